From an optimization exercise on the open Yosys and OpenROAD flow, aimed at small area and a short achievable clock period; shortcuts taken in it are not production practice. At most, simulation tests tie the RTL to the original design; equivalence was not proved. Runs are listed by start time; runs that overlapped did not see each other's results, and the first one shown may already differ from the original design. Not every run is shown, and edits may drop behaviour that the tests do not exercise. No functional check of the RTL was part of runs 3, 5 to 10, 13, 27, 29 and 30. Power and IR drop assume default switching activity.

### flow/design.v
module MAC #(parameter ABIT = 16, BBIT = 16, EBIT = 8)  
(
	i_clk,
	i_a, i_b, i_loadVal,
	i_load, i_add, i_useMul,
	o_result
);
	localparam MBIT = ABIT+BBIT;  
	localparam TBIT = MBIT+EBIT;  
	input i_clk, i_load, i_add, i_useMul;
	input signed [ABIT-1:0] i_a;
	input signed [BBIT-1:0] i_b;
	input signed [TBIT-1:0] i_loadVal;
	output reg signed [TBIT-1:0] o_result;
	wire signed [MBIT-1:0] i_a_se = {{BBIT{i_a[ABIT-1]}}, i_a};
	wire signed [TBIT-1:0] prevVal = i_load? i_loadVal: o_result;
	wire signed [MBIT-1:0] mul_result = i_a_se * i_b;
	wire signed [TBIT-1:0] mac_result = i_add? (prevVal+mul_result): (prevVal-mul_result);
	always@(posedge i_clk) begin
		o_result <= i_useMul? mac_result: prevVal;
	end
endmodule
### flow/run.sh
#!/bin/bash
# synth_recipe.tcl (not shown) runs the flow's synth.tcl, then flattens the netlist and writes it again
# the make line also repeats each setting of config.mk as NAME=value (left out here)
make -C /OpenROAD-flow-scripts/flow DESIGN_CONFIG=/design/flow/config.mk WORK_HOME=/design/flow/orfs CLKGATE_MAP_FILE= SYNTH_SCRIPT=/design/flow/synth_recipe.tcl finish
### flow/config.mk
export PLATFORM = sky130hd
export DESIGN_NAME = MAC
export DESIGN_NICKNAME = MAC
export VERILOG_FILES = /design/flow/design.v
export SDC_FILE = /design/flow/constraint.sdc
export NUM_CORES = 4
export LEC_CHECK = 0
export CAP_MARGIN = 20
export CORE_MARGIN = 2
export CORE_UTILIZATION = 40
export SLEW_MARGIN = 20
### flow/constraint.sdc
create_clock -name core_clock -period 12.0 [get_ports {i_clk}]
set_input_delay 2.4000 -clock core_clock [delete_from_list [all_inputs] [get_ports {i_clk}]]
set_output_delay 2.4000 -clock core_clock [all_outputs]
set_load 0.01 [all_outputs]
==> results_dict.tcl, run 1 <==
set metrics [dict create \
    grt_remaining_overflow 0 \
    largest_register_ffs 40 \
    wl_per_cell_um 15.3 \
    rr_endpoint "o_result[30]$_DFF_P_" \
    ys_ff_latch 40 \
    syn_inst 1718 \
    numCtsBuffers 5 \
    synth-seq-area-share_pct 5.39 \
    clockRootBuffer "clkbuf_16" \
    ios 116 \
    first_pass_iters 5 \
    final_max_slew_viol_count 0 \
    place_congestion 0.881 \
    reg2reg_from "o_result[0]$_DFF_P_" \
    status "complete, no violations" \
    path_clk_slew_ps 70 \
    ff2ff_path_depth 17 \
    grt_max_degree 75 \
    cp.required_ps 12200 \
    nNetsFinal 2294 \
    start_kind "input port" \
    async_reset_ff_share_pct 0 \
    syn_avg_cell_area_sq_um 8.64 \
    holdPathEnd "o_result[0]$_DFF_P_" \
    layout-drive-gt1-share_pct 7.66 \
    drc 0 \
    antenna_found_initial 0 \
    hp-start "o_result[0]$_DFF_P_" \
    hold_class "flop to flop" \
    grt_pass1_wl_um 60900 \
    drt-initial-drc-count 600 \
    relSlewSlack_pct 53.2 \
    synth_nets 2185 \
    wirelength_um 35200 \
    dieArea_sq_um 38700 \
    track_usage_pct 19.2 \
    final_hold_viol_count 0 \
    min_period_ps 11470 \
    worstMarginPinSlew_ps 701 \
    finalCritPeriodShare_pct 95.6 \
    skew_ps 12.1 \
    finalSetupViolations 0 \
    dieWidth_um 197 \
    rrSetupSlack_ps 8090 \
    vias 11813 \
    port-buffer-count 115 \
    grt_pass1_vias 12753 \
    num_rows 70 \
    h-tree-depth 2 \
    route.antenna.remaining_nets 0 \
    synth_cell_types 81 \
    synth_edf_count 0 \
    critPathKind "input port to flop" \
    dp.cells 2287 \
    reg_top3 "o_result: 40 flops" \
    hold_depth 2 \
    top_register "o_result" \
    dp_hpwl_um 30700 \
    start_util_pct 40.6 \
    cts.sinks 40 \
    end_kind "flop" \
    core_area_sq_um 36600 \
    syn_area_sq_um 14800 \
    viasPerCell 5.15 \
    fmax_mhz 87.2 \
    diodes 0 \
    worst_skew_pair.late_latency_ps 290 \
    ys.flop_type "dfxtp_1" \
    syn2layout_area_growth_pct 14.0 \
    clock_tree.buffer_depth 2 \
    die_h_um 197 \
    worst_path_largest_cell_delay_ps 890 \
    ys.warnings.count 1 \
    postCtsHoldBufs 0 \
    timing.critical_path.mode_cell "fa_1" \
    fin_cells 2296 \
    slowest_stage "clkdlybuf4s50_1" \
    drv_cap 0 \
    cp_max_fo 16 \
    worstPathArrival_ps 11670 \
    cts_tree "yes" \
]
final cells by class:
class,count,area (sq um)
clock inverters,3,42.5
inverters,303,1140
clock buffers,5,125
repair buffers,166,1570
multi-input cells,1311,12700
fillers,3622,19700
flip-flops and latches,40,801
well taps,468,586
synth_stat cells, types with 15 or more instances:
cell,n,share of area (%)
a31oi_1,15,0.63
nor2_1,92,2.3
xnor2_1,57,3.4
o21a_1,18,0.91
nand2b_1,21,0.88
ha_1,128,11
a21o_1,23,1.2
inv_1,303,7.7
and2_1,125,5.3
xor2_1,37,2.2
mux2_2,51,3.9
clkbuf_1,52,1.3
o21ai_0,38,1.3
nand3_1,21,0.71
a21oi_1,94,3.2
dfxtp_1,40,5.4
fa_1,263,35
nand2_1,159,4.0
per-layer routing:
layer | share of wire, % | track usage [%]
met3 | 2.4 | 1.30
met4 | 1.9 | 3.73
met1 | 43 | 24.0
met2 | 53 | 36.7
met5 | 0 | 0
critical path, delay by kind of cell:
| kind | cells | cell delay (ps) |
|---|---|---|
| buffers and inverters | 5 | 1200 |
| AOI/OAI and AO/OA | 8 | 1690 |
| and+or+nand+nor | 10 | 2260 |
| adders and majority gates | 8 | 3790 |
| xor gates and xnor gates | 2 | 330 |
worst max path at each step:
stage	startpoint	to
2_1_floorplan	i_a[15]	o_result[39]$_DFF_P_
3_3_place_gp	i_a[15]	o_result[39]$_DFF_P_
3_5_place_dp	i_a[15]	o_result[39]$_DFF_P_
4_1_cts	i_a[15]	o_result[39]$_DFF_P_
5_1_grt	i_a[14]	o_result[39]$_DFF_P_
6_report	i_b[13]	o_result[39]$_DFF_P_
metrics by stage:
| stage | cell area (sq um) | setup slack [ps] | setup TNS [ps] | hold slack (ps) | utilization, % |
|---|---|---|---|---|---|
| 6_report | 16900 | 529 | 0 | 639 | 46.2 |
| 5_1_grt | 16900 | -9.42 | -9.42 | 690 | 46.2 |
| 4_1_cts | 16900 | 316 | 0 | 648 | 46.0 |
| 3_5_place_dp | 16700 | 57.0 | 0 | 630 | 45.6 |
| 3_3_place_gp | 16700 | 238 | 0 | 625 | 45.6 |
| 2_1_floorplan | 14800 | 1110 | 0 | 648 | - |
repair_timing:
action | CTS | global route
setup endpoints to repair | 0 | 1
endpoints found under the hold margin | 0 | 0
buffers inserted | 0 | 1
gates resized for setup | 0 | 22
logic make-up after synthesis:
logic type               share of synthesized area, %
multiplexers                                     4.00
adder cells (fa/ha/maj)                          46.2
buffers and inverters                            9.41
XOR/XNOR                                         5.65
flip-flops                                       5.39
AND/OR/NAND/NOR                                  17.2
AO/OA/AOI/OAI                                    12.1
cells in the final DEF, fill, tap and decap left out, types with 4 or more instances in the layout:
cell type	instances
inv_1	303
xor2_1	36
fa_1	263
o21bai_1	11
a211o_1	4
or2_2	5
nor3_1	10
o31a_1	4
nand2b_1	21
a211oi_1	11
or3_1	7
clkbuf_16	5
and2_1	125
a21oi_1	94
dlymetal6s2s_1	18
nand4_1	11
nand3b_1	5
buf_4	51
and3_1	10
mux2_2	51
xnor2_1	57
clkdlybuf4s50_1	95
nand2_1	159
a21o_1	23
nor2_1	91
nor2b_1	7
nand3_1	21
nor3b_1	6
o21ai_0	37
ha_1	128
o21ai_1	4
o21a_1	18
o31ai_1	4
a31oi_1	15
dfxtp_1	40
Power of run 1 is left out: the tool's default activity adds up to more than one toggle a clock period on the data nets, which glitch-free logic cannot reach.
==> run 2: changes to the inputs <==
==> flow/design.v (replaced) <==
module MAC #(parameter ABIT = 16, BBIT = 16, EBIT = 8)
(
	i_clk,
	i_a, i_b, i_loadVal,
	i_load, i_add, i_useMul,
	o_result
);
	input i_clk, i_load, i_add, i_useMul;
	input signed [15:0] i_a;
	input signed [15:0] i_b;
	input signed [39:0] i_loadVal;
	output signed [39:0] o_result;
  reg [39:0] A;
  reg [30:0] PS;
  reg [28:0] PC;
  wire one1;
  wire two2;
  wire neg3;
  wire pp4;
  wire pp5;
  wire pp6;
  wire pp7;
  wire pp8;
  wire pp9;
  wire pp10;
  wire pp11;
  wire pp12;
  wire pp13;
  wire pp14;
  wire pp15;
  wire pp16;
  wire pp17;
  wire pp18;
  wire pp19;
  wire pp20;
  wire one21;
  wire two22;
  wire neg23;
  wire pp24;
  wire pp25;
  wire pp26;
  wire pp27;
  wire pp28;
  wire pp29;
  wire pp30;
  wire pp31;
  wire pp32;
  wire pp33;
  wire pp34;
  wire pp35;
  wire pp36;
  wire pp37;
  wire pp38;
  wire pp39;
  wire pp40;
  wire one41;
  wire two42;
  wire neg43;
  wire pp44;
  wire pp45;
  wire pp46;
  wire pp47;
  wire pp48;
  wire pp49;
  wire pp50;
  wire pp51;
  wire pp52;
  wire pp53;
  wire pp54;
  wire pp55;
  wire pp56;
  wire pp57;
  wire pp58;
  wire pp59;
  wire pp60;
  wire one61;
  wire two62;
  wire neg63;
  wire pp64;
  wire pp65;
  wire pp66;
  wire pp67;
  wire pp68;
  wire pp69;
  wire pp70;
  wire pp71;
  wire pp72;
  wire pp73;
  wire pp74;
  wire pp75;
  wire pp76;
  wire pp77;
  wire pp78;
  wire pp79;
  wire pp80;
  wire one81;
  wire two82;
  wire neg83;
  wire pp84;
  wire pp85;
  wire pp86;
  wire pp87;
  wire pp88;
  wire pp89;
  wire pp90;
  wire pp91;
  wire pp92;
  wire pp93;
  wire pp94;
  wire pp95;
  wire pp96;
  wire pp97;
  wire pp98;
  wire pp99;
  wire pp100;
  wire one101;
  wire two102;
  wire neg103;
  wire pp104;
  wire pp105;
  wire pp106;
  wire pp107;
  wire pp108;
  wire pp109;
  wire pp110;
  wire pp111;
  wire pp112;
  wire pp113;
  wire pp114;
  wire pp115;
  wire pp116;
  wire pp117;
  wire pp118;
  wire pp119;
  wire pp120;
  wire one121;
  wire two122;
  wire neg123;
  wire pp124;
  wire pp125;
  wire pp126;
  wire pp127;
  wire pp128;
  wire pp129;
  wire pp130;
  wire pp131;
  wire pp132;
  wire pp133;
  wire pp134;
  wire pp135;
  wire pp136;
  wire pp137;
  wire pp138;
  wire pp139;
  wire pp140;
  wire one141;
  wire two142;
  wire neg143;
  wire pp144;
  wire pp145;
  wire pp146;
  wire pp147;
  wire pp148;
  wire pp149;
  wire pp150;
  wire pp151;
  wire pp152;
  wire pp153;
  wire pp154;
  wire pp155;
  wire pp156;
  wire pp157;
  wire pp158;
  wire pp159;
  wire pp160;
  wire n161;
  wire n162;
  wire n163;
  wire n164;
  wire n165;
  wire n166;
  wire n167;
  wire n168;
  wire n169;
  wire n170;
  wire n171;
  wire n172;
  wire n173;
  wire n174;
  wire n175;
  wire n176;
  wire n177;
  wire n178;
  wire n179;
  wire n180;
  wire n181;
  wire n182;
  wire n183;
  wire n184;
  wire n185;
  wire n186;
  wire n187;
  wire n188;
  wire n189;
  wire n190;
  wire n191;
  wire n192;
  wire n193;
  wire n194;
  wire n195;
  wire n196;
  wire n197;
  wire n198;
  wire n199;
  wire n200;
  wire n201;
  wire n202;
  wire n203;
  wire n204;
  wire n205;
  wire n206;
  wire n207;
  wire n208;
  wire n209;
  wire n210;
  wire n211;
  wire n212;
  wire n213;
  wire n214;
  wire n215;
  wire n216;
  wire n217;
  wire n218;
  wire n219;
  wire n220;
  wire n221;
  wire n222;
  wire n223;
  wire n224;
  wire n225;
  wire n226;
  wire n227;
  wire n228;
  wire n229;
  wire n230;
  wire n231;
  wire n232;
  wire n233;
  wire n234;
  wire n235;
  wire n236;
  wire n237;
  wire n238;
  wire n239;
  wire n240;
  wire n241;
  wire n242;
  wire n243;
  wire n244;
  wire n245;
  wire n246;
  wire n247;
  wire n248;
  wire n249;
  wire n250;
  wire n251;
  wire n252;
  wire n253;
  wire n254;
  wire n255;
  wire n256;
  wire n257;
  wire n258;
  wire n259;
  wire n260;
  wire n261;
  wire n262;
  wire n263;
  wire n264;
  wire n265;
  wire n266;
  wire n267;
  wire n268;
  wire n269;
  wire n270;
  wire n271;
  wire n272;
  wire n273;
  wire n274;
  wire n275;
  wire n276;
  wire n277;
  wire n278;
  wire n279;
  wire n280;
  wire n281;
  wire n282;
  wire n283;
  wire n284;
  wire n285;
  wire n286;
  wire n287;
  wire n288;
  wire n289;
  wire n290;
  wire n291;
  wire n292;
  wire n293;
  wire n294;
  wire n295;
  wire n296;
  wire n297;
  wire n298;
  wire n299;
  wire n300;
  wire n301;
  wire n302;
  wire n303;
  wire n304;
  wire n305;
  wire n306;
  wire n307;
  wire n308;
  wire n309;
  wire n310;
  wire n311;
  wire n312;
  wire n313;
  wire n314;
  wire n315;
  wire n316;
  wire n317;
  wire n318;
  wire n319;
  wire n320;
  wire n321;
  wire n322;
  wire n323;
  wire n324;
  wire n325;
  wire n326;
  wire n327;
  wire n328;
  wire n329;
  wire n330;
  wire n331;
  wire n332;
  wire n333;
  wire n334;
  wire n335;
  wire n336;
  wire n337;
  wire n338;
  wire n339;
  wire n340;
  wire n341;
  wire n342;
  wire n343;
  wire n344;
  wire n345;
  wire n346;
  wire n347;
  wire n348;
  wire n349;
  wire n350;
  wire n351;
  wire n352;
  wire n353;
  wire n354;
  wire n355;
  wire n356;
  wire n357;
  wire n358;
  wire n359;
  wire n360;
  wire n361;
  wire n362;
  wire n363;
  wire n364;
  wire n365;
  wire n366;
  wire n367;
  wire n368;
  wire n369;
  wire n370;
  wire n371;
  wire n372;
  wire n373;
  wire n374;
  wire n375;
  wire n376;
  wire n377;
  wire n378;
  wire n379;
  wire n380;
  wire n381;
  wire n382;
  wire n383;
  wire n384;
  wire n385;
  wire n386;
  wire n387;
  wire n388;
  wire n389;
  wire n390;
  wire n391;
  wire n392;
  wire n393;
  wire n394;
  wire n395;
  wire n396;
  wire n397;
  wire n398;
  wire n399;
  wire n400;
  wire n401;
  wire n402;
  wire n403;
  wire n404;
  wire n405;
  wire n406;
  wire n407;
  wire n408;
  wire n409;
  wire n410;
  wire n411;
  wire n412;
  wire n413;
  wire n414;
  wire n415;
  wire n416;
  wire n417;
  wire n418;
  wire n419;
  wire n420;
  wire n421;
  wire n422;
  wire n423;
  wire n424;
  wire n425;
  wire n426;
  wire n427;
  wire n428;
  wire n429;
  wire n430;
  wire n431;
  wire n432;
  wire n433;
  wire n434;
  wire n435;
  wire n436;
  wire n437;
  wire n438;
  wire n439;
  wire n440;
  wire n441;
  wire n442;
  wire n443;
  wire n444;
  wire n445;
  wire n446;
  wire n447;
  wire n448;
  wire n449;
  wire n450;
  wire n451;
  wire n452;
  wire n453;
  wire n454;
  wire n455;
  wire n456;
  wire n457;
  wire n458;
  wire n459;
  wire n460;
  wire n461;
  wire n462;
  wire n463;
  wire n464;
  wire n465;
  wire n466;
  wire n467;
  wire n468;
  wire n469;
  wire n470;
  wire n471;
  wire n472;
  wire n473;
  wire n474;
  wire n475;
  wire n476;
  wire n477;
  wire n478;
  wire [39:0] X, Y;
  assign one1 = i_useMul & i_b[0];
  assign two2 = i_useMul & i_b[1] & ~i_b[0];
  assign neg3 = i_b[1] ^ ~i_add;
  assign pp4 = (one1 & i_a[0]) ^ neg3;
  assign pp5 = ((one1 & i_a[1]) | (two2 & i_a[0])) ^ neg3;
  assign pp6 = ((one1 & i_a[2]) | (two2 & i_a[1])) ^ neg3;
  assign pp7 = ((one1 & i_a[3]) | (two2 & i_a[2])) ^ neg3;
  assign pp8 = ((one1 & i_a[4]) | (two2 & i_a[3])) ^ neg3;
  assign pp9 = ((one1 & i_a[5]) | (two2 & i_a[4])) ^ neg3;
  assign pp10 = ((one1 & i_a[6]) | (two2 & i_a[5])) ^ neg3;
  assign pp11 = ((one1 & i_a[7]) | (two2 & i_a[6])) ^ neg3;
  assign pp12 = ((one1 & i_a[8]) | (two2 & i_a[7])) ^ neg3;
  assign pp13 = ((one1 & i_a[9]) | (two2 & i_a[8])) ^ neg3;
  assign pp14 = ((one1 & i_a[10]) | (two2 & i_a[9])) ^ neg3;
  assign pp15 = ((one1 & i_a[11]) | (two2 & i_a[10])) ^ neg3;
  assign pp16 = ((one1 & i_a[12]) | (two2 & i_a[11])) ^ neg3;
  assign pp17 = ((one1 & i_a[13]) | (two2 & i_a[12])) ^ neg3;
  assign pp18 = ((one1 & i_a[14]) | (two2 & i_a[13])) ^ neg3;
  assign pp19 = ((one1 & i_a[15]) | (two2 & i_a[14])) ^ neg3;
  assign pp20 = ~(((one1 & i_a[15]) | (two2 & i_a[15])) ^ neg3);
  assign one21 = i_useMul & (i_b[2] ^ i_b[1]);
  assign two22 = i_useMul & ((i_b[3] & ~i_b[2] & ~i_b[1]) | (~i_b[3] & i_b[2] & i_b[1]));
  assign neg23 = i_b[3] ^ ~i_add;
  assign pp24 = (one21 & i_a[0]) ^ neg23;
  assign pp25 = ((one21 & i_a[1]) | (two22 & i_a[0])) ^ neg23;
  assign pp26 = ((one21 & i_a[2]) | (two22 & i_a[1])) ^ neg23;
  assign pp27 = ((one21 & i_a[3]) | (two22 & i_a[2])) ^ neg23;
  assign pp28 = ((one21 & i_a[4]) | (two22 & i_a[3])) ^ neg23;
  assign pp29 = ((one21 & i_a[5]) | (two22 & i_a[4])) ^ neg23;
  assign pp30 = ((one21 & i_a[6]) | (two22 & i_a[5])) ^ neg23;
  assign pp31 = ((one21 & i_a[7]) | (two22 & i_a[6])) ^ neg23;
  assign pp32 = ((one21 & i_a[8]) | (two22 & i_a[7])) ^ neg23;
  assign pp33 = ((one21 & i_a[9]) | (two22 & i_a[8])) ^ neg23;
  assign pp34 = ((one21 & i_a[10]) | (two22 & i_a[9])) ^ neg23;
  assign pp35 = ((one21 & i_a[11]) | (two22 & i_a[10])) ^ neg23;
  assign pp36 = ((one21 & i_a[12]) | (two22 & i_a[11])) ^ neg23;
  assign pp37 = ((one21 & i_a[13]) | (two22 & i_a[12])) ^ neg23;
  assign pp38 = ((one21 & i_a[14]) | (two22 & i_a[13])) ^ neg23;
  assign pp39 = ((one21 & i_a[15]) | (two22 & i_a[14])) ^ neg23;
  assign pp40 = ~(((one21 & i_a[15]) | (two22 & i_a[15])) ^ neg23);
  assign one41 = i_useMul & (i_b[4] ^ i_b[3]);
  assign two42 = i_useMul & ((i_b[5] & ~i_b[4] & ~i_b[3]) | (~i_b[5] & i_b[4] & i_b[3]));
  assign neg43 = i_b[5] ^ ~i_add;
  assign pp44 = (one41 & i_a[0]) ^ neg43;
  assign pp45 = ((one41 & i_a[1]) | (two42 & i_a[0])) ^ neg43;
  assign pp46 = ((one41 & i_a[2]) | (two42 & i_a[1])) ^ neg43;
  assign pp47 = ((one41 & i_a[3]) | (two42 & i_a[2])) ^ neg43;
  assign pp48 = ((one41 & i_a[4]) | (two42 & i_a[3])) ^ neg43;
  assign pp49 = ((one41 & i_a[5]) | (two42 & i_a[4])) ^ neg43;
  assign pp50 = ((one41 & i_a[6]) | (two42 & i_a[5])) ^ neg43;
  assign pp51 = ((one41 & i_a[7]) | (two42 & i_a[6])) ^ neg43;
  assign pp52 = ((one41 & i_a[8]) | (two42 & i_a[7])) ^ neg43;
  assign pp53 = ((one41 & i_a[9]) | (two42 & i_a[8])) ^ neg43;
  assign pp54 = ((one41 & i_a[10]) | (two42 & i_a[9])) ^ neg43;
  assign pp55 = ((one41 & i_a[11]) | (two42 & i_a[10])) ^ neg43;
  assign pp56 = ((one41 & i_a[12]) | (two42 & i_a[11])) ^ neg43;
  assign pp57 = ((one41 & i_a[13]) | (two42 & i_a[12])) ^ neg43;
  assign pp58 = ((one41 & i_a[14]) | (two42 & i_a[13])) ^ neg43;
  assign pp59 = ((one41 & i_a[15]) | (two42 & i_a[14])) ^ neg43;
  assign pp60 = ~(((one41 & i_a[15]) | (two42 & i_a[15])) ^ neg43);
  assign one61 = i_useMul & (i_b[6] ^ i_b[5]);
  assign two62 = i_useMul & ((i_b[7] & ~i_b[6] & ~i_b[5]) | (~i_b[7] & i_b[6] & i_b[5]));
  assign neg63 = i_b[7] ^ ~i_add;
  assign pp64 = (one61 & i_a[0]) ^ neg63;
  assign pp65 = ((one61 & i_a[1]) | (two62 & i_a[0])) ^ neg63;
  assign pp66 = ((one61 & i_a[2]) | (two62 & i_a[1])) ^ neg63;
  assign pp67 = ((one61 & i_a[3]) | (two62 & i_a[2])) ^ neg63;
  assign pp68 = ((one61 & i_a[4]) | (two62 & i_a[3])) ^ neg63;
  assign pp69 = ((one61 & i_a[5]) | (two62 & i_a[4])) ^ neg63;
  assign pp70 = ((one61 & i_a[6]) | (two62 & i_a[5])) ^ neg63;
  assign pp71 = ((one61 & i_a[7]) | (two62 & i_a[6])) ^ neg63;
  assign pp72 = ((one61 & i_a[8]) | (two62 & i_a[7])) ^ neg63;
  assign pp73 = ((one61 & i_a[9]) | (two62 & i_a[8])) ^ neg63;
  assign pp74 = ((one61 & i_a[10]) | (two62 & i_a[9])) ^ neg63;
  assign pp75 = ((one61 & i_a[11]) | (two62 & i_a[10])) ^ neg63;
  assign pp76 = ((one61 & i_a[12]) | (two62 & i_a[11])) ^ neg63;
  assign pp77 = ((one61 & i_a[13]) | (two62 & i_a[12])) ^ neg63;
  assign pp78 = ((one61 & i_a[14]) | (two62 & i_a[13])) ^ neg63;
  assign pp79 = ((one61 & i_a[15]) | (two62 & i_a[14])) ^ neg63;
  assign pp80 = ~(((one61 & i_a[15]) | (two62 & i_a[15])) ^ neg63);
  assign one81 = i_useMul & (i_b[8] ^ i_b[7]);
  assign two82 = i_useMul & ((i_b[9] & ~i_b[8] & ~i_b[7]) | (~i_b[9] & i_b[8] & i_b[7]));
  assign neg83 = i_b[9] ^ ~i_add;
  assign pp84 = (one81 & i_a[0]) ^ neg83;
  assign pp85 = ((one81 & i_a[1]) | (two82 & i_a[0])) ^ neg83;
  assign pp86 = ((one81 & i_a[2]) | (two82 & i_a[1])) ^ neg83;
  assign pp87 = ((one81 & i_a[3]) | (two82 & i_a[2])) ^ neg83;
  assign pp88 = ((one81 & i_a[4]) | (two82 & i_a[3])) ^ neg83;
  assign pp89 = ((one81 & i_a[5]) | (two82 & i_a[4])) ^ neg83;
  assign pp90 = ((one81 & i_a[6]) | (two82 & i_a[5])) ^ neg83;
  assign pp91 = ((one81 & i_a[7]) | (two82 & i_a[6])) ^ neg83;
  assign pp92 = ((one81 & i_a[8]) | (two82 & i_a[7])) ^ neg83;
  assign pp93 = ((one81 & i_a[9]) | (two82 & i_a[8])) ^ neg83;
  assign pp94 = ((one81 & i_a[10]) | (two82 & i_a[9])) ^ neg83;
  assign pp95 = ((one81 & i_a[11]) | (two82 & i_a[10])) ^ neg83;
  assign pp96 = ((one81 & i_a[12]) | (two82 & i_a[11])) ^ neg83;
  assign pp97 = ((one81 & i_a[13]) | (two82 & i_a[12])) ^ neg83;
  assign pp98 = ((one81 & i_a[14]) | (two82 & i_a[13])) ^ neg83;
  assign pp99 = ((one81 & i_a[15]) | (two82 & i_a[14])) ^ neg83;
  assign pp100 = ~(((one81 & i_a[15]) | (two82 & i_a[15])) ^ neg83);
  assign one101 = i_useMul & (i_b[10] ^ i_b[9]);
  assign two102 = i_useMul & ((i_b[11] & ~i_b[10] & ~i_b[9]) | (~i_b[11] & i_b[10] & i_b[9]));
  assign neg103 = i_b[11] ^ ~i_add;
  assign pp104 = (one101 & i_a[0]) ^ neg103;
  assign pp105 = ((one101 & i_a[1]) | (two102 & i_a[0])) ^ neg103;
  assign pp106 = ((one101 & i_a[2]) | (two102 & i_a[1])) ^ neg103;
  assign pp107 = ((one101 & i_a[3]) | (two102 & i_a[2])) ^ neg103;
  assign pp108 = ((one101 & i_a[4]) | (two102 & i_a[3])) ^ neg103;
  assign pp109 = ((one101 & i_a[5]) | (two102 & i_a[4])) ^ neg103;
  assign pp110 = ((one101 & i_a[6]) | (two102 & i_a[5])) ^ neg103;
  assign pp111 = ((one101 & i_a[7]) | (two102 & i_a[6])) ^ neg103;
  assign pp112 = ((one101 & i_a[8]) | (two102 & i_a[7])) ^ neg103;
  assign pp113 = ((one101 & i_a[9]) | (two102 & i_a[8])) ^ neg103;
  assign pp114 = ((one101 & i_a[10]) | (two102 & i_a[9])) ^ neg103;
  assign pp115 = ((one101 & i_a[11]) | (two102 & i_a[10])) ^ neg103;
  assign pp116 = ((one101 & i_a[12]) | (two102 & i_a[11])) ^ neg103;
  assign pp117 = ((one101 & i_a[13]) | (two102 & i_a[12])) ^ neg103;
  assign pp118 = ((one101 & i_a[14]) | (two102 & i_a[13])) ^ neg103;
  assign pp119 = ((one101 & i_a[15]) | (two102 & i_a[14])) ^ neg103;
  assign pp120 = ~(((one101 & i_a[15]) | (two102 & i_a[15])) ^ neg103);
  assign one121 = i_useMul & (i_b[12] ^ i_b[11]);
  assign two122 = i_useMul & ((i_b[13] & ~i_b[12] & ~i_b[11]) | (~i_b[13] & i_b[12] & i_b[11]));
  assign neg123 = i_b[13] ^ ~i_add;
  assign pp124 = (one121 & i_a[0]) ^ neg123;
  assign pp125 = ((one121 & i_a[1]) | (two122 & i_a[0])) ^ neg123;
  assign pp126 = ((one121 & i_a[2]) | (two122 & i_a[1])) ^ neg123;
  assign pp127 = ((one121 & i_a[3]) | (two122 & i_a[2])) ^ neg123;
  assign pp128 = ((one121 & i_a[4]) | (two122 & i_a[3])) ^ neg123;
  assign pp129 = ((one121 & i_a[5]) | (two122 & i_a[4])) ^ neg123;
  assign pp130 = ((one121 & i_a[6]) | (two122 & i_a[5])) ^ neg123;
  assign pp131 = ((one121 & i_a[7]) | (two122 & i_a[6])) ^ neg123;
  assign pp132 = ((one121 & i_a[8]) | (two122 & i_a[7])) ^ neg123;
  assign pp133 = ((one121 & i_a[9]) | (two122 & i_a[8])) ^ neg123;
  assign pp134 = ((one121 & i_a[10]) | (two122 & i_a[9])) ^ neg123;
  assign pp135 = ((one121 & i_a[11]) | (two122 & i_a[10])) ^ neg123;
  assign pp136 = ((one121 & i_a[12]) | (two122 & i_a[11])) ^ neg123;
  assign pp137 = ((one121 & i_a[13]) | (two122 & i_a[12])) ^ neg123;
  assign pp138 = ((one121 & i_a[14]) | (two122 & i_a[13])) ^ neg123;
  assign pp139 = ((one121 & i_a[15]) | (two122 & i_a[14])) ^ neg123;
  assign pp140 = ~(((one121 & i_a[15]) | (two122 & i_a[15])) ^ neg123);
  assign one141 = i_useMul & (i_b[14] ^ i_b[13]);
  assign two142 = i_useMul & ((i_b[15] & ~i_b[14] & ~i_b[13]) | (~i_b[15] & i_b[14] & i_b[13]));
  assign neg143 = i_b[15] ^ ~i_add;
  assign pp144 = (one141 & i_a[0]) ^ neg143;
  assign pp145 = ((one141 & i_a[1]) | (two142 & i_a[0])) ^ neg143;
  assign pp146 = ((one141 & i_a[2]) | (two142 & i_a[1])) ^ neg143;
  assign pp147 = ((one141 & i_a[3]) | (two142 & i_a[2])) ^ neg143;
  assign pp148 = ((one141 & i_a[4]) | (two142 & i_a[3])) ^ neg143;
  assign pp149 = ((one141 & i_a[5]) | (two142 & i_a[4])) ^ neg143;
  assign pp150 = ((one141 & i_a[6]) | (two142 & i_a[5])) ^ neg143;
  assign pp151 = ((one141 & i_a[7]) | (two142 & i_a[6])) ^ neg143;
  assign pp152 = ((one141 & i_a[8]) | (two142 & i_a[7])) ^ neg143;
  assign pp153 = ((one141 & i_a[9]) | (two142 & i_a[8])) ^ neg143;
  assign pp154 = ((one141 & i_a[10]) | (two142 & i_a[9])) ^ neg143;
  assign pp155 = ((one141 & i_a[11]) | (two142 & i_a[10])) ^ neg143;
  assign pp156 = ((one141 & i_a[12]) | (two142 & i_a[11])) ^ neg143;
  assign pp157 = ((one141 & i_a[13]) | (two142 & i_a[12])) ^ neg143;
  assign pp158 = ((one141 & i_a[14]) | (two142 & i_a[13])) ^ neg143;
  assign pp159 = ((one141 & i_a[15]) | (two142 & i_a[14])) ^ neg143;
  assign pp160 = ~(((one141 & i_a[15]) | (two142 & i_a[15])) ^ neg143);
  assign n161 = neg23 ^ pp6;
  assign n162 = neg23 & pp6;
  assign n163 = pp7 ^ pp25;
  assign n164 = pp7 & pp25;
  assign n165 = neg43 ^ pp8 ^ pp26;
  assign n166 = (neg43 & pp8) | (neg43 & pp26) | (pp8 & pp26);
  assign n167 = pp44 ^ n164;
  assign n168 = pp44 & n164;
  assign n169 = pp9 ^ pp27 ^ pp45;
  assign n170 = (pp9 & pp27) | (pp9 & pp45) | (pp27 & pp45);
  assign n171 = n166 ^ n168;
  assign n172 = n166 & n168;
  assign n173 = neg63 ^ pp10 ^ pp28;
  assign n174 = (neg63 & pp10) | (neg63 & pp28) | (pp10 & pp28);
  assign n175 = pp46 ^ pp64 ^ n170;
  assign n176 = (pp46 & pp64) | (pp46 & n170) | (pp64 & n170);
  assign n177 = n173 ^ n172;
  assign n178 = n173 & n172;
  assign n179 = pp11 ^ pp29 ^ pp47;
  assign n180 = (pp11 & pp29) | (pp11 & pp47) | (pp29 & pp47);
  assign n181 = pp65 ^ n174 ^ n179;
  assign n182 = (pp65 & n174) | (pp65 & n179) | (n174 & n179);
  assign n183 = n176 ^ n178;
  assign n184 = n176 & n178;
  assign n185 = neg83 ^ pp12 ^ pp30;
  assign n186 = (neg83 & pp12) | (neg83 & pp30) | (pp12 & pp30);
  assign n187 = pp48 ^ pp66 ^ pp84;
  assign n188 = (pp48 & pp66) | (pp48 & pp84) | (pp66 & pp84);
  assign n189 = n180 ^ n185 ^ n187;
  assign n190 = (n180 & n185) | (n180 & n187) | (n185 & n187);
  assign n191 = n182 ^ n189;
  assign n192 = n182 & n189;
  assign n193 = pp13 ^ pp31 ^ pp49;
  assign n194 = (pp13 & pp31) | (pp13 & pp49) | (pp31 & pp49);
  assign n195 = pp67 ^ pp85 ^ n186;
  assign n196 = (pp67 & pp85) | (pp67 & n186) | (pp85 & n186);
  assign n197 = n188 ^ n193 ^ n195;
  assign n198 = (n188 & n193) | (n188 & n195) | (n193 & n195);
  assign n199 = n190 ^ n192;
  assign n200 = n190 & n192;
  assign n201 = neg103 ^ pp14 ^ pp32;
  assign n202 = (neg103 & pp14) | (neg103 & pp32) | (pp14 & pp32);
  assign n203 = pp50 ^ pp68 ^ pp86;
  assign n204 = (pp50 & pp68) | (pp50 & pp86) | (pp68 & pp86);
  assign n205 = pp104 ^ n194 ^ n201;
  assign n206 = (pp104 & n194) | (pp104 & n201) | (n194 & n201);
  assign n207 = n203 ^ n196 ^ n205;
  assign n208 = (n203 & n196) | (n203 & n205) | (n196 & n205);
  assign n209 = n198 ^ n200;
  assign n210 = n198 & n200;
  assign n211 = pp15 ^ pp33 ^ pp51;
  assign n212 = (pp15 & pp33) | (pp15 & pp51) | (pp33 & pp51);
  assign n213 = pp69 ^ pp87 ^ pp105;
  assign n214 = (pp69 & pp87) | (pp69 & pp105) | (pp87 & pp105);
  assign n215 = n202 ^ n204 ^ n211;
  assign n216 = (n202 & n204) | (n202 & n211) | (n204 & n211);
  assign n217 = n213 ^ n206 ^ n215;
  assign n218 = (n213 & n206) | (n213 & n215) | (n206 & n215);
  assign n219 = n208 ^ n217;
  assign n220 = n208 & n217;
  assign n221 = neg123 ^ pp16 ^ pp34;
  assign n222 = (neg123 & pp16) | (neg123 & pp34) | (pp16 & pp34);
  assign n223 = pp52 ^ pp70 ^ pp88;
  assign n224 = (pp52 & pp70) | (pp52 & pp88) | (pp70 & pp88);
  assign n225 = pp106 ^ pp124 ^ n212;
  assign n226 = (pp106 & pp124) | (pp106 & n212) | (pp124 & n212);
  assign n227 = n214 ^ n221 ^ n223;
  assign n228 = (n214 & n221) | (n214 & n223) | (n221 & n223);
  assign n229 = n225 ^ n216 ^ n227;
  assign n230 = (n225 & n216) | (n225 & n227) | (n216 & n227);
  assign n231 = n218 ^ n229;
  assign n232 = n218 & n229;
  assign n233 = pp17 ^ pp35 ^ pp53;
  assign n234 = (pp17 & pp35) | (pp17 & pp53) | (pp35 & pp53);
  assign n235 = pp71 ^ pp89 ^ pp107;
  assign n236 = (pp71 & pp89) | (pp71 & pp107) | (pp89 & pp107);
  assign n237 = pp125 ^ n222 ^ n224;
  assign n238 = (pp125 & n222) | (pp125 & n224) | (n222 & n224);
  assign n239 = n233 ^ n235 ^ n226;
  assign n240 = (n233 & n235) | (n233 & n226) | (n235 & n226);
  assign n241 = n237 ^ n228 ^ n239;
  assign n242 = (n237 & n228) | (n237 & n239) | (n228 & n239);
  assign n243 = n230 ^ n232;
  assign n244 = n230 & n232;
  assign n245 = neg143 ^ pp18 ^ pp36;
  assign n246 = (neg143 & pp18) | (neg143 & pp36) | (pp18 & pp36);
  assign n247 = pp54 ^ pp72 ^ pp90;
  assign n248 = (pp54 & pp72) | (pp54 & pp90) | (pp72 & pp90);
  assign n249 = pp108 ^ pp126 ^ pp144;
  assign n250 = (pp108 & pp126) | (pp108 & pp144) | (pp126 & pp144);
  assign n251 = n234 ^ n236 ^ n245;
  assign n252 = (n234 & n236) | (n234 & n245) | (n236 & n245);
  assign n253 = n247 ^ n249 ^ n238;
  assign n254 = (n247 & n249) | (n247 & n238) | (n249 & n238);
  assign n255 = n251 ^ n240 ^ n253;
  assign n256 = (n251 & n240) | (n251 & n253) | (n240 & n253);
  assign n257 = n242 ^ n255;
  assign n258 = n242 & n255;
  assign n259 = pp19 ^ pp37 ^ pp55;
  assign n260 = (pp19 & pp37) | (pp19 & pp55) | (pp37 & pp55);
  assign n261 = pp73 ^ pp91 ^ pp109;
  assign n262 = (pp73 & pp91) | (pp73 & pp109) | (pp91 & pp109);
  assign n263 = pp127 ^ pp145 ^ n246;
  assign n264 = (pp127 & pp145) | (pp127 & n246) | (pp145 & n246);
  assign n265 = n248 ^ n250 ^ n259;
  assign n266 = (n248 & n250) | (n248 & n259) | (n250 & n259);
  assign n267 = n261 ^ n263 ^ n252;
  assign n268 = (n261 & n263) | (n261 & n252) | (n263 & n252);
  assign n269 = n265 ^ n254 ^ n267;
  assign n270 = (n265 & n254) | (n265 & n267) | (n254 & n267);
  assign n271 = n256 ^ n269;
  assign n272 = n256 & n269;
  assign n273 = pp20 ^ pp38 ^ pp56;
  assign n274 = (pp20 & pp38) | (pp20 & pp56) | (pp38 & pp56);
  assign n275 = pp74 ^ pp92 ^ pp110;
  assign n276 = (pp74 & pp92) | (pp74 & pp110) | (pp92 & pp110);
  assign n277 = pp128 ^ pp146 ^ n260;
  assign n278 = (pp128 & pp146) | (pp128 & n260) | (pp146 & n260);
  assign n279 = n262 ^ n273 ^ n275;
  assign n280 = (n262 & n273) | (n262 & n275) | (n273 & n275);
  assign n281 = n264 ^ n277 ^ n266;
  assign n282 = (n264 & n277) | (n264 & n266) | (n277 & n266);
  assign n283 = n279 ^ n268 ^ n281;
  assign n284 = (n279 & n268) | (n279 & n281) | (n268 & n281);
  assign n285 = n270 ^ n283;
  assign n286 = n270 & n283;
  assign n287 = pp39 ^ pp57 ^ pp75;
  assign n288 = (pp39 & pp57) | (pp39 & pp75) | (pp57 & pp75);
  assign n289 = pp93 ^ pp111 ^ pp129;
  assign n290 = (pp93 & pp111) | (pp93 & pp129) | (pp111 & pp129);
  assign n291 = pp147 ^ n274 ^ n276;
  assign n292 = (pp147 & n274) | (pp147 & n276) | (n274 & n276);
  assign n293 = n287 ^ n289 ^ n278;
  assign n294 = (n287 & n289) | (n287 & n278) | (n289 & n278);
  assign n295 = n291 ^ n280 ^ n293;
  assign n296 = (n291 & n280) | (n291 & n293) | (n280 & n293);
  assign n297 = n282 ^ n295 ^ n284;
  assign n298 = (n282 & n295) | (n282 & n284) | (n295 & n284);
  assign n299 = pp40 ^ pp58 ^ pp76;
  assign n300 = (pp40 & pp58) | (pp40 & pp76) | (pp58 & pp76);
  assign n301 = pp94 ^ pp112 ^ pp130;
  assign n302 = (pp94 & pp112) | (pp94 & pp130) | (pp112 & pp130);
  assign n303 = pp148 ^ n288 ^ n290;
  assign n304 = (pp148 & n288) | (pp148 & n290) | (n288 & n290);
  assign n305 = n299 ^ n301 ^ n292;
  assign n306 = (n299 & n301) | (n299 & n292) | (n301 & n292);
  assign n307 = n303 ^ n294 ^ n305;
  assign n308 = (n303 & n294) | (n303 & n305) | (n294 & n305);
  assign n309 = n296 ^ n307;
  assign n310 = n296 & n307;
  assign n311 = pp59 ^ pp77 ^ pp95;
  assign n312 = (pp59 & pp77) | (pp59 & pp95) | (pp77 & pp95);
  assign n313 = pp113 ^ pp131 ^ pp149;
  assign n314 = (pp113 & pp131) | (pp113 & pp149) | (pp131 & pp149);
  assign n315 = n300 ^ n302 ^ n311;
  assign n316 = (n300 & n302) | (n300 & n311) | (n302 & n311);
  assign n317 = n313 ^ n304 ^ n315;
  assign n318 = (n313 & n304) | (n313 & n315) | (n304 & n315);
  assign n319 = n306 ^ n317 ^ n308;
  assign n320 = (n306 & n317) | (n306 & n308) | (n317 & n308);
  assign n321 = pp60 ^ pp78 ^ pp96;
  assign n322 = (pp60 & pp78) | (pp60 & pp96) | (pp78 & pp96);
  assign n323 = pp114 ^ pp132 ^ pp150;
  assign n324 = (pp114 & pp132) | (pp114 & pp150) | (pp132 & pp150);
  assign n325 = n312 ^ n314 ^ n321;
  assign n326 = (n312 & n314) | (n312 & n321) | (n314 & n321);
  assign n327 = n323 ^ n316 ^ n325;
  assign n328 = (n323 & n316) | (n323 & n325) | (n316 & n325);
  assign n329 = n318 ^ n327;
  assign n330 = n318 & n327;
  assign n331 = pp79 ^ pp97 ^ pp115;
  assign n332 = (pp79 & pp97) | (pp79 & pp115) | (pp97 & pp115);
  assign n333 = pp133 ^ pp151 ^ n322;
  assign n334 = (pp133 & pp151) | (pp133 & n322) | (pp151 & n322);
  assign n335 = n324 ^ n331 ^ n333;
  assign n336 = (n324 & n331) | (n324 & n333) | (n331 & n333);
  assign n337 = n326 ^ n328 ^ n335;
  assign n338 = (n326 & n328) | (n326 & n335) | (n328 & n335);
  assign n339 = pp80 ^ pp98 ^ pp116;
  assign n340 = (pp80 & pp98) | (pp80 & pp116) | (pp98 & pp116);
  assign n341 = pp134 ^ pp152 ^ n332;
  assign n342 = (pp134 & pp152) | (pp134 & n332) | (pp152 & n332);
  assign n343 = n339 ^ n334 ^ n341;
  assign n344 = (n339 & n334) | (n339 & n341) | (n334 & n341);
  assign n345 = n336 ^ n343;
  assign n346 = n336 & n343;
  assign n347 = pp99 ^ pp117 ^ pp135;
  assign n348 = (pp99 & pp117) | (pp99 & pp135) | (pp117 & pp135);
  assign n349 = pp153 ^ n340 ^ n347;
  assign n350 = (pp153 & n340) | (pp153 & n347) | (n340 & n347);
  assign n351 = n342 ^ n349 ^ n344;
  assign n352 = (n342 & n349) | (n342 & n344) | (n349 & n344);
  assign n353 = pp100 ^ pp118 ^ pp136;
  assign n354 = (pp100 & pp118) | (pp100 & pp136) | (pp118 & pp136);
  assign n355 = pp154 ^ n348 ^ n353;
  assign n356 = (pp154 & n348) | (pp154 & n353) | (n348 & n353);
  assign n357 = n350 ^ n355;
  assign n358 = n350 & n355;
  assign n359 = pp119 ^ pp137 ^ pp155;
  assign n360 = (pp119 & pp137) | (pp119 & pp155) | (pp137 & pp155);
  assign n361 = n354 ^ n359 ^ n356;
  assign n362 = (n354 & n359) | (n354 & n356) | (n359 & n356);
  assign n363 = pp120 ^ pp138 ^ pp156;
  assign n364 = (pp120 & pp138) | (pp120 & pp156) | (pp138 & pp156);
  assign n365 = n360 ^ n363;
  assign n366 = n360 & n363;
  assign n367 = pp139 ^ pp157 ^ n364;
  assign n368 = (pp139 & pp157) | (pp139 & n364) | (pp157 & n364);
  assign n369 = pp140 ^ pp158;
  assign n370 = pp140 & pp158;
  assign n371 = A[0] ^ PS[0];
  assign n372 = A[0] & PS[0];
  assign n373 = A[1] ^ PS[1];
  assign n374 = A[1] & PS[1];
  assign n375 = A[2] ^ PS[2] ^ PC[1];
  assign n376 = (A[2] & PS[2]) | (A[2] & PC[1]) | (PS[2] & PC[1]);
  assign n377 = A[3] ^ PS[3] ^ PC[2];
  assign n378 = (A[3] & PS[3]) | (A[3] & PC[2]) | (PS[3] & PC[2]);
  assign n379 = A[4] ^ PS[4] ^ PC[3];
  assign n380 = (A[4] & PS[4]) | (A[4] & PC[3]) | (PS[4] & PC[3]);
  assign n381 = A[5] ^ PS[5] ^ PC[4];
  assign n382 = (A[5] & PS[5]) | (A[5] & PC[4]) | (PS[5] & PC[4]);
  assign n383 = A[6] ^ PS[6] ^ PC[5];
  assign n384 = (A[6] & PS[6]) | (A[6] & PC[5]) | (PS[6] & PC[5]);
  assign n385 = A[7] ^ PS[7] ^ PC[6];
  assign n386 = (A[7] & PS[7]) | (A[7] & PC[6]) | (PS[7] & PC[6]);
  assign n387 = A[8] ^ PS[8] ^ PC[7];
  assign n388 = (A[8] & PS[8]) | (A[8] & PC[7]) | (PS[8] & PC[7]);
  assign n389 = A[9] ^ PS[9] ^ PC[8];
  assign n390 = (A[9] & PS[9]) | (A[9] & PC[8]) | (PS[9] & PC[8]);
  assign n391 = A[10] ^ PS[10] ^ PC[9];
  assign n392 = (A[10] & PS[10]) | (A[10] & PC[9]) | (PS[10] & PC[9]);
  assign n393 = A[11] ^ PS[11] ^ PC[10];
  assign n394 = (A[11] & PS[11]) | (A[11] & PC[10]) | (PS[11] & PC[10]);
  assign n395 = A[12] ^ PS[12] ^ PC[11];
  assign n396 = (A[12] & PS[12]) | (A[12] & PC[11]) | (PS[12] & PC[11]);
  assign n397 = A[13] ^ PS[13] ^ PC[12];
  assign n398 = (A[13] & PS[13]) | (A[13] & PC[12]) | (PS[13] & PC[12]);
  assign n399 = A[14] ^ PS[14] ^ PC[13];
  assign n400 = (A[14] & PS[14]) | (A[14] & PC[13]) | (PS[14] & PC[13]);
  assign n401 = A[15] ^ PS[15] ^ PC[14];
  assign n402 = (A[15] & PS[15]) | (A[15] & PC[14]) | (PS[15] & PC[14]);
  assign n403 = ~(A[16] ^ PS[16]);
  assign n404 = A[16] | PS[16];
  assign n405 = PC[15] ^ n403;
  assign n406 = PC[15] & n403;
  assign n407 = ~(A[17] ^ PS[17]);
  assign n408 = A[17] | PS[17];
  assign n409 = PC[16] ^ n404 ^ n407;
  assign n410 = (PC[16] & n404) | (PC[16] & n407) | (n404 & n407);
  assign n411 = A[18] ^ PS[18] ^ PC[17];
  assign n412 = (A[18] & PS[18]) | (A[18] & PC[17]) | (PS[18] & PC[17]);
  assign n413 = n408 ^ n411;
  assign n414 = n408 & n411;
  assign n415 = ~(A[19] ^ PS[19]);
  assign n416 = A[19] | PS[19];
  assign n417 = PC[18] ^ n415 ^ n412;
  assign n418 = (PC[18] & n415) | (PC[18] & n412) | (n415 & n412);
  assign n419 = A[20] ^ PS[20] ^ PC[19];
  assign n420 = (A[20] & PS[20]) | (A[20] & PC[19]) | (PS[20] & PC[19]);
  assign n421 = n416 ^ n419;
  assign n422 = n416 & n419;
  assign n423 = ~(A[21] ^ PS[21]);
  assign n424 = A[21] | PS[21];
  assign n425 = PC[20] ^ n423 ^ n420;
  assign n426 = (PC[20] & n423) | (PC[20] & n420) | (n423 & n420);
  assign n427 = A[22] ^ PS[22] ^ PC[21];
  assign n428 = (A[22] & PS[22]) | (A[22] & PC[21]) | (PS[22] & PC[21]);
  assign n429 = n424 ^ n427;
  assign n430 = n424 & n427;
  assign n431 = ~(A[23] ^ PS[23]);
  assign n432 = A[23] | PS[23];
  assign n433 = PC[22] ^ n431 ^ n428;
  assign n434 = (PC[22] & n431) | (PC[22] & n428) | (n431 & n428);
  assign n435 = A[24] ^ PS[24] ^ PC[23];
  assign n436 = (A[24] & PS[24]) | (A[24] & PC[23]) | (PS[24] & PC[23]);
  assign n437 = n432 ^ n435;
  assign n438 = n432 & n435;
  assign n439 = ~(A[25] ^ PS[25]);
  assign n440 = A[25] | PS[25];
  assign n441 = PC[24] ^ n439 ^ n436;
  assign n442 = (PC[24] & n439) | (PC[24] & n436) | (n439 & n436);
  assign n443 = A[26] ^ PS[26] ^ PC[25];
  assign n444 = (A[26] & PS[26]) | (A[26] & PC[25]) | (PS[26] & PC[25]);
  assign n445 = n440 ^ n443;
  assign n446 = n440 & n443;
  assign n447 = ~(A[27] ^ PS[27]);
  assign n448 = A[27] | PS[27];
  assign n449 = PC[26] ^ n447 ^ n444;
  assign n450 = (PC[26] & n447) | (PC[26] & n444) | (n447 & n444);
  assign n451 = A[28] ^ PS[28] ^ PC[27];
  assign n452 = (A[28] & PS[28]) | (A[28] & PC[27]) | (PS[28] & PC[27]);
  assign n453 = n448 ^ n451;
  assign n454 = n448 & n451;
  assign n455 = ~(A[29] ^ PS[29]);
  assign n456 = A[29] | PS[29];
  assign n457 = PC[28] ^ n455 ^ n452;
  assign n458 = (PC[28] & n455) | (PC[28] & n452) | (n455 & n452);
  assign n459 = A[30] ^ PS[30] ^ n456;
  assign n460 = (A[30] & PS[30]) | (A[30] & n456) | (PS[30] & n456);
  assign n461 = ~(A[31] ^ n460);
  assign n462 = A[31] | n460;
  assign n463 = ~(A[32] ^ n462);
  assign n464 = A[32] | n462;
  assign n465 = ~(A[33] ^ n464);
  assign n466 = A[33] | n464;
  assign n467 = ~(A[34] ^ n466);
  assign n468 = A[34] | n466;
  assign n469 = ~(A[35] ^ n468);
  assign n470 = A[35] | n468;
  assign n471 = ~(A[36] ^ n470);
  assign n472 = A[36] | n470;
  assign n473 = ~(A[37] ^ n472);
  assign n474 = A[37] | n472;
  assign n475 = ~(A[38] ^ n474);
  assign n476 = A[38] | n474;
  assign n477 = ~(A[39] ^ n476);
  assign n478 = A[39] | n476;
  assign X = {n477, n475, n473, n471, n469, n467, n465, n463, n461, n459, n454, n450, n446, n442, n438, n434, n430, n426, n422, n418, n414, n410, n406, n402, n400, n398, n396, n394, n392, n390, n388, n386, n384, n382, n380, n378, n376, n374, n372, PC[0]};
  assign Y = {1'b0, 1'b0, 1'b0, 1'b0, 1'b0, 1'b0, 1'b0, 1'b0, 1'b0, n458, n457, n453, n449, n445, n441, n437, n433, n429, n425, n421, n417, n413, n409, n405, n401, n399, n397, n395, n393, n391, n389, n387, n385, n383, n381, n379, n377, n375, n373, n371};
  assign o_result = X + Y;
  always @(posedge i_clk) begin
    A <= i_load ? i_loadVal : o_result;
    PS <= {pp160, pp159, n369, n366, n365, n358, n357, n346, n345, n330, n329, n310, n309, n286, n272, n258, n244, n241, n220, n210, n207, n197, n184, n181, n175, n169, n165, n162, pp24, pp5, neg3};
    PC <= {n370, n368, n367, n362, n361, n352, n351, n338, n337, n320, n319, n298, n297, n285, n271, n257, n243, n231, n219, n209, n199, n191, n183, n177, n171, n167, n163, n161, pp4};
  end
endmodule
==> run 2 against run 1 <==
Effect of this change: still clean on timing, DRC and antenna; via count shrank 30%; non-clock buffer count fell by 35; routed wire length is 24% lower; largest cell class unchanged; critical endpoint is now o_result[39].
==> results_dict.tcl, run 2 <==
set metrics [dict create \
    dp_hpwl_um 20300 \
    rsz0062_at_grt "false" \
    post-place-ws_ps 5130 \
    ys_ff_latch 100 \
    final_hold_viol_count 0 \
    synth_compound_area_share_pct 16.9 \
    rr_endpoint "A[31]$_DFF_P_" \
    core_area_sq_um 26800 \
    antenna_found_initial 0 \
    drc 0 \
    synth_edf_count 0 \
    final_max_slew_viol_count 0 \
    first_pass_iters 6 \
    holdWs_ps 621 \
    syn2layout_area_growth_pct 15.2 \
    synth-seq-area-share_pct 18.5 \
    nNetsFinal 1507 \
    postCtsSetupRepairBufs 0 \
    skew_ps 7.71 \
    synthTopCellsByCount "inv_1 (154), a22oi_1 (120), fa_1 (113), xnor2_1 (105), dfxtp_1 (100)" \
    yosys-top-cells-area "fa_1 (21%), dfxtp_1 (18%), ha_1 (8.9%)" \
    synth_adder_area_share_pct 29.7 \
    syn_inst 1199 \
    crit_chain "inv_1, ha_1, inv_1, fa_1, ha_1, a21oi_1, o21ai_0, a2111oi_2, a211oi_2, o311ai_1, a21o_1, or4_1, and2_1, clkdlybuf4s50_1" \
    yosys.area.top_type "fa_1" \
    h-tree-depth 3 \
    largest_register_ffs 40 \
    hold_depth 2 \
    dieArea_sq_um 28500 \
    synth_cell_types 59 \
    drv_cap 0 \
    worst_skew_pair.late_latency_ps 350 \
    ff2ff_path_depth 13 \
    ys.warnings.count 1 \
    synth_mux_area_share_pct 3.63 \
    clock_tree.buffer_depth 2 \
    numCtsBuffers 9 \
    final_common_cell "inv_1" \
    relSlewSlack_pct 35.8 \
    fin_area_sq_um 12500 \
    cts_resized 0 \
    cts.sinks 100 \
    hp-start "PC[0]$_DFF_P_" \
    end_kind "output port" \
    wl_met1_um 13500 \
    synth-simple-area-share_pct 7.52 \
    port-buffer-count 115 \
    synth.top_cell.area_share_pct 20.9 \
    postCtsHoldBufs 0 \
    viasPerCell 5.19 \
    synth-xor-area-share_pct 14.9 \
    top_register "A" \
    wirelength_um 26800 \
    cp_max_fo 5 \
    finalSetupViolations 0 \
    route.antenna.remaining_nets 0 \
    critPathKind "flop to output port" \
    crit_family "compound AO/OA/AOI/OAI gates" \
    setup_ws_ps 5110 \
    grt_max_degree 38 \
    route.met3.wl_um 1620 \
    vias 8243 \
    rrSetupSlack_ps 8170 \
    clockRootBuffer "clkbuf_16" \
    fmax_mhz 145 \
    drt-initial-drc-count 675 \
    grt_pass1_wl_um 43400 \
    min_period_ps 6890 \
    diodes 0 \
    fillers 2617 \
    holdPathEnd "A[0]$_DFF_P_" \
    async_reset_ff_share_pct 0 \
    start_util_pct 40.5 \
    finalCritPeriodShare_pct 57.4 \
    syn_area_sq_um 10800 \
    track_usage_pct 19.1 \
    crit_buf_inv 3 \
    fin_setup_tns_ps 0 \
    path_clk_slew_ps 70 \
    topRoutingLayerUsed "met4" \
    worstMarginPinSlew_ps 964 \
    placedInstanceArea_sq_um 12200 \
    slowest_stage "o311ai_1" \
    start_kind "flop" \
    layout-drive-gt1-share_pct 6.58 \
    wl_per_cell_um 16.9 \
    synth.most_common_cell "inv_1" \
    final_cell_mix "inv_1 (154), a22oi_1 (120), clkdlybuf4s50_1 (114)" \
    worst_path_largest_cell_delay_ps 530 \
    status "complete, no violations" \
    ios 116 \
    reg2reg_from "A[17]$_DFF_P_" \
    cts_tree "yes" \
    dieWidth_um 169 \
    ys.flop_type "dfxtp_1" \
    synth_top_family_by_area "adder cells" \
    die_h_um 169 \
    syn_avg_cell_area_sq_um 9.05 \
    reg_top3 "A: 40 flops, PS: 31 flops, PC: 29 flops" \
    grt_pass1_vias 8053 \
    worstPathArrival_ps 4490 \
    synth_nets 1465 \
    num_rows 60 \
    grt_remaining_overflow 0 \
    dr_wl_met2_um 11400 \
    place_congestion 0.896 \
    hold_class "flop to flop" \
    cp.required_ps 9600 \
]
-- run 2: worst max-delay path by stage --
stage | start | to | slack, ps | cells after the start
floorplan | i_add | PC[18]$_DFF_P_ | 5560 | 12
global placement | i_useMul | PC[16]$_DFF_P_ | 5220 | 14
detailed placement | i_b[1] | PC[16]$_DFF_P_ | 5130 | 15
CTS | A[17]$_DFF_P_ | o_result[39] | 5060 | 14
global route | A[17]$_DFF_P_ | o_result[39] | 4820 | 14
finish | A[17]$_DFF_P_ | o_result[39] | 5110 | 14
-- run 2: per-stage QoR --
stage	instances	util (%)
2_1_floorplan	1199	-
3_3_place_gp	1571	45.6
3_5_place_dp	1571	45.6
4_1_cts	1587	46.6
5_1_grt	1587	46.6
6_report	1587	46.6
-- run 2: kinds of logic after synthesis --
group                      count (synthesis)
AOI/OAI and AO/OA                        261
xor gates and xnor gates                 184
adders and majority gates                190
buffers and inverters                    257
DFF                                      100
muxes                                     35
and+or+nand+nor                          172
-- run 2: layout make-up --
cell class / count / area (sq um) / area share, %
Tap cell: 341 / 427 / 3.41
Clock inverter: 6 / 53.8 / 0.430
Inverter: 157 / 589 / 4.71
Clock buffer: 10 / 239 / 1.91
Multi-Input combinational cell: 842 / 7920 / 63.4
Timing Repair Buffer: 131 / 1270 / 10.1
Sequential cell: 100 / 2000 / 16.0
-- run 2: tightest hold or removal path: stages, from the launching register on --
cell and delay, ps:
dfxtp_1 320, ha_1 140, mux2_2 140
-- run 2: routing by layer --
metal,vias up,GRT usage (%)
li1,4047,-
met1,3875,29.4
met2,296,28.0
met3,25,2.60
met4,0,4.84
met5,-,0
Power of run 2 is left out for the same reason.
==> run 3: changes to the inputs <==
--- a/flow/design.v
+++ b/flow/design.v
@@ -13,3 +13,3 @@
   reg [39:0] A;
-  reg [30:0] PS;
+  reg [31:0] PS;
   reg [28:0] PC;
@@ -479,16 +479,2 @@
   wire n464;
-  wire n465;
-  wire n466;
-  wire n467;
-  wire n468;
-  wire n469;
-  wire n470;
-  wire n471;
-  wire n472;
-  wire n473;
-  wire n474;
-  wire n475;
-  wire n476;
-  wire n477;
-  wire n478;
   wire [39:0] X, Y;
@@ -766,210 +752,196 @@
   assign n272 = n256 & n269;
-  assign n273 = pp20 ^ pp38 ^ pp56;
-  assign n274 = (pp20 & pp38) | (pp20 & pp56) | (pp38 & pp56);
-  assign n275 = pp74 ^ pp92 ^ pp110;
-  assign n276 = (pp74 & pp92) | (pp74 & pp110) | (pp92 & pp110);
-  assign n277 = pp128 ^ pp146 ^ n260;
-  assign n278 = (pp128 & pp146) | (pp128 & n260) | (pp146 & n260);
-  assign n279 = n262 ^ n273 ^ n275;
-  assign n280 = (n262 & n273) | (n262 & n275) | (n273 & n275);
-  assign n281 = n264 ^ n277 ^ n266;
-  assign n282 = (n264 & n277) | (n264 & n266) | (n277 & n266);
-  assign n283 = n279 ^ n268 ^ n281;
-  assign n284 = (n279 & n268) | (n279 & n281) | (n268 & n281);
-  assign n285 = n270 ^ n283;
-  assign n286 = n270 & n283;
-  assign n287 = pp39 ^ pp57 ^ pp75;
-  assign n288 = (pp39 & pp57) | (pp39 & pp75) | (pp57 & pp75);
-  assign n289 = pp93 ^ pp111 ^ pp129;
-  assign n290 = (pp93 & pp111) | (pp93 & pp129) | (pp111 & pp129);
-  assign n291 = pp147 ^ n274 ^ n276;
-  assign n292 = (pp147 & n274) | (pp147 & n276) | (n274 & n276);
-  assign n293 = n287 ^ n289 ^ n278;
-  assign n294 = (n287 & n289) | (n287 & n278) | (n289 & n278);
-  assign n295 = n291 ^ n280 ^ n293;
-  assign n296 = (n291 & n280) | (n291 & n293) | (n280 & n293);
-  assign n297 = n282 ^ n295 ^ n284;
-  assign n298 = (n282 & n295) | (n282 & n284) | (n295 & n284);
-  assign n299 = pp40 ^ pp58 ^ pp76;
-  assign n300 = (pp40 & pp58) | (pp40 & pp76) | (pp58 & pp76);
-  assign n301 = pp94 ^ pp112 ^ pp130;
-  assign n302 = (pp94 & pp112) | (pp94 & pp130) | (pp112 & pp130);
-  assign n303 = pp148 ^ n288 ^ n290;
-  assign n304 = (pp148 & n288) | (pp148 & n290) | (n288 & n290);
-  assign n305 = n299 ^ n301 ^ n292;
-  assign n306 = (n299 & n301) | (n299 & n292) | (n301 & n292);
-  assign n307 = n303 ^ n294 ^ n305;
-  assign n308 = (n303 & n294) | (n303 & n305) | (n294 & n305);
-  assign n309 = n296 ^ n307;
-  assign n310 = n296 & n307;
-  assign n311 = pp59 ^ pp77 ^ pp95;
-  assign n312 = (pp59 & pp77) | (pp59 & pp95) | (pp77 & pp95);
-  assign n313 = pp113 ^ pp131 ^ pp149;
-  assign n314 = (pp113 & pp131) | (pp113 & pp149) | (pp131 & pp149);
-  assign n315 = n300 ^ n302 ^ n311;
-  assign n316 = (n300 & n302) | (n300 & n311) | (n302 & n311);
-  assign n317 = n313 ^ n304 ^ n315;
-  assign n318 = (n313 & n304) | (n313 & n315) | (n304 & n315);
-  assign n319 = n306 ^ n317 ^ n308;
-  assign n320 = (n306 & n317) | (n306 & n308) | (n317 & n308);
-  assign n321 = pp60 ^ pp78 ^ pp96;
-  assign n322 = (pp60 & pp78) | (pp60 & pp96) | (pp78 & pp96);
-  assign n323 = pp114 ^ pp132 ^ pp150;
-  assign n324 = (pp114 & pp132) | (pp114 & pp150) | (pp132 & pp150);
-  assign n325 = n312 ^ n314 ^ n321;
-  assign n326 = (n312 & n314) | (n312 & n321) | (n314 & n321);
-  assign n327 = n323 ^ n316 ^ n325;
-  assign n328 = (n323 & n316) | (n323 & n325) | (n316 & n325);
-  assign n329 = n318 ^ n327;
-  assign n330 = n318 & n327;
-  assign n331 = pp79 ^ pp97 ^ pp115;
-  assign n332 = (pp79 & pp97) | (pp79 & pp115) | (pp97 & pp115);
-  assign n333 = pp133 ^ pp151 ^ n322;
-  assign n334 = (pp133 & pp151) | (pp133 & n322) | (pp151 & n322);
-  assign n335 = n324 ^ n331 ^ n333;
-  assign n336 = (n324 & n331) | (n324 & n333) | (n331 & n333);
-  assign n337 = n326 ^ n328 ^ n335;
-  assign n338 = (n326 & n328) | (n326 & n335) | (n328 & n335);
-  assign n339 = pp80 ^ pp98 ^ pp116;
-  assign n340 = (pp80 & pp98) | (pp80 & pp116) | (pp98 & pp116);
-  assign n341 = pp134 ^ pp152 ^ n332;
-  assign n342 = (pp134 & pp152) | (pp134 & n332) | (pp152 & n332);
-  assign n343 = n339 ^ n334 ^ n341;
-  assign n344 = (n339 & n334) | (n339 & n341) | (n334 & n341);
-  assign n345 = n336 ^ n343;
-  assign n346 = n336 & n343;
-  assign n347 = pp99 ^ pp117 ^ pp135;
-  assign n348 = (pp99 & pp117) | (pp99 & pp135) | (pp117 & pp135);
-  assign n349 = pp153 ^ n340 ^ n347;
-  assign n350 = (pp153 & n340) | (pp153 & n347) | (n340 & n347);
-  assign n351 = n342 ^ n349 ^ n344;
-  assign n352 = (n342 & n349) | (n342 & n344) | (n349 & n344);
-  assign n353 = pp100 ^ pp118 ^ pp136;
-  assign n354 = (pp100 & pp118) | (pp100 & pp136) | (pp118 & pp136);
-  assign n355 = pp154 ^ n348 ^ n353;
-  assign n356 = (pp154 & n348) | (pp154 & n353) | (n348 & n353);
-  assign n357 = n350 ^ n355;
-  assign n358 = n350 & n355;
-  assign n359 = pp119 ^ pp137 ^ pp155;
-  assign n360 = (pp119 & pp137) | (pp119 & pp155) | (pp137 & pp155);
-  assign n361 = n354 ^ n359 ^ n356;
-  assign n362 = (n354 & n359) | (n354 & n356) | (n359 & n356);
-  assign n363 = pp120 ^ pp138 ^ pp156;
-  assign n364 = (pp120 & pp138) | (pp120 & pp156) | (pp138 & pp156);
-  assign n365 = n360 ^ n363;
-  assign n366 = n360 & n363;
-  assign n367 = pp139 ^ pp157 ^ n364;
-  assign n368 = (pp139 & pp157) | (pp139 & n364) | (pp157 & n364);
-  assign n369 = pp140 ^ pp158;
-  assign n370 = pp140 & pp158;
-  assign n371 = A[0] ^ PS[0];
-  assign n372 = A[0] & PS[0];
-  assign n373 = A[1] ^ PS[1];
-  assign n374 = A[1] & PS[1];
-  assign n375 = A[2] ^ PS[2] ^ PC[1];
-  assign n376 = (A[2] & PS[2]) | (A[2] & PC[1]) | (PS[2] & PC[1]);
-  assign n377 = A[3] ^ PS[3] ^ PC[2];
-  assign n378 = (A[3] & PS[3]) | (A[3] & PC[2]) | (PS[3] & PC[2]);
-  assign n379 = A[4] ^ PS[4] ^ PC[3];
-  assign n380 = (A[4] & PS[4]) | (A[4] & PC[3]) | (PS[4] & PC[3]);
-  assign n381 = A[5] ^ PS[5] ^ PC[4];
-  assign n382 = (A[5] & PS[5]) | (A[5] & PC[4]) | (PS[5] & PC[4]);
-  assign n383 = A[6] ^ PS[6] ^ PC[5];
-  assign n384 = (A[6] & PS[6]) | (A[6] & PC[5]) | (PS[6] & PC[5]);
-  assign n385 = A[7] ^ PS[7] ^ PC[6];
-  assign n386 = (A[7] & PS[7]) | (A[7] & PC[6]) | (PS[7] & PC[6]);
-  assign n387 = A[8] ^ PS[8] ^ PC[7];
-  assign n388 = (A[8] & PS[8]) | (A[8] & PC[7]) | (PS[8] & PC[7]);
-  assign n389 = A[9] ^ PS[9] ^ PC[8];
-  assign n390 = (A[9] & PS[9]) | (A[9] & PC[8]) | (PS[9] & PC[8]);
-  assign n391 = A[10] ^ PS[10] ^ PC[9];
-  assign n392 = (A[10] & PS[10]) | (A[10] & PC[9]) | (PS[10] & PC[9]);
-  assign n393 = A[11] ^ PS[11] ^ PC[10];
-  assign n394 = (A[11] & PS[11]) | (A[11] & PC[10]) | (PS[11] & PC[10]);
-  assign n395 = A[12] ^ PS[12] ^ PC[11];
-  assign n396 = (A[12] & PS[12]) | (A[12] & PC[11]) | (PS[12] & PC[11]);
-  assign n397 = A[13] ^ PS[13] ^ PC[12];
-  assign n398 = (A[13] & PS[13]) | (A[13] & PC[12]) | (PS[13] & PC[12]);
-  assign n399 = A[14] ^ PS[14] ^ PC[13];
-  assign n400 = (A[14] & PS[14]) | (A[14] & PC[13]) | (PS[14] & PC[13]);
-  assign n401 = A[15] ^ PS[15] ^ PC[14];
-  assign n402 = (A[15] & PS[15]) | (A[15] & PC[14]) | (PS[15] & PC[14]);
-  assign n403 = ~(A[16] ^ PS[16]);
-  assign n404 = A[16] | PS[16];
-  assign n405 = PC[15] ^ n403;
-  assign n406 = PC[15] & n403;
-  assign n407 = ~(A[17] ^ PS[17]);
-  assign n408 = A[17] | PS[17];
-  assign n409 = PC[16] ^ n404 ^ n407;
-  assign n410 = (PC[16] & n404) | (PC[16] & n407) | (n404 & n407);
-  assign n411 = A[18] ^ PS[18] ^ PC[17];
-  assign n412 = (A[18] & PS[18]) | (A[18] & PC[17]) | (PS[18] & PC[17]);
-  assign n413 = n408 ^ n411;
-  assign n414 = n408 & n411;
-  assign n415 = ~(A[19] ^ PS[19]);
-  assign n416 = A[19] | PS[19];
-  assign n417 = PC[18] ^ n415 ^ n412;
-  assign n418 = (PC[18] & n415) | (PC[18] & n412) | (n415 & n412);
-  assign n419 = A[20] ^ PS[20] ^ PC[19];
-  assign n420 = (A[20] & PS[20]) | (A[20] & PC[19]) | (PS[20] & PC[19]);
-  assign n421 = n416 ^ n419;
-  assign n422 = n416 & n419;
-  assign n423 = ~(A[21] ^ PS[21]);
-  assign n424 = A[21] | PS[21];
-  assign n425 = PC[20] ^ n423 ^ n420;
-  assign n426 = (PC[20] & n423) | (PC[20] & n420) | (n423 & n420);
-  assign n427 = A[22] ^ PS[22] ^ PC[21];
-  assign n428 = (A[22] & PS[22]) | (A[22] & PC[21]) | (PS[22] & PC[21]);
-  assign n429 = n424 ^ n427;
-  assign n430 = n424 & n427;
-  assign n431 = ~(A[23] ^ PS[23]);
-  assign n432 = A[23] | PS[23];
-  assign n433 = PC[22] ^ n431 ^ n428;
-  assign n434 = (PC[22] & n431) | (PC[22] & n428) | (n431 & n428);
-  assign n435 = A[24] ^ PS[24] ^ PC[23];
-  assign n436 = (A[24] & PS[24]) | (A[24] & PC[23]) | (PS[24] & PC[23]);
-  assign n437 = n432 ^ n435;
-  assign n438 = n432 & n435;
-  assign n439 = ~(A[25] ^ PS[25]);
-  assign n440 = A[25] | PS[25];
-  assign n441 = PC[24] ^ n439 ^ n436;
-  assign n442 = (PC[24] & n439) | (PC[24] & n436) | (n439 & n436);
-  assign n443 = A[26] ^ PS[26] ^ PC[25];
-  assign n444 = (A[26] & PS[26]) | (A[26] & PC[25]) | (PS[26] & PC[25]);
-  assign n445 = n440 ^ n443;
-  assign n446 = n440 & n443;
-  assign n447 = ~(A[27] ^ PS[27]);
-  assign n448 = A[27] | PS[27];
-  assign n449 = PC[26] ^ n447 ^ n444;
-  assign n450 = (PC[26] & n447) | (PC[26] & n444) | (n447 & n444);
-  assign n451 = A[28] ^ PS[28] ^ PC[27];
-  assign n452 = (A[28] & PS[28]) | (A[28] & PC[27]) | (PS[28] & PC[27]);
-  assign n453 = n448 ^ n451;
-  assign n454 = n448 & n451;
-  assign n455 = ~(A[29] ^ PS[29]);
-  assign n456 = A[29] | PS[29];
-  assign n457 = PC[28] ^ n455 ^ n452;
-  assign n458 = (PC[28] & n455) | (PC[28] & n452) | (n455 & n452);
-  assign n459 = A[30] ^ PS[30] ^ n456;
-  assign n460 = (A[30] & PS[30]) | (A[30] & n456) | (PS[30] & n456);
-  assign n461 = ~(A[31] ^ n460);
-  assign n462 = A[31] | n460;
-  assign n463 = ~(A[32] ^ n462);
-  assign n464 = A[32] | n462;
-  assign n465 = ~(A[33] ^ n464);
-  assign n466 = A[33] | n464;
-  assign n467 = ~(A[34] ^ n466);
-  assign n468 = A[34] | n466;
-  assign n469 = ~(A[35] ^ n468);
-  assign n470 = A[35] | n468;
-  assign n471 = ~(A[36] ^ n470);
-  assign n472 = A[36] | n470;
-  assign n473 = ~(A[37] ^ n472);
-  assign n474 = A[37] | n472;
-  assign n475 = ~(A[38] ^ n474);
-  assign n476 = A[38] | n474;
-  assign n477 = ~(A[39] ^ n476);
-  assign n478 = A[39] | n476;
-  assign X = {n477, n475, n473, n471, n469, n467, n465, n463, n461, n459, n454, n450, n446, n442, n438, n434, n430, n426, n422, n418, n414, n410, n406, n402, n400, n398, n396, n394, n392, n390, n388, n386, n384, n382, n380, n378, n376, n374, n372, PC[0]};
-  assign Y = {1'b0, 1'b0, 1'b0, 1'b0, 1'b0, 1'b0, 1'b0, 1'b0, 1'b0, n458, n457, n453, n449, n445, n441, n437, n433, n429, n425, n421, n417, n413, n409, n405, n401, n399, n397, n395, n393, n391, n389, n387, n385, n383, n381, n379, n377, n375, n373, n371};
+  assign n273 = ~(pp20 ^ pp38);
+  assign n274 = pp20 | pp38;
+  assign n275 = pp56 ^ pp74 ^ pp92;
+  assign n276 = (pp56 & pp74) | (pp56 & pp92) | (pp74 & pp92);
+  assign n277 = pp110 ^ pp128 ^ pp146;
+  assign n278 = (pp110 & pp128) | (pp110 & pp146) | (pp128 & pp146);
+  assign n279 = n273 ^ n260 ^ n262;
+  assign n280 = (n273 & n260) | (n273 & n262) | (n260 & n262);
+  assign n281 = n275 ^ n277 ^ n264;
+  assign n282 = (n275 & n277) | (n275 & n264) | (n277 & n264);
+  assign n283 = n279 ^ n266 ^ n281;
+  assign n284 = (n279 & n266) | (n279 & n281) | (n266 & n281);
+  assign n285 = n268 ^ n283 ^ n270;
+  assign n286 = (n268 & n283) | (n268 & n270) | (n283 & n270);
+  assign n287 = ~(pp39 ^ pp57);
+  assign n288 = pp39 | pp57;
+  assign n289 = pp75 ^ pp93 ^ pp111;
+  assign n290 = (pp75 & pp93) | (pp75 & pp111) | (pp93 & pp111);
+  assign n291 = pp129 ^ pp147 ^ n274;
+  assign n292 = (pp129 & pp147) | (pp129 & n274) | (pp147 & n274);
+  assign n293 = n287 ^ n276 ^ n278;
+  assign n294 = (n287 & n276) | (n287 & n278) | (n276 & n278);
+  assign n295 = n289 ^ n291 ^ n280;
+  assign n296 = (n289 & n291) | (n289 & n280) | (n291 & n280);
+  assign n297 = n293 ^ n282 ^ n295;
+  assign n298 = (n293 & n282) | (n293 & n295) | (n282 & n295);
+  assign n299 = n284 ^ n297;
+  assign n300 = n284 & n297;
+  assign n301 = pp40 ^ pp58 ^ pp76;
+  assign n302 = (pp40 & pp58) | (pp40 & pp76) | (pp58 & pp76);
+  assign n303 = pp94 ^ pp112 ^ pp130;
+  assign n304 = (pp94 & pp112) | (pp94 & pp130) | (pp112 & pp130);
+  assign n305 = pp148 ^ n288 ^ n290;
+  assign n306 = (pp148 & n288) | (pp148 & n290) | (n288 & n290);
+  assign n307 = n301 ^ n303 ^ n292;
+  assign n308 = (n301 & n303) | (n301 & n292) | (n303 & n292);
+  assign n309 = n294 ^ n305 ^ n307;
+  assign n310 = (n294 & n305) | (n294 & n307) | (n305 & n307);
+  assign n311 = n296 ^ n309 ^ n298;
+  assign n312 = (n296 & n309) | (n296 & n298) | (n309 & n298);
+  assign n313 = ~(pp59 ^ pp77);
+  assign n314 = pp59 | pp77;
+  assign n315 = pp95 ^ pp113 ^ pp131;
+  assign n316 = (pp95 & pp113) | (pp95 & pp131) | (pp113 & pp131);
+  assign n317 = pp149 ^ n313 ^ n302;
+  assign n318 = (pp149 & n313) | (pp149 & n302) | (n313 & n302);
+  assign n319 = n304 ^ n315 ^ n306;
+  assign n320 = (n304 & n315) | (n304 & n306) | (n315 & n306);
+  assign n321 = n317 ^ n308 ^ n319;
+  assign n322 = (n317 & n308) | (n317 & n319) | (n308 & n319);
+  assign n323 = n310 ^ n321;
+  assign n324 = n310 & n321;
+  assign n325 = pp60 ^ pp78 ^ pp96;
+  assign n326 = (pp60 & pp78) | (pp60 & pp96) | (pp78 & pp96);
+  assign n327 = pp114 ^ pp132 ^ pp150;
+  assign n328 = (pp114 & pp132) | (pp114 & pp150) | (pp132 & pp150);
+  assign n329 = n314 ^ n316 ^ n325;
+  assign n330 = (n314 & n316) | (n314 & n325) | (n316 & n325);
+  assign n331 = n327 ^ n318 ^ n329;
+  assign n332 = (n327 & n318) | (n327 & n329) | (n318 & n329);
+  assign n333 = n320 ^ n331 ^ n322;
+  assign n334 = (n320 & n331) | (n320 & n322) | (n331 & n322);
+  assign n335 = ~(pp79 ^ pp97);
+  assign n336 = pp79 | pp97;
+  assign n337 = pp115 ^ pp133 ^ pp151;
+  assign n338 = (pp115 & pp133) | (pp115 & pp151) | (pp133 & pp151);
+  assign n339 = n335 ^ n326 ^ n328;
+  assign n340 = (n335 & n326) | (n335 & n328) | (n326 & n328);
+  assign n341 = n337 ^ n339 ^ n330;
+  assign n342 = (n337 & n339) | (n337 & n330) | (n339 & n330);
+  assign n343 = n332 ^ n341;
+  assign n344 = n332 & n341;
+  assign n345 = pp80 ^ pp98 ^ pp116;
+  assign n346 = (pp80 & pp98) | (pp80 & pp116) | (pp98 & pp116);
+  assign n347 = pp134 ^ pp152 ^ n336;
+  assign n348 = (pp134 & pp152) | (pp134 & n336) | (pp152 & n336);
+  assign n349 = n338 ^ n345 ^ n347;
+  assign n350 = (n338 & n345) | (n338 & n347) | (n345 & n347);
+  assign n351 = n340 ^ n349 ^ n342;
+  assign n352 = (n340 & n349) | (n340 & n342) | (n349 & n342);
+  assign n353 = ~(pp99 ^ pp117);
+  assign n354 = pp99 | pp117;
+  assign n355 = pp135 ^ pp153 ^ n353;
+  assign n356 = (pp135 & pp153) | (pp135 & n353) | (pp153 & n353);
+  assign n357 = n346 ^ n348 ^ n355;
+  assign n358 = (n346 & n348) | (n346 & n355) | (n348 & n355);
+  assign n359 = n350 ^ n357;
+  assign n360 = n350 & n357;
+  assign n361 = pp100 ^ pp118 ^ pp136;
+  assign n362 = (pp100 & pp118) | (pp100 & pp136) | (pp118 & pp136);
+  assign n363 = pp154 ^ n354 ^ n361;
+  assign n364 = (pp154 & n354) | (pp154 & n361) | (n354 & n361);
+  assign n365 = n356 ^ n363 ^ n358;
+  assign n366 = (n356 & n363) | (n356 & n358) | (n363 & n358);
+  assign n367 = ~(pp119 ^ pp137);
+  assign n368 = pp119 | pp137;
+  assign n369 = pp155 ^ n367 ^ n362;
+  assign n370 = (pp155 & n367) | (pp155 & n362) | (n367 & n362);
+  assign n371 = n369 ^ n364;
+  assign n372 = n369 & n364;
+  assign n373 = pp120 ^ pp138 ^ pp156;
+  assign n374 = (pp120 & pp138) | (pp120 & pp156) | (pp138 & pp156);
+  assign n375 = n368 ^ n373 ^ n370;
+  assign n376 = (n368 & n373) | (n368 & n370) | (n373 & n370);
+  assign n377 = ~(pp139 ^ pp157);
+  assign n378 = pp139 | pp157;
+  assign n379 = n377 ^ n374;
+  assign n380 = n377 & n374;
+  assign n381 = pp140 ^ pp158 ^ n378;
+  assign n382 = (pp140 & pp158) | (pp140 & n378) | (pp158 & n378);
+  assign n383 = ~(pp159 ^ n382);
+  assign n384 = pp159 | n382;
+  assign n385 = A[0] ^ PS[0];
+  assign n386 = A[0] & PS[0];
+  assign n387 = A[1] ^ PS[1];
+  assign n388 = A[1] & PS[1];
+  assign n389 = A[2] ^ PS[2] ^ PC[1];
+  assign n390 = (A[2] & PS[2]) | (A[2] & PC[1]) | (PS[2] & PC[1]);
+  assign n391 = A[3] ^ PS[3] ^ PC[2];
+  assign n392 = (A[3] & PS[3]) | (A[3] & PC[2]) | (PS[3] & PC[2]);
+  assign n393 = A[4] ^ PS[4] ^ PC[3];
+  assign n394 = (A[4] & PS[4]) | (A[4] & PC[3]) | (PS[4] & PC[3]);
+  assign n395 = A[5] ^ PS[5] ^ PC[4];
+  assign n396 = (A[5] & PS[5]) | (A[5] & PC[4]) | (PS[5] & PC[4]);
+  assign n397 = A[6] ^ PS[6] ^ PC[5];
+  assign n398 = (A[6] & PS[6]) | (A[6] & PC[5]) | (PS[6] & PC[5]);
+  assign n399 = A[7] ^ PS[7] ^ PC[6];
+  assign n400 = (A[7] & PS[7]) | (A[7] & PC[6]) | (PS[7] & PC[6]);
+  assign n401 = A[8] ^ PS[8] ^ PC[7];
+  assign n402 = (A[8] & PS[8]) | (A[8] & PC[7]) | (PS[8] & PC[7]);
+  assign n403 = A[9] ^ PS[9] ^ PC[8];
+  assign n404 = (A[9] & PS[9]) | (A[9] & PC[8]) | (PS[9] & PC[8]);
+  assign n405 = A[10] ^ PS[10] ^ PC[9];
+  assign n406 = (A[10] & PS[10]) | (A[10] & PC[9]) | (PS[10] & PC[9]);
+  assign n407 = A[11] ^ PS[11] ^ PC[10];
+  assign n408 = (A[11] & PS[11]) | (A[11] & PC[10]) | (PS[11] & PC[10]);
+  assign n409 = A[12] ^ PS[12] ^ PC[11];
+  assign n410 = (A[12] & PS[12]) | (A[12] & PC[11]) | (PS[12] & PC[11]);
+  assign n411 = A[13] ^ PS[13] ^ PC[12];
+  assign n412 = (A[13] & PS[13]) | (A[13] & PC[12]) | (PS[13] & PC[12]);
+  assign n413 = A[14] ^ PS[14] ^ PC[13];
+  assign n414 = (A[14] & PS[14]) | (A[14] & PC[13]) | (PS[14] & PC[13]);
+  assign n415 = A[15] ^ PS[15] ^ PC[14];
+  assign n416 = (A[15] & PS[15]) | (A[15] & PC[14]) | (PS[15] & PC[14]);
+  assign n417 = A[16] ^ PS[16] ^ PC[15];
+  assign n418 = (A[16] & PS[16]) | (A[16] & PC[15]) | (PS[16] & PC[15]);
+  assign n419 = A[17] ^ PS[17] ^ PC[16];
+  assign n420 = (A[17] & PS[17]) | (A[17] & PC[16]) | (PS[17] & PC[16]);
+  assign n421 = A[18] ^ PS[18] ^ PC[17];
+  assign n422 = (A[18] & PS[18]) | (A[18] & PC[17]) | (PS[18] & PC[17]);
+  assign n423 = A[19] ^ PS[19] ^ PC[18];
+  assign n424 = (A[19] & PS[19]) | (A[19] & PC[18]) | (PS[19] & PC[18]);
+  assign n425 = A[20] ^ PS[20] ^ PC[19];
+  assign n426 = (A[20] & PS[20]) | (A[20] & PC[19]) | (PS[20] & PC[19]);
+  assign n427 = A[21] ^ PS[21] ^ PC[20];
+  assign n428 = (A[21] & PS[21]) | (A[21] & PC[20]) | (PS[21] & PC[20]);
+  assign n429 = A[22] ^ PS[22] ^ PC[21];
+  assign n430 = (A[22] & PS[22]) | (A[22] & PC[21]) | (PS[22] & PC[21]);
+  assign n431 = A[23] ^ PS[23] ^ PC[22];
+  assign n432 = (A[23] & PS[23]) | (A[23] & PC[22]) | (PS[23] & PC[22]);
+  assign n433 = A[24] ^ PS[24] ^ PC[23];
+  assign n434 = (A[24] & PS[24]) | (A[24] & PC[23]) | (PS[24] & PC[23]);
+  assign n435 = A[25] ^ PS[25] ^ PC[24];
+  assign n436 = (A[25] & PS[25]) | (A[25] & PC[24]) | (PS[25] & PC[24]);
+  assign n437 = A[26] ^ PS[26] ^ PC[25];
+  assign n438 = (A[26] & PS[26]) | (A[26] & PC[25]) | (PS[26] & PC[25]);
+  assign n439 = A[27] ^ PS[27] ^ PC[26];
+  assign n440 = (A[27] & PS[27]) | (A[27] & PC[26]) | (PS[27] & PC[26]);
+  assign n441 = A[28] ^ PS[28] ^ PC[27];
+  assign n442 = (A[28] & PS[28]) | (A[28] & PC[27]) | (PS[28] & PC[27]);
+  assign n443 = A[29] ^ PS[29];
+  assign n444 = A[29] & PS[29];
+  assign n445 = A[30] ^ PS[30] ^ PC[28];
+  assign n446 = (A[30] & PS[30]) | (A[30] & PC[28]) | (PS[30] & PC[28]);
+  assign n447 = A[31] ^ PS[31];
+  assign n448 = A[31] & PS[31];
+  assign n449 = ~(A[32] ^ n448);
+  assign n450 = A[32] | n448;
+  assign n451 = ~(A[33] ^ n450);
+  assign n452 = A[33] | n450;
+  assign n453 = ~(A[34] ^ n452);
+  assign n454 = A[34] | n452;
+  assign n455 = ~(A[35] ^ n454);
+  assign n456 = A[35] | n454;
+  assign n457 = ~(A[36] ^ n456);
+  assign n458 = A[36] | n456;
+  assign n459 = ~(A[37] ^ n458);
+  assign n460 = A[37] | n458;
+  assign n461 = ~(A[38] ^ n460);
+  assign n462 = A[38] | n460;
+  assign n463 = ~(A[39] ^ n462);
+  assign n464 = A[39] | n462;
+  assign X = {n463, n461, n459, n457, n455, n453, n451, n449, n447, n444, n443, n440, n438, n436, n434, n432, n430, n428, n426, n424, n422, n420, n418, n416, n414, n412, n410, n408, n406, n404, n402, n400, n398, n396, n394, n392, n390, n388, n386, PC[0]};
+  assign Y = {1'b0, 1'b0, 1'b0, 1'b0, 1'b0, 1'b0, 1'b0, 1'b0, n446, n445, n442, n441, n439, n437, n435, n433, n431, n429, n427, n425, n423, n421, n419, n417, n415, n413, n411, n409, n407, n405, n403, n401, n399, n397, n395, n393, n391, n389, n387, n385};
   assign o_result = X + Y;
@@ -977,4 +949,4 @@
     A <= i_load ? i_loadVal : o_result;
-    PS <= {pp160, pp159, n369, n366, n365, n358, n357, n346, n345, n330, n329, n310, n309, n286, n272, n258, n244, n241, n220, n210, n207, n197, n184, n181, n175, n169, n165, n162, pp24, pp5, neg3};
-    PC <= {n370, n368, n367, n362, n361, n352, n351, n338, n337, n320, n319, n298, n297, n285, n271, n257, n243, n231, n219, n209, n199, n191, n183, n177, n171, n167, n163, n161, pp4};
+    PS <= {1'b1, pp160, n383, n380, n379, n372, n371, n360, n359, n344, n343, n324, n312, n300, n299, n272, n258, n244, n241, n220, n210, n207, n197, n184, n181, n175, n169, n165, n162, pp24, pp5, neg3};
+    PC <= {n384, n381, n376, n375, n366, n365, n352, n351, n334, n333, n323, n311, n286, n285, n271, n257, n243, n231, n219, n209, n199, n191, n183, n177, n171, n167, n163, n161, pp4};
   end
==> run 3 against run 2 <==
Effect of this change: final area shrank 2.6%; clock-buffer cell count unchanged; via count shrank 1.4%; worst hold slack better by 35 ps; setup slack improved by 43 ps; first-iteration DRC count is 10% lower; routed wire length rose by 5.1%; synthesized area decreased by 2.3%; synthesized cell count is 4.8% lower; register-to-register slack better by 320 ps; fmax grew 0.62%; non-clock buffer count shrank 5; critical path type is now input port to flop.
==> results_dict.tcl, run 3 <==
set metrics [dict create \
    timing.critical_path.mode_cell "fa_1" \
    skew_ps 9.73 \
    grt_max_degree 38 \
    final_common_cell "a22oi_1" \
    clock_tree.buffer_depth 2 \
    final_max_slew_viol_count 0 \
    post-place-ws_ps 4670 \
    drt-initial-drc-count 607 \
    wirelength_um 28200 \
    synth.top_cell.area_share_pct 21.3 \
    final_hold_viol_count 0 \
    ys.warnings.count 1 \
    cp_max_fo 32 \
    setup_ws_ps 5160 \
    clockRootBuffer "clkbuf_16" \
    relSlewSlack_pct 35.0 \
    utilization_pct 46.7 \
    status "complete, no violations" \
    h-tree-depth 3 \
    worstMarginPinSlew_ps 971 \
    diodes 0 \
    start_util_pct 40.7 \
    first_pass_iters 5 \
    slowest_stage "clkdlybuf4s50_1" \
    syn_inst 1142 \
    fin_setup_tns_ps 0 \
    crit_chain "clkdlybuf4s50_1, nor2b_1, mux2_2, a22oi_1, xnor2_1, fa_1, inv_1, fa_1, fa_1, inv_1, fa_1, inv_1, ha_1" \
    numCtsBuffers 9 \
    rsz0062_at_grt "false" \
    dp_hpwl_um 21000 \
    synth.most_common_cell "a22oi_1" \
    dieWidth_um 167 \
    layout-drive-gt1-share_pct 7.43 \
    port-buffer-count 115 \
    drv_cap 0 \
    grt_pass1_wl_um 45300 \
    min_period_ps 6840 \
    cts_tree "yes" \
    cts_resized 0 \
    nNetsFinal 1438 \
    largest_register_ffs 40 \
    start_kind "input port" \
    route.antenna.remaining_nets 0 \
    synth-seq-area-share_pct 18.9 \
    synth_nets 1401 \
    final_cell_mix "a22oi_1 (121), clkdlybuf4s50_1 (114), fa_1 (113)" \
    syn2layout_area_growth_pct 14.9 \
    core_area_sq_um 26100 \
    die_h_um 167 \
    finalCritPeriodShare_pct 57.0 \
    viasPerCell 5.35 \
    holdWs_ps 655 \
    ios 116 \
    cp.required_ps 12250 \
    track_usage_pct 20.5 \
    grt_remaining_overflow 0 \
    wl_per_cell_um 18.6 \
    cts.sinks 100 \
    reg_top3 "A: 40 flops, PS: 31 flops, PC: 29 flops" \
    synthTopCellsByCount "a22oi_1 (121), fa_1 (113), xnor2_1 (105), inv_1 (103), dfxtp_1 (100)" \
    async_reset_ff_share_pct 0 \
    synth_edf_count 0 \
    synth_cell_types 59 \
    syn_area_sq_um 10600 \
    grt_pass1_vias 8160 \
    drc 0 \
    syn_avg_cell_area_sq_um 9.28 \
    antenna_found_initial 0 \
    postCtsSetupRepairBufs 0 \
    postCtsHoldBufs 0 \
    vias 8130 \
    worstPathArrival_ps 7090 \
    finalSetupViolations 0 \
    yosys-top-cells-area "fa_1 (21%), dfxtp_1 (19%), xnor2_1 (8.7%)" \
    ys_ff_latch 100 \
    fmax_mhz 146 \
    worst_path_largest_cell_delay_ps 1030 \
    end_kind "flop" \
    yosys.area.top_type "fa_1" \
    place_congestion 0.872 \
    top_register "A" \
    path_clk_slew_ps 70 \
    worst_skew_pair.late_latency_ps 360 \
    critPathKind "input port to flop" \
    ys.flop_type "dfxtp_1" \
    num_rows 59 \
    dieArea_sq_um 27800 \
    hold_class "flop to flop" \
]
[run 3: changes by cell type after synthesis, moves of 4 or more]
cell      change
inv_1        -51
a21oi_1      +11
clkbuf_1     -10
nand4_1       +9
a21o_1        -7
ha_1          -7
nand2_1       +7
nand3_1       -7
buf_2         +4
o21bai_1      +4
[run 3: routing by layer]
layer	track usage [%]	vias to the layer above	share of wire, %
met5	0	-	0
met4	5.25	0	1.8
met3	3.52	34	6.8
met2	31.0	304	43
met1	30.3	3897	48
li1	-	3895	-
[run 3: cell type report]
cell class	count	area [sq um]
Clock inverter	6	72.6
Fill cell	2504	13900
Multi-Input combinational cell	836	7830
Clock buffer	10	229
Sequential cell	100	2000
Timing Repair Buffer	126	1230
Tap cell	335	419
Inverter	106	398
[run 3: per-stage QoR]
stage          std cells  instance area, sq um
5_1_grt             1519                 12200
3_5_place_dp        1503                 11900
4_1_cts             1519                 12200
2_1_floorplan       1142                 10600
6_report            1519                 12200
3_3_place_gp        1503                 11900
[run 3: critical path: cells and delay by family]
kind	cells	cell delay, ps
muxes	1	290
buffers and inverters	4	1180
and+or+nand+nor	1	750
xor gates and xnor gates	1	190
AOI/OAI and AO/OA	1	70
adders and majority gates	5	2200
[run 3: kinds of logic after synthesis]
family,synth area share (%)
compound gates,17.1
flops,18.9
fa+ha+maj,29.6
mux,3.93
xor+xnor,15.4
buf+inv,7.73
simple gates,7.33
[run 3: worst paths after layout]
path	to	startpoint	cells past startpoint	slack (ps)
setup / recovery	PC[14]$_DFF_P_	i_useMul	13	5160
hold / removal	A[0]$_DFF_P_	PC[0]$_DFF_P_	2	660
setup reg to reg	A[37]$_DFF_P_	A[3]$_DFF_P_	10	8490
hold reg to reg	A[0]$_DFF_P_	PC[0]$_DFF_P_	2	660
Power of run 3 is left out for the same reason.
==> run 4: changes to the inputs <==
==> flow/design.v: back to that of run 2 <==
--- a/flow/config.mk
+++ b/flow/config.mk
@@ -9,3 +9,4 @@
 export CORE_MARGIN = 2
-export CORE_UTILIZATION = 40
+export CORE_UTILIZATION = 60
+export SETUP_SLACK_MARGIN = 5
 export SLEW_MARGIN = 20
==> run 4 against run 3 <==
Effect of this change: still clean; critical path depth fell by 2; register-to-register slack got worse by 290 ps; clock skew rose by 3.7 ps; final area increased by 1.3%; first-iteration DRC count up 14%; sequential share of layout area is 0.21 points lower; die area fell by 31%; critical endpoint is now o_result[39]; largest cell class unchanged; highest routed layer unchanged.
==> results_dict.tcl, run 4 <==
set metrics [dict create \
    start_util_pct 60.8 \
    wl_per_cell_um 17.4 \
    rsz0062_at_grt "false" \
    h-tree-depth 3 \
    top_register "A" \
    async_reset_ff_share_pct 0 \
    synthTopCellsByCount "inv_1 (154), a22oi_1 (120), fa_1 (113), xnor2_1 (105), dfxtp_1 (100)" \
    fmax_mhz 147 \
    synth_compound_area_share_pct 16.9 \
    port-buffer-count 115 \
    layout-drive-gt1-share_pct 6.53 \
    worst_path_largest_cell_delay_ps 540 \
    numCtsBuffers 9 \
    num_rows 49 \
    crit_buf_inv 1 \
    place_congestion 0.932 \
    worst_skew_pair.late_latency_ps 350 \
    largest_register_ffs 40 \
    first_pass_iters 7 \
    syn_inst 1199 \
    synth.top_cell.area_share_pct 20.9 \
    worstMarginPinSlew_ps 944 \
    drc 0 \
    ios 116 \
    grt_pass1_wl_um 42400 \
    ys.flop_type "dfxtp_1" \
    end_kind "output port" \
    final_common_cell "inv_1" \
    drv_cap 0 \
    synth_nets 1465 \
    synth.most_common_cell "inv_1" \
    grt_pass1_vias 8280 \
    crit_chain "fa_1, ha_1, o211ai_1, o21bai_1, o311ai_2, a211oi_2, o311ai_4, a21o_1, or4_1, and2_1, clkdlybuf4s50_1" \
    final_max_slew_viol_count 0 \
    clock_tree.buffer_depth 2 \
    critPathKind "flop to output port" \
    grt_remaining_overflow 0 \
    status "complete, no violations" \
    reg_top3 "A: 40 flops, PS: 31 flops, PC: 29 flops" \
    wirelength_um 25500 \
    synth_mux_area_share_pct 3.63 \
    cts.sinks 100 \
    yosys-top-cells-area "fa_1 (21%), dfxtp_1 (18%), ha_1 (8.9%)" \
    cts_tree "yes" \
    cp_max_fo 5 \
    worstPathArrival_ps 4390 \
    diodes 0 \
    syn_area_sq_um 10800 \
    cp.required_ps 9600 \
    nNetsFinal 1503 \
    ys.warnings.count 1 \
    dieWidth_um 138 \
    viasPerCell 5.72 \
    fillers 1449 \
    crit_family "compound AO/OA/AOI/OAI gates" \
    final_hold_viol_count 0 \
    fin_setup_tns_ps 0 \
    finalSetupViolations 0 \
    final_cell_mix "inv_1 (154), a22oi_1 (120), fa_1 (113), clkdlybuf4s50_1 (113), xnor2_1 (102)" \
    clockRootBuffer "clkbuf_16" \
    skew_ps 13.5 \
    track_usage_pct 27.1 \
    start_kind "flop" \
    post-place-ws_ps 4760 \
    synth-simple-area-share_pct 7.52 \
    antenna_found_initial 0 \
    hold_class "flop to flop" \
    route.antenna.remaining_nets 0 \
    syn2layout_area_growth_pct 13.7 \
    synth-xor-area-share_pct 14.9 \
    slowest_stage "or4_1" \
    setup_ws_ps 5210 \
    postCtsHoldBufs 0 \
    grt_max_degree 38 \
    core_area_sq_um 17800 \
    relSlewSlack_pct 37.0 \
    vias 8411 \
    die_h_um 138 \
    finalCritPeriodShare_pct 56.6 \
    dp_hpwl_um 19200 \
    synth-seq-area-share_pct 18.5 \
    drt-initial-drc-count 694 \
    synth_top_family_by_area "adder cells" \
    synth_cell_types 59 \
    synth_adder_area_share_pct 29.7 \
    seqCellArea_sq_um 2000 \
    syn_avg_cell_area_sq_um 9.05 \
    synth_edf_count 0 \
    min_period_ps 6790 \
    path_clk_slew_ps 70 \
    yosys.area.top_type "fa_1" \
    ys_ff_latch 100 \
    dieArea_sq_um 19200 \
    multi_input_comb_area_sq_um 7940 \
]
[run 4: per-layer routing]
| layer | part of all wire (%) | routed length [um] | up-vias | global-route usage [%] |
|---|---|---|---|---|
| met1 | 47 | 11900 | 3990 | 39.9 |
| met3 | 6.9 | 1770 | 37 | 4.54 |
| met2 | 44 | 11400 | 342 | 41.8 |
| li1 | - | - | 4042 | - |
| met5 | 0 | 0 | - | 0 |
| met4 | 1.8 | 461 | 0 | 7.09 |
[run 4: cells by family (layout without fill, tap and decap cells)]
group                    Yosys count  after routing
AND/OR/NAND/NOR                  172            172
AO/OA/AOI/OAI                    261            261
adder cells (fa/ha/maj)          190            190
XOR/XNOR                         184            184
buffers and inverters            257            299
flip-flops                       100            100
multiplexers                      35             35
[run 4: worst paths after layout]
check,from,slack (ps),to,cells past startpoint
worst max register to register,A[4]$_DFF_P_,8200,A[29]$_DFF_P_,10
worst min register to register,PC[0]$_DFF_P_,610,A[0]$_DFF_P_,2
worst min-delay path,PC[0]$_DFF_P_,610,A[0]$_DFF_P_,2
worst max-delay path,A[4]$_DFF_P_,5210,o_result[39],11
[run 4: what timing repair did]
item	in CTS	in global routing
setup endpoints to repair	4	6
resized for setup	2	3
hold endpoints to repair	0	0
pin swaps	0	2
setup buffers	0	1
[run 4: per-stage QoR]
step / util (%) / hold WS, ps / std cells / area (sq um)
after floorplan: - / 595 / 1199 / 10800
after global placement: 67.4 / 604 / 1454 / 12000
after detailed placement: 67.4 / 603 / 1454 / 12000
after CTS: 69.1 / 624 / 1469 / 12300
after global routing: 69.2 / 648 / 1470 / 12300
final: 69.2 / 612 / 1470 / 12300
[run 4: layout make-up]
class | count | share of cell area (%)
multi-input combinational | 842 | 64.3
clock inverter | 5 | 0.497
tap | 229 | 2.32
clock buffer | 10 | 1.86
timing repair buffer | 127 | 9.98
inverter | 157 | 4.78
sequential | 100 | 16.2
[run 4: worst register-to-register path, stage by stage (launching register included)]
cell,delay (ps)
dfxtp_1,320
fa_1,510
ha_1,350
a21o_1,220
o21bai_1,280
o311ai_2,580
a41oi_1,360
a21boi_0,430
o21ai_0,180
xor2_1,180
mux2_2,280
Power of run 4 is left out for the same reason.
--- run 5: outline of the changes from run 4 ---
flow/design.v: 981 -> 1028 lines; modules unchanged: 0
  MAC: edited, 981 -> 1028 lines, shown in part
==> module MAC, changes in run 5, first 115 of 791 lines <==
@@ -12,5 +12,4 @@
 	output signed [39:0] o_result;
-  reg [39:0] A;
-  reg [30:0] PS;
-  reg [28:0] PC;
+  reg [39:0] S;
+  reg [30:0] C;   
   wire one1;
@@ -175,42 +174,42 @@
   wire pp160;
-  wire n161;
-  wire n162;
-  wire n163;
-  wire n164;
-  wire n165;
-  wire n166;
-  wire n167;
-  wire n168;
-  wire n169;
-  wire n170;
-  wire n171;
-  wire n172;
-  wire n173;
-  wire n174;
-  wire n175;
-  wire n176;
-  wire n177;
-  wire n178;
-  wire n179;
-  wire n180;
-  wire n181;
-  wire n182;
-  wire n183;
-  wire n184;
-  wire n185;
-  wire n186;
-  wire n187;
-  wire n188;
-  wire n189;
-  wire n190;
-  wire n191;
-  wire n192;
-  wire n193;
-  wire n194;
-  wire n195;
-  wire n196;
-  wire n197;
-  wire n198;
-  wire n199;
-  wire n200;
+  wire base161;
+  wire base162;
+  wire base163;
+  wire base164;
+  wire base165;
+  wire base166;
+  wire base167;
+  wire base168;
+  wire base169;
+  wire base170;
+  wire base171;
+  wire base172;
+  wire base173;
+  wire base174;
+  wire base175;
+  wire base176;
+  wire base177;
+  wire base178;
+  wire base179;
+  wire base180;
+  wire base181;
+  wire base182;
+  wire base183;
+  wire base184;
+  wire base185;
+  wire base186;
+  wire base187;
+  wire base188;
+  wire base189;
+  wire base190;
+  wire base191;
+  wire base192;
+  wire base193;
+  wire base194;
+  wire base195;
+  wire base196;
+  wire base197;
+  wire base198;
+  wire base199;
+  wire base200;
   wire n201;
@@ -493,3 +492,28 @@
   wire n478;
-  wire [39:0] X, Y;
+  wire n479;
+  wire n480;
+  wire n481;
+  wire n482;
+  wire n483;
+  wire n484;
+  wire n485;
+  wire n486;
+  wire n487;
+  wire n488;
+  wire n489;
+  wire n490;
+  wire n491;
+  wire n492;
+  wire n493;
+  wire n494;
+  wire n495;
+  wire n496;
+  wire n497;
+  wire n498;
+  wire n499;
--- a/flow/config.mk
+++ b/flow/config.mk
@@ -9,4 +9,3 @@
 export CORE_MARGIN = 2
-export CORE_UTILIZATION = 60
-export SETUP_SLACK_MARGIN = 5
+export CORE_UTILIZATION = 40
 export SLEW_MARGIN = 20
==> run 5 against run 4 <==
Effect of this change: fmax is 2.0% lower; clock-buffer cell count up 2; setup slack got worse by 140 ps; via count is 1.6% higher; critical path depth unchanged; die area is 43% higher; global-route usage fell by 5.6 points; largest cell class unchanged; non-clock buffer count down 1; core utilization decreased by 23 points.
==> results_dict.tcl, run 5 <==
set metrics [dict create \
    status "complete, no violations" \
    clock_tree.buffer_depth 2 \
    worst_path_largest_cell_delay_ps 850 \
    yosys.area.top_type "fa_1" \
    worstPathArrival_ps 7140 \
    path_clk_slew_ps 60 \
    syn_avg_cell_area_sq_um 8.74 \
    first_pass_iters 6 \
    layout-drive-gt1-share_pct 5.41 \
    diodes 0 \
    min_period_ps 6930 \
    relSlewSlack_pct 33.0 \
    postCtsHoldBufs 0 \
    cts_tree "yes" \
    postCtsSetupRepairBufs 0 \
    fin_setup_tns_ps 0 \
    synth_nets 1455 \
    drt-initial-drc-count 729 \
    worst_skew_pair.late_latency_ps 340 \
    h-tree-depth 3 \
    synth_edf_count 0 \
    grt_pass1_wl_um 47500 \
    place_congestion 0.894 \
    wirelength_um 29600 \
    cts_resized 0 \
    final_common_cell "inv_1" \
    final_max_slew_viol_count 0 \
    finalCritPeriodShare_pct 57.7 \
    async_reset_ff_share_pct 0 \
    die_h_um 166 \
    reg_top3 "S: 40 flops, C: 31 flops" \
    finalSetupViolations 0 \
    numCtsBuffers 9 \
    start_kind "input port" \
    dp_hpwl_um 22900 \
    crit_chain "clkdlybuf4s50_1, buf_4, xnor2_1, inv_1, xnor2_1, fa_1, fa_1, fa_1, inv_1, fa_1, fa_1" \
    syn_inst 1196 \
    core_area_sq_um 25800 \
    track_usage_pct 21.5 \
    worstMarginPinSlew_ps 998 \
    num_rows 59 \
    final_hold_viol_count 0 \
    timing.critical_path.mode_cell "fa_1" \
    ys.flop_type "dfxtp_1" \
    syn2layout_area_growth_pct 15.3 \
    yosys-top-cells-area "fa_1 (22%), dfxtp_1 (14%), xnor2_1 (10%)" \
    final_cell_mix "inv_1 (151), a22oi_1 (122), xnor2_1 (121)" \
    largest_register_ffs 40 \
    route.antenna.remaining_nets 0 \
    syn_area_sq_um 10500 \
    antenna_found_initial 0 \
    grt_remaining_overflow 0 \
    slowest_stage "xnor2_1" \
    drv_cap 0 \
    top_register "S" \
    start_util_pct 40.5 \
    rsz0062_at_grt "false" \
    ys_ff_latch 71 \
    grt_max_degree 38 \
    vias 8548 \
    cts.sinks 71 \
    dieArea_sq_um 27400 \
    synth_cell_types 66 \
    clockRootBuffer "clkbuf_16" \
    critPathKind "input port to flop" \
    hold_class "flop to flop" \
    synth.top_cell.area_share_pct 21.6 \
    ys.warnings.count 1 \
    viasPerCell 5.43 \
    dieWidth_um 166 \
    drc 0 \
    grt_pass1_vias 8368 \
    ios 116 \
    end_kind "flop" \
    nNetsFinal 1492 \
    cp_max_fo 24 \
    cp.required_ps 12210 \
    synth-seq-area-share_pct 13.6 \
    fmax_mhz 144 \
    synth.most_common_cell "inv_1" \
    port-buffer-count 115 \
    wl_per_cell_um 18.8 \
    synthTopCellsByCount "inv_1 (151), xnor2_1 (124), a22oi_1 (122), fa_1 (113), clkbuf_1 (86)" \
    skew_ps 7.26 \
]
run 5: changes by cell type after synthesis, sizes merged, moves of 10 or more:
cell | previous run | this run
nand2 | 85 | 53
xnor2 | 105 | 124
mux2 | 35 | 23
a21oi | 30 | 46
xor2 | 79 | 62
mux2i | 0 | 16
dfxtp | 100 | 71
nand3 | 11 | 21
run 5: path summary, 6_finish.rpt:
kind / cells past startpoint / end / slack [ps] / startpoint
max reg2reg: 16 / C[20]$_DFF_P_ / 6560 / C[0]$_DFF_P_
max: 11 / C[18]$_DFF_P_ / 5070 / i_add
min reg2reg: 3 / S[0]$_DFF_P_ / 730 / S[0]$_DFF_P_
min: 3 / S[0]$_DFF_P_ / 730 / S[0]$_DFF_P_
run 5: cells by family (layout without fill, tap and decap cells):
| group | after synthesis | in the layout | share of synthesized area, % |
|---|---|---|---|
| simple gates | 167 | 167 | 8.08 |
| mux | 39 | 39 | 4.01 |
| buf+inv | 253 | 295 | 9.11 |
| fa+ha+maj | 183 | 183 | 30.0 |
| compound gates | 297 | 297 | 19.6 |
| flops | 71 | 71 | 13.6 |
| xor+xnor | 186 | 186 | 15.6 |
run 5: critical path: cells and delay by family:
| family | cells | cell delay [ps] |
|---|---|---|
| adders and majority gates | 5 | 2270 |
| buffers and inverters | 4 | 1310 |
| xor gates and xnor gates | 2 | 1140 |
run 5: per-stage QoR:
| step | setup WS, ps | instance area (sq um) | hold WS (ps) | utilization [%] | cells |
|---|---|---|---|---|---|
| 2_1_floorplan | 5540 | 10500 | 661 | - | 1196 |
| 3_3_place_gp | 4800 | 11800 | 714 | 45.5 | 1557 |
| 3_5_place_dp | 4770 | 11800 | 727 | 45.5 | 1557 |
| 4_1_cts | 5120 | 12100 | 740 | 46.6 | 1573 |
| 5_1_grt | 4850 | 12100 | 764 | 46.6 | 1573 |
| 6_report | 5070 | 12100 | 728 | 46.6 | 1573 |
run 5: metal layers:
layer / up-vias / GRT usage, % / part of all wire [%]
li1: 4096 / - / -
met1: 4091 / 33.3 / 50
met2: 341 / 31.6 / 42
met3: 20 / 3.49 / 7.1
met4: 0 / 4.08 / 1.2
met5: - / 0 / 0
run 5: area by class of cell:
cell class	count	area (sq um)
clock buffers	12	267
clock inverters	4	27.5
fillers	2551	13800
inverters	153	574
multi-input cells	872	8110
flip-flops and latches	71	1420
well taps	335	419
repair buffers	126	1230
Power of run 5 is not shown: the default activity estimate is doubtful for this run.
==> run 6: changes to the inputs <==
==> flow/flow/run.sh (new file) <==
#!/bin/bash
set -euo pipefail
export SETUP_SLACK_MARGIN=6.5
bash standard.sh > standard.log 2>&1
==> flow/standard.sh (new file) <==
#!/bin/bash
# synth_recipe.tcl (not shown) runs the flow's synth.tcl, then flattens the netlist and writes it again
# the make line also repeats each setting of config.mk as NAME=value (left out here)
make -C /OpenROAD-flow-scripts/flow DESIGN_CONFIG=/design/flow/config.mk WORK_HOME=/design/flow/orfs CLKGATE_MAP_FILE= SYNTH_SCRIPT=/design/flow/synth_recipe.tcl "${@:-finish}"
--- a/flow/config.mk
+++ b/flow/config.mk
@@ -9,3 +9,3 @@
 export CORE_MARGIN = 2
-export CORE_UTILIZATION = 40
+export CORE_UTILIZATION = 60
 export SLEW_MARGIN = 20
removed: flow/run.sh
==> run 6 against run 5 <==
Effect of this change: still clean on timing, DRC and antenna; routed wire length is 8.4% higher; setup slack better by 1300 ps; global-route usage rose by 13 points; clock-buffer cell count is 2 lower; sequential share of layout area down 1.4 points; register-to-register slack better by 580 ps.
==> results_dict.tcl, run 6 <==
set metrics [dict create \
    status "complete, no violations" \
    final_cell_mix "inv_1 (137), xnor2_1 (110), a22oi_1 (95)" \
    drc 0 \
    track_usage_pct 34.6 \
    hp-start "S[39]$_DFF_P_" \
    final_max_slew_viol_count 0 \
    rsz0062_at_grt "true" \
    holdWs_ps 749 \
    clockRootBuffer "clkbuf_16" \
    die_h_um 136 \
    ys_ff_latch 71 \
    h-tree-depth 3 \
    postCtsHoldBufs 0 \
    finalSetupViolations 0 \
    hold_class "flop to flop" \
    grt_max_degree 39 \
    num_rows 48 \
    synth-seq-area-share_pct 13.6 \
    final_common_cell "inv_1" \
    syn_area_sq_um 10500 \
    worstSetupStartpoint "C[0]$_DFF_P_" \
    fin_setup_tns_ps 0 \
    grt_pass1_wl_um 49100 \
    reg_top3 "S: 40 flops, C: 31 flops" \
    synth_edf_count 0 \
    port-buffer-count 115 \
    wl_per_cell_um 20.6 \
    ios 116 \
    worstMarginPinSlew_ps 807 \
    path_clk_slew_ps 60 \
    first_pass_iters 6 \
    numCtsBuffers 9 \
    nNetsFinal 1593 \
    yosys-top-cells-area "fa_1 (22%), dfxtp_1 (14%), xnor2_1 (10%)" \
    wirelength_um 32100 \
    viasPerCell 6.04 \
    cp_max_fo 6 \
    placedInstanceArea_sq_um 11800 \
    syn_inst 1196 \
    min_period_ps 5650 \
    top_register "S" \
    vias 9443 \
    yosys.area.top_type "fa_1" \
    synthTopCellsByCount "inv_1 (151), xnor2_1 (124), a22oi_1 (122), fa_1 (113), clkbuf_1 (86)" \
    clock_tree.buffer_depth 2 \
    worst_skew_pair.late_latency_ps 330 \
    skew_ps 11.6 \
    antenna_found_initial 0 \
    route.antenna.remaining_nets 0 \
    final_hold_viol_count 0 \
    async_reset_ff_share_pct 0 \
    grt_pass1_vias 9010 \
    dp_hpwl_um 21400 \
    finalCritPeriodShare_pct 47.1 \
    diodes 0 \
    cts.sinks 71 \
    relSlewSlack_pct 46.2 \
    core_area_sq_um 17200 \
    synth_cell_types 66 \
    start_util_pct 60.9 \
    fmax_mhz 177 \
    syn2layout_area_growth_pct 30.7 \
    grt_remaining_overflow 0 \
    place_congestion 0.930 \
    reg2reg_from "C[0]$_DFF_P_" \
    dieWidth_um 136 \
    cts_tree "yes" \
    synth_nets 1455 \
    start_kind "flop" \
    ys.warnings.count 1 \
    worstPathArrival_ps 3250 \
    synth.most_common_cell "inv_1" \
    end_kind "output port" \
    critPathKind "flop to output port" \
    drt-initial-drc-count 884 \
    synth.top_cell.area_share_pct 21.6 \
    ys.flop_type "dfxtp_1" \
    syn_avg_cell_area_sq_um 8.74 \
    cp.required_ps 9600 \
    fin_area_sq_um 13700 \
    dieArea_sq_um 18500 \
    largest_register_ffs 40 \
    drv_cap 0 \
    layout-drive-gt1-share_pct 25.9 \
]
==> run 6: timing repair <==
action                                  CTS  global route
pin swaps                                59            53
resized for setup                       221           106
cloned                                    6             1
endpoints found under the setup margin   83            46
buffers inserted                         74            28
==> run 6: worst paths after layout <==
kind	slack (ps)	cells after the start	end
worst max register to register	7140	17	C[19]$_DFF_P_
worst min-delay path	750	4	S[39]$_DFF_P_
worst min register to register	750	4	S[39]$_DFF_P_
worst max-delay path	6350	11	o_result[32]
==> run 6: cells by family after synthesis <==
group / synth area share [%]
buffers and inverters: 9.11
DFF: 13.6
muxes: 4.01
and+or+nand+nor: 8.08
xor gates and xnor gates: 15.6
adders and majority gates: 30.0
AOI/OAI and AO/OA: 19.6
==> run 6: area by class of cell <==
| class | count | area, sq um |
|---|---|---|
| Inverter | 153 | 588 |
| Multi-Input combinational cell | 876 | 8930 |
| Sequential cell | 71 | 1420 |
| Tap cell | 225 | 282 |
| Fill cell | 1159 | 3510 |
| Timing Repair Buffer | 223 | 2100 |
| Clock buffer | 10 | 239 |
| Clock inverter | 5 | 106 |
==> run 6: per-layer routing <==
layer	share of wire, %	GRT usage, %	routed length, um	up-vias
li1	-	-	-	4320
met1	42	49.0	13600	4480
met2	44	53.2	14300	545
met3	10	6.97	3310	98
met4	2.9	10.8	948	0
met5	0	0	0	-
==> run 6: critical path: stages (launching register included) <==
cell	delay, ps
dfxtp_1	300
ha_2	210
fa_2	390
a211oi_2	240
o211ai_1	220
a211oi_2	230
buf_4	180
nor4_4	60
o21ai_4	230
a21boi_0	140
xor2_1	150
clkdlybuf4s50_1	540
==> run 6: metrics by stage <==
step                utilization (%)  worst slack [ps]  instances
floorplan                         -              6170       1196
global placement               69.0              4840       1439
CTS                            76.8              6320       1534
detailed placement             69.0              4760       1439
global route                   79.6              6190       1563
finish                         79.6              6350       1563
Power of run 6 is not shown: the default activity estimate is doubtful for this run.
==> run 7: changes to the inputs <==
==> flow/flow/run.sh (replaced) <==
#!/bin/bash
set -euo pipefail
export BUFFER_PORTS_ARGS="-buffer_cell sky130_fd_sc_hd__buf_2"
bash standard.sh > standard.log 2>&1
==> run 7 against run 6 <==
Effect of this change: clock skew fell by 2.5 ps; register-to-register slack got worse by 570 ps; final area fell by 17%; global-route usage fell by 3.6 points; fmax fell by 14%; first-iteration DRC count fell by 11%; critical path type is now input port to flop; critical endpoint is now C[18]$_DFF_P_; synthesized area did not move; still clean on timing, DRC and antenna; worst hold slack improved by 6.0 ps; synthesized cell count did not move.
==> results_dict.tcl, run 7 <==
set metrics [dict create \
    cts_tree "yes" \
    nNetsFinal 1488 \
    fin_setup_tns_ps 0 \
    syn_inst 1196 \
    synth.top_cell.area_share_pct 21.6 \
    synth-simple-area-share_pct 8.08 \
    synth-xor-area-share_pct 15.6 \
    drv_cap 0 \
    synth_top_family_by_area "adder cells" \
    skew_ps 9.10 \
    wirelength_um 28200 \
    synthTopCellsByCount "inv_1 (151), xnor2_1 (124), a22oi_1 (122), fa_1 (113), clkbuf_1 (86)" \
    start_util_pct 60.9 \
    final_hold_viol_count 0 \
    final_max_slew_viol_count 0 \
    synth_edf_count 0 \
    ys_ff_latch 71 \
    dp_hpwl_um 21800 \
    synth_cell_types 66 \
    cp.required_ps 12210 \
    wl_per_cell_um 19.4 \
    ios 116 \
    grt_remaining_overflow 0 \
    dieWidth_um 136 \
    worst_skew_pair.late_latency_ps 330 \
    relSlewSlack_pct 38.2 \
    port-buffer-count 115 \
    synth_compound_area_share_pct 19.6 \
    final_common_cell "inv_1" \
    synth_nets 1455 \
    num_rows 48 \
    layout-drive-gt1-share_pct 14.3 \
    hold_class "flop to flop" \
    viasPerCell 5.95 \
    drt-initial-drc-count 785 \
    largest_register_ffs 40 \
    async_reset_ff_share_pct 0 \
    grt_pass1_vias 8110 \
    end_kind "flop" \
    reg_top3 "S: 40 flops, C: 31 flops" \
    antenna_found_initial 0 \
    worstPathArrival_ps 6770 \
    core_area_sq_um 17200 \
    critPathKind "input port to flop" \
    grt_max_degree 38 \
    place_congestion 0.947 \
    path_clk_slew_ps 60 \
    finalSetupViolations 0 \
    postCtsSetupRepairBufs 0 \
    first_pass_iters 6 \
    h-tree-depth 3 \
    route.antenna.remaining_nets 0 \
    start_kind "input port" \
    final_cell_mix "inv_1 (151), a22oi_1 (122), xnor2_1 (121)" \
    cts_resized 0 \
    vias 8682 \
    synth_adder_area_share_pct 30.0 \
    drc 0 \
    synth-seq-area-share_pct 13.6 \
    worstMarginPinSlew_ps 920 \
    syn2layout_area_growth_pct 8.51 \
    ys.warnings.count 1 \
    finalCritPeriodShare_pct 54.7 \
    yosys-top-cells-area "fa_1 (22%), dfxtp_1 (14%), xnor2_1 (10%)" \
    status "complete, no violations" \
    cp_max_fo 24 \
    synth.most_common_cell "inv_1" \
    syn_area_sq_um 10500 \
    cts.sinks 71 \
    top_register "S" \
    clockRootBuffer "clkbuf_16" \
    clock_tree.buffer_depth 2 \
    ys.flop_type "dfxtp_1" \
    min_period_ps 6560 \
    diodes 0 \
    postCtsHoldBufs 0 \
    dieArea_sq_um 18500 \
    syn_avg_cell_area_sq_um 8.74 \
    fmax_mhz 152 \
    track_usage_pct 31.0 \
    yosys.area.top_type "fa_1" \
    die_h_um 136 \
    synth_mux_area_share_pct 4.01 \
    rsz0062_at_grt "false" \
    grt_pass1_wl_um 43800 \
    numCtsBuffers 9 \
]
[run 7: metal layers]
layer	track usage, %	vias to the layer above	part of all wire, %
li1	-	4095	-
met1	46.2	4125	46
met2	45.8	415	43
met3	6.49	47	9.0
met4	7.81	0	2.0
met5	0	-	0
[run 7: metrics by stage]
stage	hold slack (ps)	worst slack [ps]	instance area, sq um	utilization (%)	cells
2_1_floorplan	661	5540	10500	-	1196
3_3_place_gp	695	5200	11000	64.1	1443
3_5_place_dp	736	5110	11000	64.1	1443
4_1_cts	757	5470	11300	66.0	1458
5_1_grt	783	5260	11300	66.1	1458
6_report	755	5440	11300	66.1	1458
[run 7: area by class of cell]
cell class | count | area [sq um]
clock buffers | 11 | 233
clock inverters | 4 | 95.1
flip-flops and latches | 71 | 1420
multi-input cells | 872 | 8110
inverters | 153 | 574
well taps | 225 | 282
repair buffers | 122 | 628
fillers | 1515 | 5830
[run 7: cell families after synthesis]
logic type,after synthesis
compound gates,297
xor+xnor,186
flops,71
simple gates,167
fa+ha+maj,183
buf+inv,253
mux,39
[run 7: path summary, 6_finish.rpt]
kind	start	slack [ps]	depth (start not counted)	end
max	i_add	5440	10	C[18]$_DFF_P_
min	S[39]$_DFF_P_	760	4	S[39]$_DFF_P_
max reg2reg	C[0]$_DFF_P_	6570	16	C[20]$_DFF_P_
min reg2reg	S[39]$_DFF_P_	760	4	S[39]$_DFF_P_
[run 7: worst max-delay path, cell delays in order]
cell	delay, ps
buf_2	340
xnor2_1	850
inv_1	540
xnor2_1	300
fa_1	460
fa_1	390
fa_1	490
inv_1	50
fa_1	510
fa_1	420
Power of run 7 is not shown: the default activity estimate is doubtful for this run.
==> run 8: changes to the inputs <==
==> flow/flow/run.sh (replaced) <==
#!/bin/bash
set -euo pipefail
export BUFFER_PORTS_ARGS="-buffer_cell sky130_fd_sc_hd__buf_2"
export SETUP_SLACK_MARGIN=6.5
bash standard.sh > standard.log 2>&1
==> run 8 against run 7 <==
Effect of this change: clock-buffer cell count is the same; clock skew shrank 3.0 ps; non-clock buffer count rose by 69; synthesized cell count unchanged; critical endpoint is now o_result[28]; via count rose by 6.7%; die area did not move; critical path depth rose by 1; final area is 13% higher; fmax increased by 19%; final cell count up 5.0%; setup slack better by 1100 ps; highest routed layer unchanged.
==> results_dict.tcl, run 8 <==
set metrics [dict create \
    reg_top3 "S: 40 flops, C: 31 flops" \
    synth-seq-area-share_pct 13.6 \
    finalSetupViolations 0 \
    relSlewSlack_pct 54.6 \
    top_register "S" \
    synth_adder_area_share_pct 30.0 \
    hold_depth 4 \
    cts.sinks 71 \
    wl_per_cell_um 20.4 \
    yosys.area.top_type "fa_1" \
    hold_class "flop to flop" \
    postCtsHoldBufs 0 \
    core_area_sq_um 17200 \
    synth_mux_area_share_pct 4.01 \
    crit_path_end "o_result[28]" \
    synth-xor-area-share_pct 15.6 \
    numCtsBuffers 9 \
    worst_skew_pair.late_latency_ps 340 \
    skew_ps 6.13 \
    crit_buf_inv 2 \
    final_common_cell "inv_1" \
    ys_ff_latch 71 \
    grt_remaining_overflow 0 \
    drv_cap 0 \
    start_kind "flop" \
    crit_chain "ha_4, fa_2, a211oi_2, o211ai_1, a211oi_4, buf_6, nor4_4, o21a_1, or2_4, o311ai_2, buf_2" \
    place_congestion 0.908 \
    synth-simple-area-share_pct 8.08 \
    final_max_slew_viol_count 0 \
    synth_edf_count 0 \
    dp_hpwl_um 21800 \
    die_h_um 136 \
    worstMarginPinSlew_ps 674 \
    synth.top_cell.area_share_pct 21.6 \
    synthTopCellsByCount "inv_1 (151), xnor2_1 (124), a22oi_1 (122), fa_1 (113), clkbuf_1 (86)" \
    layout-drive-gt1-share_pct 29.6 \
    reg2reg_from "S[0]$_DFF_P_" \
    synth_compound_area_share_pct 19.6 \
    status "complete, no violations" \
    first_pass_iters 6 \
    cp.depth 11 \
    finalCritPeriodShare_pct 45.9 \
    num_rows 48 \
    ff2ff_path_depth 18 \
    final_hold_viol_count 0 \
    rsz0062_at_grt "true" \
    wirelength_um 31200 \
    largest_register_ffs 40 \
    drc 0 \
    grt_max_degree 38 \
    dieArea_sq_um 18500 \
    synth_nets 1455 \
    min_period_ps 5510 \
    fin_setup_tns_ps 0 \
    syn_avg_cell_area_sq_um 8.74 \
    syn2layout_area_growth_pct 22.5 \
    antenna_found_initial 0 \
    start_util_pct 60.9 \
    final_cell_mix "inv_1 (135), xnor2_1 (106), buf_2 (100)" \
    grt_pass1_wl_um 46000 \
    syn_inst 1196 \
    drt-initial-drc-count 912 \
    holdWs_ps 730 \
    slowest_stage "fa_2" \
    synth_top_family_by_area "adder cells" \
    synth.most_common_cell "inv_1" \
    cp.required_ps 9600 \
    crit_family "compound AO/OA/AOI/OAI gates" \
    async_reset_ff_share_pct 0 \
    fillers 1303 \
    ios 116 \
    port-buffer-count 115 \
    dieWidth_um 136 \
    end_kind "output port" \
    hp-start "S[39]$_DFF_P_" \
    ys.flop_type "dfxtp_1" \
    clock_tree.buffer_depth 2 \
    fmax_mhz 181 \
    synth_cell_types 66 \
    syn_area_sq_um 10500 \
    rrSetupSlack_ps 7010 \
    worstPathArrival_ps 3110 \
    critPathKind "flop to output port" \
    h-tree-depth 3 \
    worstSetupStartpoint "S[0]$_DFF_P_" \
    grt_pass1_vias 8438 \
    route.antenna.remaining_nets 0 \
    nNetsFinal 1561 \
    path_clk_slew_ps 60 \
    clockRootBuffer "clkbuf_16" \
    worst_path_largest_cell_delay_ps 390 \
    ys.warnings.count 1 \
    vias 9263 \
    yosys-top-cells-area "fa_1 (22%), dfxtp_1 (14%), xnor2_1 (10%)" \
    track_usage_pct 32.7 \
    viasPerCell 6.05 \
    rr_endpoint "C[20]$_DFF_P_" \
    cp_max_fo 4 \
    cts_tree "yes" \
    diodes 0 \
]
## run 8: cell counts after synthesis
No cell type changed its count.
## run 8: worst register-to-register path: stages (launching register included)
cell and delay [ps]:
dfxtp_2 330, ha_4 160, fa_2 390, a211oi_2 240, o211ai_1 240, a211oi_4 280, buf_6 150, buf_6 110
or2_2 120, nand2_1 60, xnor2_1 200, mux2_2 330, fa_1 530, inv_1 50, fa_2 330, fa_1 470
fa_2 400, inv_2 70, fa_2 400
## run 8: stage by stage
stage / setup slack [ps] / cell area, sq um / utilization (%) / cells
floorplan: 6170 / 11100 / - / 1196
global placement: 5450 / 11300 / 65.6 / 1438
detailed placement: 5390 / 11300 / 65.6 / 1438
CTS: 6490 / 12100 / 70.3 / 1489
global route: 6390 / 12800 / 74.5 / 1531
finish: 6490 / 12800 / 74.5 / 1531
## run 8: cell families (layout without fill, tap and decap cells)
group	after synthesis	count (layout)
compound gates	297	297
buf+inv	253	359
xor+xnor	186	186
fa+ha+maj	183	183
simple gates	167	171
flops	71	71
mux	39	39
## run 8: metal layers
metal | up-vias | routed length (um) | GRT usage (%) | share of wire, %
met5 | - | 0 | 0 | 0
met4 | 0 | 852 | 10.3 | 2.7
met3 | 71 | 3350 | 9.17 | 11
met2 | 498 | 13400 | 46.4 | 43
met1 | 4438 | 13600 | 48.1 | 44
li1 | 4256 | - | - | -
## run 8: cell type report
class	instances	area (sq um)	share of cell area [%]
multi-input combinational	876	8880	69.3
clock buffer	11	233	1.82
inverter	153	588	4.59
clock inverter	4	47.5	0.371
sequential	71	1420	11.1
timing repair buffer	191	1350	10.6
tap	225	282	2.20
## run 8: worst min-delay path by stage
stage	to	slack, ps
after floorplan	S[39]$_DFF_P_	660
after detailed placement	S[39]$_DFF_P_	710
after global placement	S[39]$_DFF_P_	700
final	S[39]$_DFF_P_	730
after global routing	S[0]$_DFF_P_	770
after CTS	S[39]$_DFF_P_	730
## run 8: what timing repair did
item / in CTS / in global routing
resized for setup: 61 / 96
gates cloned: 0 / 4
setup endpoints to repair: 61 / 38
pin swaps: 21 / 45
endpoints found under the hold margin: 0 / 0
setup buffers: 36 / 38
Power of run 8 is not shown: the default activity estimate is doubtful for this run.
--- run 9: outline of the changes from run 8 ---
flow/design.v: 1028 -> 998 lines; modules unchanged: 0
  MAC: edited, 1028 -> 998 lines, shown in part
==> module MAC as of run 9, first 126 of 998 lines <==
module MAC #(parameter ABIT = 16, BBIT = 16, EBIT = 8)
(
	i_clk,
	i_a, i_b, i_loadVal,
	i_load, i_add, i_useMul,
	o_result
);
	input i_clk, i_load, i_add, i_useMul;
	input signed [15:0] i_a;
	input signed [15:0] i_b;
	input signed [39:0] i_loadVal;
	output signed [39:0] o_result;
  reg [39:0] S;
  reg [31:0] C;   
  wire one1;
  wire two2;
  wire neg3;
  wire pp4;
  wire pp5;
  wire pp6;
  wire pp7;
  wire pp8;
  wire pp9;
  wire pp10;
  wire pp11;
  wire pp12;
  wire pp13;
  wire pp14;
  wire pp15;
  wire pp16;
  wire pp17;
  wire pp18;
  wire pp19;
  wire pp20;
  wire one21;
  wire two22;
  wire neg23;
  wire pp24;
  wire pp25;
  wire pp26;
  wire pp27;
  wire pp28;
  wire pp29;
  wire pp30;
  wire pp31;
  wire pp32;
  wire pp33;
  wire pp34;
  wire pp35;
  wire pp36;
  wire pp37;
  wire pp38;
  wire pp39;
  wire pp40;
  wire one41;
  wire two42;
  wire neg43;
  wire pp44;
  wire pp45;
  wire pp46;
  wire pp47;
  wire pp48;
  wire pp49;
  wire pp50;
  wire pp51;
  wire pp52;
  wire pp53;
  wire pp54;
  wire pp55;
  wire pp56;
  wire pp57;
  wire pp58;
  wire pp59;
  wire pp60;
  wire one61;
  wire two62;
  wire neg63;
  wire pp64;
  wire pp65;
  wire pp66;
  wire pp67;
  wire pp68;
  wire pp69;
  wire pp70;
  wire pp71;
  wire pp72;
  wire pp73;
  wire pp74;
  wire pp75;
  wire pp76;
  wire pp77;
  wire pp78;
  wire pp79;
  wire pp80;
  wire one81;
  wire two82;
  wire neg83;
  wire pp84;
  wire pp85;
  wire pp86;
  wire pp87;
  wire pp88;
  wire pp89;
  wire pp90;
  wire pp91;
  wire pp92;
  wire pp93;
  wire pp94;
  wire pp95;
  wire pp96;
  wire pp97;
  wire pp98;
  wire pp99;
  wire pp100;
  wire one101;
  wire two102;
  wire neg103;
  wire pp104;
  wire pp105;
  wire pp106;
  wire pp107;
  wire pp108;
  wire pp109;
  wire pp110;
  wire pp111;
  wire pp112;
==> flow/flow/run.sh (replaced) <==
#!/bin/bash
set -euo pipefail
export BUFFER_PORTS_ARGS="-buffer_cell sky130_fd_sc_hd__buf_2"
bash standard.sh > standard.log 2>&1
==> run 9 against run 8 <==
Effect of this change: flip-flop and latch count grew 1; critical endpoint is now C[16]$_DFF_P_; fmax shrank 16%; core utilization shrank 7.9 points.
==> results_dict.tcl, run 9 <==
set metrics [dict create \
    status "complete, no violations" \
    final_common_cell "inv_1" \
    dieWidth_um 135 \
    dp.cells 1390 \
    path_clk_slew_ps 60 \
    vias 8243 \
    cp.required_ps 12220 \
    final_max_slew_viol_count 0 \
    worstPathArrival_ps 6750 \
    wirelength_um 27500 \
    track_usage_pct 31.6 \
    crit_family "adder cells" \
    ios 116 \
    fin_cells 1406 \
    synth_mux_area_share_pct 5.67 \
    start_util_pct 61.4 \
    drv_cap 0 \
    synth-seq-area-share_pct 14.1 \
    final_hold_viol_count 0 \
    clockRootBuffer "clkbuf_16" \
    dieArea_sq_um 18100 \
    yosys.area.top_type "fa_1" \
    worstMarginPinSlew_ps 934 \
    async_reset_ff_share_pct 0 \
    grt_max_degree 48 \
    port-buffer-count 115 \
    viasPerCell 5.86 \
    cts_tree "yes" \
    timing.critical_path.mode_cell "fa_1" \
    synth_edf_count 0 \
    ys.flop_type "dfxtp_1" \
    dp_hpwl_um 21200 \
    fin_setup_tns_ps 0 \
    synth_compound_area_share_pct 18.0 \
    grt_pass1_vias 7934 \
    relSlewSlack_pct 37.3 \
    core_area_sq_um 16600 \
    route.antenna.remaining_nets 0 \
    diodes 0 \
    yosys-top-cells-area "fa_1 (22%), dfxtp_1 (14%), xnor2_1 (9.4%)" \
    ys_ff_latch 72 \
    finalCritPeriodShare_pct 54.4 \
    postCtsSetupRepairBufs 0 \
    hold_class "flop to flop" \
    synth.top_cell.area_share_pct 22.1 \
    start_kind "input port" \
    worst_path_largest_cell_delay_ps 860 \
    finalSetupViolations 0 \
    critPathKind "input port to flop" \
    clock_tree.buffer_depth 2 \
    first_pass_iters 6 \
    ys.warnings.count 1 \
    place_congestion 0.940 \
    fmax_mhz 153 \
    skew_ps 11.6 \
    cts.sinks 72 \
    synthTopCellsByCount "inv_1 (134), a22oi_1 (120), fa_1 (113), xnor2_1 (110), xor2_1 (81)" \
    cp_max_fo 24 \
    drc 0 \
    largest_register_ffs 40 \
    top_register "S" \
    syn_area_sq_um 10200 \
    worst_skew_pair.late_latency_ps 350 \
    slowest_stage "xnor2_1" \
    layout-drive-gt1-share_pct 15.3 \
    synth_adder_area_share_pct 30.1 \
    synth-xor-area-share_pct 16.4 \
    synth_top_family_by_area "adder cells" \
    grt_remaining_overflow 0 \
    postCtsHoldBufs 0 \
    h-tree-depth 3 \
    cts_resized 0 \
    synth.most_common_cell "inv_1" \
    antenna_found_initial 0 \
    syn2layout_area_growth_pct 8.47 \
    syn_inst 1146 \
    syn_avg_cell_area_sq_um 8.92 \
    nNetsFinal 1435 \
    end_kind "flop" \
    reg_top3 "S: 40 flops, C: 32 flops" \
    min_period_ps 6530 \
    drt-initial-drc-count 694 \
    synth_cell_types 58 \
    synth-simple-area-share_pct 7.22 \
    num_rows 47 \
    synth_nets 1400 \
    holdWs_ps 698 \
    die_h_um 135 \
    fillers 1478 \
    numCtsBuffers 9 \
    final_cell_mix "inv_1 (134), a22oi_1 (120), buf_2 (115)" \
    grt_pass1_wl_um 43800 \
    rrSetupSlack_ps 6690 \
    wl_per_cell_um 19.5 \
    rsz0062_at_grt "false" \
    crit_buf_inv 5 \
    utilization_pct 66.6 \
    crit_chain "buf_2, xnor2_1, inv_1, xnor2_1, fa_1, inv_1, fa_1, inv_1, fa_1, fa_1, inv_1, fa_1" \
]
[run 9: cell count changes in the layout (fill, tap and decap cells not counted), sizes merged, moves of 6 or more]
cell and delta:
nand4 +6, nand3 -16, inv -15, o21a +7
a21o -6, mux2i +10, a21oi -7, buf -68
xnor2 -14, nand2 +6, xor2 +19
[run 9: logic make-up (layout without fill, tap and decap cells)]
kind of cell / after synthesis / after routing
flip-flops: 72 / 72
XOR/XNOR: 191 / 191
adder cells (fa/ha/maj): 178 / 178
AND/OR/NAND/NOR: 156 / 156
buffers and inverters: 230 / 270
multiplexers: 54 / 54
AO/OA/AOI/OAI: 265 / 265
[run 9: cell type report]
| class | count | area [sq um] | share of cell area [%] |
|---|---|---|---|
| Multi-Input combinational cell | 844 | 7940 | 71.6 |
| Sequential cell | 72 | 1440 | 13.0 |
| Inverter | 134 | 503 | 4.54 |
| Clock inverter | 7 | 95.1 | 0.857 |
| Tap cell | 220 | 275 | 2.48 |
| Clock buffer | 9 | 225 | 2.03 |
| Timing Repair Buffer | 120 | 613 | 5.53 |
[run 9: worst min-delay path, cell delays in order (launching register included)]
cell and delay (ps):
dfxtp_1 330, xor2_1 70, mux2i_1 170, xor2_1 80
[run 9: worst paths after layout]
kind                       from            end  cells past startpoint
setup / recovery          i_add  C[16]$_DFF_P_                     12
hold / removal    S[39]$_DFF_P_  S[39]$_DFF_P_                      3
setup reg to reg   C[0]$_DFF_P_  C[22]$_DFF_P_                     17
hold reg to reg   S[39]$_DFF_P_  S[39]$_DFF_P_                      3
[run 9: routing by layer]
metal | vias to the layer above | share of wire (%) | track usage (%)
met5 | - | 0 | 0
met4 | 0 | 2.0 | 8.54
met3 | 44 | 7.0 | 4.62
met2 | 342 | 44 | 47.3
met1 | 3962 | 47 | 47.7
li1 | 3895 | - | -
[run 9: metrics by stage]
step | setup WS [ps] | area [sq um]
global placement | 5220 | 10800
finish | 5470 | 11100
floorplan | 5520 | 10200
detailed placement | 5130 | 10800
CTS | 5490 | 11100
global route | 5200 | 11100
Power of run 9 is not shown: the default activity estimate is doubtful for this run.
==> run 10: changes to the inputs <==
==> flow/design.v: back to that of run 5 <==
==> flow/flow/run.sh (replaced) <==
#!/bin/bash
set -euo pipefail
export BUFFER_PORTS_ARGS="-buffer_cell sky130_fd_sc_hd__buf_2"
export SETUP_SLACK_MARGIN=7.0
bash standard.sh > standard.log 2>&1
==> run 10 against run 9 <==
Effect of this change: synthesized area increased by 2.3%; setup slack better by 970 ps; core utilization grew 18 points; global-route usage is 6.5 points higher; register-to-register slack better by 170 ps; first-iteration DRC count increased by 84%; non-clock buffer count grew 140; flip-flop and latch count decreased by 1; worst hold slack improved by 63 ps; critical path type is now flop to output port; final cell count grew 14%.
==> results_dict.tcl, run 10 <==
set metrics [dict create \
    async_reset_ff_share_pct 0 \
    cp.required_ps 9600 \
    crit_family "compound AO/OA/AOI/OAI gates" \
    yosys.area.top_type "fa_1" \
    grt_pass1_vias 9683 \
    synth.most_common_cell "inv_1" \
    drc 0 \
    port-buffer-count 115 \
    grt_pass1_wl_um 53500 \
    nNetsFinal 1629 \
    syn_avg_cell_area_sq_um 8.74 \
    critPathKind "flop to output port" \
    place_congestion 0.954 \
    skew_ps 9.38 \
    dieArea_sq_um 18500 \
    grt_max_degree 38 \
    postCtsHoldBufs 0 \
    layout-drive-gt1-share_pct 44.9 \
    crit_chain "ha_4, fa_2, a211oi_2, o211ai_1, a211oi_2, buf_4, nor4_4, o21a_1, buf_6, o211ai_1, o311ai_4, buf_2" \
    utilization_pct 84.8 \
    cts_tree "yes" \
    final_cell_mix "inv_1 (108), buf_4 (108), xnor2_1 (88), buf_2 (88), a22oi_1 (76)" \
    ys.flop_type "dfxtp_1" \
    finalSetupViolations 0 \
    status "complete, no violations" \
    grt_remaining_overflow 0 \
    synth-seq-area-share_pct 13.6 \
    antenna_found_initial 0 \
    synth_cell_types 66 \
    final_max_slew_viol_count 0 \
    diodes 0 \
    wl_per_cell_um 23.9 \
    h-tree-depth 3 \
    syn2layout_area_growth_pct 39.3 \
    dieWidth_um 136 \
    fillers 929 \
    reg_top3 "S: 40 flops, C: 31 flops" \
    clock_tree.buffer_depth 2 \
    ys_ff_latch 71 \
    fin_setup_tns_ps 0 \
    synth.top_cell.area_share_pct 21.6 \
    end_kind "output port" \
    synthTopCellsByCount "inv_1 (151), xnor2_1 (124), a22oi_1 (122), fa_1 (113), clkbuf_1 (86)" \
    ys.warnings.count 1 \
    worstMarginPinSlew_ps 634 \
    core_area_sq_um 17200 \
    multi_input_comb_area_sq_um 9770 \
    drv_cap 0 \
    die_h_um 136 \
    numCtsBuffers 9 \
    drt-initial-drc-count 1279 \
    syn_inst 1196 \
    relSlewSlack_pct 57.4 \
    num_rows 48 \
    path_clk_slew_ps 60 \
    hold_class "flop to flop" \
    start_util_pct 60.9 \
    worstPathArrival_ps 3160 \
    top_register "S" \
    dp_hpwl_um 22000 \
    first_pass_iters 6 \
    crit_buf_inv 3 \
    min_period_ps 5560 \
    worst_skew_pair.late_latency_ps 340 \
    finalCritPeriodShare_pct 46.3 \
    worst_path_largest_cell_delay_ps 390 \
    wirelength_um 38200 \
    rsz0062_at_grt "true" \
    vias 10280 \
    ios 116 \
    cts.sinks 71 \
    final_hold_viol_count 0 \
    start_kind "flop" \
    largest_register_ffs 40 \
    yosys-top-cells-area "fa_1 (22%), dfxtp_1 (14%), xnor2_1 (10%)" \
    track_usage_pct 38.1 \
    syn_area_sq_um 10500 \
    fmax_mhz 180 \
    route.antenna.remaining_nets 0 \
    synth_edf_count 0 \
    slowest_stage "fa_2" \
    cp_max_fo 4 \
    seqCellArea_sq_um 1440 \
    synth_nets 1455 \
    clockRootBuffer "clkbuf_16" \
    viasPerCell 6.43 \
]
run 10: cell types whose count changed after synthesis, sizes merged, moves of 6 or more:
cell / previous run / this run
a21o: 11 / 17
nand3: 5 / 21
a21oi: 39 / 46
xnor2: 110 / 124
clkbuf: 77 / 86
o21a: 9 / 2
nand2: 59 / 53
nand4: 10 / 4
inv: 134 / 153
mux2i: 26 / 16
xor2: 81 / 62
run 10: metrics by stage:
stage               hold slack [ps]  instance area, sq um  instances  worst slack, ps
finish                          762                 14600       1600             6440
global route                    804                 14600       1600             6380
CTS                             734                 13800       1566             6510
detailed placement              705                 11500       1437             5410
global placement                700                 11500       1437             5500
floorplan                       661                 11300       1196             6170
run 10: kinds of logic after synthesis:
kind of cell,synth area share (%)
buf+inv,9.11
xor+xnor,15.6
fa+ha+maj,30.0
mux,4.01
simple gates,8.08
compound gates,19.6
flops,13.6
run 10: per-layer routing:
metal,GRT usage [%],routed length (um)
met2,58.8,16900
met5,0,0
met1,51.9,14800
met3,7.83,4140
met4,16.3,2260
run 10: path summary, 6_finish.rpt:
check	startpoint	to	slack [ps]	depth (start not counted)
max	C[0]$_DFF_P_	o_result[28]	6440	12
min	S[39]$_DFF_P_	S[39]$_DFF_P_	760	4
max reg2reg	C[0]$_DFF_P_	C[20]$_DFF_P_	6860	20
min reg2reg	S[39]$_DFF_P_	S[39]$_DFF_P_	760	4
run 10: repair_timing:
action	4_1_cts	5_1_grt
buffers inserted	107	34
setup endpoints to repair	82	70
pin swaps	133	84
gates resized for setup	263	117
gates cloned	6	0
run 10: worst register-to-register path, stage by stage (launching register included):
cell	delay, ps
dfxtp_2	340
ha_4	180
fa_2	390
a211oi_2	250
o211ai_1	190
a211oi_2	260
buf_4	190
buf_4	120
buf_6	90
buf_4	90
or2_4	130
nand2_4	60
xnor2_2	170
mux2_2	330
fa_1	540
inv_1	50
fa_2	350
fa_1	460
fa_2	350
inv_2	60
fa_2	420
run 10: cell type report:
cell class | instances | share of cell area, %
clock buffer | 12 | 1.62
sequential | 71 | 9.88
clock inverter | 4 | 0.155
inverter | 153 | 4.16
tap | 225 | 1.93
multi-input combinational | 875 | 67.1
timing repair buffer | 260 | 15.2
Power of run 10 is not shown: the default activity estimate is doubtful for this run.
## Run 11: large edit since run 10, in outline
flow/design.v: 1028 -> 998 lines; modules unchanged: 0
  MAC: edited, 1028 -> 998 lines, shown in part
==> module MAC as of run 11, first 126 of 998 lines <==
module MAC #(parameter ABIT = 16, BBIT = 16, EBIT = 8)
(
	i_clk,
	i_a, i_b, i_loadVal,
	i_load, i_add, i_useMul,
	o_result
);
	input i_clk, i_load, i_add, i_useMul;
	input signed [15:0] i_a;
	input signed [15:0] i_b;
	input signed [39:0] i_loadVal;
	output signed [39:0] o_result;
  reg [39:0] S;
  reg [27:0] C;   
  wire one1;
  wire two2;
  wire neg3;
  wire pp4;
  wire pp5;
  wire pp6;
  wire pp7;
  wire pp8;
  wire pp9;
  wire pp10;
  wire pp11;
  wire pp12;
  wire pp13;
  wire pp14;
  wire pp15;
  wire pp16;
  wire pp17;
  wire pp18;
  wire pp19;
  wire pp20;
  wire one21;
  wire two22;
  wire neg23;
  wire pp24;
  wire pp25;
  wire pp26;
  wire pp27;
  wire pp28;
  wire pp29;
  wire pp30;
  wire pp31;
  wire pp32;
  wire pp33;
  wire pp34;
  wire pp35;
  wire pp36;
  wire pp37;
  wire pp38;
  wire pp39;
  wire pp40;
  wire one41;
  wire two42;
  wire neg43;
  wire pp44;
  wire pp45;
  wire pp46;
  wire pp47;
  wire pp48;
  wire pp49;
  wire pp50;
  wire pp51;
  wire pp52;
  wire pp53;
  wire pp54;
  wire pp55;
  wire pp56;
  wire pp57;
  wire pp58;
  wire pp59;
  wire pp60;
  wire one61;
  wire two62;
  wire neg63;
  wire pp64;
  wire pp65;
  wire pp66;
  wire pp67;
  wire pp68;
  wire pp69;
  wire pp70;
  wire pp71;
  wire pp72;
  wire pp73;
  wire pp74;
  wire pp75;
  wire pp76;
  wire pp77;
  wire pp78;
  wire pp79;
  wire pp80;
  wire one81;
  wire two82;
  wire neg83;
  wire pp84;
  wire pp85;
  wire pp86;
  wire pp87;
  wire pp88;
  wire pp89;
  wire pp90;
  wire pp91;
  wire pp92;
  wire pp93;
  wire pp94;
  wire pp95;
  wire pp96;
  wire pp97;
  wire pp98;
  wire pp99;
  wire pp100;
  wire one101;
  wire two102;
  wire neg103;
  wire pp104;
  wire pp105;
  wire pp106;
  wire pp107;
  wire pp108;
  wire pp109;
  wire pp110;
  wire pp111;
  wire pp112;
==> flow/flow/run.sh (replaced) <==
#!/bin/bash
set -euo pipefail
export BUFFER_PORTS_ARGS="-buffer_cell sky130_fd_sc_hd__buf_2"
export SETUP_SLACK_MARGIN=6.5
bash standard.sh > standard.log 2>&1
==> run 11 against run 10 <==
Effect of this change: register-to-register slack improved by 390 ps; fmax grew 2.1%; critical endpoint is now C[12]$_DFF_P_; flip-flop and latch count fell by 3; global-route usage shrank 5.8 points; sequential share of layout area is 1.2 points higher; core utilization shrank 11 points; first-iteration DRC count fell by 43%; synthesized cell count is 2.8% lower; via count shrank 14%; final area down 16%; final cell count fell by 6.6%; routed wire length is 23% lower.
==> results_dict.tcl, run 11 <==
set metrics [dict create \
    end_kind "flop" \
    drt-initial-drc-count 729 \
    wl_per_cell_um 19.7 \
    hold_class "flop to flop" \
    ys.warnings.count 1 \
    syn_inst 1162 \
    dieWidth_um 135 \
    cts_tree "yes" \
    final_hold_viol_count 0 \
    route.antenna.remaining_nets 0 \
    ys_ff_latch 68 \
    rsz0062_at_grt "true" \
    num_rows 47 \
    top_register "S" \
    antenna_found_initial 0 \
    ios 116 \
    fin_setup_tns_ps 0 \
    numCtsBuffers 9 \
    synth_cell_types 68 \
    port-buffer-count 115 \
    vias 8889 \
    drv_cap 0 \
    die_h_um 135 \
    track_usage_pct 32.3 \
    diodes 0 \
    grt_pass1_wl_um 45200 \
    start_util_pct 61.5 \
    viasPerCell 5.95 \
    ys.flop_type "dfxtp_1" \
    clockRootBuffer "clkbuf_16" \
    cts.sinks 68 \
    dieArea_sq_um 18100 \
    grt_pass1_vias 8432 \
    cp_max_fo 6 \
    synth-seq-area-share_pct 13.3 \
    syn2layout_area_growth_pct 20.1 \
    final_common_cell "inv_1" \
    relSlewSlack_pct 61.4 \
    synth_edf_count 0 \
    worstMarginPinSlew_ps 574 \
    critPathKind "input port to flop" \
    dp_hpwl_um 20400 \
    min_period_ps 5450 \
    synthTopCellsByCount "inv_1 (142), a22oi_1 (121), fa_1 (116), xnor2_1 (107), xor2_1 (77)" \
    fillers 1298 \
    syn_avg_cell_area_sq_um 8.81 \
    wirelength_um 29500 \
    largest_register_ffs 40 \
    synth.most_common_cell "inv_1" \
    yosys-top-cells-area "fa_1 (23%), dfxtp_1 (13%), xnor2_1 (9.2%)" \
    place_congestion 0.878 \
    skew_ps 11.2 \
    clock_tree.buffer_depth 2 \
    multi_input_comb_area_sq_um 8330 \
    grt_max_degree 38 \
    synth.top_cell.area_share_pct 22.7 \
    drc 0 \
    h-tree-depth 3 \
    finalSetupViolations 0 \
    final_cell_mix "inv_1 (134), buf_2 (105), a22oi_1 (103)" \
    worst_skew_pair.late_latency_ps 350 \
    cp.required_ps 12210 \
    yosys.area.top_type "fa_1" \
    core_area_sq_um 16600 \
    final_max_slew_viol_count 0 \
    synth_nets 1411 \
    path_clk_slew_ps 60 \
    syn_area_sq_um 10200 \
    start_kind "input port" \
    grt_remaining_overflow 0 \
    finalCritPeriodShare_pct 45.4 \
    nNetsFinal 1519 \
    status "complete, no violations" \
    first_pass_iters 6 \
    layout-drive-gt1-share_pct 26.8 \
    fmax_mhz 184 \
    async_reset_ff_share_pct 0 \
    reg_top3 "S: 40 flops, C: 28 flops" \
    worstPathArrival_ps 5660 \
    seqCellArea_sq_um 1360 \
]
run 11: cell families (layout without fill, tap and decap cells):
kind of cell,Yosys count,count (layout),synth area share [%]
and+or+nand+nor,184,188,8.92
buffers and inverters,246,355,9.69
xor gates and xnor gates,186,186,16.1
muxes,44,44,4.56
DFF,68,68,13.3
AOI/OAI and AO/OA,261,261,17.8
adders and majority gates,173,173,29.7
run 11: worst paths after layout:
check                           cells past startpoint    startpoint  slack [ps]             to
worst max-delay path                               15       i_b[11]        6550  C[12]$_DFF_P_
worst min-delay path                                2  S[0]$_DFF_P_         610   S[0]$_DFF_P_
worst max register to register                     16  C[0]$_DFF_P_        7250  C[12]$_DFF_P_
worst min register to register                      2  S[0]$_DFF_P_         610   S[0]$_DFF_P_
run 11: cell type report:
| cell class | count | share of cell area, % |
|---|---|---|
| Clock buffer | 9 | 1.83 |
| Sequential cell | 68 | 11.1 |
| Multi-Input combinational cell | 852 | 67.8 |
| Timing Repair Buffer | 197 | 11.9 |
| Clock inverter | 7 | 0.743 |
| Inverter | 142 | 4.46 |
| Tap cell | 220 | 2.24 |
run 11: repair_timing:
item | in CTS | in global routing
hold buffers | 0 | 0
setup endpoints to repair | 35 | 24
setup buffers | 30 | 46
pin swaps | 8 | 13
resized for setup | 42 | 56
cloned | 1 | 6
run 11: per-layer routing:
layer  global-route usage (%)  wire, um  vias to the layer above
met5                        0         0                        -
met3                     5.74      2510                       89
met1                     45.8     12700                     4266
li1                         -         -                     4086
met2                     50.3     13200                      448
met4                     10.6      1150                        0
run 11: through the flow:
step / utilization [%] / hold WS (ps) / cells / worst slack, ps / cell area, sq um
CTS: 69.7 / 591 / 1443 / 6480 / 11600
detailed placement: 65.3 / 576 / 1396 / 5460 / 10900
floorplan: - / 542 / 1162 / 6300 / 10800
finish: 73.8 / 610 / 1495 / 6550 / 12300
global placement: 65.3 / 563 / 1396 / 5480 / 10900
global route: 73.8 / 642 / 1495 / 6430 / 12300
run 11: critical path: stages:
cell      delay [ps]
clkbuf_4         170
nor2_2           110
nand2_1           80
o21ai_2           90
and2_4           220
a22oi_2          110
xnor2_2          170
fa_2             560
inv_1             70
fa_2             360
inv_2             70
fa_2             440
fa_2             370
inv_2             60
fa_1             390
Power of run 11 is not shown: the default activity estimate is doubtful for this run.
## Run 12: large edit since run 11, in outline
flow/design.v: 998 -> 1286 lines; modules unchanged: 0
  MAC: edited, 998 -> 1286 lines, shown in part
==> module MAC, changes in run 12, first 129 of 1859 lines <==
@@ -17,22 +17,22 @@
   wire neg3;
-  wire pp4;
-  wire pp5;
-  wire pp6;
-  wire pp7;
-  wire pp8;
-  wire pp9;
-  wire pp10;
-  wire pp11;
-  wire pp12;
-  wire pp13;
-  wire pp14;
-  wire pp15;
-  wire pp16;
-  wire pp17;
-  wire pp18;
-  wire pp19;
+  wire x4;
+  wire x5;
+  wire x6;
+  wire x7;
+  wire x8;
+  wire x9;
+  wire x10;
+  wire x11;
+  wire x12;
+  wire x13;
+  wire x14;
+  wire x15;
+  wire x16;
+  wire x17;
+  wire x18;
+  wire x19;
   wire pp20;
-  wire one21;
-  wire two22;
-  wire neg23;
+  wire pp21;
+  wire pp22;
+  wire pp23;
   wire pp24;
@@ -51,22 +51,22 @@
   wire pp37;
-  wire pp38;
-  wire pp39;
-  wire pp40;
-  wire one41;
-  wire two42;
-  wire neg43;
-  wire pp44;
-  wire pp45;
-  wire pp46;
-  wire pp47;
-  wire pp48;
-  wire pp49;
-  wire pp50;
-  wire pp51;
-  wire pp52;
-  wire pp53;
-  wire pp54;
-  wire pp55;
-  wire pp56;
-  wire pp57;
+  wire negc38;
+  wire one39;
+  wire two40;
+  wire neg41;
+  wire x42;
+  wire x43;
+  wire x44;
+  wire x45;
+  wire x46;
+  wire x47;
+  wire x48;
+  wire x49;
+  wire x50;
+  wire x51;
+  wire x52;
+  wire x53;
+  wire x54;
+  wire x55;
+  wire x56;
+  wire x57;
   wire pp58;
@@ -74,5 +74,5 @@
   wire pp60;
-  wire one61;
-  wire two62;
-  wire neg63;
+  wire pp61;
+  wire pp62;
+  wire pp63;
   wire pp64;
@@ -89,22 +89,22 @@
   wire pp75;
-  wire pp76;
-  wire pp77;
-  wire pp78;
-  wire pp79;
-  wire pp80;
-  wire one81;
-  wire two82;
-  wire neg83;
-  wire pp84;
-  wire pp85;
-  wire pp86;
-  wire pp87;
-  wire pp88;
-  wire pp89;
-  wire pp90;
-  wire pp91;
-  wire pp92;
-  wire pp93;
-  wire pp94;
-  wire pp95;
+  wire negc76;
+  wire one77;
+  wire two78;
+  wire neg79;
+  wire x80;
+  wire x81;
+  wire x82;
+  wire x83;
+  wire x84;
+  wire x85;
+  wire x86;
+  wire x87;
+  wire x88;
==> flow/flow/run.sh (replaced) <==
#!/bin/bash
set -euo pipefail
export BUFFER_PORTS_ARGS="-buffer_cell sky130_fd_sc_hd__buf_2"
export SETUP_SLACK_MARGIN=7.0
bash standard.sh > standard.log 2>&1
==> run 12 against run 11 <==
Effect of this change: core utilization rose by 6.4 points; clock-buffer cell count did not move; final cell count rose by 1.7%; critical path depth did not move; setup slack got worse by 22 ps; final area rose by 7.9%; synthesized area fell by 1.6%; flip-flop and latch count did not move; highest routed layer unchanged.
==> results_dict.tcl, run 12 <==
set metrics [dict create \
    status "complete, no violations" \
    cts_tree "yes" \
    worst_path_largest_cell_delay_ps 550 \
    syn_area_sq_um 10100 \
    port-buffer-count 115 \
    final_hold_viol_count 0 \
    nNetsFinal 1545 \
    fin_setup_tns_ps 0 \
    grt_pass1_wl_um 47500 \
    finalCritPeriodShare_pct 45.6 \
    critPathKind "input port to flop" \
    viasPerCell 5.96 \
    synth_edf_count 0 \
    start_kind "input port" \
    wirelength_um 31300 \
    num_rows 47 \
    syn_avg_cell_area_sq_um 8.59 \
    hold_depth 3 \
    ios 116 \
    fin_area_sq_um 13300 \
    ys.warnings.count 1 \
    cts.sinks 68 \
    seqCellArea_sq_um 1370 \
    syn_inst 1173 \
    ys_ff_latch 68 \
    track_usage_pct 34.4 \
    worst_skew_pair.late_latency_ps 340 \
    syn2layout_area_growth_pct 31.6 \
    ys.flop_type "dfxtp_1" \
    crit_family "adder cells" \
    ff2ff_path_depth 16 \
    grt_pass1_vias 8812 \
    route.antenna.remaining_nets 0 \
    drc 0 \
    yosys-top-cells-area "fa_1 (23%), dfxtp_1 (14%), xnor2_1 (9.1%)" \
    synthTopCellsByCount "inv_1 (136), fa_1 (117), nand2_1 (111), xnor2_1 (105), xor2_1 (73)" \
    timing.critical_path.mode_cell "fa_2" \
    path_clk_slew_ps 60 \
    core_area_sq_um 16500 \
    reg_top3 "S: 40 flops, C: 28 flops" \
    rr_endpoint "C[16]$_DFF_P_" \
    fin_total_pwr_uw 3650 \
    grt_max_degree 47 \
    finalSetupViolations 0 \
    crit_chain "buf_8, buf_12, buf_12, xnor2_4, buf_6, xor2_2, a22oi_2, fa_2, inv_2, fa_2, inv_2, fa_2, fa_2, inv_2, fa_1" \
    power_density_nw_per_um2 276 \
    first_pass_iters 5 \
    slowest_stage "fa_2" \
    place_congestion 0.939 \
    final_common_cell "inv_1" \
    numCtsBuffers 9 \
    h-tree-depth 3 \
    grt_remaining_overflow 0 \
    fmax_mhz 183 \
    fillers 1089 \
    rrSetupSlack_ps 7050 \
    top_register "S" \
    drv_cap 0 \
    holdPathEnd "S[39]$_DFF_P_" \
    worstMarginPinSlew_ps 696 \
    clockRootBuffer "clkbuf_16" \
    reg2reg_from "S[4]$_DFF_P_" \
    synth.most_common_cell "inv_1" \
    skew_ps 13.2 \
    dieArea_sq_um 17800 \
    largest_register_ffs 40 \
    cp_max_fo 7 \
    synth_cell_types 64 \
    diodes 0 \
    relSlewSlack_pct 53.2 \
    min_period_ps 5470 \
    final_max_slew_viol_count 0 \
    placedInstanceArea_sq_um 10900 \
    end_kind "flop" \
    worstPathArrival_ps 5680 \
    peakVddDrop_mv 0.162 \
    vias 9057 \
    clock_tree.buffer_depth 2 \
    p_leak_uw 0.00574 \
    dp_hpwl_um 22500 \
    postCtsHoldBufs 0 \
    layout-drive-gt1-share_pct 35.5 \
    wl_per_cell_um 20.6 \
    hp-start "S[39]$_DFF_P_" \
    cp.required_ps 12210 \
    drt-initial-drc-count 649 \
    synth-seq-area-share_pct 13.5 \
    synth.top_cell.area_share_pct 23.2 \
    final_cell_mix "inv_1 (122), buf_2 (108), nand2_1 (106)" \
    start_util_pct 61.0 \
    synth_nets 1423 \
    fin_cells 1520 \
    antenna_found_initial 0 \
    async_reset_ff_share_pct 0 \
    rsz0062_at_grt "true" \
    crit_buf_inv 7 \
    cp.depth 15 \
    hold_class "flop to flop" \
    dp.cells 1427 \
    die_h_um 134 \
    yosys.area.top_type "fa_1" \
    dieWidth_um 134 \
    multi_input_comb_area_sq_um 9310 \
]
==> run 12: changes by cell type after synthesis, moves of 10 or more <==
cell	previous run	this run
buf_1	6	19
a21boi_0	1	11
o22ai_1	0	22
a22oi_1	121	49
nor2_1	33	43
a21oi_1	35	45
clkbuf_1	73	43
o211ai_1	3	14
nand2_1	75	111
mux2_2	20	8
==> run 12: worst max path at each step <==
stage / startpoint / endpoint / slack, ps
final: i_add / C[12]$_DFF_P_ / 6530
after global routing: i_add / C[14]$_DFF_P_ / 6460
after CTS: i_add / C[12]$_DFF_P_ / 6550
after detailed placement: i_add / C[12]$_DFF_P_ / 5570
after global placement: i_add / C[12]$_DFF_P_ / 5630
after floorplan: i_b[3] / C[12]$_DFF_P_ / 6310
==> run 12: timing repair <==
action,4_1_cts,5_1_grt
endpoints found under the setup margin,66,62
pin swaps,78,60
cloned,2,0
setup buffers,60,15
resized for setup,158,128
==> run 12: cell families (layout without fill, tap and decap cells) <==
logic type	count (synthesis)	after routing	share of synthesized area [%]
XOR/XNOR	179	179	15.6
flip-flops	68	68	13.5
buffers and inverters	220	347	8.56
adder cells (fa/ha/maj)	174	174	30.3
multiplexers	36	36	3.68
AND/OR/NAND/NOR	230	230	10.5
AO/OA/AOI/OAI	266	266	17.8
==> run 12: cell type report <==
type	count	area share (%)
tap	220	2.08
multi-input combinational	885	70.2
clock buffer	9	1.70
clock inverter	7	0.793
timing repair buffer	194	11.0
inverter	137	3.92
sequential	68	10.3
==> run 12: report_power, final <==
| part | switching [uW] | leakage, uW | internal (uW) | total [uW] |
|---|---|---|---|---|
| clock network | 112 | 0.000159 | 186 | 298 |
| registers | 73.3 | 0.000570 | 372 | 445 |
| logic | 1610 | 0.00501 | 1300 | 2910 |
| total | 1790 | 0.00574 | 1860 | 3650 |
==> run 12: routing by layer <==
layer / global-route usage, % / up-vias / share of wire, %
li1: - / 4142 / -
met1: 48.0 / 4357 / 41
met2: 54.2 / 474 / 46
met3: 7.57 / 84 / 9.1
met4: 10.2 / 0 / 3.7
met5: 0 / - / 0
==> run 12: through the flow <==
step / hold WS (ps) / worst slack, ps / utilization [%]
2_1_floorplan: 695 / 6310 / -
3_3_place_gp: 673 / 5630 / 65.8
3_5_place_dp: 687 / 5570 / 65.8
4_1_cts: 699 / 6550 / 75.7
5_1_grt: 758 / 6460 / 80.2
6_report: 714 / 6530 / 80.2
==> run 12: tightest hold or removal path, stage by stage (launching register included) <==
cell and delay (ps):
dfxtp_1 330, xor2_1 80, mux2i_1 170, xor2_1 90
==> run 13: changes to the inputs <==
--- a/flow/design.v
+++ b/flow/design.v
@@ -992,288 +992,153 @@
   assign btop345 = {base344, base343, base342, base341, base340, base339, base338, base337} + 8'd255;
-  assign n346 = base305 ^ pp20 ^ negc38;
-  assign n347 = (base305 & pp20) | (base305 & negc38) | (pp20 & negc38);
-  assign n348 = base306 ^ pp21 ^ n347;
-  assign n349 = (base306 & pp21) | (base306 & n347) | (pp21 & n347);
-  assign n350 = base307 ^ pp22 ^ pp58;
-  assign n351 = (base307 & pp22) | (base307 & pp58) | (pp22 & pp58);
-  assign n352 = negc76 ^ n350 ^ n349;
-  assign n353 = (negc76 & n350) | (negc76 & n349) | (n350 & n349);
-  assign n354 = base308 ^ pp23 ^ pp59;
-  assign n355 = (base308 & pp23) | (base308 & pp59) | (pp23 & pp59);
-  assign n356 = n351 ^ n354 ^ n353;
-  assign n357 = (n351 & n354) | (n351 & n353) | (n354 & n353);
-  assign n358 = base309 ^ pp24 ^ pp60;
-  assign n359 = (base309 & pp24) | (base309 & pp60) | (pp24 & pp60);
-  assign n360 = pp96 ^ negc114 ^ n355;
-  assign n361 = (pp96 & negc114) | (pp96 & n355) | (negc114 & n355);
-  assign n362 = n358 ^ n360;
-  assign n363 = n358 & n360;
-  assign n364 = base310 ^ pp25 ^ pp61;
-  assign n365 = (base310 & pp25) | (base310 & pp61) | (pp25 & pp61);
-  assign n366 = pp97 ^ n359 ^ n364;
-  assign n367 = (pp97 & n359) | (pp97 & n364) | (n359 & n364);
-  assign n368 = n361 ^ n366;
-  assign n369 = n361 & n366;
-  assign n370 = base311 ^ pp26 ^ pp62;
-  assign n371 = (base311 & pp26) | (base311 & pp62) | (pp26 & pp62);
-  assign n372 = pp98 ^ pp134 ^ negc152;
-  assign n373 = (pp98 & pp134) | (pp98 & negc152) | (pp134 & negc152);
-  assign n374 = n365 ^ n370 ^ n372;
-  assign n375 = (n365 & n370) | (n365 & n372) | (n370 & n372);
-  assign n376 = n367 ^ n374;
-  assign n377 = n367 & n374;
-  assign n378 = base312 ^ pp27 ^ pp63;
-  assign n379 = (base312 & pp27) | (base312 & pp63) | (pp27 & pp63);
-  assign n380 = pp99 ^ pp135 ^ n371;
-  assign n381 = (pp99 & pp135) | (pp99 & n371) | (pp135 & n371);
-  assign n382 = n373 ^ n378 ^ n380;
-  assign n383 = (n373 & n378) | (n373 & n380) | (n378 & n380);
-  assign n384 = n375 ^ n377;
-  assign n385 = n375 & n377;
-  assign n386 = base313 ^ pp28 ^ pp64;
-  assign n387 = (base313 & pp28) | (base313 & pp64) | (pp28 & pp64);
-  assign n388 = pp100 ^ pp136 ^ pp172;
-  assign n389 = (pp100 & pp136) | (pp100 & pp172) | (pp136 & pp172);
-  assign n390 = negc190 ^ n379 ^ n386;
-  assign n391 = (negc190 & n379) | (negc190 & n386) | (n379 & n386);
-  assign n392 = n388 ^ n381 ^ n390;
-  assign n393 = (n388 & n381) | (n388 & n390) | (n381 & n390);
-  assign n394 = n383 ^ n385;
-  assign n395 = n383 & n385;
-  assign n396 = base314 ^ pp29 ^ pp65;
-  assign n397 = (base314 & pp29) | (base314 & pp65) | (pp29 & pp65);
-  assign n398 = pp101 ^ pp137 ^ pp173;
-  assign n399 = (pp101 & pp137) | (pp101 & pp173) | (pp137 & pp173);
-  assign n400 = n387 ^ n389 ^ n396;
-  assign n401 = (n387 & n389) | (n387 & n396) | (n389 & n396);
-  assign n402 = n398 ^ n391 ^ n400;
-  assign n403 = (n398 & n391) | (n398 & n400) | (n391 & n400);
-  assign n404 = n393 ^ n402;
-  assign n405 = n393 & n402;
-  assign n406 = base315 ^ pp30 ^ pp66;
-  assign n407 = (base315 & pp30) | (base315 & pp66) | (pp30 & pp66);
-  assign n408 = pp102 ^ pp138 ^ pp174;
-  assign n409 = (pp102 & pp138) | (pp102 & pp174) | (pp138 & pp174);
-  assign n410 = pp210 ^ negc228 ^ n397;
-  assign n411 = (pp210 & negc228) | (pp210 & n397) | (negc228 & n397);
-  assign n412 = n399 ^ n406 ^ n408;
-  assign n413 = (n399 & n406) | (n399 & n408) | (n406 & n408);
-  assign n414 = n410 ^ n401 ^ n412;
-  assign n415 = (n410 & n401) | (n410 & n412) | (n401 & n412);
-  assign n416 = n403 ^ n414;
-  assign n417 = n403 & n414;
-  assign n418 = base316 ^ pp31 ^ pp67;
-  assign n419 = (base316 & pp31) | (base316 & pp67) | (pp31 & pp67);
-  assign n420 = pp103 ^ pp139 ^ pp175;
-  assign n421 = (pp103 & pp139) | (pp103 & pp175) | (pp139 & pp175);
-  assign n422 = pp211 ^ n407 ^ n409;
-  assign n423 = (pp211 & n407) | (pp211 & n409) | (n407 & n409);
-  assign n424 = n418 ^ n420 ^ n411;
-  assign n425 = (n418 & n420) | (n418 & n411) | (n420 & n411);
-  assign n426 = n422 ^ n413 ^ n424;
-  assign n427 = (n422 & n413) | (n422 & n424) | (n413 & n424);
-  assign n428 = n415 ^ n417;
-  assign n429 = n415 & n417;
-  assign n430 = base317 ^ pp32 ^ pp68;
-  assign n431 = (base317 & pp32) | (base317 & pp68) | (pp32 & pp68);
-  assign n432 = pp104 ^ pp140 ^ pp176;
-  assign n433 = (pp104 & pp140) | (pp104 & pp176) | (pp140 & pp176);
-  assign n434 = pp212 ^ pp248 ^ negc266;
-  assign n435 = (pp212 & pp248) | (pp212 & negc266) | (pp248 & negc266);
-  assign n436 = n419 ^ n421 ^ n430;
-  assign n437 = (n419 & n421) | (n419 & n430) | (n421 & n430);
-  assign n438 = n432 ^ n434 ^ n423;
-  assign n439 = (n432 & n434) | (n432 & n423) | (n434 & n423);
-  assign n440 = n436 ^ n425 ^ n438;
-  assign n441 = (n436 & n425) | (n436 & n438) | (n425 & n438);
-  assign n442 = n427 ^ n440;
-  assign n443 = n427 & n440;
-  assign n444 = base318 ^ pp33 ^ pp69;
-  assign n445 = (base318 & pp33) | (base318 & pp69) | (pp33 & pp69);
-  assign n446 = pp105 ^ pp141 ^ pp177;
-  assign n447 = (pp105 & pp141) | (pp105 & pp177) | (pp141 & pp177);
-  assign n448 = pp213 ^ pp249 ^ n431;
-  assign n449 = (pp213 & pp249) | (pp213 & n431) | (pp249 & n431);
-  assign n450 = n433 ^ n435 ^ n444;
-  assign n451 = (n433 & n435) | (n433 & n444) | (n435 & n444);
-  assign n452 = n446 ^ n448 ^ n437;
-  assign n453 = (n446 & n448) | (n446 & n437) | (n448 & n437);
-  assign n454 = n450 ^ n439 ^ n452;
-  assign n455 = (n450 & n439) | (n450 & n452) | (n439 & n452);
-  assign n456 = n441 ^ n454;
-  assign n457 = n441 & n454;
-  assign n458 = base319 ^ pp34 ^ pp70;
-  assign n459 = (base319 & pp34) | (base319 & pp70) | (pp34 & pp70);
-  assign n460 = pp106 ^ pp142 ^ pp178;
-  assign n461 = (pp106 & pp142) | (pp106 & pp178) | (pp142 & pp178);
-  assign n462 = pp214 ^ pp250 ^ pp286;
-  assign n463 = (pp214 & pp250) | (pp214 & pp286) | (pp250 & pp286);
-  assign n464 = negc304 ^ n445 ^ n447;
-  assign n465 = (negc304 & n445) | (negc304 & n447) | (n445 & n447);
-  assign n466 = n458 ^ n460 ^ n462;
-  assign n467 = (n458 & n460) | (n458 & n462) | (n460 & n462);
-  assign n468 = n449 ^ n464 ^ n451;
-  assign n469 = (n449 & n464) | (n449 & n451) | (n464 & n451);
-  assign n470 = n466 ^ n453 ^ n468;
-  assign n471 = (n466 & n453) | (n466 & n468) | (n453 & n468);
-  assign n472 = n455 ^ n470;
-  assign n473 = n455 & n470;
-  assign n474 = base320 ^ pp35 ^ pp71;
-  assign n475 = (base320 & pp35) | (base320 & pp71) | (pp35 & pp71);
-  assign n476 = pp107 ^ pp143 ^ pp179;
-  assign n477 = (pp107 & pp143) | (pp107 & pp179) | (pp143 & pp179);
-  assign n478 = pp215 ^ pp251 ^ pp287;
-  assign n479 = (pp215 & pp251) | (pp215 & pp287) | (pp251 & pp287);
-  assign n480 = n459 ^ n461 ^ n463;
-  assign n481 = (n459 & n461) | (n459 & n463) | (n461 & n463);
-  assign n482 = n474 ^ n476 ^ n478;
-  assign n483 = (n474 & n476) | (n474 & n478) | (n476 & n478);
-  assign n484 = n465 ^ n480 ^ n467;
-  assign n485 = (n465 & n480) | (n465 & n467) | (n480 & n467);
-  assign n486 = n482 ^ n469 ^ n484;
-  assign n487 = (n482 & n469) | (n482 & n484) | (n469 & n484);
-  assign n488 = n471 ^ n486;
-  assign n489 = n471 & n486;
+  MAC_fa un346 (.a(base305), .b(pp20), .c(negc38), .s(n346), .co(n347));
+  MAC_fa un348 (.a(base306), .b(pp21), .c(n347), .s(n348), .co(n349));
+  MAC_fa un350 (.a(base307), .b(pp22), .c(pp58), .s(n350), .co(n351));
+  MAC_fa un352 (.a(negc76), .b(n350), .c(n349), .s(n352), .co(n353));
+  MAC_fa un354 (.a(base308), .b(pp23), .c(pp59), .s(n354), .co(n355));
+  MAC_fa un356 (.a(n351), .b(n354), .c(n353), .s(n356), .co(n357));
+  MAC_fa un358 (.a(base309), .b(pp24), .c(pp60), .s(n358), .co(n359));
+  MAC_fa un360 (.a(pp96), .b(negc114), .c(n355), .s(n360), .co(n361));
+  MAC_ha un362 (.a(n358), .b(n360), .s(n362), .co(n363));
+  MAC_fa un364 (.a(base310), .b(pp25), .c(pp61), .s(n364), .co(n365));
+  MAC_fa un366 (.a(pp97), .b(n359), .c(n364), .s(n366), .co(n367));
+  MAC_ha un368 (.a(n361), .b(n366), .s(n368), .co(n369));
+  MAC_fa un370 (.a(base311), .b(pp26), .c(pp62), .s(n370), .co(n371));
+  MAC_fa un372 (.a(pp98), .b(pp134), .c(negc152), .s(n372), .co(n373));
+  MAC_fa un374 (.a(n365), .b(n370), .c(n372), .s(n374), .co(n375));
+  MAC_ha un376 (.a(n367), .b(n374), .s(n376), .co(n377));
+  MAC_fa un378 (.a(base312), .b(pp27), .c(pp63), .s(n378), .co(n379));
+  MAC_fa un380 (.a(pp99), .b(pp135), .c(n371), .s(n380), .co(n381));
+  MAC_fa un382 (.a(n373), .b(n378), .c(n380), .s(n382), .co(n383));
+  MAC_ha un384 (.a(n375), .b(n377), .s(n384), .co(n385));
+  MAC_fa un386 (.a(base313), .b(pp28), .c(pp64), .s(n386), .co(n387));
+  MAC_fa un388 (.a(pp100), .b(pp136), .c(pp172), .s(n388), .co(n389));
+  MAC_fa un390 (.a(negc190), .b(n379), .c(n386), .s(n390), .co(n391));
+  MAC_fa un392 (.a(n388), .b(n381), .c(n390), .s(n392), .co(n393));
+  MAC_ha un394 (.a(n383), .b(n385), .s(n394), .co(n395));
+  MAC_fa un396 (.a(base314), .b(pp29), .c(pp65), .s(n396), .co(n397));
+  MAC_fa un398 (.a(pp101), .b(pp137), .c(pp173), .s(n398), .co(n399));
+  MAC_fa un400 (.a(n387), .b(n389), .c(n396), .s(n400), .co(n401));
+  MAC_fa un402 (.a(n398), .b(n391), .c(n400), .s(n402), .co(n403));
+  MAC_ha un404 (.a(n393), .b(n402), .s(n404), .co(n405));
+  MAC_fa un406 (.a(base315), .b(pp30), .c(pp66), .s(n406), .co(n407));
+  MAC_fa un408 (.a(pp102), .b(pp138), .c(pp174), .s(n408), .co(n409));
+  MAC_fa un410 (.a(pp210), .b(negc228), .c(n397), .s(n410), .co(n411));
+  MAC_fa un412 (.a(n399), .b(n406), .c(n408), .s(n412), .co(n413));
+  MAC_fa un414 (.a(n410), .b(n401), .c(n412), .s(n414), .co(n415));
+  MAC_ha un416 (.a(n403), .b(n414), .s(n416), .co(n417));
+  MAC_fa un418 (.a(base316), .b(pp31), .c(pp67), .s(n418), .co(n419));
+  MAC_fa un420 (.a(pp103), .b(pp139), .c(pp175), .s(n420), .co(n421));
+  MAC_fa un422 (.a(pp211), .b(n407), .c(n409), .s(n422), .co(n423));
+  MAC_fa un424 (.a(n418), .b(n420), .c(n411), .s(n424), .co(n425));
+  MAC_fa un426 (.a(n422), .b(n413), .c(n424), .s(n426), .co(n427));
+  MAC_ha un428 (.a(n415), .b(n417), .s(n428), .co(n429));
+  MAC_fa un430 (.a(base317), .b(pp32), .c(pp68), .s(n430), .co(n431));
+  MAC_fa un432 (.a(pp104), .b(pp140), .c(pp176), .s(n432), .co(n433));
+  MAC_fa un434 (.a(pp212), .b(pp248), .c(negc266), .s(n434), .co(n435));
+  MAC_fa un436 (.a(n419), .b(n421), .c(n430), .s(n436), .co(n437));
+  MAC_fa un438 (.a(n432), .b(n434), .c(n423), .s(n438), .co(n439));
+  MAC_fa un440 (.a(n436), .b(n425), .c(n438), .s(n440), .co(n441));
+  MAC_ha un442 (.a(n427), .b(n440), .s(n442), .co(n443));
+  MAC_fa un444 (.a(base318), .b(pp33), .c(pp69), .s(n444), .co(n445));
+  MAC_fa un446 (.a(pp105), .b(pp141), .c(pp177), .s(n446), .co(n447));
+  MAC_fa un448 (.a(pp213), .b(pp249), .c(n431), .s(n448), .co(n449));
+  MAC_fa un450 (.a(n433), .b(n435), .c(n444), .s(n450), .co(n451));
+  MAC_fa un452 (.a(n446), .b(n448), .c(n437), .s(n452), .co(n453));
+  MAC_fa un454 (.a(n450), .b(n439), .c(n452), .s(n454), .co(n455));
+  MAC_ha un456 (.a(n441), .b(n454), .s(n456), .co(n457));
+  MAC_fa un458 (.a(base319), .b(pp34), .c(pp70), .s(n458), .co(n459));
+  MAC_fa un460 (.a(pp106), .b(pp142), .c(pp178), .s(n460), .co(n461));
+  MAC_fa un462 (.a(pp214), .b(pp250), .c(pp286), .s(n462), .co(n463));
+  MAC_fa un464 (.a(negc304), .b(n445), .c(n447), .s(n464), .co(n465));
+  MAC_fa un466 (.a(n458), .b(n460), .c(n462), .s(n466), .co(n467));
+  MAC_fa un468 (.a(n449), .b(n464), .c(n451), .s(n468), .co(n469));
+  MAC_fa un470 (.a(n466), .b(n453), .c(n468), .s(n470), .co(n471));
+  MAC_ha un472 (.a(n455), .b(n470), .s(n472), .co(n473));
+  MAC_fa un474 (.a(base320), .b(pp35), .c(pp71), .s(n474), .co(n475));
+  MAC_fa un476 (.a(pp107), .b(pp143), .c(pp179), .s(n476), .co(n477));
+  MAC_fa un478 (.a(pp215), .b(pp251), .c(pp287), .s(n478), .co(n479));
+  MAC_fa un480 (.a(n459), .b(n461), .c(n463), .s(n480), .co(n481));
+  MAC_fa un482 (.a(n474), .b(n476), .c(n478), .s(n482), .co(n483));
+  MAC_fa un484 (.a(n465), .b(n480), .c(n467), .s(n484), .co(n485));
+  MAC_fa un486 (.a(n482), .b(n469), .c(n484), .s(n486), .co(n487));
+  MAC_ha un488 (.a(n471), .b(n486), .s(n488), .co(n489));
   assign n490 = ~(base321 ^ pp37);
   assign n491 = base321 | pp37;
-  assign n492 = pp72 ^ pp108 ^ pp144;
-  assign n493 = (pp72 & pp108) | (pp72 & pp144) | (pp108 & pp144);
-  assign n494 = pp180 ^ pp216 ^ pp252;
-  assign n495 = (pp180 & pp216) | (pp180 & pp252) | (pp216 & pp252);
-  assign n496 = pp288 ^ n490 ^ n475;
-  assign n497 = (pp288 & n490) | (pp288 & n475) | (n490 & n475);
-  assign n498 = n477 ^ n479 ^ n492;
-  assign n499 = (n477 & n479) | (n477 & n492) | (n479 & n492);
-  assign n500 = n494 ^ n481 ^ n496;
-  assign n501 = (n494 & n481) | (n494 & n496) | (n481 & n496);
-  assign n502 = n483 ^ n498 ^ n485;
-  assign n503 = (n483 & n498) | (n483 & n485) | (n498 & n485);
-  assign n504 = n500 ^ n487 ^ n502;
-  assign n505 = (n500 & n487) | (n500 & n502) | (n487 & n502);
+  MAC_fa un492 (.a(pp72), .b(pp108), .c(pp144), .s(n492), .co(n493));
+  MAC_fa un494 (.a(pp180), .b(pp216), .c(pp252), .s(n494), .co(n495));
+  MAC_fa un496 (.a(pp288), .b(n490), .c(n475), .s(n496), .co(n497));
+  MAC_fa un498 (.a(n477), .b(n479), .c(n492), .s(n498), .co(n499));
+  MAC_fa un500 (.a(n494), .b(n481), .c(n496), .s(n500), .co(n501));
+  MAC_fa un502 (.a(n483), .b(n498), .c(n485), .s(n502), .co(n503));
+  MAC_fa un504 (.a(n500), .b(n487), .c(n502), .s(n504), .co(n505));
   assign n506 = ~(base322 ^ pp73);
   assign n507 = base322 | pp73;
-  assign n508 = pp109 ^ pp145 ^ pp181;
-  assign n509 = (pp109 & pp145) | (pp109 & pp181) | (pp145 & pp181);
-  assign n510 = pp217 ^ pp253 ^ pp289;
-  assign n511 = (pp217 & pp253) | (pp217 & pp289) | (pp253 & pp289);
-  assign n512 = n491 ^ n506 ^ n493;
-  assign n513 = (n491 & n506) | (n491 & n493) | (n506 & n493);
-  assign n514 = n495 ^ n508 ^ n510;
-  assign n515 = (n495 & n508) | (n495 & n510) | (n508 & n510);
-  assign n516 = n497 ^ n512 ^ n499;
-  assign n517 = (n497 & n512) | (n497 & n499) | (n512 & n499);
-  assign n518 = n514 ^ n501 ^ n516;
-  assign n519 = (n514 & n501) | (n514 & n516) | (n501 & n516);
-  assign n520 = n503 ^ n518;
-  assign n521 = n503 & n518;
-  assign n522 = base323 ^ pp75 ^ pp110;
-  assign n523 = (base323 & pp75) | (base323 & pp110) | (pp75 & pp110);
-  assign n524 = pp146 ^ pp182 ^ pp218;
-  assign n525 = (pp146 & pp182) | (pp146 & pp218) | (pp182 & pp218);
-  assign n526 = pp254 ^ pp290 ^ n507;
-  assign n527 = (pp254 & pp290) | (pp254 & n507) | (pp290 & n507);
-  assign n528 = n509 ^ n511 ^ n522;
-  assign n529 = (n509 & n511) | (n509 & n522) | (n511 & n522);
-  assign n530 = n524 ^ n526 ^ n513;
-  assign n531 = (n524 & n526) | (n524 & n513) | (n526 & n513);
-  assign n532 = n515 ^ n528 ^ n530;
-  assign n533 = (n515 & n528) | (n515 & n530) | (n528 & n530);
-  assign n534 = n517 ^ n532 ^ n519;
-  assign n535 = (n517 & n532) | (n517 & n519) | (n532 & n519);
+  MAC_fa un508 (.a(pp109), .b(pp145), .c(pp181), .s(n508), .co(n509));
+  MAC_fa un510 (.a(pp217), .b(pp253), .c(pp289), .s(n510), .co(n511));
+  MAC_fa un512 (.a(n491), .b(n506), .c(n493), .s(n512), .co(n513));
+  MAC_fa un514 (.a(n495), .b(n508), .c(n510), .s(n514), .co(n515));
+  MAC_fa un516 (.a(n497), .b(n512), .c(n499), .s(n516), .co(n517));
+  MAC_fa un518 (.a(n514), .b(n501), .c(n516), .s(n518), .co(n519));
+  MAC_ha un520 (.a(n503), .b(n518), .s(n520), .co(n521));
+  MAC_fa un522 (.a(base323), .b(pp75), .c(pp110), .s(n522), .co(n523));
+  MAC_fa un524 (.a(pp146), .b(pp182), .c(pp218), .s(n524), .co(n525));
+  MAC_fa un526 (.a(pp254), .b(pp290), .c(n507), .s(n526), .co(n527));
+  MAC_fa un528 (.a(n509), .b(n511), .c(n522), .s(n528), .co(n529));
+  MAC_fa un530 (.a(n524), .b(n526), .c(n513), .s(n530), .co(n531));
+  MAC_fa un532 (.a(n515), .b(n528), .c(n530), .s(n532), .co(n533));
+  MAC_fa un534 (.a(n517), .b(n532), .c(n519), .s(n534), .co(n535));
   assign n536 = ~(base324 ^ pp111);
   assign n537 = base324 | pp111;
-  assign n538 = pp147 ^ pp183 ^ pp219;
-  assign n539 = (pp147 & pp183) | (pp147 & pp219) | (pp183 & pp219);
-  assign n540 = pp255 ^ pp291 ^ n536;
-  assign n541 = (pp255 & pp291) | (pp255 & n536) | (pp291 & n536);
-  assign n542 = n523 ^ n525 ^ n538;
-  assign n543 = (n523 & n525) | (n523 & n538) | (n525 & n538);
-  assign n544 = n527 ^ n540 ^ n529;
-  assign n545 = (n527 & n540) | (n527 & n529) | (n540 & n529);
-  assign n546 = n542 ^ n531 ^ n544;
-  assign n547 = (n542 & n531) | (n542 & n544) | (n531 & n544);
-  assign n548 = n533 ^ n546;
-  assign n549 = n533 & n546;
-  assign n550 = base325 ^ pp113 ^ pp148;
-  assign n551 = (base325 & pp113) | (base325 & pp148) | (pp113 & pp148);
-  assign n552 = pp184 ^ pp220 ^ pp256;
-  assign n553 = (pp184 & pp220) | (pp184 & pp256) | (pp220 & pp256);
-  assign n554 = pp292 ^ n537 ^ n539;
-  assign n555 = (pp292 & n537) | (pp292 & n539) | (n537 & n539);
-  assign n556 = n550 ^ n552 ^ n541;
-  assign n557 = (n550 & n552) | (n550 & n541) | (n552 & n541);
-  assign n558 = n554 ^ n543 ^ n556;
-  assign n559 = (n554 & n543) | (n554 & n556) | (n543 & n556);
-  assign n560 = n545 ^ n558 ^ n547;
-  assign n561 = (n545 & n558) | (n545 & n547) | (n558 & n547);
+  MAC_fa un538 (.a(pp147), .b(pp183), .c(pp219), .s(n538), .co(n539));
+  MAC_fa un540 (.a(pp255), .b(pp291), .c(n536), .s(n540), .co(n541));
+  MAC_fa un542 (.a(n523), .b(n525), .c(n538), .s(n542), .co(n543));
+  MAC_fa un544 (.a(n527), .b(n540), .c(n529), .s(n544), .co(n545));
+  MAC_fa un546 (.a(n542), .b(n531), .c(n544), .s(n546), .co(n547));
+  MAC_ha un548 (.a(n533), .b(n546), .s(n548), .co(n549));
+  MAC_fa un550 (.a(base325), .b(pp113), .c(pp148), .s(n550), .co(n551));
+  MAC_fa un552 (.a(pp184), .b(pp220), .c(pp256), .s(n552), .co(n553));
+  MAC_fa un554 (.a(pp292), .b(n537), .c(n539), .s(n554), .co(n555));
+  MAC_fa un556 (.a(n550), .b(n552), .c(n541), .s(n556), .co(n557));
+  MAC_fa un558 (.a(n554), .b(n543), .c(n556), .s(n558), .co(n559));
+  MAC_fa un560 (.a(n545), .b(n558), .c(n547), .s(n560), .co(n561));
   assign n562 = ~(base326 ^ pp149);
   assign n563 = base326 | pp149;
-  assign n564 = pp185 ^ pp221 ^ pp257;
-  assign n565 = (pp185 & pp221) | (pp185 & pp257) | (pp221 & pp257);
-  assign n566 = pp293 ^ n562 ^ n551;
-  assign n567 = (pp293 & n562) | (pp293 & n551) | (n562 & n551);
-  assign n568 = n553 ^ n564 ^ n555;
-  assign n569 = (n553 & n564) | (n553 & n555) | (n564 & n555);
-  assign n570 = n566 ^ n557 ^ n568;
-  assign n571 = (n566 & n557) | (n566 & n568) | (n557 & n568);
-  assign n572 = n559 ^ n570;
-  assign n573 = n559 & n570;
-  assign n574 = base327 ^ pp151 ^ pp186;
-  assign n575 = (base327 & pp151) | (base327 & pp186) | (pp151 & pp186);
-  assign n576 = pp222 ^ pp258 ^ pp294;
-  assign n577 = (pp222 & pp258) | (pp222 & pp294) | (pp258 & pp294);
-  assign n578 = n563 ^ n565 ^ n574;
-  assign n579 = (n563 & n565) | (n563 & n574) | (n565 & n574);
-  assign n580 = n576 ^ n567 ^ n578;
-  assign n581 = (n576 & n567) | (n576 & n578) | (n567 & n578);
-  assign n582 = n569 ^ n580 ^ n571;
-  assign n583 = (n569 & n580) | (n569 & n571) | (n580 & n571);
+  MAC_fa un564 (.a(pp185), .b(pp221), .c(pp257), .s(n564), .co(n565));
+  MAC_fa un566 (.a(pp293), .b(n562), .c(n551), .s(n566), .co(n567));
+  MAC_fa un568 (.a(n553), .b(n564), .c(n555), .s(n568), .co(n569));
+  MAC_fa un570 (.a(n566), .b(n557), .c(n568), .s(n570), .co(n571));
+  MAC_ha un572 (.a(n559), .b(n570), .s(n572), .co(n573));
+  MAC_fa un574 (.a(base327), .b(pp151), .c(pp186), .s(n574), .co(n575));
+  MAC_fa un576 (.a(pp222), .b(pp258), .c(pp294), .s(n576), .co(n577));
+  MAC_fa un578 (.a(n563), .b(n565), .c(n574), .s(n578), .co(n579));
+  MAC_fa un580 (.a(n576), .b(n567), .c(n578), .s(n580), .co(n581));
+  MAC_fa un582 (.a(n569), .b(n580), .c(n571), .s(n582), .co(n583));
   assign n584 = ~(base328 ^ pp187);
   assign n585 = base328 | pp187;
-  assign n586 = pp223 ^ pp259 ^ pp295;
-  assign n587 = (pp223 & pp259) | (pp223 & pp295) | (pp259 & pp295);
-  assign n588 = n584 ^ n575 ^ n577;
-  assign n589 = (n584 & n575) | (n584 & n577) | (n575 & n577);
-  assign n590 = n586 ^ n588 ^ n579;
-  assign n591 = (n586 & n588) | (n586 & n579) | (n588 & n579);
-  assign n592 = n581 ^ n590;
-  assign n593 = n581 & n590;
-  assign n594 = base329 ^ pp189 ^ pp224;
-  assign n595 = (base329 & pp189) | (base329 & pp224) | (pp189 & pp224);
-  assign n596 = pp260 ^ pp296 ^ n585;
-  assign n597 = (pp260 & pp296) | (pp260 & n585) | (pp296 & n585);
-  assign n598 = n587 ^ n594 ^ n596;
-  assign n599 = (n587 & n594) | (n587 & n596) | (n594 & n596);
-  assign n600 = n589 ^ n598 ^ n591;
-  assign n601 = (n589 & n598) | (n589 & n591) | (n598 & n591);
+  MAC_fa un586 (.a(pp223), .b(pp259), .c(pp295), .s(n586), .co(n587));
+  MAC_fa un588 (.a(n584), .b(n575), .c(n577), .s(n588), .co(n589));
+  MAC_fa un590 (.a(n586), .b(n588), .c(n579), .s(n590), .co(n591));
+  MAC_ha un592 (.a(n581), .b(n590), .s(n592), .co(n593));
+  MAC_fa un594 (.a(base329), .b(pp189), .c(pp224), .s(n594), .co(n595));
+  MAC_fa un596 (.a(pp260), .b(pp296), .c(n585), .s(n596), .co(n597));
+  MAC_fa un598 (.a(n587), .b(n594), .c(n596), .s(n598), .co(n599));
+  MAC_fa un600 (.a(n589), .b(n598), .c(n591), .s(n600), .co(n601));
   assign n602 = ~(base330 ^ pp225);
   assign n603 = base330 | pp225;
-  assign n604 = pp261 ^ pp297 ^ n602;
-  assign n605 = (pp261 & pp297) | (pp261 & n602) | (pp297 & n602);
-  assign n606 = n595 ^ n597 ^ n604;
-  assign n607 = (n595 & n597) | (n595 & n604) | (n597 & n604);
-  assign n608 = n599 ^ n606;
-  assign n609 = n599 & n606;
-  assign n610 = base331 ^ pp227 ^ pp262;
-  assign n611 = (base331 & pp227) | (base331 & pp262) | (pp227 & pp262);
-  assign n612 = pp298 ^ n603 ^ n610;
-  assign n613 = (pp298 & n603) | (pp298 & n610) | (n603 & n610);
-  assign n614 = n605 ^ n612 ^ n607;
-  assign n615 = (n605 & n612) | (n605 & n607) | (n612 & n607);
+  MAC_fa un604 (.a(pp261), .b(pp297), .c(n602), .s(n604), .co(n605));
+  MAC_fa un606 (.a(n595), .b(n597), .c(n604), .s(n606), .co(n607));
+  MAC_ha un608 (.a(n599), .b(n606), .s(n608), .co(n609));
+  MAC_fa un610 (.a(base331), .b(pp227), .c(pp262), .s(n610), .co(n611));
+  MAC_fa un612 (.a(pp298), .b(n603), .c(n610), .s(n612), .co(n613));
+  MAC_fa un614 (.a(n605), .b(n612), .c(n607), .s(n614), .co(n615));
   assign n616 = ~(base332 ^ pp263);
   assign n617 = base332 | pp263;
-  assign n618 = pp299 ^ n616 ^ n611;
-  assign n619 = (pp299 & n616) | (pp299 & n611) | (n616 & n611);
-  assign n620 = n618 ^ n613;
-  assign n621 = n618 & n613;
-  assign n622 = base333 ^ pp265 ^ pp300;
-  assign n623 = (base333 & pp265) | (base333 & pp300) | (pp265 & pp300);
-  assign n624 = n617 ^ n622 ^ n619;
-  assign n625 = (n617 & n622) | (n617 & n619) | (n622 & n619);
+  MAC_fa un618 (.a(pp299), .b(n616), .c(n611), .s(n618), .co(n619));
+  MAC_ha un620 (.a(n618), .b(n613), .s(n620), .co(n621));
+  MAC_fa un622 (.a(base333), .b(pp265), .c(pp300), .s(n622), .co(n623));
+  MAC_fa un624 (.a(n617), .b(n622), .c(n619), .s(n624), .co(n625));
   assign n626 = ~(base334 ^ pp301);
   assign n627 = base334 | pp301;
-  assign n628 = n626 ^ n623;
-  assign n629 = n626 & n623;
-  assign n630 = base335 ^ pp303 ^ n627;
-  assign n631 = (base335 & pp303) | (base335 & n627) | (pp303 & n627);
+  MAC_ha un628 (.a(n626), .b(n623), .s(n628), .co(n629));
+  MAC_fa un630 (.a(base335), .b(pp303), .c(n627), .s(n630), .co(n631));
   assign n632 = ~(base336 ^ n631);
@@ -1286 +1151,9 @@
 endmodule
+module MAC_fa(input a, input b, input c, output s, output co);
+  assign s = a ^ b ^ c;
+  assign co = (a & b) | (a & c) | (b & c);
+endmodule
+module MAC_ha(input a, input b, output s, output co);
+  assign s = a ^ b;
+  assign co = a & b;
+endmodule
==> flow/flow/run.sh (replaced) <==
#!/bin/bash
set -euo pipefail
export BUFFER_PORTS_ARGS="-buffer_cell sky130_fd_sc_hd__buf_2"
export SETUP_SLACK_MARGIN=6.5
bash standard.sh > standard.log 2>&1
--- a/flow/config.mk
+++ b/flow/config.mk
@@ -11 +11,3 @@
 export SLEW_MARGIN = 20
+export SYNTH_HIERARCHICAL = 1
+export SYNTH_MINIMUM_KEEP_SIZE = 0
==> run 13 against run 12 <==
Effect of this change: routed wire length grew 8.6%; largest power group unchanged; fmax fell by 0.79%; power decreased by 3.8%; still clean on timing, DRC and antenna; sequential share of layout area rose by 0.61 points.
==> results_dict.tcl, run 13 <==
set metrics [dict create \
    status "complete, no violations" \
    worstMarginPinSlew_ps 822 \
    holdPathEnd "S[1]$_DFF_P_" \
    yosys-top-cells-area "fa_1 (22%), dfxtp_1 (13%), a22oi_1 (8.4%)" \
    synth.most_common_cell "nor2_1" \
    final_common_cell "nor2_1" \
    hp-start "S[1]$_DFF_P_" \
    cts.sinks 68 \
    final_cell_mix "nor2_1 (146), a21oi_1 (115), a22oi_1 (113)" \
    numCtsBuffers 9 \
    ff2ff_path_depth 14 \
    wl_per_cell_um 20.8 \
    rrSetupSlack_ps 7020 \
    drc 0 \
    wirelength_um 34000 \
    reg2reg_from "C[11]$_DFF_P_" \
    clock_tree.buffer_depth 2 \
    grt_remaining_overflow 0 \
    async_reset_ff_share_pct 0 \
    min_period_ps 5510 \
    yosys.area.top_type "fa_1" \
    layout-drive-gt1-share_pct 24.2 \
    syn_avg_cell_area_sq_um 7.93 \
    drt-initial-drc-count 1287 \
    rr_endpoint "C[16]$_DFF_P_" \
    finalSetupViolations 0 \
    nNetsFinal 1654 \
    ys.warnings.count 7 \
    diodes 0 \
    antenna_found_initial 0 \
    num_rows 48 \
    critPathKind "flop to output port" \
    vias 10544 \
    synth_cell_types 63 \
    reg_top3 "S: 40 flops, C: 28 flops" \
    syn2layout_area_growth_pct 16.5 \
    h-tree-depth 3 \
    peakVddDrop_mv 0.210 \
    core_area_sq_um 17400 \
    end_kind "output port" \
    cts_tree "yes" \
    synth_edf_count 0 \
    utilization_pct 71.9 \
    track_usage_pct 35.9 \
    grt_pass1_vias 9186 \
    syn_area_sq_um 10700 \
    synthTopCellsByCount "nor2_1 (147), a21oi_1 (132), a22oi_1 (120), clkbuf_1 (120), fa_1 (117)" \
    drv_cap 0 \
    cp_max_fo 8 \
    clockRootBuffer "clkbuf_16" \
    start_kind "flop" \
    hold_depth 2 \
    cp.required_ps 9600 \
    fmax_mhz 181 \
    synth-seq-area-share_pct 12.7 \
    viasPerCell 6.45 \
    fillers 1371 \
    power_density_nw_per_um2 282 \
    first_pass_iters 6 \
    start_util_pct 61.7 \
    hold_class "flop to flop" \
    grt_pass1_wl_um 51400 \
    final_max_slew_viol_count 0 \
    skew_ps 14.4 \
    ys.flop_type "dfxtp_1" \
    final_hold_viol_count 0 \
    dieWidth_um 138 \
    die_h_um 138 \
    syn_inst 1350 \
    path_clk_slew_ps 70 \
    relSlewSlack_pct 44.6 \
    synth.top_cell.area_share_pct 21.9 \
    finalCritPeriodShare_pct 45.9 \
    dp_hpwl_um 24200 \
    worst_skew_pair.late_latency_ps 350 \
    rsz0062_at_grt "true" \
    place_congestion 0.950 \
    worstPathArrival_ps 3110 \
    largest_register_ffs 40 \
    synth_nets 1600 \
    fin_setup_tns_ps 0 \
    route.antenna.remaining_nets 0 \
    ios 116 \
    grt_max_degree 47 \
    p_leak_uw 0.00518 \
    port-buffer-count 115 \
    top_register "S" \
    ys_ff_latch 68 \
    dieArea_sq_um 18900 \
]
run 13: worst max-delay path, stage by stage (launching register included):
cell and delay (ps):
dfxtp_1 310, ha_1 440, and3_1 230, nand2_1 50
o21ai_0 670, nor2_1 220, a21oi_2 280, a21oi_1 140
xnor2_1 260, buf_2 180
run 13: Yosys stat by module, one instance, submodules excluded:
module,flops+latches,cells
MAC_ha,0,1
MAC,68,1215
MAC_fa,0,1
run 13: how the worst max path moves through the flow:
stage	depth (start not counted)	slack, ps	to	startpoint
floorplan	12	6390	C[12]$_DFF_P_	i_useMul
global placement	8	5490	C[12]$_DFF_P_	i_load
finish	9	6490	o_result[28]	C[11]$_DFF_P_
global route	12	6420	C[14]$_DFF_P_	i_b[3]
detailed placement	8	5430	C[12]$_DFF_P_	i_load
CTS	11	6500	C[12]$_DFF_P_	i_b[11]
run 13: cells by family (layout without fill, tap and decap cells):
| logic type | after synthesis | count (layout) | share of synthesized area, % |
|---|---|---|---|
| fa+ha+maj | 174 | 174 | 28.5 |
| mux | 24 | 24 | 2.35 |
| simple gates | 352 | 352 | 14.5 |
| compound gates | 466 | 466 | 28.0 |
| flops | 68 | 68 | 12.7 |
| buf+inv | 176 | 235 | 6.61 |
| xor+xnor | 90 | 90 | 7.36 |
run 13: routing by layer:
metal | GRT usage (%) | part of all wire [%] | up-vias
li1 | - | - | 4887
met1 | 54.5 | 44 | 4963
met2 | 51.9 | 42 | 635
met3 | 8.39 | 12 | 59
met4 | 7.62 | 2.2 | 0
met5 | 0 | 0 | -
run 13: layout make-up:
type	count	area (sq um)	area share [%]
clock buffer	10	239	1.92
clock inverter	6	63.8	0.511
inverter	27	114	0.912
multi-input combinational	1106	9150	73.3
sequential	68	1360	10.9
tap	225	282	2.26
timing repair buffer	192	1270	10.2
run 13: power by group:
part | total, uW | internal [uW] | leakage, uW | switching [uW]
registers | 440 | 389 | 0.000571 | 50.7
clock network | 273 | 166 | 0.000144 | 107
logic | 2800 | 1200 | 0.00446 | 1600
total | 3510 | 1760 | 0.00518 | 1760
run 13: metrics by stage:
step / hold slack, ps / setup slack, ps / cell area [sq um] / power (uW) / cells
2_1_floorplan: 636 / 6390 / 11100 / 2360 / 1350
3_3_place_gp: 643 / 5490 / 11200 / 2990 / 1548
3_5_place_dp: 661 / 5430 / 11200 / 3100 / 1548
4_1_cts: 691 / 6500 / 11900 / 3430 / 1595
5_1_grt: 744 / 6420 / 12500 / 3910 / 1634
6_report: 696 / 6490 / 12500 / 3510 / 1634
run 13: timing repair:
item / CTS / global route
setup buffers: 31 / 39
endpoints found under the setup margin: 42 / 29
hold buffers: 0 / 0
resized for setup: 64 / 65
pin swaps: 4 / 14
==> run 14: changes to the inputs <==
==> flow/design.v: back to that of run 12 <==
--- a/flow/config.mk
+++ b/flow/config.mk
@@ -11,3 +11 @@
 export SLEW_MARGIN = 20
-export SYNTH_HIERARCHICAL = 1
-export SYNTH_MINIMUM_KEEP_SIZE = 0
==> run 14 against run 13 <==
Effect of this change: first-iteration DRC count down 52%; worst hold slack worse by 7.1 ps; global-route usage down 4.5 points; synthesized area down 5.9%; final cell count down 9.5%; sequential power down 4.5%; critical endpoint is now C[10]$_DFF_P_; combinational power down 15%; fmax up 1.7%; still clean; flip-flop and latch count unchanged; via count down 20%; non-clock buffer count down 38; largest cell class unchanged; clock-buffer cell count down 1.
==> results_dict.tcl, run 14 <==
set metrics [dict create \
    status "complete, no violations" \
    ios 116 \
    relSlewSlack_pct 53.9 \
    syn_area_sq_um 10100 \
    largest_register_ffs 40 \
    path_clk_slew_ps 60 \
    power_density_nw_per_um2 263 \
    synth_adder_area_share_pct 30.3 \
    syn_avg_cell_area_sq_um 8.59 \
    async_reset_ff_share_pct 0 \
    fin_setup_tns_ps 0 \
    skew_ps 10.6 \
    grt_remaining_overflow 0 \
    diodes 0 \
    start_kind "input port" \
    end_kind "flop" \
    place_congestion 0.922 \
    dieWidth_um 134 \
    critPathKind "input port to flop" \
    hold_class "flop to flop" \
    antenna_found_initial 0 \
    cp.required_ps 12210 \
    worstMarginPinSlew_ps 685 \
    dieArea_sq_um 17800 \
    synth-seq-area-share_pct 13.5 \
    drv_cap 0 \
    synth_cell_types 64 \
    top_register "S" \
    synth_nets 1423 \
    rrSetupSlack_ps 7200 \
    port-buffer-count 115 \
    ys.warnings.count 1 \
    drt-initial-drc-count 612 \
    numCtsBuffers 9 \
    final_cell_mix "inv_1 (132), buf_2 (109), nand2_1 (107)" \
    wirelength_um 27600 \
    ys_ff_latch 68 \
    grt_max_degree 47 \
    ys.flop_type "dfxtp_1" \
    final_hold_viol_count 0 \
    final_common_cell "inv_1" \
    synth_mux_area_share_pct 3.68 \
    synth_edf_count 0 \
    peakVddDrop_mv 0.273 \
    num_rows 47 \
    track_usage_pct 31.4 \
    fillers 1357 \
    utilization_pct 70.3 \
    clockRootBuffer "clkbuf_16" \
    first_pass_iters 5 \
    synth.top_cell.area_share_pct 23.2 \
    worstPathArrival_ps 5630 \
    fmax_mhz 184 \
    rsz0062_at_grt "true" \
    viasPerCell 5.68 \
    worst_skew_pair.late_latency_ps 330 \
    layout-drive-gt1-share_pct 20.3 \
    synth-xor-area-share_pct 15.6 \
    holdWs_ps 689 \
    p_leak_uw 0.00519 \
    postCtsHoldBufs 0 \
    wl_per_cell_um 18.7 \
    h-tree-depth 3 \
    reg_top3 "S: 40 flops, C: 28 flops" \
    yosys.area.top_type "fa_1" \
    synth_compound_area_share_pct 17.8 \
    cts_tree "yes" \
    grt_pass1_wl_um 43200 \
    synthTopCellsByCount "inv_1 (136), fa_1 (117), nand2_1 (111), xnor2_1 (105), xor2_1 (73)" \
    finalCritPeriodShare_pct 45.2 \
    cp_max_fo 28 \
    syn_inst 1173 \
    die_h_um 134 \
    synth.most_common_cell "inv_1" \
    synth-simple-area-share_pct 10.5 \
    min_period_ps 5420 \
    nNetsFinal 1505 \
    final_max_slew_viol_count 0 \
    dp_hpwl_um 22200 \
    cts.sinks 68 \
    clock_tree.buffer_depth 2 \
    yosys-top-cells-area "fa_1 (23%), dfxtp_1 (14%), xnor2_1 (9.1%)" \
    drc 0 \
    core_area_sq_um 16500 \
    synth_top_family_by_area "adder cells" \
    syn2layout_area_growth_pct 15.3 \
    start_util_pct 61.0 \
    grt_pass1_vias 7982 \
    vias 8395 \
    finalSetupViolations 0 \
    route.antenna.remaining_nets 0 \
]
run 14: worst paths after layout:
path	startpoint	end	depth (start not counted)
max	i_load	C[10]$_DFF_P_	11
min	S[39]$_DFF_P_	S[39]$_DFF_P_	3
max reg2reg	C[0]$_DFF_P_	C[16]$_DFF_P_	14
min reg2reg	S[39]$_DFF_P_	S[39]$_DFF_P_	3
run 14: critical path: stages:
cell and delay (ps):
buf_4 220, inv_4 150, buf_12 170, mux2_2 400, fa_2 570, inv_1 50, fa_1 380, fa_1 480
fa_1 490, inv_1 40, ha_1 250
run 14: kinds of logic after synthesis:
| logic type | Yosys count |
|---|---|
| adders and majority gates | 174 |
| muxes | 36 |
| DFF | 68 |
| AOI/OAI and AO/OA | 266 |
| and+or+nand+nor | 230 |
| buffers and inverters | 220 |
| xor gates and xnor gates | 179 |
run 14: cell type report:
class / count / area, sq um / area share (%)
multi-input combinational: 885 / 8180 / 70.3
sequential: 68 / 1360 / 11.7
timing repair buffer: 154 / 1020 / 8.78
inverter: 137 / 522 / 4.49
tap: 220 / 275 / 2.37
clock buffer: 9 / 225 / 1.94
clock inverter: 6 / 42.5 / 0.366
run 14: through the flow:
stage / power (uW) / cells / setup WS, ps / area [sq um]
after floorplan: 2090 / 1173 / 6310 / 10400
after global routing: 3430 / 1479 / 6440 / 11600
final: 3050 / 1479 / 6580 / 11600
after detailed placement: 2720 / 1426 / 5350 / 10800
after global placement: 2660 / 1426 / 5380 / 10800
after CTS: 3040 / 1470 / 6510 / 11400
run 14: per-layer routing:
layer	vias to the layer above	share of wire [%]	track usage (%)
li1	4065	-	-
met1	3973	47	47.8
met2	323	43	48.1
met3	34	7.4	3.96
met4	0	2.1	7.27
met5	-	0	0
run 14: timing repair:
| item | in CTS | in global routing |
|---|---|---|
| setup buffers | 29 | 7 |
| cloned | 0 | 2 |
| gates resized for setup | 23 | 32 |
| endpoints found under the setup margin | 40 | 23 |
| pin swaps | 13 | 4 |
run 14: where the power goes:
group	switching (uW)	leakage, uW	internal (uW)
clock	103	0.000127	139
combinational	1390	0.00450	997
sequential	50.8	0.000569	370
total	1550	0.00519	1510
==> run 15: changes to the inputs <==
==> flow/flow/run.sh (replaced) <==
#!/bin/bash
set -euo pipefail
export BUFFER_PORTS_ARGS="-buffer_cell sky130_fd_sc_hd__buf_2"
export SETUP_SLACK_MARGIN=6.0
bash standard.sh > standard.log 2>&1
==> run 15 against run 14 <==
Effect of this change: still clean on timing, DRC and antenna; register-to-register slack got worse by 120 ps; synthesized cell count unchanged; setup slack got worse by 410 ps; non-clock buffer count shrank 13; flip-flop and latch count unchanged; clock skew decreased by 0.56 ps; routed wire length shrank 2.3%; clock-buffer cell count unchanged; global-route usage decreased by 0.80 points; largest power group unchanged; highest routed layer unchanged.
==> results_dict.tcl, run 15 <==
set metrics [dict create \
    p_sw_uw 1500 \
    fin_setup_tns_ps 0 \
    finalSetupViolations 0 \
    wl_per_cell_um 18.4 \
    place_congestion 0.950 \
    rsz0062_at_grt "true" \
    reg_top3 "S: 40 flops, C: 28 flops" \
    numCtsBuffers 9 \
    route.antenna.remaining_nets 0 \
    gr-max-usage-layer "met1" \
    top_register "S" \
    worst_skew_pair.late_latency_ps 330 \
    dp_hpwl_um 22200 \
    grt_pass1_vias 7768 \
    clkPwrFrac_pct 9.4 \
    port-buffer-count 115 \
    yosys-top-cells-area "fa_1 (23%), dfxtp_1 (14%), xnor2_1 (9.1%)" \
    use_met2_pct 45.2 \
    worstPathArrival_ps 6040 \
    postCtsHoldBufs 0 \
    final_cell_mix "inv_1 (136), fa_1 (117), buf_2 (113)" \
    synth-seq-area-share_pct 13.5 \
    first_pass_iters 5 \
    ys.warnings.count 1 \
    synth-simple-area-share_pct 10.5 \
    finalCritPeriodShare_pct 48.6 \
    fmax_mhz 171 \
    end_kind "flop" \
    cts_tree "yes" \
    dieWidth_um 134 \
    core_area_sq_um 16500 \
    grt_remaining_overflow 0 \
    worstMarginPinSlew_ps 756 \
    yosys.area.top_type "fa_1" \
    synth_mux_area_share_pct 3.68 \
    hold_class "flop to flop" \
    synth_edf_count 0 \
    min_period_ps 5840 \
    critPathKind "input port to flop" \
    synth_adder_area_share_pct 30.3 \
    dieArea_sq_um 17800 \
    final_max_slew_viol_count 0 \
    pwr-share-comb_pct 76.5 \
    track_usage_pct 30.7 \
    syn_area_sq_um 10100 \
    vias 8420 \
    setup_ws_ps 6160 \
    start_util_pct 61.0 \
    drt-initial-drc-count 618 \
    antenna_found_initial 0 \
    intPower_uw 1490 \
    p_leak_uw 0.00508 \
    syn_inst 1173 \
    synth_compound_area_share_pct 17.8 \
    start_kind "input port" \
    post-place-ws_ps 5490 \
    largest_register_ffs 40 \
    h-tree-depth 3 \
    final_hold_viol_count 0 \
    syn2layout_area_growth_pct 12.4 \
    relSlewSlack_pct 49.1 \
    synth_cell_types 64 \
    ys.flop_type "dfxtp_1" \
    num_rows 47 \
    path_clk_slew_ps 60 \
    synth.top_cell.area_share_pct 23.2 \
    seqPwrFrac_pct 14.1 \
    use_met1_pct 47.1 \
    syn_avg_cell_area_sq_um 8.59 \
    synthTopCellsByCount "inv_1 (136), fa_1 (117), nand2_1 (111), xnor2_1 (105), xor2_1 (73)" \
    power_density_nw_per_um2 264 \
    grt_max_degree 47 \
    layout-drive-gt1-share_pct 15.3 \
    async_reset_ff_share_pct 0 \
    wirelength_um 27000 \
    final_common_cell "inv_1" \
    drv_cap 0 \
    synth_top_family_by_area "adder cells" \
    diodes 0 \
    peakVddDrop_mv 0.145 \
    ios 116 \
    cp.required_ps 12210 \
    viasPerCell 5.74 \
    clock_tree.buffer_depth 2 \
    fillers 1417 \
    drc 0 \
    cp_max_fo 16 \
    die_h_um 134 \
    grt_util_met3_pct 3.27 \
    status "complete, no violations" \
    nNetsFinal 1492 \
    ys_ff_latch 68 \
    synth_nets 1423 \
    grt_pass1_wl_um 42100 \
    swShare_pct 50.2 \
    clockRootBuffer "clkbuf_16" \
    skew_ps 10.0 \
    synth.most_common_cell "inv_1" \
    cts.sinks 68 \
    synth-xor-area-share_pct 15.6 \
]
-- run 15: critical path, cell delays in order --
cell and delay (ps):
buf_2 270, clkinvlp_4 340, nor2_2 410, a22oi_1 150, nor2b_1 200, fa_1 470
fa_1 430, inv_1 80, fa_1 430, fa_1 370, inv_1 90, fa_1 410
-- run 15: cell type report --
type                            instances  area, sq um  area share, %
Timing Repair Buffer                  141          871           7.69
Tap cell                              220          275           2.43
Clock buffer                            9          225           1.99
Clock inverter                          6         88.8          0.784
Multi-Input combinational cell        885         7990           70.5
Sequential cell                        68         1360           12.0
Inverter                              137          518           4.57
-- run 15: metrics by stage --
step / area (sq um) / util (%) / std cells / power, uW / hold WS, ps
5_1_grt: 11300 / 68.5 / 1466 / 3330 / 742
6_report: 11300 / 68.5 / 1466 / 2990 / 678
3_5_place_dp: 10700 / 64.9 / 1427 / 2680 / 677
3_3_place_gp: 10700 / 64.9 / 1427 / 2600 / 673
4_1_cts: 11200 / 67.5 / 1453 / 2990 / 685
2_1_floorplan: 10200 / - / 1173 / 2060 / 695
-- run 15: final timing paths --
check / start / to / slack (ps) / cells past startpoint
min: S[39]$_DFF_P_ / S[39]$_DFF_P_ / 680 / 3
max: i_b[0] / C[12]$_DFF_P_ / 6160 / 12
max reg2reg: C[4]$_DFF_P_ / C[14]$_DFF_P_ / 7080 / 17
min reg2reg: S[39]$_DFF_P_ / S[39]$_DFF_P_ / 680 / 3
-- run 15: power by group through the flow --
stage | Clock [uW] | Combinational, uW | Sequential, uW
6_report | 281 | 2290 | 423
5_1_grt | 293 | 2610 | 432
4_1_cts | 286 | 2280 | 423
3_5_place_dp | 0 | 2250 | 427
3_3_place_gp | 0 | 2180 | 426
2_1_floorplan | 0 | 1660 | 405
-- run 15: repair_timing --
item	CTS	global route
setup buffers	11	13
pin swaps	4	3
gates resized for setup	1	7
setup endpoints to repair	8	11
cloned	0	0
-- run 15: logic make-up after synthesis --
logic type | after synthesis
AO/OA/AOI/OAI | 266
AND/OR/NAND/NOR | 230
buffers and inverters | 220
XOR/XNOR | 179
adder cells (fa/ha/maj) | 174
flip-flops | 68
multiplexers | 36
-- run 15: layer usage --
layer	up-vias	wire length [um]
met5	-	0
met4	0	804
met3	43	1860
met1	3987	12800
met2	347	11500
li1	4043	-
==> run 16: changes to the inputs <==
==> flow/flow/run.sh (replaced) <==
#!/bin/bash
set -euo pipefail
export BUFFER_PORTS_ARGS="-buffer_cell sky130_fd_sc_hd__buf_2"
export SETUP_SLACK_MARGIN=6.5
bash standard.sh > standard.log 2>&1
--- a/flow/config.mk
+++ b/flow/config.mk
@@ -10,2 +10,3 @@
 export CORE_UTILIZATION = 60
+export CTS_BUF_LIST = sky130_fd_sc_hd__clkbuf_4 sky130_fd_sc_hd__clkbuf_8
 export SLEW_MARGIN = 20
==> run 16 against run 15 <==
Effect of this change: register-to-register slack better by 150 ps; power decreased by 0.76%; routed wire length is 1.6% higher; critical path type is now flop to output port; critical endpoint is now o_result[24].
==> results_dict.tcl, run 16 <==
set metrics [dict create \
    place_congestion 0.922 \
    final_hold_viol_count 0 \
    final_common_cell "inv_1" \
    power_density_nw_per_um2 258 \
    fin_setup_tns_ps 0 \
    worstMarginPinSlew_ps 691 \
    end_kind "output port" \
    min_period_ps 5440 \
    worstPathArrival_ps 3040 \
    worst_path_largest_cell_delay_ps 440 \
    die_h_um 134 \
    synth_adder_area_share_pct 30.3 \
    vias 8351 \
    drc 0 \
    worst_skew_pair.late_latency_ps 350 \
    port-buffer-count 115 \
    cp_max_fo 5 \
    antenna_found_initial 0 \
    num_rows 47 \
    syn_area_sq_um 10100 \
    p_leak_uw 0.00515 \
    post-place-ws_ps 5350 \
    critPathKind "flop to output port" \
    async_reset_ff_share_pct 0 \
    skew_ps 13.7 \
    synthTopCellsByCount "inv_1 (136), fa_1 (117), nand2_1 (111), xnor2_1 (105), xor2_1 (73)" \
    synth-simple-area-share_pct 10.5 \
    ios 116 \
    synth_compound_area_share_pct 17.8 \
    yosys.area.top_type "fa_1" \
    syn2layout_area_growth_pct 14.4 \
    dieWidth_um 134 \
    track_usage_pct 31.2 \
    reg_top3 "S: 40 flops, C: 28 flops" \
    grt_pass1_vias 7956 \
    grt_remaining_overflow 0 \
    cts_tree "yes" \
    synth_top_family_by_area "adder cells" \
    synth.top_cell.area_share_pct 23.2 \
    route.antenna.remaining_nets 0 \
    wl_met1_um 13100 \
    final_max_slew_viol_count 0 \
    largest_register_ffs 40 \
    crit_chain "ha_1, fa_2, a21o_1, a221o_2, a311oi_4, o21bai_2, a21o_1, a21oi_1, xnor2_1, buf_2" \
    cp.required_ps 9600 \
    yosys-top-cells-area "fa_1 (23%), dfxtp_1 (14%), xnor2_1 (9.1%)" \
    dr_wl_met2_um 11900 \
    placedInstanceArea_sq_um 10800 \
    dp_hpwl_um 22200 \
    synth.most_common_cell "inv_1" \
    rsz0062_at_grt "true" \
    synth_cell_types 64 \
    diodes 0 \
    layout-drive-gt1-share_pct 20.1 \
    start_util_pct 61.0 \
    ys_ff_latch 68 \
    synth_nets 1423 \
    clockRootBuffer "clkbuf_8" \
    top_register "S" \
    status "complete, no violations" \
    relSlewSlack_pct 53.5 \
    viasPerCell 5.63 \
    slowest_stage "a221o_2" \
    grt_max_degree 47 \
    cts.sinks 68 \
    syn_inst 1173 \
    fin_area_sq_um 11500 \
    hold_class "flop to flop" \
    fmax_mhz 184 \
    wl_per_cell_um 18.5 \
    ys.flop_type "dfxtp_1" \
    synth-xor-area-share_pct 15.6 \
    fin_total_pwr_uw 2970 \
    path_clk_slew_ps 70 \
    first_pass_iters 5 \
    finalCritPeriodShare_pct 45.3 \
    synth_mux_area_share_pct 3.68 \
    route.met3.wl_um 1930 \
    synth_edf_count 0 \
    wirelength_um 27400 \
    dieArea_sq_um 17800 \
    grt_pass1_wl_um 43000 \
    synth-seq-area-share_pct 13.5 \
    start_kind "flop" \
    peakVddDrop_mv 0.264 \
    clock_tree.buffer_depth 2 \
    numCtsBuffers 9 \
    core_area_sq_um 16500 \
    syn_avg_cell_area_sq_um 8.59 \
    drt-initial-drc-count 563 \
    drv_cap 0 \
    rrSetupSlack_ps 7230 \
    finalSetupViolations 0 \
    timing.critical_path.mode_cell "a21o_1" \
    setup_ws_ps 6560 \
    ys.warnings.count 1 \
    topRoutingLayerUsed "met4" \
    postCtsHoldBufs 0 \
    nNetsFinal 1509 \
    h-tree-depth 3 \
    final_cell_mix "inv_1 (132), buf_2 (109), nand2_1 (107)" \
]
[run 16: final timing paths]
check | endpoint | depth (start not counted) | start
max | o_result[24] | 10 | C[0]$_DFF_P_
max reg2reg | C[16]$_DFF_P_ | 14 | C[0]$_DFF_P_
min | S[39]$_DFF_P_ | 3 | S[39]$_DFF_P_
min reg2reg | S[39]$_DFF_P_ | 3 | S[39]$_DFF_P_
[run 16: logic make-up after synthesis]
group                    after synthesis
AND/OR/NAND/NOR                      230
buffers and inverters                220
flip-flops                            68
AO/OA/AOI/OAI                        266
XOR/XNOR                             179
adder cells (fa/ha/maj)              174
multiplexers                          36
[run 16: worst max-delay path, delay by kind of cell (launching register included)]
kind                       cells  cell delay [ps]
AOI/OAI and AO/OA              6             1440
xor gates and xnor gates       1              180
adders and majority gates      2              590
buffers and inverters          1              180
DFF                            1              310
[run 16: repair_timing]
item,CTS,global route
setup buffers,28,12
gates cloned,0,2
setup endpoints to repair,41,25
pin swaps,12,6
resized for setup,20,29
[run 16: power by group]
group          switching [uW]  leakage [uW]  internal [uW]
registers                50.8      0.000569            369
logic                    1380       0.00450           1000
clock network            92.6     0.0000811           73.7
[run 16: metal layers]
layer	track usage, %	vias up
met5	0	-
met4	7.45	0
met3	3.96	34
met2	47.7	288
met1	47.4	3959
li1	-	4070
[run 16: per-stage QoR]
step                      std cells  utilization, %  hold slack (ps)
after floorplan                1173               -              695
after global placement         1426            65.4              671
after detailed placement       1426            65.4              672
after CTS                      1469            68.5              687
after global routing           1483            69.7              756
final                          1483            69.7              691
[run 16: layout make-up]
type	count	area (sq um)
clock buffers	9	124
well taps	220	275
multi-input cells	885	8140
fillers	1376	5000
clock inverters	6	42.5
flip-flops and latches	68	1360
repair buffers	158	1050
inverters	137	523
==> run 17: changes to the inputs <==
--- a/flow/config.mk
+++ b/flow/config.mk
@@ -9,3 +9,3 @@
 export CORE_MARGIN = 2
-export CORE_UTILIZATION = 60
+export CORE_UTILIZATION = 70
 export CTS_BUF_LIST = sky130_fd_sc_hd__clkbuf_4 sky130_fd_sc_hd__clkbuf_8
==> run 17 against run 16 <==
Effect of this change: sequential power about the same; largest power group unchanged; clock power up 69%; first-iteration DRC count up 57%; fmax about the same; critical endpoint is now o_result[38]; final area down 0.12%; clock-buffer cell count up 1; combinational power up 2%.
==> results_dict.tcl, run 17 <==
set metrics [dict create \
    syn_area_sq_um 10100 \
    hold_class "flop to flop" \
    multi_input_comb_area_sq_um 8150 \
    reg_top3 "S: 40 flops, C: 28 flops" \
    ys_ff_latch 68 \
    largest_register_ffs 40 \
    ff2ff_path_depth 17 \
    gr-max-usage-layer "met2" \
    fillers 947 \
    placedInstanceArea_sq_um 10800 \
    fin_cells 1434 \
    synth_edf_count 0 \
    h-tree-depth 3 \
    synthTopCellsByCount "inv_1 (136), fa_1 (117), nand2_1 (111), xnor2_1 (105), xor2_1 (73)" \
    end_kind "output port" \
    yosys.area.top_type "fa_1" \
    critPathKind "flop to output port" \
    synth.most_common_cell "inv_1" \
    peakVddDrop_mv 0.189 \
    cp.required_ps 9600 \
    async_reset_ff_share_pct 0 \
    top_register "S" \
    wirelength_um 28200 \
    syn_avg_cell_area_sq_um 8.59 \
    finalSetupViolations 0 \
    dieArea_sq_um 15400 \
    rsz0062_at_grt "true" \
    final_cell_mix "inv_1 (132), nand2_1 (109), buf_2 (108)" \
    use_met2_pct 58.0 \
    antenna_found_initial 0 \
    finalCritPeriodShare_pct 45.3 \
    core_area_sq_um 14000 \
    fin_setup_tns_ps 0 \
    fmax_mhz 184 \
    seqCellArea_sq_um 1360 \
    drc 0 \
    layout-drive-gt1-share_pct 19.5 \
    synth_cell_types 64 \
    port-buffer-count 115 \
    synth-seq-area-share_pct 13.5 \
    syn2layout_area_growth_pct 14.2 \
    power_density_nw_per_um2 272 \
    viasPerCell 6.14 \
    synth.top_cell.area_share_pct 23.2 \
    path_clk_slew_ps 80 \
    relSlewSlack_pct 54.3 \
    die_h_um 124 \
    start_util_pct 72.0 \
    drt-initial-drc-count 885 \
    worst_skew_pair.late_latency_ps 360 \
    dp_hpwl_um 22200 \
    hold_depth 3 \
    final_max_slew_viol_count 0 \
    grt_util_met3_pct 9.20 \
    track_usage_pct 37.6 \
    ys.flop_type "dfxtp_1" \
    first_pass_iters 5 \
    skew_ps 8.68 \
    p_leak_uw 0.00515 \
    grt_pass1_wl_um 43100 \
    grt_remaining_overflow 0 \
    final_hold_viol_count 0 \
    syn_inst 1173 \
    worstPathArrival_ps 3040 \
    nNetsFinal 1499 \
    grt_pass1_vias 8243 \
    ys.warnings.count 1 \
    yosys-top-cells-area "fa_1 (23%), dfxtp_1 (14%), xnor2_1 (9.1%)" \
    drv_cap 0 \
    route.antenna.remaining_nets 0 \
    status "complete, no violations" \
    clock_tree.buffer_depth 2 \
    use_met1_pct 53.7 \
    vias 8808 \
    holdWs_ps 704 \
    final_common_cell "inv_1" \
    synth_nets 1423 \
    start_kind "flop" \
    fin_area_sq_um 11500 \
    min_period_ps 5440 \
    cts_tree "yes" \
    grt_max_degree 47 \
    diodes 0 \
    numCtsBuffers 9 \
    num_rows 43 \
    dp.cells 1386 \
    clockRootBuffer "clkbuf_8" \
    cts.sinks 68 \
    place_congestion 0.987 \
    dieWidth_um 124 \
    cp_max_fo 5 \
    wl_per_cell_um 19.6 \
    ios 116 \
    worstMarginPinSlew_ps 680 \
]
==> run 17: cell counts after synthesis <==
No cell type changed its count.
==> run 17: metal layers <==
metal | share of wire (%) | vias to the layer above
met4 | 2.2 | 0
met2 | 44 | 497
met3 | 11 | 66
li1 | - | 4047
met1 | 43 | 4198
met5 | 0 | -
==> run 17: final cells by class <==
class,instances,share of cell area (%)
Inverter,137,4.54
Multi-Input combinational cell,885,70.8
Timing Repair Buffer,148,8.27
Clock buffer,10,1.20
Sequential cell,68,11.8
Clock inverter,6,1.38
Tap cell,180,1.96
==> run 17: critical path, stage by stage, from the launching register on <==
cell      delay, ps
dfxtp_1         320
ha_1            210
fa_2            350
a21o_1          180
a221o_2         430
nand4_2         160
a311oi_2        140
o31ai_4         350
nor3_2          100
or2_2           280
buf_2           140
==> run 17: stage by stage <==
| step | total power [uW] | utilization [%] | setup slack (ps) |
|---|---|---|---|
| after global placement | 2600 | 76.9 | 5430 |
| after detailed placement | 2740 | 76.9 | 5320 |
| after CTS | 3100 | 81.4 | 6500 |
| final | 3130 | 82.3 | 6560 |
| after floorplan | 2090 | - | 6310 |
| after global routing | 3460 | 82.3 | 6450 |
==> run 17: where the power goes <==
part / total [uW] / internal, uW / switching (uW)
Sequential: 423 / 369 / 53.5
Clock: 280 / 186 / 93.5
Combinational: 2420 / 999 / 1420
Total: 3130 / 1550 / 1570
==> run 17: kinds of logic after synthesis <==
logic type	synth area share [%]
AOI/OAI and AO/OA	17.8
and+or+nand+nor	10.5
buffers and inverters	8.56
xor gates and xnor gates	15.6
adders and majority gates	30.3
DFF	13.5
muxes	3.68
==> run 17: path summary, 6_finish.rpt <==
check	startpoint	endpoint	slack, ps
worst max-delay path	S[4]$_DFF_P_	o_result[38]	6560
worst min-delay path	S[39]$_DFF_P_	S[39]$_DFF_P_	700
worst max register to register	C[4]$_DFF_P_	C[14]$_DFF_P_	7140
worst min register to register	S[39]$_DFF_P_	S[39]$_DFF_P_	700
==> run 17: timing repair <==
item	in CTS	in global routing
gates resized for setup	23	31
pin swaps	11	6
hold buffers	0	0
endpoints found under the setup margin	41	21
gates cloned	0	1
setup buffers	26	5
==> run 18: changes to the inputs <==
==> flow/flow/run.sh (replaced) <==
#!/bin/bash
set -euo pipefail
export BUFFER_PORTS_ARGS="-buffer_cell sky130_fd_sc_hd__buf_1"
export SETUP_SLACK_MARGIN=6.5
bash standard.sh > standard.log 2>&1
==> run 18 against run 17 <==
Effect of this change: still clean; critical path depth is 3 higher; worst hold slack better by 1.0 ps; clock power fell by 8.2%; fmax is 1.6% lower; register-to-register slack better by 30 ps; flip-flop and latch count did not move; via count rose by 3.7%; final cell count up 0.91%; routed wire length grew 5.9%; non-clock buffer count up 13; combinational power is essentially flat; synthesized cell count did not move; critical path type is now input port to flop; critical endpoint is now C[11]$_DFF_P_.
==> results_dict.tcl, run 18 <==
set metrics [dict create \
    relSlewSlack_pct 39.8 \
    fillers 817 \
    status "complete, no violations" \
    viasPerCell 6.31 \
    rsz0062_at_grt "true" \
    path_clk_slew_ps 80 \
    final_max_slew_viol_count 0 \
    clockRootBuffer "clkbuf_8" \
    start_util_pct 72.0 \
    drv_cap 0 \
    drt-initial-drc-count 951 \
    hp-start "S[39]$_DFF_P_" \
    route.antenna.remaining_nets 0 \
    largest_register_ffs 40 \
    critPathKind "input port to flop" \
    yosys-top-cells-area "fa_1 (23%), dfxtp_1 (14%), xnor2_1 (9.1%)" \
    p_leak_uw 0.00506 \
    synth_cell_types 64 \
    finalSetupViolations 0 \
    peakVddDrop_mv 0.118 \
    ys.warnings.count 1 \
    syn_avg_cell_area_sq_um 8.59 \
    synth.top_cell.area_share_pct 23.2 \
    hold_class "flop to flop" \
    final_common_cell "inv_1" \
    synthTopCellsByCount "inv_1 (136), fa_1 (117), nand2_1 (111), xnor2_1 (105), xor2_1 (73)" \
    die_h_um 124 \
    nNetsFinal 1512 \
    fin_area_sq_um 11800 \
    seqCellArea_sq_um 1360 \
    numCtsBuffers 9 \
    layout-drive-gt1-share_pct 16.0 \
    vias 9135 \
    dieWidth_um 124 \
    synth_edf_count 0 \
    top_register "S" \
    clock_tree.buffer_depth 2 \
    h-tree-depth 3 \
    synth.most_common_cell "inv_1" \
    reg2reg_from "C[0]$_DFF_P_" \
    min_period_ps 5530 \
    hold_depth 3 \
    fin_setup_tns_ps 0 \
    utilization_pct 84.7 \
    fin_cells 1447 \
    core_area_sq_um 14000 \
    synth-seq-area-share_pct 13.5 \
    power_density_nw_per_um2 263 \
    dp.cells 1389 \
    worstPathArrival_ps 5810 \
    grt_pass1_wl_um 42900 \
    synth_nets 1423 \
    diodes 0 \
    port-buffer-count 115 \
    syn_area_sq_um 10100 \
    ys_ff_latch 68 \
    syn2layout_area_growth_pct 17.6 \
    placedInstanceArea_sq_um 10600 \
    rr_endpoint "C[18]$_DFF_P_" \
    worstMarginPinSlew_ps 903 \
    grt_max_degree 47 \
    async_reset_ff_share_pct 0 \
    finalCritPeriodShare_pct 46.1 \
    reg_top3 "S: 40 flops, C: 28 flops" \
    cp.required_ps 12290 \
    end_kind "flop" \
    cp_max_fo 6 \
    first_pass_iters 6 \
    skew_ps 19.5 \
    final_cell_mix "inv_1 (130), nand2_1 (108), fa_1 (97)" \
    cts_tree "yes" \
    wl_per_cell_um 20.6 \
    final_hold_viol_count 0 \
    multi_input_comb_area_sq_um 8410 \
    fmax_mhz 181 \
    worst_skew_pair.late_latency_ps 350 \
    ys.flop_type "dfxtp_1" \
    wirelength_um 29800 \
    drc 0 \
    track_usage_pct 37.2 \
    cts.sinks 68 \
    grt_pass1_vias 8349 \
    start_kind "input port" \
    holdPathEnd "S[39]$_DFF_P_" \
    dp_hpwl_um 21800 \
    ios 116 \
    grt_remaining_overflow 0 \
    place_congestion 1.00 \
    syn_inst 1173 \
    rrSetupSlack_ps 7170 \
    ff2ff_path_depth 15 \
    num_rows 43 \
    antenna_found_initial 0 \
    yosys.area.top_type "fa_1" \
    dieArea_sq_um 15400 \
]
## run 18: cell counts after synthesis
No cell type changed its count.
## run 18: logic make-up after synthesis
family,Yosys count,synth area share (%)
and+or+nand+nor,230,10.5
adders and majority gates,174,30.3
xor gates and xnor gates,179,15.6
muxes,36,3.68
AOI/OAI and AO/OA,266,17.8
buffers and inverters,220,8.56
DFF,68,13.5
## run 18: per-stage QoR
step           worst slack, ps  total power [uW]  hold slack (ps)
2_1_floorplan             6310              2090              695
3_3_place_gp              5630              2570              679
3_5_place_dp              5520              2680              696
4_1_cts                   6480              3020              706
5_1_grt                   6380              3470              727
6_report                  6470              3120              705
## run 18: how the worst max path moves through the flow
stage	startpoint	end	slack, ps	depth (start not counted)
after floorplan	i_b[3]	C[12]$_DFF_P_	6310	12
after global placement	i_b[1]	C[14]$_DFF_P_	5630	11
after detailed placement	i_add	C[14]$_DFF_P_	5520	11
after CTS	i_add	C[9]$_DFF_P_	6480	13
after global routing	i_add	C[7]$_DFF_P_	6380	13
final	i_add	C[11]$_DFF_P_	6470	13
## run 18: area by class of cell
cell class,instances,share of cell area [%]
Tap cell,180,1.90
Timing Repair Buffer,161,8.89
Clock inverter,7,1.23
Multi-Input combinational cell,885,71.0
Clock buffer,9,1.05
Inverter,137,4.42
Sequential cell,68,11.5
## run 18: layer usage
metal | GRT usage [%] | up-vias | share of wire, % | wire length [um]
met2 | 57.1 | 647 | 44 | 13200
met4 | 14.0 | 0 | 4.3 | 1290
li1 | - | 4092 | - | -
met5 | 0 | - | 0 | 0
met1 | 53.4 | 4272 | 41 | 12100
met3 | 5.63 | 124 | 11 | 3290
## run 18: where the power goes
part / internal, uW / leakage (uW) / switching, uW / total [uW]
sequential: 369 / 0.000569 / 54.9 / 424
combinational: 982 / 0.00436 / 1450 / 2430
clock: 161 / 0.000130 / 96.8 / 257
total: 1510 / 0.00506 / 1600 / 3120
## run 18: repair_timing
action / 4_1_cts / 5_1_grt
buffers inserted: 33 / 4
setup endpoints to repair: 33 / 33
hold buffers: 0 / 0
pin swaps: 14 / 21
resized for setup: 52 / 77
cloned: 3 / 2
## run 18: worst max-delay path, stage by stage
cell     delay (ps)
buf_6           120
buf_12          170
xor2_4          320
buf_4           200
xor2_2          220
o21ai_2         100
fa_2            410
fa_1            490
inv_1            50
fa_1            460
fa_2            530
inv_1            40
ha_2            300
==> run 19: changes to the inputs <==
==> flow/flow/run.sh (replaced) <==
#!/bin/bash
set -euo pipefail
export BUFFER_PORTS_ARGS="-buffer_cell sky130_fd_sc_hd__buf_2"
export SYNTH_ARGS="-noabc"
export SETUP_SLACK_MARGIN=6.7
bash standard.sh > standard.log 2>&1
--- a/flow/config.mk
+++ b/flow/config.mk
@@ -9,3 +9,3 @@
 export CORE_MARGIN = 2
-export CORE_UTILIZATION = 70
+export CORE_UTILIZATION = 60
 export CTS_BUF_LIST = sky130_fd_sc_hd__clkbuf_4 sky130_fd_sc_hd__clkbuf_8
==> run 19 against run 18 <==
Effect of this change: highest routed layer unchanged; combinational power up 3%; clock-buffer cell count up 1; clock power down 14%; flip-flop and latch count unchanged; synthesized area down 6.6%; fmax up 1.7%; via count down 10%; die area up 8.6%; non-clock buffer count up 29.
==> results_dict.tcl, run 19 <==
set metrics [dict create \
    hold_depth 2 \
    rrSetupSlack_ps 7190 \
    grt_pass1_wl_um 41300 \
    antenna_found_initial 0 \
    grt_max_degree 40 \
    start_util_pct 61.6 \
    cts_tree "yes" \
    port-buffer-count 115 \
    syn_inst 1024 \
    synthTopCellsByCount "xnor2_1 (149), fa_1 (117), o22ai_1 (92), nand2_1 (77), dfxtp_1 (68)" \
    holdWs_ps 656 \
    num_rows 45 \
    largest_register_ffs 40 \
    relSlewSlack_pct 63.6 \
    ios 116 \
    ff2ff_path_depth 16 \
    rr_endpoint "C[16]$_DFF_P_" \
    start_kind "input port" \
    synth_nets 1274 \
    yosys.area.top_type "fa_1" \
    fmax_mhz 184 \
    final_max_slew_viol_count 0 \
    vias 8221 \
    die_h_um 129 \
    fin_setup_tns_ps 0 \
    top_register "S" \
    drv_cap 0 \
    synth.top_cell.area_share_pct 24.9 \
    wirelength_um 27800 \
    reg_top3 "S: 40 flops, C: 28 flops" \
    dp_hpwl_um 20100 \
    wl_per_cell_um 20.3 \
    synth_edf_count 0 \
    worst_path_largest_cell_delay_ps 550 \
    viasPerCell 6.02 \
    finalCritPeriodShare_pct 45.3 \
    async_reset_ff_share_pct 0 \
    drt-initial-drc-count 725 \
    reg2reg_from "C[0]$_DFF_P_" \
    rsz0062_at_grt "true" \
    synth_cell_types 59 \
    final_hold_viol_count 0 \
    end_kind "flop" \
    worstMarginPinSlew_ps 541 \
    diodes 0 \
    path_clk_slew_ps 90 \
    p_leak_uw 0.00509 \
    clock_tree.buffer_depth 2 \
    hold_class "flop to flop" \
    clockRootBuffer "clkbuf_8" \
    multi_input_comb_area_sq_um 8580 \
    cts.sinks 68 \
    ys.flop_type "dfxtp_1" \
    cp_max_fo 6 \
    min_period_ps 5430 \
    drc 0 \
    fillers 1045 \
    grt_pass1_vias 7827 \
    syn2layout_area_growth_pct 27.0 \
    ys_ff_latch 68 \
    cp.required_ps 12310 \
    grt_remaining_overflow 0 \
    track_usage_pct 32.7 \
    synth.most_common_cell "xnor2_1" \
    syn_avg_cell_area_sq_um 9.19 \
    holdPathEnd "S[0]$_DFF_P_" \
    slowest_stage "fa_2" \
    dieWidth_um 129 \
    status "complete, no violations" \
    utilization_pct 78.3 \
    peakVddDrop_mv 0.203 \
    dieArea_sq_um 16700 \
    yosys-top-cells-area "fa_1 (25%), dfxtp_1 (14%), xnor2_1 (14%)" \
    crit_chain "buf_12, buf_12, and2_4, nor2_4, buf_12, xnor2_4, a22oi_2, nor2b_2, fa_2, fa_1, fa_2, fa_2, fa_2" \
    fin_total_pwr_uw 3140 \
    route.antenna.remaining_nets 0 \
    worst_skew_pair.late_latency_ps 370 \
    final_common_cell "xnor2_1" \
    nNetsFinal 1400 \
    critPathKind "input port to flop" \
    first_pass_iters 5 \
    finalSetupViolations 0 \
    power_density_nw_per_um2 263 \
    hp-start "S[0]$_DFF_P_" \
    seqCellArea_sq_um 1370 \
    ys.warnings.count 1 \
    postCtsHoldBufs 0 \
    timing.critical_path.mode_cell "fa_2" \
    numCtsBuffers 9 \
    synth-seq-area-share_pct 14.5 \
    layout-drive-gt1-share_pct 34.0 \
    skew_ps 17.8 \
    worstPathArrival_ps 5740 \
    core_area_sq_um 15300 \
    place_congestion 0.962 \
    final_cell_mix "xnor2_1 (119), buf_2 (110), o22ai_1 (79)" \
    syn_area_sq_um 9410 \
    h-tree-depth 3 \
]
[run 19: cell count changes in the layout (fill, tap and decap cells not counted), sizes merged, moves of 10 or more]
cell	change
a22oi	-33
and2	-16
buf	+38
inv	-90
nand2	-32
nor2b	+12
o211ai	-10
o21ai	-29
o22ai	+70
xnor2	+44
xor2	-27
[run 19: worst max-delay path by stage]
stage | cells past startpoint | from | endpoint | slack [ps]
floorplan | 11 | i_add | C[12]$_DFF_P_ | 6180
CTS | 13 | i_add | C[12]$_DFF_P_ | 6640
global route | 13 | i_add | C[12]$_DFF_P_ | 6490
finish | 13 | i_add | C[12]$_DFF_P_ | 6570
global placement | 12 | i_add | C[12]$_DFF_P_ | 5570
detailed placement | 12 | i_add | C[11]$_DFF_P_ | 5510
[run 19: per-layer routing]
metal / GRT usage [%] / share of wire [%]
met5: 0 / 0
met1: 45.8 / 43
met2: 51.8 / 47
met4: 12.0 / 3.6
met3: 5.20 / 6.7
[run 19: repair_timing]
item	CTS	global route
buffers inserted	48	23
endpoints found under the setup margin	58	40
cloned	3	1
pin swaps	38	37
gates resized for setup	75	91
[run 19: report_power, final]
| part | switching, uW | total [uW] | leakage (uW) | internal [uW] |
|---|---|---|---|---|
| clock | 99.0 | 222 | 0.000113 | 123 |
| sequential | 55.7 | 425 | 0.000570 | 370 |
| combinational | 1370 | 2500 | 0.00440 | 1130 |
| total | 1530 | 3140 | 0.00509 | 1620 |
[run 19: layout make-up]
| type | count | area share, % |
|---|---|---|
| inverter | 46 | 1.49 |
| multi-input combinational | 835 | 71.8 |
| timing repair buffer | 190 | 11.2 |
| sequential | 68 | 11.4 |
| tap | 211 | 2.21 |
| clock inverter | 6 | 0.722 |
| clock buffer | 10 | 1.15 |
[run 19: logic make-up after synthesis]
family / after synthesis / synth area share (%)
fa+ha+maj: 174 / 32.5
compound gates: 241 / 16.5
flops: 68 / 14.5
simple gates: 190 / 9.68
xor+xnor: 196 / 18.2
buf+inv: 123 / 5.08
mux: 32 / 3.55
[run 19: stage by stage]
step	area, sq um	setup slack, ps	cells
after floorplan	9890	6180	1024
after global routing	12000	6490	1366
after global placement	10300	5570	1275
after CTS	11300	6640	1342
after detailed placement	10300	5510	1275
final	12000	6570	1366
[run 19: critical path, delay by kind of cell]
kind / cells / cell delay [ps]
AO/OA/AOI/OAI: 1 / 140
XOR/XNOR: 1 / 70
adder cells (fa/ha/maj): 5 / 2300
buffers and inverters: 3 / 410
AND/OR/NAND/NOR: 3 / 390
==> run 20: changes to the inputs <==
==> flow/flow/run.sh (replaced) <==
#!/bin/bash
set -euo pipefail
export BUFFER_PORTS_ARGS="-buffer_cell sky130_fd_sc_hd__buf_2"
export SYNTH_ARGS="-noabc"
export SETUP_SLACK_MARGIN=6.5
bash standard.sh > standard.log 2>&1
==> run 20 against run 19 <==
Effect of this change: still clean; setup slack got worse by 98 ps; sequential power fell by 3%; flip-flop and latch count did not move; die area did not move; routed wire length fell by 6.3%; register-to-register slack got worse by 190 ps; synthesized area did not move; largest cell class unchanged.
==> results_dict.tcl, run 20 <==
set metrics [dict create \
    h-tree-depth 3 \
    largest_register_ffs 40 \
    first_pass_iters 7 \
    fin_setup_tns_ps 0 \
    synth.most_common_cell "xnor2_1" \
    ys_ff_latch 68 \
    hold_class "flop to flop" \
    critPathKind "input port to flop" \
    fin_total_pwr_uw 2900 \
    ys.flop_type "dfxtp_1" \
    reg_top3 "S: 40 flops, C: 28 flops" \
    numCtsBuffers 9 \
    route.antenna.remaining_nets 0 \
    grt_pass1_vias 7601 \
    final_cell_mix "xnor2_1 (130), buf_2 (112), o22ai_1 (85)" \
    synth-seq-area-share_pct 14.5 \
    diodes 0 \
    dieWidth_um 129 \
    drt-initial-drc-count 756 \
    final_common_cell "xnor2_1" \
    grt_remaining_overflow 0 \
    cp.required_ps 12320 \
    viasPerCell 5.96 \
    top_register "S" \
    worstMarginPinSlew_ps 535 \
    hold_depth 2 \
    grt_max_degree 39 \
    layout-drive-gt1-share_pct 26.9 \
    clock_tree.buffer_depth 2 \
    rsz0062_at_grt "true" \
    nNetsFinal 1377 \
    p_leak_uw 0.00492 \
    finalCritPeriodShare_pct 46.1 \
    cp_max_fo 5 \
    syn_avg_cell_area_sq_um 9.19 \
    synth_cell_types 59 \
    ios 116 \
    dp_hpwl_um 19600 \
    cts.sinks 68 \
    fmax_mhz 181 \
    syn2layout_area_growth_pct 20.8 \
    vias 8010 \
    ys.warnings.count 1 \
    place_congestion 0.955 \
    synthTopCellsByCount "xnor2_1 (149), fa_1 (117), o22ai_1 (92), nand2_1 (77), dfxtp_1 (68)" \
    min_period_ps 5530 \
    worst_skew_pair.late_latency_ps 380 \
    dieArea_sq_um 16700 \
    status "complete, no violations" \
    postCtsHoldBufs 0 \
    dp.cells 1275 \
    p_sw_uw 1420 \
    cts_tree "yes" \
    wirelength_um 26000 \
    ff2ff_path_depth 16 \
    clkPwrFrac_pct 7.6 \
    crit_chain "buf_8, buf_12, buf_8, xnor2_4, buf_12, xor2_4, a31oi_4, fa_1, inv_2, fa_2, fa_1, fa_2, fa_2" \
    worstPathArrival_ps 5850 \
    worst_path_largest_cell_delay_ps 560 \
    swShare_pct 48.9 \
    pwr-share-comb_pct 78.1 \
    fin_area_sq_um 11400 \
    grt_pass1_wl_um 39800 \
    syn_inst 1024 \
    wl_per_cell_um 19.4 \
    core_area_sq_um 15300 \
    synth_edf_count 0 \
    timing.critical_path.mode_cell "fa_2" \
    antenna_found_initial 0 \
    port-buffer-count 115 \
    die_h_um 129 \
    power_density_nw_per_um2 255 \
    slowest_stage "fa_1" \
    yosys.area.top_type "fa_1" \
    async_reset_ff_share_pct 0 \
    clockRootBuffer "clkbuf_8" \
    utilization_pct 74.4 \
    start_kind "input port" \
    relSlewSlack_pct 64.0 \
    fin_cells 1343 \
    start_util_pct 61.6 \
    syn_area_sq_um 9410 \
    drv_cap 0 \
    synth.top_cell.area_share_pct 24.9 \
    yosys-top-cells-area "fa_1 (25%), dfxtp_1 (14%), xnor2_1 (14%)" \
    drc 0 \
    placedInstanceArea_sq_um 10300 \
    rrSetupSlack_ps 7000 \
    final_max_slew_viol_count 0 \
    track_usage_pct 31.4 \
    num_rows 45 \
    synth_nets 1274 \
    intPower_uw 1480 \
    final_hold_viol_count 0 \
    seqPwrFrac_pct 14.3 \
    finalSetupViolations 0 \
    peakVddDrop_mv 0.210 \
    end_kind "flop" \
    path_clk_slew_ps 80 \
    skew_ps 17.5 \
]
## run 20: cell counts after synthesis
No cell type changed its count.
## run 20: kinds of logic (layout without fill, tap and decap cells)
group	count (synthesis)	in the layout	share of synthesized area [%]
and+or+nand+nor	190	190	9.68
AOI/OAI and AO/OA	241	241	16.5
DFF	68	68	14.5
xor gates and xnor gates	196	196	18.2
adders and majority gates	174	174	32.5
muxes	32	32	3.55
buffers and inverters	123	231	5.08
## run 20: final timing paths
path,start,endpoint
setup / recovery,i_add,C[16]$_DFF_P_
hold / removal,S[0]$_DFF_P_,S[0]$_DFF_P_
setup reg to reg,C[0]$_DFF_P_,C[16]$_DFF_P_
hold reg to reg,S[0]$_DFF_P_,S[0]$_DFF_P_
## run 20: stage by stage
stage	setup WS [ps]	hold slack [ps]
finish	6470	647
global route	6430	693
CTS	6510	654
detailed placement	5510	635
global placement	5540	641
floorplan	6180	615
## run 20: area by class of cell
class | count | area, sq um
clock buffer | 10 | 138
clock inverter | 6 | 87.6
fill | 1154 | 3900
inverter | 46 | 178
multi-input combinational | 833 | 8170
sequential | 68 | 1360
tap | 211 | 264
timing repair buffer | 169 | 1160
## run 20: power by group through the flow
stage | combinational, uW | sequential, uW | clock, uW
global placement | 2090 | 414 | 0
CTS | 2210 | 412 | 227
detailed placement | 2150 | 416 | 0
global route | 2580 | 423 | 236
finish | 2260 | 414 | 221
floorplan | 1580 | 404 | 0
## run 20: repair_timing
item	in CTS	in global routing
endpoints found under the setup margin	43	28
buffers inserted	35	15
resized for setup	25	54
pin swaps	11	25
cloned	1	1
## run 20: routing by layer
metal,vias to the layer above,share of wire (%),track usage [%]
li1,3753,-,-
met1,3798,44,44.9
met2,395,45,48.8
met3,64,8.4,5.53
met4,0,3.0,10.4
met5,-,0,0
## run 20: worst max-delay path, delay by kind of cell
family / cells / cell delay (ps)
adders and majority gates: 5 / 2310
xor gates and xnor gates: 2 / 440
buffers and inverters: 5 / 580
AOI/OAI and AO/OA: 1 / 120
==> run 21: changes to the inputs <==
--- a/flow/config.mk
+++ b/flow/config.mk
@@ -11,2 +11,3 @@
 export CTS_BUF_LIST = sky130_fd_sc_hd__clkbuf_4 sky130_fd_sc_hd__clkbuf_8
+export PLACE_DENSITY = 0.7
 export SLEW_MARGIN = 20
==> run 21 against run 20 <==
Effect of this change: still clean on timing, DRC and antenna; clock-buffer cell count did not move; power shrank 2.8%; synthesized area did not move; core utilization decreased by 1.9 points; combinational power decreased by 2%; worst hold slack got worse by 0.76 ps; fmax grew 1.3%; clock power down about 10%; flip-flop and latch count did not move; sequential share of layout area up 0.29 points; synthesized cell count is the same; critical path type unchanged; largest power group unchanged.
==> results_dict.tcl, run 21 <==
set metrics [dict create \
    p_sw_uw 1380 \
    hold_class "flop to flop" \
    skew_ps 16.0 \
    pwr-share-comb_pct 78.3 \
    cp.required_ps 12250 \
    synth_edf_count 0 \
    end_kind "flop" \
    relSlewSlack_pct 58.3 \
    fin_setup_tns_ps 0 \
    post-place-ws_ps 5540 \
    diodes 0 \
    synth-seq-area-share_pct 14.5 \
    seqPwrFrac_pct 14.6 \
    grt_pass1_vias 7487 \
    clockRootBuffer "clkbuf_8" \
    ios 116 \
    yosys-top-cells-area "fa_1 (25%), dfxtp_1 (14%), xnor2_1 (14%)" \
    syn_area_sq_um 9410 \
    port-buffer-count 115 \
    hp-start "S[0]$_DFF_P_" \
    cts.sinks 68 \
    synth.top_cell.area_share_pct 24.9 \
    syn_avg_cell_area_sq_um 9.19 \
    wl_per_cell_um 18.9 \
    final_max_slew_viol_count 0 \
    ys_ff_latch 68 \
    vias 7947 \
    antenna_found_initial 0 \
    synthTopCellsByCount "xnor2_1 (149), fa_1 (117), o22ai_1 (92), nand2_1 (77), dfxtp_1 (68)" \
    dieWidth_um 129 \
    synth_cell_types 59 \
    rsz0062_at_grt "true" \
    worstPathArrival_ps 5710 \
    cts_tree "yes" \
    die_h_um 129 \
    final_cell_mix "xnor2_1 (136), buf_2 (113), o22ai_1 (86)" \
    yosys.area.top_type "fa_1" \
    intPower_uw 1430 \
    drv_cap 0 \
    setup_ws_ps 6540 \
    power_density_nw_per_um2 255 \
    critPathKind "input port to flop" \
    worstMarginPinSlew_ps 623 \
    reg2reg_from "C[0]$_DFF_P_" \
    dp_hpwl_um 19700 \
    top_register "S" \
    async_reset_ff_share_pct 0 \
    placedInstanceArea_sq_um 10300 \
    largest_register_ffs 40 \
    reg_top3 "S: 40 flops, C: 28 flops" \
    clkPwrFrac_pct 7.0 \
    start_kind "input port" \
    min_period_ps 5460 \
    nNetsFinal 1372 \
    hold_depth 2 \
    numCtsBuffers 9 \
    clock_tree.buffer_depth 2 \
    grt_max_degree 39 \
    path_clk_slew_ps 80 \
    route.antenna.remaining_nets 0 \
    drt-initial-drc-count 579 \
    p_leak_uw 0.00478 \
    fin_cells 1338 \
    rr_endpoint "C[16]$_DFF_P_" \
    first_pass_iters 5 \
    start_util_pct 61.6 \
    ys.flop_type "dfxtp_1" \
    fin_area_sq_um 11100 \
    swShare_pct 49.1 \
    peakVddDrop_mv 0.181 \
    wirelength_um 25200 \
    num_rows 45 \
    fmax_mhz 183 \
    grt_remaining_overflow 0 \
    grt_pass1_wl_um 39500 \
    ys.warnings.count 1 \
    status "complete, no violations" \
    finalSetupViolations 0 \
    syn2layout_area_growth_pct 17.7 \
    rrSetupSlack_ps 7050 \
    dp.cells 1275 \
    holdPathEnd "S[0]$_DFF_P_" \
    syn_inst 1024 \
    fillers 1209 \
    final_hold_viol_count 0 \
    track_usage_pct 31.1 \
    worst_skew_pair.late_latency_ps 380 \
    final_common_cell "xnor2_1" \
    synth.most_common_cell "xnor2_1" \
    viasPerCell 5.94 \
    synth_nets 1274 \
    dieArea_sq_um 16700 \
    ff2ff_path_depth 16 \
    place_congestion 0.941 \
    cp_max_fo 11 \
    h-tree-depth 3 \
    drc 0 \
    core_area_sq_um 15300 \
    layout-drive-gt1-share_pct 25.9 \
    finalCritPeriodShare_pct 45.5 \
]
==> run 21: how the worst max path moves through the flow <==
stage          start             to  depth (start not counted)
6_report       i_add   C[7]$_DFF_P_                         13
5_1_grt        i_add  C[12]$_DFF_P_                         12
4_1_cts        i_add   C[9]$_DFF_P_                         13
3_5_place_dp   i_add  C[12]$_DFF_P_                         12
3_3_place_gp   i_add  C[12]$_DFF_P_                         12
2_1_floorplan  i_add  C[12]$_DFF_P_                         11
==> run 21: cell type report <==
| class | instances | area, sq um | share of cell area (%) |
|---|---|---|---|
| Tap cell | 211 | 264 | 2.38 |
| Clock buffer | 10 | 131 | 1.19 |
| Sequential cell | 68 | 1360 | 12.3 |
| Multi-Input combinational cell | 833 | 8040 | 72.7 |
| Inverter | 46 | 178 | 1.61 |
| Timing Repair Buffer | 164 | 1030 | 9.28 |
| Clock inverter | 6 | 63.8 | 0.576 |
==> run 21: per-stage QoR <==
stage	utilization, %	power (uW)	hold slack [ps]
6_report	72.5	2820	646
2_1_floorplan	-	1980	615
3_3_place_gp	67.3	2500	627
3_5_place_dp	67.3	2540	626
4_1_cts	71.2	2800	645
5_1_grt	72.5	3150	696
==> run 21: kinds of logic after synthesis <==
family	synth area share, %
and+or+nand+nor	9.68
muxes	3.55
buffers and inverters	5.08
xor gates and xnor gates	18.2
DFF	14.5
adders and majority gates	32.5
AOI/OAI and AO/OA	16.5
==> run 21: routing by layer <==
metal | part of all wire [%] | global-route usage (%) | vias up
met5 | 0 | 0 | -
met4 | 3.5 | 12.0 | 0
met3 | 7.1 | 4.91 | 55
met2 | 44 | 47.3 | 349
met1 | 46 | 45.1 | 3816
li1 | - | - | 3727
==> run 21: power by group through the flow <==
stage / logic [uW] / clock network [uW] / registers, uW
6_report: 2210 / 198 / 413
5_1_grt: 2510 / 212 / 424
4_1_cts: 2190 / 201 / 413
3_5_place_dp: 2130 / 0 / 417
3_3_place_gp: 2080 / 0 / 415
2_1_floorplan: 1580 / 0 / 404
==> run 21: worst max-delay path, cell delays in order <==
cell,delay (ps)
buf_2,130
buf_12,170
and2_4,180
nor2_4,240
buf_4,260
xnor2_1,90
a22oi_1,210
nor2b_1,130
fa_1,470
fa_1,480
fa_1,490
ha_1,190
ha_1,260
==> run 21: repair_timing <==
action                                  4_1_cts  5_1_grt
hold buffers                                  0        0
endpoints found under the setup margin       42       22
buffers inserted                             33       13
cloned                                        1        0
gates resized for setup                      28       28
pin swaps                                    12       12
==> run 22: changes to the inputs <==
==> flow/flow/run.sh (replaced) <==
#!/bin/bash
set -euo pipefail
export BUFFER_PORTS_ARGS="-buffer_cell sky130_fd_sc_hd__buf_2"
export SETUP_SLACK_MARGIN=6.5
bash standard.sh > standard.log 2>&1
==> run 22 against run 21 <==
Effect of this change: die area is 6.9% higher; power is 6.4% higher; sequential power increased by 2%; flip-flop and latch count unchanged; global-route usage up 0.41 points; critical path type is now flop to output port; routed wire length increased by 10%; still clean; combinational power up 8%; core utilization down 3.0 points; final cell count is 10% higher; worst hold slack improved by 76 ps.
==> results_dict.tcl, run 22 <==
set metrics [dict create \
    status "complete, no violations" \
    ios 116 \
    final_cell_mix "inv_1 (132), buf_2 (109), nand2_1 (107)" \
    end_kind "output port" \
    antenna_found_initial 0 \
    h-tree-depth 3 \
    layout-drive-gt1-share_pct 20.0 \
    worst_skew_pair.late_latency_ps 350 \
    num_rows 47 \
    grt_max_degree 47 \
    syn2layout_area_growth_pct 14.0 \
    ys_ff_latch 68 \
    largest_register_ffs 40 \
    numCtsBuffers 9 \
    top_register "S" \
    die_h_um 134 \
    syn_area_sq_um 10100 \
    synth.most_common_cell "inv_1" \
    critPathKind "flop to output port" \
    drt-initial-drc-count 684 \
    cts_tree "yes" \
    path_clk_slew_ps 80 \
    worstMarginPinSlew_ps 688 \
    drv_cap 0 \
    synth_cell_types 64 \
    ys.warnings.count 1 \
    dp.cells 1426 \
    cts.sinks 68 \
    rrSetupSlack_ps 7120 \
    clock_tree.buffer_depth 2 \
    route.antenna.remaining_nets 0 \
    clockRootBuffer "clkbuf_8" \
    port-buffer-count 115 \
    rsz0062_at_grt "true" \
    syn_inst 1173 \
    start_kind "flop" \
    grt_pass1_vias 8075 \
    dieWidth_um 134 \
    relSlewSlack_pct 53.7 \
    p_leak_uw 0.00509 \
    fin_cells 1474 \
    synth_nets 1423 \
    final_hold_viol_count 0 \
    fillers 1396 \
    ys.flop_type "dfxtp_1" \
    nNetsFinal 1500 \
    power_density_nw_per_um2 261 \
    reg_top3 "S: 40 flops, C: 28 flops" \
    grt_remaining_overflow 0 \
    dieArea_sq_um 17800 \
    fmax_mhz 184 \
    fin_setup_tns_ps 0 \
    final_max_slew_viol_count 0 \
    cp.required_ps 9600 \
    postCtsHoldBufs 0 \
    first_pass_iters 5 \
    track_usage_pct 31.6 \
    core_area_sq_um 16500 \
    dp_hpwl_um 22400 \
    wirelength_um 27800 \
    finalSetupViolations 0 \
    yosys-top-cells-area "fa_1 (23%), dfxtp_1 (14%), xnor2_1 (9.1%)" \
    finalCritPeriodShare_pct 45.2 \
    min_period_ps 5420 \
    synthTopCellsByCount "inv_1 (136), fa_1 (117), nand2_1 (111), xnor2_1 (105), xor2_1 (73)" \
    utilization_pct 69.5 \
    fin_total_pwr_uw 3000 \
    cp_max_fo 8 \
    drc 0 \
    diodes 0 \
    start_util_pct 61.0 \
    hold_class "flop to flop" \
    viasPerCell 5.77 \
    peakVddDrop_mv 0.145 \
    worstPathArrival_ps 3020 \
    vias 8505 \
    final_common_cell "inv_1" \
    skew_ps 12.5 \
    syn_avg_cell_area_sq_um 8.59 \
    wl_per_cell_um 18.8 \
    synth-seq-area-share_pct 13.5 \
    place_congestion 0.942 \
    yosys.area.top_type "fa_1" \
    synth.top_cell.area_share_pct 23.2 \
    async_reset_ff_share_pct 0 \
    grt_pass1_wl_um 43400 \
    synth_edf_count 0 \
]
[run 22: final cells by class]
cell class / instances / area, sq um / share of cell area (%)
clock buffers: 9 / 124 / 1.08
clock inverters: 6 / 66.3 / 0.577
inverters: 137 / 523 / 4.55
multi-input cells: 885 / 8180 / 71.2
flip-flops and latches: 68 / 1360 / 11.9
well taps: 220 / 275 / 2.40
repair buffers: 149 / 953 / 8.30
[run 22: kinds of logic after synthesis]
kind of cell,after synthesis,share of synthesized area [%]
adder cells (fa/ha/maj),174,30.3
XOR/XNOR,179,15.6
AO/OA/AOI/OAI,266,17.8
buffers and inverters,220,8.56
flip-flops,68,13.5
AND/OR/NAND/NOR,230,10.5
multiplexers,36,3.68
[run 22: power by group]
part           switching [uW]  total, uW  internal (uW)
registers                52.9        422            369
logic                    1400       2390            991
clock network            91.5        186           94.7
[run 22: path summary, 6_finish.rpt]
kind,startpoint,end,depth (start not counted)
max reg2reg,C[4]$_DFF_P_,C[14]$_DFF_P_,17
min reg2reg,S[39]$_DFF_P_,S[39]$_DFF_P_,3
min,S[39]$_DFF_P_,S[39]$_DFF_P_,3
max,C[19]$_DFF_P_,o_result[38],9
[run 22: through the flow]
step	hold slack, ps	setup slack (ps)	cell area (sq um)
6_report	722	6580	11500
5_1_grt	782	6450	11500
4_1_cts	729	6500	11300
3_5_place_dp	707	5350	10800
3_3_place_gp	672	5410	10800
2_1_floorplan	695	6310	10400
[run 22: timing repair]
item                                    4_1_cts  5_1_grt
gates cloned                                  0        1
gates resized for setup                      22       33
setup buffers                                24        8
pin swaps                                    12        8
endpoints found under the setup margin       41       23
[run 22: per-layer routing]
| layer | GRT usage (%) | share of wire [%] | vias to the layer above |
|---|---|---|---|
| met5 | 0 | 0 | - |
| met4 | 8.16 | 2.5 | 0 |
| met3 | 5.75 | 8.2 | 41 |
| met2 | 48.7 | 43 | 370 |
| met1 | 46.1 | 46 | 4043 |
| li1 | - | - | 4051 |
[run 22: critical path, stage by stage (launching register included)]
cell and delay (ps):
dfxtp_1 320, ha_1 450, nand4_1 290, nor2_2 290
nand4_4 140, a311oi_2 370, o31ai_4 150, o21a_1 230
or2_2 290, buf_2 140
==> run 23: changes to the inputs <==
--- a/flow/design.v
+++ b/flow/design.v
@@ -1280,3 +1280,206 @@
   assign n633 = base336 | n631;
-  assign o_result = S + {1'b0, 1'b0, 1'b0, 1'b0, 1'b0, 1'b0, 1'b0, C[27], 1'b0, C[26], C[25], C[24], C[23], C[22], C[21], C[20], C[19], C[18], C[17], C[16], C[15], C[14], C[13], C[12], C[11], C[10], C[9], C[8], C[7], C[6], C[5], C[4], C[3], C[2], C[1], C[0], 1'b0, 1'b0, 1'b0, 1'b0};
+  wire [39:0] cy = {1'b0, 1'b0, 1'b0, 1'b0, 1'b0, 1'b0, 1'b0, C[27], 1'b0, C[26], C[25], C[24], C[23], C[22], C[21], C[20], C[19], C[18], C[17], C[16], C[15], C[14], C[13], C[12], C[11], C[10], C[9], C[8], C[7], C[6], C[5], C[4], C[3], C[2], C[1], C[0], 1'b0, 1'b0, 1'b0, 1'b0};
+  wire [39:0] pg_p = S ^ cy;
+  wire [39:0] pg_g = S & cy;
+  wire sg0_1 = pg_g[1] | (pg_p[1] & pg_g[0]);
+  wire sp0_1 = pg_p[1] & pg_p[0];
+  wire sg0_3 = pg_g[3] | (pg_p[3] & pg_g[2]);
+  wire sp0_3 = pg_p[3] & pg_p[2];
+  wire sg0_5 = pg_g[5] | (pg_p[5] & pg_g[4]);
+  wire sp0_5 = pg_p[5] & pg_p[4];
+  wire sg0_7 = pg_g[7] | (pg_p[7] & pg_g[6]);
+  wire sp0_7 = pg_p[7] & pg_p[6];
+  wire sg0_9 = pg_g[9] | (pg_p[9] & pg_g[8]);
+  wire sp0_9 = pg_p[9] & pg_p[8];
+  wire sg0_11 = pg_g[11] | (pg_p[11] & pg_g[10]);
+  wire sp0_11 = pg_p[11] & pg_p[10];
+  wire sg0_13 = pg_g[13] | (pg_p[13] & pg_g[12]);
+  wire sp0_13 = pg_p[13] & pg_p[12];
+  wire sg0_15 = pg_g[15] | (pg_p[15] & pg_g[14]);
+  wire sp0_15 = pg_p[15] & pg_p[14];
+  wire sg0_17 = pg_g[17] | (pg_p[17] & pg_g[16]);
+  wire sp0_17 = pg_p[17] & pg_p[16];
+  wire sg0_19 = pg_g[19] | (pg_p[19] & pg_g[18]);
+  wire sp0_19 = pg_p[19] & pg_p[18];
+  wire sg0_21 = pg_g[21] | (pg_p[21] & pg_g[20]);
+  wire sp0_21 = pg_p[21] & pg_p[20];
+  wire sg0_23 = pg_g[23] | (pg_p[23] & pg_g[22]);
+  wire sp0_23 = pg_p[23] & pg_p[22];
+  wire sg0_25 = pg_g[25] | (pg_p[25] & pg_g[24]);
+  wire sp0_25 = pg_p[25] & pg_p[24];
+  wire sg0_27 = pg_g[27] | (pg_p[27] & pg_g[26]);
+  wire sp0_27 = pg_p[27] & pg_p[26];
+  wire sg0_29 = pg_g[29] | (pg_p[29] & pg_g[28]);
+  wire sp0_29 = pg_p[29] & pg_p[28];
+  wire sg0_31 = pg_g[31] | (pg_p[31] & pg_g[30]);
+  wire sp0_31 = pg_p[31] & pg_p[30];
+  wire sg0_33 = pg_g[33] | (pg_p[33] & pg_g[32]);
+  wire sp0_33 = pg_p[33] & pg_p[32];
+  wire sg0_35 = pg_g[35] | (pg_p[35] & pg_g[34]);
+  wire sp0_35 = pg_p[35] & pg_p[34];
+  wire sg0_37 = pg_g[37] | (pg_p[37] & pg_g[36]);
+  wire sp0_37 = pg_p[37] & pg_p[36];
+  wire sg0_39 = pg_g[39] | (pg_p[39] & pg_g[38]);
+  wire sp0_39 = pg_p[39] & pg_p[38];
+  wire sg1_2 = pg_g[2] | (pg_p[2] & sg0_1);
+  wire sp1_2 = pg_p[2] & sp0_1;
+  wire sg1_3 = sg0_3 | (sp0_3 & sg0_1);
+  wire sp1_3 = sp0_3 & sp0_1;
+  wire sg1_6 = pg_g[6] | (pg_p[6] & sg0_5);
+  wire sp1_6 = pg_p[6] & sp0_5;
+  wire sg1_7 = sg0_7 | (sp0_7 & sg0_5);
+  wire sp1_7 = sp0_7 & sp0_5;
+  wire sg1_10 = pg_g[10] | (pg_p[10] & sg0_9);
+  wire sp1_10 = pg_p[10] & sp0_9;
+  wire sg1_11 = sg0_11 | (sp0_11 & sg0_9);
+  wire sp1_11 = sp0_11 & sp0_9;
+  wire sg1_14 = pg_g[14] | (pg_p[14] & sg0_13);
+  wire sp1_14 = pg_p[14] & sp0_13;
+  wire sg1_15 = sg0_15 | (sp0_15 & sg0_13);
+  wire sp1_15 = sp0_15 & sp0_13;
+  wire sg1_18 = pg_g[18] | (pg_p[18] & sg0_17);
+  wire sp1_18 = pg_p[18] & sp0_17;
+  wire sg1_19 = sg0_19 | (sp0_19 & sg0_17);
+  wire sp1_19 = sp0_19 & sp0_17;
+  wire sg1_22 = pg_g[22] | (pg_p[22] & sg0_21);
+  wire sp1_22 = pg_p[22] & sp0_21;
+  wire sg1_23 = sg0_23 | (sp0_23 & sg0_21);
+  wire sp1_23 = sp0_23 & sp0_21;
+  wire sg1_26 = pg_g[26] | (pg_p[26] & sg0_25);
+  wire sp1_26 = pg_p[26] & sp0_25;
+  wire sg1_27 = sg0_27 | (sp0_27 & sg0_25);
+  wire sp1_27 = sp0_27 & sp0_25;
+  wire sg1_30 = pg_g[30] | (pg_p[30] & sg0_29);
+  wire sp1_30 = pg_p[30] & sp0_29;
+  wire sg1_31 = sg0_31 | (sp0_31 & sg0_29);
+  wire sp1_31 = sp0_31 & sp0_29;
+  wire sg1_34 = pg_g[34] | (pg_p[34] & sg0_33);
+  wire sp1_34 = pg_p[34] & sp0_33;
+  wire sg1_35 = sg0_35 | (sp0_35 & sg0_33);
+  wire sp1_35 = sp0_35 & sp0_33;
+  wire sg1_38 = pg_g[38] | (pg_p[38] & sg0_37);
+  wire sp1_38 = pg_p[38] & sp0_37;
+  wire sg1_39 = sg0_39 | (sp0_39 & sg0_37);
+  wire sp1_39 = sp0_39 & sp0_37;
+  wire sg2_4 = pg_g[4] | (pg_p[4] & sg1_3);
+  wire sp2_4 = pg_p[4] & sp1_3;
+  wire sg2_5 = sg0_5 | (sp0_5 & sg1_3);
+  wire sp2_5 = sp0_5 & sp1_3;
+  wire sg2_6 = sg1_6 | (sp1_6 & sg1_3);
+  wire sp2_6 = sp1_6 & sp1_3;
+  wire sg2_7 = sg1_7 | (sp1_7 & sg1_3);
+  wire sp2_7 = sp1_7 & sp1_3;
+  wire sg2_12 = pg_g[12] | (pg_p[12] & sg1_11);
+  wire sp2_12 = pg_p[12] & sp1_11;
+  wire sg2_13 = sg0_13 | (sp0_13 & sg1_11);
+  wire sp2_13 = sp0_13 & sp1_11;
+  wire sg2_14 = sg1_14 | (sp1_14 & sg1_11);
+  wire sp2_14 = sp1_14 & sp1_11;
+  wire sg2_15 = sg1_15 | (sp1_15 & sg1_11);
+  wire sp2_15 = sp1_15 & sp1_11;
+  wire sg2_20 = pg_g[20] | (pg_p[20] & sg1_19);
+  wire sp2_20 = pg_p[20] & sp1_19;
+  wire sg2_21 = sg0_21 | (sp0_21 & sg1_19);
+  wire sp2_21 = sp0_21 & sp1_19;
+  wire sg2_22 = sg1_22 | (sp1_22 & sg1_19);
+  wire sp2_22 = sp1_22 & sp1_19;
+  wire sg2_23 = sg1_23 | (sp1_23 & sg1_19);
+  wire sp2_23 = sp1_23 & sp1_19;
+  wire sg2_28 = pg_g[28] | (pg_p[28] & sg1_27);
+  wire sp2_28 = pg_p[28] & sp1_27;
+  wire sg2_29 = sg0_29 | (sp0_29 & sg1_27);
+  wire sp2_29 = sp0_29 & sp1_27;
+  wire sg2_30 = sg1_30 | (sp1_30 & sg1_27);
+  wire sp2_30 = sp1_30 & sp1_27;
+  wire sg2_31 = sg1_31 | (sp1_31 & sg1_27);
+  wire sp2_31 = sp1_31 & sp1_27;
+  wire sg2_36 = pg_g[36] | (pg_p[36] & sg1_35);
+  wire sp2_36 = pg_p[36] & sp1_35;
+  wire sg2_37 = sg0_37 | (sp0_37 & sg1_35);
+  wire sp2_37 = sp0_37 & sp1_35;
+  wire sg2_38 = sg1_38 | (sp1_38 & sg1_35);
+  wire sp2_38 = sp1_38 & sp1_35;
+  wire sg2_39 = sg1_39 | (sp1_39 & sg1_35);
+  wire sp2_39 = sp1_39 & sp1_35;
+  wire sg3_8 = pg_g[8] | (pg_p[8] & sg2_7);
+  wire sp3_8 = pg_p[8] & sp2_7;
+  wire sg3_9 = sg0_9 | (sp0_9 & sg2_7);
+  wire sp3_9 = sp0_9 & sp2_7;
+  wire sg3_10 = sg1_10 | (sp1_10 & sg2_7);
+  wire sp3_10 = sp1_10 & sp2_7;
+  wire sg3_11 = sg1_11 | (sp1_11 & sg2_7);
+  wire sp3_11 = sp1_11 & sp2_7;
+  wire sg3_12 = sg2_12 | (sp2_12 & sg2_7);
+  wire sp3_12 = sp2_12 & sp2_7;
+  wire sg3_13 = sg2_13 | (sp2_13 & sg2_7);
+  wire sp3_13 = sp2_13 & sp2_7;
+  wire sg3_14 = sg2_14 | (sp2_14 & sg2_7);
+  wire sp3_14 = sp2_14 & sp2_7;
+  wire sg3_15 = sg2_15 | (sp2_15 & sg2_7);
+  wire sp3_15 = sp2_15 & sp2_7;
+  wire sg3_24 = pg_g[24] | (pg_p[24] & sg2_23);
+  wire sp3_24 = pg_p[24] & sp2_23;
+  wire sg3_25 = sg0_25 | (sp0_25 & sg2_23);
+  wire sp3_25 = sp0_25 & sp2_23;
+  wire sg3_26 = sg1_26 | (sp1_26 & sg2_23);
+  wire sp3_26 = sp1_26 & sp2_23;
+  wire sg3_27 = sg1_27 | (sp1_27 & sg2_23);
+  wire sp3_27 = sp1_27 & sp2_23;
+  wire sg3_28 = sg2_28 | (sp2_28 & sg2_23);
+  wire sp3_28 = sp2_28 & sp2_23;
+  wire sg3_29 = sg2_29 | (sp2_29 & sg2_23);
+  wire sp3_29 = sp2_29 & sp2_23;
+  wire sg3_30 = sg2_30 | (sp2_30 & sg2_23);
+  wire sp3_30 = sp2_30 & sp2_23;
+  wire sg3_31 = sg2_31 | (sp2_31 & sg2_23);
+  wire sp3_31 = sp2_31 & sp2_23;
+  wire sg4_16 = pg_g[16] | (pg_p[16] & sg3_15);
+  wire sp4_16 = pg_p[16] & sp3_15;
+  wire sg4_17 = sg0_17 | (sp0_17 & sg3_15);
+  wire sp4_17 = sp0_17 & sp3_15;
+  wire sg4_18 = sg1_18 | (sp1_18 & sg3_15);
+  wire sp4_18 = sp1_18 & sp3_15;
+  wire sg4_19 = sg1_19 | (sp1_19 & sg3_15);
+  wire sp4_19 = sp1_19 & sp3_15;
+  wire sg4_20 = sg2_20 | (sp2_20 & sg3_15);
+  wire sp4_20 = sp2_20 & sp3_15;
+  wire sg4_21 = sg2_21 | (sp2_21 & sg3_15);
+  wire sp4_21 = sp2_21 & sp3_15;
+  wire sg4_22 = sg2_22 | (sp2_22 & sg3_15);
+  wire sp4_22 = sp2_22 & sp3_15;
+  wire sg4_23 = sg2_23 | (sp2_23 & sg3_15);
+  wire sp4_23 = sp2_23 & sp3_15;
+  wire sg4_24 = sg3_24 | (sp3_24 & sg3_15);
+  wire sp4_24 = sp3_24 & sp3_15;
+  wire sg4_25 = sg3_25 | (sp3_25 & sg3_15);
+  wire sp4_25 = sp3_25 & sp3_15;
+  wire sg4_26 = sg3_26 | (sp3_26 & sg3_15);
+  wire sp4_26 = sp3_26 & sp3_15;
+  wire sg4_27 = sg3_27 | (sp3_27 & sg3_15);
+  wire sp4_27 = sp3_27 & sp3_15;
+  wire sg4_28 = sg3_28 | (sp3_28 & sg3_15);
+  wire sp4_28 = sp3_28 & sp3_15;
+  wire sg4_29 = sg3_29 | (sp3_29 & sg3_15);
+  wire sp4_29 = sp3_29 & sp3_15;
+  wire sg4_30 = sg3_30 | (sp3_30 & sg3_15);
+  wire sp4_30 = sp3_30 & sp3_15;
+  wire sg4_31 = sg3_31 | (sp3_31 & sg3_15);
+  wire sp4_31 = sp3_31 & sp3_15;
+  wire sg5_32 = pg_g[32] | (pg_p[32] & sg4_31);
+  wire sp5_32 = pg_p[32] & sp4_31;
+  wire sg5_33 = sg0_33 | (sp0_33 & sg4_31);
+  wire sp5_33 = sp0_33 & sp4_31;
+  wire sg5_34 = sg1_34 | (sp1_34 & sg4_31);
+  wire sp5_34 = sp1_34 & sp4_31;
+  wire sg5_35 = sg1_35 | (sp1_35 & sg4_31);
+  wire sp5_35 = sp1_35 & sp4_31;
+  wire sg5_36 = sg2_36 | (sp2_36 & sg4_31);
+  wire sp5_36 = sp2_36 & sp4_31;
+  wire sg5_37 = sg2_37 | (sp2_37 & sg4_31);
+  wire sp5_37 = sp2_37 & sp4_31;
+  wire sg5_38 = sg2_38 | (sp2_38 & sg4_31);
+  wire sp5_38 = sp2_38 & sp4_31;
+  wire sg5_39 = sg2_39 | (sp2_39 & sg4_31);
+  wire sp5_39 = sp2_39 & sp4_31;
+  assign o_result = {(pg_p[39] ^ sg5_38), (pg_p[38] ^ sg5_37), (pg_p[37] ^ sg5_36), (pg_p[36] ^ sg5_35), (pg_p[35] ^ sg5_34), (pg_p[34] ^ sg5_33), (pg_p[33] ^ sg5_32), (pg_p[32] ^ sg4_31), (pg_p[31] ^ sg4_30), (pg_p[30] ^ sg4_29), (pg_p[29] ^ sg4_28), (pg_p[28] ^ sg4_27), (pg_p[27] ^ sg4_26), (pg_p[26] ^ sg4_25), (pg_p[25] ^ sg4_24), (pg_p[24] ^ sg4_23), (pg_p[23] ^ sg4_22), (pg_p[22] ^ sg4_21), (pg_p[21] ^ sg4_20), (pg_p[20] ^ sg4_19), (pg_p[19] ^ sg4_18), (pg_p[18] ^ sg4_17), (pg_p[17] ^ sg4_16), (pg_p[16] ^ sg3_15), (pg_p[15] ^ sg3_14), (pg_p[14] ^ sg3_13), (pg_p[13] ^ sg3_12), (pg_p[12] ^ sg3_11), (pg_p[11] ^ sg3_10), (pg_p[10] ^ sg3_9), (pg_p[9] ^ sg3_8), (pg_p[8] ^ sg2_7), (pg_p[7] ^ sg2_6), (pg_p[6] ^ sg2_5), (pg_p[5] ^ sg2_4), (pg_p[4] ^ sg1_3), (pg_p[3] ^ sg1_2), (pg_p[2] ^ sg0_1), (pg_p[1] ^ pg_g[0]), (pg_p[0])};
   always @(posedge i_clk) begin
==> run 23 against run 22 <==
Effect of this change: core utilization is 5.2 points higher; still clean; critical endpoint is now o_result[32]; synthesized cell count is 8.4% lower; sequential power hardly changed.
==> results_dict.tcl, run 23 <==
set metrics [dict create \
    multi_input_comb_area_sq_um 8150 \
    dieWidth_um 131 \
    postCtsHoldBufs 0 \
    fin_total_pwr_uw 2980 \
    drv_cap 0 \
    yosys-top-cells-area "fa_1 (25%), dfxtp_1 (14%), xnor2_1 (8.6%)" \
    core_area_sq_um 15800 \
    grt_pass1_vias 7662 \
    worstPathArrival_ps 3170 \
    start_kind "flop" \
    holdPathEnd "S[39]$_DFF_P_" \
    dieArea_sq_um 17000 \
    syn_area_sq_um 9600 \
    synth.most_common_cell "inv_1" \
    synth.top_cell.area_share_pct 25.2 \
    rsz0062_at_grt "true" \
    hold_class "flop to flop" \
    min_period_ps 5570 \
    vias 8207 \
    synth_nets 1328 \
    drt-initial-drc-count 759 \
    reg2reg_from "C[0]$_DFF_P_" \
    drc 0 \
    hold_depth 3 \
    synth_cell_types 57 \
    largest_register_ffs 40 \
    cts_tree "yes" \
    clock_tree.buffer_depth 2 \
    cp.required_ps 9600 \
    wl_per_cell_um 19.0 \
    seqCellArea_sq_um 1360 \
    ff2ff_path_depth 18 \
    rrSetupSlack_ps 7110 \
    first_pass_iters 6 \
    cp_max_fo 5 \
    final_cell_mix "inv_1 (124), buf_2 (105), fa_1 (102)" \
    diodes 0 \
    skew_ps 13.7 \
    layout-drive-gt1-share_pct 27.4 \
    start_util_pct 60.9 \
    rr_endpoint "C[16]$_DFF_P_" \
    grt_max_degree 48 \
    relSlewSlack_pct 61.3 \
    final_max_slew_viol_count 0 \
    cts.sinks 68 \
    syn_avg_cell_area_sq_um 8.93 \
    worst_skew_pair.late_latency_ps 370 \
    grt_pass1_wl_um 40600 \
    syn_inst 1075 \
    route.antenna.remaining_nets 0 \
    nNetsFinal 1447 \
    synth_edf_count 0 \
    synth-seq-area-share_pct 14.2 \
    grt_remaining_overflow 0 \
    synthTopCellsByCount "inv_1 (129), fa_1 (121), xnor2_1 (94), nand2_1 (85), xor2_1 (75)" \
    reg_top3 "S: 40 flops, C: 28 flops" \
    clockRootBuffer "clkbuf_8" \
    worstMarginPinSlew_ps 575 \
    dp_hpwl_um 19700 \
    final_common_cell "inv_1" \
    peakVddDrop_mv 0.209 \
    power_density_nw_per_um2 253 \
    fin_area_sq_um 11800 \
    critPathKind "flop to output port" \
    num_rows 46 \
    viasPerCell 5.80 \
    status "complete, no violations" \
    ys_ff_latch 68 \
    top_register "S" \
    syn2layout_area_growth_pct 22.7 \
    fin_setup_tns_ps 0 \
    antenna_found_initial 0 \
    finalSetupViolations 0 \
    placedInstanceArea_sq_um 10400 \
    finalCritPeriodShare_pct 46.4 \
    p_leak_uw 0.00530 \
    fillers 1216 \
    h-tree-depth 3 \
    port-buffer-count 115 \
    final_hold_viol_count 0 \
    yosys.area.top_type "fa_1" \
    hp-start "S[39]$_DFF_P_" \
    track_usage_pct 31.5 \
    place_congestion 0.979 \
    die_h_um 131 \
    ys.flop_type "dfxtp_1" \
    path_clk_slew_ps 80 \
    wirelength_um 26900 \
    utilization_pct 74.7 \
    fmax_mhz 179 \
    ys.warnings.count 1 \
    numCtsBuffers 9 \
    end_kind "output port" \
    async_reset_ff_share_pct 0 \
    ios 116 \
]
## run 23: cell types whose count changed after synthesis, sizes merged, moves of 6 or more
cell | before | now
nor2 | 44 | 38
nand2 | 111 | 85
o21ai | 57 | 47
clkbuf | 45 | 52
nand4 | 14 | 3
xnor2 | 105 | 94
a221oi | 1 | 11
nor3 | 9 | 3
buf | 38 | 20
inv | 136 | 129
o211ai | 14 | 8
## run 23: logic make-up after synthesis
kind of cell / count (synthesis) / synth area share, %
AOI/OAI and AO/OA: 246 / 17.4
xor gates and xnor gates: 169 / 15.4
adders and majority gates: 177 / 32.5
buffers and inverters: 202 / 8.08
DFF: 68 / 14.2
muxes: 34 / 3.71
and+or+nand+nor: 179 / 8.69
## run 23: through the flow
stage                     instances  worst slack, ps  hold WS (ps)
after floorplan                1075             6310           718
after global placement         1337             5610           667
after detailed placement       1337             5580           678
after CTS                      1390             6360           701
after global routing           1415             6300           760
final                          1415             6430           696
## run 23: power breakdown
group	internal, uW	switching, uW
clock network	123	95.6
registers	375	48.6
logic	1040	1300
## run 23: timing repair
| item | 4_1_cts | 5_1_grt |
|---|---|---|
| setup endpoints to repair | 53 | 35 |
| pin swaps | 11 | 24 |
| cloned | 1 | 5 |
| hold endpoints to repair | 0 | 0 |
| resized for setup | 48 | 95 |
| buffers inserted | 36 | 20 |
## run 23: layer usage
metal / vias up / wire length [um] / global-route usage (%)
met2: 402 / 11800 / 47.0
met4: 0 / 672 / 7.13
met5: - / 0 / 0
met1: 3922 / 11900 / 47.4
li1: 3817 / - / -
met3: 66 / 2480 / 6.68
## run 23: worst max-delay path: stages, from the launching register on
cell	delay, ps
dfxtp_2	330
ha_4	150
fa_2	360
a211oi_2	260
o21ai_2	120
a22o_1	230
a21o_4	240
a21o_4	220
a21o_1	200
nand2_2	70
fa_2	440
inv_2	70
buf_6	90
## run 23: area by class of cell
type | instances | area share, %
clock buffers | 10 | 1.17
clock inverters | 6 | 0.733
inverters | 130 | 4.19
multi-input cells | 807 | 69.2
flip-flops and latches | 68 | 11.6
well taps | 216 | 2.29
repair buffers | 178 | 10.8
## run 23: worst max path at each step
stage | start | end
final | C[0]$_DFF_P_ | o_result[32]
after detailed placement | i_add | C[13]$_DFF_P_
after global routing | C[0]$_DFF_P_ | o_result[27]
after global placement | i_add | C[12]$_DFF_P_
after CTS | C[0]$_DFF_P_ | o_result[32]
after floorplan | i_add | C[12]$_DFF_P_
==> run 24: changes to the inputs <==
--- a/flow/flow/run.sh
+++ b/flow/flow/run.sh
@@ -3,2 +3,3 @@
 export BUFFER_PORTS_ARGS="-buffer_cell sky130_fd_sc_hd__buf_2"
+export SYNTH_ARGS="-noabc"
 export SETUP_SLACK_MARGIN=6.5
==> run 24 against run 23 <==
Effect of this change: final area up 3.0%; flip-flop and latch count unchanged; die area up 6.3%; fmax up 2.4%; register-to-register slack better by 90 ps; clock skew up 5.4 ps; via count up 20%; largest cell class unchanged; critical path depth unchanged; first-iteration DRC count up 90%; synthesized cell count up 12%; global-route usage up 3.0 points; critical path type is now input port to flop; combinational power up 9.8%.
==> results_dict.tcl, run 24 <==
set metrics [dict create \
    crit_buf_inv 2 \
    synth_cell_types 56 \
    grt_pass1_vias 8778 \
    synth-seq-area-share_pct 13.3 \
    ys.warnings.count 1 \
    end_kind "flop" \
    hold_class "flop to flop" \
    ys.flop_type "dfxtp_1" \
    h-tree-depth 3 \
    syn_inst 1209 \
    fin_area_sq_um 12100 \
    pwr-share-comb_pct 79.6 \
    worst_path_largest_cell_delay_ps 570 \
    antenna_found_initial 0 \
    wirelength_um 32000 \
    dieWidth_um 135 \
    cp.required_ps 12240 \
    skew_ps 19.1 \
    route.antenna.remaining_nets 0 \
    rsz0062_at_grt "true" \
    final_max_slew_viol_count 0 \
    critPathKind "input port to flop" \
    finalCritPeriodShare_pct 45.3 \
    p_sw_uw 1560 \
    final_cell_mix "a22oi_1 (116), nor2_1 (113), buf_2 (104)" \
    fmax_mhz 184 \
    worstPathArrival_ps 5680 \
    vias 9846 \
    worst_skew_pair.late_latency_ps 370 \
    synth_nets 1462 \
    start_util_pct 61.4 \
    seqPwrFrac_pct 13.8 \
    power_density_nw_per_um2 265 \
    track_usage_pct 34.5 \
    numCtsBuffers 9 \
    grt_max_degree 50 \
    p_leak_uw 0.00501 \
    clock_tree.buffer_depth 2 \
    utilization_pct 73.0 \
    final_hold_viol_count 0 \
    finalSetupViolations 0 \
    largest_register_ffs 40 \
    ys_ff_latch 68 \
    postCtsHoldBufs 0 \
    num_rows 47 \
    dieArea_sq_um 18100 \
    synth_edf_count 0 \
    async_reset_ff_share_pct 0 \
    reg_top3 "S: 40 flops, C: 28 flops" \
    nNetsFinal 1536 \
    placedInstanceArea_sq_um 10800 \
    peakVddDrop_mv 0.234 \
    port-buffer-count 115 \
    cts_tree "yes" \
    synthTopCellsByCount "a22oi_1 (122), fa_1 (121), nor2_1 (116), a21oi_1 (115), clkbuf_1 (113)" \
    syn_avg_cell_area_sq_um 8.46 \
    grt_pass1_wl_um 48400 \
    drt-initial-drc-count 1444 \
    syn_area_sq_um 10200 \
    synth.top_cell.area_share_pct 23.7 \
    cts.sinks 68 \
    timing.critical_path.mode_cell "fa_1" \
    ios 116 \
    diodes 0 \
    wl_per_cell_um 21.2 \
    drc 0 \
    final_common_cell "a22oi_1" \
    first_pass_iters 9 \
    yosys-top-cells-area "fa_1 (24%), dfxtp_1 (13%), a22oi_1 (9.0%)" \
    worstMarginPinSlew_ps 791 \
    crit_family "adder cells" \
    viasPerCell 6.53 \
    yosys.area.top_type "fa_1" \
    start_kind "input port" \
    place_congestion 0.928 \
    relSlewSlack_pct 46.7 \
    drv_cap 0 \
    cp_max_fo 12 \
    grt_remaining_overflow 0 \
    slowest_stage "fa_1" \
    die_h_um 135 \
    fin_setup_tns_ps 0 \
    fillers 1312 \
    core_area_sq_um 16600 \
    min_period_ps 5440 \
    crit_chain "buf_2, xor2_2, and2_4, a22oi_1, nand2_1, o21ai_0, ha_1, inv_1, fa_1, fa_1, fa_1, fa_1" \
    synth.most_common_cell "a22oi_1" \
    clkPwrFrac_pct 6.6 \
    intPower_uw 1660 \
    dp_hpwl_um 21900 \
    status "complete, no violations" \
    path_clk_slew_ps 90 \
    layout-drive-gt1-share_pct 27.8 \
    clockRootBuffer "clkbuf_8" \
    syn2layout_area_growth_pct 18.7 \
    swShare_pct 48.5 \
    top_register "S" \
]
[run 24: cell type report]
| cell class | instances | area [sq um] | share of cell area (%) |
|---|---|---|---|
| sequential | 68 | 1360 | 11.2 |
| inverter | 43 | 161 | 1.33 |
| tap | 220 | 275 | 2.27 |
| timing repair buffer | 189 | 1280 | 10.6 |
| clock buffer | 9 | 124 | 1.02 |
| multi-input combinational | 972 | 8850 | 72.9 |
| clock inverter | 6 | 88.8 | 0.732 |
[run 24: path summary, 6_finish.rpt]
path	startpoint	end	slack, ps	cells after the start
setup / recovery	i_b[4]	C[16]$_DFF_P_	6560	12
hold / removal	S[0]$_DFF_P_	S[0]$_DFF_P_	660	2
setup reg to reg	C[0]$_DFF_P_	C[16]$_DFF_P_	7200	17
hold reg to reg	S[0]$_DFF_P_	S[0]$_DFF_P_	660	2
[run 24: worst min-delay path, cell delays in order (launching register included)]
cell     delay (ps)
dfxtp_1         330
mux2_2          160
fa_1            150
[run 24: what timing repair did]
item,CTS,global route
pin swaps,10,36
endpoints found under the setup margin,47,28
resized for setup,50,82
setup buffers,16,50
cloned,2,4
[run 24: cell families (layout without fill, tap and decap cells)]
group                    count (synthesis)  in the layout  share of synthesized area, %
buffers and inverters                  174            247                          6.61
adder cells (fa/ha/maj)                177            177                          30.5
AO/OA/AOI/OAI                          414            414                          26.3
AND/OR/NAND/NOR                        249            252                          11.4
XOR/XNOR                                88             90                          7.68
flip-flops                              68             68                          13.3
multiplexers                            39             39                          4.14
[run 24: routing by layer]
metal / part of all wire [%] / routed length (um) / track usage, %
met1: 39 / 12300 / 47.3
met2: 45 / 14400 / 53.8
met3: 11 / 3530 / 6.27
met4: 5.4 / 1740 / 15.0
met5: 0 / 0 / 0
[run 24: stage by stage]
step | cells | worst slack [ps] | power [uW] | hold WS, ps
after floorplan | 1209 | 6440 | 2220 | 615
after global placement | 1420 | 5380 | 2810 | 623
after detailed placement | 1420 | 5350 | 2920 | 651
after CTS | 1453 | 6480 | 3180 | 661
after global routing | 1507 | 6460 | 3630 | 684
final | 1507 | 6560 | 3220 | 658
[run 24: power groups by stage]
stage / logic [uW] / clock network, uW / registers, uW
global placement: 2370 / 0 / 447
finish: 2570 / 212 / 445
CTS: 2520 / 218 / 444
floorplan: 1780 / 0 / 437
detailed placement: 2470 / 0 / 449
global route: 2950 / 228 / 457
==> run 25: changes to the inputs <==
==> flow/design.v: back to that of run 12 <==
--- a/flow/config.mk
+++ b/flow/config.mk
@@ -11,3 +11,3 @@
 export CTS_BUF_LIST = sky130_fd_sc_hd__clkbuf_4 sky130_fd_sc_hd__clkbuf_8
-export PLACE_DENSITY = 0.7
+export PLACE_DENSITY = 0.8
 export SLEW_MARGIN = 20
==> run 25 against run 24 <==
Effect of this change: still clean; worst hold slack improved by 4.9 ps; setup slack got worse by 48 ps; die area decreased by 7.8%; clock power decreased by 17%; final cell count decreased by 11%; critical endpoint is now C[14]$_DFF_P_.
==> results_dict.tcl, run 25 <==
set metrics [dict create \
    post-place-ws_ps 5510 \
    synth-simple-area-share_pct 9.68 \
    rsz0062_at_grt "true" \
    final_common_cell "xnor2_1" \
    path_clk_slew_ps 80 \
    worst_skew_pair.late_latency_ps 370 \
    first_pass_iters 6 \
    synth_edf_count 0 \
    fillers 1122 \
    drc 0 \
    synth_compound_area_share_pct 16.5 \
    grt_remaining_overflow 0 \
    syn2layout_area_growth_pct 18.2 \
    reg_top3 "S: 40 flops, C: 28 flops" \
    synth_adder_area_share_pct 32.5 \
    nNetsFinal 1376 \
    hp-start "S[1]$_DFF_P_" \
    hold_class "flop to flop" \
    p_leak_uw 0.00481 \
    synth_top_family_by_area "adder cells" \
    async_reset_ff_share_pct 0 \
    diodes 0 \
    synth.most_common_cell "xnor2_1" \
    yosys.area.top_type "fa_1" \
    synth-xor-area-share_pct 18.2 \
    grt_pass1_vias 7638 \
    finalCritPeriodShare_pct 45.7 \
    cp.required_ps 12310 \
    place_congestion 0.931 \
    yosys-top-cells-area "fa_1 (25%), dfxtp_1 (14%), xnor2_1 (14%)" \
    status "complete, no violations" \
    min_period_ps 5490 \
    dieWidth_um 129 \
    vias 8058 \
    track_usage_pct 31.9 \
    top_register "S" \
    grt_max_degree 39 \
    start_kind "input port" \
    finalSetupViolations 0 \
    route.antenna.remaining_nets 0 \
    num_rows 45 \
    wl_per_cell_um 19.6 \
    relSlewSlack_pct 62.1 \
    seqCellArea_sq_um 1360 \
    multi_input_comb_area_sq_um 8060 \
    syn_avg_cell_area_sq_um 9.19 \
    syn_area_sq_um 9410 \
    largest_register_ffs 40 \
    synth_nets 1274 \
    h-tree-depth 3 \
    fin_setup_tns_ps 0 \
    ys_ff_latch 68 \
    ys.warnings.count 1 \
    power_density_nw_per_um2 263 \
    synth.top_cell.area_share_pct 24.9 \
    peakVddDrop_mv 0.178 \
    skew_ps 14.3 \
    end_kind "flop" \
    worstMarginPinSlew_ps 562 \
    reg2reg_from "C[0]$_DFF_P_" \
    layout-drive-gt1-share_pct 26.3 \
    syn_inst 1024 \
    wirelength_um 26200 \
    synth_mux_area_share_pct 3.55 \
    critPathKind "input port to flop" \
    cp_max_fo 17 \
    fin_total_pwr_uw 2930 \
    clock_tree.buffer_depth 2 \
    final_hold_viol_count 0 \
    grt_pass1_wl_um 40700 \
    drv_cap 0 \
    core_area_sq_um 15300 \
    drt-initial-drc-count 656 \
    final_max_slew_viol_count 0 \
    setup_ws_ps 6510 \
    final_cell_mix "xnor2_1 (137), buf_2 (114), o22ai_1 (85)" \
    cts.sinks 68 \
    worstPathArrival_ps 5800 \
    die_h_um 129 \
    postCtsHoldBufs 0 \
    ys.flop_type "dfxtp_1" \
    synth-seq-area-share_pct 14.5 \
    viasPerCell 6.00 \
    antenna_found_initial 0 \
    clockRootBuffer "clkbuf_8" \
    dp_hpwl_um 20300 \
    port-buffer-count 115 \
    fmax_mhz 182 \
    synth_cell_types 59 \
    numCtsBuffers 9 \
    start_util_pct 61.6 \
    worstSetupStartpoint "i_b[3]" \
    ios 116 \
    cts_tree "yes" \
    synthTopCellsByCount "xnor2_1 (149), fa_1 (117), o22ai_1 (92), nand2_1 (77), dfxtp_1 (68)" \
    dieArea_sq_um 16700 \
]
run 25: changes by cell type in the layout (fill, tap and decap cells not counted), moves of 12 or more:
cell	change
buf_4	-22
xor2_2	-14
nand2_2	+12
a21o_1	+13
o22ai_1	-18
fa_1	-12
xnor2_1	+105
a21oi_1	-65
and2_4	-12
a22oi_1	-101
nand2_1	+28
nor2_1	-75
run 25: worst max-delay path, stage by stage:
cell and delay [ps]:
buf_2 230, xor2_1 320, nand2_2 280, o22ai_2 250
fa_2 500, fa_2 410, fa_1 470, fa_2 410
fa_2 510
run 25: through the flow:
stage	util (%)	instances	hold slack, ps	cell area, sq um
4_1_cts	71.2	1322	663	10900
6_report	72.9	1342	663	11100
3_5_place_dp	67.2	1274	645	10300
2_1_floorplan	-	1024	615	9850
3_3_place_gp	67.2	1274	635	10300
5_1_grt	72.9	1342	685	11100
run 25: timing repair:
action                                 CTS  global route
pin swaps                               10            25
gates cloned                             1             0
endpoints found under the hold margin    0             0
setup buffers                           31            20
gates resized for setup                 32            29
setup endpoints to repair               42            32
run 25: final timing paths:
| kind | cells past startpoint | slack, ps | end |
|---|---|---|---|
| setup / recovery | 9 | 6510 | C[14]$_DFF_P_ |
| hold / removal | 2 | 660 | S[1]$_DFF_P_ |
| setup reg to reg | 16 | 7110 | C[16]$_DFF_P_ |
| hold reg to reg | 2 | 660 | S[1]$_DFF_P_ |
run 25: cells by family after synthesis:
logic type / count (synthesis)
muxes: 32
DFF: 68
adders and majority gates: 174
AOI/OAI and AO/OA: 241
and+or+nand+nor: 190
buffers and inverters: 123
xor gates and xnor gates: 196
run 25: where the power goes:
group          internal, uW  leakage [uW]  switching, uW
Combinational          1030       0.00416           1310
Clock                  84.5     0.0000892           90.7
Sequential              368      0.000570           48.5
Total                  1480       0.00481           1450
run 25: cell type report:
cell class / instances / share of cell area (%)
multi-input combinational: 833 / 72.4
tap: 211 / 2.37
clock buffer: 12 / 1.37
inverter: 46 / 1.60
clock inverter: 4 / 0.225
sequential: 68 / 12.3
timing repair buffer: 168 / 9.74
run 25: layer usage:
metal / routed length [um] / vias to the layer above / part of all wire [%] / global-route usage [%]
met5: 0 / - / 0 / 0
met4: 690 / 0 / 2.6 / 10.9
met3: 2280 / 51 / 8.7 / 5.62
met2: 11600 / 404 / 44 / 48.0
met1: 11700 / 3867 / 44 / 46.7
li1: - / 3736 / - / -
==> run 26: changes to the inputs <==
==> flow/flow/run.sh (replaced) <==
#!/bin/bash
set -euo pipefail
export BUFFER_PORTS_ARGS="-buffer_cell sky130_fd_sc_hd__buf_2"
export SYNTH_ARGS="-noabc"
export SETUP_SLACK_MARGIN=6.6
bash standard.sh > standard.log 2>&1
--- a/flow/config.mk
+++ b/flow/config.mk
@@ -11,3 +11,3 @@
 export CTS_BUF_LIST = sky130_fd_sc_hd__clkbuf_4 sky130_fd_sc_hd__clkbuf_8
-export PLACE_DENSITY = 0.8
+export PLACE_DENSITY = 0.7
 export SLEW_MARGIN = 20
==> run 26 against run 25 <==
Effect of this change: core utilization grew 4.9 points; synthesized cell count is the same; critical path depth grew 3; via count grew 5.4%; fmax grew 0.70%; clock skew grew 5.1 ps; largest cell class unchanged; largest power group unchanged.
==> results_dict.tcl, run 26 <==
set metrics [dict create \
    viasPerCell 6.22 \
    grt_pass1_wl_um 40800 \
    p_sw_uw 1440 \
    final_common_cell "buf_2" \
    synthTopCellsByCount "xnor2_1 (149), fa_1 (117), o22ai_1 (92), nand2_1 (77), dfxtp_1 (68)" \
    ys.flop_type "dfxtp_1" \
    clock_tree.buffer_depth 2 \
    wirelength_um 28200 \
    final_hold_viol_count 0 \
    final_cell_mix "buf_2 (112), xnor2_1 (108), o22ai_1 (75)" \
    critPathKind "input port to flop" \
    vias 8490 \
    syn_inst 1024 \
    syn_avg_cell_area_sq_um 9.19 \
    seqPwrFrac_pct 14.0 \
    ys_ff_latch 68 \
    syn_area_sq_um 9410 \
    pwr-share-comb_pct 77.9 \
    synth_nets 1274 \
    relSlewSlack_pct 59.4 \
    rrSetupSlack_ps 7190 \
    rsz0062_at_grt "true" \
    die_h_um 129 \
    peakVddDrop_mv 0.203 \
    end_kind "flop" \
    postCtsHoldBufs 0 \
    path_clk_slew_ps 90 \
    fin_setup_tns_ps 0 \
    numCtsBuffers 9 \
    track_usage_pct 32.1 \
    synth.top_cell.area_share_pct 24.9 \
    first_pass_iters 7 \
    reg_top3 "S: 40 flops, C: 28 flops" \
    holdWs_ps 654 \
    cts_tree "yes" \
    status "complete, no violations" \
    finalCritPeriodShare_pct 45.4 \
    yosys.area.top_type "fa_1" \
    wl_per_cell_um 20.6 \
    finalSetupViolations 0 \
    synth_edf_count 0 \
    min_period_ps 5450 \
    ios 116 \
    cts.sinks 68 \
    h-tree-depth 3 \
    synth.most_common_cell "xnor2_1" \
    power_density_nw_per_um2 251 \
    core_area_sq_um 15300 \
    syn2layout_area_growth_pct 26.1 \
    drt-initial-drc-count 936 \
    antenna_found_initial 0 \
    drc 0 \
    route.antenna.remaining_nets 0 \
    nNetsFinal 1399 \
    p_leak_uw 0.00516 \
    cp.required_ps 12270 \
    synth_cell_types 59 \
    grt_remaining_overflow 0 \
    port-buffer-count 115 \
    intPower_uw 1540 \
    clockRootBuffer "clkbuf_8" \
    dieArea_sq_um 16700 \
    layout-drive-gt1-share_pct 33.5 \
    async_reset_ff_share_pct 0 \
    ys.warnings.count 1 \
    drv_cap 0 \
    yosys-top-cells-area "fa_1 (25%), dfxtp_1 (14%), xnor2_1 (14%)" \
    cp_max_fo 8 \
    worstMarginPinSlew_ps 603 \
    clkPwrFrac_pct 8.1 \
    skew_ps 19.4 \
    worst_skew_pair.late_latency_ps 380 \
    fmax_mhz 183 \
    final_max_slew_viol_count 0 \
    worstPathArrival_ps 5720 \
    largest_register_ffs 40 \
    dieWidth_um 129 \
    place_congestion 0.939 \
    num_rows 45 \
    swShare_pct 48.4 \
    grt_pass1_vias 7748 \
    hold_class "flop to flop" \
    synth-seq-area-share_pct 14.5 \
    grt_max_degree 39 \
    start_kind "input port" \
    start_util_pct 61.6 \
    dp_hpwl_um 19900 \
    top_register "S" \
    diodes 0 \
]
-- run 26: cell counts after synthesis --
Identical to the previous run, type by type.
-- run 26: stage by stage --
| step | instance area, sq um | power, uW | setup WS, ps | cells | utilization, % |
|---|---|---|---|---|---|
| global route | 11900 | 3310 | 6480 | 1365 | 77.8 |
| floorplan | 9870 | 1990 | 6180 | 1024 | - |
| global placement | 10300 | 2500 | 5570 | 1275 | 67.4 |
| finish | 11900 | 2980 | 6550 | 1365 | 77.8 |
| detailed placement | 10300 | 2560 | 5530 | 1275 | 67.4 |
| CTS | 11100 | 2890 | 6600 | 1337 | 73.0 |
-- run 26: cell type report --
type,count,area (sq um)
clock buffers,10,131
clock inverters,6,113
fillers,1051,3390
inverters,46,180
multi-input cells,835,8500
flip-flops and latches,68,1370
well taps,211,264
repair buffers,189,1310
-- run 26: kinds of logic after synthesis --
family                   after synthesis  synth area share, %
flip-flops                            68                 14.5
adder cells (fa/ha/maj)              174                 32.5
multiplexers                          32                 3.55
buffers and inverters                123                 5.08
AO/OA/AOI/OAI                        241                 16.5
XOR/XNOR                             196                 18.2
AND/OR/NAND/NOR                      190                 9.68
-- run 26: power by group through the flow --
| stage | combinational, uW | clock (uW) | sequential, uW |
|---|---|---|---|
| 3_3_place_gp | 2090 | 0 | 415 |
| 2_1_floorplan | 1580 | 0 | 404 |
| 4_1_cts | 2230 | 244 | 413 |
| 6_report | 2320 | 241 | 418 |
| 5_1_grt | 2630 | 253 | 427 |
| 3_5_place_dp | 2140 | 0 | 417 |
-- run 26: worst paths after layout --
check	from	end	cells after the start
worst max register to register	C[0]$_DFF_P_	C[16]$_DFF_P_	16
worst max-delay path	i_add	C[16]$_DFF_P_	12
worst min-delay path	S[0]$_DFF_P_	S[0]$_DFF_P_	2
worst min register to register	S[0]$_DFF_P_	S[0]$_DFF_P_	2
-- run 26: routing by layer --
metal	up-vias	wire length [um]	global-route usage, %
met5	-	0	0
met4	0	870	8.12
met3	100	2800	6.23
met2	505	12800	50.4
met1	4078	11700	45.9
li1	3807	-	-
-- run 26: worst max-delay path: stages --
cell	delay, ps
buf_8	100
buf_12	140
xnor2_4	270
buf_4	220
xnor2_1	160
nor2_1	100
a31oi_1	390
fa_1	490
inv_1	80
fa_1	430
fa_1	520
fa_2	430
-- run 26: timing repair --
item	in CTS	in global routing
cloned	1	2
pin swaps	23	34
resized for setup	50	96
setup endpoints to repair	53	37
hold endpoints to repair	0	0
setup buffers	45	26
==> run 27: changes to the inputs <==
--- a/flow/design.v
+++ b/flow/design.v
@@ -992,144 +992,84 @@
   assign btop345 = {base344, base343, base342, base341, base340, base339, base338, base337} + 8'd255;
-  assign n346 = base305 ^ pp20 ^ negc38;
-  assign n347 = (base305 & pp20) | (base305 & negc38) | (pp20 & negc38);
-  assign n348 = base306 ^ pp21 ^ n347;
-  assign n349 = (base306 & pp21) | (base306 & n347) | (pp21 & n347);
-  assign n350 = base307 ^ pp22 ^ pp58;
-  assign n351 = (base307 & pp22) | (base307 & pp58) | (pp22 & pp58);
-  assign n352 = negc76 ^ n350 ^ n349;
-  assign n353 = (negc76 & n350) | (negc76 & n349) | (n350 & n349);
-  assign n354 = base308 ^ pp23 ^ pp59;
-  assign n355 = (base308 & pp23) | (base308 & pp59) | (pp23 & pp59);
-  assign n356 = n351 ^ n354 ^ n353;
-  assign n357 = (n351 & n354) | (n351 & n353) | (n354 & n353);
-  assign n358 = base309 ^ pp24 ^ pp60;
-  assign n359 = (base309 & pp24) | (base309 & pp60) | (pp24 & pp60);
-  assign n360 = pp96 ^ negc114 ^ n355;
-  assign n361 = (pp96 & negc114) | (pp96 & n355) | (negc114 & n355);
+  assign {n347, n346} = base305 + pp20 + negc38;
+  assign {n349, n348} = base306 + pp21 + n347;
+  assign {n351, n350} = base307 + pp22 + pp58;
+  assign {n353, n352} = negc76 + n350 + n349;
+  assign {n355, n354} = base308 + pp23 + pp59;
+  assign {n357, n356} = n351 + n354 + n353;
+  assign {n359, n358} = base309 + pp24 + pp60;
+  assign {n361, n360} = pp96 + negc114 + n355;
   assign n362 = n358 ^ n360;
   assign n363 = n358 & n360;
-  assign n364 = base310 ^ pp25 ^ pp61;
-  assign n365 = (base310 & pp25) | (base310 & pp61) | (pp25 & pp61);
-  assign n366 = pp97 ^ n359 ^ n364;
-  assign n367 = (pp97 & n359) | (pp97 & n364) | (n359 & n364);
+  assign {n365, n364} = base310 + pp25 + pp61;
+  assign {n367, n366} = pp97 + n359 + n364;
   assign n368 = n361 ^ n366;
   assign n369 = n361 & n366;
-  assign n370 = base311 ^ pp26 ^ pp62;
-  assign n371 = (base311 & pp26) | (base311 & pp62) | (pp26 & pp62);
-  assign n372 = pp98 ^ pp134 ^ negc152;
-  assign n373 = (pp98 & pp134) | (pp98 & negc152) | (pp134 & negc152);
-  assign n374 = n365 ^ n370 ^ n372;
-  assign n375 = (n365 & n370) | (n365 & n372) | (n370 & n372);
+  assign {n371, n370} = base311 + pp26 + pp62;
+  assign {n373, n372} = pp98 + pp134 + negc152;
+  assign {n375, n374} = n365 + n370 + n372;
   assign n376 = n367 ^ n374;
   assign n377 = n367 & n374;
-  assign n378 = base312 ^ pp27 ^ pp63;
-  assign n379 = (base312 & pp27) | (base312 & pp63) | (pp27 & pp63);
-  assign n380 = pp99 ^ pp135 ^ n371;
-  assign n381 = (pp99 & pp135) | (pp99 & n371) | (pp135 & n371);
-  assign n382 = n373 ^ n378 ^ n380;
-  assign n383 = (n373 & n378) | (n373 & n380) | (n378 & n380);
+  assign {n379, n378} = base312 + pp27 + pp63;
+  assign {n381, n380} = pp99 + pp135 + n371;
+  assign {n383, n382} = n373 + n378 + n380;
   assign n384 = n375 ^ n377;
   assign n385 = n375 & n377;
-  assign n386 = base313 ^ pp28 ^ pp64;
-  assign n387 = (base313 & pp28) | (base313 & pp64) | (pp28 & pp64);
-  assign n388 = pp100 ^ pp136 ^ pp172;
-  assign n389 = (pp100 & pp136) | (pp100 & pp172) | (pp136 & pp172);
-  assign n390 = negc190 ^ n379 ^ n386;
-  assign n391 = (negc190 & n379) | (negc190 & n386) | (n379 & n386);
-  assign n392 = n388 ^ n381 ^ n390;
-  assign n393 = (n388 & n381) | (n388 & n390) | (n381 & n390);
+  assign {n387, n386} = base313 + pp28 + pp64;
+  assign {n389, n388} = pp100 + pp136 + pp172;
+  assign {n391, n390} = negc190 + n379 + n386;
+  assign {n393, n392} = n388 + n381 + n390;
   assign n394 = n383 ^ n385;
   assign n395 = n383 & n385;
-  assign n396 = base314 ^ pp29 ^ pp65;
-  assign n397 = (base314 & pp29) | (base314 & pp65) | (pp29 & pp65);
-  assign n398 = pp101 ^ pp137 ^ pp173;
-  assign n399 = (pp101 & pp137) | (pp101 & pp173) | (pp137 & pp173);
-  assign n400 = n387 ^ n389 ^ n396;
-  assign n401 = (n387 & n389) | (n387 & n396) | (n389 & n396);
-  assign n402 = n398 ^ n391 ^ n400;
-  assign n403 = (n398 & n391) | (n398 & n400) | (n391 & n400);
+  assign {n397, n396} = base314 + pp29 + pp65;
+  assign {n399, n398} = pp101 + pp137 + pp173;
+  assign {n401, n400} = n387 + n389 + n396;
+  assign {n403, n402} = n398 + n391 + n400;
   assign n404 = n393 ^ n402;
   assign n405 = n393 & n402;
-  assign n406 = base315 ^ pp30 ^ pp66;
-  assign n407 = (base315 & pp30) | (base315 & pp66) | (pp30 & pp66);
-  assign n408 = pp102 ^ pp138 ^ pp174;
-  assign n409 = (pp102 & pp138) | (pp102 & pp174) | (pp138 & pp174);
-  assign n410 = pp210 ^ negc228 ^ n397;
-  assign n411 = (pp210 & negc228) | (pp210 & n397) | (negc228 & n397);
-  assign n412 = n399 ^ n406 ^ n408;
-  assign n413 = (n399 & n406) | (n399 & n408) | (n406 & n408);
-  assign n414 = n410 ^ n401 ^ n412;
-  assign n415 = (n410 & n401) | (n410 & n412) | (n401 & n412);
+  assign {n407, n406} = base315 + pp30 + pp66;
+  assign {n409, n408} = pp102 + pp138 + pp174;
+  assign {n411, n410} = pp210 + negc228 + n397;
+  assign {n413, n412} = n399 + n406 + n408;
+  assign {n415, n414} = n410 + n401 + n412;
   assign n416 = n403 ^ n414;
   assign n417 = n403 & n414;
-  assign n418 = base316 ^ pp31 ^ pp67;
-  assign n419 = (base316 & pp31) | (base316 & pp67) | (pp31 & pp67);
-  assign n420 = pp103 ^ pp139 ^ pp175;
-  assign n421 = (pp103 & pp139) | (pp103 & pp175) | (pp139 & pp175);
-  assign n422 = pp211 ^ n407 ^ n409;
-  assign n423 = (pp211 & n407) | (pp211 & n409) | (n407 & n409);
-  assign n424 = n418 ^ n420 ^ n411;
-  assign n425 = (n418 & n420) | (n418 & n411) | (n420 & n411);
-  assign n426 = n422 ^ n413 ^ n424;
-  assign n427 = (n422 & n413) | (n422 & n424) | (n413 & n424);
+  assign {n419, n418} = base316 + pp31 + pp67;
+  assign {n421, n420} = pp103 + pp139 + pp175;
+  assign {n423, n422} = pp211 + n407 + n409;
+  assign {n425, n424} = n418 + n420 + n411;
+  assign {n427, n426} = n422 + n413 + n424;
   assign n428 = n415 ^ n417;
   assign n429 = n415 & n417;
-  assign n430 = base317 ^ pp32 ^ pp68;
-  assign n431 = (base317 & pp32) | (base317 & pp68) | (pp32 & pp68);
-  assign n432 = pp104 ^ pp140 ^ pp176;
-  assign n433 = (pp104 & pp140) | (pp104 & pp176) | (pp140 & pp176);
-  assign n434 = pp212 ^ pp248 ^ negc266;
-  assign n435 = (pp212 & pp248) | (pp212 & negc266) | (pp248 & negc266);
-  assign n436 = n419 ^ n421 ^ n430;
-  assign n437 = (n419 & n421) | (n419 & n430) | (n421 & n430);
-  assign n438 = n432 ^ n434 ^ n423;
-  assign n439 = (n432 & n434) | (n432 & n423) | (n434 & n423);
-  assign n440 = n436 ^ n425 ^ n438;
-  assign n441 = (n436 & n425) | (n436 & n438) | (n425 & n438);
+  assign {n431, n430} = base317 + pp32 + pp68;
+  assign {n433, n432} = pp104 + pp140 + pp176;
+  assign {n435, n434} = pp212 + pp248 + negc266;
+  assign {n437, n436} = n419 + n421 + n430;
+  assign {n439, n438} = n432 + n434 + n423;
+  assign {n441, n440} = n436 + n425 + n438;
   assign n442 = n427 ^ n440;
   assign n443 = n427 & n440;
-  assign n444 = base318 ^ pp33 ^ pp69;
-  assign n445 = (base318 & pp33) | (base318 & pp69) | (pp33 & pp69);
-  assign n446 = pp105 ^ pp141 ^ pp177;
-  assign n447 = (pp105 & pp141) | (pp105 & pp177) | (pp141 & pp177);
-  assign n448 = pp213 ^ pp249 ^ n431;
-  assign n449 = (pp213 & pp249) | (pp213 & n431) | (pp249 & n431);
-  assign n450 = n433 ^ n435 ^ n444;
-  assign n451 = (n433 & n435) | (n433 & n444) | (n435 & n444);
-  assign n452 = n446 ^ n448 ^ n437;
-  assign n453 = (n446 & n448) | (n446 & n437) | (n448 & n437);
-  assign n454 = n450 ^ n439 ^ n452;
-  assign n455 = (n450 & n439) | (n450 & n452) | (n439 & n452);
+  assign {n445, n444} = base318 + pp33 + pp69;
+  assign {n447, n446} = pp105 + pp141 + pp177;
+  assign {n449, n448} = pp213 + pp249 + n431;
+  assign {n451, n450} = n433 + n435 + n444;
+  assign {n453, n452} = n446 + n448 + n437;
+  assign {n455, n454} = n450 + n439 + n452;
   assign n456 = n441 ^ n454;
   assign n457 = n441 & n454;
-  assign n458 = base319 ^ pp34 ^ pp70;
-  assign n459 = (base319 & pp34) | (base319 & pp70) | (pp34 & pp70);
-  assign n460 = pp106 ^ pp142 ^ pp178;
-  assign n461 = (pp106 & pp142) | (pp106 & pp178) | (pp142 & pp178);
-  assign n462 = pp214 ^ pp250 ^ pp286;
-  assign n463 = (pp214 & pp250) | (pp214 & pp286) | (pp250 & pp286);
-  assign n464 = negc304 ^ n445 ^ n447;
-  assign n465 = (negc304 & n445) | (negc304 & n447) | (n445 & n447);
-  assign n466 = n458 ^ n460 ^ n462;
-  assign n467 = (n458 & n460) | (n458 & n462) | (n460 & n462);
-  assign n468 = n449 ^ n464 ^ n451;
-  assign n469 = (n449 & n464) | (n449 & n451) | (n464 & n451);
-  assign n470 = n466 ^ n453 ^ n468;
-  assign n471 = (n466 & n453) | (n466 & n468) | (n453 & n468);
+  assign {n459, n458} = base319 + pp34 + pp70;
+  assign {n461, n460} = pp106 + pp142 + pp178;
+  assign {n463, n462} = pp214 + pp250 + pp286;
+  assign {n465, n464} = negc304 + n445 + n447;
+  assign {n467, n466} = n458 + n460 + n462;
+  assign {n469, n468} = n449 + n464 + n451;
+  assign {n471, n470} = n466 + n453 + n468;
   assign n472 = n455 ^ n470;
   assign n473 = n455 & n470;
-  assign n474 = base320 ^ pp35 ^ pp71;
-  assign n475 = (base320 & pp35) | (base320 & pp71) | (pp35 & pp71);
-  assign n476 = pp107 ^ pp143 ^ pp179;
-  assign n477 = (pp107 & pp143) | (pp107 & pp179) | (pp143 & pp179);
-  assign n478 = pp215 ^ pp251 ^ pp287;
-  assign n479 = (pp215 & pp251) | (pp215 & pp287) | (pp251 & pp287);
-  assign n480 = n459 ^ n461 ^ n463;
-  assign n481 = (n459 & n461) | (n459 & n463) | (n461 & n463);
-  assign n482 = n474 ^ n476 ^ n478;
-  assign n483 = (n474 & n476) | (n474 & n478) | (n476 & n478);
-  assign n484 = n465 ^ n480 ^ n467;
-  assign n485 = (n465 & n480) | (n465 & n467) | (n480 & n467);
-  assign n486 = n482 ^ n469 ^ n484;
-  assign n487 = (n482 & n469) | (n482 & n484) | (n469 & n484);
+  assign {n475, n474} = base320 + pp35 + pp71;
+  assign {n477, n476} = pp107 + pp143 + pp179;
+  assign {n479, n478} = pp215 + pp251 + pp287;
+  assign {n481, n480} = n459 + n461 + n463;
+  assign {n483, n482} = n474 + n476 + n478;
+  assign {n485, n484} = n465 + n480 + n467;
+  assign {n487, n486} = n482 + n469 + n484;
   assign n488 = n471 ^ n486;
@@ -1138,136 +1078,81 @@
   assign n491 = base321 | pp37;
-  assign n492 = pp72 ^ pp108 ^ pp144;
-  assign n493 = (pp72 & pp108) | (pp72 & pp144) | (pp108 & pp144);
-  assign n494 = pp180 ^ pp216 ^ pp252;
-  assign n495 = (pp180 & pp216) | (pp180 & pp252) | (pp216 & pp252);
-  assign n496 = pp288 ^ n490 ^ n475;
-  assign n497 = (pp288 & n490) | (pp288 & n475) | (n490 & n475);
-  assign n498 = n477 ^ n479 ^ n492;
-  assign n499 = (n477 & n479) | (n477 & n492) | (n479 & n492);
-  assign n500 = n494 ^ n481 ^ n496;
-  assign n501 = (n494 & n481) | (n494 & n496) | (n481 & n496);
-  assign n502 = n483 ^ n498 ^ n485;
-  assign n503 = (n483 & n498) | (n483 & n485) | (n498 & n485);
-  assign n504 = n500 ^ n487 ^ n502;
-  assign n505 = (n500 & n487) | (n500 & n502) | (n487 & n502);
+  assign {n493, n492} = pp72 + pp108 + pp144;
+  assign {n495, n494} = pp180 + pp216 + pp252;
+  assign {n497, n496} = pp288 + n490 + n475;
+  assign {n499, n498} = n477 + n479 + n492;
+  assign {n501, n500} = n494 + n481 + n496;
+  assign {n503, n502} = n483 + n498 + n485;
+  assign {n505, n504} = n500 + n487 + n502;
   assign n506 = ~(base322 ^ pp73);
   assign n507 = base322 | pp73;
-  assign n508 = pp109 ^ pp145 ^ pp181;
-  assign n509 = (pp109 & pp145) | (pp109 & pp181) | (pp145 & pp181);
-  assign n510 = pp217 ^ pp253 ^ pp289;
-  assign n511 = (pp217 & pp253) | (pp217 & pp289) | (pp253 & pp289);
-  assign n512 = n491 ^ n506 ^ n493;
-  assign n513 = (n491 & n506) | (n491 & n493) | (n506 & n493);
-  assign n514 = n495 ^ n508 ^ n510;
-  assign n515 = (n495 & n508) | (n495 & n510) | (n508 & n510);
-  assign n516 = n497 ^ n512 ^ n499;
-  assign n517 = (n497 & n512) | (n497 & n499) | (n512 & n499);
-  assign n518 = n514 ^ n501 ^ n516;
-  assign n519 = (n514 & n501) | (n514 & n516) | (n501 & n516);
+  assign {n509, n508} = pp109 + pp145 + pp181;
+  assign {n511, n510} = pp217 + pp253 + pp289;
+  assign {n513, n512} = n491 + n506 + n493;
+  assign {n515, n514} = n495 + n508 + n510;
+  assign {n517, n516} = n497 + n512 + n499;
+  assign {n519, n518} = n514 + n501 + n516;
   assign n520 = n503 ^ n518;
   assign n521 = n503 & n518;
-  assign n522 = base323 ^ pp75 ^ pp110;
-  assign n523 = (base323 & pp75) | (base323 & pp110) | (pp75 & pp110);
-  assign n524 = pp146 ^ pp182 ^ pp218;
-  assign n525 = (pp146 & pp182) | (pp146 & pp218) | (pp182 & pp218);
-  assign n526 = pp254 ^ pp290 ^ n507;
-  assign n527 = (pp254 & pp290) | (pp254 & n507) | (pp290 & n507);
-  assign n528 = n509 ^ n511 ^ n522;
-  assign n529 = (n509 & n511) | (n509 & n522) | (n511 & n522);
-  assign n530 = n524 ^ n526 ^ n513;
-  assign n531 = (n524 & n526) | (n524 & n513) | (n526 & n513);
-  assign n532 = n515 ^ n528 ^ n530;
-  assign n533 = (n515 & n528) | (n515 & n530) | (n528 & n530);
-  assign n534 = n517 ^ n532 ^ n519;
-  assign n535 = (n517 & n532) | (n517 & n519) | (n532 & n519);
+  assign {n523, n522} = base323 + pp75 + pp110;
+  assign {n525, n524} = pp146 + pp182 + pp218;
+  assign {n527, n526} = pp254 + pp290 + n507;
+  assign {n529, n528} = n509 + n511 + n522;
+  assign {n531, n530} = n524 + n526 + n513;
+  assign {n533, n532} = n515 + n528 + n530;
+  assign {n535, n534} = n517 + n532 + n519;
   assign n536 = ~(base324 ^ pp111);
   assign n537 = base324 | pp111;
-  assign n538 = pp147 ^ pp183 ^ pp219;
-  assign n539 = (pp147 & pp183) | (pp147 & pp219) | (pp183 & pp219);
-  assign n540 = pp255 ^ pp291 ^ n536;
-  assign n541 = (pp255 & pp291) | (pp255 & n536) | (pp291 & n536);
-  assign n542 = n523 ^ n525 ^ n538;
-  assign n543 = (n523 & n525) | (n523 & n538) | (n525 & n538);
-  assign n544 = n527 ^ n540 ^ n529;
-  assign n545 = (n527 & n540) | (n527 & n529) | (n540 & n529);
-  assign n546 = n542 ^ n531 ^ n544;
-  assign n547 = (n542 & n531) | (n542 & n544) | (n531 & n544);
+  assign {n539, n538} = pp147 + pp183 + pp219;
+  assign {n541, n540} = pp255 + pp291 + n536;
+  assign {n543, n542} = n523 + n525 + n538;
+  assign {n545, n544} = n527 + n540 + n529;
+  assign {n547, n546} = n542 + n531 + n544;
   assign n548 = n533 ^ n546;
   assign n549 = n533 & n546;
-  assign n550 = base325 ^ pp113 ^ pp148;
-  assign n551 = (base325 & pp113) | (base325 & pp148) | (pp113 & pp148);
-  assign n552 = pp184 ^ pp220 ^ pp256;
-  assign n553 = (pp184 & pp220) | (pp184 & pp256) | (pp220 & pp256);
-  assign n554 = pp292 ^ n537 ^ n539;
-  assign n555 = (pp292 & n537) | (pp292 & n539) | (n537 & n539);
-  assign n556 = n550 ^ n552 ^ n541;
-  assign n557 = (n550 & n552) | (n550 & n541) | (n552 & n541);
-  assign n558 = n554 ^ n543 ^ n556;
-  assign n559 = (n554 & n543) | (n554 & n556) | (n543 & n556);
-  assign n560 = n545 ^ n558 ^ n547;
-  assign n561 = (n545 & n558) | (n545 & n547) | (n558 & n547);
+  assign {n551, n550} = base325 + pp113 + pp148;
+  assign {n553, n552} = pp184 + pp220 + pp256;
+  assign {n555, n554} = pp292 + n537 + n539;
+  assign {n557, n556} = n550 + n552 + n541;
+  assign {n559, n558} = n554 + n543 + n556;
+  assign {n561, n560} = n545 + n558 + n547;
   assign n562 = ~(base326 ^ pp149);
   assign n563 = base326 | pp149;
-  assign n564 = pp185 ^ pp221 ^ pp257;
-  assign n565 = (pp185 & pp221) | (pp185 & pp257) | (pp221 & pp257);
-  assign n566 = pp293 ^ n562 ^ n551;
-  assign n567 = (pp293 & n562) | (pp293 & n551) | (n562 & n551);
-  assign n568 = n553 ^ n564 ^ n555;
-  assign n569 = (n553 & n564) | (n553 & n555) | (n564 & n555);
-  assign n570 = n566 ^ n557 ^ n568;
-  assign n571 = (n566 & n557) | (n566 & n568) | (n557 & n568);
+  assign {n565, n564} = pp185 + pp221 + pp257;
+  assign {n567, n566} = pp293 + n562 + n551;
+  assign {n569, n568} = n553 + n564 + n555;
+  assign {n571, n570} = n566 + n557 + n568;
   assign n572 = n559 ^ n570;
   assign n573 = n559 & n570;
-  assign n574 = base327 ^ pp151 ^ pp186;
-  assign n575 = (base327 & pp151) | (base327 & pp186) | (pp151 & pp186);
-  assign n576 = pp222 ^ pp258 ^ pp294;
-  assign n577 = (pp222 & pp258) | (pp222 & pp294) | (pp258 & pp294);
-  assign n578 = n563 ^ n565 ^ n574;
-  assign n579 = (n563 & n565) | (n563 & n574) | (n565 & n574);
-  assign n580 = n576 ^ n567 ^ n578;
-  assign n581 = (n576 & n567) | (n576 & n578) | (n567 & n578);
-  assign n582 = n569 ^ n580 ^ n571;
-  assign n583 = (n569 & n580) | (n569 & n571) | (n580 & n571);
+  assign {n575, n574} = base327 + pp151 + pp186;
+  assign {n577, n576} = pp222 + pp258 + pp294;
+  assign {n579, n578} = n563 + n565 + n574;
+  assign {n581, n580} = n576 + n567 + n578;
+  assign {n583, n582} = n569 + n580 + n571;
   assign n584 = ~(base328 ^ pp187);
   assign n585 = base328 | pp187;
-  assign n586 = pp223 ^ pp259 ^ pp295;
-  assign n587 = (pp223 & pp259) | (pp223 & pp295) | (pp259 & pp295);
-  assign n588 = n584 ^ n575 ^ n577;
-  assign n589 = (n584 & n575) | (n584 & n577) | (n575 & n577);
-  assign n590 = n586 ^ n588 ^ n579;
-  assign n591 = (n586 & n588) | (n586 & n579) | (n588 & n579);
+  assign {n587, n586} = pp223 + pp259 + pp295;
+  assign {n589, n588} = n584 + n575 + n577;
+  assign {n591, n590} = n586 + n588 + n579;
   assign n592 = n581 ^ n590;
   assign n593 = n581 & n590;
-  assign n594 = base329 ^ pp189 ^ pp224;
-  assign n595 = (base329 & pp189) | (base329 & pp224) | (pp189 & pp224);
-  assign n596 = pp260 ^ pp296 ^ n585;
-  assign n597 = (pp260 & pp296) | (pp260 & n585) | (pp296 & n585);
-  assign n598 = n587 ^ n594 ^ n596;
-  assign n599 = (n587 & n594) | (n587 & n596) | (n594 & n596);
-  assign n600 = n589 ^ n598 ^ n591;
-  assign n601 = (n589 & n598) | (n589 & n591) | (n598 & n591);
+  assign {n595, n594} = base329 + pp189 + pp224;
+  assign {n597, n596} = pp260 + pp296 + n585;
+  assign {n599, n598} = n587 + n594 + n596;
+  assign {n601, n600} = n589 + n598 + n591;
   assign n602 = ~(base330 ^ pp225);
   assign n603 = base330 | pp225;
-  assign n604 = pp261 ^ pp297 ^ n602;
-  assign n605 = (pp261 & pp297) | (pp261 & n602) | (pp297 & n602);
-  assign n606 = n595 ^ n597 ^ n604;
-  assign n607 = (n595 & n597) | (n595 & n604) | (n597 & n604);
+  assign {n605, n604} = pp261 + pp297 + n602;
+  assign {n607, n606} = n595 + n597 + n604;
   assign n608 = n599 ^ n606;
   assign n609 = n599 & n606;
-  assign n610 = base331 ^ pp227 ^ pp262;
-  assign n611 = (base331 & pp227) | (base331 & pp262) | (pp227 & pp262);
-  assign n612 = pp298 ^ n603 ^ n610;
-  assign n613 = (pp298 & n603) | (pp298 & n610) | (n603 & n610);
-  assign n614 = n605 ^ n612 ^ n607;
-  assign n615 = (n605 & n612) | (n605 & n607) | (n612 & n607);
+  assign {n611, n610} = base331 + pp227 + pp262;
+  assign {n613, n612} = pp298 + n603 + n610;
+  assign {n615, n614} = n605 + n612 + n607;
   assign n616 = ~(base332 ^ pp263);
   assign n617 = base332 | pp263;
-  assign n618 = pp299 ^ n616 ^ n611;
-  assign n619 = (pp299 & n616) | (pp299 & n611) | (n616 & n611);
+  assign {n619, n618} = pp299 + n616 + n611;
   assign n620 = n618 ^ n613;
   assign n621 = n618 & n613;
-  assign n622 = base333 ^ pp265 ^ pp300;
-  assign n623 = (base333 & pp265) | (base333 & pp300) | (pp265 & pp300);
-  assign n624 = n617 ^ n622 ^ n619;
-  assign n625 = (n617 & n622) | (n617 & n619) | (n622 & n619);
+  assign {n623, n622} = base333 + pp265 + pp300;
+  assign {n625, n624} = n617 + n622 + n619;
   assign n626 = ~(base334 ^ pp301);
@@ -1276,4 +1161,3 @@
   assign n629 = n626 & n623;
-  assign n630 = base335 ^ pp303 ^ n627;
-  assign n631 = (base335 & pp303) | (base335 & n627) | (pp303 & n627);
+  assign {n631, n630} = base335 + pp303 + n627;
   assign n632 = ~(base336 ^ n631);
==> flow/flow/run.sh (replaced) <==
#!/bin/bash
set -euo pipefail
export BUFFER_PORTS_ARGS="-buffer_cell sky130_fd_sc_hd__buf_2"
export SYNTH_ARGS="-noabc"
export SETUP_SLACK_MARGIN=6.5
bash standard.sh > standard.log 2>&1
==> run 27 against run 26 <==
Effect of this change: still clean; clock power fell by 16%; routed wire length fell by 0.73%; sequential share of layout area rose by 0.61 points; via count rose by 0.21%; clock-buffer cell count fell by 1; non-clock buffer count fell by 34; core utilization fell by 7.3 points; flip-flop and latch count did not move; final cell count rose by 2.5%; first-iteration DRC count fell by 31%; combinational power rose by 2%; final area fell by 5.3%; largest power group unchanged; highest routed layer unchanged.
==> results_dict.tcl, run 27 <==
set metrics [dict create \
    viasPerCell 6.08 \
    synth-simple-area-share_pct 12.2 \
    numCtsBuffers 9 \
    finalSetupViolations 0 \
    fin_cells 1399 \
    top_register "S" \
    async_reset_ff_share_pct 0 \
    critPathKind "input port to flop" \
    core_area_sq_um 15900 \
    ys.warnings.count 1 \
    worstMarginPinSlew_ps 565 \
    num_rows 46 \
    track_usage_pct 32.3 \
    syn_area_sq_um 9800 \
    synth.most_common_cell "xnor2_1" \
    antenna_found_initial 0 \
    p_leak_uw 0.00475 \
    wirelength_um 28000 \
    largest_register_ffs 40 \
    peakVddDrop_mv 0.155 \
    drt-initial-drc-count 647 \
    reg_top3 "S: 40 flops, C: 28 flops" \
    fin_setup_tns_ps 0 \
    synth_adder_area_share_pct 31.2 \
    synth-xor-area-share_pct 16.5 \
    synth_mux_area_share_pct 2.48 \
    final_max_slew_viol_count 0 \
    drc 0 \
    synthTopCellsByCount "xnor2_1 (133), nand2_1 (118), fa_1 (117), o22ai_1 (97), dfxtp_1 (68)" \
    final_common_cell "xnor2_1" \
    layout-drive-gt1-share_pct 23.9 \
    cts.sinks 68 \
    clock_tree.buffer_depth 2 \
    finalCritPeriodShare_pct 45.3 \
    worst_skew_pair.late_latency_ps 390 \
    h-tree-depth 3 \
    cp_max_fo 16 \
    min_period_ps 5430 \
    nNetsFinal 1428 \
    grt_pass1_vias 8266 \
    wl_per_cell_um 20.0 \
    synth_cell_types 66 \
    yosys-top-cells-area "fa_1 (24%), dfxtp_1 (14%), xnor2_1 (12%)" \
    synth.top_cell.area_share_pct 23.9 \
    start_util_pct 61.5 \
    ys.flop_type "dfxtp_1" \
    final_cell_mix "xnor2_1 (124), buf_2 (112), nand2_1 (104)" \
    place_congestion 0.999 \
    skew_ps 27.1 \
    worstPathArrival_ps 5690 \
    grt_remaining_overflow 0 \
    ys_ff_latch 68 \
    syn2layout_area_growth_pct 14.6 \
    fmax_mhz 184 \
    vias 8508 \
    start_kind "input port" \
    diodes 0 \
    dieArea_sq_um 17400 \
    yosys.area.top_type "fa_1" \
    clockRootBuffer "clkbuf_8" \
    end_kind "flop" \
    synth_edf_count 0 \
    grt_pass1_wl_um 43800 \
    die_h_um 132 \
    path_clk_slew_ps 100 \
    dp.cells 1345 \
    cp.required_ps 12250 \
    syn_avg_cell_area_sq_um 8.90 \
    synth_nets 1351 \
    rsz0062_at_grt "true" \
    dieWidth_um 132 \
    final_hold_viol_count 0 \
    ios 116 \
    status "complete, no violations" \
    syn_inst 1101 \
    hold_class "flop to flop" \
    port-buffer-count 115 \
    power_density_nw_per_um2 267 \
    synth_top_family_by_area "adder cells" \
    cts_tree "yes" \
    synth_compound_area_share_pct 18.7 \
    grt_max_degree 45 \
    first_pass_iters 6 \
    synth-seq-area-share_pct 13.9 \
    fin_total_pwr_uw 2990 \
    route.antenna.remaining_nets 0 \
    relSlewSlack_pct 62.3 \
    dp_hpwl_um 22000 \
    drv_cap 0 \
]
## run 27: cell types whose count changed in the layout (fill, tap and decap cells not counted), sizes merged, moves of 7 or more
cell,previous run,this run
a21oi,39,55
a22oi,16,31
mux2i,21,13
buf,187,154
nand2,79,118
nor2,39,51
xnor2,149,134
a21o,16,8
and2,4,11
inv,46,34
## run 27: per-layer routing
metal | wire length, um | vias to the layer above | GRT usage, %
li1 | - | 3987 | -
met1 | 12400 | 4034 | 45.5
met2 | 12400 | 423 | 50.4
met3 | 2440 | 64 | 6.31
met4 | 746 | 0 | 10.4
met5 | 0 | - | 0
## run 27: metrics by stage
stage | hold WS (ps) | util, % | instance area, sq um | setup WS [ps]
after floorplan | 614 | - | 10200 | 6370
final | 654 | 70.5 | 11200 | 6570
after global routing | 686 | 70.5 | 11200 | 6460
after global placement | 627 | 66.0 | 10500 | 5280
after CTS | 659 | 69.0 | 11000 | 6470
after detailed placement | 635 | 66.0 | 10500 | 5210
## run 27: final cells by class
type                       count  area [sq um]
fill                        1323          4710
timing repair buffer         155           927
tap                          216           270
clock inverter                 7          75.1
sequential                    68          1360
inverter                      34           140
multi-input combinational    910          8340
clock buffer                   9           124
## run 27: cells by family after synthesis
logic type / after synthesis
xor gates and xnor gates: 184
adders and majority gates: 174
and+or+nand+nor: 257
buffers and inverters: 123
DFF: 68
AOI/OAI and AO/OA: 272
muxes: 23
## run 27: path summary, 6_finish.rpt
path | start | endpoint | slack, ps | cells past startpoint
setup / recovery | i_b[3] | C[12]$_DFF_P_ | 6570 | 10
hold / removal | S[0]$_DFF_P_ | S[0]$_DFF_P_ | 650 | 2
setup reg to reg | C[0]$_DFF_P_ | C[12]$_DFF_P_ | 7260 | 17
hold reg to reg | S[0]$_DFF_P_ | S[0]$_DFF_P_ | 650 | 2
## run 27: worst max-delay path: stages
cell     delay (ps)
buf_2           210
nand2_1          70
o21ai_1         330
nand2_4         210
o22ai_1         270
fa_2            500
fa_2            370
fa_2            340
fa_1            480
fa_1            490
## run 27: what timing repair did
action | CTS | global route
buffers inserted | 24 | 14
endpoints found under the setup margin | 43 | 29
pin swaps | 11 | 8
gates cloned | 0 | 0
hold buffers | 0 | 0
resized for setup | 25 | 37
## run 27: power by group
group | internal, uW | switching [uW] | total, uW | leakage [uW]
clock | 96.6 | 105 | 202 | 0.0000918
sequential | 370 | 53.3 | 424 | 0.000569
combinational | 1020 | 1350 | 2370 | 0.00409
==> run 28: changes to the inputs <==
==> flow/design.v: back to that of run 12 <==
--- a/flow/config.mk
+++ b/flow/config.mk
@@ -7,3 +7,3 @@
 export LEC_CHECK = 0
-export CAP_MARGIN = 20
+export CAP_MARGIN = 5
 export CORE_MARGIN = 2
@@ -12,2 +12,2 @@
 export PLACE_DENSITY = 0.7
-export SLEW_MARGIN = 20
+export SLEW_MARGIN = 5
==> run 28 against run 27 <==
Effect of this change: global-route usage fell by 1.1 points; non-clock buffer count rose by 9; synthesized cell count fell by 7.0%; routed wire length fell by 9.8%; via count fell by 6.6%; register-to-register slack got worse by 210 ps; synthesized area fell by 4.0%; power fell by 5.9%; fmax fell by 0.46%; clock power fell by 2%.
==> results_dict.tcl, run 28 <==
set metrics [dict create \
    route.antenna.remaining_nets 0 \
    port-buffer-count 115 \
    drt-initial-drc-count 579 \
    start_util_pct 61.6 \
    synth_adder_area_share_pct 32.5 \
    die_h_um 129 \
    hp-start "S[0]$_DFF_P_" \
    synth.top_cell.area_share_pct 24.9 \
    synth_edf_count 0 \
    final_max_slew_viol_count 0 \
    dieWidth_um 129 \
    path_clk_slew_ps 80 \
    grt_remaining_overflow 0 \
    topRoutingLayerUsed "met4" \
    viasPerCell 5.94 \
    clkPwrFrac_pct 7.0 \
    numCtsBuffers 9 \
    clock_tree.buffer_depth 2 \
    critPathKind "input port to flop" \
    finalCritPeriodShare_pct 45.5 \
    cp.required_ps 12250 \
    skew_ps 16.0 \
    antenna_found_initial 0 \
    clockRootBuffer "clkbuf_8" \
    wl_met1_um 11500 \
    route.met3.wl_um 1800 \
    drv_cap 0 \
    p_leak_uw 0.00478 \
    hold_class "flop to flop" \
    finalSetupViolations 0 \
    ys.warnings.count 1 \
    grt_pass1_vias 7487 \
    synth-xor-area-share_pct 18.2 \
    place_congestion 0.941 \
    layout-drive-gt1-share_pct 25.9 \
    drc 0 \
    rsz0062_at_grt "true" \
    power_density_nw_per_um2 255 \
    dp_hpwl_um 19700 \
    final_cell_mix "xnor2_1 (136), buf_2 (113), o22ai_1 (86)" \
    vias 7947 \
    top_register "S" \
    fin_setup_tns_ps 0 \
    diodes 0 \
    relSlewSlack_pct 58.3 \
    min_period_ps 5460 \
    synth_nets 1274 \
    num_rows 45 \
    syn_inst 1024 \
    fmax_mhz 183 \
    pwr-share-comb_pct 78.3 \
    synth_compound_area_share_pct 16.5 \
    worst_skew_pair.late_latency_ps 380 \
    swShare_pct 49.1 \
    status "complete, no violations" \
    reg2reg_from "C[0]$_DFF_P_" \
    synthTopCellsByCount "xnor2_1 (149), fa_1 (117), o22ai_1 (92), nand2_1 (77), dfxtp_1 (68)" \
    track_usage_pct 31.1 \
    first_pass_iters 5 \
    nNetsFinal 1372 \
    cts_tree "yes" \
    intPower_uw 1430 \
    worstSetupStartpoint "i_add" \
    reg_top3 "S: 40 flops, C: 28 flops" \
    dieArea_sq_um 16700 \
    fin_total_pwr_uw 2820 \
    p_sw_uw 1380 \
    synth-seq-area-share_pct 14.5 \
    h-tree-depth 3 \
    seqPwrFrac_pct 14.6 \
    yosys-top-cells-area "fa_1 (25%), dfxtp_1 (14%), xnor2_1 (14%)" \
    peakVddDrop_mv 0.181 \
    start_kind "input port" \
    hold_depth 2 \
    ys.flop_type "dfxtp_1" \
    ys_ff_latch 68 \
    ff2ff_path_depth 16 \
    largest_register_ffs 40 \
    yosys.area.top_type "fa_1" \
    synth_mux_area_share_pct 3.55 \
    wl_per_cell_um 18.9 \
    worstMarginPinSlew_ps 623 \
    final_hold_viol_count 0 \
    ios 116 \
    syn_avg_cell_area_sq_um 9.19 \
    dr_wl_met2_um 11000 \
    synth_top_family_by_area "adder cells" \
    async_reset_ff_share_pct 0 \
    worstPathArrival_ps 5710 \
    wirelength_um 25200 \
    synth_cell_types 59 \
    grt_pass1_wl_um 39500 \
    syn_area_sq_um 9410 \
    core_area_sq_um 15300 \
    synth-simple-area-share_pct 9.68 \
    syn2layout_area_growth_pct 17.7 \
    grt_max_degree 39 \
    cp_max_fo 11 \
    synth.most_common_cell "xnor2_1" \
    end_kind "flop" \
    cts.sinks 68 \
    final_common_cell "xnor2_1" \
]
run 28: cell count changes after synthesis, moves of 11 or more:
cell,delta
a21oi_1,-15
a22oi_1,-15
buf_1,+14
buf_2,-20
inv_1,+12
nand2_1,-41
nor2_1,-11
xnor2_1,+16
run 28: layer usage:
layer / up-vias / global-route usage, %
met5: - / 0
met4: 0 / 12.0
met3: 55 / 4.91
met2: 349 / 47.3
met1: 3816 / 45.1
li1: 3727 / -
run 28: logic make-up (layout without fill, tap and decap cells):
| family | Yosys count | count (layout) |
|---|---|---|
| compound gates | 241 | 241 |
| fa+ha+maj | 174 | 174 |
| buf+inv | 123 | 226 |
| mux | 32 | 32 |
| xor+xnor | 196 | 196 |
| simple gates | 190 | 190 |
| flops | 68 | 68 |
run 28: worst max-delay path: stages:
cell	delay [ps]
buf_2	130
buf_12	170
and2_4	180
nor2_4	240
buf_4	260
xnor2_1	90
a22oi_1	210
nor2b_1	130
fa_1	470
fa_1	480
fa_1	490
ha_1	190
ha_1	260
run 28: worst paths after layout:
check / slack (ps) / end
worst max-delay path: 6540 / C[7]$_DFF_P_
worst min-delay path: 650 / S[0]$_DFF_P_
worst max register to register: 7050 / C[16]$_DFF_P_
worst min register to register: 650 / S[0]$_DFF_P_
run 28: layout make-up:
type	count	area, sq um
Fill cell	1209	4190
Clock buffer	10	131
Sequential cell	68	1360
Multi-Input combinational cell	833	8040
Timing Repair Buffer	164	1030
Tap cell	211	264
Inverter	46	178
Clock inverter	6	63.8
run 28: timing repair:
| action | in CTS | in global routing |
|---|---|---|
| resized for setup | 28 | 28 |
| cloned | 1 | 0 |
| setup buffers | 33 | 13 |
| pin swaps | 12 | 12 |
| endpoints found under the setup margin | 42 | 22 |
| hold buffers | 0 | 0 |
run 28: power by group through the flow:
stage / combinational, uW / sequential [uW] / clock [uW]
after detailed placement: 2130 / 417 / 0
after global placement: 2080 / 415 / 0
final: 2210 / 413 / 198
after global routing: 2510 / 424 / 212
after floorplan: 1580 / 404 / 0
after CTS: 2190 / 413 / 201
run 28: per-stage QoR:
step	cells	util, %	hold WS, ps	area (sq um)	worst slack [ps]
2_1_floorplan	1024	-	615	9850	6180
3_3_place_gp	1275	67.3	627	10300	5600
3_5_place_dp	1275	67.3	626	10300	5540
4_1_cts	1325	71.2	645	10900	6520
5_1_grt	1338	72.5	696	11100	6470
6_report	1338	72.5	646	11100	6540
==> run 29: changes to the inputs <==
--- a/flow/design.v
+++ b/flow/design.v
@@ -992,30 +992,30 @@
   assign btop345 = {base344, base343, base342, base341, base340, base339, base338, base337} + 8'd255;
-  assign n346 = base305 ^ pp20 ^ negc38;
-  assign n347 = (base305 & pp20) | (base305 & negc38) | (pp20 & negc38);
-  assign n348 = base306 ^ pp21 ^ n347;
-  assign n349 = (base306 & pp21) | (base306 & n347) | (pp21 & n347);
-  assign n350 = base307 ^ pp22 ^ pp58;
-  assign n351 = (base307 & pp22) | (base307 & pp58) | (pp22 & pp58);
-  assign n352 = negc76 ^ n350 ^ n349;
-  assign n353 = (negc76 & n350) | (negc76 & n349) | (n350 & n349);
-  assign n354 = base308 ^ pp23 ^ pp59;
-  assign n355 = (base308 & pp23) | (base308 & pp59) | (pp23 & pp59);
+  assign n346 = pp20 ^ negc38 ^ base305;
+  assign n347 = (pp20 & negc38) | (pp20 & base305) | (negc38 & base305);
+  assign n348 = pp21 ^ base306 ^ n347;
+  assign n349 = (pp21 & base306) | (pp21 & n347) | (base306 & n347);
+  assign n350 = pp22 ^ pp58 ^ negc76;
+  assign n351 = (pp22 & pp58) | (pp22 & negc76) | (pp58 & negc76);
+  assign n352 = base307 ^ n350 ^ n349;
+  assign n353 = (base307 & n350) | (base307 & n349) | (n350 & n349);
+  assign n354 = pp23 ^ pp59 ^ base308;
+  assign n355 = (pp23 & pp59) | (pp23 & base308) | (pp59 & base308);
   assign n356 = n351 ^ n354 ^ n353;
   assign n357 = (n351 & n354) | (n351 & n353) | (n354 & n353);
-  assign n358 = base309 ^ pp24 ^ pp60;
-  assign n359 = (base309 & pp24) | (base309 & pp60) | (pp24 & pp60);
-  assign n360 = pp96 ^ negc114 ^ n355;
-  assign n361 = (pp96 & negc114) | (pp96 & n355) | (negc114 & n355);
+  assign n358 = pp24 ^ pp60 ^ pp96;
+  assign n359 = (pp24 & pp60) | (pp24 & pp96) | (pp60 & pp96);
+  assign n360 = negc114 ^ base309 ^ n355;
+  assign n361 = (negc114 & base309) | (negc114 & n355) | (base309 & n355);
   assign n362 = n358 ^ n360;
   assign n363 = n358 & n360;
-  assign n364 = base310 ^ pp25 ^ pp61;
-  assign n365 = (base310 & pp25) | (base310 & pp61) | (pp25 & pp61);
-  assign n366 = pp97 ^ n359 ^ n364;
-  assign n367 = (pp97 & n359) | (pp97 & n364) | (n359 & n364);
+  assign n364 = pp25 ^ pp61 ^ pp97;
+  assign n365 = (pp25 & pp61) | (pp25 & pp97) | (pp61 & pp97);
+  assign n366 = base310 ^ n359 ^ n364;
+  assign n367 = (base310 & n359) | (base310 & n364) | (n359 & n364);
   assign n368 = n361 ^ n366;
   assign n369 = n361 & n366;
-  assign n370 = base311 ^ pp26 ^ pp62;
-  assign n371 = (base311 & pp26) | (base311 & pp62) | (pp26 & pp62);
-  assign n372 = pp98 ^ pp134 ^ negc152;
-  assign n373 = (pp98 & pp134) | (pp98 & negc152) | (pp134 & negc152);
+  assign n370 = pp26 ^ pp62 ^ pp98;
+  assign n371 = (pp26 & pp62) | (pp26 & pp98) | (pp62 & pp98);
+  assign n372 = pp134 ^ negc152 ^ base311;
+  assign n373 = (pp134 & negc152) | (pp134 & base311) | (negc152 & base311);
   assign n374 = n365 ^ n370 ^ n372;
@@ -1024,16 +1024,16 @@
   assign n377 = n367 & n374;
-  assign n378 = base312 ^ pp27 ^ pp63;
-  assign n379 = (base312 & pp27) | (base312 & pp63) | (pp27 & pp63);
-  assign n380 = pp99 ^ pp135 ^ n371;
-  assign n381 = (pp99 & pp135) | (pp99 & n371) | (pp135 & n371);
-  assign n382 = n373 ^ n378 ^ n380;
-  assign n383 = (n373 & n378) | (n373 & n380) | (n378 & n380);
-  assign n384 = n375 ^ n377;
-  assign n385 = n375 & n377;
-  assign n386 = base313 ^ pp28 ^ pp64;
-  assign n387 = (base313 & pp28) | (base313 & pp64) | (pp28 & pp64);
-  assign n388 = pp100 ^ pp136 ^ pp172;
-  assign n389 = (pp100 & pp136) | (pp100 & pp172) | (pp136 & pp172);
-  assign n390 = negc190 ^ n379 ^ n386;
-  assign n391 = (negc190 & n379) | (negc190 & n386) | (n379 & n386);
+  assign n378 = pp27 ^ pp63 ^ pp99;
+  assign n379 = (pp27 & pp63) | (pp27 & pp99) | (pp63 & pp99);
+  assign n380 = pp135 ^ base312 ^ n371;
+  assign n381 = (pp135 & base312) | (pp135 & n371) | (base312 & n371);
+  assign n382 = n373 ^ n378 ^ n375;
+  assign n383 = (n373 & n378) | (n373 & n375) | (n378 & n375);
+  assign n384 = n380 ^ n377;
+  assign n385 = n380 & n377;
+  assign n386 = pp28 ^ pp64 ^ pp100;
+  assign n387 = (pp28 & pp64) | (pp28 & pp100) | (pp64 & pp100);
+  assign n388 = pp136 ^ pp172 ^ negc190;
+  assign n389 = (pp136 & pp172) | (pp136 & negc190) | (pp172 & negc190);
+  assign n390 = base313 ^ n379 ^ n386;
+  assign n391 = (base313 & n379) | (base313 & n386) | (n379 & n386);
   assign n392 = n388 ^ n381 ^ n390;
@@ -1042,6 +1042,6 @@
   assign n395 = n383 & n385;
-  assign n396 = base314 ^ pp29 ^ pp65;
-  assign n397 = (base314 & pp29) | (base314 & pp65) | (pp29 & pp65);
-  assign n398 = pp101 ^ pp137 ^ pp173;
-  assign n399 = (pp101 & pp137) | (pp101 & pp173) | (pp137 & pp173);
+  assign n396 = pp29 ^ pp65 ^ pp101;
+  assign n397 = (pp29 & pp65) | (pp29 & pp101) | (pp65 & pp101);
+  assign n398 = pp137 ^ pp173 ^ base314;
+  assign n399 = (pp137 & pp173) | (pp137 & base314) | (pp173 & base314);
   assign n400 = n387 ^ n389 ^ n396;
@@ -1052,32 +1052,32 @@
   assign n405 = n393 & n402;
-  assign n406 = base315 ^ pp30 ^ pp66;
-  assign n407 = (base315 & pp30) | (base315 & pp66) | (pp30 & pp66);
-  assign n408 = pp102 ^ pp138 ^ pp174;
-  assign n409 = (pp102 & pp138) | (pp102 & pp174) | (pp138 & pp174);
-  assign n410 = pp210 ^ negc228 ^ n397;
-  assign n411 = (pp210 & negc228) | (pp210 & n397) | (negc228 & n397);
+  assign n406 = pp30 ^ pp66 ^ pp102;
+  assign n407 = (pp30 & pp66) | (pp30 & pp102) | (pp66 & pp102);
+  assign n408 = pp138 ^ pp174 ^ pp210;
+  assign n409 = (pp138 & pp174) | (pp138 & pp210) | (pp174 & pp210);
+  assign n410 = negc228 ^ base315 ^ n397;
+  assign n411 = (negc228 & base315) | (negc228 & n397) | (base315 & n397);
   assign n412 = n399 ^ n406 ^ n408;
   assign n413 = (n399 & n406) | (n399 & n408) | (n406 & n408);
-  assign n414 = n410 ^ n401 ^ n412;
-  assign n415 = (n410 & n401) | (n410 & n412) | (n401 & n412);
+  assign n414 = n401 ^ n410 ^ n412;
+  assign n415 = (n401 & n410) | (n401 & n412) | (n410 & n412);
   assign n416 = n403 ^ n414;
   assign n417 = n403 & n414;
-  assign n418 = base316 ^ pp31 ^ pp67;
-  assign n419 = (base316 & pp31) | (base316 & pp67) | (pp31 & pp67);
-  assign n420 = pp103 ^ pp139 ^ pp175;
-  assign n421 = (pp103 & pp139) | (pp103 & pp175) | (pp139 & pp175);
-  assign n422 = pp211 ^ n407 ^ n409;
-  assign n423 = (pp211 & n407) | (pp211 & n409) | (n407 & n409);
+  assign n418 = pp31 ^ pp67 ^ pp103;
+  assign n419 = (pp31 & pp67) | (pp31 & pp103) | (pp67 & pp103);
+  assign n420 = pp139 ^ pp175 ^ pp211;
+  assign n421 = (pp139 & pp175) | (pp139 & pp211) | (pp175 & pp211);
+  assign n422 = base316 ^ n407 ^ n409;
+  assign n423 = (base316 & n407) | (base316 & n409) | (n407 & n409);
   assign n424 = n418 ^ n420 ^ n411;
   assign n425 = (n418 & n420) | (n418 & n411) | (n420 & n411);
-  assign n426 = n422 ^ n413 ^ n424;
-  assign n427 = (n422 & n413) | (n422 & n424) | (n413 & n424);
+  assign n426 = n413 ^ n422 ^ n424;
+  assign n427 = (n413 & n422) | (n413 & n424) | (n422 & n424);
   assign n428 = n415 ^ n417;
   assign n429 = n415 & n417;
-  assign n430 = base317 ^ pp32 ^ pp68;
-  assign n431 = (base317 & pp32) | (base317 & pp68) | (pp32 & pp68);
-  assign n432 = pp104 ^ pp140 ^ pp176;
-  assign n433 = (pp104 & pp140) | (pp104 & pp176) | (pp140 & pp176);
-  assign n434 = pp212 ^ pp248 ^ negc266;
-  assign n435 = (pp212 & pp248) | (pp212 & negc266) | (pp248 & negc266);
+  assign n430 = pp32 ^ pp68 ^ pp104;
+  assign n431 = (pp32 & pp68) | (pp32 & pp104) | (pp68 & pp104);
+  assign n432 = pp140 ^ pp176 ^ pp212;
+  assign n433 = (pp140 & pp176) | (pp140 & pp212) | (pp176 & pp212);
+  assign n434 = pp248 ^ negc266 ^ base317;
+  assign n435 = (pp248 & negc266) | (pp248 & base317) | (negc266 & base317);
   assign n436 = n419 ^ n421 ^ n430;
@@ -1090,12 +1090,12 @@
   assign n443 = n427 & n440;
-  assign n444 = base318 ^ pp33 ^ pp69;
-  assign n445 = (base318 & pp33) | (base318 & pp69) | (pp33 & pp69);
-  assign n446 = pp105 ^ pp141 ^ pp177;
-  assign n447 = (pp105 & pp141) | (pp105 & pp177) | (pp141 & pp177);
-  assign n448 = pp213 ^ pp249 ^ n431;
-  assign n449 = (pp213 & pp249) | (pp213 & n431) | (pp249 & n431);
+  assign n444 = pp33 ^ pp69 ^ pp105;
+  assign n445 = (pp33 & pp69) | (pp33 & pp105) | (pp69 & pp105);
+  assign n446 = pp141 ^ pp177 ^ pp213;
+  assign n447 = (pp141 & pp177) | (pp141 & pp213) | (pp177 & pp213);
+  assign n448 = pp249 ^ base318 ^ n431;
+  assign n449 = (pp249 & base318) | (pp249 & n431) | (base318 & n431);
   assign n450 = n433 ^ n435 ^ n444;
   assign n451 = (n433 & n435) | (n433 & n444) | (n435 & n444);
-  assign n452 = n446 ^ n448 ^ n437;
-  assign n453 = (n446 & n448) | (n446 & n437) | (n448 & n437);
+  assign n452 = n446 ^ n437 ^ n448;
+  assign n453 = (n446 & n437) | (n446 & n448) | (n437 & n448);
   assign n454 = n450 ^ n439 ^ n452;
@@ -1104,14 +1104,14 @@
   assign n457 = n441 & n454;
-  assign n458 = base319 ^ pp34 ^ pp70;
-  assign n459 = (base319 & pp34) | (base319 & pp70) | (pp34 & pp70);
-  assign n460 = pp106 ^ pp142 ^ pp178;
-  assign n461 = (pp106 & pp142) | (pp106 & pp178) | (pp142 & pp178);
-  assign n462 = pp214 ^ pp250 ^ pp286;
-  assign n463 = (pp214 & pp250) | (pp214 & pp286) | (pp250 & pp286);
-  assign n464 = negc304 ^ n445 ^ n447;
-  assign n465 = (negc304 & n445) | (negc304 & n447) | (n445 & n447);
+  assign n458 = pp34 ^ pp70 ^ pp106;
+  assign n459 = (pp34 & pp70) | (pp34 & pp106) | (pp70 & pp106);
+  assign n460 = pp142 ^ pp178 ^ pp214;
+  assign n461 = (pp142 & pp178) | (pp142 & pp214) | (pp178 & pp214);
+  assign n462 = pp250 ^ pp286 ^ negc304;
+  assign n463 = (pp250 & pp286) | (pp250 & negc304) | (pp286 & negc304);
+  assign n464 = base319 ^ n445 ^ n447;
+  assign n465 = (base319 & n445) | (base319 & n447) | (n445 & n447);
   assign n466 = n458 ^ n460 ^ n462;
   assign n467 = (n458 & n460) | (n458 & n462) | (n460 & n462);
-  assign n468 = n449 ^ n464 ^ n451;
-  assign n469 = (n449 & n464) | (n449 & n451) | (n464 & n451);
+  assign n468 = n449 ^ n451 ^ n464;
+  assign n469 = (n449 & n451) | (n449 & n464) | (n451 & n464);
   assign n470 = n466 ^ n453 ^ n468;
@@ -1120,8 +1120,8 @@
   assign n473 = n455 & n470;
-  assign n474 = base320 ^ pp35 ^ pp71;
-  assign n475 = (base320 & pp35) | (base320 & pp71) | (pp35 & pp71);
-  assign n476 = pp107 ^ pp143 ^ pp179;
-  assign n477 = (pp107 & pp143) | (pp107 & pp179) | (pp143 & pp179);
-  assign n478 = pp215 ^ pp251 ^ pp287;
-  assign n479 = (pp215 & pp251) | (pp215 & pp287) | (pp251 & pp287);
+  assign n474 = pp35 ^ pp71 ^ pp107;
+  assign n475 = (pp35 & pp71) | (pp35 & pp107) | (pp71 & pp107);
+  assign n476 = pp143 ^ pp179 ^ pp215;
+  assign n477 = (pp143 & pp179) | (pp143 & pp215) | (pp179 & pp215);
+  assign n478 = pp251 ^ pp287 ^ base320;
+  assign n479 = (pp251 & pp287) | (pp251 & base320) | (pp287 & base320);
   assign n480 = n459 ^ n461 ^ n463;
@@ -1130,4 +1130,4 @@
   assign n483 = (n474 & n476) | (n474 & n478) | (n476 & n478);
-  assign n484 = n465 ^ n480 ^ n467;
-  assign n485 = (n465 & n480) | (n465 & n467) | (n480 & n467);
+  assign n484 = n465 ^ n467 ^ n480;
+  assign n485 = (n465 & n467) | (n465 & n480) | (n467 & n480);
   assign n486 = n482 ^ n469 ^ n484;
@@ -1136,24 +1136,24 @@
   assign n489 = n471 & n486;
-  assign n490 = ~(base321 ^ pp37);
-  assign n491 = base321 | pp37;
-  assign n492 = pp72 ^ pp108 ^ pp144;
-  assign n493 = (pp72 & pp108) | (pp72 & pp144) | (pp108 & pp144);
-  assign n494 = pp180 ^ pp216 ^ pp252;
-  assign n495 = (pp180 & pp216) | (pp180 & pp252) | (pp216 & pp252);
-  assign n496 = pp288 ^ n490 ^ n475;
-  assign n497 = (pp288 & n490) | (pp288 & n475) | (n490 & n475);
+  assign n490 = ~(pp37 ^ pp72);
+  assign n491 = pp37 | pp72;
+  assign n492 = pp108 ^ pp144 ^ pp180;
+  assign n493 = (pp108 & pp144) | (pp108 & pp180) | (pp144 & pp180);
+  assign n494 = pp216 ^ pp252 ^ pp288;
+  assign n495 = (pp216 & pp252) | (pp216 & pp288) | (pp252 & pp288);
+  assign n496 = base321 ^ n490 ^ n475;
+  assign n497 = (base321 & n490) | (base321 & n475) | (n490 & n475);
   assign n498 = n477 ^ n479 ^ n492;
   assign n499 = (n477 & n479) | (n477 & n492) | (n479 & n492);
-  assign n500 = n494 ^ n481 ^ n496;
-  assign n501 = (n494 & n481) | (n494 & n496) | (n481 & n496);
-  assign n502 = n483 ^ n498 ^ n485;
-  assign n503 = (n483 & n498) | (n483 & n485) | (n498 & n485);
+  assign n500 = n494 ^ n481 ^ n483;
+  assign n501 = (n494 & n481) | (n494 & n483) | (n481 & n483);
+  assign n502 = n496 ^ n498 ^ n485;
+  assign n503 = (n496 & n498) | (n496 & n485) | (n498 & n485);
   assign n504 = n500 ^ n487 ^ n502;
   assign n505 = (n500 & n487) | (n500 & n502) | (n487 & n502);
-  assign n506 = ~(base322 ^ pp73);
-  assign n507 = base322 | pp73;
-  assign n508 = pp109 ^ pp145 ^ pp181;
-  assign n509 = (pp109 & pp145) | (pp109 & pp181) | (pp145 & pp181);
-  assign n510 = pp217 ^ pp253 ^ pp289;
-  assign n511 = (pp217 & pp253) | (pp217 & pp289) | (pp253 & pp289);
+  assign n506 = ~(pp73 ^ pp109);
+  assign n507 = pp73 | pp109;
+  assign n508 = pp145 ^ pp181 ^ pp217;
+  assign n509 = (pp145 & pp181) | (pp145 & pp217) | (pp181 & pp217);
+  assign n510 = pp253 ^ pp289 ^ base322;
+  assign n511 = (pp253 & pp289) | (pp253 & base322) | (pp289 & base322);
   assign n512 = n491 ^ n506 ^ n493;
@@ -1162,4 +1162,4 @@
   assign n515 = (n495 & n508) | (n495 & n510) | (n508 & n510);
-  assign n516 = n497 ^ n512 ^ n499;
-  assign n517 = (n497 & n512) | (n497 & n499) | (n512 & n499);
+  assign n516 = n497 ^ n499 ^ n512;
+  assign n517 = (n497 & n499) | (n497 & n512) | (n499 & n512);
   assign n518 = n514 ^ n501 ^ n516;
@@ -1168,8 +1168,8 @@
   assign n521 = n503 & n518;
-  assign n522 = base323 ^ pp75 ^ pp110;
-  assign n523 = (base323 & pp75) | (base323 & pp110) | (pp75 & pp110);
-  assign n524 = pp146 ^ pp182 ^ pp218;
-  assign n525 = (pp146 & pp182) | (pp146 & pp218) | (pp182 & pp218);
-  assign n526 = pp254 ^ pp290 ^ n507;
-  assign n527 = (pp254 & pp290) | (pp254 & n507) | (pp290 & n507);
+  assign n522 = pp75 ^ pp110 ^ pp146;
+  assign n523 = (pp75 & pp110) | (pp75 & pp146) | (pp110 & pp146);
+  assign n524 = pp182 ^ pp218 ^ pp254;
+  assign n525 = (pp182 & pp218) | (pp182 & pp254) | (pp218 & pp254);
+  assign n526 = pp290 ^ base323 ^ n507;
+  assign n527 = (pp290 & base323) | (pp290 & n507) | (base323 & n507);
   assign n528 = n509 ^ n511 ^ n522;
@@ -1182,8 +1182,8 @@
   assign n535 = (n517 & n532) | (n517 & n519) | (n532 & n519);
-  assign n536 = ~(base324 ^ pp111);
-  assign n537 = base324 | pp111;
-  assign n538 = pp147 ^ pp183 ^ pp219;
-  assign n539 = (pp147 & pp183) | (pp147 & pp219) | (pp183 & pp219);
-  assign n540 = pp255 ^ pp291 ^ n536;
-  assign n541 = (pp255 & pp291) | (pp255 & n536) | (pp291 & n536);
+  assign n536 = ~(pp111 ^ pp147);
+  assign n537 = pp111 | pp147;
+  assign n538 = pp183 ^ pp219 ^ pp255;
+  assign n539 = (pp183 & pp219) | (pp183 & pp255) | (pp219 & pp255);
+  assign n540 = pp291 ^ base324 ^ n536;
+  assign n541 = (pp291 & base324) | (pp291 & n536) | (base324 & n536);
   assign n542 = n523 ^ n525 ^ n538;
@@ -1196,20 +1196,20 @@
   assign n549 = n533 & n546;
-  assign n550 = base325 ^ pp113 ^ pp148;
-  assign n551 = (base325 & pp113) | (base325 & pp148) | (pp113 & pp148);
-  assign n552 = pp184 ^ pp220 ^ pp256;
-  assign n553 = (pp184 & pp220) | (pp184 & pp256) | (pp220 & pp256);
-  assign n554 = pp292 ^ n537 ^ n539;
-  assign n555 = (pp292 & n537) | (pp292 & n539) | (n537 & n539);
+  assign n550 = pp113 ^ pp148 ^ pp184;
+  assign n551 = (pp113 & pp148) | (pp113 & pp184) | (pp148 & pp184);
+  assign n552 = pp220 ^ pp256 ^ pp292;
+  assign n553 = (pp220 & pp256) | (pp220 & pp292) | (pp256 & pp292);
+  assign n554 = base325 ^ n537 ^ n539;
+  assign n555 = (base325 & n537) | (base325 & n539) | (n537 & n539);
   assign n556 = n550 ^ n552 ^ n541;
   assign n557 = (n550 & n552) | (n550 & n541) | (n552 & n541);
-  assign n558 = n554 ^ n543 ^ n556;
-  assign n559 = (n554 & n543) | (n554 & n556) | (n543 & n556);
+  assign n558 = n543 ^ n554 ^ n556;
+  assign n559 = (n543 & n554) | (n543 & n556) | (n554 & n556);
   assign n560 = n545 ^ n558 ^ n547;
   assign n561 = (n545 & n558) | (n545 & n547) | (n558 & n547);
-  assign n562 = ~(base326 ^ pp149);
-  assign n563 = base326 | pp149;
-  assign n564 = pp185 ^ pp221 ^ pp257;
-  assign n565 = (pp185 & pp221) | (pp185 & pp257) | (pp221 & pp257);
-  assign n566 = pp293 ^ n562 ^ n551;
-  assign n567 = (pp293 & n562) | (pp293 & n551) | (n562 & n551);
+  assign n562 = ~(pp149 ^ pp185);
+  assign n563 = pp149 | pp185;
+  assign n564 = pp221 ^ pp257 ^ pp293;
+  assign n565 = (pp221 & pp257) | (pp221 & pp293) | (pp257 & pp293);
+  assign n566 = base326 ^ n562 ^ n551;
+  assign n567 = (base326 & n562) | (base326 & n551) | (n562 & n551);
   assign n568 = n553 ^ n564 ^ n555;
@@ -1220,6 +1220,6 @@
   assign n573 = n559 & n570;
-  assign n574 = base327 ^ pp151 ^ pp186;
-  assign n575 = (base327 & pp151) | (base327 & pp186) | (pp151 & pp186);
-  assign n576 = pp222 ^ pp258 ^ pp294;
-  assign n577 = (pp222 & pp258) | (pp222 & pp294) | (pp258 & pp294);
+  assign n574 = pp151 ^ pp186 ^ pp222;
+  assign n575 = (pp151 & pp186) | (pp151 & pp222) | (pp186 & pp222);
+  assign n576 = pp258 ^ pp294 ^ base327;
+  assign n577 = (pp258 & pp294) | (pp258 & base327) | (pp294 & base327);
   assign n578 = n563 ^ n565 ^ n574;
@@ -1230,16 +1230,16 @@
   assign n583 = (n569 & n580) | (n569 & n571) | (n580 & n571);
-  assign n584 = ~(base328 ^ pp187);
-  assign n585 = base328 | pp187;
-  assign n586 = pp223 ^ pp259 ^ pp295;
-  assign n587 = (pp223 & pp259) | (pp223 & pp295) | (pp259 & pp295);
+  assign n584 = ~(pp187 ^ pp223);
+  assign n585 = pp187 | pp223;
+  assign n586 = pp259 ^ pp295 ^ base328;
+  assign n587 = (pp259 & pp295) | (pp259 & base328) | (pp295 & base328);
   assign n588 = n584 ^ n575 ^ n577;
   assign n589 = (n584 & n575) | (n584 & n577) | (n575 & n577);
-  assign n590 = n586 ^ n588 ^ n579;
-  assign n591 = (n586 & n588) | (n586 & n579) | (n588 & n579);
+  assign n590 = n586 ^ n579 ^ n588;
+  assign n591 = (n586 & n579) | (n586 & n588) | (n579 & n588);
   assign n592 = n581 ^ n590;
   assign n593 = n581 & n590;
-  assign n594 = base329 ^ pp189 ^ pp224;
-  assign n595 = (base329 & pp189) | (base329 & pp224) | (pp189 & pp224);
-  assign n596 = pp260 ^ pp296 ^ n585;
-  assign n597 = (pp260 & pp296) | (pp260 & n585) | (pp296 & n585);
+  assign n594 = pp189 ^ pp224 ^ pp260;
+  assign n595 = (pp189 & pp224) | (pp189 & pp260) | (pp224 & pp260);
+  assign n596 = pp296 ^ base329 ^ n585;
+  assign n597 = (pp296 & base329) | (pp296 & n585) | (base329 & n585);
   assign n598 = n587 ^ n594 ^ n596;
@@ -1248,6 +1248,6 @@
   assign n601 = (n589 & n598) | (n589 & n591) | (n598 & n591);
-  assign n602 = ~(base330 ^ pp225);
-  assign n603 = base330 | pp225;
-  assign n604 = pp261 ^ pp297 ^ n602;
-  assign n605 = (pp261 & pp297) | (pp261 & n602) | (pp297 & n602);
+  assign n602 = ~(pp225 ^ pp261);
+  assign n603 = pp225 | pp261;
+  assign n604 = pp297 ^ base330 ^ n602;
+  assign n605 = (pp297 & base330) | (pp297 & n602) | (base330 & n602);
   assign n606 = n595 ^ n597 ^ n604;
@@ -1256,24 +1256,24 @@
   assign n609 = n599 & n606;
-  assign n610 = base331 ^ pp227 ^ pp262;
-  assign n611 = (base331 & pp227) | (base331 & pp262) | (pp227 & pp262);
-  assign n612 = pp298 ^ n603 ^ n610;
-  assign n613 = (pp298 & n603) | (pp298 & n610) | (n603 & n610);
+  assign n610 = pp227 ^ pp262 ^ pp298;
+  assign n611 = (pp227 & pp262) | (pp227 & pp298) | (pp262 & pp298);
+  assign n612 = base331 ^ n603 ^ n610;
+  assign n613 = (base331 & n603) | (base331 & n610) | (n603 & n610);
   assign n614 = n605 ^ n612 ^ n607;
   assign n615 = (n605 & n612) | (n605 & n607) | (n612 & n607);
-  assign n616 = ~(base332 ^ pp263);
-  assign n617 = base332 | pp263;
-  assign n618 = pp299 ^ n616 ^ n611;
-  assign n619 = (pp299 & n616) | (pp299 & n611) | (n616 & n611);
-  assign n620 = n618 ^ n613;
-  assign n621 = n618 & n613;
-  assign n622 = base333 ^ pp265 ^ pp300;
-  assign n623 = (base333 & pp265) | (base333 & pp300) | (pp265 & pp300);
+  assign n616 = ~(pp263 ^ pp299);
+  assign n617 = pp263 | pp299;
+  assign n618 = base332 ^ n616 ^ n611;
+  assign n619 = (base332 & n616) | (base332 & n611) | (n616 & n611);
+  assign n620 = n613 ^ n618;
+  assign n621 = n613 & n618;
+  assign n622 = pp265 ^ pp300 ^ base333;
+  assign n623 = (pp265 & pp300) | (pp265 & base333) | (pp300 & base333);
   assign n624 = n617 ^ n622 ^ n619;
   assign n625 = (n617 & n622) | (n617 & n619) | (n622 & n619);
-  assign n626 = ~(base334 ^ pp301);
-  assign n627 = base334 | pp301;
+  assign n626 = ~(pp301 ^ base334);
+  assign n627 = pp301 | base334;
   assign n628 = n626 ^ n623;
   assign n629 = n626 & n623;
-  assign n630 = base335 ^ pp303 ^ n627;
-  assign n631 = (base335 & pp303) | (base335 & n627) | (pp303 & n627);
+  assign n630 = pp303 ^ base335 ^ n627;
+  assign n631 = (pp303 & base335) | (pp303 & n627) | (base335 & n627);
   assign n632 = ~(base336 ^ n631);
@@ -1282,4 +1282,4 @@
   always @(posedge i_clk) begin
-    S <= {btop345[7], btop345[6], btop345[5], btop345[4], btop345[3], btop345[2], btop345[1], btop345[0], n632, n629, n628, n621, n620, n609, n608, n593, n592, n573, n572, n549, n535, n521, n505, n489, n473, n457, n443, n429, n426, n405, n395, n392, n382, n369, n363, n362, n356, n352, n348, n346};
-    C <= {n633, n630, n625, n624, n615, n614, n601, n600, n583, n582, n561, n560, n548, n534, n520, n504, n488, n472, n456, n442, n428, n416, n404, n394, n384, n376, n368, n357};
+    S <= {btop345[7], btop345[6], btop345[5], btop345[4], btop345[3], btop345[2], btop345[1], btop345[0], n632, n629, n628, n621, n620, n609, n608, n593, n592, n573, n572, n549, n548, n521, n520, n489, n473, n457, n443, n429, n426, n405, n395, n392, n382, n369, n363, n362, n356, n352, n348, n346};
+    C <= {n633, n630, n625, n624, n615, n614, n601, n600, n583, n582, n561, n560, n535, n534, n505, n504, n488, n472, n456, n442, n428, n416, n404, n394, n384, n376, n368, n357};
   end
--- a/flow/config.mk
+++ b/flow/config.mk
@@ -7,3 +7,3 @@
 export LEC_CHECK = 0
-export CAP_MARGIN = 5
+export CAP_MARGIN = 20
 export CORE_MARGIN = 2
@@ -12,2 +12,2 @@
 export PLACE_DENSITY = 0.7
-export SLEW_MARGIN = 5
+export SLEW_MARGIN = 20
==> run 29 against run 28 <==
Effect of this change: largest cell class unchanged; power grew 3.5%; synthesized cell count grew 0.78%; highest routed layer unchanged; largest power group unchanged; via count grew 0.59%; fmax shrank 1.4%; global-route usage shrank 1.0 points; routed wire length grew 0.88%; register-to-register slack gained 350 ps; still clean on timing, DRC and antenna.
==> results_dict.tcl, run 29 <==
set metrics [dict create \
    p_sw_uw 1420 \
    dp.cells 1288 \
    dieWidth_um 131 \
    synth.most_common_cell "xnor2_1" \
    intPower_uw 1500 \
    dieArea_sq_um 17100 \
    clock_tree.buffer_depth 2 \
    min_period_ps 5540 \
    slowest_stage "fa_1" \
    synth_edf_count 0 \
    worstMarginPinSlew_ps 710 \
    peakVddDrop_mv 0.186 \
    swShare_pct 48.7 \
    syn_avg_cell_area_sq_um 9.34 \
    layout-drive-gt1-share_pct 27.2 \
    port-buffer-count 115 \
    final_common_cell "xnor2_1" \
    dp_hpwl_um 19600 \
    syn2layout_area_growth_pct 18.2 \
    largest_register_ffs 40 \
    ys.flop_type "dfxtp_1" \
    yosys.area.top_type "fa_1" \
    numCtsBuffers 9 \
    final_hold_viol_count 0 \
    antenna_found_initial 0 \
    cts_tree "yes" \
    worstPathArrival_ps 5770 \
    nNetsFinal 1384 \
    vias 7994 \
    relSlewSlack_pct 52.6 \
    ys_ff_latch 68 \
    synthTopCellsByCount "xnor2_1 (143), fa_1 (117), o22ai_1 (80), dfxtp_1 (68), nand2_1 (66)" \
    yosys-top-cells-area "fa_1 (24%), dfxtp_1 (14%), xnor2_1 (13%)" \
    reg_top3 "S: 40 flops, C: 28 flops" \
    async_reset_ff_share_pct 0 \
    grt_pass1_wl_um 39000 \
    start_kind "input port" \
    drt-initial-drc-count 558 \
    num_rows 46 \
    fmax_mhz 181 \
    seqPwrFrac_pct 14.5 \
    synth_cell_types 69 \
    wl_per_cell_um 18.8 \
    synth-seq-area-share_pct 14.1 \
    diodes 0 \
    track_usage_pct 30.1 \
    h-tree-depth 3 \
    synth.top_cell.area_share_pct 24.3 \
    fin_cells 1355 \
    grt_max_degree 56 \
    grt_pass1_vias 7524 \
    rsz0062_at_grt "true" \
    status "complete, no violations" \
    worst_path_largest_cell_delay_ps 530 \
    fin_setup_tns_ps 0 \
    final_cell_mix "xnor2_1 (125), buf_2 (113), fa_1 (86)" \
    clkPwrFrac_pct 7.8 \
    synth_nets 1282 \
    clockRootBuffer "clkbuf_8" \
    crit_chain "clkbuf_4, clkbuf_16, xnor2_4, buf_4, xnor2_1, o22ai_1, fa_2, fa_2, fa_2, fa_1, fa_1" \
    cp_max_fo 6 \
    final_max_slew_viol_count 0 \
    crit_family "adder cells" \
    finalSetupViolations 0 \
    grt_remaining_overflow 0 \
    end_kind "flop" \
    skew_ps 19.9 \
    start_util_pct 61.1 \
    timing.critical_path.mode_cell "fa_2" \
    wirelength_um 25400 \
    crit_buf_inv 3 \
    drc 0 \
    p_leak_uw 0.00481 \
    power_density_nw_per_um2 256 \
    syn_inst 1032 \
    cp.required_ps 12230 \
    viasPerCell 5.90 \
    path_clk_slew_ps 90 \
    worst_skew_pair.late_latency_ps 370 \
    syn_area_sq_um 9630 \
    finalCritPeriodShare_pct 46.1 \
    core_area_sq_um 15800 \
    cts.sinks 68 \
    drv_cap 0 \
    pwr-share-comb_pct 77.7 \
    first_pass_iters 5 \
    ys.warnings.count 1 \
    place_congestion 0.926 \
    route.antenna.remaining_nets 0 \
    postCtsHoldBufs 0 \
    critPathKind "input port to flop" \
    die_h_um 131 \
    top_register "S" \
    ios 116 \
    hold_class "flop to flop" \
]
run 29: worst min-delay path, stage by stage, from the launching register on:
cell	delay [ps]
dfxtp_1	330
mux2_2	150
fa_1	150
run 29: worst paths after layout:
kind	depth (start not counted)	startpoint	end	slack, ps
max	11	i_add	C[12]$_DFF_P_	6460
min	2	S[0]$_DFF_P_	S[0]$_DFF_P_	660
max reg2reg	13	C[6]$_DFF_P_	C[16]$_DFF_P_	7400
min reg2reg	2	S[0]$_DFF_P_	S[0]$_DFF_P_	660
run 29: layout make-up:
class,count,area (sq um)
Sequential cell,68,1360
Multi-Input combinational cell,841,8230
Tap cell,216,270
Timing Repair Buffer,168,1120
Inverter,46,173
Clock inverter,5,83.8
Clock buffer,11,151
Fill cell,1234,4380
run 29: cells by family (layout without fill, tap and decap cells):
kind of cell / count (synthesis) / count (layout) / synth area share (%)
AOI/OAI and AO/OA: 258 / 258 / 18.0
xor gates and xnor gates: 197 / 198 / 17.9
and+or+nand+nor: 175 / 175 / 8.87
adders and majority gates: 174 / 174 / 31.7
buffers and inverters: 124 / 230 / 5.26
DFF: 68 / 68 / 14.1
muxes: 36 / 36 / 4.08
run 29: what timing repair did:
item | in CTS | in global routing
setup endpoints to repair | 34 | 25
buffers inserted | 32 | 16
gates resized for setup | 13 | 43
gates cloned | 1 | 2
pin swaps | 10 | 14
run 29: power by group through the flow:
| stage | logic [uW] | registers, uW | clock network (uW) |
|---|---|---|---|
| finish | 2270 | 421 | 228 |
| CTS | 2240 | 421 | 231 |
| global route | 2570 | 433 | 238 |
| floorplan | 1600 | 409 | 0 |
| global placement | 2120 | 424 | 0 |
| detailed placement | 2180 | 426 | 0 |
run 29: per-layer routing:
layer	up-vias	global-route usage (%)	part of all wire (%)
li1	3783	-	-
met1	3832	42.9	44
met4	0	10.4	3.0
met3	48	5.46	7.1
met5	-	0	0
met2	331	46.7	45
run 29: metrics by stage:
stage / hold WS, ps / total power (uW) / cell area [sq um] / worst slack, ps / utilization [%]
6_report: 659 / 2920 / 11400 / 6460 / 72.2
5_1_grt: 691 / 3240 / 11400 / 6380 / 72.2
4_1_cts: 665 / 2890 / 11000 / 6510 / 70.0
3_5_place_dp: 637 / 2600 / 10400 / 5490 / 66.2
3_3_place_gp: 637 / 2540 / 10400 / 5550 / 66.2
2_1_floorplan: 615 / 2010 / 10000 / 6210 / -
==> run 30: changes to the inputs <==
--- a/flow/design.v
+++ b/flow/design.v
@@ -13,3 +13,3 @@
   reg [39:0] S;
-  reg [27:0] C;   
+  reg [26:0] C;   
   wire one1;
@@ -992,30 +992,30 @@
   assign btop345 = {base344, base343, base342, base341, base340, base339, base338, base337} + 8'd255;
-  assign n346 = pp20 ^ negc38 ^ base305;
-  assign n347 = (pp20 & negc38) | (pp20 & base305) | (negc38 & base305);
-  assign n348 = pp21 ^ base306 ^ n347;
-  assign n349 = (pp21 & base306) | (pp21 & n347) | (base306 & n347);
-  assign n350 = pp22 ^ pp58 ^ negc76;
-  assign n351 = (pp22 & pp58) | (pp22 & negc76) | (pp58 & negc76);
-  assign n352 = base307 ^ n350 ^ n349;
-  assign n353 = (base307 & n350) | (base307 & n349) | (n350 & n349);
-  assign n354 = pp23 ^ pp59 ^ base308;
-  assign n355 = (pp23 & pp59) | (pp23 & base308) | (pp59 & base308);
+  assign n346 = base305 ^ pp20 ^ negc38;
+  assign n347 = (base305 & pp20) | (base305 & negc38) | (pp20 & negc38);
+  assign n348 = base306 ^ pp21 ^ n347;
+  assign n349 = (base306 & pp21) | (base306 & n347) | (pp21 & n347);
+  assign n350 = base307 ^ pp22 ^ pp58;
+  assign n351 = (base307 & pp22) | (base307 & pp58) | (pp22 & pp58);
+  assign n352 = negc76 ^ n350 ^ n349;
+  assign n353 = (negc76 & n350) | (negc76 & n349) | (n350 & n349);
+  assign n354 = base308 ^ pp23 ^ pp59;
+  assign n355 = (base308 & pp23) | (base308 & pp59) | (pp23 & pp59);
   assign n356 = n351 ^ n354 ^ n353;
   assign n357 = (n351 & n354) | (n351 & n353) | (n354 & n353);
-  assign n358 = pp24 ^ pp60 ^ pp96;
-  assign n359 = (pp24 & pp60) | (pp24 & pp96) | (pp60 & pp96);
-  assign n360 = negc114 ^ base309 ^ n355;
-  assign n361 = (negc114 & base309) | (negc114 & n355) | (base309 & n355);
-  assign n362 = n358 ^ n360;
-  assign n363 = n358 & n360;
-  assign n364 = pp25 ^ pp61 ^ pp97;
-  assign n365 = (pp25 & pp61) | (pp25 & pp97) | (pp61 & pp97);
-  assign n366 = base310 ^ n359 ^ n364;
-  assign n367 = (base310 & n359) | (base310 & n364) | (n359 & n364);
+  assign n358 = base309 ^ pp24 ^ pp60;
+  assign n359 = (base309 & pp24) | (base309 & pp60) | (pp24 & pp60);
+  assign n360 = pp96 ^ negc114 ^ n355;
+  assign n361 = (pp96 & negc114) | (pp96 & n355) | (negc114 & n355);
+  assign n362 = n358 ^ n360 ^ n357;
+  assign n363 = (n358 & n360) | (n358 & n357) | (n360 & n357);
+  assign n364 = base310 ^ pp25 ^ pp61;
+  assign n365 = (base310 & pp25) | (base310 & pp61) | (pp25 & pp61);
+  assign n366 = pp97 ^ n359 ^ n364;
+  assign n367 = (pp97 & n359) | (pp97 & n364) | (n359 & n364);
   assign n368 = n361 ^ n366;
   assign n369 = n361 & n366;
-  assign n370 = pp26 ^ pp62 ^ pp98;
-  assign n371 = (pp26 & pp62) | (pp26 & pp98) | (pp62 & pp98);
-  assign n372 = pp134 ^ negc152 ^ base311;
-  assign n373 = (pp134 & negc152) | (pp134 & base311) | (negc152 & base311);
+  assign n370 = base311 ^ pp26 ^ pp62;
+  assign n371 = (base311 & pp26) | (base311 & pp62) | (pp26 & pp62);
+  assign n372 = pp98 ^ pp134 ^ negc152;
+  assign n373 = (pp98 & pp134) | (pp98 & negc152) | (pp134 & negc152);
   assign n374 = n365 ^ n370 ^ n372;
@@ -1024,16 +1024,16 @@
   assign n377 = n367 & n374;
-  assign n378 = pp27 ^ pp63 ^ pp99;
-  assign n379 = (pp27 & pp63) | (pp27 & pp99) | (pp63 & pp99);
-  assign n380 = pp135 ^ base312 ^ n371;
-  assign n381 = (pp135 & base312) | (pp135 & n371) | (base312 & n371);
-  assign n382 = n373 ^ n378 ^ n375;
-  assign n383 = (n373 & n378) | (n373 & n375) | (n378 & n375);
-  assign n384 = n380 ^ n377;
-  assign n385 = n380 & n377;
-  assign n386 = pp28 ^ pp64 ^ pp100;
-  assign n387 = (pp28 & pp64) | (pp28 & pp100) | (pp64 & pp100);
-  assign n388 = pp136 ^ pp172 ^ negc190;
-  assign n389 = (pp136 & pp172) | (pp136 & negc190) | (pp172 & negc190);
-  assign n390 = base313 ^ n379 ^ n386;
-  assign n391 = (base313 & n379) | (base313 & n386) | (n379 & n386);
+  assign n378 = base312 ^ pp27 ^ pp63;
+  assign n379 = (base312 & pp27) | (base312 & pp63) | (pp27 & pp63);
+  assign n380 = pp99 ^ pp135 ^ n371;
+  assign n381 = (pp99 & pp135) | (pp99 & n371) | (pp135 & n371);
+  assign n382 = n373 ^ n378 ^ n380;
+  assign n383 = (n373 & n378) | (n373 & n380) | (n378 & n380);
+  assign n384 = n375 ^ n377;
+  assign n385 = n375 & n377;
+  assign n386 = base313 ^ pp28 ^ pp64;
+  assign n387 = (base313 & pp28) | (base313 & pp64) | (pp28 & pp64);
+  assign n388 = pp100 ^ pp136 ^ pp172;
+  assign n389 = (pp100 & pp136) | (pp100 & pp172) | (pp136 & pp172);
+  assign n390 = negc190 ^ n379 ^ n386;
+  assign n391 = (negc190 & n379) | (negc190 & n386) | (n379 & n386);
   assign n392 = n388 ^ n381 ^ n390;
@@ -1042,6 +1042,6 @@
   assign n395 = n383 & n385;
-  assign n396 = pp29 ^ pp65 ^ pp101;
-  assign n397 = (pp29 & pp65) | (pp29 & pp101) | (pp65 & pp101);
-  assign n398 = pp137 ^ pp173 ^ base314;
-  assign n399 = (pp137 & pp173) | (pp137 & base314) | (pp173 & base314);
+  assign n396 = base314 ^ pp29 ^ pp65;
+  assign n397 = (base314 & pp29) | (base314 & pp65) | (pp29 & pp65);
+  assign n398 = pp101 ^ pp137 ^ pp173;
+  assign n399 = (pp101 & pp137) | (pp101 & pp173) | (pp137 & pp173);
   assign n400 = n387 ^ n389 ^ n396;
@@ -1052,32 +1052,32 @@
   assign n405 = n393 & n402;
-  assign n406 = pp30 ^ pp66 ^ pp102;
-  assign n407 = (pp30 & pp66) | (pp30 & pp102) | (pp66 & pp102);
-  assign n408 = pp138 ^ pp174 ^ pp210;
-  assign n409 = (pp138 & pp174) | (pp138 & pp210) | (pp174 & pp210);
-  assign n410 = negc228 ^ base315 ^ n397;
-  assign n411 = (negc228 & base315) | (negc228 & n397) | (base315 & n397);
+  assign n406 = base315 ^ pp30 ^ pp66;
+  assign n407 = (base315 & pp30) | (base315 & pp66) | (pp30 & pp66);
+  assign n408 = pp102 ^ pp138 ^ pp174;
+  assign n409 = (pp102 & pp138) | (pp102 & pp174) | (pp138 & pp174);
+  assign n410 = pp210 ^ negc228 ^ n397;
+  assign n411 = (pp210 & negc228) | (pp210 & n397) | (negc228 & n397);
   assign n412 = n399 ^ n406 ^ n408;
   assign n413 = (n399 & n406) | (n399 & n408) | (n406 & n408);
-  assign n414 = n401 ^ n410 ^ n412;
-  assign n415 = (n401 & n410) | (n401 & n412) | (n410 & n412);
+  assign n414 = n410 ^ n401 ^ n412;
+  assign n415 = (n410 & n401) | (n410 & n412) | (n401 & n412);
   assign n416 = n403 ^ n414;
   assign n417 = n403 & n414;
-  assign n418 = pp31 ^ pp67 ^ pp103;
-  assign n419 = (pp31 & pp67) | (pp31 & pp103) | (pp67 & pp103);
-  assign n420 = pp139 ^ pp175 ^ pp211;
-  assign n421 = (pp139 & pp175) | (pp139 & pp211) | (pp175 & pp211);
-  assign n422 = base316 ^ n407 ^ n409;
-  assign n423 = (base316 & n407) | (base316 & n409) | (n407 & n409);
+  assign n418 = base316 ^ pp31 ^ pp67;
+  assign n419 = (base316 & pp31) | (base316 & pp67) | (pp31 & pp67);
+  assign n420 = pp103 ^ pp139 ^ pp175;
+  assign n421 = (pp103 & pp139) | (pp103 & pp175) | (pp139 & pp175);
+  assign n422 = pp211 ^ n407 ^ n409;
+  assign n423 = (pp211 & n407) | (pp211 & n409) | (n407 & n409);
   assign n424 = n418 ^ n420 ^ n411;
   assign n425 = (n418 & n420) | (n418 & n411) | (n420 & n411);
-  assign n426 = n413 ^ n422 ^ n424;
-  assign n427 = (n413 & n422) | (n413 & n424) | (n422 & n424);
+  assign n426 = n422 ^ n413 ^ n424;
+  assign n427 = (n422 & n413) | (n422 & n424) | (n413 & n424);
   assign n428 = n415 ^ n417;
   assign n429 = n415 & n417;
-  assign n430 = pp32 ^ pp68 ^ pp104;
-  assign n431 = (pp32 & pp68) | (pp32 & pp104) | (pp68 & pp104);
-  assign n432 = pp140 ^ pp176 ^ pp212;
-  assign n433 = (pp140 & pp176) | (pp140 & pp212) | (pp176 & pp212);
-  assign n434 = pp248 ^ negc266 ^ base317;
-  assign n435 = (pp248 & negc266) | (pp248 & base317) | (negc266 & base317);
+  assign n430 = base317 ^ pp32 ^ pp68;
+  assign n431 = (base317 & pp32) | (base317 & pp68) | (pp32 & pp68);
+  assign n432 = pp104 ^ pp140 ^ pp176;
+  assign n433 = (pp104 & pp140) | (pp104 & pp176) | (pp140 & pp176);
+  assign n434 = pp212 ^ pp248 ^ negc266;
+  assign n435 = (pp212 & pp248) | (pp212 & negc266) | (pp248 & negc266);
   assign n436 = n419 ^ n421 ^ n430;
@@ -1090,12 +1090,12 @@
   assign n443 = n427 & n440;
-  assign n444 = pp33 ^ pp69 ^ pp105;
-  assign n445 = (pp33 & pp69) | (pp33 & pp105) | (pp69 & pp105);
-  assign n446 = pp141 ^ pp177 ^ pp213;
-  assign n447 = (pp141 & pp177) | (pp141 & pp213) | (pp177 & pp213);
-  assign n448 = pp249 ^ base318 ^ n431;
-  assign n449 = (pp249 & base318) | (pp249 & n431) | (base318 & n431);
+  assign n444 = base318 ^ pp33 ^ pp69;
+  assign n445 = (base318 & pp33) | (base318 & pp69) | (pp33 & pp69);
+  assign n446 = pp105 ^ pp141 ^ pp177;
+  assign n447 = (pp105 & pp141) | (pp105 & pp177) | (pp141 & pp177);
+  assign n448 = pp213 ^ pp249 ^ n431;
+  assign n449 = (pp213 & pp249) | (pp213 & n431) | (pp249 & n431);
   assign n450 = n433 ^ n435 ^ n444;
   assign n451 = (n433 & n435) | (n433 & n444) | (n435 & n444);
-  assign n452 = n446 ^ n437 ^ n448;
-  assign n453 = (n446 & n437) | (n446 & n448) | (n437 & n448);
+  assign n452 = n446 ^ n448 ^ n437;
+  assign n453 = (n446 & n448) | (n446 & n437) | (n448 & n437);
   assign n454 = n450 ^ n439 ^ n452;
@@ -1104,14 +1104,14 @@
   assign n457 = n441 & n454;
-  assign n458 = pp34 ^ pp70 ^ pp106;
-  assign n459 = (pp34 & pp70) | (pp34 & pp106) | (pp70 & pp106);
-  assign n460 = pp142 ^ pp178 ^ pp214;
-  assign n461 = (pp142 & pp178) | (pp142 & pp214) | (pp178 & pp214);
-  assign n462 = pp250 ^ pp286 ^ negc304;
-  assign n463 = (pp250 & pp286) | (pp250 & negc304) | (pp286 & negc304);
-  assign n464 = base319 ^ n445 ^ n447;
-  assign n465 = (base319 & n445) | (base319 & n447) | (n445 & n447);
+  assign n458 = base319 ^ pp34 ^ pp70;
+  assign n459 = (base319 & pp34) | (base319 & pp70) | (pp34 & pp70);
+  assign n460 = pp106 ^ pp142 ^ pp178;
+  assign n461 = (pp106 & pp142) | (pp106 & pp178) | (pp142 & pp178);
+  assign n462 = pp214 ^ pp250 ^ pp286;
+  assign n463 = (pp214 & pp250) | (pp214 & pp286) | (pp250 & pp286);
+  assign n464 = negc304 ^ n445 ^ n447;
+  assign n465 = (negc304 & n445) | (negc304 & n447) | (n445 & n447);
   assign n466 = n458 ^ n460 ^ n462;
   assign n467 = (n458 & n460) | (n458 & n462) | (n460 & n462);
-  assign n468 = n449 ^ n451 ^ n464;
-  assign n469 = (n449 & n451) | (n449 & n464) | (n451 & n464);
+  assign n468 = n449 ^ n464 ^ n451;
+  assign n469 = (n449 & n464) | (n449 & n451) | (n464 & n451);
   assign n470 = n466 ^ n453 ^ n468;
@@ -1120,8 +1120,8 @@
   assign n473 = n455 & n470;
-  assign n474 = pp35 ^ pp71 ^ pp107;
-  assign n475 = (pp35 & pp71) | (pp35 & pp107) | (pp71 & pp107);
-  assign n476 = pp143 ^ pp179 ^ pp215;
-  assign n477 = (pp143 & pp179) | (pp143 & pp215) | (pp179 & pp215);
-  assign n478 = pp251 ^ pp287 ^ base320;
-  assign n479 = (pp251 & pp287) | (pp251 & base320) | (pp287 & base320);
+  assign n474 = base320 ^ pp35 ^ pp71;
+  assign n475 = (base320 & pp35) | (base320 & pp71) | (pp35 & pp71);
+  assign n476 = pp107 ^ pp143 ^ pp179;
+  assign n477 = (pp107 & pp143) | (pp107 & pp179) | (pp143 & pp179);
+  assign n478 = pp215 ^ pp251 ^ pp287;
+  assign n479 = (pp215 & pp251) | (pp215 & pp287) | (pp251 & pp287);
   assign n480 = n459 ^ n461 ^ n463;
@@ -1130,4 +1130,4 @@
   assign n483 = (n474 & n476) | (n474 & n478) | (n476 & n478);
-  assign n484 = n465 ^ n467 ^ n480;
-  assign n485 = (n465 & n467) | (n465 & n480) | (n467 & n480);
+  assign n484 = n465 ^ n480 ^ n467;
+  assign n485 = (n465 & n480) | (n465 & n467) | (n480 & n467);
   assign n486 = n482 ^ n469 ^ n484;
@@ -1136,24 +1136,24 @@
   assign n489 = n471 & n486;
-  assign n490 = ~(pp37 ^ pp72);
-  assign n491 = pp37 | pp72;
-  assign n492 = pp108 ^ pp144 ^ pp180;
-  assign n493 = (pp108 & pp144) | (pp108 & pp180) | (pp144 & pp180);
-  assign n494 = pp216 ^ pp252 ^ pp288;
-  assign n495 = (pp216 & pp252) | (pp216 & pp288) | (pp252 & pp288);
-  assign n496 = base321 ^ n490 ^ n475;
-  assign n497 = (base321 & n490) | (base321 & n475) | (n490 & n475);
+  assign n490 = ~(base321 ^ pp37);
+  assign n491 = base321 | pp37;
+  assign n492 = pp72 ^ pp108 ^ pp144;
+  assign n493 = (pp72 & pp108) | (pp72 & pp144) | (pp108 & pp144);
+  assign n494 = pp180 ^ pp216 ^ pp252;
+  assign n495 = (pp180 & pp216) | (pp180 & pp252) | (pp216 & pp252);
+  assign n496 = pp288 ^ n490 ^ n475;
+  assign n497 = (pp288 & n490) | (pp288 & n475) | (n490 & n475);
   assign n498 = n477 ^ n479 ^ n492;
   assign n499 = (n477 & n479) | (n477 & n492) | (n479 & n492);
-  assign n500 = n494 ^ n481 ^ n483;
-  assign n501 = (n494 & n481) | (n494 & n483) | (n481 & n483);
-  assign n502 = n496 ^ n498 ^ n485;
-  assign n503 = (n496 & n498) | (n496 & n485) | (n498 & n485);
+  assign n500 = n494 ^ n481 ^ n496;
+  assign n501 = (n494 & n481) | (n494 & n496) | (n481 & n496);
+  assign n502 = n483 ^ n498 ^ n485;
+  assign n503 = (n483 & n498) | (n483 & n485) | (n498 & n485);
   assign n504 = n500 ^ n487 ^ n502;
   assign n505 = (n500 & n487) | (n500 & n502) | (n487 & n502);
-  assign n506 = ~(pp73 ^ pp109);
-  assign n507 = pp73 | pp109;
-  assign n508 = pp145 ^ pp181 ^ pp217;
-  assign n509 = (pp145 & pp181) | (pp145 & pp217) | (pp181 & pp217);
-  assign n510 = pp253 ^ pp289 ^ base322;
-  assign n511 = (pp253 & pp289) | (pp253 & base322) | (pp289 & base322);
+  assign n506 = ~(base322 ^ pp73);
+  assign n507 = base322 | pp73;
+  assign n508 = pp109 ^ pp145 ^ pp181;
+  assign n509 = (pp109 & pp145) | (pp109 & pp181) | (pp145 & pp181);
+  assign n510 = pp217 ^ pp253 ^ pp289;
+  assign n511 = (pp217 & pp253) | (pp217 & pp289) | (pp253 & pp289);
   assign n512 = n491 ^ n506 ^ n493;
@@ -1162,4 +1162,4 @@
   assign n515 = (n495 & n508) | (n495 & n510) | (n508 & n510);
-  assign n516 = n497 ^ n499 ^ n512;
-  assign n517 = (n497 & n499) | (n497 & n512) | (n499 & n512);
+  assign n516 = n497 ^ n512 ^ n499;
+  assign n517 = (n497 & n512) | (n497 & n499) | (n512 & n499);
   assign n518 = n514 ^ n501 ^ n516;
@@ -1168,8 +1168,8 @@
   assign n521 = n503 & n518;
-  assign n522 = pp75 ^ pp110 ^ pp146;
-  assign n523 = (pp75 & pp110) | (pp75 & pp146) | (pp110 & pp146);
-  assign n524 = pp182 ^ pp218 ^ pp254;
-  assign n525 = (pp182 & pp218) | (pp182 & pp254) | (pp218 & pp254);
-  assign n526 = pp290 ^ base323 ^ n507;
-  assign n527 = (pp290 & base323) | (pp290 & n507) | (base323 & n507);
+  assign n522 = base323 ^ pp75 ^ pp110;
+  assign n523 = (base323 & pp75) | (base323 & pp110) | (pp75 & pp110);
+  assign n524 = pp146 ^ pp182 ^ pp218;
+  assign n525 = (pp146 & pp182) | (pp146 & pp218) | (pp182 & pp218);
+  assign n526 = pp254 ^ pp290 ^ n507;
+  assign n527 = (pp254 & pp290) | (pp254 & n507) | (pp290 & n507);
   assign n528 = n509 ^ n511 ^ n522;
@@ -1182,8 +1182,8 @@
   assign n535 = (n517 & n532) | (n517 & n519) | (n532 & n519);
-  assign n536 = ~(pp111 ^ pp147);
-  assign n537 = pp111 | pp147;
-  assign n538 = pp183 ^ pp219 ^ pp255;
-  assign n539 = (pp183 & pp219) | (pp183 & pp255) | (pp219 & pp255);
-  assign n540 = pp291 ^ base324 ^ n536;
-  assign n541 = (pp291 & base324) | (pp291 & n536) | (base324 & n536);
+  assign n536 = ~(base324 ^ pp111);
+  assign n537 = base324 | pp111;
+  assign n538 = pp147 ^ pp183 ^ pp219;
+  assign n539 = (pp147 & pp183) | (pp147 & pp219) | (pp183 & pp219);
+  assign n540 = pp255 ^ pp291 ^ n536;
+  assign n541 = (pp255 & pp291) | (pp255 & n536) | (pp291 & n536);
   assign n542 = n523 ^ n525 ^ n538;
@@ -1196,20 +1196,20 @@
   assign n549 = n533 & n546;
-  assign n550 = pp113 ^ pp148 ^ pp184;
-  assign n551 = (pp113 & pp148) | (pp113 & pp184) | (pp148 & pp184);
-  assign n552 = pp220 ^ pp256 ^ pp292;
-  assign n553 = (pp220 & pp256) | (pp220 & pp292) | (pp256 & pp292);
-  assign n554 = base325 ^ n537 ^ n539;
-  assign n555 = (base325 & n537) | (base325 & n539) | (n537 & n539);
+  assign n550 = base325 ^ pp113 ^ pp148;
+  assign n551 = (base325 & pp113) | (base325 & pp148) | (pp113 & pp148);
+  assign n552 = pp184 ^ pp220 ^ pp256;
+  assign n553 = (pp184 & pp220) | (pp184 & pp256) | (pp220 & pp256);
+  assign n554 = pp292 ^ n537 ^ n539;
+  assign n555 = (pp292 & n537) | (pp292 & n539) | (n537 & n539);
   assign n556 = n550 ^ n552 ^ n541;
   assign n557 = (n550 & n552) | (n550 & n541) | (n552 & n541);
-  assign n558 = n543 ^ n554 ^ n556;
-  assign n559 = (n543 & n554) | (n543 & n556) | (n554 & n556);
+  assign n558 = n554 ^ n543 ^ n556;
+  assign n559 = (n554 & n543) | (n554 & n556) | (n543 & n556);
   assign n560 = n545 ^ n558 ^ n547;
   assign n561 = (n545 & n558) | (n545 & n547) | (n558 & n547);
-  assign n562 = ~(pp149 ^ pp185);
-  assign n563 = pp149 | pp185;
-  assign n564 = pp221 ^ pp257 ^ pp293;
-  assign n565 = (pp221 & pp257) | (pp221 & pp293) | (pp257 & pp293);
-  assign n566 = base326 ^ n562 ^ n551;
-  assign n567 = (base326 & n562) | (base326 & n551) | (n562 & n551);
+  assign n562 = ~(base326 ^ pp149);
+  assign n563 = base326 | pp149;
+  assign n564 = pp185 ^ pp221 ^ pp257;
+  assign n565 = (pp185 & pp221) | (pp185 & pp257) | (pp221 & pp257);
+  assign n566 = pp293 ^ n562 ^ n551;
+  assign n567 = (pp293 & n562) | (pp293 & n551) | (n562 & n551);
   assign n568 = n553 ^ n564 ^ n555;
@@ -1220,6 +1220,6 @@
   assign n573 = n559 & n570;
-  assign n574 = pp151 ^ pp186 ^ pp222;
-  assign n575 = (pp151 & pp186) | (pp151 & pp222) | (pp186 & pp222);
-  assign n576 = pp258 ^ pp294 ^ base327;
-  assign n577 = (pp258 & pp294) | (pp258 & base327) | (pp294 & base327);
+  assign n574 = base327 ^ pp151 ^ pp186;
+  assign n575 = (base327 & pp151) | (base327 & pp186) | (pp151 & pp186);
+  assign n576 = pp222 ^ pp258 ^ pp294;
+  assign n577 = (pp222 & pp258) | (pp222 & pp294) | (pp258 & pp294);
   assign n578 = n563 ^ n565 ^ n574;
@@ -1230,16 +1230,16 @@
   assign n583 = (n569 & n580) | (n569 & n571) | (n580 & n571);
-  assign n584 = ~(pp187 ^ pp223);
-  assign n585 = pp187 | pp223;
-  assign n586 = pp259 ^ pp295 ^ base328;
-  assign n587 = (pp259 & pp295) | (pp259 & base328) | (pp295 & base328);
+  assign n584 = ~(base328 ^ pp187);
+  assign n585 = base328 | pp187;
+  assign n586 = pp223 ^ pp259 ^ pp295;
+  assign n587 = (pp223 & pp259) | (pp223 & pp295) | (pp259 & pp295);
   assign n588 = n584 ^ n575 ^ n577;
   assign n589 = (n584 & n575) | (n584 & n577) | (n575 & n577);
-  assign n590 = n586 ^ n579 ^ n588;
-  assign n591 = (n586 & n579) | (n586 & n588) | (n579 & n588);
+  assign n590 = n586 ^ n588 ^ n579;
+  assign n591 = (n586 & n588) | (n586 & n579) | (n588 & n579);
   assign n592 = n581 ^ n590;
   assign n593 = n581 & n590;
-  assign n594 = pp189 ^ pp224 ^ pp260;
-  assign n595 = (pp189 & pp224) | (pp189 & pp260) | (pp224 & pp260);
-  assign n596 = pp296 ^ base329 ^ n585;
-  assign n597 = (pp296 & base329) | (pp296 & n585) | (base329 & n585);
+  assign n594 = base329 ^ pp189 ^ pp224;
+  assign n595 = (base329 & pp189) | (base329 & pp224) | (pp189 & pp224);
+  assign n596 = pp260 ^ pp296 ^ n585;
+  assign n597 = (pp260 & pp296) | (pp260 & n585) | (pp296 & n585);
   assign n598 = n587 ^ n594 ^ n596;
@@ -1248,6 +1248,6 @@
   assign n601 = (n589 & n598) | (n589 & n591) | (n598 & n591);
-  assign n602 = ~(pp225 ^ pp261);
-  assign n603 = pp225 | pp261;
-  assign n604 = pp297 ^ base330 ^ n602;
-  assign n605 = (pp297 & base330) | (pp297 & n602) | (base330 & n602);
+  assign n602 = ~(base330 ^ pp225);
+  assign n603 = base330 | pp225;
+  assign n604 = pp261 ^ pp297 ^ n602;
+  assign n605 = (pp261 & pp297) | (pp261 & n602) | (pp297 & n602);
   assign n606 = n595 ^ n597 ^ n604;
@@ -1256,30 +1256,30 @@
   assign n609 = n599 & n606;
-  assign n610 = pp227 ^ pp262 ^ pp298;
-  assign n611 = (pp227 & pp262) | (pp227 & pp298) | (pp262 & pp298);
-  assign n612 = base331 ^ n603 ^ n610;
-  assign n613 = (base331 & n603) | (base331 & n610) | (n603 & n610);
+  assign n610 = base331 ^ pp227 ^ pp262;
+  assign n611 = (base331 & pp227) | (base331 & pp262) | (pp227 & pp262);
+  assign n612 = pp298 ^ n603 ^ n610;
+  assign n613 = (pp298 & n603) | (pp298 & n610) | (n603 & n610);
   assign n614 = n605 ^ n612 ^ n607;
   assign n615 = (n605 & n612) | (n605 & n607) | (n612 & n607);
-  assign n616 = ~(pp263 ^ pp299);
-  assign n617 = pp263 | pp299;
-  assign n618 = base332 ^ n616 ^ n611;
-  assign n619 = (base332 & n616) | (base332 & n611) | (n616 & n611);
-  assign n620 = n613 ^ n618;
-  assign n621 = n613 & n618;
-  assign n622 = pp265 ^ pp300 ^ base333;
-  assign n623 = (pp265 & pp300) | (pp265 & base333) | (pp300 & base333);
+  assign n616 = ~(base332 ^ pp263);
+  assign n617 = base332 | pp263;
+  assign n618 = pp299 ^ n616 ^ n611;
+  assign n619 = (pp299 & n616) | (pp299 & n611) | (n616 & n611);
+  assign n620 = n618 ^ n613;
+  assign n621 = n618 & n613;
+  assign n622 = base333 ^ pp265 ^ pp300;
+  assign n623 = (base333 & pp265) | (base333 & pp300) | (pp265 & pp300);
   assign n624 = n617 ^ n622 ^ n619;
   assign n625 = (n617 & n622) | (n617 & n619) | (n622 & n619);
-  assign n626 = ~(pp301 ^ base334);
-  assign n627 = pp301 | base334;
+  assign n626 = ~(base334 ^ pp301);
+  assign n627 = base334 | pp301;
   assign n628 = n626 ^ n623;
   assign n629 = n626 & n623;
-  assign n630 = pp303 ^ base335 ^ n627;
-  assign n631 = (pp303 & base335) | (pp303 & n627) | (base335 & n627);
+  assign n630 = base335 ^ pp303 ^ n627;
+  assign n631 = (base335 & pp303) | (base335 & n627) | (pp303 & n627);
   assign n632 = ~(base336 ^ n631);
   assign n633 = base336 | n631;
-  assign o_result = S + {1'b0, 1'b0, 1'b0, 1'b0, 1'b0, 1'b0, 1'b0, C[27], 1'b0, C[26], C[25], C[24], C[23], C[22], C[21], C[20], C[19], C[18], C[17], C[16], C[15], C[14], C[13], C[12], C[11], C[10], C[9], C[8], C[7], C[6], C[5], C[4], C[3], C[2], C[1], C[0], 1'b0, 1'b0, 1'b0, 1'b0};
+  assign o_result = S + {1'b0, 1'b0, 1'b0, 1'b0, 1'b0, 1'b0, 1'b0, C[26], 1'b0, C[25], C[24], C[23], C[22], C[21], C[20], C[19], C[18], C[17], C[16], C[15], C[14], C[13], C[12], C[11], C[10], C[9], C[8], C[7], C[6], C[5], C[4], C[3], C[2], C[1], C[0], 1'b0, 1'b0, 1'b0, 1'b0, 1'b0};
   always @(posedge i_clk) begin
-    S <= {btop345[7], btop345[6], btop345[5], btop345[4], btop345[3], btop345[2], btop345[1], btop345[0], n632, n629, n628, n621, n620, n609, n608, n593, n592, n573, n572, n549, n548, n521, n520, n489, n473, n457, n443, n429, n426, n405, n395, n392, n382, n369, n363, n362, n356, n352, n348, n346};
-    C <= {n633, n630, n625, n624, n615, n614, n601, n600, n583, n582, n561, n560, n535, n534, n505, n504, n488, n472, n456, n442, n428, n416, n404, n394, n384, n376, n368, n357};
+    S <= {btop345[7], btop345[6], btop345[5], btop345[4], btop345[3], btop345[2], btop345[1], btop345[0], n632, n629, n628, n621, n620, n609, n608, n593, n592, n573, n572, n549, n535, n521, n505, n489, n473, n457, n443, n429, n426, n405, n395, n392, n382, n369, n368, n362, n356, n352, n348, n346};
+    C <= {n633, n630, n625, n624, n615, n614, n601, n600, n583, n582, n561, n560, n548, n534, n520, n504, n488, n472, n456, n442, n428, n416, n404, n394, n384, n376, n363};
   end
==> run 30 against run 29 <==
Effect of this change: critical path depth fell by 1; largest power group unchanged; sequential power is 3% higher; first-iteration DRC count rose by 110%; flip-flop and latch count fell by 1; routed wire length up 22%; sequential share of layout area down 0.69 points; via count rose by 20%; worst hold slack lost 2.8 ps; non-clock buffer count shrank 1; clock-buffer cell count decreased by 1; synthesized cell count increased by 19%; core utilization fell by 0.92 points.
==> results_dict.tcl, run 30 <==
set metrics [dict create \
    yosys-top-cells-area "fa_1 (23%), dfxtp_1 (13%), xnor2_1 (7.1%)" \
    ys_ff_latch 67 \
    clkPwrFrac_pct 6.8 \
    rrSetupSlack_ps 7290 \
    skew_ps 13.4 \
    wl_per_cell_um 20.5 \
    synth_cell_types 64 \
    core_area_sq_um 16700 \
    ys.flop_type "dfxtp_1" \
    worstSetupStartpoint "i_b[11]" \
    finalCritPeriodShare_pct 45.6 \
    p_leak_uw 0.00498 \
    grt_remaining_overflow 0 \
    synth_nets 1474 \
    port-buffer-count 115 \
    synth_mux_area_share_pct 3.12 \
    ys.warnings.count 1 \
    reg_top3 "S: 40 flops, C: 27 flops" \
    pwr-share-comb_pct 79.7 \
    min_period_ps 5470 \
    antenna_found_initial 0 \
    diodes 0 \
    rr_endpoint "C[15]$_DFF_P_" \
    status "complete, no violations" \
    layout-drive-gt1-share_pct 23.9 \
    nNetsFinal 1540 \
    peakVddDrop_mv 0.240 \
    swShare_pct 50.5 \
    synth_adder_area_share_pct 29.6 \
    num_rows 47 \
    synth.top_cell.area_share_pct 22.9 \
    fillers 1367 \
    crit_path_end "C[11]$_DFF_P_" \
    async_reset_ff_share_pct 0 \
    syn2layout_area_growth_pct 15.6 \
    wirelength_um 31100 \
    worst_skew_pair.late_latency_ps 370 \
    p_sw_uw 1620 \
    power_density_nw_per_um2 269 \
    seqPwrFrac_pct 13.5 \
    finalSetupViolations 0 \
    place_congestion 0.971 \
    path_clk_slew_ps 70 \
    worstPathArrival_ps 5710 \
    cts.sinks 67 \
    top_register "S" \
    postCtsHoldBufs 0 \
    end_kind "flop" \
    synth_top_family_by_area "adder cells" \
    final_common_cell "buf_2" \
    fmax_mhz 183 \
    syn_avg_cell_area_sq_um 8.41 \
    grt_max_degree 44 \
    ff2ff_path_depth 14 \
    synth-xor-area-share_pct 11.5 \
    start_util_pct 61.7 \
    cts_tree "yes" \
    critPathKind "input port to flop" \
    numCtsBuffers 9 \
    synth.most_common_cell "fa_1" \
    drc 0 \
    fin_setup_tns_ps 0 \
    h-tree-depth 3 \
    viasPerCell 6.32 \
    synth-seq-area-share_pct 13.0 \
    intPower_uw 1590 \
    synth_compound_area_share_pct 24.2 \
    drt-initial-drc-count 1196 \
    final_max_slew_viol_count 0 \
    holdWs_ps 656 \
    die_h_um 135 \
    cp.required_ps 12240 \
    relSlewSlack_pct 46.2 \
    first_pass_iters 7 \
    final_cell_mix "buf_2 (109), nor2_1 (103), a21oi_1 (95)" \
    synth-simple-area-share_pct 12.1 \
    syn_area_sq_um 10300 \
    yosys.area.top_type "fa_1" \
    dp_hpwl_um 22600 \
    reg2reg_from "C[1]$_DFF_P_" \
    start_kind "input port" \
    largest_register_ffs 40 \
    clockRootBuffer "clkbuf_8" \
    vias 9577 \
    route.antenna.remaining_nets 0 \
    dieWidth_um 135 \
    grt_pass1_wl_um 47800 \
    cp_max_fo 16 \
    hold_class "flop to flop" \
    grt_pass1_vias 8854 \
    ios 116 \
    final_hold_viol_count 0 \
    worstMarginPinSlew_ps 799 \
    syn_inst 1225 \
    synth_edf_count 0 \
    track_usage_pct 34.3 \
    rsz0062_at_grt "true" \
    drv_cap 0 \
    dieArea_sq_um 18200 \
    synthTopCellsByCount "fa_1 (118), nor2_1 (104), a21oi_1 (103), o22ai_1 (97), nand2_1 (87)" \
    clock_tree.buffer_depth 2 \
]
==> run 30: changes by cell type in the layout (fill, tap and decap cells not counted), moves of 10 or more <==
| cell | change |
|---|---|
| mux2_2 | -15 |
| o21ai_0 | +10 |
| nand2_1 | +22 |
| xor2_1 | -10 |
| mux2i_1 | +10 |
| o22ai_1 | +21 |
| nor2_1 | +69 |
| xnor2_1 | -49 |
| a21oi_1 | +39 |
| a22oi_1 | +50 |
==> run 30: worst min path at each step <==
stage	from	endpoint	slack (ps)	cells after the start
after floorplan	S[0]$_DFF_P_	S[0]$_DFF_P_	610	2
after global placement	S[0]$_DFF_P_	S[0]$_DFF_P_	620	2
after detailed placement	S[0]$_DFF_P_	S[0]$_DFF_P_	650	2
after CTS	S[0]$_DFF_P_	S[0]$_DFF_P_	660	2
after global routing	S[0]$_DFF_P_	S[0]$_DFF_P_	700	2
final	S[0]$_DFF_P_	S[0]$_DFF_P_	660	2
==> run 30: critical path, cell delays in order <==
cell and delay (ps):
buf_2 200, xor2_2 240, and2_4 300, a22oi_1 120
a21oi_1 270, fa_2 520, fa_2 380, fa_2 350
fa_1 520, fa_1 400
==> run 30: metrics by stage <==
stage                     total power (uW)  instances  util, %  worst slack [ps]  cell area [sq um]
after CTS                             3200       1497     69.6              6480              11600
final                                 3200       1516     71.3              6530              11900
after global placement                2850       1447     65.7              5360              11000
after detailed placement              2940       1447     65.7              5240              11000
after floorplan                       2280       1225        -              6320              10800
after global routing                  3600       1516     71.3              6450              11900
==> run 30: cells by family after synthesis <==
family	Yosys count
xor+xnor	135
buf+inv	165
compound gates	379
mux	31
fa+ha+maj	173
flops	67
simple gates	275
==> run 30: repair_timing <==
action / in CTS / in global routing
resized for setup: 44 / 38
setup buffers: 32 / 17
pin swaps: 7 / 8
endpoints found under the setup margin: 48 / 33
cloned: 2 / 2
==> run 30: area by class of cell <==
cell class / count / area [sq um] / area share [%]
Multi-Input combinational cell: 997 / 8820 / 74.0
Sequential cell: 67 / 1340 / 11.3
Timing Repair Buffer: 167 / 1060 / 8.92
Tap cell: 220 / 275 / 2.31
Inverter: 49 / 185 / 1.55
Clock buffer: 10 / 138 / 1.16
Clock inverter: 6 / 88.8 / 0.746
==> run 30: layer usage <==
layer | track usage, % | vias to the layer above | wire, um
met2 | 55.5 | 486 | 14400
met1 | 44.6 | 4553 | 12600
met4 | 17.0 | 0 | 1740
met5 | 0 | - | 0
met3 | 6.12 | 94 | 2430
li1 | - | 4444 | -
==> run 30: power groups by stage <==
stage	clock, uW	combinational (uW)	sequential, uW
6_report	216	2550	433
5_1_grt	230	2920	444
4_1_cts	221	2540	434
3_5_place_dp	0	2500	438
3_3_place_gp	0	2410	436
2_1_floorplan	0	1870	415
==> run 31: changes to the inputs <==
--- a/flow/design.v
+++ b/flow/design.v
@@ -13,3 +13,3 @@
   reg [39:0] S;
-  reg [26:0] C;   
+  reg [27:0] C;   
   wire one1;
@@ -1008,4 +1008,4 @@
   assign n361 = (pp96 & negc114) | (pp96 & n355) | (negc114 & n355);
-  assign n362 = n358 ^ n360 ^ n357;
-  assign n363 = (n358 & n360) | (n358 & n357) | (n360 & n357);
+  assign n362 = n358 ^ n360;
+  assign n363 = n358 & n360;
   assign n364 = base310 ^ pp25 ^ pp61;
@@ -1280,6 +1280,6 @@
   assign n633 = base336 | n631;
-  assign o_result = S + {1'b0, 1'b0, 1'b0, 1'b0, 1'b0, 1'b0, 1'b0, C[26], 1'b0, C[25], C[24], C[23], C[22], C[21], C[20], C[19], C[18], C[17], C[16], C[15], C[14], C[13], C[12], C[11], C[10], C[9], C[8], C[7], C[6], C[5], C[4], C[3], C[2], C[1], C[0], 1'b0, 1'b0, 1'b0, 1'b0, 1'b0};
+  assign o_result = S + {1'b0, 1'b0, 1'b0, 1'b0, 1'b0, 1'b0, 1'b0, C[27], 1'b0, C[26], C[25], C[24], C[23], C[22], C[21], C[20], C[19], C[18], C[17], C[16], C[15], C[14], C[13], C[12], C[11], C[10], C[9], C[8], C[7], C[6], C[5], C[4], C[3], C[2], C[1], C[0], 1'b0, 1'b0, 1'b0, 1'b0};
   always @(posedge i_clk) begin
-    S <= {btop345[7], btop345[6], btop345[5], btop345[4], btop345[3], btop345[2], btop345[1], btop345[0], n632, n629, n628, n621, n620, n609, n608, n593, n592, n573, n572, n549, n535, n521, n505, n489, n473, n457, n443, n429, n426, n405, n395, n392, n382, n369, n368, n362, n356, n352, n348, n346};
-    C <= {n633, n630, n625, n624, n615, n614, n601, n600, n583, n582, n561, n560, n548, n534, n520, n504, n488, n472, n456, n442, n428, n416, n404, n394, n384, n376, n363};
+    S <= {btop345[7], btop345[6], btop345[5], btop345[4], btop345[3], btop345[2], btop345[1], btop345[0], n632, n629, n628, n621, n620, n609, n608, n593, n592, n573, n572, n549, n535, n521, n505, n489, n473, n457, n443, n429, n426, n405, n395, n392, n382, n369, n363, n362, n356, n352, n348, n346};
+    C <= {n633, n630, n625, n624, n615, n614, n601, n600, n583, n582, n561, n560, n548, n534, n520, n504, n488, n472, n456, n442, n428, n416, n404, n394, n384, n376, n368, n357};
   end
--- a/flow/config.mk
+++ b/flow/config.mk
@@ -11,2 +11,3 @@
 export CTS_BUF_LIST = sky130_fd_sc_hd__clkbuf_4 sky130_fd_sc_hd__clkbuf_8
+export GPL_ROUTABILITY_DRIVEN = 0
 export PLACE_DENSITY = 0.7
==> run 31 against run 30 <==
Effect of this change: still clean; combinational power down 13%; routed wire length is 19% lower; setup slack improved by 12 ps; critical path type unchanged.
==> results_dict.tcl, run 31 <==
set metrics [dict create \
    status "complete, no violations" \
    synth_edf_count 0 \
    synth.top_cell.area_share_pct 24.9 \
    cp_max_fo 11 \
    track_usage_pct 31.1 \
    grt_max_degree 39 \
    power_density_nw_per_um2 255 \
    holdWs_ps 646 \
    ff2ff_path_depth 16 \
    diodes 0 \
    dp.cells 1275 \
    route.antenna.remaining_nets 0 \
    synth.most_common_cell "xnor2_1" \
    start_util_pct 61.6 \
    critPathKind "input port to flop" \
    top_register "S" \
    wl_per_cell_um 18.9 \
    setup_ws_ps 6540 \
    ys.flop_type "dfxtp_1" \
    hold_depth 2 \
    worst_skew_pair.late_latency_ps 380 \
    worstMarginPinSlew_ps 623 \
    ys_ff_latch 68 \
    drv_cap 0 \
    final_hold_viol_count 0 \
    layout-drive-gt1-share_pct 25.9 \
    nNetsFinal 1372 \
    die_h_um 129 \
    syn_avg_cell_area_sq_um 9.19 \
    yosys.area.top_type "fa_1" \
    synth_nets 1274 \
    min_period_ps 5460 \
    fmax_mhz 183 \
    async_reset_ff_share_pct 0 \
    syn_area_sq_um 9410 \
    start_kind "input port" \
    synthTopCellsByCount "xnor2_1 (149), fa_1 (117), o22ai_1 (92), nand2_1 (77), dfxtp_1 (68)" \
    fillers 1209 \
    final_cell_mix "xnor2_1 (136), buf_2 (113), o22ai_1 (86)" \
    viasPerCell 5.94 \
    post-place-ws_ps 5540 \
    vias 7947 \
    p_leak_uw 0.00478 \
    yosys-top-cells-area "fa_1 (25%), dfxtp_1 (14%), xnor2_1 (14%)" \
    wirelength_um 25200 \
    relSlewSlack_pct 58.3 \
    antenna_found_initial 0 \
    path_clk_slew_ps 80 \
    cp.required_ps 12250 \
    multi_input_comb_area_sq_um 8040 \
    finalCritPeriodShare_pct 45.5 \
    dieArea_sq_um 16700 \
    grt_pass1_vias 7487 \
    numCtsBuffers 9 \
    worstPathArrival_ps 5710 \
    skew_ps 16.0 \
    cts_tree "yes" \
    drt-initial-drc-count 579 \
    drc 0 \
    fin_setup_tns_ps 0 \
    grt_pass1_wl_um 39500 \
    num_rows 45 \
    syn_inst 1024 \
    largest_register_ffs 40 \
    final_common_cell "xnor2_1" \
    seqCellArea_sq_um 1360 \
    ios 116 \
    finalSetupViolations 0 \
    cts.sinks 68 \
    ys.warnings.count 1 \
    syn2layout_area_growth_pct 17.7 \
    port-buffer-count 115 \
    dieWidth_um 129 \
    synth-seq-area-share_pct 14.5 \
    dp_hpwl_um 19700 \
    grt_remaining_overflow 0 \
    first_pass_iters 5 \
    peakVddDrop_mv 0.181 \
    postCtsHoldBufs 0 \
    fin_cells 1338 \
    hold_class "flop to flop" \
    clockRootBuffer "clkbuf_8" \
    final_max_slew_viol_count 0 \
    rsz0062_at_grt "true" \
    end_kind "flop" \
    clock_tree.buffer_depth 2 \
    h-tree-depth 3 \
    synth_cell_types 59 \
    core_area_sq_um 15300 \
    reg_top3 "S: 40 flops, C: 28 flops" \
]
[run 31: changes by cell type after synthesis, sizes merged, moves of 10 or more]
cell	previous run	this run
nand2	87	77
a21oi	105	39
o21ai	44	28
nor2	104	39
a22oi	77	16
clkbuf	85	52
xnor2	84	149
[run 31: worst max-delay path, cell delays in order]
cell     delay [ps]
buf_2           130
buf_12          170
and2_4          180
nor2_4          240
buf_4           260
xnor2_1          90
a22oi_1         210
nor2b_1         130
fa_1            470
fa_1            480
fa_1            490
ha_1            190
ha_1            260
[run 31: metal layers]
layer | vias up | track usage, % | wire, um
li1 | 3727 | - | -
met1 | 3816 | 45.1 | 11500
met2 | 349 | 47.3 | 11000
met3 | 55 | 4.91 | 1800
met4 | 0 | 12.0 | 873
met5 | - | 0 | 0
[run 31: power by group]
group	switching, uW	total, uW	leakage (uW)	internal, uW
clock network	99.7	198	0.0000961	98.3
registers	45.0	413	0.000569	368
logic	1240	2210	0.00411	967
[run 31: cells by family after synthesis]
group	synth area share, %
XOR/XNOR	18.2
AND/OR/NAND/NOR	9.68
flip-flops	14.5
adder cells (fa/ha/maj)	32.5
AO/OA/AOI/OAI	16.5
multiplexers	3.55
buffers and inverters	5.08
[run 31: final cells by class]
cell class | instances | area share [%]
Multi-Input combinational cell | 833 | 72.7
Sequential cell | 68 | 12.3
Timing Repair Buffer | 164 | 9.28
Tap cell | 211 | 2.38
Inverter | 46 | 1.61
Clock buffer | 10 | 1.19
Clock inverter | 6 | 0.576
[run 31: per-stage QoR]
stage	total power, uW	utilization [%]	instance area (sq um)
6_report	2820	72.5	11100
5_1_grt	3150	72.5	11100
4_1_cts	2800	71.2	10900
3_5_place_dp	2540	67.3	10300
3_3_place_gp	2500	67.3	10300
2_1_floorplan	1980	-	9850
[run 31: path summary, 6_finish.rpt]
check	slack, ps	start	to
worst max-delay path	6540	i_add	C[7]$_DFF_P_
worst min-delay path	650	S[0]$_DFF_P_	S[0]$_DFF_P_
worst max register to register	7050	C[0]$_DFF_P_	C[16]$_DFF_P_
worst min register to register	650	S[0]$_DFF_P_	S[0]$_DFF_P_
[run 31: repair_timing]
action	CTS	global route
gates resized for setup	28	28
cloned	1	0
setup endpoints to repair	42	22
pin swaps	12	12
setup buffers	33	13
==> run 32: changes to the inputs <==
--- a/flow/config.mk
+++ b/flow/config.mk
@@ -11,4 +11,3 @@
 export CTS_BUF_LIST = sky130_fd_sc_hd__clkbuf_4 sky130_fd_sc_hd__clkbuf_8
-export GPL_ROUTABILITY_DRIVEN = 0
-export PLACE_DENSITY = 0.7
+export PLACE_DENSITY = 0.75
 export SLEW_MARGIN = 20
==> run 32 against run 31 <==
Effect of this change: power is 3.5% higher; register-to-register slack better by 90 ps; sequential share of layout area is 0.32 points lower; setup slack worse by 9.3 ps; core utilization is 2.0 points higher; flip-flop and latch count stayed put; synthesized cell count stayed put; via count is 2.3% higher; clock-buffer cell count is 1 higher; final area is 2.7% higher; worst hold slack better by 5.0 ps; combinational power is 2% higher.
==> results_dict.tcl, run 32 <==
set metrics [dict create \
    post-place-ws_ps 5500 \
    grt_max_degree 39 \
    reg_top3 "S: 40 flops, C: 28 flops" \
    final_max_slew_viol_count 0 \
    fillers 1100 \
    fmax_mhz 183 \
    dp_hpwl_um 19800 \
    synthTopCellsByCount "xnor2_1 (149), fa_1 (117), o22ai_1 (92), nand2_1 (77), dfxtp_1 (68)" \
    peakVddDrop_mv 0.196 \
    finalCritPeriodShare_pct 45.6 \
    synth-seq-area-share_pct 14.5 \
    ys.flop_type "dfxtp_1" \
    synth-simple-area-share_pct 9.68 \
    yosys.area.top_type "fa_1" \
    grt_pass1_vias 7687 \
    hold_depth 2 \
    worst_skew_pair.late_latency_ps 390 \
    wl_per_cell_um 19.5 \
    synth_nets 1274 \
    syn_inst 1024 \
    fin_cells 1355 \
    synth_compound_area_share_pct 16.5 \
    syn2layout_area_growth_pct 20.9 \
    grt_pass1_wl_um 39800 \
    cp_max_fo 7 \
    cp.depth 13 \
    postCtsHoldBufs 0 \
    crit_family "adder cells" \
    num_rows 45 \
    track_usage_pct 31.5 \
    core_area_sq_um 15300 \
    yosys-top-cells-area "fa_1 (25%), dfxtp_1 (14%), xnor2_1 (14%)" \
    first_pass_iters 5 \
    min_period_ps 5470 \
    synth.top_cell.area_share_pct 24.9 \
    start_kind "input port" \
    status "complete, no violations" \
    relSlewSlack_pct 51.0 \
    worstMarginPinSlew_ps 727 \
    cts_tree "yes" \
    synth.most_common_cell "xnor2_1" \
    final_cell_mix "xnor2_1 (136), buf_2 (112), o22ai_1 (85)" \
    viasPerCell 6.00 \
    antenna_found_initial 0 \
    cp.required_ps 12260 \
    die_h_um 129 \
    skew_ps 17.7 \
    critPathKind "input port to flop" \
    vias 8133 \
    final_hold_viol_count 0 \
    async_reset_ff_share_pct 0 \
    p_leak_uw 0.00493 \
    synth_adder_area_share_pct 32.5 \
    diodes 0 \
    end_kind "flop" \
    setup_ws_ps 6530 \
    worst_path_largest_cell_delay_ps 580 \
    dieWidth_um 129 \
    clock_tree.buffer_depth 2 \
    clockRootBuffer "clkbuf_8" \
    crit_buf_inv 3 \
    ios 116 \
    fin_area_sq_um 11400 \
    slowest_stage "fa_2" \
    route.antenna.remaining_nets 0 \
    syn_area_sq_um 9410 \
    nNetsFinal 1389 \
    cts.sinks 68 \
    ys.warnings.count 1 \
    dieArea_sq_um 16700 \
    wirelength_um 26400 \
    finalSetupViolations 0 \
    hold_class "flop to flop" \
    synth_mux_area_share_pct 3.55 \
    top_register "S" \
    port-buffer-count 115 \
    rsz0062_at_grt "true" \
    ff2ff_path_depth 16 \
    drc 0 \
    path_clk_slew_ps 80 \
    drv_cap 0 \
    worstPathArrival_ps 5730 \
    synth-xor-area-share_pct 18.2 \
    start_util_pct 61.6 \
    fin_setup_tns_ps 0 \
    synth_edf_count 0 \
    final_common_cell "xnor2_1" \
    drt-initial-drc-count 623 \
    grt_remaining_overflow 0 \
    syn_avg_cell_area_sq_um 9.19 \
    ys_ff_latch 68 \
    h-tree-depth 3 \
    dp.cells 1275 \
    numCtsBuffers 9 \
    layout-drive-gt1-share_pct 27.6 \
    largest_register_ffs 40 \
    synth_cell_types 59 \
    fin_total_pwr_uw 2920 \
    crit_chain "buf_6, buf_12, and2_4, nor2_4, buf_6, xnor2_1, a22oi_1, nor2b_2, fa_1, fa_2, fa_2, fa_1, ha_1" \
    synth_top_family_by_area "adder cells" \
    placedInstanceArea_sq_um 10300 \
    place_congestion 0.948 \
    power_density_nw_per_um2 257 \
]
==> run 32: cell counts after synthesis <==
No cell type changed its count.
==> run 32: cell families (layout without fill, tap and decap cells) <==
| group | after synthesis | after routing |
|---|---|---|
| XOR/XNOR | 196 | 196 |
| AND/OR/NAND/NOR | 190 | 190 |
| AO/OA/AOI/OAI | 241 | 241 |
| adder cells (fa/ha/maj) | 174 | 174 |
| multiplexers | 32 | 32 |
| flip-flops | 68 | 68 |
| buffers and inverters | 123 | 243 |
==> run 32: layout make-up <==
cell class | count | area (sq um) | share of cell area (%)
Timing Repair Buffer | 181 | 1230 | 10.8
Tap cell | 211 | 264 | 2.32
Multi-Input combinational cell | 833 | 8080 | 71.1
Clock buffer | 11 | 151 | 1.33
Inverter | 46 | 175 | 1.54
Sequential cell | 68 | 1360 | 12.0
Clock inverter | 5 | 108 | 0.947
==> run 32: repair_timing <==
item                                    4_1_cts  5_1_grt
endpoints found under the setup margin       41       28
setup buffers                                29       33
cloned                                        1        1
pin swaps                                     9       28
resized for setup                            25       51
==> run 32: where the power goes <==
part | switching [uW] | leakage, uW | internal [uW] | total, uW
logic | 1260 | 0.00423 | 991 | 2250
clock network | 97.8 | 0.000130 | 150 | 248
registers | 46.6 | 0.000569 | 368 | 414
total | 1410 | 0.00493 | 1510 | 2920
==> run 32: per-stage QoR <==
step,util (%),hold slack (ps)
floorplan,-,615
CTS,71.4,659
global route,74.5,686
global placement,67.3,629
finish,74.5,651
detailed placement,67.3,647
==> run 32: per-layer routing <==
metal	routed length, um	vias to the layer above	GRT usage (%)	part of all wire [%]
met2	11700	394	47.9	44
met3	2110	86	6.44	8.0
li1	-	3762	-	-
met4	1280	0	15.1	4.8
met1	11400	3891	43.3	43
met5	0	-	0	0
==> run 32: path summary, 6_finish.rpt <==
kind / startpoint / end / slack (ps)
min: S[1]$_DFF_P_ / S[1]$_DFF_P_ / 650
min reg2reg: S[1]$_DFF_P_ / S[1]$_DFF_P_ / 650
max: i_add / C[8]$_DFF_P_ / 6530
max reg2reg: C[0]$_DFF_P_ / C[16]$_DFF_P_ / 7140
==> run 32: worst reg2reg max path, stage by stage (launching register included) <==
cell and delay [ps]:
dfxtp_1 330, ha_2 210, fa_2 400, a211oi_2 250
o211a_1 280, a2111oi_4 70, or2_2 320, and3_1 200
nor2_1 110, xnor2_1 150, mux2i_1 200, fa_1 540
inv_1 50, fa_2 340, fa_1 490, fa_2 360
fa_2 530

-- what the ideal ports hide --
Ports are ideal in the flow. The routed layouts listed here were re-timed in OpenROAD.
Step 1, drivers: a clkbuf_16 drives i_clk and a buf_2 each remaining input, both assumed.
Step 2 also shifts input and output timing later by t, the mid clock arrival at the registers, as if the neighbouring blocks saw the same clock.
Slacks: ideal / step 1 / step 2; pairs: ideal / step 1.
| run | t, ns | setup slack, ns | slew at the worst register clock pin (ns) | worst data-port slew with drivers (ns) | pins driven straight from the clock port |
|---|---|---|---|---|---|
| run 1 | 0.324 | 0.529 / 0.544 / 0.220 | 0.07 / 0.07 | 0.05 | 1 |
| run 2 | 0.388 | 5.113 / 5.070 / 5.083 | 0.07 / 0.07 | 0.05 | 1 |
| run 3 | 0.394 | 5.156 / 5.175 / 4.781 | 0.07 / 0.07 | 0.04 | 1 |
| run 4 | 0.389 | 5.211 / 5.166 / 4.848 | 0.08 / 0.08 | 0.04 | 1 |
| run 5 | 0.379 | 5.070 / 5.090 / 4.711 | 0.06 / 0.06 | 0.04 | 1 |
| run 6 | 0.373 | 6.347 / 6.301 / 6.101 | 0.06 / 0.06 | 0.06 | 1 |
| run 7 | 0.374 | 5.436 / 5.463 / 5.089 | 0.06 / 0.06 | 0.03 | 1 |
| run 8 | 0.381 | 6.489 / 6.445 / 6.124 | 0.06 / 0.06 | 0.06 | 1 |
| run 9 | 0.390 | 5.473 / 5.502 / 5.112 | 0.06 / 0.06 | 0.04 | 1 |
| run 10 | 0.384 | 6.443 / 6.399 / 6.041 | 0.06 / 0.06 | 0.12 | 1 |
| run 11 | 0.389 | 6.555 / 6.578 / 6.189 | 0.06 / 0.06 | 0.06 | 1 |
| run 12 | 0.378 | 6.533 / 6.537 / 6.160 | 0.07 / 0.07 | 0.05 | 1 |
| run 13 | 0.392 | 6.489 / 6.443 / 6.142 | 0.07 / 0.07 | 0.06 | 1 |
| run 14 | 0.366 | 6.579 / 6.549 / 6.183 | 0.06 / 0.06 | 0.17 | 1 |
| run 15 | 0.376 | 6.164 / 6.189 / 5.813 | 0.06 / 0.06 | 0.04 | 1 |
| run 16 | 0.379 | 6.559 / 6.522 / 6.183 | 0.09 / 0.09 | 0.17 | 1 |
| run 17 | 0.391 | 6.563 / 6.496 / 6.105 | 0.08 / 0.08 | 0.15 | 1 |
| run 18 | 0.380 | 6.473 / 6.471 / 6.092 | 0.09 / 0.09 | 0.04 | 1 |
| run 19 | 0.403 | 6.566 / 6.557 / 6.153 | 0.09 / 0.09 | 0.06 | 1 |
| run 20 | 0.412 | 6.469 / 6.473 / 6.060 | 0.09 / 0.09 | 0.05 | 1 |
| run 21 | 0.407 | 6.540 / 6.561 / 6.154 | 0.09 / 0.09 | 0.04 | 1 |
| run 22 | 0.382 | 6.578 / 6.540 / 6.163 | 0.08 / 0.08 | 0.15 | 1 |
| run 23 | 0.403 | 6.427 / 6.390 / 6.117 | 0.08 / 0.08 | 0.06 | 1 |
| run 24 | 0.398 | 6.560 / 6.513 / 6.114 | 0.09 / 0.09 | 0.20 | 1 |
| run 25 | 0.402 | 6.512 / 6.528 / 6.126 | 0.08 / 0.08 | 0.05 | 1 |
| run 26 | 0.415 | 6.550 / 6.538 / 6.137 | 0.09 / 0.09 | 0.05 | 1 |
| run 27 | 0.412 | 6.565 / 6.573 / 6.165 | 0.10 / 0.10 | 0.08 | 1 |
| run 28 | 0.407 | 6.540 / 6.561 / 6.154 | 0.09 / 0.09 | 0.04 | 1 |
| run 29 | 0.404 | 6.463 / 6.481 / 6.077 | 0.09 / 0.09 | 0.03 | 1 |
| run 30 | 0.398 | 6.528 / 6.520 / 6.122 | 0.08 / 0.08 | 0.08 | 1 |
| run 31 | 0.407 | 6.540 / 6.561 / 6.154 | 0.09 / 0.09 | 0.04 | 1 |
| run 32 | 0.417 | 6.531 / 6.534 / 6.117 | 0.09 / 0.09 | 0.05 | 1 |
After both steps setup and hold are still met in every run listed. The setup slack of run 17, which loses most, moves by -0.067 ns with the drivers and by -0.458 ns with both steps.
